This design comes from an exercise in tuning for small area, a short achievable clock period and few clock cycles per item on the open sky130 flow, not from production work.
At most, simulation tests tie the RTL to the original design; equivalence was not proved.
Order is by start time. A run may have started before the one above it ended, and the first run may already hold edits.
Not every run is shown, and edits may drop behaviour that the tests do not exercise.
No functional check of the RTL was part of runs 2 to 9, 11, 18, 19, 21 and 31.
No activity file was given, so power comes from the tool's default toggle rates.

==> design.v <==
`timescale 1ns / 1ps
module decision_tree_classifier (
    input   wire    clk,
    input   wire    rst,
    input   wire    start,
    input   signed  [31:0]  psd_gamma,
    input   signed  [31:0]  psd_beta,
    input   signed  [31:0]  psd_alpha,
    input   signed  [31:0]  psd_theta,
    input   signed  [31:0]  psd_delta,
    input   signed  [31:0]  peak_amplitude,
    input           [ 7:0]  zero_counter,
    input   signed  [31:0]  dwt_gamma_max,
    input   signed  [31:0]  dwt_gamma_min,
    input   signed  [31:0]  dwt_gamma_mean,
    input   signed  [31:0]  dwt_gamma_sum,
    input   signed  [31:0]  dwt_beta_max,
    input   signed  [31:0]  dwt_beta_min,
    input   signed  [31:0]  dwt_beta_mean,
    input   signed  [31:0]  dwt_beta_sum,
    input   signed  [31:0]  dwt_alpha_max,
    input   signed  [31:0]  dwt_alpha_min,
    input   signed  [31:0]  dwt_alpha_mean,
    input   signed  [31:0]  dwt_alpha_sum,
    input   signed  [31:0]  dwt_theta_max,
    input   signed  [31:0]  dwt_theta_min,
    input   signed  [31:0]  dwt_theta_mean,
    input   signed  [31:0]  dwt_theta_sum,
    input   signed  [31:0]  dwt_delta_max,
    input   signed  [31:0]  dwt_delta_min,
    input   signed  [31:0]  dwt_delta_mean,
    input   signed  [31:0]  dwt_delta_sum,
    output  reg             done,
    output  reg     [3:0]   class_label
);
wire c0 = ($signed(psd_gamma) <= 32'sd815035);
wire c1 = ($signed(psd_gamma) <= 32'sd875487);
wire c2 = ($signed(psd_gamma) <= 32'sd1182274);
wire c3 = ($signed(psd_gamma) <= 32'sd1217277);
wire c4 = ($signed(psd_gamma) <= 32'sd1366078);
wire c5 = ($signed(psd_gamma) <= 32'sd1370908);
wire c6 = ($signed(psd_gamma) <= 32'sd1501151);
wire c7 = ($signed(psd_gamma) <= 32'sd1604313);
wire c8 = ($signed(psd_gamma) <= 32'sd1800747);
wire c9 = ($signed(psd_gamma) <= 32'sd1919423);
wire c10 = ($signed(psd_gamma) <= 32'sd2688027);
wire c11 = ($signed(psd_gamma) <= 32'sd2994797);
wire c12 = ($signed(psd_gamma) <= 32'sd3041874);
wire c13 = ($signed(psd_gamma) <= 32'sd3140963);
wire c14 = ($signed(psd_beta) <= 32'sd3025512);
wire c15 = ($signed(psd_beta) <= 32'sd3143694);
wire c16 = ($signed(psd_beta) <= 32'sd3504967);
wire c17 = ($signed(psd_beta) <= 32'sd4378543);
wire c18 = ($signed(psd_beta) <= 32'sd4991638);
wire c19 = ($signed(psd_beta) <= 32'sd6257570);
wire c20 = ($signed(psd_beta) <= 32'sd6920256);
wire c21 = ($signed(psd_alpha) <= 32'sd126855);
wire c22 = ($signed(psd_alpha) <= 32'sd128415);
wire c23 = ($signed(psd_alpha) <= 32'sd215002);
wire c24 = ($signed(psd_alpha) <= 32'sd239630);
wire c25 = ($signed(psd_alpha) <= 32'sd244508);
wire c26 = ($signed(psd_alpha) <= 32'sd463859);
wire c27 = ($signed(psd_alpha) <= 32'sd541499);
wire c28 = ($signed(psd_alpha) <= 32'sd615941);
wire c29 = ($signed(psd_alpha) <= 32'sd652852);
wire c30 = ($signed(psd_alpha) <= 32'sd669194);
wire c31 = ($signed(psd_alpha) <= 32'sd703357);
wire c32 = ($signed(psd_theta) <= 32'sd32866);
wire c33 = ($signed(psd_theta) <= 32'sd80213);
wire c34 = ($signed(psd_theta) <= 32'sd95329);
wire c35 = ($signed(psd_theta) <= 32'sd402215);
wire c36 = ($signed(psd_theta) <= 32'sd559135);
wire c37 = ($signed(psd_theta) <= 32'sd754201);
wire c38 = ($signed(psd_delta) <= 32'sd252198);
wire c39 = ($signed(psd_delta) <= 32'sd633939);
wire c40 = ($signed(psd_delta) <= 32'sd1322965);
wire c41 = ($signed(psd_delta) <= 32'sd1343231);
wire c42 = ($signed(psd_delta) <= 32'sd1686486);
wire c43 = ($signed(psd_delta) <= 32'sd2312553);
wire c44 = ($signed(peak_amplitude) <= 32'sd75604453);
wire c45 = ($signed(peak_amplitude) <= 32'sd84867325);
wire c46 = ($signed(peak_amplitude) <= 32'sd94098117);
wire c47 = ($signed(peak_amplitude) <= 32'sd105453043);
wire c48 = ($signed(peak_amplitude) <= 32'sd110049603);
wire c49 = ($signed(peak_amplitude) <= 32'sd112447901);
wire c50 = ($signed(peak_amplitude) <= 32'sd129352280);
wire c51 = ($signed(peak_amplitude) <= 32'sd145984465);
wire c52 = ($signed(peak_amplitude) <= 32'sd149485014);
wire c53 = ($signed(peak_amplitude) <= 32'sd192959015);
wire c54 = (zero_counter <= 8'd17);
wire c55 = (zero_counter <= 8'd28);
wire c56 = (zero_counter <= 8'd33);
wire c57 = (zero_counter <= 8'd34);
wire c58 = (zero_counter <= 8'd38);
wire c59 = (zero_counter <= 8'd40);
wire c60 = (zero_counter <= 8'd47);
wire c61 = (zero_counter <= 8'd49);
wire c62 = (zero_counter <= 8'd50);
wire c63 = ($signed(dwt_gamma_max) <= 32'sd61825683);
wire c64 = ($signed(dwt_gamma_max) <= 32'sd65438014);
wire c65 = ($signed(dwt_gamma_max) <= 32'sd114394300);
wire c66 = ($signed(dwt_gamma_max) <= 32'sd131577013);
wire c67 = ($signed(dwt_gamma_max) <= 32'sd134226977);
wire c68 = ($signed(dwt_gamma_min) <= -32'sd102109119);
wire c69 = ($signed(dwt_gamma_mean) <= 32'sd1560615);
wire c70 = ($signed(dwt_gamma_sum) <= 32'sd26152231);
wire c71 = ($signed(dwt_gamma_sum) <= 32'sd27449297);
wire c72 = ($signed(dwt_gamma_sum) <= 32'sd28159081);
wire c73 = ($signed(dwt_beta_max) <= 32'sd82033567);
wire c74 = ($signed(dwt_beta_max) <= 32'sd127562425);
wire c75 = ($signed(dwt_beta_max) <= 32'sd167871929);
wire c76 = ($signed(dwt_beta_min) <= -32'sd147598970);
wire c77 = ($signed(dwt_beta_min) <= -32'sd96510523);
wire c78 = ($signed(dwt_beta_min) <= -32'sd59379567);
wire c79 = ($signed(dwt_beta_sum) <= 32'sd21858356);
wire c80 = ($signed(dwt_beta_sum) <= 32'sd25273349);
wire c81 = ($signed(dwt_alpha_max) <= 32'sd165487211);
wire c82 = ($signed(dwt_alpha_min) <= -32'sd263668372);
wire c83 = ($signed(dwt_alpha_min) <= -32'sd92713851);
wire c84 = ($signed(dwt_alpha_min) <= -32'sd76544730);
wire c85 = ($signed(dwt_alpha_min) <= -32'sd59088209);
wire c86 = ($signed(dwt_alpha_mean) <= -32'sd1310241);
wire c87 = ($signed(dwt_alpha_sum) <= 32'sd44097402);
wire c88 = ($signed(dwt_theta_max) <= 32'sd89924686);
wire c89 = ($signed(dwt_theta_mean) <= -32'sd21042471);
wire c90 = ($signed(dwt_delta_max) <= 32'sd144744219);
wire c91 = ($signed(dwt_delta_sum) <= 32'sd76125584);
wire label_w = (c51 ? (c59 ? (c31 ? (c73 ? (c64 ? (c14 ? (c10 ? (c42 ? (c79 ? 1'b0 : 1'b1) : 1'b0) : 1'b0) : (c87 ? (c27 ? (c1 ? 1'b0 : (c35 ? 1'b1 : 1'b0)) : (c34 ? 1'b1 : 1'b0)) : (c47 ? (c80 ? 1'b1 : (c45 ? 1'b1 : 1'b0)) : (c25 ? (c50 ? 1'b0 : 1'b1) : 1'b1)))) : (c22 ? (c91 ? (c84 ? 1'b0 : 1'b1) : 1'b1) : (c41 ? (c69 ? 1'b1 : 1'b0) : 1'b0))) : (c11 ? (c82 ? 1'b0 : (c44 ? 1'b0 : (c43 ? (c76 ? (c57 ? 1'b1 : 1'b0) : 1'b1) : 1'b0))) : (c83 ? (c26 ? (c21 ? 1'b0 : (c16 ? 1'b0 : 1'b1)) : (c72 ? (c12 ? 1'b1 : 1'b0) : 1'b1)) : (c46 ? 1'b1 : (c71 ? (c78 ? 1'b0 : 1'b1) : 1'b1))))) : (c55 ? (c54 ? 1'b0 : 1'b1) : 1'b0)) : (c5 ? (c49 ? (c61 ? (c39 ? (c60 ? 1'b1 : (c0 ? 1'b0 : 1'b1)) : (c15 ? 1'b1 : 1'b0)) : (c23 ? 1'b0 : (c4 ? 1'b1 : 1'b0))) : (c85 ? 1'b0 : 1'b1)) : (c70 ? (c47 ? (c65 ? (c90 ? (c6 ? (c86 ? 1'b1 : 1'b0) : (c40 ? 1'b0 : 1'b1)) : (c28 ? 1'b1 : 1'b0)) : 1'b1) : (c77 ? (c19 ? 1'b0 : 1'b1) : (c7 ? 1'b0 : 1'b1))) : (c48 ? (c62 ? (c63 ? 1'b0 : (c29 ? 1'b1 : 1'b0)) : 1'b0) : 1'b0)))) : (c37 ? (c81 ? (c68 ? (c53 ? (c56 ? 1'b1 : 1'b0) : (c74 ? 1'b0 : (c8 ? 1'b1 : 1'b0))) : (c18 ? (c17 ? (c30 ? 1'b0 : 1'b1) : (c33 ? 1'b0 : (c38 ? 1'b0 : 1'b1))) : (c58 ? (c36 ? (c89 ? 1'b1 : 1'b0) : 1'b1) : (c13 ? 1'b1 : 1'b0)))) : (c75 ? (c52 ? (c3 ? 1'b0 : 1'b1) : (c32 ? (c24 ? (c2 ? 1'b0 : 1'b1) : 1'b0) : (c66 ? 1'b0 : (c67 ? 1'b1 : 1'b0)))) : (c88 ? 1'b0 : 1'b1))) : (c9 ? (c20 ? 1'b1 : 1'b0) : 1'b1)));
always_ff @(posedge clk or posedge rst) begin
    if (rst) begin
        done        <= 1'b0;
        class_label <= 4'd0;
    end else begin
        done <= start;
        if (start) class_label <= {3'd0, label_w};
    end
end
endmodule
==> run.sh <==
#!/bin/bash
# synth_recipe.tcl (not shown) runs the flow's synth.tcl, then flattens the netlist and writes it again
# the make line also repeats each setting of config.mk as NAME=value (left out here)
make -C /OpenROAD-flow-scripts/flow DESIGN_CONFIG=/design/flow/config.mk WORK_HOME=/design/flow/orfs CLKGATE_MAP_FILE= SYNTH_SCRIPT=/design/flow/synth_recipe.tcl finish
==> config.mk <==
export PLATFORM = sky130hd
export DESIGN_NAME = decision_tree_classifier
export DESIGN_NICKNAME = decision_tree_classifier
export VERILOG_FILES = /design/flow/design.v
export SDC_FILE = /design/flow/constraint.sdc
export NUM_CORES = 4
export LEC_CHECK = 0
export CAP_MARGIN = 20
export CORE_AREA = 5 5 355 355
export DIE_AREA = 0 0 360 360
export PLACE_DENSITY = 0.6
export SLEW_MARGIN = 20
export SYNTH_MEMORY_MAX_BITS = 65536
==> constraint.sdc <==
create_clock -name core_clock -period 14.0 [get_ports {clk}]
set_input_delay 2.8000 -clock core_clock [delete_from_list [all_inputs] [get_ports {clk}]]
set_output_delay 2.8000 -clock core_clock [all_outputs]
set_load 0.01 [all_outputs]
==> results of run 1 <==
-- layer usage --
layer / part of all wire, % / GRT usage [%] / vias up
met3: 9.0 / 3.258 / 149
met4: 2.3 / 1.857 / 22
met2: 48 / 20.77 / 1122
met5: 0.17 / 0 / -
li1: - / - / 7570
met1: 40 / 14.52 / 7621
-- cells in the final DEF (no fill, tap or decap), drive strengths merged, types with 23 or more instances in the layout --
cell           netlist  routed
nand3               77      77
a21oi               93      93
a21o                25      25
a211oi              27      27
o31ai               24      24
nor3                84      84
nor4b               30      30
o21ai               91      91
or4                 34      34
a31oi               45      45
nand4               86      86
nor2               111     111
nand2              125     125
inv                 27      27
clkdlybuf4s50        0     675
nand4b              27      27
or3                 30      30
nor4               113     113
and3                23      23
nand2b              26      26
o211ai              26      26
-- final timing paths --
path                                             from                    endpoint  slack, ps
min in group asynchronous                         rst              done$_DFF_PP0_       2730
min reg2reg                class_label[0]$_DFFE_PP0P_  class_label[0]$_DFFE_PP0P_        690
max in group asynchronous                         rst  class_label[0]$_DFFE_PP0P_      11160
min                        class_label[0]$_DFFE_PP0P_  class_label[0]$_DFFE_PP0P_        690
max reg2reg                class_label[0]$_DFFE_PP0P_  class_label[0]$_DFFE_PP0P_      13090
max                                     psd_gamma[31]  class_label[0]$_DFFE_PP0P_       7180
-- kinds of logic after synthesis --
group,Yosys count,share of synthesized area [%]
other,1,0.04019
AND/OR/NAND/NOR,893,56.11
buffers and inverters,109,4.586
AO/OA/AOI/OAI,510,37.91
multiplexers,7,0.8180
flip-flops,2,0.5364
-- Yosys cell counts, types with 9 or more instances --
cell type	n	area [um^2]
nor2b_1	16	100.1
a41o_1	9	90.09
nand3_1	77	385.4
a21oi_1	93	465.5
a21o_1	25	187.7
o21ai_0	91	455.4
o31ai_1	24	180.2
inv_1	27	101.4
and4_1	15	131.4
nor2_1	111	416.7
or4_1	32	240.2
a41oi_1	9	78.83
a31oi_1	45	281.5
nand3b_1	14	105.1
a211oi_1	27	202.7
o211ai_1	26	195.2
a21boi_0	13	97.59
nor3_1	84	420.4
o31a_1	12	105.1
nor4_1	112	700.7
nand2b_1	26	162.7
o21a_1	16	120.1
nor4bb_1	20	200.2
and3_1	23	143.9
a211o_1	16	140.1
and2_1	12	75.07
a2111oi_0	12	105.1
nand2_1	125	469.2
nor4b_1	30	262.8
clkbuf_1	78	292.8
or3_1	29	181.4
nand4_1	86	538.0
or2_2	17	106.4
nand4b_1	27	236.5
-- power by group --
| group | switching (W) | internal (W) |
|---|---|---|
| registers | 0.000000335 | 0.00000646 |
| clock network | 0.00000645 | 0.0000363 |
| logic | 0.000203 | 0.000229 |
-- layout make-up --
| class | instances | area, um^2 |
|---|---|---|
| multi-input cells | 1413 | 8872 |
| inverters | 27 | 101.3 |
| fillers | 13930 | 103700 |
| flip-flops and latches | 2 | 50.05 |
| clock buffers | 3 | 75.07 |
| repair buffers | 687 | 6847 |
| diodes | 16 | 40.04 |
| well taps | 1625 | 2033 |
-- flip-flops by register name (all words and copies together), names as in the netlist --
signal	cells
class_label	1
done	1
-- stage by stage --
stage | setup slack (ps) | power (W) | instance area, um^2
floorplan | 8587 | 0.0001345 | 9338
global placement | 6929 | 0.0004341 | 17900
detailed placement | 6866 | 0.0004350 | 17900
CTS | 7060 | 0.0004809 | 17970
global route | 6981 | 0.0005114 | 17990
finish | 7181 | 0.0004813 | 18020
-- critical path: stages --
cell,delay (ps)
clkdlybuf4s50_1,810
or4_1,840
nor4_2,570
nand2_1,270
nor4_1,870
o31a_1,240
a31oi_1,50
a21oi_1,160
o2111ai_1,120
o211ai_1,210
==> reports/metrics.cfg, run 1 <==
[cts]
cts.repair.resized = 0
clock-root-buffer = clkbuf_16
cts_buffer_depth = 2
htreeDepth = 1
cts_tree = built
holdBufCountCts = 0
numCtsBuffers = 3
clk_latency_ps = 220
numClockSinks = 2
cts_setup_buffers = 0
clk_transition_reported_paths_ps = 30

[die]
die_width_um = 360
core_mm2 = 0.1217
die-area_mm2 = 0.1296
die_h_um = 360
io_pins = 848
num_rows = 128
start_util_pct = 7.666

[run_status]
status = complete, no violations

[global_routing]
overflow = 0
grt_pass1_wl_um = 114000
grt_pass1_vias = 15980
grt_max_degree = 18
grt_util_all_layers_pct = 11.77
antenna_found_initial = 60

[worst_setup_path]
arrival_ps = 6950
crit_type = input pin to flop
endpoint_kind = flop
crit_path_max_fanout = 13
crit_required_ps = 14130
cp-start-kind = input pin
reg2reg_depth = 3

[power]
ir_drop_mv = 0.01724
p_per_area_mw_per_mm2 = 26.71
p_leak_nw = 5.159

[timing]
min_period_over_period_pct = 48.71
relSlewSlack_pct = 22.59
drv_slew = 0
rsz0062_at_grt = false
setup_viol = 0
max_slew.worst_pin.slew_ps = 1151
holdWs_ps = 692.3
max_freq_mhz = 146.6
fin_setup_tns_ps = 0
skew_ps = 0
hold_viol = 0
period_needed_ps = 6819

[detailed_routing]
final_antenna_net_count = 0
drtPass1Iterations = 5
via_count = 16480
routed_wl_um = 81860
routedWlPerCell_um = 21.70
dr.first_iter.drc_count = 1576
routed_via_density = 4.369
route.detailed.drc = 0

[synthesis]
syn_inst = 1522
synth-async-reset-ratio_pct = 100.0
synth-edff-count = 0
ys_seq_elements = 2
synthDistinctLibCells = 78
synth_flop_cell = dfrtp_1
yosys_warnings = 1
ys_seq_area_share_pct = 0.5364
syn_avg_cell_area_um2 = 6.130
synthesis.area_mm2 = 0.009330

[placed_design]
place.port_buffers = 675
hpwl_um = 72750
gp_congestion = 0.9518
dp_cells = 3754

[final_layout]
syn_to_final_growth_pct = 93.12
drive_above_1_share_pct = 2.814
final_cells = 3773
final_util_pct = 14.80
final_nets = 2977

[run]
maxCapViolCount = 0

[hold_path]
hold_depth = 3
hp-class = flop to flop

Testbench counts, summed over its fixed seeds: cycles 3,200, items 3,200.
==> inputs of run 2 (changes only) <==
==> design.v (replaced) <==
`timescale 1ns / 1ps
module decision_tree_classifier (
    input   wire    clk,
    input   wire    rst,
    input   wire    start,
    input   signed  [31:0]  psd_gamma,
    input   signed  [31:0]  psd_beta,
    input   signed  [31:0]  psd_alpha,
    input   signed  [31:0]  psd_theta,
    input   signed  [31:0]  psd_delta,
    input   signed  [31:0]  peak_amplitude,
    input           [ 7:0]  zero_counter,
    input   signed  [31:0]  dwt_gamma_max,
    input   signed  [31:0]  dwt_gamma_min,
    input   signed  [31:0]  dwt_gamma_mean,
    input   signed  [31:0]  dwt_gamma_sum,
    input   signed  [31:0]  dwt_beta_max,
    input   signed  [31:0]  dwt_beta_min,
    input   signed  [31:0]  dwt_beta_mean,
    input   signed  [31:0]  dwt_beta_sum,
    input   signed  [31:0]  dwt_alpha_max,
    input   signed  [31:0]  dwt_alpha_min,
    input   signed  [31:0]  dwt_alpha_mean,
    input   signed  [31:0]  dwt_alpha_sum,
    input   signed  [31:0]  dwt_theta_max,
    input   signed  [31:0]  dwt_theta_min,
    input   signed  [31:0]  dwt_theta_mean,
    input   signed  [31:0]  dwt_theta_sum,
    input   signed  [31:0]  dwt_delta_max,
    input   signed  [31:0]  dwt_delta_min,
    input   signed  [31:0]  dwt_delta_mean,
    input   signed  [31:0]  dwt_delta_sum,
    output  reg             done,
    output  reg     [3:0]   class_label
);
wire c0 = ~(~psd_gamma[31] & (psd_gamma[30] | (psd_gamma[29] | (psd_gamma[28] | (psd_gamma[27] | (psd_gamma[26] | (psd_gamma[25] | (psd_gamma[24] | (psd_gamma[23] | (psd_gamma[22] | (psd_gamma[21] | (psd_gamma[20] | (psd_gamma[19] & (psd_gamma[18] & (psd_gamma[17] | (psd_gamma[16] | (psd_gamma[15] | (psd_gamma[14] & (psd_gamma[13] & (psd_gamma[12] | (psd_gamma[11] & (psd_gamma[10] & (psd_gamma[9] & (psd_gamma[8] & (psd_gamma[7] & (psd_gamma[6] | (psd_gamma[5] & (psd_gamma[4] & (psd_gamma[3] & psd_gamma[2])))))))))))))))))))))))))))));
wire c1 = ~(~psd_gamma[31] & (psd_gamma[30] | (psd_gamma[29] | (psd_gamma[28] | (psd_gamma[27] | (psd_gamma[26] | (psd_gamma[25] | (psd_gamma[24] | (psd_gamma[23] | (psd_gamma[22] | (psd_gamma[21] | (psd_gamma[20] | (psd_gamma[19] & (psd_gamma[18] & (psd_gamma[17] | (psd_gamma[16] & (psd_gamma[15] | (psd_gamma[14] & (psd_gamma[13] | (psd_gamma[12] & (psd_gamma[11] & (psd_gamma[10] | (psd_gamma[9] & (psd_gamma[8] & (psd_gamma[7] & (psd_gamma[6] & psd_gamma[5]))))))))))))))))))))))))));
wire c2 = ~(~psd_gamma[31] & (psd_gamma[30] | (psd_gamma[29] | (psd_gamma[28] | (psd_gamma[27] | (psd_gamma[26] | (psd_gamma[25] | (psd_gamma[24] | (psd_gamma[23] | (psd_gamma[22] | (psd_gamma[21] | (psd_gamma[20] & (psd_gamma[19] | (psd_gamma[18] | (psd_gamma[17] & (psd_gamma[16] | (psd_gamma[15] | (psd_gamma[14] | (psd_gamma[13] | (psd_gamma[12] | (psd_gamma[11] & (psd_gamma[10] | (psd_gamma[9] & (psd_gamma[8] | (psd_gamma[7] | (psd_gamma[6] & (psd_gamma[5] | (psd_gamma[4] | (psd_gamma[3] | (psd_gamma[2] | (psd_gamma[1] & psd_gamma[0])))))))))))))))))))))))))))))));
wire c3 = ~(~psd_gamma[31] & (psd_gamma[30] | (psd_gamma[29] | (psd_gamma[28] | (psd_gamma[27] | (psd_gamma[26] | (psd_gamma[25] | (psd_gamma[24] | (psd_gamma[23] | (psd_gamma[22] | (psd_gamma[21] | (psd_gamma[20] & (psd_gamma[19] | (psd_gamma[18] | (psd_gamma[17] & (psd_gamma[16] | (psd_gamma[15] & (psd_gamma[14] | (psd_gamma[13] | (psd_gamma[12] & (psd_gamma[11] | (psd_gamma[10] | (psd_gamma[9] & (psd_gamma[8] | (psd_gamma[7] & (psd_gamma[6] & (psd_gamma[5] & (psd_gamma[4] & (psd_gamma[3] & (psd_gamma[2] & psd_gamma[1]))))))))))))))))))))))))))))));
wire c4 = ~(~psd_gamma[31] & (psd_gamma[30] | (psd_gamma[29] | (psd_gamma[28] | (psd_gamma[27] | (psd_gamma[26] | (psd_gamma[25] | (psd_gamma[24] | (psd_gamma[23] | (psd_gamma[22] | (psd_gamma[21] | (psd_gamma[20] & (psd_gamma[19] | (psd_gamma[18] & (psd_gamma[17] | (psd_gamma[16] | (psd_gamma[15] & (psd_gamma[14] & (psd_gamma[13] | (psd_gamma[12] & (psd_gamma[11] & (psd_gamma[10] | (psd_gamma[9] | (psd_gamma[8] | (psd_gamma[7] | (psd_gamma[6] | (psd_gamma[5] & (psd_gamma[4] & (psd_gamma[3] & (psd_gamma[2] & (psd_gamma[1] & psd_gamma[0])))))))))))))))))))))))))))))));
wire c5 = ~(~psd_gamma[31] & (psd_gamma[30] | (psd_gamma[29] | (psd_gamma[28] | (psd_gamma[27] | (psd_gamma[26] | (psd_gamma[25] | (psd_gamma[24] | (psd_gamma[23] | (psd_gamma[22] | (psd_gamma[21] | (psd_gamma[20] & (psd_gamma[19] | (psd_gamma[18] & (psd_gamma[17] | (psd_gamma[16] | (psd_gamma[15] & (psd_gamma[14] & (psd_gamma[13] & (psd_gamma[12] | (psd_gamma[11] & (psd_gamma[10] | (psd_gamma[9] & (psd_gamma[8] & (psd_gamma[7] | (psd_gamma[6] | (psd_gamma[5] | (psd_gamma[4] & (psd_gamma[3] & (psd_gamma[2] & (psd_gamma[1] | psd_gamma[0])))))))))))))))))))))))))))))));
wire c6 = ~(~psd_gamma[31] & (psd_gamma[30] | (psd_gamma[29] | (psd_gamma[28] | (psd_gamma[27] | (psd_gamma[26] | (psd_gamma[25] | (psd_gamma[24] | (psd_gamma[23] | (psd_gamma[22] | (psd_gamma[21] | (psd_gamma[20] & (psd_gamma[19] | (psd_gamma[18] & (psd_gamma[17] & (psd_gamma[16] | (psd_gamma[15] & (psd_gamma[14] & (psd_gamma[13] & (psd_gamma[12] | (psd_gamma[11] | (psd_gamma[10] & (psd_gamma[9] & (psd_gamma[8] & (psd_gamma[7] & (psd_gamma[6] & psd_gamma[5]))))))))))))))))))))))))));
wire c7 = ~(~psd_gamma[31] & (psd_gamma[30] | (psd_gamma[29] | (psd_gamma[28] | (psd_gamma[27] | (psd_gamma[26] | (psd_gamma[25] | (psd_gamma[24] | (psd_gamma[23] | (psd_gamma[22] | (psd_gamma[21] | (psd_gamma[20] & (psd_gamma[19] & (psd_gamma[18] | (psd_gamma[17] | (psd_gamma[16] | (psd_gamma[15] | (psd_gamma[14] & (psd_gamma[13] & (psd_gamma[12] & (psd_gamma[11] & (psd_gamma[10] | (psd_gamma[9] & (psd_gamma[8] | (psd_gamma[7] & (psd_gamma[6] & (psd_gamma[5] | (psd_gamma[4] & (psd_gamma[3] & (psd_gamma[2] | psd_gamma[1]))))))))))))))))))))))))))))));
wire c8 = ~(~psd_gamma[31] & (psd_gamma[30] | (psd_gamma[29] | (psd_gamma[28] | (psd_gamma[27] | (psd_gamma[26] | (psd_gamma[25] | (psd_gamma[24] | (psd_gamma[23] | (psd_gamma[22] | (psd_gamma[21] | (psd_gamma[20] & (psd_gamma[19] & (psd_gamma[18] | (psd_gamma[17] & (psd_gamma[16] & (psd_gamma[15] | (psd_gamma[14] & (psd_gamma[13] & (psd_gamma[12] & (psd_gamma[11] & (psd_gamma[10] | (psd_gamma[9] & (psd_gamma[8] | (psd_gamma[7] | (psd_gamma[6] | (psd_gamma[5] & (psd_gamma[4] | (psd_gamma[3] & psd_gamma[2])))))))))))))))))))))))))))));
wire c9 = ~(~psd_gamma[31] & (psd_gamma[30] | (psd_gamma[29] | (psd_gamma[28] | (psd_gamma[27] | (psd_gamma[26] | (psd_gamma[25] | (psd_gamma[24] | (psd_gamma[23] | (psd_gamma[22] | (psd_gamma[21] | (psd_gamma[20] & (psd_gamma[19] & (psd_gamma[18] & (psd_gamma[17] | (psd_gamma[16] & (psd_gamma[15] | (psd_gamma[14] & (psd_gamma[13] | (psd_gamma[12] | (psd_gamma[11] & (psd_gamma[10] | (psd_gamma[9] | (psd_gamma[8] & (psd_gamma[7] & psd_gamma[6])))))))))))))))))))))))));
wire c10 = ~(~psd_gamma[31] & (psd_gamma[30] | (psd_gamma[29] | (psd_gamma[28] | (psd_gamma[27] | (psd_gamma[26] | (psd_gamma[25] | (psd_gamma[24] | (psd_gamma[23] | (psd_gamma[22] | (psd_gamma[21] & (psd_gamma[20] | (psd_gamma[19] & (psd_gamma[18] | (psd_gamma[17] | (psd_gamma[16] & (psd_gamma[15] | (psd_gamma[14] | (psd_gamma[13] | (psd_gamma[12] | (psd_gamma[11] | (psd_gamma[10] & (psd_gamma[9] | (psd_gamma[8] | (psd_gamma[7] | (psd_gamma[6] | (psd_gamma[5] | (psd_gamma[4] & (psd_gamma[3] & psd_gamma[2])))))))))))))))))))))))))))));
wire c11 = ~(~psd_gamma[31] & (psd_gamma[30] | (psd_gamma[29] | (psd_gamma[28] | (psd_gamma[27] | (psd_gamma[26] | (psd_gamma[25] | (psd_gamma[24] | (psd_gamma[23] | (psd_gamma[22] | (psd_gamma[21] & (psd_gamma[20] | (psd_gamma[19] & (psd_gamma[18] & (psd_gamma[17] | (psd_gamma[16] & (psd_gamma[15] & (psd_gamma[14] | (psd_gamma[13] & (psd_gamma[12] & (psd_gamma[11] | (psd_gamma[10] | (psd_gamma[9] & (psd_gamma[8] | (psd_gamma[7] | (psd_gamma[6] & (psd_gamma[5] & (psd_gamma[4] | (psd_gamma[3] & (psd_gamma[2] & psd_gamma[1]))))))))))))))))))))))))))))));
wire c12 = ~(~psd_gamma[31] & (psd_gamma[30] | (psd_gamma[29] | (psd_gamma[28] | (psd_gamma[27] | (psd_gamma[26] | (psd_gamma[25] | (psd_gamma[24] | (psd_gamma[23] | (psd_gamma[22] | (psd_gamma[21] & (psd_gamma[20] | (psd_gamma[19] & (psd_gamma[18] & (psd_gamma[17] & (psd_gamma[16] | (psd_gamma[15] | (psd_gamma[14] & (psd_gamma[13] & (psd_gamma[12] | (psd_gamma[11] & (psd_gamma[10] | (psd_gamma[9] & (psd_gamma[8] | (psd_gamma[7] | (psd_gamma[6] & (psd_gamma[5] | (psd_gamma[4] & (psd_gamma[3] | (psd_gamma[2] | (psd_gamma[1] & psd_gamma[0])))))))))))))))))))))))))))))));
wire c13 = ~(~psd_gamma[31] & (psd_gamma[30] | (psd_gamma[29] | (psd_gamma[28] | (psd_gamma[27] | (psd_gamma[26] | (psd_gamma[25] | (psd_gamma[24] | (psd_gamma[23] | (psd_gamma[22] | (psd_gamma[21] & (psd_gamma[20] | (psd_gamma[19] & (psd_gamma[18] & (psd_gamma[17] & (psd_gamma[16] & (psd_gamma[15] & (psd_gamma[14] & (psd_gamma[13] & (psd_gamma[12] | (psd_gamma[11] & (psd_gamma[10] & (psd_gamma[9] | (psd_gamma[8] & (psd_gamma[7] | (psd_gamma[6] & (psd_gamma[5] & (psd_gamma[4] | (psd_gamma[3] | psd_gamma[2])))))))))))))))))))))))))))));
wire c14 = ~(~psd_beta[31] & (psd_beta[30] | (psd_beta[29] | (psd_beta[28] | (psd_beta[27] | (psd_beta[26] | (psd_beta[25] | (psd_beta[24] | (psd_beta[23] | (psd_beta[22] | (psd_beta[21] & (psd_beta[20] | (psd_beta[19] & (psd_beta[18] & (psd_beta[17] & (psd_beta[16] | (psd_beta[15] | (psd_beta[14] | (psd_beta[13] & (psd_beta[12] | (psd_beta[11] & (psd_beta[10] | (psd_beta[9] & (psd_beta[8] | (psd_beta[7] | (psd_beta[6] & (psd_beta[5] & (psd_beta[4] | (psd_beta[3] & (psd_beta[2] | (psd_beta[1] | psd_beta[0])))))))))))))))))))))))))))))));
wire c15 = ~(~psd_beta[31] & (psd_beta[30] | (psd_beta[29] | (psd_beta[28] | (psd_beta[27] | (psd_beta[26] | (psd_beta[25] | (psd_beta[24] | (psd_beta[23] | (psd_beta[22] | (psd_beta[21] & (psd_beta[20] | (psd_beta[19] & (psd_beta[18] & (psd_beta[17] & (psd_beta[16] & (psd_beta[15] & (psd_beta[14] & (psd_beta[13] & (psd_beta[12] & (psd_beta[11] & (psd_beta[10] | (psd_beta[9] | (psd_beta[8] | (psd_beta[7] | (psd_beta[6] | (psd_beta[5] | (psd_beta[4] | (psd_beta[3] & (psd_beta[2] & (psd_beta[1] & psd_beta[0])))))))))))))))))))))))))))))));
wire c16 = ~(~psd_beta[31] & (psd_beta[30] | (psd_beta[29] | (psd_beta[28] | (psd_beta[27] | (psd_beta[26] | (psd_beta[25] | (psd_beta[24] | (psd_beta[23] | (psd_beta[22] | (psd_beta[21] & (psd_beta[20] & (psd_beta[19] | (psd_beta[18] & (psd_beta[17] | (psd_beta[16] & (psd_beta[15] | (psd_beta[14] & (psd_beta[13] & (psd_beta[12] & (psd_beta[11] & (psd_beta[10] | (psd_beta[9] & (psd_beta[8] & (psd_beta[7] | (psd_beta[6] & (psd_beta[5] | (psd_beta[4] | psd_beta[3]))))))))))))))))))))))))))));
wire c17 = ~(~psd_beta[31] & (psd_beta[30] | (psd_beta[29] | (psd_beta[28] | (psd_beta[27] | (psd_beta[26] | (psd_beta[25] | (psd_beta[24] | (psd_beta[23] | (psd_beta[22] & (psd_beta[21] | (psd_beta[20] | (psd_beta[19] | (psd_beta[18] | (psd_beta[17] & (psd_beta[16] | (psd_beta[15] & (psd_beta[14] & (psd_beta[13] | (psd_beta[12] | (psd_beta[11] & (psd_beta[10] & (psd_beta[9] & (psd_beta[8] & (psd_beta[7] & (psd_beta[6] | (psd_beta[5] & psd_beta[4])))))))))))))))))))))))))));
wire c18 = ~(~psd_beta[31] & (psd_beta[30] | (psd_beta[29] | (psd_beta[28] | (psd_beta[27] | (psd_beta[26] | (psd_beta[25] | (psd_beta[24] | (psd_beta[23] | (psd_beta[22] & (psd_beta[21] | (psd_beta[20] | (psd_beta[19] & (psd_beta[18] & (psd_beta[17] | (psd_beta[16] | (psd_beta[15] | (psd_beta[14] | (psd_beta[13] & (psd_beta[12] | (psd_beta[11] & (psd_beta[10] | (psd_beta[9] & (psd_beta[8] | (psd_beta[7] & (psd_beta[6] | (psd_beta[5] | (psd_beta[4] & (psd_beta[3] | (psd_beta[2] & (psd_beta[1] & psd_beta[0])))))))))))))))))))))))))))))));
wire c19 = ~(~psd_beta[31] & (psd_beta[30] | (psd_beta[29] | (psd_beta[28] | (psd_beta[27] | (psd_beta[26] | (psd_beta[25] | (psd_beta[24] | (psd_beta[23] | (psd_beta[22] & (psd_beta[21] | (psd_beta[20] & (psd_beta[19] & (psd_beta[18] & (psd_beta[17] & (psd_beta[16] & (psd_beta[15] | (psd_beta[14] & (psd_beta[13] & (psd_beta[12] & (psd_beta[11] & (psd_beta[10] | (psd_beta[9] & (psd_beta[8] & (psd_beta[7] & (psd_beta[6] | (psd_beta[5] & (psd_beta[4] | (psd_beta[3] | (psd_beta[2] | (psd_beta[1] & psd_beta[0])))))))))))))))))))))))))))))));
wire c20 = ~(~psd_beta[31] & (psd_beta[30] | (psd_beta[29] | (psd_beta[28] | (psd_beta[27] | (psd_beta[26] | (psd_beta[25] | (psd_beta[24] | (psd_beta[23] | (psd_beta[22] & (psd_beta[21] & (psd_beta[20] | (psd_beta[19] & (psd_beta[18] | (psd_beta[17] | (psd_beta[16] & (psd_beta[15] & (psd_beta[14] | (psd_beta[13] | (psd_beta[12] & (psd_beta[11] & (psd_beta[10] | (psd_beta[9] | (psd_beta[8] | (psd_beta[7] | (psd_beta[6] & (psd_beta[5] | (psd_beta[4] | (psd_beta[3] | (psd_beta[2] | (psd_beta[1] | psd_beta[0])))))))))))))))))))))))))))))));
wire c21 = ~(~psd_alpha[31] & (psd_alpha[30] | (psd_alpha[29] | (psd_alpha[28] | (psd_alpha[27] | (psd_alpha[26] | (psd_alpha[25] | (psd_alpha[24] | (psd_alpha[23] | (psd_alpha[22] | (psd_alpha[21] | (psd_alpha[20] | (psd_alpha[19] | (psd_alpha[18] | (psd_alpha[17] | (psd_alpha[16] & (psd_alpha[15] & (psd_alpha[14] & (psd_alpha[13] & (psd_alpha[12] | (psd_alpha[11] & (psd_alpha[10] & (psd_alpha[9] & (psd_alpha[8] & (psd_alpha[7] & (psd_alpha[6] | (psd_alpha[5] | (psd_alpha[4] | psd_alpha[3]))))))))))))))))))))))))))));
wire c22 = ~(~psd_alpha[31] & (psd_alpha[30] | (psd_alpha[29] | (psd_alpha[28] | (psd_alpha[27] | (psd_alpha[26] | (psd_alpha[25] | (psd_alpha[24] | (psd_alpha[23] | (psd_alpha[22] | (psd_alpha[21] | (psd_alpha[20] | (psd_alpha[19] | (psd_alpha[18] | (psd_alpha[17] | (psd_alpha[16] & (psd_alpha[15] & (psd_alpha[14] & (psd_alpha[13] & (psd_alpha[12] & (psd_alpha[11] | (psd_alpha[10] & (psd_alpha[9] | (psd_alpha[8] & (psd_alpha[7] & (psd_alpha[6] | psd_alpha[5]))))))))))))))))))))))))));
wire c23 = ~(~psd_alpha[31] & (psd_alpha[30] | (psd_alpha[29] | (psd_alpha[28] | (psd_alpha[27] | (psd_alpha[26] | (psd_alpha[25] | (psd_alpha[24] | (psd_alpha[23] | (psd_alpha[22] | (psd_alpha[21] | (psd_alpha[20] | (psd_alpha[19] | (psd_alpha[18] | (psd_alpha[17] & (psd_alpha[16] & (psd_alpha[15] | (psd_alpha[14] & (psd_alpha[13] | (psd_alpha[12] | (psd_alpha[11] | (psd_alpha[10] & (psd_alpha[9] & (psd_alpha[8] & (psd_alpha[7] & (psd_alpha[6] & (psd_alpha[5] | (psd_alpha[4] & (psd_alpha[3] & (psd_alpha[2] | (psd_alpha[1] & psd_alpha[0])))))))))))))))))))))))))))))));
wire c24 = ~(~psd_alpha[31] & (psd_alpha[30] | (psd_alpha[29] | (psd_alpha[28] | (psd_alpha[27] | (psd_alpha[26] | (psd_alpha[25] | (psd_alpha[24] | (psd_alpha[23] | (psd_alpha[22] | (psd_alpha[21] | (psd_alpha[20] | (psd_alpha[19] | (psd_alpha[18] | (psd_alpha[17] & (psd_alpha[16] & (psd_alpha[15] & (psd_alpha[14] | (psd_alpha[13] & (psd_alpha[12] | (psd_alpha[11] & (psd_alpha[10] | (psd_alpha[9] | (psd_alpha[8] | (psd_alpha[7] | (psd_alpha[6] | (psd_alpha[5] | (psd_alpha[4] | (psd_alpha[3] & (psd_alpha[2] & (psd_alpha[1] & psd_alpha[0])))))))))))))))))))))))))))))));
wire c25 = ~(~psd_alpha[31] & (psd_alpha[30] | (psd_alpha[29] | (psd_alpha[28] | (psd_alpha[27] | (psd_alpha[26] | (psd_alpha[25] | (psd_alpha[24] | (psd_alpha[23] | (psd_alpha[22] | (psd_alpha[21] | (psd_alpha[20] | (psd_alpha[19] | (psd_alpha[18] | (psd_alpha[17] & (psd_alpha[16] & (psd_alpha[15] & (psd_alpha[14] | (psd_alpha[13] & (psd_alpha[12] & (psd_alpha[11] & (psd_alpha[10] | (psd_alpha[9] & (psd_alpha[8] & (psd_alpha[7] | (psd_alpha[6] | (psd_alpha[5] | (psd_alpha[4] & (psd_alpha[3] & (psd_alpha[2] & (psd_alpha[1] | psd_alpha[0])))))))))))))))))))))))))))))));
wire c26 = ~(~psd_alpha[31] & (psd_alpha[30] | (psd_alpha[29] | (psd_alpha[28] | (psd_alpha[27] | (psd_alpha[26] | (psd_alpha[25] | (psd_alpha[24] | (psd_alpha[23] | (psd_alpha[22] | (psd_alpha[21] | (psd_alpha[20] | (psd_alpha[19] | (psd_alpha[18] & (psd_alpha[17] & (psd_alpha[16] & (psd_alpha[15] | (psd_alpha[14] | (psd_alpha[13] | (psd_alpha[12] & (psd_alpha[11] | (psd_alpha[10] | (psd_alpha[9] & (psd_alpha[8] & (psd_alpha[7] & (psd_alpha[6] & (psd_alpha[5] & (psd_alpha[4] & (psd_alpha[3] | psd_alpha[2])))))))))))))))))))))))))))));
wire c27 = ~(~psd_alpha[31] & (psd_alpha[30] | (psd_alpha[29] | (psd_alpha[28] | (psd_alpha[27] | (psd_alpha[26] | (psd_alpha[25] | (psd_alpha[24] | (psd_alpha[23] | (psd_alpha[22] | (psd_alpha[21] | (psd_alpha[20] | (psd_alpha[19] & (psd_alpha[18] | (psd_alpha[17] | (psd_alpha[16] | (psd_alpha[15] | (psd_alpha[14] & (psd_alpha[13] | (psd_alpha[12] | (psd_alpha[11] | (psd_alpha[10] | (psd_alpha[9] & (psd_alpha[8] & (psd_alpha[7] | (psd_alpha[6] | (psd_alpha[5] & (psd_alpha[4] & (psd_alpha[3] & psd_alpha[2])))))))))))))))))))))))))))));
wire c28 = ~(~psd_alpha[31] & (psd_alpha[30] | (psd_alpha[29] | (psd_alpha[28] | (psd_alpha[27] | (psd_alpha[26] | (psd_alpha[25] | (psd_alpha[24] | (psd_alpha[23] | (psd_alpha[22] | (psd_alpha[21] | (psd_alpha[20] | (psd_alpha[19] & (psd_alpha[18] | (psd_alpha[17] | (psd_alpha[16] & (psd_alpha[15] | (psd_alpha[14] & (psd_alpha[13] & (psd_alpha[12] | (psd_alpha[11] | (psd_alpha[10] & (psd_alpha[9] & (psd_alpha[8] | (psd_alpha[7] | (psd_alpha[6] | (psd_alpha[5] | (psd_alpha[4] | (psd_alpha[3] | (psd_alpha[2] & psd_alpha[1]))))))))))))))))))))))))))))));
wire c29 = ~(~psd_alpha[31] & (psd_alpha[30] | (psd_alpha[29] | (psd_alpha[28] | (psd_alpha[27] | (psd_alpha[26] | (psd_alpha[25] | (psd_alpha[24] | (psd_alpha[23] | (psd_alpha[22] | (psd_alpha[21] | (psd_alpha[20] | (psd_alpha[19] & (psd_alpha[18] | (psd_alpha[17] | (psd_alpha[16] & (psd_alpha[15] & (psd_alpha[14] & (psd_alpha[13] & (psd_alpha[12] & (psd_alpha[11] | (psd_alpha[10] & (psd_alpha[9] & (psd_alpha[8] | (psd_alpha[7] | (psd_alpha[6] | (psd_alpha[5] & (psd_alpha[4] & (psd_alpha[3] | (psd_alpha[2] & (psd_alpha[1] | psd_alpha[0])))))))))))))))))))))))))))))));
wire c30 = ~(~psd_alpha[31] & (psd_alpha[30] | (psd_alpha[29] | (psd_alpha[28] | (psd_alpha[27] | (psd_alpha[26] | (psd_alpha[25] | (psd_alpha[24] | (psd_alpha[23] | (psd_alpha[22] | (psd_alpha[21] | (psd_alpha[20] | (psd_alpha[19] & (psd_alpha[18] | (psd_alpha[17] & (psd_alpha[16] | (psd_alpha[15] | (psd_alpha[14] | (psd_alpha[13] & (psd_alpha[12] & (psd_alpha[11] | (psd_alpha[10] & (psd_alpha[9] & (psd_alpha[8] | (psd_alpha[7] | (psd_alpha[6] | (psd_alpha[5] | (psd_alpha[4] | (psd_alpha[3] & (psd_alpha[2] | (psd_alpha[1] & psd_alpha[0])))))))))))))))))))))))))))))));
wire c31 = ~(~psd_alpha[31] & (psd_alpha[30] | (psd_alpha[29] | (psd_alpha[28] | (psd_alpha[27] | (psd_alpha[26] | (psd_alpha[25] | (psd_alpha[24] | (psd_alpha[23] | (psd_alpha[22] | (psd_alpha[21] | (psd_alpha[20] | (psd_alpha[19] & (psd_alpha[18] | (psd_alpha[17] & (psd_alpha[16] | (psd_alpha[15] & (psd_alpha[14] | (psd_alpha[13] & (psd_alpha[12] & (psd_alpha[11] & (psd_alpha[10] | (psd_alpha[9] & (psd_alpha[8] & (psd_alpha[7] | (psd_alpha[6] & (psd_alpha[5] & (psd_alpha[4] & (psd_alpha[3] & (psd_alpha[2] & psd_alpha[1]))))))))))))))))))))))))))))));
wire c32 = ~(~psd_theta[31] & (psd_theta[30] | (psd_theta[29] | (psd_theta[28] | (psd_theta[27] | (psd_theta[26] | (psd_theta[25] | (psd_theta[24] | (psd_theta[23] | (psd_theta[22] | (psd_theta[21] | (psd_theta[20] | (psd_theta[19] | (psd_theta[18] | (psd_theta[17] | (psd_theta[16] | (psd_theta[15] & (psd_theta[14] | (psd_theta[13] | (psd_theta[12] | (psd_theta[11] | (psd_theta[10] | (psd_theta[9] | (psd_theta[8] | (psd_theta[7] | (psd_theta[6] & (psd_theta[5] & (psd_theta[4] | (psd_theta[3] | (psd_theta[2] | (psd_theta[1] & psd_theta[0])))))))))))))))))))))))))))))));
wire c33 = ~(~psd_theta[31] & (psd_theta[30] | (psd_theta[29] | (psd_theta[28] | (psd_theta[27] | (psd_theta[26] | (psd_theta[25] | (psd_theta[24] | (psd_theta[23] | (psd_theta[22] | (psd_theta[21] | (psd_theta[20] | (psd_theta[19] | (psd_theta[18] | (psd_theta[17] | (psd_theta[16] & (psd_theta[15] | (psd_theta[14] | (psd_theta[13] & (psd_theta[12] & (psd_theta[11] & (psd_theta[10] | (psd_theta[9] | (psd_theta[8] & (psd_theta[7] | (psd_theta[6] & (psd_theta[5] | (psd_theta[4] & (psd_theta[3] | (psd_theta[2] & psd_theta[1]))))))))))))))))))))))))))))));
wire c34 = ~(~psd_theta[31] & (psd_theta[30] | (psd_theta[29] | (psd_theta[28] | (psd_theta[27] | (psd_theta[26] | (psd_theta[25] | (psd_theta[24] | (psd_theta[23] | (psd_theta[22] | (psd_theta[21] | (psd_theta[20] | (psd_theta[19] | (psd_theta[18] | (psd_theta[17] | (psd_theta[16] & (psd_theta[15] | (psd_theta[14] & (psd_theta[13] & (psd_theta[12] & (psd_theta[11] | (psd_theta[10] & (psd_theta[9] | (psd_theta[8] | (psd_theta[7] | (psd_theta[6] & (psd_theta[5] & (psd_theta[4] | (psd_theta[3] | (psd_theta[2] | psd_theta[1]))))))))))))))))))))))))))))));
wire c35 = ~(~psd_theta[31] & (psd_theta[30] | (psd_theta[29] | (psd_theta[28] | (psd_theta[27] | (psd_theta[26] | (psd_theta[25] | (psd_theta[24] | (psd_theta[23] | (psd_theta[22] | (psd_theta[21] | (psd_theta[20] | (psd_theta[19] | (psd_theta[18] & (psd_theta[17] & (psd_theta[16] | (psd_theta[15] | (psd_theta[14] | (psd_theta[13] & (psd_theta[12] | (psd_theta[11] | (psd_theta[10] | (psd_theta[9] & (psd_theta[8] & (psd_theta[7] | (psd_theta[6] | (psd_theta[5] & (psd_theta[4] | psd_theta[3]))))))))))))))))))))))))))));
wire c36 = ~(~psd_theta[31] & (psd_theta[30] | (psd_theta[29] | (psd_theta[28] | (psd_theta[27] | (psd_theta[26] | (psd_theta[25] | (psd_theta[24] | (psd_theta[23] | (psd_theta[22] | (psd_theta[21] | (psd_theta[20] | (psd_theta[19] & (psd_theta[18] | (psd_theta[17] | (psd_theta[16] | (psd_theta[15] & (psd_theta[14] | (psd_theta[13] | (psd_theta[12] | (psd_theta[11] & (psd_theta[10] | (psd_theta[9] | (psd_theta[8] | (psd_theta[7] | (psd_theta[6] | psd_theta[5]))))))))))))))))))))))))));
wire c37 = ~(~psd_theta[31] & (psd_theta[30] | (psd_theta[29] | (psd_theta[28] | (psd_theta[27] | (psd_theta[26] | (psd_theta[25] | (psd_theta[24] | (psd_theta[23] | (psd_theta[22] | (psd_theta[21] | (psd_theta[20] | (psd_theta[19] & (psd_theta[18] | (psd_theta[17] & (psd_theta[16] & (psd_theta[15] & (psd_theta[14] | (psd_theta[13] | (psd_theta[12] | (psd_theta[11] | (psd_theta[10] | (psd_theta[9] & (psd_theta[8] | (psd_theta[7] | (psd_theta[6] | (psd_theta[5] | (psd_theta[4] & (psd_theta[3] & (psd_theta[2] | psd_theta[1]))))))))))))))))))))))))))))));
wire c38 = ~(~psd_delta[31] & (psd_delta[30] | (psd_delta[29] | (psd_delta[28] | (psd_delta[27] | (psd_delta[26] | (psd_delta[25] | (psd_delta[24] | (psd_delta[23] | (psd_delta[22] | (psd_delta[21] | (psd_delta[20] | (psd_delta[19] | (psd_delta[18] | (psd_delta[17] & (psd_delta[16] & (psd_delta[15] & (psd_delta[14] & (psd_delta[13] | (psd_delta[12] & (psd_delta[11] & (psd_delta[10] | (psd_delta[9] | (psd_delta[8] & (psd_delta[7] | (psd_delta[6] | (psd_delta[5] & (psd_delta[4] | (psd_delta[3] | (psd_delta[2] & (psd_delta[1] & psd_delta[0])))))))))))))))))))))))))))))));
wire c39 = ~(~psd_delta[31] & (psd_delta[30] | (psd_delta[29] | (psd_delta[28] | (psd_delta[27] | (psd_delta[26] | (psd_delta[25] | (psd_delta[24] | (psd_delta[23] | (psd_delta[22] | (psd_delta[21] | (psd_delta[20] | (psd_delta[19] & (psd_delta[18] | (psd_delta[17] | (psd_delta[16] & (psd_delta[15] & (psd_delta[14] | (psd_delta[13] & (psd_delta[12] | (psd_delta[11] & (psd_delta[10] & (psd_delta[9] | (psd_delta[8] | (psd_delta[7] | (psd_delta[6] & (psd_delta[5] | (psd_delta[4] & (psd_delta[3] | psd_delta[2])))))))))))))))))))))))))))));
wire c40 = ~(~psd_delta[31] & (psd_delta[30] | (psd_delta[29] | (psd_delta[28] | (psd_delta[27] | (psd_delta[26] | (psd_delta[25] | (psd_delta[24] | (psd_delta[23] | (psd_delta[22] | (psd_delta[21] | (psd_delta[20] & (psd_delta[19] | (psd_delta[18] & (psd_delta[17] | (psd_delta[16] | (psd_delta[15] | (psd_delta[14] | (psd_delta[13] & (psd_delta[12] | (psd_delta[11] & (psd_delta[10] & (psd_delta[9] & (psd_delta[8] & (psd_delta[7] & (psd_delta[6] & (psd_delta[5] | (psd_delta[4] & (psd_delta[3] | (psd_delta[2] & psd_delta[1]))))))))))))))))))))))))))))));
wire c41 = ~(~psd_delta[31] & (psd_delta[30] | (psd_delta[29] | (psd_delta[28] | (psd_delta[27] | (psd_delta[26] | (psd_delta[25] | (psd_delta[24] | (psd_delta[23] | (psd_delta[22] | (psd_delta[21] | (psd_delta[20] & (psd_delta[19] | (psd_delta[18] & (psd_delta[17] | (psd_delta[16] | (psd_delta[15] | (psd_delta[14] & (psd_delta[13] & (psd_delta[12] & (psd_delta[11] & (psd_delta[10] & (psd_delta[9] & psd_delta[8])))))))))))))))))))))));
wire c42 = ~(~psd_delta[31] & (psd_delta[30] | (psd_delta[29] | (psd_delta[28] | (psd_delta[27] | (psd_delta[26] | (psd_delta[25] | (psd_delta[24] | (psd_delta[23] | (psd_delta[22] | (psd_delta[21] | (psd_delta[20] & (psd_delta[19] & (psd_delta[18] | (psd_delta[17] | (psd_delta[16] & (psd_delta[15] & (psd_delta[14] | (psd_delta[13] & (psd_delta[12] & (psd_delta[11] & (psd_delta[10] | (psd_delta[9] & (psd_delta[8] & (psd_delta[7] & (psd_delta[6] & (psd_delta[5] | (psd_delta[4] & (psd_delta[3] | (psd_delta[2] & (psd_delta[1] & psd_delta[0])))))))))))))))))))))))))))))));
wire c43 = ~(~psd_delta[31] & (psd_delta[30] | (psd_delta[29] | (psd_delta[28] | (psd_delta[27] | (psd_delta[26] | (psd_delta[25] | (psd_delta[24] | (psd_delta[23] | (psd_delta[22] | (psd_delta[21] & (psd_delta[20] | (psd_delta[19] | (psd_delta[18] | (psd_delta[17] & (psd_delta[16] & (psd_delta[15] | (psd_delta[14] & (psd_delta[13] | (psd_delta[12] | (psd_delta[11] & (psd_delta[10] | (psd_delta[9] | (psd_delta[8] & (psd_delta[7] | (psd_delta[6] & (psd_delta[5] & (psd_delta[4] | (psd_delta[3] & (psd_delta[2] | psd_delta[1]))))))))))))))))))))))))))))));
wire c44 = ~(~peak_amplitude[31] & (peak_amplitude[30] | (peak_amplitude[29] | (peak_amplitude[28] | (peak_amplitude[27] | (peak_amplitude[26] & (peak_amplitude[25] | (peak_amplitude[24] | (peak_amplitude[23] & (peak_amplitude[22] | (peak_amplitude[21] | (peak_amplitude[20] | (peak_amplitude[19] | (peak_amplitude[18] | (peak_amplitude[17] | (peak_amplitude[16] & (peak_amplitude[15] & (peak_amplitude[14] | (peak_amplitude[13] & (peak_amplitude[12] | (peak_amplitude[11] | (peak_amplitude[10] | (peak_amplitude[9] | (peak_amplitude[8] & (peak_amplitude[7] & (peak_amplitude[6] & (peak_amplitude[5] & (peak_amplitude[4] | (peak_amplitude[3] | (peak_amplitude[2] & peak_amplitude[1]))))))))))))))))))))))))))))));
wire c45 = ~(~peak_amplitude[31] & (peak_amplitude[30] | (peak_amplitude[29] | (peak_amplitude[28] | (peak_amplitude[27] | (peak_amplitude[26] & (peak_amplitude[25] | (peak_amplitude[24] & (peak_amplitude[23] | (peak_amplitude[22] | (peak_amplitude[21] | (peak_amplitude[20] | (peak_amplitude[19] & (peak_amplitude[18] & (peak_amplitude[17] & (peak_amplitude[16] | (peak_amplitude[15] & (peak_amplitude[14] & (peak_amplitude[13] & (peak_amplitude[12] & (peak_amplitude[11] & (peak_amplitude[10] | (peak_amplitude[9] | (peak_amplitude[8] | (peak_amplitude[7] & (peak_amplitude[6] & (peak_amplitude[5] & (peak_amplitude[4] & (peak_amplitude[3] & (peak_amplitude[2] & peak_amplitude[1]))))))))))))))))))))))))))))));
wire c46 = ~(~peak_amplitude[31] & (peak_amplitude[30] | (peak_amplitude[29] | (peak_amplitude[28] | (peak_amplitude[27] | (peak_amplitude[26] & (peak_amplitude[25] | (peak_amplitude[24] & (peak_amplitude[23] & (peak_amplitude[22] | (peak_amplitude[21] | (peak_amplitude[20] & (peak_amplitude[19] & (peak_amplitude[18] | (peak_amplitude[17] & (peak_amplitude[16] & (peak_amplitude[15] & (peak_amplitude[14] & (peak_amplitude[13] | (peak_amplitude[12] & (peak_amplitude[11] | (peak_amplitude[10] | (peak_amplitude[9] & (peak_amplitude[8] | (peak_amplitude[7] & (peak_amplitude[6] & (peak_amplitude[5] | (peak_amplitude[4] | (peak_amplitude[3] | (peak_amplitude[2] & peak_amplitude[1]))))))))))))))))))))))))))))));
wire c47 = ~(~peak_amplitude[31] & (peak_amplitude[30] | (peak_amplitude[29] | (peak_amplitude[28] | (peak_amplitude[27] | (peak_amplitude[26] & (peak_amplitude[25] & (peak_amplitude[24] | (peak_amplitude[23] | (peak_amplitude[22] & (peak_amplitude[21] | (peak_amplitude[20] | (peak_amplitude[19] & (peak_amplitude[18] | (peak_amplitude[17] | (peak_amplitude[16] & (peak_amplitude[15] | (peak_amplitude[14] | (peak_amplitude[13] | (peak_amplitude[12] & (peak_amplitude[11] | (peak_amplitude[10] & (peak_amplitude[9] | (peak_amplitude[8] & (peak_amplitude[7] & (peak_amplitude[6] & (peak_amplitude[5] & (peak_amplitude[4] & (peak_amplitude[3] | peak_amplitude[2])))))))))))))))))))))))))))));
wire c48 = ~(~peak_amplitude[31] & (peak_amplitude[30] | (peak_amplitude[29] | (peak_amplitude[28] | (peak_amplitude[27] | (peak_amplitude[26] & (peak_amplitude[25] & (peak_amplitude[24] | (peak_amplitude[23] & (peak_amplitude[22] | (peak_amplitude[21] | (peak_amplitude[20] | (peak_amplitude[19] & (peak_amplitude[18] & (peak_amplitude[17] & (peak_amplitude[16] & (peak_amplitude[15] | (peak_amplitude[14] | (peak_amplitude[13] & (peak_amplitude[12] & (peak_amplitude[11] & (peak_amplitude[10] | (peak_amplitude[9] | (peak_amplitude[8] & (peak_amplitude[7] | (peak_amplitude[6] & (peak_amplitude[5] | (peak_amplitude[4] | (peak_amplitude[3] | peak_amplitude[2])))))))))))))))))))))))))))));
wire c49 = ~(~peak_amplitude[31] & (peak_amplitude[30] | (peak_amplitude[29] | (peak_amplitude[28] | (peak_amplitude[27] | (peak_amplitude[26] & (peak_amplitude[25] & (peak_amplitude[24] | (peak_amplitude[23] & (peak_amplitude[22] | (peak_amplitude[21] & (peak_amplitude[20] & (peak_amplitude[19] | (peak_amplitude[18] | (peak_amplitude[17] & (peak_amplitude[16] & (peak_amplitude[15] & (peak_amplitude[14] & (peak_amplitude[13] | (peak_amplitude[12] & (peak_amplitude[11] | (peak_amplitude[10] | (peak_amplitude[9] | (peak_amplitude[8] & (peak_amplitude[7] & (peak_amplitude[6] | (peak_amplitude[5] | (peak_amplitude[4] & (peak_amplitude[3] & (peak_amplitude[2] & peak_amplitude[1]))))))))))))))))))))))))))))));
wire c50 = ~(~peak_amplitude[31] & (peak_amplitude[30] | (peak_amplitude[29] | (peak_amplitude[28] | (peak_amplitude[27] | (peak_amplitude[26] & (peak_amplitude[25] & (peak_amplitude[24] & (peak_amplitude[23] & (peak_amplitude[22] | (peak_amplitude[21] & (peak_amplitude[20] & (peak_amplitude[19] | (peak_amplitude[18] & (peak_amplitude[17] | (peak_amplitude[16] & (peak_amplitude[15] & (peak_amplitude[14] & (peak_amplitude[13] | (peak_amplitude[12] | (peak_amplitude[11] | (peak_amplitude[10] | (peak_amplitude[9] & (peak_amplitude[8] | (peak_amplitude[7] | (peak_amplitude[6] & (peak_amplitude[5] | (peak_amplitude[4] & (peak_amplitude[3] & (peak_amplitude[2] | (peak_amplitude[1] | peak_amplitude[0])))))))))))))))))))))))))))))));
wire c51 = ~(~peak_amplitude[31] & (peak_amplitude[30] | (peak_amplitude[29] | (peak_amplitude[28] | (peak_amplitude[27] & (peak_amplitude[26] | (peak_amplitude[25] | (peak_amplitude[24] | (peak_amplitude[23] & (peak_amplitude[22] | (peak_amplitude[21] & (peak_amplitude[20] & (peak_amplitude[19] | (peak_amplitude[18] | (peak_amplitude[17] & (peak_amplitude[16] & (peak_amplitude[15] & (peak_amplitude[14] | (peak_amplitude[13] | (peak_amplitude[12] | (peak_amplitude[11] & (peak_amplitude[10] | (peak_amplitude[9] & (peak_amplitude[8] & (peak_amplitude[7] & (peak_amplitude[6] & (peak_amplitude[5] | (peak_amplitude[4] & (peak_amplitude[3] | (peak_amplitude[2] | peak_amplitude[1]))))))))))))))))))))))))))))));
wire c52 = ~(~peak_amplitude[31] & (peak_amplitude[30] | (peak_amplitude[29] | (peak_amplitude[28] | (peak_amplitude[27] & (peak_amplitude[26] | (peak_amplitude[25] | (peak_amplitude[24] | (peak_amplitude[23] & (peak_amplitude[22] & (peak_amplitude[21] & (peak_amplitude[20] | (peak_amplitude[19] & (peak_amplitude[18] | (peak_amplitude[17] | (peak_amplitude[16] | (peak_amplitude[15] & (peak_amplitude[14] & (peak_amplitude[13] & (peak_amplitude[12] & (peak_amplitude[11] | (peak_amplitude[10] & (peak_amplitude[9] | (peak_amplitude[8] & (peak_amplitude[7] & (peak_amplitude[6] & (peak_amplitude[5] | (peak_amplitude[4] & (peak_amplitude[3] | (peak_amplitude[2] & (peak_amplitude[1] & peak_amplitude[0])))))))))))))))))))))))))))))));
wire c53 = ~(~peak_amplitude[31] & (peak_amplitude[30] | (peak_amplitude[29] | (peak_amplitude[28] | (peak_amplitude[27] & (peak_amplitude[26] | (peak_amplitude[25] & (peak_amplitude[24] & (peak_amplitude[23] & (peak_amplitude[22] | (peak_amplitude[21] | (peak_amplitude[20] | (peak_amplitude[19] | (peak_amplitude[18] | (peak_amplitude[17] | (peak_amplitude[16] | (peak_amplitude[15] | (peak_amplitude[14] & (peak_amplitude[13] | (peak_amplitude[12] & (peak_amplitude[11] | (peak_amplitude[10] | (peak_amplitude[9] & (peak_amplitude[8] | (peak_amplitude[7] | (peak_amplitude[6] | (peak_amplitude[5] & (peak_amplitude[4] | peak_amplitude[3]))))))))))))))))))))))))))));
wire c54 = ~(zero_counter[7] | (zero_counter[6] | (zero_counter[5] | (zero_counter[4] & (zero_counter[3] | (zero_counter[2] | zero_counter[1]))))));
wire c55 = ~(zero_counter[7] | (zero_counter[6] | (zero_counter[5] | (zero_counter[4] & (zero_counter[3] & (zero_counter[2] & (zero_counter[1] | zero_counter[0])))))));
wire c56 = ~(zero_counter[7] | (zero_counter[6] | (zero_counter[5] & (zero_counter[4] | (zero_counter[3] | (zero_counter[2] | zero_counter[1]))))));
wire c57 = ~(zero_counter[7] | (zero_counter[6] | (zero_counter[5] & (zero_counter[4] | (zero_counter[3] | (zero_counter[2] | (zero_counter[1] & zero_counter[0])))))));
wire c58 = ~(zero_counter[7] | (zero_counter[6] | (zero_counter[5] & (zero_counter[4] | (zero_counter[3] | (zero_counter[2] & (zero_counter[1] & zero_counter[0])))))));
wire c59 = ~(zero_counter[7] | (zero_counter[6] | (zero_counter[5] & (zero_counter[4] | (zero_counter[3] & (zero_counter[2] | (zero_counter[1] | zero_counter[0])))))));
wire c60 = ~(zero_counter[7] | (zero_counter[6] | (zero_counter[5] & zero_counter[4])));
wire c61 = ~(zero_counter[7] | (zero_counter[6] | (zero_counter[5] & (zero_counter[4] & (zero_counter[3] | (zero_counter[2] | zero_counter[1]))))));
wire c62 = ~(zero_counter[7] | (zero_counter[6] | (zero_counter[5] & (zero_counter[4] & (zero_counter[3] | (zero_counter[2] | (zero_counter[1] & zero_counter[0])))))));
wire c63 = ~(~dwt_gamma_max[31] & (dwt_gamma_max[30] | (dwt_gamma_max[29] | (dwt_gamma_max[28] | (dwt_gamma_max[27] | (dwt_gamma_max[26] | (dwt_gamma_max[25] & (dwt_gamma_max[24] & (dwt_gamma_max[23] & (dwt_gamma_max[22] | (dwt_gamma_max[21] & (dwt_gamma_max[20] | (dwt_gamma_max[19] & (dwt_gamma_max[18] & (dwt_gamma_max[17] & (dwt_gamma_max[16] & (dwt_gamma_max[15] | (dwt_gamma_max[14] & (dwt_gamma_max[13] & (dwt_gamma_max[12] | (dwt_gamma_max[11] | (dwt_gamma_max[10] | (dwt_gamma_max[9] & (dwt_gamma_max[8] | (dwt_gamma_max[7] & (dwt_gamma_max[6] | (dwt_gamma_max[5] | (dwt_gamma_max[4] & (dwt_gamma_max[3] | dwt_gamma_max[2])))))))))))))))))))))))))))));
wire c64 = ~(~dwt_gamma_max[31] & (dwt_gamma_max[30] | (dwt_gamma_max[29] | (dwt_gamma_max[28] | (dwt_gamma_max[27] | (dwt_gamma_max[26] | (dwt_gamma_max[25] & (dwt_gamma_max[24] & (dwt_gamma_max[23] & (dwt_gamma_max[22] & (dwt_gamma_max[21] & (dwt_gamma_max[20] | (dwt_gamma_max[19] | (dwt_gamma_max[18] & (dwt_gamma_max[17] & (dwt_gamma_max[16] | (dwt_gamma_max[15] & (dwt_gamma_max[14] | (dwt_gamma_max[13] | (dwt_gamma_max[12] | (dwt_gamma_max[11] | (dwt_gamma_max[10] | (dwt_gamma_max[9] | (dwt_gamma_max[8] & (dwt_gamma_max[7] | (dwt_gamma_max[6] | (dwt_gamma_max[5] & (dwt_gamma_max[4] & (dwt_gamma_max[3] & (dwt_gamma_max[2] & (dwt_gamma_max[1] & dwt_gamma_max[0])))))))))))))))))))))))))))))));
wire c65 = ~(~dwt_gamma_max[31] & (dwt_gamma_max[30] | (dwt_gamma_max[29] | (dwt_gamma_max[28] | (dwt_gamma_max[27] | (dwt_gamma_max[26] & (dwt_gamma_max[25] & (dwt_gamma_max[24] | (dwt_gamma_max[23] & (dwt_gamma_max[22] & (dwt_gamma_max[21] | (dwt_gamma_max[20] & (dwt_gamma_max[19] | (dwt_gamma_max[18] | (dwt_gamma_max[17] | (dwt_gamma_max[16] & (dwt_gamma_max[15] & (dwt_gamma_max[14] | (dwt_gamma_max[13] | (dwt_gamma_max[12] | (dwt_gamma_max[11] | (dwt_gamma_max[10] & (dwt_gamma_max[9] | (dwt_gamma_max[8] | (dwt_gamma_max[7] & (dwt_gamma_max[6] | (dwt_gamma_max[5] & (dwt_gamma_max[4] & (dwt_gamma_max[3] & (dwt_gamma_max[2] & (dwt_gamma_max[1] | dwt_gamma_max[0])))))))))))))))))))))))))))))));
wire c66 = ~(~dwt_gamma_max[31] & (dwt_gamma_max[30] | (dwt_gamma_max[29] | (dwt_gamma_max[28] | (dwt_gamma_max[27] | (dwt_gamma_max[26] & (dwt_gamma_max[25] & (dwt_gamma_max[24] & (dwt_gamma_max[23] & (dwt_gamma_max[22] & (dwt_gamma_max[21] | (dwt_gamma_max[20] & (dwt_gamma_max[19] | (dwt_gamma_max[18] & (dwt_gamma_max[17] & (dwt_gamma_max[16] & (dwt_gamma_max[15] & (dwt_gamma_max[14] | (dwt_gamma_max[13] & (dwt_gamma_max[12] & (dwt_gamma_max[11] | (dwt_gamma_max[10] & (dwt_gamma_max[9] | (dwt_gamma_max[8] | (dwt_gamma_max[7] & (dwt_gamma_max[6] | (dwt_gamma_max[5] & (dwt_gamma_max[4] & (dwt_gamma_max[3] | (dwt_gamma_max[2] & dwt_gamma_max[1]))))))))))))))))))))))))))))));
wire c67 = ~(~dwt_gamma_max[31] & (dwt_gamma_max[30] | (dwt_gamma_max[29] | (dwt_gamma_max[28] | (dwt_gamma_max[27] & (dwt_gamma_max[26] | (dwt_gamma_max[25] | (dwt_gamma_max[24] | (dwt_gamma_max[23] | (dwt_gamma_max[22] | (dwt_gamma_max[21] | (dwt_gamma_max[20] | (dwt_gamma_max[19] | (dwt_gamma_max[18] | (dwt_gamma_max[17] | (dwt_gamma_max[16] | (dwt_gamma_max[15] | (dwt_gamma_max[14] | (dwt_gamma_max[13] & (dwt_gamma_max[12] | (dwt_gamma_max[11] | (dwt_gamma_max[10] & (dwt_gamma_max[9] | (dwt_gamma_max[8] | (dwt_gamma_max[7] | (dwt_gamma_max[6] | (dwt_gamma_max[5] & (dwt_gamma_max[4] | (dwt_gamma_max[3] | (dwt_gamma_max[2] | dwt_gamma_max[1]))))))))))))))))))))))))))))));
wire c68 = ~(~dwt_gamma_min[31] | (dwt_gamma_min[30] & (dwt_gamma_min[29] & (dwt_gamma_min[28] & (dwt_gamma_min[27] & (dwt_gamma_min[26] | (dwt_gamma_min[25] | (dwt_gamma_min[24] & (dwt_gamma_min[23] & (dwt_gamma_min[22] & (dwt_gamma_min[21] & (dwt_gamma_min[20] | (dwt_gamma_min[19] & (dwt_gamma_min[18] | (dwt_gamma_min[17] | (dwt_gamma_min[16] & (dwt_gamma_min[15] & (dwt_gamma_min[14] & (dwt_gamma_min[13] & (dwt_gamma_min[12] & (dwt_gamma_min[11] | (dwt_gamma_min[10] | (dwt_gamma_min[9] | (dwt_gamma_min[8] | (dwt_gamma_min[7] | (dwt_gamma_min[6] & (dwt_gamma_min[5] | (dwt_gamma_min[4] | (dwt_gamma_min[3] | (dwt_gamma_min[2] | dwt_gamma_min[1]))))))))))))))))))))))))))))));
wire c69 = ~(~dwt_gamma_mean[31] & (dwt_gamma_mean[30] | (dwt_gamma_mean[29] | (dwt_gamma_mean[28] | (dwt_gamma_mean[27] | (dwt_gamma_mean[26] | (dwt_gamma_mean[25] | (dwt_gamma_mean[24] | (dwt_gamma_mean[23] | (dwt_gamma_mean[22] | (dwt_gamma_mean[21] | (dwt_gamma_mean[20] & (dwt_gamma_mean[19] | (dwt_gamma_mean[18] & (dwt_gamma_mean[17] & (dwt_gamma_mean[16] & (dwt_gamma_mean[15] & (dwt_gamma_mean[14] & (dwt_gamma_mean[13] | (dwt_gamma_mean[12] & (dwt_gamma_mean[11] | (dwt_gamma_mean[10] | (dwt_gamma_mean[9] | (dwt_gamma_mean[8] | (dwt_gamma_mean[7] | (dwt_gamma_mean[6] | (dwt_gamma_mean[5] & (dwt_gamma_mean[4] | dwt_gamma_mean[3]))))))))))))))))))))))))))));
wire c70 = ~(~dwt_gamma_sum[31] & (dwt_gamma_sum[30] | (dwt_gamma_sum[29] | (dwt_gamma_sum[28] | (dwt_gamma_sum[27] | (dwt_gamma_sum[26] | (dwt_gamma_sum[25] | (dwt_gamma_sum[24] & (dwt_gamma_sum[23] & (dwt_gamma_sum[22] | (dwt_gamma_sum[21] | (dwt_gamma_sum[20] | (dwt_gamma_sum[19] & (dwt_gamma_sum[18] & (dwt_gamma_sum[17] & (dwt_gamma_sum[16] & (dwt_gamma_sum[15] | (dwt_gamma_sum[14] | (dwt_gamma_sum[13] | (dwt_gamma_sum[12] | (dwt_gamma_sum[11] & (dwt_gamma_sum[10] & (dwt_gamma_sum[9] | (dwt_gamma_sum[8] & (dwt_gamma_sum[7] | (dwt_gamma_sum[6] | (dwt_gamma_sum[5] & (dwt_gamma_sum[4] | dwt_gamma_sum[3]))))))))))))))))))))))))))));
wire c71 = ~(~dwt_gamma_sum[31] & (dwt_gamma_sum[30] | (dwt_gamma_sum[29] | (dwt_gamma_sum[28] | (dwt_gamma_sum[27] | (dwt_gamma_sum[26] | (dwt_gamma_sum[25] | (dwt_gamma_sum[24] & (dwt_gamma_sum[23] & (dwt_gamma_sum[22] | (dwt_gamma_sum[21] & (dwt_gamma_sum[20] | (dwt_gamma_sum[19] | (dwt_gamma_sum[18] | (dwt_gamma_sum[17] & (dwt_gamma_sum[16] | (dwt_gamma_sum[15] & (dwt_gamma_sum[14] & (dwt_gamma_sum[13] | (dwt_gamma_sum[12] & (dwt_gamma_sum[11] | (dwt_gamma_sum[10] & (dwt_gamma_sum[9] & (dwt_gamma_sum[8] & (dwt_gamma_sum[7] & (dwt_gamma_sum[6] & (dwt_gamma_sum[5] | (dwt_gamma_sum[4] & (dwt_gamma_sum[3] | (dwt_gamma_sum[2] | dwt_gamma_sum[1]))))))))))))))))))))))))))))));
wire c72 = ~(~dwt_gamma_sum[31] & (dwt_gamma_sum[30] | (dwt_gamma_sum[29] | (dwt_gamma_sum[28] | (dwt_gamma_sum[27] | (dwt_gamma_sum[26] | (dwt_gamma_sum[25] | (dwt_gamma_sum[24] & (dwt_gamma_sum[23] & (dwt_gamma_sum[22] | (dwt_gamma_sum[21] & (dwt_gamma_sum[20] | (dwt_gamma_sum[19] & (dwt_gamma_sum[18] & (dwt_gamma_sum[17] | (dwt_gamma_sum[16] & (dwt_gamma_sum[15] & (dwt_gamma_sum[14] | (dwt_gamma_sum[13] & (dwt_gamma_sum[12] | (dwt_gamma_sum[11] & (dwt_gamma_sum[10] & (dwt_gamma_sum[9] | (dwt_gamma_sum[8] | (dwt_gamma_sum[7] | (dwt_gamma_sum[6] & (dwt_gamma_sum[5] & (dwt_gamma_sum[4] | (dwt_gamma_sum[3] & (dwt_gamma_sum[2] | dwt_gamma_sum[1]))))))))))))))))))))))))))))));
wire c73 = ~(~dwt_beta_max[31] & (dwt_beta_max[30] | (dwt_beta_max[29] | (dwt_beta_max[28] | (dwt_beta_max[27] | (dwt_beta_max[26] & (dwt_beta_max[25] | (dwt_beta_max[24] | (dwt_beta_max[23] & (dwt_beta_max[22] & (dwt_beta_max[21] & (dwt_beta_max[20] | (dwt_beta_max[19] | (dwt_beta_max[18] | (dwt_beta_max[17] & (dwt_beta_max[16] & (dwt_beta_max[15] & (dwt_beta_max[14] | (dwt_beta_max[13] & (dwt_beta_max[12] & (dwt_beta_max[11] & (dwt_beta_max[10] | (dwt_beta_max[9] & (dwt_beta_max[8] & (dwt_beta_max[7] & (dwt_beta_max[6] | dwt_beta_max[5]))))))))))))))))))))))))));
wire c74 = ~(~dwt_beta_max[31] & (dwt_beta_max[30] | (dwt_beta_max[29] | (dwt_beta_max[28] | (dwt_beta_max[27] | (dwt_beta_max[26] & (dwt_beta_max[25] & (dwt_beta_max[24] & (dwt_beta_max[23] & (dwt_beta_max[22] | (dwt_beta_max[21] | (dwt_beta_max[20] & (dwt_beta_max[19] & (dwt_beta_max[18] | (dwt_beta_max[17] & (dwt_beta_max[16] | (dwt_beta_max[15] | (dwt_beta_max[14] & (dwt_beta_max[13] & (dwt_beta_max[12] & (dwt_beta_max[11] | (dwt_beta_max[10] | (dwt_beta_max[9] & (dwt_beta_max[8] | (dwt_beta_max[7] & (dwt_beta_max[6] | (dwt_beta_max[5] & (dwt_beta_max[4] & (dwt_beta_max[3] & (dwt_beta_max[2] | dwt_beta_max[1]))))))))))))))))))))))))))))));
wire c75 = ~(~dwt_beta_max[31] & (dwt_beta_max[30] | (dwt_beta_max[29] | (dwt_beta_max[28] | (dwt_beta_max[27] & (dwt_beta_max[26] | (dwt_beta_max[25] & (dwt_beta_max[24] | (dwt_beta_max[23] | (dwt_beta_max[22] | (dwt_beta_max[21] | (dwt_beta_max[20] | (dwt_beta_max[19] | (dwt_beta_max[18] | (dwt_beta_max[17] | (dwt_beta_max[16] & (dwt_beta_max[15] & (dwt_beta_max[14] | (dwt_beta_max[13] | (dwt_beta_max[12] | (dwt_beta_max[11] | (dwt_beta_max[10] & (dwt_beta_max[9] | (dwt_beta_max[8] & (dwt_beta_max[7] & (dwt_beta_max[6] | (dwt_beta_max[5] & (dwt_beta_max[4] & (dwt_beta_max[3] & (dwt_beta_max[2] | dwt_beta_max[1]))))))))))))))))))))))))))))));
wire c76 = ~(~dwt_beta_min[31] | (dwt_beta_min[30] & (dwt_beta_min[29] & (dwt_beta_min[28] & (dwt_beta_min[27] | (dwt_beta_min[26] & (dwt_beta_min[25] & (dwt_beta_min[24] & (dwt_beta_min[23] | (dwt_beta_min[22] | (dwt_beta_min[21] & (dwt_beta_min[20] & (dwt_beta_min[19] | (dwt_beta_min[18] | (dwt_beta_min[17] & (dwt_beta_min[16] & (dwt_beta_min[15] & (dwt_beta_min[14] & (dwt_beta_min[13] | (dwt_beta_min[12] & (dwt_beta_min[11] | (dwt_beta_min[10] | (dwt_beta_min[9] | (dwt_beta_min[8] & (dwt_beta_min[7] & (dwt_beta_min[6] | (dwt_beta_min[5] | (dwt_beta_min[4] | (dwt_beta_min[3] | (dwt_beta_min[2] & (dwt_beta_min[1] & dwt_beta_min[0])))))))))))))))))))))))))))))));
wire c77 = ~(~dwt_beta_min[31] | (dwt_beta_min[30] & (dwt_beta_min[29] & (dwt_beta_min[28] & (dwt_beta_min[27] & (dwt_beta_min[26] | (dwt_beta_min[25] & (dwt_beta_min[24] | (dwt_beta_min[23] | (dwt_beta_min[22] | (dwt_beta_min[21] & (dwt_beta_min[20] & (dwt_beta_min[19] & (dwt_beta_min[18] & (dwt_beta_min[17] & (dwt_beta_min[16] & (dwt_beta_min[15] | (dwt_beta_min[14] & (dwt_beta_min[13] | (dwt_beta_min[12] & (dwt_beta_min[11] & (dwt_beta_min[10] & (dwt_beta_min[9] | (dwt_beta_min[8] & (dwt_beta_min[7] & (dwt_beta_min[6] & (dwt_beta_min[5] | (dwt_beta_min[4] | (dwt_beta_min[3] | (dwt_beta_min[2] & dwt_beta_min[1]))))))))))))))))))))))))))))));
wire c78 = ~(~dwt_beta_min[31] | (dwt_beta_min[30] & (dwt_beta_min[29] & (dwt_beta_min[28] & (dwt_beta_min[27] & (dwt_beta_min[26] & (dwt_beta_min[25] | (dwt_beta_min[24] | (dwt_beta_min[23] | (dwt_beta_min[22] & (dwt_beta_min[21] & (dwt_beta_min[20] & (dwt_beta_min[19] | (dwt_beta_min[18] & (dwt_beta_min[17] | (dwt_beta_min[16] & (dwt_beta_min[15] & (dwt_beta_min[14] & (dwt_beta_min[13] & (dwt_beta_min[12] & (dwt_beta_min[11] | (dwt_beta_min[10] | (dwt_beta_min[9] | (dwt_beta_min[8] | (dwt_beta_min[7] & (dwt_beta_min[6] | (dwt_beta_min[5] | (dwt_beta_min[4] & (dwt_beta_min[3] | (dwt_beta_min[2] | dwt_beta_min[1]))))))))))))))))))))))))))))));
wire c79 = ~(~dwt_beta_sum[31] & (dwt_beta_sum[30] | (dwt_beta_sum[29] | (dwt_beta_sum[28] | (dwt_beta_sum[27] | (dwt_beta_sum[26] | (dwt_beta_sum[25] | (dwt_beta_sum[24] & (dwt_beta_sum[23] | (dwt_beta_sum[22] & (dwt_beta_sum[21] | (dwt_beta_sum[20] | (dwt_beta_sum[19] & (dwt_beta_sum[18] & (dwt_beta_sum[17] | (dwt_beta_sum[16] & (dwt_beta_sum[15] & (dwt_beta_sum[14] | (dwt_beta_sum[13] | (dwt_beta_sum[12] | (dwt_beta_sum[11] & (dwt_beta_sum[10] | (dwt_beta_sum[9] | (dwt_beta_sum[8] | (dwt_beta_sum[7] | (dwt_beta_sum[6] | (dwt_beta_sum[5] & (dwt_beta_sum[4] & (dwt_beta_sum[3] | (dwt_beta_sum[2] & (dwt_beta_sum[1] | dwt_beta_sum[0])))))))))))))))))))))))))))))));
wire c80 = ~(~dwt_beta_sum[31] & (dwt_beta_sum[30] | (dwt_beta_sum[29] | (dwt_beta_sum[28] | (dwt_beta_sum[27] | (dwt_beta_sum[26] | (dwt_beta_sum[25] | (dwt_beta_sum[24] & (dwt_beta_sum[23] & (dwt_beta_sum[22] | (dwt_beta_sum[21] | (dwt_beta_sum[20] | (dwt_beta_sum[19] | (dwt_beta_sum[18] | (dwt_beta_sum[17] | (dwt_beta_sum[16] & (dwt_beta_sum[15] & (dwt_beta_sum[14] | (dwt_beta_sum[13] & (dwt_beta_sum[12] | (dwt_beta_sum[11] | (dwt_beta_sum[10] & (dwt_beta_sum[9] | (dwt_beta_sum[8] | (dwt_beta_sum[7] | (dwt_beta_sum[6] | (dwt_beta_sum[5] | (dwt_beta_sum[4] | (dwt_beta_sum[3] | (dwt_beta_sum[2] & dwt_beta_sum[1]))))))))))))))))))))))))))))));
wire c81 = ~(~dwt_alpha_max[31] & (dwt_alpha_max[30] | (dwt_alpha_max[29] | (dwt_alpha_max[28] | (dwt_alpha_max[27] & (dwt_alpha_max[26] | (dwt_alpha_max[25] | (dwt_alpha_max[24] & (dwt_alpha_max[23] & (dwt_alpha_max[22] & (dwt_alpha_max[21] | (dwt_alpha_max[20] & (dwt_alpha_max[19] & (dwt_alpha_max[18] & (dwt_alpha_max[17] | (dwt_alpha_max[16] & (dwt_alpha_max[15] | (dwt_alpha_max[14] | (dwt_alpha_max[13] & (dwt_alpha_max[12] | (dwt_alpha_max[11] | (dwt_alpha_max[10] | (dwt_alpha_max[9] & (dwt_alpha_max[8] | (dwt_alpha_max[7] | (dwt_alpha_max[6] & (dwt_alpha_max[5] & (dwt_alpha_max[4] | (dwt_alpha_max[3] & dwt_alpha_max[2])))))))))))))))))))))))))))));
wire c82 = ~(~dwt_alpha_min[31] | (dwt_alpha_min[30] & (dwt_alpha_min[29] & (dwt_alpha_min[28] & (dwt_alpha_min[27] | (dwt_alpha_min[26] | (dwt_alpha_min[25] | (dwt_alpha_min[24] | (dwt_alpha_min[23] | (dwt_alpha_min[22] & (dwt_alpha_min[21] | (dwt_alpha_min[20] | (dwt_alpha_min[19] & (dwt_alpha_min[18] | (dwt_alpha_min[17] | (dwt_alpha_min[16] | (dwt_alpha_min[15] & (dwt_alpha_min[14] | (dwt_alpha_min[13] & (dwt_alpha_min[12] & (dwt_alpha_min[11] & (dwt_alpha_min[10] & (dwt_alpha_min[9] | (dwt_alpha_min[8] & (dwt_alpha_min[7] | (dwt_alpha_min[6] & (dwt_alpha_min[5] & (dwt_alpha_min[4] | (dwt_alpha_min[3] & (dwt_alpha_min[2] & (dwt_alpha_min[1] | dwt_alpha_min[0])))))))))))))))))))))))))))))));
wire c83 = ~(~dwt_alpha_min[31] | (dwt_alpha_min[30] & (dwt_alpha_min[29] & (dwt_alpha_min[28] & (dwt_alpha_min[27] & (dwt_alpha_min[26] | (dwt_alpha_min[25] & (dwt_alpha_min[24] | (dwt_alpha_min[23] | (dwt_alpha_min[22] & (dwt_alpha_min[21] & (dwt_alpha_min[20] & (dwt_alpha_min[19] & (dwt_alpha_min[18] | (dwt_alpha_min[17] | (dwt_alpha_min[16] & (dwt_alpha_min[15] | (dwt_alpha_min[14] & (dwt_alpha_min[13] | (dwt_alpha_min[12] | (dwt_alpha_min[11] & (dwt_alpha_min[10] & (dwt_alpha_min[9] | (dwt_alpha_min[8] | (dwt_alpha_min[7] & (dwt_alpha_min[6] | (dwt_alpha_min[5] | (dwt_alpha_min[4] | (dwt_alpha_min[3] | (dwt_alpha_min[2] & dwt_alpha_min[1]))))))))))))))))))))))))))))));
wire c84 = ~(~dwt_alpha_min[31] | (dwt_alpha_min[30] & (dwt_alpha_min[29] & (dwt_alpha_min[28] & (dwt_alpha_min[27] & (dwt_alpha_min[26] | (dwt_alpha_min[25] & (dwt_alpha_min[24] & (dwt_alpha_min[23] | (dwt_alpha_min[22] & (dwt_alpha_min[21] & (dwt_alpha_min[20] & (dwt_alpha_min[19] | (dwt_alpha_min[18] | (dwt_alpha_min[17] | (dwt_alpha_min[16] | (dwt_alpha_min[15] | (dwt_alpha_min[14] | (dwt_alpha_min[13] | (dwt_alpha_min[12] | (dwt_alpha_min[11] | (dwt_alpha_min[10] & (dwt_alpha_min[9] | (dwt_alpha_min[8] & (dwt_alpha_min[7] | (dwt_alpha_min[6] | (dwt_alpha_min[5] & (dwt_alpha_min[4] | (dwt_alpha_min[3] | (dwt_alpha_min[2] & (dwt_alpha_min[1] & dwt_alpha_min[0])))))))))))))))))))))))))))))));
wire c85 = ~(~dwt_alpha_min[31] | (dwt_alpha_min[30] & (dwt_alpha_min[29] & (dwt_alpha_min[28] & (dwt_alpha_min[27] & (dwt_alpha_min[26] & (dwt_alpha_min[25] | (dwt_alpha_min[24] | (dwt_alpha_min[23] | (dwt_alpha_min[22] & (dwt_alpha_min[21] & (dwt_alpha_min[20] & (dwt_alpha_min[19] & (dwt_alpha_min[18] | (dwt_alpha_min[17] & (dwt_alpha_min[16] | (dwt_alpha_min[15] | (dwt_alpha_min[14] & (dwt_alpha_min[13] & (dwt_alpha_min[12] | (dwt_alpha_min[11] | (dwt_alpha_min[10] | (dwt_alpha_min[9] & (dwt_alpha_min[8] | (dwt_alpha_min[7] & (dwt_alpha_min[6] | (dwt_alpha_min[5] & dwt_alpha_min[4])))))))))))))))))))))))))));
wire c86 = ~(~dwt_alpha_mean[31] | (dwt_alpha_mean[30] & (dwt_alpha_mean[29] & (dwt_alpha_mean[28] & (dwt_alpha_mean[27] & (dwt_alpha_mean[26] & (dwt_alpha_mean[25] & (dwt_alpha_mean[24] & (dwt_alpha_mean[23] & (dwt_alpha_mean[22] & (dwt_alpha_mean[21] & (dwt_alpha_mean[20] | (dwt_alpha_mean[19] & (dwt_alpha_mean[18] & (dwt_alpha_mean[17] | (dwt_alpha_mean[16] | (dwt_alpha_mean[15] | (dwt_alpha_mean[14] | (dwt_alpha_mean[13] | (dwt_alpha_mean[12] | (dwt_alpha_mean[11] | (dwt_alpha_mean[10] | (dwt_alpha_mean[9] | (dwt_alpha_mean[8] & (dwt_alpha_mean[7] & (dwt_alpha_mean[6] & dwt_alpha_mean[5]))))))))))))))))))))))))));
wire c87 = ~(~dwt_alpha_sum[31] & (dwt_alpha_sum[30] | (dwt_alpha_sum[29] | (dwt_alpha_sum[28] | (dwt_alpha_sum[27] | (dwt_alpha_sum[26] | (dwt_alpha_sum[25] & (dwt_alpha_sum[24] | (dwt_alpha_sum[23] & (dwt_alpha_sum[22] | (dwt_alpha_sum[21] & (dwt_alpha_sum[20] | (dwt_alpha_sum[19] | (dwt_alpha_sum[18] | (dwt_alpha_sum[17] | (dwt_alpha_sum[16] | (dwt_alpha_sum[15] & (dwt_alpha_sum[14] & (dwt_alpha_sum[13] | (dwt_alpha_sum[12] & (dwt_alpha_sum[11] & (dwt_alpha_sum[10] & (dwt_alpha_sum[9] & (dwt_alpha_sum[8] & (dwt_alpha_sum[7] | (dwt_alpha_sum[6] & (dwt_alpha_sum[5] & (dwt_alpha_sum[4] & (dwt_alpha_sum[3] & (dwt_alpha_sum[2] | (dwt_alpha_sum[1] & dwt_alpha_sum[0])))))))))))))))))))))))))))))));
wire c88 = ~(~dwt_theta_max[31] & (dwt_theta_max[30] | (dwt_theta_max[29] | (dwt_theta_max[28] | (dwt_theta_max[27] | (dwt_theta_max[26] & (dwt_theta_max[25] | (dwt_theta_max[24] & (dwt_theta_max[23] | (dwt_theta_max[22] & (dwt_theta_max[21] | (dwt_theta_max[20] & (dwt_theta_max[19] & (dwt_theta_max[18] & (dwt_theta_max[17] | (dwt_theta_max[16] | (dwt_theta_max[15] | (dwt_theta_max[14] | (dwt_theta_max[13] & (dwt_theta_max[12] | (dwt_theta_max[11] | (dwt_theta_max[10] & (dwt_theta_max[9] | (dwt_theta_max[8] | (dwt_theta_max[7] | (dwt_theta_max[6] & (dwt_theta_max[5] | (dwt_theta_max[4] | (dwt_theta_max[3] & (dwt_theta_max[2] & (dwt_theta_max[1] & dwt_theta_max[0])))))))))))))))))))))))))))))));
wire c89 = ~(~dwt_theta_mean[31] | (dwt_theta_mean[30] & (dwt_theta_mean[29] & (dwt_theta_mean[28] & (dwt_theta_mean[27] & (dwt_theta_mean[26] & (dwt_theta_mean[25] & (dwt_theta_mean[24] | (dwt_theta_mean[23] & (dwt_theta_mean[22] | (dwt_theta_mean[21] & (dwt_theta_mean[20] & (dwt_theta_mean[19] & (dwt_theta_mean[18] & (dwt_theta_mean[17] & (dwt_theta_mean[16] | (dwt_theta_mean[15] & (dwt_theta_mean[14] & (dwt_theta_mean[13] & (dwt_theta_mean[12] | (dwt_theta_mean[11] & (dwt_theta_mean[10] | (dwt_theta_mean[9] & (dwt_theta_mean[8] | (dwt_theta_mean[7] & (dwt_theta_mean[6] & (dwt_theta_mean[5] | (dwt_theta_mean[4] & (dwt_theta_mean[3] & (dwt_theta_mean[2] | dwt_theta_mean[1]))))))))))))))))))))))))))))));
wire c90 = ~(~dwt_delta_max[31] & (dwt_delta_max[30] | (dwt_delta_max[29] | (dwt_delta_max[28] | (dwt_delta_max[27] & (dwt_delta_max[26] | (dwt_delta_max[25] | (dwt_delta_max[24] | (dwt_delta_max[23] & (dwt_delta_max[22] | (dwt_delta_max[21] & (dwt_delta_max[20] | (dwt_delta_max[19] | (dwt_delta_max[18] | (dwt_delta_max[17] | (dwt_delta_max[16] | (dwt_delta_max[15] & (dwt_delta_max[14] | (dwt_delta_max[13] | (dwt_delta_max[12] & (dwt_delta_max[11] & (dwt_delta_max[10] & (dwt_delta_max[9] & (dwt_delta_max[8] & (dwt_delta_max[7] | (dwt_delta_max[6] | (dwt_delta_max[5] | (dwt_delta_max[4] & (dwt_delta_max[3] & dwt_delta_max[2])))))))))))))))))))))))))))));
wire c91 = ~(~dwt_delta_sum[31] & (dwt_delta_sum[30] | (dwt_delta_sum[29] | (dwt_delta_sum[28] | (dwt_delta_sum[27] | (dwt_delta_sum[26] & (dwt_delta_sum[25] | (dwt_delta_sum[24] | (dwt_delta_sum[23] & (dwt_delta_sum[22] | (dwt_delta_sum[21] | (dwt_delta_sum[20] | (dwt_delta_sum[19] & (dwt_delta_sum[18] | (dwt_delta_sum[17] | (dwt_delta_sum[16] & (dwt_delta_sum[15] & (dwt_delta_sum[14] | (dwt_delta_sum[13] | (dwt_delta_sum[12] & (dwt_delta_sum[11] | (dwt_delta_sum[10] & (dwt_delta_sum[9] | (dwt_delta_sum[8] & (dwt_delta_sum[7] & (dwt_delta_sum[6] | (dwt_delta_sum[5] | (dwt_delta_sum[4] & (dwt_delta_sum[3] | (dwt_delta_sum[2] | (dwt_delta_sum[1] | dwt_delta_sum[0])))))))))))))))))))))))))))))));
wire label_w = (c51 ? (c59 ? (c31 ? (c73 ? (c64 ? (c14 ? (c10 ? (c42 ? (c79 ? 1'b0 : 1'b1) : 1'b0) : 1'b0) : (c87 ? (c27 ? (c1 ? 1'b0 : (c35 ? 1'b1 : 1'b0)) : (c34 ? 1'b1 : 1'b0)) : (c47 ? (c80 ? 1'b1 : (c45 ? 1'b1 : 1'b0)) : (c25 ? (c50 ? 1'b0 : 1'b1) : 1'b1)))) : (c22 ? (c91 ? (c84 ? 1'b0 : 1'b1) : 1'b1) : (c41 ? (c69 ? 1'b1 : 1'b0) : 1'b0))) : (c11 ? (c82 ? 1'b0 : (c44 ? 1'b0 : (c43 ? (c76 ? (c57 ? 1'b1 : 1'b0) : 1'b1) : 1'b0))) : (c83 ? (c26 ? (c21 ? 1'b0 : (c16 ? 1'b0 : 1'b1)) : (c72 ? (c12 ? 1'b1 : 1'b0) : 1'b1)) : (c46 ? 1'b1 : (c71 ? (c78 ? 1'b0 : 1'b1) : 1'b1))))) : (c55 ? (c54 ? 1'b0 : 1'b1) : 1'b0)) : (c5 ? (c49 ? (c61 ? (c39 ? (c60 ? 1'b1 : (c0 ? 1'b0 : 1'b1)) : (c15 ? 1'b1 : 1'b0)) : (c23 ? 1'b0 : (c4 ? 1'b1 : 1'b0))) : (c85 ? 1'b0 : 1'b1)) : (c70 ? (c47 ? (c65 ? (c90 ? (c6 ? (c86 ? 1'b1 : 1'b0) : (c40 ? 1'b0 : 1'b1)) : (c28 ? 1'b1 : 1'b0)) : 1'b1) : (c77 ? (c19 ? 1'b0 : 1'b1) : (c7 ? 1'b0 : 1'b1))) : (c48 ? (c62 ? (c63 ? 1'b0 : (c29 ? 1'b1 : 1'b0)) : 1'b0) : 1'b0)))) : (c37 ? (c81 ? (c68 ? (c53 ? (c56 ? 1'b1 : 1'b0) : (c74 ? 1'b0 : (c8 ? 1'b1 : 1'b0))) : (c18 ? (c17 ? (c30 ? 1'b0 : 1'b1) : (c33 ? 1'b0 : (c38 ? 1'b0 : 1'b1))) : (c58 ? (c36 ? (c89 ? 1'b1 : 1'b0) : 1'b1) : (c13 ? 1'b1 : 1'b0)))) : (c75 ? (c52 ? (c3 ? 1'b0 : 1'b1) : (c32 ? (c24 ? (c2 ? 1'b0 : 1'b1) : 1'b0) : (c66 ? 1'b0 : (c67 ? 1'b1 : 1'b0)))) : (c88 ? 1'b0 : 1'b1))) : (c9 ? (c20 ? 1'b1 : 1'b0) : 1'b1)));
always_ff @(posedge clk or posedge rst) begin
    if (rst) begin
        done        <= 1'b0;
        class_label <= 4'd0;
    end else begin
        done <= start;
        if (start) class_label <= {3'd0, label_w};
    end
end
endmodule
==> reports/metrics.cfg, run 2 <==
[global_routing]
grt_max_degree = 16  ; -2
grt_pass1_vias = 11850  ; -26%
grtUsageMet3_pct = 2.152  ; -1.1 points
grtUsageMet1_pct = 9.925  ; -4.6 points
antenna_found_initial = 20  ; -67%
grt_util_all_layers_pct = 9.403  ; -2.4 points
globalRouteMet2Util_pct = 19.23  ; -1.5 points
overflow = 0  ; unchanged
grt_pass1_wl_um = 87350  ; -23%
busiest_layer = met2

[detailed_routing]
final_antenna_net_count = 0  ; unchanged
via_count = 11570  ; -30%
routed_wl_um = 65490  ; -20%
routedWlPerCell_um = 19.91  ; -8.2%
drtPass1Iterations = 5  ; unchanged
route.detailed.drc = 0  ; unchanged
dr.first_iter.drc_count = 691  ; -56%
routed_via_density = 3.518  ; -19%

[timing]
max_freq_mhz = 151.4  ; +3.2%
min_period_over_period_pct = 47.18  ; -1.5 points
holdWs_ps = 795.6  ; +103.3 ps
skew_ps = 0  ; unchanged
period_needed_ps = 6605  ; -214.1 ps
max_slew.worst_pin.slew_ps = 1088  ; -62.39 ps
setup_viol = 0  ; unchanged
drv_slew = 0  ; unchanged
rsz0062_at_grt = false
relSlewSlack_pct = 27.12  ; +4.5 points
hold_viol = 0  ; unchanged
fin_ws_ps = 7395  ; +214.1 ps
fin_setup_tns_ps = 0  ; unchanged

[cts]
numCtsBuffers = 3  ; unchanged
clk_latency_ps = 220  ; about the same
cts_tree = built
cts_setup_buffers = 0  ; unchanged
cts.repair.resized = 0  ; unchanged
clk_transition_reported_paths_ps = 30  ; about the same
clock-root-buffer = clkbuf_16
cts_buffer_depth = 2  ; unchanged
holdBufCountCts = 0  ; unchanged
numClockSinks = 2  ; unchanged
htreeDepth = 1  ; unchanged

[final_layout]
fillCellCount = 14130  ; +1.4%
layout_common_cells = clkdlybuf4s50_1 (668), nor2_1 (100), o21ai_0 (90)
final_cells = 3289  ; -13%
top_regs = class_label x1, done x1
drive_above_1_share_pct = 2.838  ; +0.024 points
final_common_cell = clkdlybuf4s50_1
final_nets = 2501  ; -16%
syn_to_final_growth_pct = 148.5

[synthesis]
synth_area_leader_cell = o21ai_0
synth-async-reset-ratio_pct = 100.0  ; unchanged
synthDistinctLibCells = 69  ; -12%
yosysMostFrequentCell = nor2_1
synth_flop_cell = dfrtp_1
ys_seq_elements = 2  ; unchanged
syn_avg_cell_area_um2 = 5.928  ; -3.3%
ys_seq_area_share_pct = 0.8393  ; +0.30 points
yosys_warnings = 1  ; unchanged
synth_common_cells = nor2_1 (100), o21ai_0 (91), a21oi_1 (82), nand2_1 (82), nor3_1 (70)
synth_area_leaders = o21ai_0 (7.6%), a21oi_1 (6.9%), nor2_1 (6.3%)
synth-edff-count = 0  ; unchanged
synthesis.area_mm2 = 0.005963  ; -36%
syn_inst = 1006  ; -34%
yosysTopAreaCellShare_pct = 7.637  ; +0.13 points

[hold_path]
min_from = class_label[0]$_DFFE_PP0P_
hold_depth = 3  ; unchanged
hp-class = flop to flop
holdPathEnd = class_label[0]$_DFFE_PP0P_

[worst_setup_path]
crit_path_max_fanout = 6  ; -7
crit_top_cell = o211ai_1
reg2reg_depth = 3  ; unchanged
path_cells = clkdlybuf4s50_1 > nor4_1 > nand3_1 > a2111oi_2 > o211ai_1 > a2111oi_0 > buf_4 > a211oi_1 > nand2_1 > nand4b_1 > o211ai_1 > a32oi_1
slowest_delay_ps = 630  ; -240 ps
cpMaxStageDelayCell = a2111oi_0
crit_type = input pin to flop
crit_required_ps = 14070  ; -60 ps
rr_endpoint = class_label[0]$_DFFE_PP0P_
regToRegSetupSlack_ps = 13040  ; -50 ps
arrival_ps = 6670  ; -280 ps
endpoint_kind = flop
rr_startpoint = class_label[0]$_DFFE_PP0P_
cp-start-kind = input pin

[power]
p_leak_nw = 4.342  ; -16%
ir_drop_mv = 0.03018  ; +75%
p_per_area_mw_per_mm2 = 28.06  ; +5.0%

[placed_design]
hpwl_um = 60950  ; -16%
place.port_buffers = 668  ; -1.0%
dp_cells = 3278  ; -13%
pre_cts_ws_ps = 6872  ; +6.000 ps
gp_congestion = 0.9208  ; -3.3%

[die]
io_pins = 848  ; unchanged
die_width_um = 360  ; unchanged
core_mm2 = 0.1217  ; unchanged
num_rows = 128  ; unchanged
die-area_mm2 = 0.1296  ; unchanged
start_util_pct = 4.899  ; -2.8 points
die_h_um = 360  ; unchanged

[run]
maxCapViolCount = 0  ; unchanged

[run_status]
status = complete, no violations

-- run 2: changes by cell type after synthesis, moves of 23 or more --
cell	change
nand2_1	-43
nor4_1	-62
nand4b_1	-23
nor4b_1	-27
nand4_1	-28
nand3_1	-31
clkbuf_1	-41
-- run 2: metal layers --
layer  vias to the layer above  share of wire (%)  wire length, um
li1                       5502                  -                -
met5                         -              0.041               27
met1                      5386                 37            24150
met2                       627                 55            36150
met3                        51                6.6             4302
met4                         4                1.3              857
-- run 2: worst max path at each step --
stage                                 end           from  depth (start not counted)  slack [ps]
3_5_place_dp   class_label[0]$_DFFE_PP0P_  psd_alpha[23]                         12        6870
5_1_grt        class_label[0]$_DFFE_PP0P_  psd_alpha[23]                         12        7060
3_3_place_gp   class_label[0]$_DFFE_PP0P_  psd_alpha[23]                         12        6900
6_report       class_label[0]$_DFFE_PP0P_  psd_alpha[23]                         12        7390
2_1_floorplan  class_label[0]$_DFFE_PP0P_    psd_beta[5]                         10        9180
4_1_cts        class_label[0]$_DFFE_PP0P_  psd_alpha[23]                         12        7080
-- run 2: where the power goes --
group | switching, W | internal (W)
logic | 0.000156 | 0.000210
registers | 0.000000286 | 0.00000648
clock network | 0.00000718 | 0.0000364
total | 0.000163 | 0.000253
-- run 2: cells by family after synthesis --
| kind of cell | synth area share [%] |
|---|---|
| simple gates | 43.85 |
| compound gates | 50.36 |
| mux | 0.9022 |
| other cells | 0.06289 |
| flops | 0.8393 |
| buf+inv | 3.986 |
-- run 2: final cells by class --
cell class	count	area, um^2	area share (%)
Timing Repair Buffer	686	6822	46.04
Multi-Input combinational cell	946	5746	38.78
Tap cell	1625	2033	13.72
Clock buffer	3	75.07	0.5067
Inverter	19	71.32	0.4813
Sequential cell	2	50.05	0.3378
Antenna cell	8	20.02	0.1351
-- run 2: metrics by stage --
stage / util [%] / power, W / cell area (um^2)
3_5_place_dp: 12.10 / 0.0003754 / 14720
4_1_cts: 12.16 / 0.0004212 / 14800
6_report: 12.17 / 0.0004157 / 14820
3_3_place_gp: 12.08 / 0.0003735 / 14710
5_1_grt: 12.17 / 0.0004428 / 14810
2_1_floorplan: - / 0.00009128 / 5971
-- run 2: critical path, delay by kind of cell --
kind | cells | cell delay [ps]
AND/OR/NAND/NOR | 4 | 1110
buffers and inverters | 2 | 690
AO/OA/AOI/OAI | 6 | 2060
==> inputs of run 3 (changes only) <==
==> flow/run.sh (new file) <==
#!/bin/bash
# Own layout flow: the standard ORFS flow (standard synthesis unchanged), with
# the port buffers made as the smallest buffer (buf_1) instead of buffer_ports'
# default pick, and timing repair aimed at a setup margin.
set -euo pipefail
cd "$(dirname "$0")/.."
source flow/opts.sh
bash standard.sh > standard.log 2>&1
==> flow/opts.sh (new file) <==
export BUFFER_PORTS_ARGS="-buffer_cell sky130_fd_sc_hd__buf_1"
==> standard.sh (new file) <==
#!/bin/bash
# synth_recipe.tcl (not shown) runs the flow's synth.tcl, then flattens the netlist and writes it again
# the make line also repeats each setting of config.mk as NAME=value (left out here)
make -C /OpenROAD-flow-scripts/flow DESIGN_CONFIG=/design/flow/config.mk WORK_HOME=/design/flow/orfs CLKGATE_MAP_FILE= SYNTH_SCRIPT=/design/flow/synth_recipe.tcl "${@:-finish}"
removed: run.sh
==> reports/metrics.cfg, run 3 <==
[cts]
cts_setup_buffers = 0  ; unchanged
numClockSinks = 2  ; unchanged
clk_transition_reported_paths_ps = 30  ; about the same
cts.repair.resized = 0  ; unchanged
cts_buffer_depth = 2  ; unchanged
holdBufCountCts = 0  ; unchanged
htreeDepth = 1  ; unchanged
cts_tree = built
clk_latency_ps = 220  ; about the same
clock-root-buffer = clkbuf_16
numCtsBuffers = 3  ; unchanged

[hold_path]
hp-class = flop to flop

[power]
ir_drop_mv = 0.02221  ; -26%
p_per_area_mw_per_mm2 = 27.16  ; -3.2%
p_leak_nw = 2.488  ; -43%

[detailed_routing]
via_count = 11670  ; +0.85%
routed_via_density = 3.540  ; +0.63%
routed_wl_um = 63830  ; -2.5%
dr.first_iter.drc_count = 1076  ; +56%
routedWlPerCell_um = 19.37  ; -2.7%
final_antenna_net_count = 0  ; unchanged
drtPass1Iterations = 6  ; +1
route.detailed.drc = 0  ; unchanged

[timing]
period_needed_ps = 6241  ; -364.1 ps
hold_viol = 0  ; unchanged
max_freq_mhz = 160.2  ; +5.8%
rsz0062_at_grt = false
min_period_over_period_pct = 44.58  ; -2.6 points
holdWs_ps = 864.4  ; +68.79 ps
setup_viol = 0  ; unchanged
relSlewSlack_pct = 21.12  ; -6.0 points
max_slew.worst_pin.slew_ps = 1171  ; +82.63 ps
drv_slew = 0  ; unchanged
skew_ps = 0  ; unchanged
fin_setup_tns_ps = 0  ; unchanged

[die]
core_mm2 = 0.1217  ; unchanged
die-area_mm2 = 0.1296  ; unchanged
die_width_um = 360  ; unchanged
io_pins = 848  ; unchanged
num_rows = 128  ; unchanged
start_util_pct = 4.899  ; unchanged
die_h_um = 360  ; unchanged

[run_status]
status = complete, no violations

[final_layout]
fillCellCount = 14490  ; +2.5%
final_nets = 2495  ; -0.24%
layout_common_cells = buf_1 (668), nor2_1 (100), o21ai_0 (90)
drive_above_1_share_pct = 2.545  ; -0.29 points
top_regs = class_label x1, done x1
final_common_cell = buf_1
syn_to_final_growth_pct = 78.26

[synthesis]
synth_area_leaders = o21ai_0 (7.6%), a21oi_1 (6.9%), nor2_1 (6.3%)
ys_seq_area_share_pct = 0.8393  ; unchanged
synth_flop_cell = dfrtp_1
yosysTopAreaCellShare_pct = 7.637  ; unchanged
synth-edff-count = 0  ; unchanged
ys_seq_elements = 2  ; unchanged
synth_area_leader_cell = o21ai_0
synth_common_cells = nor2_1 (100), o21ai_0 (91), a21oi_1 (82), nand2_1 (82), nor3_1 (70)
yosysMostFrequentCell = nor2_1
syn_avg_cell_area_um2 = 5.928  ; unchanged
syn_inst = 1006  ; unchanged
synthesis.area_mm2 = 0.005963  ; unchanged
yosys_warnings = 1  ; unchanged
synth-async-reset-ratio_pct = 100.0  ; unchanged
synthDistinctLibCells = 69  ; unchanged

[global_routing]
grt_util_all_layers_pct = 9.007  ; -0.40 points
grt_max_degree = 16  ; unchanged
overflow = 0  ; unchanged
antenna_found_initial = 42  ; +110%
grt_pass1_wl_um = 82590  ; -5.5%
grt_pass1_vias = 11260  ; -5.0%

[worst_setup_path]
regToRegSetupSlack_ps = 12980  ; -60 ps
arrival_ps = 6300  ; -370 ps
endpoint_kind = flop
cp-start-kind = input pin
crit_path_max_fanout = 6  ; unchanged
crit_required_ps = 14060  ; about the same
crit_type = input pin to flop

[placed_design]
place.port_buffers = 668  ; unchanged
hpwl_um = 59410  ; -2.5%
gp_congestion = 0.9513  ; +3.3%

[run]
maxCapViolCount = 0  ; unchanged

## run 3: cell counts after synthesis
No cell type changed its count.
## run 3: worst max-delay path, stage by stage
cell and delay (ps):
buf_1 110, nor4_1 420, nand3_1 330, a2111oi_2 640
o211ai_1 410, a2111oi_1 830, a211oi_1 100, nand2_1 110
nand4b_1 160, o211ai_1 190, a32oi_1 190
## run 3: cell type report
class | count | area, um^2 | share of cell area (%)
multi-input cells | 946 | 5751 | 54.10
repair buffers | 680 | 2597 | 24.44
well taps | 1625 | 2033 | 19.13
clock buffers | 3 | 75.07 | 0.7062
inverters | 19 | 71.32 | 0.6709
diodes | 21 | 52.55 | 0.4944
flip-flops and latches | 2 | 50.05 | 0.4708
## run 3: per-layer routing
metal  global-route usage (%)  share of wire, %  vias up
li1                         -                 -     5498
met3                    1.939               7.3       96
met5                        0              0.13        -
met1                    9.393                36     5343
met4                    2.440               3.1       14
met2                    17.98                54      717
## run 3: stage by stage
stage                     instances  cell area [um^2]   power [W]  utilization [%]  worst slack, ps
after floorplan                1008              5971  0.00009128                -             9184
after global placement         3272             10500   0.0002475            8.629             7185
after detailed placement       3272             10500   0.0002496            8.629             7152
after CTS                      3275             10580   0.0002944            8.690             7359
after global routing           3293             10620   0.0003175            8.727             7475
final                          3296             10630   0.0002887            8.734             7759
## run 3: logic make-up after synthesis
| family | share of synthesized area, % |
|---|---|
| compound gates | 50.36 |
| buf+inv | 3.986 |
| flops | 0.8393 |
| mux | 0.9022 |
| other cells | 0.06289 |
| simple gates | 43.85 |
## run 3: path summary, 6_finish.rpt
check,start,to,depth (start not counted)
max in group asynchronous,rst,done$_DFF_PP0_,2
worst min register to register,class_label[0]$_DFFE_PP0P_,class_label[0]$_DFFE_PP0P_,3
worst max-delay path,psd_alpha[23],class_label[0]$_DFFE_PP0P_,11
min in group asynchronous,rst,class_label[0]$_DFFE_PP0P_,2
worst max register to register,class_label[0]$_DFFE_PP0P_,class_label[0]$_DFFE_PP0P_,3
worst min-delay path,class_label[0]$_DFFE_PP0P_,class_label[0]$_DFFE_PP0P_,3
## run 3: report_power, final
part	total, W	leakage [nW]	internal, W	switching (W)
Combinational	0.000239	2.43	0.0000867	0.000152
Clock	0.0000427	0.0371	0.0000363	0.00000637
Sequential	0.00000700	0.0234	0.00000649	0.000000507
Total	0.000289	2.49	0.000129	0.000159
==> inputs of run 4 (changes only) <==
==> flow/opts.sh (replaced) <==
export BUFFER_PORTS_ARGS="-buffer_cell sky130_fd_sc_hd__buf_1"
export SETUP_SLACK_MARGIN=9
==> reports/metrics.cfg, run 4 <==
[worst_setup_path]
endpoint_kind = flop
arrival_ps = 5550  ; -750 ps
crit_path_max_fanout = 4  ; -2
crit_type = input pin to flop
cpMaxStageDelayCell = or4_1
path_cells = clkbuf_2 > or4_1 > nor2_4 > buf_12 > nand3_1 > o31a_4 > nand3_1 > a31oi_1 > o21ai_0 > nand4b_1 > a31oi_1 > a32oi_1
crit_required_ps = 14070  ; about the same
slowest_delay_ps = 620  ; -210 ps
cp-start-kind = input pin

[synthesis]
yosysTopAreaCellShare_pct = 7.637  ; unchanged
synthesis.area_mm2 = 0.005963  ; unchanged
synth_area_leader_cell = o21ai_0
ys_seq_elements = 2  ; unchanged
synth-async-reset-ratio_pct = 100.0  ; unchanged
syn_avg_cell_area_um2 = 5.928  ; unchanged
synthDistinctLibCells = 69  ; unchanged
syn_inst = 1006  ; unchanged
yosysMostFrequentCell = nor2_1
ys_seq_area_share_pct = 0.8393  ; unchanged
synth_flop_cell = dfrtp_1
synth-edff-count = 0  ; unchanged
synth_common_cells = nor2_1 (100), o21ai_0 (91), a21oi_1 (82), nand2_1 (82), nor3_1 (70)
yosys_warnings = 1  ; unchanged
synth_area_leaders = o21ai_0 (7.6%), a21oi_1 (6.9%), nor2_1 (6.3%)

[cts]
clk_latency_ps = 220  ; about the same
cts_buffer_depth = 2  ; unchanged
cts_tree = built
clock-root-buffer = clkbuf_16
numCtsBuffers = 3  ; unchanged
htreeDepth = 1  ; unchanged
clk_transition_reported_paths_ps = 30  ; about the same
numClockSinks = 2  ; unchanged

[final_layout]
drive_above_1_share_pct = 5.317  ; +2.8 points
syn_to_final_growth_pct = 84.52
top_regs = class_label x1, done x1
final_nets = 2500  ; +0.20%
layout_common_cells = buf_1 (659), nor2_1 (98), o21ai_0 (86)
final_common_cell = buf_1
final_util_pct = 9.040  ; +0.31 points

[global_routing]
grt_util_all_layers_pct = 9.041  ; +0.034 points
grt_pass1_wl_um = 82760  ; +0.21%
antenna_found_initial = 41  ; -2.4%
overflow = 0  ; unchanged
grt_max_degree = 16  ; unchanged
grt_pass1_vias = 11330  ; +0.68%

[detailed_routing]
final_antenna_net_count = 0  ; unchanged
dr.first_iter.drc_count = 1013  ; -5.9%
routedWlPerCell_um = 19.40  ; +0.17%
via_count = 11800  ; +1.2%
route.detailed.drc = 0  ; unchanged
routed_wl_um = 64100  ; +0.42%
drtPass1Iterations = 8  ; +2
routed_via_density = 3.572  ; +0.91%

[placed_design]
hpwl_um = 59410  ; unchanged
place.port_buffers = 668  ; unchanged
gp_congestion = 0.9513  ; unchanged

[timing]
period_needed_ps = 5482  ; -759.1 ps
min_period_over_period_pct = 39.16  ; -5.4 points
setup_viol = 0  ; unchanged
drv_slew = 0  ; unchanged
hold_viol = 0  ; unchanged
max_freq_mhz = 182.4  ; +14%
relSlewSlack_pct = 29.51  ; +8.4 points
skew_ps = 0  ; unchanged
fin_setup_tns_ps = 0  ; unchanged
max_slew.worst_pin.slew_ps = 1049  ; -121.5 ps
rsz0062_at_grt = true

[run_status]
status = complete, no violations

[power]
ir_drop_mv = 0.02250  ; +1.3%
p_leak_nw = 2.583  ; +3.8%
p_per_area_mw_per_mm2 = 27.13  ; -0.10%

[die]
start_util_pct = 4.899  ; unchanged
die_h_um = 360  ; unchanged
io_pins = 848  ; unchanged
num_rows = 128  ; unchanged
die-area_mm2 = 0.1296  ; unchanged
die_width_um = 360  ; unchanged
core_mm2 = 0.1217  ; unchanged

[hold_path]
hp-class = flop to flop

[run]
maxCapViolCount = 0  ; unchanged

[run 4: final cells by class]
cell class	count	area (um^2)
diodes	24	60.06
inverters	19	71.32
multi-input cells	946	6038
repair buffers	685	2675
well taps	1625	2033
flip-flops and latches	2	50.05
fillers	14470	110700
clock buffers	3	75.07
[run 4: path summary, 6_finish.rpt]
path / to / depth (start not counted) / start / slack (ps)
max in group asynchronous: done$_DFF_PP0_ / 2 / rst / 11490
max: class_label[0]$_DFFE_PP0P_ / 12 / psd_theta[19] / 8520
min reg2reg: class_label[0]$_DFFE_PP0P_ / 3 / class_label[0]$_DFFE_PP0P_ / 870
min in group asynchronous: class_label[0]$_DFFE_PP0P_ / 2 / rst / 2400
max reg2reg: class_label[0]$_DFFE_PP0P_ / 3 / class_label[0]$_DFFE_PP0P_ / 12970
min: class_label[0]$_DFFE_PP0P_ / 3 / class_label[0]$_DFFE_PP0P_ / 870
[run 4: power breakdown]
part	internal [W]	total (W)	switching, W
Combinational	0.0000901	0.000249	0.000158
Sequential	0.00000649	0.00000701	0.000000519
Clock	0.0000363	0.0000430	0.00000663
[run 4: cells by family (layout without fill, tap and decap cells)]
family / after synthesis / in the layout / share of synthesized area (%)
AND/OR/NAND/NOR: 498 / 498 / 43.85
other: 1 / 27 / 0.06289
AO/OA/AOI/OAI: 440 / 440 / 50.36
multiplexers: 5 / 5 / 0.9022
buffers and inverters: 60 / 707 / 3.986
flip-flops: 2 / 2 / 0.8393
[run 4: timing repair]
action,4_1_cts,5_1_grt
buffers inserted,3,2
pin swaps,14,18
hold buffers,0,0
resized for setup,36,33
setup endpoints to repair,1,1
[run 4: worst max-delay path: cells and delay by family]
family | cells | cell delay (ps)
AO/OA/AOI/OAI | 5 | 1240
buffers and inverters | 2 | 340
AND/OR/NAND/NOR | 5 | 1120
[run 4: metal layers]
| metal | vias to the layer above | global-route usage (%) | share of wire [%] |
|---|---|---|---|
| li1 | 5522 | - | - |
| met4 | 16 | 2.487 | 3.3 |
| met2 | 734 | 18.06 | 54 |
| met1 | 5427 | 9.418 | 35 |
| met5 | - | 0 | 0.15 |
| met3 | 104 | 1.929 | 7.5 |
[run 4: through the flow]
step / std cells / worst slack, ps / hold WS (ps) / power, W / cell area (um^2)
6_report: 3304 / 8518 / 866.5 / 0.0002985 / 11000
5_1_grt: 3298 / 8428 / 904.9 / 0.0003259 / 10990
4_1_cts: 3278 / 8276 / 889.5 / 0.0002983 / 10790
3_5_place_dp: 3272 / 7152 / 879.4 / 0.0002496 / 10500
3_3_place_gp: 3272 / 7185 / 835.7 / 0.0002475 / 10500
2_1_floorplan: 1008 / 9184 / 718.6 / 0.00009128 / 5971
==> inputs of run 5 (changes only) <==
--- a/config.mk
+++ b/config.mk
@@ -8,4 +8,4 @@
 export CAP_MARGIN = 20
-export CORE_AREA = 5 5 355 355
-export DIE_AREA = 0 0 360 360
+export CORE_AREA = 5 5 215 215
+export DIE_AREA = 0 0 220 220
 export PLACE_DENSITY = 0.6
==> reports/metrics.cfg, run 5 <==
[synthesis]
yosys.area_share.adder_pct = 0  ; unchanged
synth_simple_gate_area_share_pct = 43.85  ; unchanged
synth-edff-count = 0  ; unchanged
syn_inst = 1006  ; unchanged
synth_top_family_by_area = compound AO/OA/AOI/OAI gates
ys_seq_area_share_pct = 0.8393  ; unchanged
synthesis.area_mm2 = 0.005963  ; unchanged
synthDistinctLibCells = 69  ; unchanged
synth_area_leaders = o21ai_0 (7.6%), a21oi_1 (6.9%), nor2_1 (6.3%)
ys_seq_elements = 2  ; unchanged
synth-async-reset-ratio_pct = 100.0  ; unchanged
synth_common_cells = nor2_1 (100), o21ai_0 (91), a21oi_1 (82), nand2_1 (82), nor3_1 (70)
yosys_warnings = 1  ; unchanged
synth_compound_area_share_pct = 50.36  ; unchanged
synth_flop_cell = dfrtp_1
yosysMostFrequentCell = nor2_1
yosysTopAreaCellShare_pct = 7.637  ; unchanged
synth_area_leader_cell = o21ai_0
synthMuxAreaShare_pct = 0.9022  ; unchanged
synthXorXnorAreaFrac_pct = 0  ; unchanged
syn_avg_cell_area_um2 = 5.928  ; unchanged

[die]
start_util_pct = 13.57  ; +8.7 points
num_rows = 77  ; -40%
die_width_um = 220  ; -39%
die_h_um = 220  ; -39%

[run_status]
failed_stage = I/O pin placement (3_2_place_iop)
error = [ERROR PPL-0024] Number of IO pins (848) exceeds maximum number of available positions (790). Increase the die perimeter from 880.00um to 1153.28um.
status = aborted with a tool error

==> run 5: cells by family after synthesis <==
kind of cell	count (synthesis)
AOI/OAI and AO/OA	440
other	1
muxes	5
and+or+nand+nor	498
buffers and inverters	60
DFF	2
==> inputs of run 6 (changes only) <==
--- a/config.mk
+++ b/config.mk
@@ -8,4 +8,4 @@
 export CAP_MARGIN = 20
-export CORE_AREA = 5 5 215 215
-export DIE_AREA = 0 0 220 220
+export CORE_AREA = 5 5 265 265
+export DIE_AREA = 0 0 270 270
 export PLACE_DENSITY = 0.6
==> reports/metrics.cfg, run 6 <==
[worst_setup_path]
regToRegSetupSlack_ps = 12890
cpMaxStageDelayCell = or4_1
cp-start-kind = input pin
rr_endpoint = class_label[0]$_DFFE_PP0P_
endpoint_kind = flop
rr_startpoint = class_label[0]$_DFFE_PP0P_
path_cells = buf_1 > or4_1 > a311o_2 > a2111o_1 > a31oi_1 > o211ai_1 > nand4_1 > nand4b_1 > o211ai_1 > a32oi_2
arrival_ps = 5550
slowest_delay_ps = 530
crit_top_cell = o211ai_1
crit_type = input pin to flop
crit_required_ps = 14070
crit_path_max_fanout = 2
reg2reg_depth = 3

[final_layout]
seq_area_um2 = 50.05
fillCellCount = 7916
syn_to_final_growth_pct = 62.13
drive_above_1_share_pct = 2.921
top_regs = class_label x1, done x1
layout_common_cells = buf_1 (662), nor2_1 (97), o21ai_0 (89)
final_common_cell = buf_1
final_nets = 2488
multiInputGateArea_mm2 = 0.005789

[detailed_routing]
routed_wl_um = 57730
route.detailed.drc = 0
drtPass1Iterations = 5
routedWlPerCell_um = 22.81
final_antenna_net_count = 0
routed_via_density = 4.639
via_count = 11740
dr.first_iter.drc_count = 689

[die]
io_pins = 848
num_rows = 95  ; +23%
core_mm2 = 0.06716
die_width_um = 270  ; +23%
start_util_pct = 8.879  ; -4.7 points
die-area_mm2 = 0.07290
die_h_um = 270  ; +23%

[cts]
clk_transition_reported_paths_ps = 30
htreeDepth = 1
numClockSinks = 2
holdBufCountCts = 0
clk_latency_ps = 220
clock-root-buffer = clkbuf_16
cts_buffer_depth = 2
numCtsBuffers = 3
cts_tree = built

[hold_path]
holdPathEnd = class_label[0]$_DFFE_PP0P_
hp-class = flop to flop
min_from = class_label[0]$_DFFE_PP0P_
hold_depth = 3

[run_status]
status = complete, no violations

[synthesis]
yosysTopAreaCellShare_pct = 7.637  ; unchanged
ys_seq_area_share_pct = 0.8393  ; unchanged
synth_area_leader_cell = o21ai_0
synth-async-reset-ratio_pct = 100.0  ; unchanged
synth_flop_cell = dfrtp_1
synthesis.area_mm2 = 0.005963  ; unchanged
synth_area_leaders = o21ai_0 (7.6%), a21oi_1 (6.9%), nor2_1 (6.3%)
yosysMostFrequentCell = nor2_1
ys_seq_elements = 2  ; unchanged
syn_avg_cell_area_um2 = 5.928  ; unchanged
synth_common_cells = nor2_1 (100), o21ai_0 (91), a21oi_1 (82), nand2_1 (82), nor3_1 (70)
yosys_warnings = 1  ; unchanged
synth-edff-count = 0  ; unchanged
synthDistinctLibCells = 69  ; unchanged
syn_inst = 1006  ; unchanged

[timing]
period_needed_ps = 5487
max_freq_mhz = 182.2
hold_viol = 0
relSlewSlack_pct = 31.93
min_period_over_period_pct = 39.19
max_slew.worst_pin.slew_ps = 1010
fin_setup_tns_ps = 0
fin_ws_ps = 8513
skew_ps = 0
drv_slew = 0
setup_viol = 0
rsz0062_at_grt = true

[power]
ir_drop_mv = 0.03653
p_leak_nw = 2.476
p_per_area_mw_per_mm2 = 29.01
total_power_w = 0.0002805

[global_routing]
grt_max_degree = 16
grt_pass1_vias = 11360
grt_pass1_wl_um = 77740
grt_util_all_layers_pct = 14.42
overflow = 0
antenna_found_initial = 36

[run]
maxCapViolCount = 0

[placed_design]
hpwl_um = 52910
gp_congestion = 1.011
pre_cts_ws_ps = 7478
place.port_buffers = 668

==> run 6: cell counts after synthesis <==
Identical to the previous run, type by type.
==> run 6: worst max-delay path by stage <==
stage | start | endpoint | cells past startpoint
CTS | dwt_beta_sum[9] | class_label[0]$_DFFE_PP0P_ | 10
global placement | psd_alpha[23] | class_label[0]$_DFFE_PP0P_ | 11
floorplan | psd_beta[5] | class_label[0]$_DFFE_PP0P_ | 10
global route | dwt_beta_sum[9] | class_label[0]$_DFFE_PP0P_ | 10
detailed placement | psd_alpha[23] | class_label[0]$_DFFE_PP0P_ | 11
finish | dwt_beta_sum[9] | class_label[0]$_DFFE_PP0P_ | 10
==> run 6: report_power, final <==
group          switching [W]  internal (W)
Clock             0.00000611     0.0000363
Sequential       0.000000988    0.00000648
Combinational       0.000144     0.0000863
Total               0.000151      0.000129
==> run 6: timing repair <==
| action | in CTS | in global routing |
|---|---|---|
| buffers inserted | 0 | 0 |
| endpoints found under the setup margin | 1 | 1 |
| gates cloned | 0 | 0 |
| resized for setup | 24 | 4 |
| pin swaps | 8 | 4 |
==> run 6: logic make-up (layout without fill, tap and decap cells) <==
logic type      after synthesis  count (layout)  synth area share [%]
compound gates              440             440                 50.36
buf+inv                      60             695                 3.986
flops                         2               2                0.8393
mux                           5               5                0.9022
other cells                   1              18               0.06289
simple gates                498             498                 43.85
==> run 6: worst max-delay path: cells and delay by family <==
family	cells	cell delay, ps
simple gates	3	1050
buf+inv	1	70
compound gates	6	1630
==> run 6: layout make-up <==
type | count | share of cell area (%)
flip-flops and latches | 2 | 0.5177
repair buffers | 673 | 26.40
well taps | 873 | 11.30
inverters | 19 | 0.7377
diodes | 15 | 0.3882
clock buffers | 3 | 0.7765
multi-input cells | 946 | 59.88
==> run 6: metal layers <==
metal / track usage (%) / part of all wire, %
met2: 25.24 / 47
met3: 6.147 / 12
met4: 4.674 / 3.8
met5: 0 / 0.42
met1: 15.77 / 37
==> run 6: through the flow <==
step | utilization [%] | hold WS (ps) | std cells | cell area [um^2]
after floorplan | - | 718.6 | 1008 | 5971
after global placement | 14.07 | 997.1 | 2513 | 9449
after detailed placement | 14.07 | 991.9 | 2513 | 9449
after CTS | 14.31 | 955.7 | 2516 | 9612
after global routing | 14.38 | 976.2 | 2528 | 9661
final | 14.40 | 953.9 | 2531 | 9668
==> inputs of run 7 (changes only) <==
--- a/design.v
+++ b/design.v
@@ -129,9 +129,7 @@
 always_ff @(posedge clk or posedge rst) begin
-    if (rst) begin
-        done        <= 1'b0;
-        class_label <= 4'd0;
-    end else begin
-        done <= start;
-        if (start) class_label <= {3'd0, label_w};
-    end
+    if (rst) done <= 1'b0;
+    else     done <= start;
+end
+always_ff @(posedge clk) begin
+    class_label <= {3'd0, label_w};
 end
==> flow/run.sh (replaced) <==
#!/bin/bash
# Own layout flow: the standard ORFS flow and synthesis script, with three changes:
#  - ABC maps the logic with flow/abc.script (delay-targeted map) instead of ORFS's script;
#  - the port buffers are buf_1 instead of buffer_ports' default pick;
#  - the flow's timing repair aims at the setup margin set in flow/opts.sh.
# Each tool's output goes to the ORFS logs (orfs/logs/...) and to standard.log here.
set -euo pipefail
cd "$(dirname "$0")/.."
W=$(pwd)
source flow/opts.sh
cat > my_synth.tcl <<EOT
# synth_recipe.tcl with ABC's script replaced by flow/abc.script
proc abc {args} {
  set i [lsearch -exact \$args -script]
  if {\$i >= 0} { lset args [expr {\$i + 1}] $W/flow/abc.script }
  yosys abc {*}\$args
}
source $W/synth_recipe.tcl
EOT
sed "s#SYNTH_SCRIPT=[^ ]*synth_recipe.tcl#SYNTH_SCRIPT=$W/my_synth.tcl#" standard.sh > my_standard.sh
grep -q "SYNTH_SCRIPT=$W/my_synth.tcl" my_standard.sh
bash my_standard.sh > standard.log 2>&1
==> flow/abc.script (new file) <==
strash
balance
rewrite
refactor
balance
rewrite
rewrite -z
balance
refactor -z
rewrite -z
balance
dch
map -D 1200
topo
stime -c
buffer -c
upsize -c
dnsize -c
==> reports/metrics.cfg, run 7 <==
[power]
p_per_area_mw_per_mm2 = 28.19  ; -2.8%
p_leak_nw = 3.347  ; +35%
clock_power_share_pct = 16.1  ; +1.0 points
total_power_w = 0.0002783  ; -0.80%
p_int_w = 0.0001309  ; +1.4%
seq_power_share_pct = 2.4  ; -0.3 points
p_sw_w = 0.0001474  ; -2.7%
ir_drop_mv = 0.02004  ; -45%
p_comb_share_pct = 81.4  ; -0.8 points
switching_share_pct = 52.97  ; -1.0 points

[synthesis]
synth-async-reset-ratio_pct = 50.00  ; -50 points
yosysMostFrequentCell = inv_1
ys_seq_elements = 2  ; unchanged
syn_inst = 1161  ; +15%
yosysTopAreaCellShare_pct = 11.50  ; +3.9 points
synth_area_leaders = inv_1 (12%), nand2_1 (10%), nor2_1 (9.9%)
yosys_warnings = 1  ; unchanged
synth_common_cells = inv_1 (184), nand2_1 (160), nor2_1 (158)
synthesis.area_mm2 = 0.006003  ; +0.67%
synth_flop_cell = dfxtp_1
ys_seq_area_share_pct = 0.7503  ; -0.089 points
synth-edff-count = 0  ; unchanged
synthDistinctLibCells = 71  ; +2.9%
syn_avg_cell_area_um2 = 5.171  ; -13%
synth_area_leader_cell = inv_1

[placed_design]
place.port_buffers = 668  ; unchanged
dp_cells = 2703  ; +7.6%
gp_congestion = 0.9956  ; -1.5%
hpwl_um = 46720  ; -12%
pre_cts_ws_ps = 8119  ; +641.5 ps

[final_layout]
final_nets = 2680  ; +7.7%
final_common_cell = buf_1
drive_above_1_share_pct = 4.031  ; +1.1 points
syn_to_final_growth_pct = 64.40
fillCellCount = 7947  ; +0.39%
final_cells = 2726  ; +7.7%
layout_common_cells = buf_1 (668), inv_1 (184), nand2_1 (160)
top_regs = class_label x1, done x1

[detailed_routing]
routedWlPerCell_um = 18.33  ; -20%
dr.first_iter.drc_count = 656  ; -4.8%
wl_met1_um = 19180  ; -9.0%
met3WireLength_um = 4305  ; -38%
final_antenna_net_count = 0  ; unchanged
routed_wl_um = 49980  ; -13%
top_layer_used = met5
route.detailed.drc = 0  ; unchanged
route.met2.wl_um = 24120  ; -12%
routed_via_density = 4.169  ; -10%
via_count = 11370  ; -3.2%
drtPass1Iterations = 5  ; unchanged

[worst_setup_path]
crit_path_max_fanout = 4  ; +2
endpoint_kind = flop
arrival_ps = 5330  ; -220 ps
cp-start-kind = input pin
crit_required_ps = 14130  ; +60 ps
crit_type = input pin to flop

[timing]
max_slew.worst_pin.slew_ps = 910.1  ; -100.3 ps
setup_viol = 0  ; unchanged
fin_setup_tns_ps = 0  ; unchanged
relSlewSlack_pct = 38.56  ; +6.6 points
hold_viol = 0  ; unchanged
rsz0062_at_grt = true
drv_slew = 0  ; unchanged
min_period_over_period_pct = 37.10  ; -2.1 points
period_needed_ps = 5193  ; -293.9 ps
fin_ws_ps = 8807  ; +293.9 ps
max_freq_mhz = 192.6  ; +5.7%

[die]
io_pins = 848  ; unchanged
die_h_um = 270  ; unchanged
num_rows = 95  ; unchanged
start_util_pct = 8.939  ; +0.060 points
die-area_mm2 = 0.07290  ; unchanged
die_width_um = 270  ; unchanged
core_mm2 = 0.06716  ; unchanged

[global_routing]
grt_pass1_wl_um = 68190  ; -12%
overflow = 0  ; unchanged
grt_max_degree = 10  ; -6
grt_util_all_layers_pct = 12.50  ; -1.9 points
antenna_found_initial = 34  ; -5.6%
grt_pass1_vias = 11200  ; -1.5%

[cts]
numCtsBuffers = 3  ; unchanged
holdBufCountCts = 0  ; unchanged
cts_tree = built
htreeDepth = 1  ; unchanged
clk_transition_reported_paths_ps = 30  ; about the same
cts_buffer_depth = 2  ; unchanged
numClockSinks = 2  ; unchanged
clock-root-buffer = clkbuf_16

[run_status]
status = complete, no violations

[hold_path]
hp-class = input pin to asynchronous set/reset pin

[run]
maxCapViolCount = 0  ; unchanged

-- run 7: cell count changes after synthesis, sizes merged, moves of 16 or more --
cell    before  now
a21oi       82   98
clkbuf      37    2
inv         19  200
nand2       82  162
nand3       46   68
nand4       58   36
nor2       100  162
nor4        51   28
or4         23    7
-- run 7: critical path, stage by stage --
cell and delay (ps):
buf_1 180, nor4_1 70, nand3_1 180, nor2_1 80, nor2_1 230, clkinv_1 160
a31oi_1 650, a41oi_1 90, a21oi_1 190, o2111ai_1 130, a21boi_1 190, o2bb2ai_1 150
a21oi_2 80, o22ai_2 150
-- run 7: stage by stage --
stage                     util (%)  hold slack, ps  instance area, um^2
after floorplan                  -            2529                 6011
after global placement       14.31            2612                 9613
after detailed placement     14.31            2616                 9613
after CTS                    14.55            2380                 9772
after global routing         14.68            2385                 9857
final                        14.70            2381                 9869
-- run 7: cell type report --
type	count	area (um^2)	area share, %
multi-input cells	954	5296	53.66
diodes	17	42.54	0.4310
well taps	873	1092	11.07
flip-flops and latches	2	45.04	0.4564
repair buffers	675	2560	25.94
clock buffers	4	78.83	0.7987
inverters	201	754.5	7.645
-- run 7: cell families (layout without fill, tap and decap cells) --
group	count (synthesis)	in the layout	synth area share (%)
other cells	1	20	0.06247
compound gates	389	389	42.68
simple gates	562	562	43.35
flops	2	2	0.7503
buf+inv	207	880	13.15
-- run 7: timing repair --
item | 4_1_cts | 5_1_grt
endpoints found under the setup margin | 1 | 1
resized for setup | 14 | 9
buffers inserted | 0 | 2
hold endpoints to repair | 0 | 0
pin swaps | 1 | 3
-- run 7: power groups by stage --
stage               sequential [W]  combinational [W]  clock (W)
CTS                     0.00000688           0.000226  0.0000463
global placement        0.00000692           0.000222          0
global route            0.00000685           0.000254  0.0000475
finish                  0.00000676           0.000227  0.0000449
detailed placement      0.00000695           0.000223          0
floorplan               0.00000689          0.0000920          0
-- run 7: worst paths after layout --
| check | cells after the start | slack (ps) | start | end |
|---|---|---|---|---|
| setup / recovery | 14 | 8810 | psd_alpha[22] | class_label[0]$_DFF_P_ |
| max in group asynchronous | 2 | 11530 | rst | done$_DFF_PP0_ |
| hold / removal | 2 | 2380 | rst | done$_DFF_PP0_ |
| min in group core_clock | 1 | 2740 | start | done$_DFF_PP0_ |
-- run 7: metal layers --
metal,up-vias,GRT usage (%)
li1,5615,-
met1,4990,13.88
met2,625,22.58
met3,108,3.616
met4,28,4.715
met5,-,0
==> inputs of run 8 (changes only) <==
--- a/config.mk
+++ b/config.mk
@@ -10,3 +10,3 @@
 export DIE_AREA = 0 0 270 270
-export PLACE_DENSITY = 0.6
+export PLACE_DENSITY = 0.85
 export SLEW_MARGIN = 20
==> reports/metrics.cfg, run 8 <==
[detailed_routing]
route.detailed.drc = 0  ; unchanged
via_count = 11670  ; +2.7%
routed_wl_um = 51970  ; +4.0%
final_antenna_net_count = 0  ; unchanged
drtPass1Iterations = 5  ; unchanged
routed_via_density = 4.282  ; +2.7%
dr.first_iter.drc_count = 710  ; +8.2%
routedWlPerCell_um = 19.07  ; +4.0%

[final_layout]
layout_common_cells = buf_1 (666), inv_1 (184), nand2_1 (160)
top_regs = class_label x1, done x1
seq_area_um2 = 45.04  ; unchanged
final_common_cell = buf_1
multiInputGateArea_mm2 = 0.005451  ; +2.9%
syn_to_final_growth_pct = 66.82
drive_above_1_share_pct = 5.071  ; +1.0 points
fillCellCount = 7936  ; -0.14%
final_nets = 2678  ; -0.075%

[cts]
numClockSinks = 2  ; unchanged
cts_tree = built
clk_transition_reported_paths_ps = 30  ; about the same
htreeDepth = 1  ; unchanged
clock-root-buffer = clkbuf_16
cts_buffer_depth = 2  ; unchanged
holdBufCountCts = 0  ; unchanged
numCtsBuffers = 3  ; unchanged

[placed_design]
place.port_buffers = 668  ; unchanged
hpwl_um = 48310  ; +3.4%
pre_cts_ws_ps = 8067  ; -52.44 ps
gp_congestion = 0.9899  ; -0.57%

[die]
die-area_mm2 = 0.07290  ; unchanged
core_mm2 = 0.06716  ; unchanged
start_util_pct = 8.939  ; unchanged
die_h_um = 270  ; unchanged
io_pins = 848  ; unchanged
die_width_um = 270  ; unchanged
num_rows = 95  ; unchanged

[synthesis]
yosys_warnings = 1  ; unchanged
synth_top_family_by_area = simple AND/OR/NAND/NOR gates
ys_seq_elements = 2  ; unchanged
synth_flop_cell = dfxtp_1
synth_compound_area_share_pct = 42.68  ; unchanged
synth-edff-count = 0  ; unchanged
synth_area_leader_cell = inv_1
synth_common_cells = inv_1 (184), nand2_1 (160), nor2_1 (158)
yosys.area_share.adder_pct = 0  ; unchanged
synthXorXnorAreaFrac_pct = 0  ; unchanged
ys_seq_area_share_pct = 0.7503  ; unchanged
syn_avg_cell_area_um2 = 5.171  ; unchanged
synthMuxAreaShare_pct = 0  ; unchanged
synthesis.area_mm2 = 0.006003  ; unchanged
synth_area_leaders = inv_1 (12%), nand2_1 (10%), nor2_1 (9.9%)
synthDistinctLibCells = 71  ; unchanged
synth_simple_gate_area_share_pct = 43.35  ; unchanged
yosysTopAreaCellShare_pct = 11.50  ; unchanged
synth-async-reset-ratio_pct = 50.00  ; unchanged
syn_inst = 1161  ; unchanged
yosysMostFrequentCell = inv_1

[run]
maxCapViolCount = 0  ; unchanged

[timing]
hold_viol = 0  ; unchanged
setup_viol = 0  ; unchanged
relSlewSlack_pct = 44.30  ; +5.7 points
max_slew.worst_pin.slew_ps = 826.4  ; -83.63 ps
fin_ws_ps = 8903  ; +96.78 ps
period_needed_ps = 5097  ; -96.78 ps
rsz0062_at_grt = true
drv_slew = 0  ; unchanged
max_freq_mhz = 196.2  ; +1.9%
fin_setup_tns_ps = 0  ; unchanged
min_period_over_period_pct = 36.40  ; -0.69 points

[worst_setup_path]
endpoint_kind = flop
crit_type = input pin to flop
arrival_ps = 5180  ; -150 ps
cp-start-kind = input pin
crit_required_ps = 14080  ; -50 ps
crit_path_max_fanout = 2  ; -2

[power]
total_power_w = 0.0002848  ; +2.3%
p_leak_nw = 3.373  ; +0.78%
p_per_area_mw_per_mm2 = 28.44  ; +0.86%
ir_drop_mv = 0.02599  ; +30%

[global_routing]
antenna_found_initial = 35  ; +2.9%
overflow = 0  ; unchanged
grt_util_all_layers_pct = 13.03  ; +0.52 points
grt_pass1_vias = 11600  ; +3.6%
grt_max_degree = 10  ; unchanged
grt_pass1_wl_um = 71460  ; +4.8%

[run_status]
status = complete, no violations

[hold_path]
hp-class = input pin to asynchronous set/reset pin

[run 8: cell counts after synthesis]
Identical to the previous run, type by type.
[run 8: repair_timing]
action                                  CTS  global route
buffers inserted                          0             4
cloned                                    0             0
pin swaps                                 3             9
endpoints found under the setup margin    1             1
resized for setup                        29            24
[run 8: worst paths after layout]
kind                                   from                     end  slack, ps
worst max-delay path       dwt_theta_max[4]  class_label[0]$_DFF_P_       8900
worst min-delay path                    rst          done$_DFF_PP0_       2380
max in group asynchronous               rst          done$_DFF_PP0_      11530
min in group core_clock               start          done$_DFF_PP0_       2680
[run 8: final cells by class]
type,count,share of cell area (%)
clock buffer,4,0.7871
tap,873,10.91
sequential,2,0.4498
timing repair buffer,673,25.44
inverter,201,7.534
antenna,18,0.4498
multi-input combinational,954,54.44
[run 8: stage by stage]
stage / hold WS, ps / std cells / util, % / instance area (um^2)
final: 2382 / 2725 / 14.91 / 10010
after global routing: 2399 / 2721 / 14.90 / 10000
after CTS: 2383 / 2703 / 14.65 / 9836
after detailed placement: 2616 / 2699 / 14.29 / 9598
after global placement: 2612 / 2699 / 14.29 / 9598
after floorplan: 2529 / 1163 / - / 6011
[run 8: logic make-up after synthesis]
group,Yosys count
AOI/OAI and AO/OA,389
other,1
DFF,2
and+or+nand+nor,562
buffers and inverters,207
[run 8: power by group]
part           switching [W]  internal [W]
sequential       0.000000323    0.00000638
combinational       0.000146     0.0000879
clock             0.00000696     0.0000375
total               0.000153      0.000132
[run 8: worst max-delay path, stage by stage]
cell and delay, ps:
buf_1 70, nor2_1 130, a21oi_1 100, o41ai_2 260, a21oi_1 110, o2111ai_1 190
a21boi_1 120, o21ai_2 170, a21boi_0 100, o211ai_1 470, o21ai_1 210, nand2_1 110
nand2_1 60, a21oi_2 140, o22ai_2 120
[run 8: routing by layer]
metal | share of wire [%] | routed length [um] | global-route usage (%) | vias up
li1 | - | - | - | 5610
met1 | 37 | 19250 | 14.02 | 5205
met2 | 50 | 25790 | 24.38 | 717
met3 | 8.3 | 4338 | 2.985 | 129
met4 | 4.9 | 2555 | 5.487 | 8
met5 | 0.075 | 39 | 0 | -
==> inputs of run 9 (changes only) <==
--- a/flow/opts.sh
+++ b/flow/opts.sh
@@ -2 +2,2 @@
 export SETUP_SLACK_MARGIN=9
+export SETUP_SLACK_MARGIN=11
--- a/config.mk
+++ b/config.mk
@@ -10,3 +10,3 @@
 export DIE_AREA = 0 0 270 270
-export PLACE_DENSITY = 0.85
+export PLACE_DENSITY = 0.6
 export SLEW_MARGIN = 20
==> reports/metrics.cfg, run 9 <==
[run_status]
status = complete, no violations

[timing]
rsz0062_at_grt = true
period_needed_ps = 5033  ; -63.56 ps
relSlewSlack_pct = 36.82  ; -7.5 points
hold_viol = 0  ; unchanged
drv_slew = 0  ; unchanged
min_period_over_period_pct = 35.95  ; -0.45 points
max_slew.worst_pin.slew_ps = 943.3  ; +116.8 ps
max_freq_mhz = 198.7  ; +1.3%
fin_setup_tns_ps = 0  ; unchanged
setup_viol = 0  ; unchanged

[global_routing]
grt_util_all_layers_pct = 12.31  ; -0.72 points
grt_max_degree = 10  ; unchanged
grt_pass1_vias = 11090  ; -4.5%
overflow = 0  ; unchanged
grt_pass1_wl_um = 67610  ; -5.4%
antenna_found_initial = 28  ; -20%

[detailed_routing]
route.detailed.drc = 0  ; unchanged
via_count = 11350  ; -2.8%
routedWlPerCell_um = 17.95  ; -5.9%
routed_wl_um = 49100  ; -5.5%
drtPass1Iterations = 6  ; +1
final_antenna_net_count = 0  ; unchanged
routed_via_density = 4.149  ; -3.1%
dr.first_iter.drc_count = 750  ; +5.6%

[placed_design]
hpwl_um = 46010  ; -4.7%
gp_congestion = 1.012  ; +2.2%
place.port_buffers = 668  ; unchanged

[final_layout]
final_common_cell = buf_1
final_nets = 2684  ; +0.22%
top_regs = class_label x1, done x1
syn_to_final_growth_pct = 66.84  ; about the same
layout_common_cells = buf_1 (666), inv_1 (184), nand2_1 (159)
fillCellCount = 7977  ; +0.52%
drive_above_1_share_pct = 4.837  ; -0.23 points

[die]
die-area_mm2 = 0.07290  ; unchanged
num_rows = 95  ; unchanged
start_util_pct = 8.939  ; unchanged
io_pins = 848  ; unchanged
core_mm2 = 0.06716  ; unchanged
die_width_um = 270  ; unchanged
die_h_um = 270  ; unchanged

[synthesis]
yosysMostFrequentCell = inv_1
synth_flop_cell = dfxtp_1
synth_area_leaders = inv_1 (12%), nand2_1 (10%), nor2_1 (9.9%)
synthDistinctLibCells = 71  ; unchanged
yosys_warnings = 1  ; unchanged
synth-async-reset-ratio_pct = 50.00  ; unchanged
synth-edff-count = 0  ; unchanged
ys_seq_elements = 2  ; unchanged
ys_seq_area_share_pct = 0.7503  ; unchanged
syn_avg_cell_area_um2 = 5.171  ; unchanged
yosysTopAreaCellShare_pct = 11.50  ; unchanged
synth_area_leader_cell = inv_1
synth_common_cells = inv_1 (184), nand2_1 (160), nor2_1 (158)
syn_inst = 1161  ; unchanged
synthesis.area_mm2 = 0.006003  ; unchanged

[worst_setup_path]
endpoint_kind = flop
arrival_ps = 5120  ; -60 ps
crit_required_ps = 14090  ; about the same
cp-start-kind = input pin
crit_path_max_fanout = 3  ; +1
critPathLaunch = dwt_beta_min[1]
crit_type = input pin to flop

[power]
total_power_w = 0.0002844  ; -0.12%
p_per_area_mw_per_mm2 = 28.40  ; -0.13%
p_leak_nw = 3.392  ; +0.56%
ir_drop_mv = 0.02736  ; +5.2%

[cts]
numClockSinks = 2  ; unchanged
cts_tree = built
clk_transition_reported_paths_ps = 30  ; about the same
holdBufCountCts = 0  ; unchanged
numCtsBuffers = 3  ; unchanged
clock-root-buffer = clkbuf_16
htreeDepth = 1  ; unchanged
cts_buffer_depth = 2  ; unchanged

[run]
maxCapViolCount = 0  ; unchanged

[hold_path]
hp-class = input pin to asynchronous set/reset pin

[run 9: changes by cell type in the layout (fill, tap and decap cells not counted), sizes merged]
cell | before | now
buf | 671 | 679
diode | 18 | 22
clkbuf | 6 | 4
[run 9: worst max path at each step]
stage                              to  slack [ps]
3_5_place_dp   class_label[0]$_DFF_P_        8000
4_1_cts        class_label[0]$_DFF_P_        8840
5_1_grt        class_label[0]$_DFF_P_        8810
6_report       class_label[0]$_DFF_P_        8970
3_3_place_gp   class_label[0]$_DFF_P_        8010
2_1_floorplan  class_label[0]$_DFF_P_        9380
[run 9: layout make-up]
cell class | count | area (um^2) | area share, %
diodes | 22 | 55.05 | 0.5497
clock buffers | 4 | 78.83 | 0.7870
inverters | 201 | 754.5 | 7.533
multi-input cells | 954 | 5385 | 53.77
flip-flops and latches | 2 | 45.04 | 0.4497
well taps | 873 | 1092 | 10.91
repair buffers | 679 | 2605 | 26.01
[run 9: logic make-up after synthesis]
| family | count (synthesis) | synth area share (%) |
|---|---|---|
| buffers and inverters | 207 | 13.15 |
| other | 1 | 0.06247 |
| AOI/OAI and AO/OA | 389 | 42.68 |
| and+or+nand+nor | 562 | 43.35 |
| DFF | 2 | 0.7503 |
[run 9: power breakdown]
| part | total (W) | switching [W] | internal, W |
|---|---|---|---|
| combinational | 0.000233 | 0.000143 | 0.0000893 |
| clock | 0.0000452 | 0.00000766 | 0.0000376 |
| sequential | 0.00000660 | 0.000000233 | 0.00000637 |
| total | 0.000284 | 0.000151 | 0.000133 |
[run 9: timing repair]
action	CTS	global route
endpoints found under the hold margin	0	0
buffers inserted	0	4
setup endpoints to repair	3	3
gates resized for setup	35	9
cloned	0	0
pin swaps	6	4
[run 9: through the flow]
stage	setup WS (ps)	hold WS, ps	cell area (um^2)	instances	util (%)
CTS	8837	2374	9888	2709	14.72
global route	8806	2394	9998	2728	14.89
global placement	8006	2610	9637	2705	14.35
finish	8967	2374	10020	2735	14.91
floorplan	9378	2529	6020	1163	-
detailed placement	8000	2608	9637	2705	14.35
[run 9: critical path, stage by stage]
cell and delay, ps:
buf_1 100, o31ai_1 260, a31oi_1 120, o311ai_1 290
a31oi_1 150, nor4_2 230, o2111ai_1 170, a21oi_1 310
o2bb2ai_4 120, a21oi_4 230, o2bb2ai_2 80, a21oi_2 180
o22ai_2 90
[run 9: metal layers]
metal / global-route usage [%] / share of wire, % / up-vias
met5: 0 / 0.19 / -
met4: 5.203 / 4.7 / 14
met3: 4.202 / 9.3 / 87
met2: 21.87 / 48 / 595
met1: 13.33 / 37 / 5024
li1: - / - / 5627
==> inputs of run 10 (changes only) <==
--- a/design.v
+++ b/design.v
@@ -33,3 +33,3 @@
     output  reg             done,
-    output  reg     [3:0]   class_label
+    output  wire    [3:0]   class_label
 );
@@ -127,3 +127,9 @@
 wire c91 = ~(~dwt_delta_sum[31] & (dwt_delta_sum[30] | (dwt_delta_sum[29] | (dwt_delta_sum[28] | (dwt_delta_sum[27] | (dwt_delta_sum[26] & (dwt_delta_sum[25] | (dwt_delta_sum[24] | (dwt_delta_sum[23] & (dwt_delta_sum[22] | (dwt_delta_sum[21] | (dwt_delta_sum[20] | (dwt_delta_sum[19] & (dwt_delta_sum[18] | (dwt_delta_sum[17] | (dwt_delta_sum[16] & (dwt_delta_sum[15] & (dwt_delta_sum[14] | (dwt_delta_sum[13] | (dwt_delta_sum[12] & (dwt_delta_sum[11] | (dwt_delta_sum[10] & (dwt_delta_sum[9] | (dwt_delta_sum[8] & (dwt_delta_sum[7] & (dwt_delta_sum[6] | (dwt_delta_sum[5] | (dwt_delta_sum[4] & (dwt_delta_sum[3] | (dwt_delta_sum[2] | (dwt_delta_sum[1] | dwt_delta_sum[0])))))))))))))))))))))))))))))));
-wire label_w = (c51 ? (c59 ? (c31 ? (c73 ? (c64 ? (c14 ? (c10 ? (c42 ? (c79 ? 1'b0 : 1'b1) : 1'b0) : 1'b0) : (c87 ? (c27 ? (c1 ? 1'b0 : (c35 ? 1'b1 : 1'b0)) : (c34 ? 1'b1 : 1'b0)) : (c47 ? (c80 ? 1'b1 : (c45 ? 1'b1 : 1'b0)) : (c25 ? (c50 ? 1'b0 : 1'b1) : 1'b1)))) : (c22 ? (c91 ? (c84 ? 1'b0 : 1'b1) : 1'b1) : (c41 ? (c69 ? 1'b1 : 1'b0) : 1'b0))) : (c11 ? (c82 ? 1'b0 : (c44 ? 1'b0 : (c43 ? (c76 ? (c57 ? 1'b1 : 1'b0) : 1'b1) : 1'b0))) : (c83 ? (c26 ? (c21 ? 1'b0 : (c16 ? 1'b0 : 1'b1)) : (c72 ? (c12 ? 1'b1 : 1'b0) : 1'b1)) : (c46 ? 1'b1 : (c71 ? (c78 ? 1'b0 : 1'b1) : 1'b1))))) : (c55 ? (c54 ? 1'b0 : 1'b1) : 1'b0)) : (c5 ? (c49 ? (c61 ? (c39 ? (c60 ? 1'b1 : (c0 ? 1'b0 : 1'b1)) : (c15 ? 1'b1 : 1'b0)) : (c23 ? 1'b0 : (c4 ? 1'b1 : 1'b0))) : (c85 ? 1'b0 : 1'b1)) : (c70 ? (c47 ? (c65 ? (c90 ? (c6 ? (c86 ? 1'b1 : 1'b0) : (c40 ? 1'b0 : 1'b1)) : (c28 ? 1'b1 : 1'b0)) : 1'b1) : (c77 ? (c19 ? 1'b0 : 1'b1) : (c7 ? 1'b0 : 1'b1))) : (c48 ? (c62 ? (c63 ? 1'b0 : (c29 ? 1'b1 : 1'b0)) : 1'b0) : 1'b0)))) : (c37 ? (c81 ? (c68 ? (c53 ? (c56 ? 1'b1 : 1'b0) : (c74 ? 1'b0 : (c8 ? 1'b1 : 1'b0))) : (c18 ? (c17 ? (c30 ? 1'b0 : 1'b1) : (c33 ? 1'b0 : (c38 ? 1'b0 : 1'b1))) : (c58 ? (c36 ? (c89 ? 1'b1 : 1'b0) : 1'b1) : (c13 ? 1'b1 : 1'b0)))) : (c75 ? (c52 ? (c3 ? 1'b0 : 1'b1) : (c32 ? (c24 ? (c2 ? 1'b0 : 1'b1) : 1'b0) : (c66 ? 1'b0 : (c67 ? 1'b1 : 1'b0)))) : (c88 ? 1'b0 : 1'b1))) : (c9 ? (c20 ? 1'b1 : 1'b0) : 1'b1)));
+reg cmp_q0;
+reg cmp_q1;
+reg sub_q2;
+reg sub_q3;
+reg cmp_q4;
+reg sub_q5;
+reg sub_q6;
 always_ff @(posedge clk or posedge rst) begin
@@ -133,4 +139,11 @@
 always_ff @(posedge clk) begin
-    class_label <= {3'd0, label_w};
+    cmp_q0 <= c51;
+    cmp_q1 <= c59;
+    sub_q2 <= (c31 ? (c73 ? (c64 ? (c14 ? (c10 ? (c42 ? (c79 ? 1'b0 : 1'b1) : 1'b0) : 1'b0) : (c87 ? (c27 ? (c1 ? 1'b0 : (c35 ? 1'b1 : 1'b0)) : (c34 ? 1'b1 : 1'b0)) : (c47 ? (c80 ? 1'b1 : (c45 ? 1'b1 : 1'b0)) : (c25 ? (c50 ? 1'b0 : 1'b1) : 1'b1)))) : (c22 ? (c91 ? (c84 ? 1'b0 : 1'b1) : 1'b1) : (c41 ? (c69 ? 1'b1 : 1'b0) : 1'b0))) : (c11 ? (c82 ? 1'b0 : (c44 ? 1'b0 : (c43 ? (c76 ? (c57 ? 1'b1 : 1'b0) : 1'b1) : 1'b0))) : (c83 ? (c26 ? (c21 ? 1'b0 : (c16 ? 1'b0 : 1'b1)) : (c72 ? (c12 ? 1'b1 : 1'b0) : 1'b1)) : (c46 ? 1'b1 : (c71 ? (c78 ? 1'b0 : 1'b1) : 1'b1))))) : (c55 ? (c54 ? 1'b0 : 1'b1) : 1'b0));
+    sub_q3 <= (c5 ? (c49 ? (c61 ? (c39 ? (c60 ? 1'b1 : (c0 ? 1'b0 : 1'b1)) : (c15 ? 1'b1 : 1'b0)) : (c23 ? 1'b0 : (c4 ? 1'b1 : 1'b0))) : (c85 ? 1'b0 : 1'b1)) : (c70 ? (c47 ? (c65 ? (c90 ? (c6 ? (c86 ? 1'b1 : 1'b0) : (c40 ? 1'b0 : 1'b1)) : (c28 ? 1'b1 : 1'b0)) : 1'b1) : (c77 ? (c19 ? 1'b0 : 1'b1) : (c7 ? 1'b0 : 1'b1))) : (c48 ? (c62 ? (c63 ? 1'b0 : (c29 ? 1'b1 : 1'b0)) : 1'b0) : 1'b0)));
+    cmp_q4 <= c37;
+    sub_q5 <= (c81 ? (c68 ? (c53 ? (c56 ? 1'b1 : 1'b0) : (c74 ? 1'b0 : (c8 ? 1'b1 : 1'b0))) : (c18 ? (c17 ? (c30 ? 1'b0 : 1'b1) : (c33 ? 1'b0 : (c38 ? 1'b0 : 1'b1))) : (c58 ? (c36 ? (c89 ? 1'b1 : 1'b0) : 1'b1) : (c13 ? 1'b1 : 1'b0)))) : (c75 ? (c52 ? (c3 ? 1'b0 : 1'b1) : (c32 ? (c24 ? (c2 ? 1'b0 : 1'b1) : 1'b0) : (c66 ? 1'b0 : (c67 ? 1'b1 : 1'b0)))) : (c88 ? 1'b0 : 1'b1)));
+    sub_q6 <= (c9 ? (c20 ? 1'b1 : 1'b0) : 1'b1);
 end
+assign class_label = {3'd0, (cmp_q0 ? (cmp_q1 ? sub_q2 : sub_q3) : (cmp_q4 ? sub_q5 : sub_q6))};
 endmodule
==> reports/metrics.cfg, run 10 <==
[synthesis]
synth_common_cells = inv_1 (182), nor2_1 (181), nand2_1 (148)
synth-async-reset-ratio_pct = 12.50  ; -38 points
synth-edff-count = 0  ; unchanged
yosysTopAreaCellShare_pct = 11.29  ; -0.22 points
synthesis.area_mm2 = 0.006053  ; +0.83%
synthDistinctLibCells = 57  ; -20%
synth_area_leader_cell = inv_1
syn_inst = 1171  ; +0.86%
synth_area_leaders = inv_1 (11%), nor2_1 (11%), nand2_1 (9.2%)
yosysMostFrequentCell = inv_1
synth_flop_cell = dfxtp_1
syn_avg_cell_area_um2 = 5.169  ; about the same
ys_seq_area_share_pct = 2.728  ; +2.0 points
ys_seq_elements = 8  ; +6
yosys_warnings = 1  ; unchanged

[detailed_routing]
dr.first_iter.drc_count = 840  ; +12%
routed_wl_um = 50900  ; +3.7%
final_antenna_net_count = 0  ; unchanged
drtPass1Iterations = 6  ; unchanged
routed_via_density = 4.228  ; +1.9%
via_count = 11620  ; +2.4%
routedWlPerCell_um = 18.52  ; +3.1%
route.detailed.drc = 0  ; unchanged

[timing]
setup_viol = 0  ; unchanged
rsz0062_at_grt = true
fin_setup_tns_ps = 0  ; unchanged
drv_slew = 0  ; unchanged
max_slew.worst_pin.slew_ps = 945.3  ; +2.093 ps
relSlewSlack_pct = 36.44  ; -0.38 points
hold_viol = 0  ; unchanged
min_period_over_period_pct = 34.67  ; -1.3 points
max_freq_mhz = 206.0  ; +3.7%
period_needed_ps = 4854  ; -179.3 ps

[power]
p_per_area_mw_per_mm2 = 31.02  ; +9.2%
p_leak_nw = 3.496  ; +3.1%
ir_drop_mv = 0.02898  ; +5.9%

[global_routing]
overflow = 0  ; unchanged
grt_pass1_vias = 11200  ; +1.1%
grt_pass1_wl_um = 68700  ; +1.6%
antenna_found_initial = 27  ; -3.6%
grt_util_all_layers_pct = 12.52  ; +0.21 points
grt_max_degree = 9  ; -1

[worst_setup_path]
crit_type = input pin to flop
path_cells = buf_1 > nor2_1 > nor2_1 > o311ai_0 > a21oi_1 > o31ai_1 > a21oi_1 > o21ai_1 > o21ai_0 > nor2_1 > nand2_1 > a21oi_1 > a21oi_2 > a21oi_2
arrival_ps = 5030  ; -90 ps
crit_required_ps = 14180  ; +90 ps
endpoint_kind = flop
crit_path_max_fanout = 3  ; unchanged
cpMaxStageDelayCell = o21ai_1
slowest_delay_ps = 430  ; +120 ps
cp-start-kind = input pin

[die]
core_mm2 = 0.06716  ; unchanged
die_h_um = 270  ; unchanged
start_util_pct = 9.014  ; +0.075 points
die-area_mm2 = 0.07290  ; unchanged
num_rows = 95  ; unchanged
io_pins = 848  ; unchanged
die_width_um = 270  ; unchanged

[cts]
clock-root-buffer = clkbuf_16
numCtsBuffers = 3  ; unchanged
clk_transition_reported_paths_ps = 50  ; +20 ps
numClockSinks = 8  ; +6
cts_tree = built
cts_buffer_depth = 2  ; unchanged
htreeDepth = 1  ; unchanged

[placed_design]
dpl_cell_area_mm2 = 0.009709  ; +0.75%
hpwl_um = 46860  ; +1.8%
place.port_buffers = 668  ; unchanged
gp_congestion = 1.001  ; -1.1%

[final_layout]
syn_to_final_growth_pct = 71.60
fin_area_mm2 = 0.01039  ; +3.7%
final_nets = 2700  ; +0.60%
final_common_cell = buf_1
final_util_pct = 15.47  ; +0.55 points
fillCellCount = 7930  ; -0.59%
drive_above_1_share_pct = 6.950  ; +2.1 points
layout_common_cells = buf_1 (660), inv_1 (178), nor2_1 (169)

[run_status]
status = complete, no violations

[hold_path]
hp-class = input pin to asynchronous set/reset pin

[run]
maxCapViolCount = 0  ; unchanged

run 10: changes by cell type in the layout (fill, tap and decap cells not counted), moves of 8 or more:
cell and change:
o21ai_1 -25, o21ai_0 +19, nand2_1 -17, nand3_1 +15, o2111ai_1 -14, nor2_1 +12, a21oi_2 +8, nor4_1 +8
run 10: where the power goes:
part	switching (W)	internal, W
registers	0.00000103	0.0000249
clock network	0.0000157	0.0000384
logic	0.000150	0.0000925
total	0.000167	0.000156
run 10: layout make-up:
class,count,area [um^2],area share (%)
flip-flops and latches,8,166.4,1.602
well taps,873,1092,10.52
diodes,20,50.05,0.4818
repair buffers,684,2675,25.75
clock buffers,4,78.83,0.7589
multi-input cells,971,5615,54.06
inverters,189,709.4,6.830
run 10: path summary, 6_finish.rpt:
path,startpoint,endpoint,slack [ps],cells after the start
hold / removal,rst,done$_DFF_PP0_,2360,2
min in group core_clock,start,done$_DFF_PP0_,2660,1
setup / recovery,psd_delta[2],sub_q2$_DFF_P_,9150,14
max in group asynchronous,rst,done$_DFF_PP0_,11550,2
run 10: stage by stage:
step	worst slack, ps	power [W]	cells	hold WS [ps]
2_1_floorplan	9426	0.0001148	1173	2529
3_3_place_gp	8326	0.0002518	2715	2612
3_5_place_dp	8337	0.0002522	2715	2609
4_1_cts	9137	0.0003183	2727	2356
5_1_grt	8997	0.0003522	2746	2359
6_report	9146	0.0003223	2749	2362
run 10: layer usage:
metal	vias to the layer above	track usage [%]	wire length (um)
met3	85	3.109	4519
met1	5166	14.52	19890
met2	700	21.88	23940
met4	4	5.365	2507
met5	-	0	40
li1	5668	-	-
run 10: timing repair:
| item | 4_1_cts | 5_1_grt |
|---|---|---|
| buffers inserted | 8 | 2 |
| pin swaps | 25 | 16 |
| resized for setup | 75 | 42 |
| setup endpoints to repair | 9 | 9 |
| hold buffers | 0 | 0 |
| cloned | 0 | 0 |
run 10: cell families (layout without fill, tap and decap cells):
logic type             after synthesis  after routing  synth area share, %
AOI/OAI and AO/OA                  379            379                40.24
buffers and inverters              194            877                12.22
DFF                                  8              8                2.728
other                                1             23              0.06195
and+or+nand+nor                    589            589                44.75
run 10: critical path, delay by kind of cell:
family,cells,cell delay (ps)
AO/OA/AOI/OAI,9,1770
AND/OR/NAND/NOR,4,340
buffers and inverters,1,110
Testbench counts for the RTL of run 10, summed over its fixed seeds: cycles 3,200, items 3,200.
==> inputs of run 11 (changes only) <==
--- a/design.v
+++ b/design.v
@@ -129,7 +129,14 @@
 reg cmp_q1;
-reg sub_q2;
+reg cmp_q2;
 reg sub_q3;
-reg cmp_q4;
-reg sub_q5;
+reg sub_q4;
+reg cmp_q5;
 reg sub_q6;
+reg sub_q7;
+reg cmp_q8;
+reg cmp_q9;
+reg sub_q10;
+reg sub_q11;
+reg cmp_q12;
+reg sub_q13;
 always_ff @(posedge clk or posedge rst) begin
@@ -141,9 +148,16 @@
     cmp_q1 <= c59;
-    sub_q2 <= (c31 ? (c73 ? (c64 ? (c14 ? (c10 ? (c42 ? (c79 ? 1'b0 : 1'b1) : 1'b0) : 1'b0) : (c87 ? (c27 ? (c1 ? 1'b0 : (c35 ? 1'b1 : 1'b0)) : (c34 ? 1'b1 : 1'b0)) : (c47 ? (c80 ? 1'b1 : (c45 ? 1'b1 : 1'b0)) : (c25 ? (c50 ? 1'b0 : 1'b1) : 1'b1)))) : (c22 ? (c91 ? (c84 ? 1'b0 : 1'b1) : 1'b1) : (c41 ? (c69 ? 1'b1 : 1'b0) : 1'b0))) : (c11 ? (c82 ? 1'b0 : (c44 ? 1'b0 : (c43 ? (c76 ? (c57 ? 1'b1 : 1'b0) : 1'b1) : 1'b0))) : (c83 ? (c26 ? (c21 ? 1'b0 : (c16 ? 1'b0 : 1'b1)) : (c72 ? (c12 ? 1'b1 : 1'b0) : 1'b1)) : (c46 ? 1'b1 : (c71 ? (c78 ? 1'b0 : 1'b1) : 1'b1))))) : (c55 ? (c54 ? 1'b0 : 1'b1) : 1'b0));
-    sub_q3 <= (c5 ? (c49 ? (c61 ? (c39 ? (c60 ? 1'b1 : (c0 ? 1'b0 : 1'b1)) : (c15 ? 1'b1 : 1'b0)) : (c23 ? 1'b0 : (c4 ? 1'b1 : 1'b0))) : (c85 ? 1'b0 : 1'b1)) : (c70 ? (c47 ? (c65 ? (c90 ? (c6 ? (c86 ? 1'b1 : 1'b0) : (c40 ? 1'b0 : 1'b1)) : (c28 ? 1'b1 : 1'b0)) : 1'b1) : (c77 ? (c19 ? 1'b0 : 1'b1) : (c7 ? 1'b0 : 1'b1))) : (c48 ? (c62 ? (c63 ? 1'b0 : (c29 ? 1'b1 : 1'b0)) : 1'b0) : 1'b0)));
-    cmp_q4 <= c37;
-    sub_q5 <= (c81 ? (c68 ? (c53 ? (c56 ? 1'b1 : 1'b0) : (c74 ? 1'b0 : (c8 ? 1'b1 : 1'b0))) : (c18 ? (c17 ? (c30 ? 1'b0 : 1'b1) : (c33 ? 1'b0 : (c38 ? 1'b0 : 1'b1))) : (c58 ? (c36 ? (c89 ? 1'b1 : 1'b0) : 1'b1) : (c13 ? 1'b1 : 1'b0)))) : (c75 ? (c52 ? (c3 ? 1'b0 : 1'b1) : (c32 ? (c24 ? (c2 ? 1'b0 : 1'b1) : 1'b0) : (c66 ? 1'b0 : (c67 ? 1'b1 : 1'b0)))) : (c88 ? 1'b0 : 1'b1)));
-    sub_q6 <= (c9 ? (c20 ? 1'b1 : 1'b0) : 1'b1);
+    cmp_q2 <= c31;
+    sub_q3 <= (c73 ? (c64 ? (c14 ? (c10 ? (c42 ? (c79 ? 1'b0 : 1'b1) : 1'b0) : 1'b0) : (c87 ? (c27 ? (c1 ? 1'b0 : (c35 ? 1'b1 : 1'b0)) : (c34 ? 1'b1 : 1'b0)) : (c47 ? (c80 ? 1'b1 : (c45 ? 1'b1 : 1'b0)) : (c25 ? (c50 ? 1'b0 : 1'b1) : 1'b1)))) : (c22 ? (c91 ? (c84 ? 1'b0 : 1'b1) : 1'b1) : (c41 ? (c69 ? 1'b1 : 1'b0) : 1'b0))) : (c11 ? (c82 ? 1'b0 : (c44 ? 1'b0 : (c43 ? (c76 ? (c57 ? 1'b1 : 1'b0) : 1'b1) : 1'b0))) : (c83 ? (c26 ? (c21 ? 1'b0 : (c16 ? 1'b0 : 1'b1)) : (c72 ? (c12 ? 1'b1 : 1'b0) : 1'b1)) : (c46 ? 1'b1 : (c71 ? (c78 ? 1'b0 : 1'b1) : 1'b1)))));
+    sub_q4 <= (c55 ? (c54 ? 1'b0 : 1'b1) : 1'b0);
+    cmp_q5 <= c5;
+    sub_q6 <= (c49 ? (c61 ? (c39 ? (c60 ? 1'b1 : (c0 ? 1'b0 : 1'b1)) : (c15 ? 1'b1 : 1'b0)) : (c23 ? 1'b0 : (c4 ? 1'b1 : 1'b0))) : (c85 ? 1'b0 : 1'b1));
+    sub_q7 <= (c70 ? (c47 ? (c65 ? (c90 ? (c6 ? (c86 ? 1'b1 : 1'b0) : (c40 ? 1'b0 : 1'b1)) : (c28 ? 1'b1 : 1'b0)) : 1'b1) : (c77 ? (c19 ? 1'b0 : 1'b1) : (c7 ? 1'b0 : 1'b1))) : (c48 ? (c62 ? (c63 ? 1'b0 : (c29 ? 1'b1 : 1'b0)) : 1'b0) : 1'b0));
+    cmp_q8 <= c37;
+    cmp_q9 <= c81;
+    sub_q10 <= (c68 ? (c53 ? (c56 ? 1'b1 : 1'b0) : (c74 ? 1'b0 : (c8 ? 1'b1 : 1'b0))) : (c18 ? (c17 ? (c30 ? 1'b0 : 1'b1) : (c33 ? 1'b0 : (c38 ? 1'b0 : 1'b1))) : (c58 ? (c36 ? (c89 ? 1'b1 : 1'b0) : 1'b1) : (c13 ? 1'b1 : 1'b0))));
+    sub_q11 <= (c75 ? (c52 ? (c3 ? 1'b0 : 1'b1) : (c32 ? (c24 ? (c2 ? 1'b0 : 1'b1) : 1'b0) : (c66 ? 1'b0 : (c67 ? 1'b1 : 1'b0)))) : (c88 ? 1'b0 : 1'b1));
+    cmp_q12 <= c9;
+    sub_q13 <= (c20 ? 1'b1 : 1'b0);
 end
-assign class_label = {3'd0, (cmp_q0 ? (cmp_q1 ? sub_q2 : sub_q3) : (cmp_q4 ? sub_q5 : sub_q6))};
+assign class_label = {3'd0, (cmp_q0 ? (cmp_q1 ? (cmp_q2 ? sub_q3 : sub_q4) : (cmp_q5 ? sub_q6 : sub_q7)) : (cmp_q8 ? (cmp_q9 ? sub_q10 : sub_q11) : (cmp_q12 ? sub_q13 : 1'b1)))};
 endmodule
==> reports/metrics.cfg, run 11 <==
[placed_design]
pre_cts_ws_ps = 7992  ; -345.0 ps
gp_congestion = 0.9708  ; -3.0%
dpl_cell_area_mm2 = 0.009906  ; +2.0%
place.port_buffers = 668  ; unchanged
hpwl_um = 46010  ; -1.8%

[worst_setup_path]
path_cells = buf_1 > inv_2 > nor2_4 > o21ai_0 > a31oi_1 > o21ai_0 > nand2_1 > nand4_1 > o21bai_4 > o2bb2ai_1 > a32oi_1 > o2bb2ai_2
cp-start-kind = input pin
arrival_ps = 4990  ; -40 ps
crit_type = input pin to flop
cpMaxStageDelayCell = o21bai_4
crit_cells = 12  ; -2
crit_top_cell = o21ai_0
slowest_delay_ps = 330  ; -100 ps
crit_required_ps = 14130  ; -50 ps
endpoint_kind = flop
critPathBufInv = 2  ; +1
crit_path_max_fanout = 6  ; +3
critPathTopFamily = compound AO/OA/AOI/OAI gates

[final_layout]
layout_common_cells = buf_1 (638), inv_1 (207), nor2_1 (152)
drive_above_1_share_pct = 9.760  ; +2.8 points
multiInputGateArea_mm2 = 0.005777  ; +2.9%
fin_area_mm2 = 0.01082  ; +4.2%
fillCellCount = 7873  ; -0.72%
final_nets = 2719  ; +0.70%
seq_area_um2 = 305.3  ; +83%
final_util_pct = 16.11  ; +0.65 points
final_common_cell = buf_1
syn_to_final_growth_pct = 74.06

[detailed_routing]
routedWlPerCell_um = 18.24  ; -1.5%
dr.first_iter.drc_count = 681  ; -19%
routed_wl_um = 50300  ; -1.2%
final_antenna_net_count = 0  ; unchanged
route.detailed.drc = 0  ; unchanged
via_count = 11570  ; -0.50%
routed_via_density = 4.193  ; -0.82%
drtPass1Iterations = 5  ; -1

[synthesis]
yosysTopAreaCellShare_pct = 13.16  ; +1.9 points
synth_flop_cell = dfxtp_1
yosys_warnings = 1  ; unchanged
synthesis.area_mm2 = 0.006217  ; +2.7%
synthDistinctLibCells = 57  ; unchanged
syn_inst = 1190  ; +1.6%
syn_avg_cell_area_um2 = 5.225  ; +1.1%
synth-async-reset-ratio_pct = 6.667  ; -5.8 points
ys_seq_area_share_pct = 4.910  ; +2.2 points
synth_area_leaders = inv_1 (13%), nor2_1 (10%), nand2_1 (8.6%)
synth_common_cells = inv_1 (218), nor2_1 (171), nand2_1 (142)
synth_area_leader_cell = inv_1
yosysMostFrequentCell = inv_1
synth-edff-count = 0  ; unchanged
ys_seq_elements = 15  ; +7

[global_routing]
grt_pass1_wl_um = 68160  ; -0.79%
overflow = 0  ; unchanged
grt_max_degree = 11  ; +2
grt_pass1_vias = 11210  ; +0.054%
antenna_found_initial = 20  ; -26%
grt_util_all_layers_pct = 12.41  ; -0.10 points

[die]
num_rows = 95  ; unchanged
core_mm2 = 0.06716  ; unchanged
die_h_um = 270  ; unchanged
die-area_mm2 = 0.07290  ; unchanged
start_util_pct = 9.258  ; +0.24 points
die_width_um = 270  ; unchanged
io_pins = 848  ; unchanged

[timing]
drv_slew = 0  ; unchanged
hold_viol = 0  ; unchanged
fin_setup_tns_ps = 0  ; unchanged
max_slew.worst_pin.slew_ps = 763.7  ; -181.6 ps
rsz0062_at_grt = true
relSlewSlack_pct = 48.55  ; +12 points
min_period_over_period_pct = 34.67  ; about the same
setup_viol = 0  ; unchanged
period_needed_ps = 4854  ; +0.2900 ps
fin_ws_ps = 9146  ; -0.2900 ps
max_freq_mhz = 206.0  ; about the same

[power]
p_leak_nw = 3.773  ; +7.9%
p_per_area_mw_per_mm2 = 33.21  ; +7.0%
total_power_w = 0.0003594  ; +12%
ir_drop_mv = 0.03619  ; +25%

[cts]
numClockSinks = 15  ; +7
clock-root-buffer = clkbuf_16
cts_tree = built
clk_transition_reported_paths_ps = 60  ; about the same
cts_buffer_depth = 2  ; unchanged
htreeDepth = 1  ; unchanged
numCtsBuffers = 3  ; unchanged

[hold_path]
hp-class = input pin to asynchronous set/reset pin

[run]
maxCapViolCount = 0  ; unchanged

[run_status]
status = complete, no violations

## run 11: worst max path at each step
stage | startpoint | slack, ps | endpoint
after CTS | psd_alpha[20] | 9010 | sub_q3$_DFF_P_
after global routing | psd_beta[2] | 9000 | sub_q3$_DFF_P_
after detailed placement | dwt_gamma_sum[11] | 7990 | sub_q7$_DFF_P_
after global placement | dwt_gamma_sum[11] | 7980 | sub_q7$_DFF_P_
final | psd_gamma[9] | 9150 | sub_q3$_DFF_P_
after floorplan | psd_alpha[20] | 9580 | sub_q3$_DFF_P_
## run 11: cell families after synthesis
group	after synthesis	share of synthesized area [%]
flip-flops	15	4.910
AND/OR/NAND/NOR	573	42.22
other	1	0.06032
buffers and inverters	223	13.64
AO/OA/AOI/OAI	378	39.16
## run 11: what timing repair did
action / 4_1_cts / 5_1_grt
gates cloned: 0 / 0
hold endpoints to repair: 0 / 0
endpoints found under the setup margin: 16 / 16
resized for setup: 104 / 94
pin swaps: 40 / 54
hold buffers: 0 / 0
setup buffers: 5 / 9
## run 11: layout make-up
class                      instances  share of cell area, %
multi-input combinational        954                  53.38
timing repair buffer             684                  25.08
tap                              873                  10.09
inverter                         218                  7.631
sequential                        15                  2.821
clock buffer                       3                 0.6937
antenna                           10                 0.2312
clock inverter                     1                0.06937
## run 11: power breakdown
| group | internal, W | switching, W | total [W] |
|---|---|---|---|
| Combinational | 0.0000947 | 0.000154 | 0.000248 |
| Sequential | 0.0000461 | 0.00000143 | 0.0000475 |
| Clock | 0.0000387 | 0.0000247 | 0.0000634 |
## run 11: metrics by stage
stage               hold WS, ps  std cells
finish                     2340       2758
global route               2348       2752
CTS                        2336       2739
detailed placement         2616       2730
global placement           2612       2730
floorplan                  2529       1192
## run 11: per-layer routing
layer / wire length (um) / track usage, % / part of all wire (%)
met1: 18830 / 13.57 / 37
met3: 5044 / 4.673 / 10
met4: 1543 / 3.401 / 3.1
met5: 126 / 0 / 0.25
met2: 24750 / 22.50 / 49
==> inputs of run 12 (changes only) <==
==> design.v: back to that of run 10 <==
==> flow/opts.sh (replaced) <==
export BUFFER_PORTS_ARGS="-buffer_cell sky130_fd_sc_hd__buf_1"
export SETUP_SLACK_MARGIN=9
==> reports/metrics.cfg, run 12 <==
[run_status]
status = complete, no violations

[synthesis]
synth_area_leaders = inv_1 (11%), nor2_1 (11%), nand2_1 (9.2%)
synth_top_family_by_area = simple AND/OR/NAND/NOR gates
synthDistinctLibCells = 57  ; unchanged
ys_seq_elements = 8  ; -7
synth_common_cells = inv_1 (182), nor2_1 (181), nand2_1 (148)
syn_avg_cell_area_um2 = 5.169  ; -1.1%
yosysMostFrequentCell = inv_1
synth_flop_cell = dfxtp_1
yosys_warnings = 1  ; unchanged
synth_simple_gate_area_share_pct = 44.75  ; +2.5 points
yosys.area_share.adder_pct = 0  ; unchanged
synth_area_leader_cell = inv_1
synthesis.area_mm2 = 0.006053  ; -2.6%
synth-edff-count = 0  ; unchanged
synth_compound_area_share_pct = 40.24  ; +1.1 points
synthMuxAreaShare_pct = 0  ; unchanged
synth-async-reset-ratio_pct = 12.50  ; +5.8 points
syn_inst = 1171  ; -1.6%
synthXorXnorAreaFrac_pct = 0  ; unchanged
ys_seq_area_share_pct = 2.728  ; -2.2 points
yosysTopAreaCellShare_pct = 11.29  ; -1.9 points

[placed_design]
dpl_cell_area_mm2 = 0.009638  ; -2.7%
place.port_buffers = 668  ; unchanged
dp_cells = 2710  ; -0.73%
gp_congestion = 0.9371  ; -3.5%
hpwl_um = 49090  ; +6.7%

[final_layout]
layout_common_cells = buf_1 (666), inv_1 (180), nor2_1 (171)
fin_area_mm2 = 0.01014  ; -6.3%
seq_area_um2 = 165.2  ; -46%
final_nets = 2688  ; -1.1%
fillCellCount = 7903  ; +0.38%
drive_above_1_share_pct = 4.881  ; -4.9 points
multiInputGateArea_mm2 = 0.005495  ; -4.9%
final_util_pct = 15.09  ; -1.0 points
final_cells = 2737  ; -0.76%
final_common_cell = buf_1
syn_to_final_growth_pct = 67.47

[die]
io_pins = 848  ; unchanged
die_width_um = 270  ; unchanged
core_mm2 = 0.06716  ; unchanged
die_h_um = 270  ; unchanged
die-area_mm2 = 0.07290  ; unchanged
start_util_pct = 9.014  ; -0.24 points
num_rows = 95  ; unchanged

[worst_setup_path]
arrival_ps = 5000  ; about the same
crit_required_ps = 14160  ; +30 ps
crit_type = input pin to flop
cp-start-kind = input pin
crit_path_max_fanout = 3  ; -3
endpoint_kind = flop

[global_routing]
overflow = 0  ; unchanged
grt_max_degree = 9  ; -2
antenna_found_initial = 31  ; +55%
grt_util_all_layers_pct = 13.33  ; +0.92 points
grt_pass1_wl_um = 72190  ; +5.9%
grt_pass1_vias = 11010  ; -1.8%

[detailed_routing]
routedWlPerCell_um = 19.45  ; +6.6%
drtPass1Iterations = 5  ; unchanged
final_antenna_net_count = 0  ; unchanged
routed_via_density = 4.234  ; +0.98%
routed_wl_um = 53220  ; +5.8%
route.detailed.drc = 0  ; unchanged
dr.first_iter.drc_count = 816  ; +20%
via_count = 11590  ; +0.21%

[timing]
drv_slew = 0  ; unchanged
max_slew.worst_pin.slew_ps = 1046  ; +282.0 ps
max_freq_mhz = 206.5  ; +0.26%
rsz0062_at_grt = true
period_needed_ps = 4842  ; -12.50 ps
hold_viol = 0  ; unchanged
fin_setup_tns_ps = 0  ; unchanged
setup_viol = 0  ; unchanged
relSlewSlack_pct = 29.64  ; -19 points
min_period_over_period_pct = 34.58  ; -0.089 points

[run]
maxCapViolCount = 0  ; unchanged

[power]
ir_drop_mv = 0.02481  ; -31%
total_power_w = 0.0003122  ; -13%
p_leak_nw = 3.388  ; -10%
p_per_area_mw_per_mm2 = 30.80  ; -7.3%

[cts]
holdBufCountCts = 0  ; unchanged
numCtsBuffers = 3  ; unchanged
numClockSinks = 8  ; -7
cts_tree = built
cts_buffer_depth = 2  ; unchanged
clock-root-buffer = clkbuf_16
clk_transition_reported_paths_ps = 50  ; about the same
htreeDepth = 1  ; unchanged

[hold_path]
hp-class = input pin to asynchronous set/reset pin

-- run 12: metal layers --
layer	routed length [um]	global-route usage, %	up-vias
met5	86	0	-
met4	1232	3.536	12
met3	4448	3.660	66
met2	25330	22.99	640
met1	22130	16.37	5228
li1	-	-	5643
-- run 12: per-stage QoR --
step	hold WS (ps)	setup slack, ps
global placement	2609	8294
global route	2352	8974
floorplan	2529	9391
finish	2354	9158
CTS	2342	8971
detailed placement	2609	8246
-- run 12: report_power, final --
group | internal, W | switching [W] | leakage (nW) | total (W)
registers | 0.0000248 | 0.000000726 | 0.0704 | 0.0000255
clock network | 0.0000383 | 0.0000144 | 0.0383 | 0.0000527
logic | 0.0000879 | 0.000146 | 3.28 | 0.000234
total | 0.000151 | 0.000161 | 3.39 | 0.000312
-- run 12: final cells by class --
cell class | count | share of cell area [%]
antenna | 20 | 0.4937
clock buffer | 4 | 0.7776
timing repair buffer | 672 | 25.09
inverter | 189 | 7.023
multi-input combinational | 971 | 54.21
tap | 873 | 10.78
sequential | 8 | 1.629
-- run 12: worst max-delay path: stages --
cell and delay, ps:
buf_1 130, nor4_1 870, nor2_1 70, a21oi_1 620, a21boi_2 310, nand2_1 70
a21oi_1 130
-- run 12: worst max-delay path by stage --
stage / depth (start not counted) / start / slack (ps) / endpoint
6_report: 7 / dwt_beta_max[28] / 9160 / sub_q2$_DFF_P_
2_1_floorplan: 10 / psd_alpha[20] / 9390 / sub_q5$_DFF_P_
3_5_place_dp: 11 / psd_gamma[25] / 8250 / sub_q5$_DFF_P_
4_1_cts: 11 / psd_alpha[20] / 8970 / sub_q5$_DFF_P_
3_3_place_gp: 11 / psd_gamma[25] / 8290 / sub_q5$_DFF_P_
5_1_grt: 12 / peak_amplitude[10] / 8970 / sub_q5$_DFF_P_
-- run 12: repair_timing --
action	CTS	global route
gates cloned	0	0
pin swaps	8	21
resized for setup	39	41
setup endpoints to repair	3	3
setup buffers	1	2
-- run 12: logic make-up (layout without fill, tap and decap cells) --
kind of cell / count (synthesis) / in the layout
buffers and inverters: 194 / 865
AOI/OAI and AO/OA: 379 / 379
other: 1 / 23
and+or+nand+nor: 589 / 589
DFF: 8 / 8
Testbench counts for the RTL of run 12, summed over its fixed seeds: cycles 3,200, items 3,200.
==> inputs of run 13 (changes only) <==
--- a/config.mk
+++ b/config.mk
@@ -9,2 +9,3 @@
 export CORE_AREA = 5 5 265 265
+export CTS_BUF_LIST = sky130_fd_sc_hd__clkbuf_4
 export DIE_AREA = 0 0 270 270
==> reports/metrics.cfg, run 13 <==
[run_status]
status = complete, no violations

[cts]
htreeDepth = 1  ; unchanged
cts_tree = built
holdBufCountCts = 0  ; unchanged
clk_transition_reported_paths_ps = 80  ; +30 ps
numCtsBuffers = 3  ; unchanged
clock-root-buffer = clkbuf_4
cts_buffer_depth = 2  ; unchanged
numClockSinks = 8  ; unchanged

[detailed_routing]
dr.first_iter.drc_count = 827  ; +1.3%
routed_via_density = 4.209  ; -0.59%
routed_wl_um = 53070  ; -0.29%
route.detailed.drc = 0  ; unchanged
drtPass1Iterations = 5  ; unchanged
final_antenna_net_count = 0  ; unchanged
via_count = 11530  ; -0.48%
routedWlPerCell_um = 19.37  ; -0.40%

[placed_design]
hpwl_um = 49090  ; unchanged
dpl_cell_area_mm2 = 0.009638  ; unchanged
pre_cts_ws_ps = 8246  ; unchanged
gp_congestion = 0.9371  ; unchanged
place.port_buffers = 668  ; unchanged

[timing]
setup_viol = 0  ; unchanged
drv_slew = 0  ; unchanged
period_needed_ps = 4876  ; +34.91 ps
fin_ws_ps = 9124  ; -34.91 ps
max_slew.worst_pin.slew_ps = 1054  ; +7.943 ps
hold_viol = 0  ; unchanged
min_period_over_period_pct = 34.83  ; +0.25 points
rsz0062_at_grt = false
fin_setup_tns_ps = 0  ; unchanged
max_freq_mhz = 205.1  ; -0.72%
relSlewSlack_pct = 29.11  ; -0.53 points

[worst_setup_path]
endpoint_kind = flop
path_cells = buf_1 > or4_4 > nor2_4 > inv_1 > nor2_1 > inv_1 > o21ai_0 > nand4_1 > a21oi_1 > a21oi_2 > o22ai_1
arrival_ps = 5070  ; +70 ps
crit_path_max_fanout = 3  ; unchanged
cpMaxStageDelayCell = o21ai_0
slowest_delay_ps = 730  ; -140 ps
crit_top_cell = inv_1
critPathTopFamily = compound AO/OA/AOI/OAI gates
crit_required_ps = 14190  ; +30 ps
critPathBufInv = 3  ; +2
cp-start-kind = input pin
crit_type = input pin to flop

[synthesis]
yosysMostFrequentCell = inv_1
ys_seq_area_share_pct = 2.728  ; unchanged
synth_compound_area_share_pct = 40.24  ; unchanged
synthXorXnorAreaFrac_pct = 0  ; unchanged
syn_inst = 1171  ; unchanged
synthMuxAreaShare_pct = 0  ; unchanged
yosys.area_share.adder_pct = 0  ; unchanged
synthDistinctLibCells = 57  ; unchanged
synth_top_family_by_area = simple AND/OR/NAND/NOR gates
yosys_warnings = 1  ; unchanged
synth-async-reset-ratio_pct = 12.50  ; unchanged
synth-edff-count = 0  ; unchanged
ys_seq_elements = 8  ; unchanged
yosysTopAreaCellShare_pct = 11.29  ; unchanged
syn_avg_cell_area_um2 = 5.169  ; unchanged
synth_flop_cell = dfxtp_1
synth_simple_gate_area_share_pct = 44.75  ; unchanged
synth_area_leaders = inv_1 (11%), nor2_1 (11%), nand2_1 (9.2%)
synth_common_cells = inv_1 (182), nor2_1 (181), nand2_1 (148)
synthesis.area_mm2 = 0.006053  ; unchanged
synth_area_leader_cell = inv_1

[global_routing]
overflow = 0  ; unchanged
grt_pass1_vias = 11020  ; +0.055%
grt_util_all_layers_pct = 13.33  ; about the same
grt_max_degree = 9  ; unchanged
antenna_found_initial = 32  ; +3.2%
grt_pass1_wl_um = 72150  ; about the same

[die]
start_util_pct = 9.014  ; unchanged
die-area_mm2 = 0.07290  ; unchanged
io_pins = 848  ; unchanged
die_h_um = 270  ; unchanged
core_mm2 = 0.06716  ; unchanged
num_rows = 95  ; unchanged
die_width_um = 270  ; unchanged

[hold_path]
hp-class = input pin to asynchronous set/reset pin

[final_layout]
seq_area_um2 = 165.2  ; unchanged
fillCellCount = 7899  ; -0.051%
syn_to_final_growth_pct = 65.56
final_common_cell = buf_1
fin_area_mm2 = 0.01002  ; -1.1%
multiInputGateArea_mm2 = 0.005429  ; -1.2%
layout_common_cells = buf_1 (665), inv_1 (180), nor2_1 (173)
final_nets = 2687  ; -0.037%
drive_above_1_share_pct = 4.612  ; -0.27 points

[power]
total_power_w = 0.0002819  ; -9.7%
p_leak_nw = 3.351  ; -1.1%
ir_drop_mv = 0.01133  ; -54%
p_per_area_mw_per_mm2 = 28.13  ; -8.7%

[run]
maxCapViolCount = 0  ; unchanged

## run 13: timing repair
item,CTS,global route
setup endpoints to repair,3,3
buffers inserted,1,1
pin swaps,7,20
resized for setup,31,37
## run 13: worst paths after layout
| check | slack, ps | endpoint | start | cells after the start |
|---|---|---|---|---|
| setup / recovery | 9120 | sub_q3$_DFF_P_ | psd_alpha[20] | 11 |
| hold / removal | 2300 | done$_DFF_PP0_ | rst | 2 |
| max in group asynchronous | 11610 | done$_DFF_PP0_ | rst | 2 |
| min in group core_clock | 2620 | done$_DFF_PP0_ | start | 1 |
## run 13: layout make-up
type                       count  share of cell area (%)
tap                          873                   10.90
sequential                     8                   1.648
antenna                       24                  0.5993
timing repair buffer         671                   25.28
multi-input combinational    971                   54.17
inverter                     189                   7.104
clock buffer                   4                  0.2996
## run 13: kinds of logic after synthesis
group,Yosys count
buffers and inverters,194
flip-flops,8
other,1
AO/OA/AOI/OAI,379
AND/OR/NAND/NOR,589
## run 13: per-layer routing
metal / vias to the layer above / part of all wire, % / routed length, um / track usage (%)
li1: 5643 / - / - / -
met1: 5191 / 42 / 22120 / 16.31
met2: 621 / 47 / 25200 / 23.06
met3: 66 / 8.3 / 4416 / 3.660
met4: 12 / 2.3 / 1244 / 3.536
met5: - / 0.16 / 86 / 0
## run 13: stage by stage
stage,instances,hold slack (ps),utilization [%]
3_3_place_gp,2710,2609,14.35
2_1_floorplan,1173,2529,-
4_1_cts,2715,2273,14.59
5_1_grt,2731,2281,14.89
6_report,2740,2303,14.92
3_5_place_dp,2710,2609,14.35
## run 13: power by group
group | switching (W) | internal [W] | total, W
Clock | 0.0000114 | 0.0000130 | 0.0000244
Sequential | 0.000000724 | 0.0000247 | 0.0000254
Combinational | 0.000145 | 0.0000872 | 0.000232
==> inputs of run 14 (changes only) <==
--- a/flow/abc.script
+++ b/flow/abc.script
@@ -11,3 +11,13 @@
 balance
-dch
+balance
+rewrite
+refactor
+balance
+rewrite
+rewrite -z
+balance
+refactor -z
+rewrite -z
+balance
+dch -f
 map -D 1200
==> reports/metrics.cfg, run 14 <==
[run_status]
status = complete, no violations

[synthesis]
synthesis.area_mm2 = 0.006048  ; about the same
yosys.area_share.adder_pct = 0  ; unchanged
syn_inst = 1163  ; -0.68%
synthXorXnorAreaFrac_pct = 0  ; unchanged
synth_flop_cell = dfxtp_1
synth-async-reset-ratio_pct = 12.50  ; unchanged
synthDistinctLibCells = 63  ; +11%
yosys_warnings = 1  ; unchanged
synth-edff-count = 0  ; unchanged
ys_seq_area_share_pct = 2.731  ; about the same
synth_simple_gate_area_share_pct = 42.26  ; -2.5 points
synthMuxAreaShare_pct = 0.1655  ; +0.17 points
synth_area_leaders = inv_1 (12%), nor2_1 (9.7%), nand2_1 (9.2%)
synth_area_leader_cell = inv_1
ys_seq_elements = 8  ; unchanged
synth_top_family_by_area = simple AND/OR/NAND/NOR gates
synth_common_cells = inv_1 (186), nor2_1 (156), nand2_1 (149)
synth_compound_area_share_pct = 41.85  ; +1.6 points
yosysTopAreaCellShare_pct = 11.54  ; +0.26 points
syn_avg_cell_area_um2 = 5.201  ; +0.60%
yosysMostFrequentCell = inv_1

[cts]
clk_transition_reported_paths_ps = 90  ; about the same
numCtsBuffers = 3  ; unchanged
htreeDepth = 1  ; unchanged
clock-root-buffer = clkbuf_4
cts_tree = built
cts_buffer_depth = 2  ; unchanged
holdBufCountCts = 0  ; unchanged
numClockSinks = 8  ; unchanged

[timing]
setup_viol = 0  ; unchanged
min_period_over_period_pct = 34.99  ; +0.16 points
max_slew.worst_pin.slew_ps = 1002  ; -51.27 ps
fin_setup_tns_ps = 0  ; unchanged
max_freq_mhz = 204.1  ; -0.46%
relSlewSlack_pct = 32.66  ; +3.6 points
rsz0062_at_grt = true
period_needed_ps = 4899  ; +22.49 ps
drv_slew = 0  ; unchanged
hold_viol = 0  ; unchanged

[final_layout]
layout_common_cells = buf_1 (664), inv_1 (186), nor2_1 (151)
syn_to_final_growth_pct = 66.11
drive_above_1_share_pct = 4.674  ; +0.062 points
final_nets = 2684  ; -0.11%
final_cells = 2724  ; -0.58%
fillCellCount = 7952  ; +0.67%
final_common_cell = buf_1

[placed_design]
dp_cells = 2705  ; -0.18%
hpwl_um = 50610  ; +3.1%
place.port_buffers = 668  ; unchanged
gp_congestion = 0.9818  ; +4.8%

[worst_setup_path]
path_cells = buf_1 > or4_1 > nand3b_4 > or2_4 > clkinv_4 > nand2_4 > o21ai_4 > nand3_2 > o21ai_4 > a21oi_2 > o311a_1 > a21oi_2
crit_required_ps = 14220  ; +30 ps
cp-start-kind = input pin
slowest_delay_ps = 510  ; -220 ps
crit_path_max_fanout = 5  ; +2
critPathTopFamily = simple AND/OR/NAND/NOR gates
critPathBufInv = 2  ; -1
endpoint_kind = flop
crit_type = input pin to flop
cpMaxStageDelayCell = or4_1
arrival_ps = 5120  ; +50 ps

[power]
p_comb_share_pct = 82.0  ; -0.3 points
seq_power_share_pct = 8.9  ; about the same
clock_power_share_pct = 9.1  ; +0.4 points
switching_share_pct = 56.52  ; +0.82 points
p_int_w = 0.0001264  ; +1.2%
p_sw_w = 0.0001643  ; +4.6%
p_per_area_mw_per_mm2 = 28.93  ; +2.8%
ir_drop_mv = 0.01686  ; +49%
p_leak_nw = 3.431  ; +2.4%

[detailed_routing]
route.detailed.drc = 0  ; unchanged
via_count = 11560  ; +0.19%
routed_wl_um = 54490  ; +2.7%
drtPass1Iterations = 5  ; unchanged
routed_via_density = 4.242  ; +0.78%
routedWlPerCell_um = 20.00  ; +3.3%
final_antenna_net_count = 0  ; unchanged
dr.first_iter.drc_count = 685  ; -17%

[global_routing]
grt_pass1_vias = 10970  ; -0.40%
grt_pass1_wl_um = 74290  ; +3.0%
overflow = 0  ; unchanged
busiest_layer = met2
antenna_found_initial = 29  ; -9.4%
grt_max_degree = 9  ; unchanged
grt_util_all_layers_pct = 13.76  ; +0.44 points
grtUsageMet3_pct = 4.264  ; +0.60 points
grtUsageMet1_pct = 17.17  ; +0.87 points
globalRouteMet2Util_pct = 23.85  ; +0.79 points

[die]
die_h_um = 270  ; unchanged
die-area_mm2 = 0.07290  ; unchanged
core_mm2 = 0.06716  ; unchanged
die_width_um = 270  ; unchanged
num_rows = 95  ; unchanged
io_pins = 848  ; unchanged
start_util_pct = 9.006  ; about the same

[hold_path]
hp-class = input pin to asynchronous set/reset pin

[run]
maxCapViolCount = 0  ; unchanged

## run 14: cell count changes after synthesis, moves of 9 or more
cell     delta
o21ai_1    +54
a21oi_1    -11
o21ai_0    -30
nor4_1     -14
a31oi_1    +17
nor2_1     -25
nor3_1     +17
nand3_1     -9
## run 14: layout make-up
class / instances / area [um^2] / share of cell area [%]
Antenna cell: 11 / 27.53 / 0.2740
Clock buffer: 4 / 30.03 / 0.2989
Inverter: 201 / 759.5 / 7.559
Multi-Input combinational cell: 952 / 5408 / 53.82
Sequential cell: 8 / 165.2 / 1.644
Tap cell: 873 / 1092 / 10.87
Timing Repair Buffer: 675 / 2565 / 25.53
## run 14: routing by layer
metal	vias up	part of all wire [%]
li1	5603	-
met3	56	9.1
met2	639	47
met1	5243	42
met4	14	1.6
met5	-	0.16
## run 14: power by group through the flow
stage	clock [W]	combinational [W]	sequential [W]
finish	0.0000265	0.000238	0.0000258
floorplan	0	0.0000907	0.0000257
global placement	0	0.000230	0.0000264
CTS	0.0000298	0.000236	0.0000258
global route	0.0000300	0.000267	0.0000261
detailed placement	0	0.000231	0.0000263
## run 14: repair_timing
item,in CTS,in global routing
gates resized for setup,29,37
buffers inserted,1,3
pin swaps,2,13
endpoints found under the setup margin,3,3
## run 14: worst paths after layout
check	start	to	depth (start not counted)	slack [ps]
min in group core_clock	start	done$_DFF_PP0_	1	2660
max in group asynchronous	rst	done$_DFF_PP0_	2	11560
min	rst	done$_DFF_PP0_	2	2320
max	psd_alpha[23]	sub_q5$_DFF_P_	12	9100
## run 14: logic make-up after synthesis
kind of cell,Yosys count
AOI/OAI and AO/OA,395
DFF,8
buffers and inverters,205
muxes,1
and+or+nand+nor,553
other,1
## run 14: through the flow
stage                     total power [W]  worst slack (ps)  hold slack (ps)  util, %  instance area, um^2
after floorplan                 0.0001164              9381             2529        -                 6056
after global placement          0.0002564              8226             2642    14.39                 9666
after detailed placement        0.0002570              8245             2639    14.39                 9666
after CTS                       0.0002919              8965             2294    14.65                 9837
after global routing            0.0003231              8945             2305    14.95                10040
final                           0.0002906              9101             2320    14.96                10050
==> inputs of run 15 (changes only) <==
==> flow/abc.script (replaced) <==
strash
balance
rewrite
refactor
balance
rewrite
rewrite -z
balance
refactor -z
rewrite -z
balance
dch
map -D 1200
topo
stime -c
buffer -c
upsize -c
dnsize -c
--- a/config.mk
+++ b/config.mk
@@ -12,3 +12,3 @@
 export PLACE_DENSITY = 0.6
-export SLEW_MARGIN = 20
+export SLEW_MARGIN = 70
 export SYNTH_MEMORY_MAX_BITS = 65536
==> reports/metrics.cfg, run 15 <==
[run_status]
status = complete, no violations

[timing]
period_needed_ps = 4882  ; -17.19 ps
max_freq_mhz = 204.8  ; +0.35%
rsz0062_at_grt = false
setup_viol = 0  ; unchanged
hold_viol = 0  ; unchanged
min_period_over_period_pct = 34.87  ; -0.12 points
fin_setup_tns_ps = 0  ; unchanged
drv_slew = 0  ; unchanged

[detailed_routing]
drtPass1Iterations = 5  ; unchanged
dr.first_iter.drc_count = 711  ; +3.8%
route.detailed.drc = 0  ; unchanged
routed_wl_um = 53300  ; -2.2%
via_count = 11540  ; -0.095%
routedWlPerCell_um = 19.44  ; -2.8%
routed_via_density = 4.210  ; -0.75%
final_antenna_net_count = 0  ; unchanged

[worst_setup_path]
path_cells = buf_1 > or4_4 > nor2_4 > nand2_2 > or2_4 > a31oi_2 > o211ai_1 > o21bai_4 > a21oi_1 > o311a_1 > a21oi_2
crit_required_ps = 14210  ; about the same
cp-endpoint = sub_q5$_DFF_P_
endpoint_kind = flop
crit_type = input pin to flop
critPathLaunch = psd_alpha[20]
arrival_ps = 5090  ; -30 ps
crit_path_max_fanout = 4  ; -1
cpMaxStageDelayCell = or4_4
slowest_delay_ps = 540  ; +30 ps
cp-start-kind = input pin

[cts]
cts_tree = built
numCtsBuffers = 3  ; unchanged
numClockSinks = 8  ; unchanged
clock-root-buffer = clkbuf_4
clk_transition_reported_paths_ps = 90  ; about the same
htreeDepth = 1  ; unchanged
cts_buffer_depth = 2  ; unchanged

[die]
die_h_um = 270  ; unchanged
core_mm2 = 0.06716  ; unchanged
start_util_pct = 9.014  ; about the same
num_rows = 95  ; unchanged
die_width_um = 270  ; unchanged
io_pins = 848  ; unchanged
die-area_mm2 = 0.07290  ; unchanged

[final_layout]
final_cells = 2742  ; +0.66%
final_common_cell = buf_1
final_nets = 2694  ; +0.37%
drive_above_1_share_pct = 7.189  ; +2.5 points
layout_common_cells = buf_1 (663), inv_1 (181), nor2_1 (166)
syn_to_final_growth_pct = 70.67

[synthesis]
yosysMostFrequentCell = inv_1
synth-async-reset-ratio_pct = 12.50  ; unchanged
synth_area_leader_cell = inv_1
synth_common_cells = inv_1 (182), nor2_1 (181), nand2_1 (148)
synth_flop_cell = dfxtp_1
syn_inst = 1171  ; +0.69%
syn_avg_cell_area_um2 = 5.169  ; -0.60%
synthesis.area_mm2 = 0.006053  ; about the same
synth-edff-count = 0  ; unchanged
ys_seq_area_share_pct = 2.728  ; about the same
ys_seq_elements = 8  ; unchanged
synthDistinctLibCells = 57  ; -9.5%
yosys_warnings = 1  ; unchanged
yosysTopAreaCellShare_pct = 11.29  ; -0.26 points
synth_area_leaders = inv_1 (11%), nor2_1 (11%), nand2_1 (9.2%)

[power]
p_per_area_mw_per_mm2 = 28.10  ; -2.8%
total_power_w = 0.0002903  ; about the same
ir_drop_mv = 0.01145  ; -32%
p_leak_nw = 3.451  ; +0.61%

[global_routing]
overflow = 0  ; unchanged
grt_util_all_layers_pct = 13.31  ; -0.46 points
grt_pass1_wl_um = 72010  ; -3.1%
grt_max_degree = 9  ; unchanged
grt_pass1_vias = 10960  ; -0.13%
antenna_found_initial = 28  ; -3.4%

[placed_design]
place.port_buffers = 668  ; unchanged
gp_congestion = 0.9371  ; -4.6%
dp_cells = 2713  ; +0.30%
hpwl_um = 49260  ; -2.7%

[hold_path]
hp-class = input pin to asynchronous set/reset pin

[run]
maxCapViolCount = 0  ; unchanged

## run 15: cell count changes after synthesis, moves of 5 or more
cell,change
o21ai_0,+30
o211ai_1,+5
o21ai_1,-54
nor2_1,+25
nor3_1,-17
a31oi_1,-17
a21boi_0,+7
a21oi_1,+11
or2_2,+5
nor4_1,+14
o21bai_1,+6
nand3_1,+9
## run 15: worst max-delay path, delay by kind of cell
family          cells  cell delay (ps)
simple gates        4              980
buf+inv             1               70
compound gates      6             1240
## run 15: kinds of logic (layout without fill, tap and decap cells)
logic type	count (synthesis)	after routing	synth area share [%]
and+or+nand+nor	589	589	44.75
AOI/OAI and AO/OA	379	379	40.24
buffers and inverters	194	871	12.22
DFF	8	8	2.728
other	1	22	0.06195
## run 15: final cells by class
type	count	area, um^2
well taps	873	1092
inverters	189	709.4
multi-input cells	971	5703
diodes	19	47.55
clock buffers	4	30.03
repair buffers	678	2584
fillers	7905	56830
flip-flops and latches	8	165.2
## run 15: timing repair
action | in CTS | in global routing
hold buffers | 0 | 0
gates cloned | 0 | 0
pin swaps | 5 | 19
buffers inserted | 2 | 2
gates resized for setup | 9 | 22
setup endpoints to repair | 3 | 3
## run 15: how the worst min path moves through the flow
stage / cells past startpoint / startpoint / endpoint / slack [ps]
after global routing: 2 / rst / done$_DFF_PP0_ / 2300
after detailed placement: 2 / rst / done$_DFF_PP0_ / 2610
after CTS: 2 / rst / done$_DFF_PP0_ / 2270
final: 2 / rst / done$_DFF_PP0_ / 2310
after floorplan: 1 / rst / done$_DFF_PP0_ / 2530
after global placement: 2 / rst / done$_DFF_PP0_ / 2610
## run 15: metrics by stage
stage	util (%)	setup slack [ps]	hold WS [ps]	area (um^2)
floorplan	-	9391	2529	6061
global placement	14.35	8294	2609	9638
detailed placement	14.94	8514	2609	10030
CTS	15.07	9005	2274	10120
global route	15.35	9008	2298	10310
finish	15.38	9118	2306	10330
## run 15: layer usage
metal / wire, um / track usage, % / up-vias
met2: 25520 / 23.55 / 600
met3: 4353 / 3.402 / 66
met1: 22210 / 16.40 / 5220
li1: - / - / 5650
met4: 1165 / 2.574 / 8
met5: 55 / 0 / -
## run 15: power breakdown
part	total (W)	internal, W	leakage (nW)	switching, W
Clock	0.0000244	0.0000130	0.0185	0.0000114
Combinational	0.000241	0.0000903	3.36	0.000150
Sequential	0.0000254	0.0000247	0.0704	0.000000748
Total	0.000290	0.000128	3.45	0.000162
==> inputs of run 16 (changes only) <==
--- a/flow/opts.sh
+++ b/flow/opts.sh
@@ -2 +2,2 @@
 export SETUP_SLACK_MARGIN=9
+export SETUP_SLACK_MARGIN=10.2
--- a/config.mk
+++ b/config.mk
@@ -12,3 +12,3 @@
 export PLACE_DENSITY = 0.6
-export SLEW_MARGIN = 70
+export SLEW_MARGIN = 20
 export SYNTH_MEMORY_MAX_BITS = 65536
==> reports/metrics.cfg, run 16 <==
[synthesis]
yosys_warnings = 1  ; unchanged
ys_seq_elements = 8  ; unchanged
syn_avg_cell_area_um2 = 5.169  ; unchanged
yosysMostFrequentCell = inv_1
yosysTopAreaCellShare_pct = 11.29  ; unchanged
synthDistinctLibCells = 57  ; unchanged
synth_area_leaders = inv_1 (11%), nor2_1 (11%), nand2_1 (9.2%)
synth-async-reset-ratio_pct = 12.50  ; unchanged
synth_flop_cell = dfxtp_1
synth-edff-count = 0  ; unchanged
ys_seq_area_share_pct = 2.728  ; unchanged
syn_inst = 1171  ; unchanged
synthesis.area_mm2 = 0.006053  ; unchanged
synth_common_cells = inv_1 (182), nor2_1 (181), nand2_1 (148)
synth_area_leader_cell = inv_1

[cts]
numClockSinks = 8  ; unchanged
clk_transition_reported_paths_ps = 120  ; +30 ps
numCtsBuffers = 3  ; unchanged
cts_buffer_depth = 2  ; unchanged
clock-root-buffer = clkbuf_4
htreeDepth = 1  ; unchanged
cts_tree = built

[die]
core_mm2 = 0.06716  ; unchanged
start_util_pct = 9.014  ; unchanged
die-area_mm2 = 0.07290  ; unchanged
die_h_um = 270  ; unchanged
io_pins = 848  ; unchanged
num_rows = 95  ; unchanged
die_width_um = 270  ; unchanged

[timing]
period_needed_ps = 4905  ; +23.68 ps
fin_ws_ps = 9095  ; -23.68 ps
relSlewSlack_pct = 37.24
hold_viol = 0  ; unchanged
setup_viol = 0  ; unchanged
fin_setup_tns_ps = 0  ; unchanged
drv_slew = 0  ; unchanged
max_slew.worst_pin.slew_ps = 932.8
rsz0062_at_grt = true
holdWs_ps = 2275  ; -30.69 ps
max_freq_mhz = 203.9  ; -0.48%
min_period_over_period_pct = 35.04  ; +0.17 points

[worst_setup_path]
crit_required_ps = 14150  ; -60 ps
critPathBufInv = 2  ; +1
crit_type = input pin to flop
critPathLaunch = psd_gamma[25]
arrival_ps = 5050  ; -40 ps
cp-start-kind = input pin
crit_path_max_fanout = 3  ; -1
endpoint_kind = flop
critPathTopFamily = compound AO/OA/AOI/OAI gates
slowest_delay_ps = 460  ; -80 ps
cpMaxStageDelayCell = or4_4
path_cells = buf_1 > nor4_2 > nand2_1 > or4_4 > nor2_4 > buf_4 > o221ai_2 > a31oi_2 > o2111ai_1 > a21oi_2 > o22ai_1

[final_layout]
final_util_pct = 15.49  ; +0.10 points
fillCellCount = 7839  ; -0.83%
syn_to_final_growth_pct = 71.81
drive_above_1_share_pct = 6.237  ; -0.95 points
final_common_cell = buf_1
seq_area_um2 = 168.9  ; +2.3%
multiInputGateArea_mm2 = 0.005655  ; -0.83%
layout_common_cells = buf_1 (666), inv_1 (181), nor2_1 (172)
final_nets = 2704  ; +0.37%

[detailed_routing]
routedWlPerCell_um = 18.33  ; -5.7%
route.detailed.drc = 0  ; unchanged
dr.first_iter.drc_count = 848  ; +19%
routed_via_density = 4.237  ; +0.64%
final_antenna_net_count = 0  ; unchanged
routed_wl_um = 50450  ; -5.3%
via_count = 11660  ; +1.0%
drtPass1Iterations = 6  ; +1

[placed_design]
place.port_buffers = 668  ; unchanged
gp_congestion = 1.031  ; +10%
hpwl_um = 46460  ; -5.7%
pre_cts_ws_ps = 8116  ; -398.0 ps

[global_routing]
antenna_found_initial = 26  ; -7.1%
grt_pass1_wl_um = 69140  ; -4.0%
grt_max_degree = 9  ; unchanged
grt_pass1_vias = 10980  ; +0.22%
overflow = 0  ; unchanged
grt_util_all_layers_pct = 12.57  ; -0.74 points

[run_status]
status = complete, no violations

[power]
ir_drop_mv = 0.01738  ; +52%
p_per_area_mw_per_mm2 = 28.18  ; +0.26%
total_power_w = 0.0002930  ; +0.93%
p_leak_nw = 3.491  ; +1.1%

[hold_path]
hp-class = input pin to asynchronous set/reset pin

[run]
maxCapViolCount = 0  ; unchanged

## run 16: what timing repair did
action | in CTS | in global routing
buffers inserted | 6 | 10
resized for setup | 69 | 38
endpoints found under the hold margin | 0 | 0
hold buffers | 0 | 0
endpoints found under the setup margin | 7 | 7
pin swaps | 14 | 22
cloned | 0 | 0
## run 16: path summary, 6_finish.rpt
path	slack (ps)	cells past startpoint	end
max	9090	11	sub_q3$_DFF_P_
min	2270	2	done$_DFF_PP0_
max in group asynchronous	11640	2	done$_DFF_PP0_
min in group core_clock	2580	1	done$_DFF_PP0_
## run 16: logic make-up (layout without fill, tap and decap cells)
kind of cell    Yosys count  after routing  share of synthesized area (%)
simple gates            589            589                          44.75
compound gates          379            379                          40.24
buf+inv                 194            881                          12.22
flops                     8              8                          2.728
other cells               1             22                        0.06195
## run 16: report_power, final
part | internal (W) | total, W | switching [W]
Combinational | 0.0000920 | 0.000239 | 0.000147
Clock | 0.0000130 | 0.0000282 | 0.0000152
Sequential | 0.0000246 | 0.0000255 | 0.000000908
## run 16: final cells by class
cell class / count / area share, %
inverter: 189 / 6.918
tap: 873 / 10.50
sequential: 8 / 1.624
multi-input combinational: 971 / 54.38
timing repair buffer: 688 / 25.83
clock buffer: 4 / 0.2887
antenna: 19 / 0.4572
## run 16: metrics by stage
step	cells	area, um^2
global placement	2713	9661
floorplan	1173	6061
detailed placement	2713	9661
finish	2752	10400
global route	2746	10390
CTS	2723	10070
## run 16: routing by layer
layer | vias to the layer above | track usage (%) | share of wire [%]
li1 | 5660 | - | -
met1 | 5232 | 15.34 | 40
met2 | 673 | 21.77 | 47
met3 | 79 | 3.447 | 9.1
met4 | 16 | 3.414 | 3.1
met5 | - | 0 | 0.18
==> inputs of run 17 (changes only) <==
==> flow/opts.sh (replaced) <==
export BUFFER_PORTS_ARGS="-buffer_cell sky130_fd_sc_hd__buf_1"
export SETUP_SLACK_MARGIN=9
export SETUP_SLACK_MARGIN=9.6
==> reports/metrics.cfg, run 17 <==
[timing]
fin_setup_tns_ps = 0  ; unchanged
drv_slew = 0  ; unchanged
relSlewSlack_pct = 38.77  ; +1.5 points
min_period_over_period_pct = 35.00  ; -0.039 points
period_needed_ps = 4900  ; -5.460 ps
holdWs_ps = 2274  ; -0.6600 ps
rsz0062_at_grt = true
max_freq_mhz = 204.1  ; +0.11%
hold_viol = 0  ; unchanged
max_slew.worst_pin.slew_ps = 910.1  ; -22.65 ps
setup_viol = 0  ; unchanged

[worst_setup_path]
endpoint_kind = flop
cp-start-kind = input pin
crit_required_ps = 14150  ; about the same
crit_type = input pin to flop
arrival_ps = 5050  ; about the same
crit_path_max_fanout = 3  ; unchanged

[final_layout]
final_cells = 2756  ; +0.15%
fillCellCount = 7844  ; +0.064%
drive_above_1_share_pct = 5.914  ; -0.32 points
layout_common_cells = buf_1 (667), inv_1 (181), nor2_1 (172)
syn_to_final_growth_pct = 71.52
final_util_pct = 15.46  ; -0.026 points
final_nets = 2704  ; unchanged
final_common_cell = buf_1

[power]
seq_power_share_pct = 8.7  ; about the same
p_int_w = 0.0001291  ; -0.38%
p_comb_share_pct = 81.6  ; about the same
switching_share_pct = 55.91  ; +0.14 points
p_sw_w = 0.0001638  ; +0.20%
p_per_area_mw_per_mm2 = 28.21  ; +0.11%
p_leak_nw = 3.484  ; -0.20%
ir_drop_mv = 0.01760  ; +1.3%
clock_power_share_pct = 9.7  ; about the same

[detailed_routing]
final_antenna_net_count = 0  ; unchanged
route.detailed.drc = 0  ; unchanged
via_count = 11640  ; -0.19%
routed_wl_um = 50450  ; about the same
dr.first_iter.drc_count = 778  ; -8.3%
drtPass1Iterations = 6  ; unchanged
routed_via_density = 4.223  ; -0.33%
routedWlPerCell_um = 18.31  ; -0.14%

[placed_design]
gp_congestion = 1.031  ; unchanged
hpwl_um = 46460  ; unchanged
dp_cells = 2713  ; unchanged
place.port_buffers = 668  ; unchanged

[synthesis]
ys_seq_area_share_pct = 2.728  ; unchanged
syn_avg_cell_area_um2 = 5.169  ; unchanged
synth-async-reset-ratio_pct = 12.50  ; unchanged
synthesis.area_mm2 = 0.006053  ; unchanged
syn_inst = 1171  ; unchanged
yosysTopAreaCellShare_pct = 11.29  ; unchanged
yosys_warnings = 1  ; unchanged
synth-edff-count = 0  ; unchanged
synth_area_leader_cell = inv_1
yosysMostFrequentCell = inv_1
synth_area_leaders = inv_1 (11%), nor2_1 (11%), nand2_1 (9.2%)
synth_common_cells = inv_1 (182), nor2_1 (181), nand2_1 (148)
synth_flop_cell = dfxtp_1
synthDistinctLibCells = 57  ; unchanged
ys_seq_elements = 8  ; unchanged

[global_routing]
grt_pass1_vias = 10980  ; +0.018%
overflow = 0  ; unchanged
grt_util_all_layers_pct = 12.57  ; unchanged
antenna_found_initial = 26  ; unchanged
grt_pass1_wl_um = 69140  ; unchanged
grt_max_degree = 9  ; unchanged

[cts]
numClockSinks = 8  ; unchanged
numCtsBuffers = 3  ; unchanged
clock-root-buffer = clkbuf_4
cts_buffer_depth = 2  ; unchanged
clk_transition_reported_paths_ps = 120  ; about the same
holdBufCountCts = 0  ; unchanged
htreeDepth = 1  ; unchanged
cts_tree = built

[die]
start_util_pct = 9.014  ; unchanged
num_rows = 95  ; unchanged
io_pins = 848  ; unchanged
core_mm2 = 0.06716  ; unchanged
die-area_mm2 = 0.07290  ; unchanged
die_width_um = 270  ; unchanged
die_h_um = 270  ; unchanged

[run]
maxCapViolCount = 0  ; unchanged

[hold_path]
hp-class = input pin to asynchronous set/reset pin

[run_status]
status = complete, no violations

## run 17: cell counts after synthesis
No cell type changed its count.
## run 17: through the flow
step | cell area, um^2 | power [W] | worst slack, ps
3_5_place_dp | 9661 | 0.0002473 | 8116
3_3_place_gp | 9661 | 0.0002464 | 8065
5_1_grt | 10360 | 0.0003227 | 9036
4_1_cts | 10050 | 0.0002891 | 9059
6_report | 10380 | 0.0002929 | 9100
2_1_floorplan | 6061 | 0.0001140 | 9426
## run 17: per-layer routing
metal  up-vias  share of wire (%)  global-route usage [%]
li1       5670                  -                       -
met1      5207                 41                   15.34
met2       662                 47                   21.77
met3        83                8.8                   3.447
met4        16                3.2                   3.414
met5         -               0.18                       0
## run 17: how the worst max path moves through the flow
stage	slack [ps]	cells after the start	from	to
after floorplan	9430	10	psd_alpha[20]	sub_q5$_DFF_P_
after global placement	8070	11	psd_gamma[24]	sub_q5$_DFF_P_
after detailed placement	8120	14	dwt_theta_mean[1]	sub_q5$_DFF_P_
after CTS	9060	12	psd_gamma[27]	sub_q3$_DFF_P_
after global routing	9040	12	psd_beta[26]	sub_q5$_DFF_P_
final	9100	11	psd_gamma[25]	sub_q3$_DFF_P_
## run 17: power by group through the flow
stage	clock network, W	logic, W	registers, W
after global placement	0	0.000220	0.0000260
after global routing	0.0000316	0.000265	0.0000257
after floorplan	0	0.0000883	0.0000257
final	0.0000284	0.000239	0.0000256
after detailed placement	0	0.000221	0.0000261
after CTS	0.0000318	0.000232	0.0000256
## run 17: cell families (layout without fill, tap and decap cells)
family / Yosys count / in the layout / synth area share, %
and+or+nand+nor: 589 / 589 / 44.75
AOI/OAI and AO/OA: 379 / 379 / 40.24
buffers and inverters: 194 / 881 / 12.22
DFF: 8 / 8 / 2.728
other: 1 / 26 / 0.06195
## run 17: what timing repair did
| item | 4_1_cts | 5_1_grt |
|---|---|---|
| pin swaps | 14 | 21 |
| setup buffers | 6 | 10 |
| endpoints found under the setup margin | 4 | 4 |
| gates resized for setup | 63 | 36 |
## run 17: final cells by class
cell class | instances | area, um^2 | area share [%]
timing repair buffer | 688 | 2683 | 25.84
antenna | 23 | 57.56 | 0.5543
clock buffer | 4 | 30.03 | 0.2892
multi-input combinational | 971 | 5635 | 54.28
tap | 873 | 1092 | 10.52
inverter | 189 | 719.4 | 6.929
sequential | 8 | 165.2 | 1.591
## run 17: worst max-delay path: stages
cell       delay [ps]
buf_1              80
nor4_2            300
nand2_1            80
or4_4             460
nor2_4            160
buf_4             140
o221ai_2          120
a31oi_2           370
o2111ai_1         200
a21oi_2           240
o22ai_1            90
==> inputs of run 18 (changes only) <==
==> design.v (replaced) <==
`timescale 1ns / 1ps
module decision_tree_classifier (
    input   wire    clk,
    input   wire    rst,
    input   wire    start,
    input   signed  [31:0]  psd_gamma,
    input   signed  [31:0]  psd_beta,
    input   signed  [31:0]  psd_alpha,
    input   signed  [31:0]  psd_theta,
    input   signed  [31:0]  psd_delta,
    input   signed  [31:0]  peak_amplitude,
    input           [ 7:0]  zero_counter,
    input   signed  [31:0]  dwt_gamma_max,
    input   signed  [31:0]  dwt_gamma_min,
    input   signed  [31:0]  dwt_gamma_mean,
    input   signed  [31:0]  dwt_gamma_sum,
    input   signed  [31:0]  dwt_beta_max,
    input   signed  [31:0]  dwt_beta_min,
    input   signed  [31:0]  dwt_beta_mean,
    input   signed  [31:0]  dwt_beta_sum,
    input   signed  [31:0]  dwt_alpha_max,
    input   signed  [31:0]  dwt_alpha_min,
    input   signed  [31:0]  dwt_alpha_mean,
    input   signed  [31:0]  dwt_alpha_sum,
    input   signed  [31:0]  dwt_theta_max,
    input   signed  [31:0]  dwt_theta_min,
    input   signed  [31:0]  dwt_theta_mean,
    input   signed  [31:0]  dwt_theta_sum,
    input   signed  [31:0]  dwt_delta_max,
    input   signed  [31:0]  dwt_delta_min,
    input   signed  [31:0]  dwt_delta_mean,
    input   signed  [31:0]  dwt_delta_sum,
    output  reg             done,
    output  wire    [3:0]   class_label
);
wire c0 = ~(~psd_gamma[31] & (psd_gamma[30] | (psd_gamma[29] | (psd_gamma[28] | (psd_gamma[27] | (psd_gamma[26] | (psd_gamma[25] | (psd_gamma[24] | (psd_gamma[23] | (psd_gamma[22] | (psd_gamma[21] | (psd_gamma[20] | (psd_gamma[19] & (psd_gamma[18] & (psd_gamma[17] | (psd_gamma[16] | (psd_gamma[15] | (psd_gamma[14] & (psd_gamma[13] & (psd_gamma[12] | (psd_gamma[11] & (psd_gamma[10] & (psd_gamma[9] & (psd_gamma[8] & (psd_gamma[7] & (psd_gamma[6] | (psd_gamma[5] & (psd_gamma[4] & (psd_gamma[3] & psd_gamma[2])))))))))))))))))))))))))))));    
wire c1 = ~(~psd_gamma[31] & (psd_gamma[30] | (psd_gamma[29] | (psd_gamma[28] | (psd_gamma[27] | (psd_gamma[26] | (psd_gamma[25] | (psd_gamma[24] | (psd_gamma[23] | (psd_gamma[22] | (psd_gamma[21] | (psd_gamma[20] | (psd_gamma[19] & (psd_gamma[18] & (psd_gamma[17] | (psd_gamma[16] & (psd_gamma[15] | (psd_gamma[14] & (psd_gamma[13] | (psd_gamma[12] & (psd_gamma[11] & (psd_gamma[10] | (psd_gamma[9] & (psd_gamma[8] & (psd_gamma[7] & (psd_gamma[6] & psd_gamma[5]))))))))))))))))))))))))));    
wire c2 = ~(~psd_gamma[31] & (psd_gamma[30] | (psd_gamma[29] | (psd_gamma[28] | (psd_gamma[27] | (psd_gamma[26] | (psd_gamma[25] | (psd_gamma[24] | (psd_gamma[23] | (psd_gamma[22] | (psd_gamma[21] | (psd_gamma[20] & (psd_gamma[19] | (psd_gamma[18] | (psd_gamma[17] & (psd_gamma[16] | (psd_gamma[15] | (psd_gamma[14] | (psd_gamma[13] | (psd_gamma[12] | (psd_gamma[11] & (psd_gamma[10] | (psd_gamma[9] & (psd_gamma[8] | (psd_gamma[7] | (psd_gamma[6] & (psd_gamma[5] | (psd_gamma[4] | (psd_gamma[3] | (psd_gamma[2] | (psd_gamma[1] & psd_gamma[0])))))))))))))))))))))))))))))));    
wire c3 = ~(~psd_gamma[31] & (psd_gamma[30] | (psd_gamma[29] | (psd_gamma[28] | (psd_gamma[27] | (psd_gamma[26] | (psd_gamma[25] | (psd_gamma[24] | (psd_gamma[23] | (psd_gamma[22] | (psd_gamma[21] | (psd_gamma[20] & (psd_gamma[19] | (psd_gamma[18] | (psd_gamma[17] & (psd_gamma[16] | (psd_gamma[15] & (psd_gamma[14] | (psd_gamma[13] | (psd_gamma[12] & (psd_gamma[11] | (psd_gamma[10] | (psd_gamma[9] & (psd_gamma[8] | (psd_gamma[7] & (psd_gamma[6] & (psd_gamma[5] & (psd_gamma[4] & (psd_gamma[3] & (psd_gamma[2] & psd_gamma[1]))))))))))))))))))))))))))))));    
wire c4 = ~(~psd_gamma[31] & (psd_gamma[30] | (psd_gamma[29] | (psd_gamma[28] | (psd_gamma[27] | (psd_gamma[26] | (psd_gamma[25] | (psd_gamma[24] | (psd_gamma[23] | (psd_gamma[22] | (psd_gamma[21] | (psd_gamma[20] & (psd_gamma[19] | (psd_gamma[18] & (psd_gamma[17] | (psd_gamma[16] | (psd_gamma[15] & (psd_gamma[14] & (psd_gamma[13] | (psd_gamma[12] & (psd_gamma[11] & (psd_gamma[10] | (psd_gamma[9] | (psd_gamma[8] | (psd_gamma[7] | (psd_gamma[6] | (psd_gamma[5] & (psd_gamma[4] & (psd_gamma[3] & (psd_gamma[2] & (psd_gamma[1] & psd_gamma[0])))))))))))))))))))))))))))))));    
wire c5 = ~(~psd_gamma[31] & (psd_gamma[30] | (psd_gamma[29] | (psd_gamma[28] | (psd_gamma[27] | (psd_gamma[26] | (psd_gamma[25] | (psd_gamma[24] | (psd_gamma[23] | (psd_gamma[22] | (psd_gamma[21] | (psd_gamma[20] & (psd_gamma[19] | (psd_gamma[18] & (psd_gamma[17] | (psd_gamma[16] | (psd_gamma[15] & (psd_gamma[14] & (psd_gamma[13] & (psd_gamma[12] | (psd_gamma[11] & (psd_gamma[10] | (psd_gamma[9] & (psd_gamma[8] & (psd_gamma[7] | (psd_gamma[6] | (psd_gamma[5] | (psd_gamma[4] & (psd_gamma[3] & (psd_gamma[2] & (psd_gamma[1] | psd_gamma[0])))))))))))))))))))))))))))))));    
wire c6 = ~(~psd_gamma[31] & (psd_gamma[30] | (psd_gamma[29] | (psd_gamma[28] | (psd_gamma[27] | (psd_gamma[26] | (psd_gamma[25] | (psd_gamma[24] | (psd_gamma[23] | (psd_gamma[22] | (psd_gamma[21] | (psd_gamma[20] & (psd_gamma[19] | (psd_gamma[18] & (psd_gamma[17] & (psd_gamma[16] | (psd_gamma[15] & (psd_gamma[14] & (psd_gamma[13] & (psd_gamma[12] | (psd_gamma[11] | (psd_gamma[10] & (psd_gamma[9] & (psd_gamma[8] & (psd_gamma[7] & (psd_gamma[6] & psd_gamma[5]))))))))))))))))))))))))));    
wire c7 = ~(~psd_gamma[31] & (psd_gamma[30] | (psd_gamma[29] | (psd_gamma[28] | (psd_gamma[27] | (psd_gamma[26] | (psd_gamma[25] | (psd_gamma[24] | (psd_gamma[23] | (psd_gamma[22] | (psd_gamma[21] | (psd_gamma[20] & (psd_gamma[19] & (psd_gamma[18] | (psd_gamma[17] | (psd_gamma[16] | (psd_gamma[15] | (psd_gamma[14] & (psd_gamma[13] & (psd_gamma[12] & (psd_gamma[11] & (psd_gamma[10] | (psd_gamma[9] & (psd_gamma[8] | (psd_gamma[7] & (psd_gamma[6] & (psd_gamma[5] | (psd_gamma[4] & (psd_gamma[3] & (psd_gamma[2] | psd_gamma[1]))))))))))))))))))))))))))))));    
wire c8 = ~(~psd_gamma[31] & (psd_gamma[30] | (psd_gamma[29] | (psd_gamma[28] | (psd_gamma[27] | (psd_gamma[26] | (psd_gamma[25] | (psd_gamma[24] | (psd_gamma[23] | (psd_gamma[22] | (psd_gamma[21] | (psd_gamma[20] & (psd_gamma[19] & (psd_gamma[18] | (psd_gamma[17] & (psd_gamma[16] & (psd_gamma[15] | (psd_gamma[14] & (psd_gamma[13] & (psd_gamma[12] & (psd_gamma[11] & (psd_gamma[10] | (psd_gamma[9] & (psd_gamma[8] | (psd_gamma[7] | (psd_gamma[6] | (psd_gamma[5] & (psd_gamma[4] | (psd_gamma[3] & psd_gamma[2])))))))))))))))))))))))))))));    
wire c9 = ~(~psd_gamma[31] & (psd_gamma[30] | (psd_gamma[29] | (psd_gamma[28] | (psd_gamma[27] | (psd_gamma[26] | (psd_gamma[25] | (psd_gamma[24] | (psd_gamma[23] | (psd_gamma[22] | (psd_gamma[21] | (psd_gamma[20] & (psd_gamma[19] & (psd_gamma[18] & (psd_gamma[17] | (psd_gamma[16] & (psd_gamma[15] | (psd_gamma[14] & (psd_gamma[13] | (psd_gamma[12] | (psd_gamma[11] & (psd_gamma[10] | (psd_gamma[9] | (psd_gamma[8] & (psd_gamma[7] & psd_gamma[6])))))))))))))))))))))))));    
wire c10 = ~(~psd_gamma[31] & (psd_gamma[30] | (psd_gamma[29] | (psd_gamma[28] | (psd_gamma[27] | (psd_gamma[26] | (psd_gamma[25] | (psd_gamma[24] | (psd_gamma[23] | (psd_gamma[22] | (psd_gamma[21] & (psd_gamma[20] | (psd_gamma[19] & (psd_gamma[18] | (psd_gamma[17] | (psd_gamma[16] & (psd_gamma[15] | (psd_gamma[14] | (psd_gamma[13] | (psd_gamma[12] | (psd_gamma[11] | (psd_gamma[10] & (psd_gamma[9] | (psd_gamma[8] | (psd_gamma[7] | (psd_gamma[6] | (psd_gamma[5] | (psd_gamma[4] & (psd_gamma[3] & psd_gamma[2])))))))))))))))))))))))))))));    
wire c11 = ~(~psd_gamma[31] & (psd_gamma[30] | (psd_gamma[29] | (psd_gamma[28] | (psd_gamma[27] | (psd_gamma[26] | (psd_gamma[25] | (psd_gamma[24] | (psd_gamma[23] | (psd_gamma[22] | (psd_gamma[21] & (psd_gamma[20] | (psd_gamma[19] & (psd_gamma[18] & (psd_gamma[17] | (psd_gamma[16] & (psd_gamma[15] & (psd_gamma[14] | (psd_gamma[13] & (psd_gamma[12] & (psd_gamma[11] | (psd_gamma[10] | (psd_gamma[9] & (psd_gamma[8] | (psd_gamma[7] | (psd_gamma[6] & (psd_gamma[5] & (psd_gamma[4] | (psd_gamma[3] & (psd_gamma[2] & psd_gamma[1]))))))))))))))))))))))))))))));    
wire c12 = ~(~psd_gamma[31] & (psd_gamma[30] | (psd_gamma[29] | (psd_gamma[28] | (psd_gamma[27] | (psd_gamma[26] | (psd_gamma[25] | (psd_gamma[24] | (psd_gamma[23] | (psd_gamma[22] | (psd_gamma[21] & (psd_gamma[20] | (psd_gamma[19] & (psd_gamma[18] & (psd_gamma[17] & (psd_gamma[16] | (psd_gamma[15] | (psd_gamma[14] & (psd_gamma[13] & (psd_gamma[12] | (psd_gamma[11] & (psd_gamma[10] | (psd_gamma[9] & (psd_gamma[8] | (psd_gamma[7] | (psd_gamma[6] & (psd_gamma[5] | (psd_gamma[4] & (psd_gamma[3] | (psd_gamma[2] | (psd_gamma[1] & psd_gamma[0])))))))))))))))))))))))))))))));    
wire c13 = ~(~psd_gamma[31] & (psd_gamma[30] | (psd_gamma[29] | (psd_gamma[28] | (psd_gamma[27] | (psd_gamma[26] | (psd_gamma[25] | (psd_gamma[24] | (psd_gamma[23] | (psd_gamma[22] | (psd_gamma[21] & (psd_gamma[20] | (psd_gamma[19] & (psd_gamma[18] & (psd_gamma[17] & (psd_gamma[16] & (psd_gamma[15] & (psd_gamma[14] & (psd_gamma[13] & (psd_gamma[12] | (psd_gamma[11] & (psd_gamma[10] & (psd_gamma[9] | (psd_gamma[8] & (psd_gamma[7] | (psd_gamma[6] & (psd_gamma[5] & (psd_gamma[4] | (psd_gamma[3] | psd_gamma[2])))))))))))))))))))))))))))));    
wire c14 = ~(~psd_beta[31] & (psd_beta[30] | (psd_beta[29] | (psd_beta[28] | (psd_beta[27] | (psd_beta[26] | (psd_beta[25] | (psd_beta[24] | (psd_beta[23] | (psd_beta[22] | (psd_beta[21] & (psd_beta[20] | (psd_beta[19] & (psd_beta[18] & (psd_beta[17] & (psd_beta[16] | (psd_beta[15] | (psd_beta[14] | (psd_beta[13] & (psd_beta[12] | (psd_beta[11] & (psd_beta[10] | (psd_beta[9] & (psd_beta[8] | (psd_beta[7] | (psd_beta[6] & (psd_beta[5] & (psd_beta[4] | (psd_beta[3] & (psd_beta[2] | (psd_beta[1] | psd_beta[0])))))))))))))))))))))))))))))));    
wire c15 = ~(~psd_beta[31] & (psd_beta[30] | (psd_beta[29] | (psd_beta[28] | (psd_beta[27] | (psd_beta[26] | (psd_beta[25] | (psd_beta[24] | (psd_beta[23] | (psd_beta[22] | (psd_beta[21] & (psd_beta[20] | (psd_beta[19] & (psd_beta[18] & (psd_beta[17] & (psd_beta[16] & (psd_beta[15] & (psd_beta[14] & (psd_beta[13] & (psd_beta[12] & (psd_beta[11] & (psd_beta[10] | (psd_beta[9] | (psd_beta[8] | (psd_beta[7] | (psd_beta[6] | (psd_beta[5] | (psd_beta[4] | (psd_beta[3] & (psd_beta[2] & (psd_beta[1] & psd_beta[0])))))))))))))))))))))))))))))));    
wire c16 = ~(~psd_beta[31] & (psd_beta[30] | (psd_beta[29] | (psd_beta[28] | (psd_beta[27] | (psd_beta[26] | (psd_beta[25] | (psd_beta[24] | (psd_beta[23] | (psd_beta[22] | (psd_beta[21] & (psd_beta[20] & (psd_beta[19] | (psd_beta[18] & (psd_beta[17] | (psd_beta[16] & (psd_beta[15] | (psd_beta[14] & (psd_beta[13] & (psd_beta[12] & (psd_beta[11] & (psd_beta[10] | (psd_beta[9] & (psd_beta[8] & (psd_beta[7] | (psd_beta[6] & (psd_beta[5] | (psd_beta[4] | psd_beta[3]))))))))))))))))))))))))))));    
wire c17 = ~(~psd_beta[31] & (psd_beta[30] | (psd_beta[29] | (psd_beta[28] | (psd_beta[27] | (psd_beta[26] | (psd_beta[25] | (psd_beta[24] | (psd_beta[23] | (psd_beta[22] & (psd_beta[21] | (psd_beta[20] | (psd_beta[19] | (psd_beta[18] | (psd_beta[17] & (psd_beta[16] | (psd_beta[15] & (psd_beta[14] & (psd_beta[13] | (psd_beta[12] | (psd_beta[11] & (psd_beta[10] & (psd_beta[9] & (psd_beta[8] & (psd_beta[7] & (psd_beta[6] | (psd_beta[5] & psd_beta[4])))))))))))))))))))))))))));    
wire c18 = ~(~psd_beta[31] & (psd_beta[30] | (psd_beta[29] | (psd_beta[28] | (psd_beta[27] | (psd_beta[26] | (psd_beta[25] | (psd_beta[24] | (psd_beta[23] | (psd_beta[22] & (psd_beta[21] | (psd_beta[20] | (psd_beta[19] & (psd_beta[18] & (psd_beta[17] | (psd_beta[16] | (psd_beta[15] | (psd_beta[14] | (psd_beta[13] & (psd_beta[12] | (psd_beta[11] & (psd_beta[10] | (psd_beta[9] & (psd_beta[8] | (psd_beta[7] & (psd_beta[6] | (psd_beta[5] | (psd_beta[4] & (psd_beta[3] | (psd_beta[2] & (psd_beta[1] & psd_beta[0])))))))))))))))))))))))))))))));    
wire c19 = ~(~psd_beta[31] & (psd_beta[30] | (psd_beta[29] | (psd_beta[28] | (psd_beta[27] | (psd_beta[26] | (psd_beta[25] | (psd_beta[24] | (psd_beta[23] | (psd_beta[22] & (psd_beta[21] | (psd_beta[20] & (psd_beta[19] & (psd_beta[18] & (psd_beta[17] & (psd_beta[16] & (psd_beta[15] | (psd_beta[14] & (psd_beta[13] & (psd_beta[12] & (psd_beta[11] & (psd_beta[10] | (psd_beta[9] & (psd_beta[8] & (psd_beta[7] & (psd_beta[6] | (psd_beta[5] & (psd_beta[4] | (psd_beta[3] | (psd_beta[2] | (psd_beta[1] & psd_beta[0])))))))))))))))))))))))))))))));    
wire c20 = ~(~psd_beta[31] & (psd_beta[30] | (psd_beta[29] | (psd_beta[28] | (psd_beta[27] | (psd_beta[26] | (psd_beta[25] | (psd_beta[24] | (psd_beta[23] | (psd_beta[22] & (psd_beta[21] & (psd_beta[20] | (psd_beta[19] & (psd_beta[18] | (psd_beta[17] | (psd_beta[16] & (psd_beta[15] & (psd_beta[14] | (psd_beta[13] | (psd_beta[12] & (psd_beta[11] & (psd_beta[10] | (psd_beta[9] | (psd_beta[8] | (psd_beta[7] | (psd_beta[6] & (psd_beta[5] | (psd_beta[4] | (psd_beta[3] | (psd_beta[2] | (psd_beta[1] | psd_beta[0])))))))))))))))))))))))))))))));    
wire c21 = ~(~psd_alpha[31] & (psd_alpha[30] | (psd_alpha[29] | (psd_alpha[28] | (psd_alpha[27] | (psd_alpha[26] | (psd_alpha[25] | (psd_alpha[24] | (psd_alpha[23] | (psd_alpha[22] | (psd_alpha[21] | (psd_alpha[20] | (psd_alpha[19] | (psd_alpha[18] | (psd_alpha[17] | (psd_alpha[16] & (psd_alpha[15] & (psd_alpha[14] & (psd_alpha[13] & (psd_alpha[12] | (psd_alpha[11] & (psd_alpha[10] & (psd_alpha[9] & (psd_alpha[8] & (psd_alpha[7] & (psd_alpha[6] | (psd_alpha[5] | (psd_alpha[4] | psd_alpha[3]))))))))))))))))))))))))))));    
wire c22 = ~(~psd_alpha[31] & (psd_alpha[30] | (psd_alpha[29] | (psd_alpha[28] | (psd_alpha[27] | (psd_alpha[26] | (psd_alpha[25] | (psd_alpha[24] | (psd_alpha[23] | (psd_alpha[22] | (psd_alpha[21] | (psd_alpha[20] | (psd_alpha[19] | (psd_alpha[18] | (psd_alpha[17] | (psd_alpha[16] & (psd_alpha[15] & (psd_alpha[14] & (psd_alpha[13] & (psd_alpha[12] & (psd_alpha[11] | (psd_alpha[10] & (psd_alpha[9] | (psd_alpha[8] & (psd_alpha[7] & (psd_alpha[6] | psd_alpha[5]))))))))))))))))))))))))));    
wire c23 = ~(~psd_alpha[31] & (psd_alpha[30] | (psd_alpha[29] | (psd_alpha[28] | (psd_alpha[27] | (psd_alpha[26] | (psd_alpha[25] | (psd_alpha[24] | (psd_alpha[23] | (psd_alpha[22] | (psd_alpha[21] | (psd_alpha[20] | (psd_alpha[19] | (psd_alpha[18] | (psd_alpha[17] & (psd_alpha[16] & (psd_alpha[15] | (psd_alpha[14] & (psd_alpha[13] | (psd_alpha[12] | (psd_alpha[11] | (psd_alpha[10] & (psd_alpha[9] & (psd_alpha[8] & (psd_alpha[7] & (psd_alpha[6] & (psd_alpha[5] | (psd_alpha[4] & (psd_alpha[3] & (psd_alpha[2] | (psd_alpha[1] & psd_alpha[0])))))))))))))))))))))))))))))));    
wire c24 = ~(~psd_alpha[31] & (psd_alpha[30] | (psd_alpha[29] | (psd_alpha[28] | (psd_alpha[27] | (psd_alpha[26] | (psd_alpha[25] | (psd_alpha[24] | (psd_alpha[23] | (psd_alpha[22] | (psd_alpha[21] | (psd_alpha[20] | (psd_alpha[19] | (psd_alpha[18] | (psd_alpha[17] & (psd_alpha[16] & (psd_alpha[15] & (psd_alpha[14] | (psd_alpha[13] & (psd_alpha[12] | (psd_alpha[11] & (psd_alpha[10] | (psd_alpha[9] | (psd_alpha[8] | (psd_alpha[7] | (psd_alpha[6] | (psd_alpha[5] | (psd_alpha[4] | (psd_alpha[3] & (psd_alpha[2] & (psd_alpha[1] & psd_alpha[0])))))))))))))))))))))))))))))));    
wire c25 = ~(~psd_alpha[31] & (psd_alpha[30] | (psd_alpha[29] | (psd_alpha[28] | (psd_alpha[27] | (psd_alpha[26] | (psd_alpha[25] | (psd_alpha[24] | (psd_alpha[23] | (psd_alpha[22] | (psd_alpha[21] | (psd_alpha[20] | (psd_alpha[19] | (psd_alpha[18] | (psd_alpha[17] & (psd_alpha[16] & (psd_alpha[15] & (psd_alpha[14] | (psd_alpha[13] & (psd_alpha[12] & (psd_alpha[11] & (psd_alpha[10] | (psd_alpha[9] & (psd_alpha[8] & (psd_alpha[7] | (psd_alpha[6] | (psd_alpha[5] | (psd_alpha[4] & (psd_alpha[3] & (psd_alpha[2] & (psd_alpha[1] | psd_alpha[0])))))))))))))))))))))))))))))));    
wire c26 = ~(~psd_alpha[31] & (psd_alpha[30] | (psd_alpha[29] | (psd_alpha[28] | (psd_alpha[27] | (psd_alpha[26] | (psd_alpha[25] | (psd_alpha[24] | (psd_alpha[23] | (psd_alpha[22] | (psd_alpha[21] | (psd_alpha[20] | (psd_alpha[19] | (psd_alpha[18] & (psd_alpha[17] & (psd_alpha[16] & (psd_alpha[15] | (psd_alpha[14] | (psd_alpha[13] | (psd_alpha[12] & (psd_alpha[11] | (psd_alpha[10] | (psd_alpha[9] & (psd_alpha[8] & (psd_alpha[7] & (psd_alpha[6] & (psd_alpha[5] & (psd_alpha[4] & (psd_alpha[3] | psd_alpha[2])))))))))))))))))))))))))))));    
wire c27 = ~(~psd_alpha[31] & (psd_alpha[30] | (psd_alpha[29] | (psd_alpha[28] | (psd_alpha[27] | (psd_alpha[26] | (psd_alpha[25] | (psd_alpha[24] | (psd_alpha[23] | (psd_alpha[22] | (psd_alpha[21] | (psd_alpha[20] | (psd_alpha[19] & (psd_alpha[18] | (psd_alpha[17] | (psd_alpha[16] | (psd_alpha[15] | (psd_alpha[14] & (psd_alpha[13] | (psd_alpha[12] | (psd_alpha[11] | (psd_alpha[10] | (psd_alpha[9] & (psd_alpha[8] & (psd_alpha[7] | (psd_alpha[6] | (psd_alpha[5] & (psd_alpha[4] & (psd_alpha[3] & psd_alpha[2])))))))))))))))))))))))))))));    
wire c28 = ~(~psd_alpha[31] & (psd_alpha[30] | (psd_alpha[29] | (psd_alpha[28] | (psd_alpha[27] | (psd_alpha[26] | (psd_alpha[25] | (psd_alpha[24] | (psd_alpha[23] | (psd_alpha[22] | (psd_alpha[21] | (psd_alpha[20] | (psd_alpha[19] & (psd_alpha[18] | (psd_alpha[17] | (psd_alpha[16] & (psd_alpha[15] | (psd_alpha[14] & (psd_alpha[13] & (psd_alpha[12] | (psd_alpha[11] | (psd_alpha[10] & (psd_alpha[9] & (psd_alpha[8] | (psd_alpha[7] | (psd_alpha[6] | (psd_alpha[5] | (psd_alpha[4] | (psd_alpha[3] | (psd_alpha[2] & psd_alpha[1]))))))))))))))))))))))))))))));    
wire c29 = ~(~psd_alpha[31] & (psd_alpha[30] | (psd_alpha[29] | (psd_alpha[28] | (psd_alpha[27] | (psd_alpha[26] | (psd_alpha[25] | (psd_alpha[24] | (psd_alpha[23] | (psd_alpha[22] | (psd_alpha[21] | (psd_alpha[20] | (psd_alpha[19] & (psd_alpha[18] | (psd_alpha[17] | (psd_alpha[16] & (psd_alpha[15] & (psd_alpha[14] & (psd_alpha[13] & (psd_alpha[12] & (psd_alpha[11] | (psd_alpha[10] & (psd_alpha[9] & (psd_alpha[8] | (psd_alpha[7] | (psd_alpha[6] | (psd_alpha[5] & (psd_alpha[4] & (psd_alpha[3] | (psd_alpha[2] & (psd_alpha[1] | psd_alpha[0])))))))))))))))))))))))))))))));    
wire c30 = ~(~psd_alpha[31] & (psd_alpha[30] | (psd_alpha[29] | (psd_alpha[28] | (psd_alpha[27] | (psd_alpha[26] | (psd_alpha[25] | (psd_alpha[24] | (psd_alpha[23] | (psd_alpha[22] | (psd_alpha[21] | (psd_alpha[20] | (psd_alpha[19] & (psd_alpha[18] | (psd_alpha[17] & (psd_alpha[16] | (psd_alpha[15] | (psd_alpha[14] | (psd_alpha[13] & (psd_alpha[12] & (psd_alpha[11] | (psd_alpha[10] & (psd_alpha[9] & (psd_alpha[8] | (psd_alpha[7] | (psd_alpha[6] | (psd_alpha[5] | (psd_alpha[4] | (psd_alpha[3] & (psd_alpha[2] | (psd_alpha[1] & psd_alpha[0])))))))))))))))))))))))))))))));    
wire c31 = ~(~psd_alpha[31] & (psd_alpha[30] | (psd_alpha[29] | (psd_alpha[28] | (psd_alpha[27] | (psd_alpha[26] | (psd_alpha[25] | (psd_alpha[24] | (psd_alpha[23] | (psd_alpha[22] | (psd_alpha[21] | (psd_alpha[20] | (psd_alpha[19] & (psd_alpha[18] | (psd_alpha[17] & (psd_alpha[16] | (psd_alpha[15] & (psd_alpha[14] | (psd_alpha[13] & (psd_alpha[12] & (psd_alpha[11] & (psd_alpha[10] | (psd_alpha[9] & (psd_alpha[8] & (psd_alpha[7] | (psd_alpha[6] & (psd_alpha[5] & (psd_alpha[4] & (psd_alpha[3] & (psd_alpha[2] & psd_alpha[1]))))))))))))))))))))))))))))));    
wire c32 = ~(~psd_theta[31] & (psd_theta[30] | (psd_theta[29] | (psd_theta[28] | (psd_theta[27] | (psd_theta[26] | (psd_theta[25] | (psd_theta[24] | (psd_theta[23] | (psd_theta[22] | (psd_theta[21] | (psd_theta[20] | (psd_theta[19] | (psd_theta[18] | (psd_theta[17] | (psd_theta[16] | (psd_theta[15] & (psd_theta[14] | (psd_theta[13] | (psd_theta[12] | (psd_theta[11] | (psd_theta[10] | (psd_theta[9] | (psd_theta[8] | (psd_theta[7] | (psd_theta[6] & (psd_theta[5] & (psd_theta[4] | (psd_theta[3] | (psd_theta[2] | (psd_theta[1] & psd_theta[0])))))))))))))))))))))))))))))));    
wire c33 = ~(~psd_theta[31] & (psd_theta[30] | (psd_theta[29] | (psd_theta[28] | (psd_theta[27] | (psd_theta[26] | (psd_theta[25] | (psd_theta[24] | (psd_theta[23] | (psd_theta[22] | (psd_theta[21] | (psd_theta[20] | (psd_theta[19] | (psd_theta[18] | (psd_theta[17] | (psd_theta[16] & (psd_theta[15] | (psd_theta[14] | (psd_theta[13] & (psd_theta[12] & (psd_theta[11] & (psd_theta[10] | (psd_theta[9] | (psd_theta[8] & (psd_theta[7] | (psd_theta[6] & (psd_theta[5] | (psd_theta[4] & (psd_theta[3] | (psd_theta[2] & psd_theta[1]))))))))))))))))))))))))))))));    
wire c34 = ~(~psd_theta[31] & (psd_theta[30] | (psd_theta[29] | (psd_theta[28] | (psd_theta[27] | (psd_theta[26] | (psd_theta[25] | (psd_theta[24] | (psd_theta[23] | (psd_theta[22] | (psd_theta[21] | (psd_theta[20] | (psd_theta[19] | (psd_theta[18] | (psd_theta[17] | (psd_theta[16] & (psd_theta[15] | (psd_theta[14] & (psd_theta[13] & (psd_theta[12] & (psd_theta[11] | (psd_theta[10] & (psd_theta[9] | (psd_theta[8] | (psd_theta[7] | (psd_theta[6] & (psd_theta[5] & (psd_theta[4] | (psd_theta[3] | (psd_theta[2] | psd_theta[1]))))))))))))))))))))))))))))));    
wire c35 = ~(~psd_theta[31] & (psd_theta[30] | (psd_theta[29] | (psd_theta[28] | (psd_theta[27] | (psd_theta[26] | (psd_theta[25] | (psd_theta[24] | (psd_theta[23] | (psd_theta[22] | (psd_theta[21] | (psd_theta[20] | (psd_theta[19] | (psd_theta[18] & (psd_theta[17] & (psd_theta[16] | (psd_theta[15] | (psd_theta[14] | (psd_theta[13] & (psd_theta[12] | (psd_theta[11] | (psd_theta[10] | (psd_theta[9] & (psd_theta[8] & (psd_theta[7] | (psd_theta[6] | (psd_theta[5] & (psd_theta[4] | psd_theta[3]))))))))))))))))))))))))))));    
wire c36 = ~(~psd_theta[31] & (psd_theta[30] | (psd_theta[29] | (psd_theta[28] | (psd_theta[27] | (psd_theta[26] | (psd_theta[25] | (psd_theta[24] | (psd_theta[23] | (psd_theta[22] | (psd_theta[21] | (psd_theta[20] | (psd_theta[19] & (psd_theta[18] | (psd_theta[17] | (psd_theta[16] | (psd_theta[15] & (psd_theta[14] | (psd_theta[13] | (psd_theta[12] | (psd_theta[11] & (psd_theta[10] | (psd_theta[9] | (psd_theta[8] | (psd_theta[7] | (psd_theta[6] | psd_theta[5]))))))))))))))))))))))))));    
wire c37 = ~(~psd_theta[31] & (psd_theta[30] | (psd_theta[29] | (psd_theta[28] | (psd_theta[27] | (psd_theta[26] | (psd_theta[25] | (psd_theta[24] | (psd_theta[23] | (psd_theta[22] | (psd_theta[21] | (psd_theta[20] | (psd_theta[19] & (psd_theta[18] | (psd_theta[17] & (psd_theta[16] & (psd_theta[15] & (psd_theta[14] | (psd_theta[13] | (psd_theta[12] | (psd_theta[11] | (psd_theta[10] | (psd_theta[9] & (psd_theta[8] | (psd_theta[7] | (psd_theta[6] | (psd_theta[5] | (psd_theta[4] & (psd_theta[3] & (psd_theta[2] | psd_theta[1]))))))))))))))))))))))))))))));    
wire c38 = ~(~psd_delta[31] & (psd_delta[30] | (psd_delta[29] | (psd_delta[28] | (psd_delta[27] | (psd_delta[26] | (psd_delta[25] | (psd_delta[24] | (psd_delta[23] | (psd_delta[22] | (psd_delta[21] | (psd_delta[20] | (psd_delta[19] | (psd_delta[18] | (psd_delta[17] & (psd_delta[16] & (psd_delta[15] & (psd_delta[14] & (psd_delta[13] | (psd_delta[12] & (psd_delta[11] & (psd_delta[10] | (psd_delta[9] | (psd_delta[8] & (psd_delta[7] | (psd_delta[6] | (psd_delta[5] & (psd_delta[4] | (psd_delta[3] | (psd_delta[2] & (psd_delta[1] & psd_delta[0])))))))))))))))))))))))))))))));    
wire c39 = ~(~psd_delta[31] & (psd_delta[30] | (psd_delta[29] | (psd_delta[28] | (psd_delta[27] | (psd_delta[26] | (psd_delta[25] | (psd_delta[24] | (psd_delta[23] | (psd_delta[22] | (psd_delta[21] | (psd_delta[20] | (psd_delta[19] & (psd_delta[18] | (psd_delta[17] | (psd_delta[16] & (psd_delta[15] & (psd_delta[14] | (psd_delta[13] & (psd_delta[12] | (psd_delta[11] & (psd_delta[10] & (psd_delta[9] | (psd_delta[8] | (psd_delta[7] | (psd_delta[6] & (psd_delta[5] | (psd_delta[4] & (psd_delta[3] | psd_delta[2])))))))))))))))))))))))))))));    
wire c40 = ~(~psd_delta[31] & (psd_delta[30] | (psd_delta[29] | (psd_delta[28] | (psd_delta[27] | (psd_delta[26] | (psd_delta[25] | (psd_delta[24] | (psd_delta[23] | (psd_delta[22] | (psd_delta[21] | (psd_delta[20] & (psd_delta[19] | (psd_delta[18] & (psd_delta[17] | (psd_delta[16] | (psd_delta[15] | (psd_delta[14] | (psd_delta[13] & (psd_delta[12] | (psd_delta[11] & (psd_delta[10] & (psd_delta[9] & (psd_delta[8] & (psd_delta[7] & (psd_delta[6] & (psd_delta[5] | (psd_delta[4] & (psd_delta[3] | (psd_delta[2] & psd_delta[1]))))))))))))))))))))))))))))));    
wire c41 = ~(~psd_delta[31] & (psd_delta[30] | (psd_delta[29] | (psd_delta[28] | (psd_delta[27] | (psd_delta[26] | (psd_delta[25] | (psd_delta[24] | (psd_delta[23] | (psd_delta[22] | (psd_delta[21] | (psd_delta[20] & (psd_delta[19] | (psd_delta[18] & (psd_delta[17] | (psd_delta[16] | (psd_delta[15] | (psd_delta[14] & (psd_delta[13] & (psd_delta[12] & (psd_delta[11] & (psd_delta[10] & (psd_delta[9] & psd_delta[8])))))))))))))))))))))));    
wire c42 = ~(~psd_delta[31] & (psd_delta[30] | (psd_delta[29] | (psd_delta[28] | (psd_delta[27] | (psd_delta[26] | (psd_delta[25] | (psd_delta[24] | (psd_delta[23] | (psd_delta[22] | (psd_delta[21] | (psd_delta[20] & (psd_delta[19] & (psd_delta[18] | (psd_delta[17] | (psd_delta[16] & (psd_delta[15] & (psd_delta[14] | (psd_delta[13] & (psd_delta[12] & (psd_delta[11] & (psd_delta[10] | (psd_delta[9] & (psd_delta[8] & (psd_delta[7] & (psd_delta[6] & (psd_delta[5] | (psd_delta[4] & (psd_delta[3] | (psd_delta[2] & (psd_delta[1] & psd_delta[0])))))))))))))))))))))))))))))));    
wire c43 = ~(~psd_delta[31] & (psd_delta[30] | (psd_delta[29] | (psd_delta[28] | (psd_delta[27] | (psd_delta[26] | (psd_delta[25] | (psd_delta[24] | (psd_delta[23] | (psd_delta[22] | (psd_delta[21] & (psd_delta[20] | (psd_delta[19] | (psd_delta[18] | (psd_delta[17] & (psd_delta[16] & (psd_delta[15] | (psd_delta[14] & (psd_delta[13] | (psd_delta[12] | (psd_delta[11] & (psd_delta[10] | (psd_delta[9] | (psd_delta[8] & (psd_delta[7] | (psd_delta[6] & (psd_delta[5] & (psd_delta[4] | (psd_delta[3] & (psd_delta[2] | psd_delta[1]))))))))))))))))))))))))))))));    
wire c44 = ~(~peak_amplitude[31] & (peak_amplitude[30] | (peak_amplitude[29] | (peak_amplitude[28] | (peak_amplitude[27] | (peak_amplitude[26] & (peak_amplitude[25] | (peak_amplitude[24] | (peak_amplitude[23] & (peak_amplitude[22] | (peak_amplitude[21] | (peak_amplitude[20] | (peak_amplitude[19] | (peak_amplitude[18] | (peak_amplitude[17] | (peak_amplitude[16] & (peak_amplitude[15] & (peak_amplitude[14] | (peak_amplitude[13] & (peak_amplitude[12] | (peak_amplitude[11] | (peak_amplitude[10] | (peak_amplitude[9] | (peak_amplitude[8] & (peak_amplitude[7] & (peak_amplitude[6] & (peak_amplitude[5] & (peak_amplitude[4] | (peak_amplitude[3] | (peak_amplitude[2] & peak_amplitude[1]))))))))))))))))))))))))))))));    
wire c45 = ~(~peak_amplitude[31] & (peak_amplitude[30] | (peak_amplitude[29] | (peak_amplitude[28] | (peak_amplitude[27] | (peak_amplitude[26] & (peak_amplitude[25] | (peak_amplitude[24] & (peak_amplitude[23] | (peak_amplitude[22] | (peak_amplitude[21] | (peak_amplitude[20] | (peak_amplitude[19] & (peak_amplitude[18] & (peak_amplitude[17] & (peak_amplitude[16] | (peak_amplitude[15] & (peak_amplitude[14] & (peak_amplitude[13] & (peak_amplitude[12] & (peak_amplitude[11] & (peak_amplitude[10] | (peak_amplitude[9] | (peak_amplitude[8] | (peak_amplitude[7] & (peak_amplitude[6] & (peak_amplitude[5] & (peak_amplitude[4] & (peak_amplitude[3] & (peak_amplitude[2] & peak_amplitude[1]))))))))))))))))))))))))))))));    
wire c46 = ~(~peak_amplitude[31] & (peak_amplitude[30] | (peak_amplitude[29] | (peak_amplitude[28] | (peak_amplitude[27] | (peak_amplitude[26] & (peak_amplitude[25] | (peak_amplitude[24] & (peak_amplitude[23] & (peak_amplitude[22] | (peak_amplitude[21] | (peak_amplitude[20] & (peak_amplitude[19] & (peak_amplitude[18] | (peak_amplitude[17] & (peak_amplitude[16] & (peak_amplitude[15] & (peak_amplitude[14] & (peak_amplitude[13] | (peak_amplitude[12] & (peak_amplitude[11] | (peak_amplitude[10] | (peak_amplitude[9] & (peak_amplitude[8] | (peak_amplitude[7] & (peak_amplitude[6] & (peak_amplitude[5] | (peak_amplitude[4] | (peak_amplitude[3] | (peak_amplitude[2] & peak_amplitude[1]))))))))))))))))))))))))))))));    
wire c47 = ~(~peak_amplitude[31] & (peak_amplitude[30] | (peak_amplitude[29] | (peak_amplitude[28] | (peak_amplitude[27] | (peak_amplitude[26] & (peak_amplitude[25] & (peak_amplitude[24] | (peak_amplitude[23] | (peak_amplitude[22] & (peak_amplitude[21] | (peak_amplitude[20] | (peak_amplitude[19] & (peak_amplitude[18] | (peak_amplitude[17] | (peak_amplitude[16] & (peak_amplitude[15] | (peak_amplitude[14] | (peak_amplitude[13] | (peak_amplitude[12] & (peak_amplitude[11] | (peak_amplitude[10] & (peak_amplitude[9] | (peak_amplitude[8] & (peak_amplitude[7] & (peak_amplitude[6] & (peak_amplitude[5] & (peak_amplitude[4] & (peak_amplitude[3] | peak_amplitude[2])))))))))))))))))))))))))))));    
wire c48 = ~(~peak_amplitude[31] & (peak_amplitude[30] | (peak_amplitude[29] | (peak_amplitude[28] | (peak_amplitude[27] | (peak_amplitude[26] & (peak_amplitude[25] & (peak_amplitude[24] | (peak_amplitude[23] & (peak_amplitude[22] | (peak_amplitude[21] | (peak_amplitude[20] | (peak_amplitude[19] & (peak_amplitude[18] & (peak_amplitude[17] & (peak_amplitude[16] & (peak_amplitude[15] | (peak_amplitude[14] | (peak_amplitude[13] & (peak_amplitude[12] & (peak_amplitude[11] & (peak_amplitude[10] | (peak_amplitude[9] | (peak_amplitude[8] & (peak_amplitude[7] | (peak_amplitude[6] & (peak_amplitude[5] | (peak_amplitude[4] | (peak_amplitude[3] | peak_amplitude[2])))))))))))))))))))))))))))));    
wire c49 = ~(~peak_amplitude[31] & (peak_amplitude[30] | (peak_amplitude[29] | (peak_amplitude[28] | (peak_amplitude[27] | (peak_amplitude[26] & (peak_amplitude[25] & (peak_amplitude[24] | (peak_amplitude[23] & (peak_amplitude[22] | (peak_amplitude[21] & (peak_amplitude[20] & (peak_amplitude[19] | (peak_amplitude[18] | (peak_amplitude[17] & (peak_amplitude[16] & (peak_amplitude[15] & (peak_amplitude[14] & (peak_amplitude[13] | (peak_amplitude[12] & (peak_amplitude[11] | (peak_amplitude[10] | (peak_amplitude[9] | (peak_amplitude[8] & (peak_amplitude[7] & (peak_amplitude[6] | (peak_amplitude[5] | (peak_amplitude[4] & (peak_amplitude[3] & (peak_amplitude[2] & peak_amplitude[1]))))))))))))))))))))))))))))));    
wire c50 = ~(~peak_amplitude[31] & (peak_amplitude[30] | (peak_amplitude[29] | (peak_amplitude[28] | (peak_amplitude[27] | (peak_amplitude[26] & (peak_amplitude[25] & (peak_amplitude[24] & (peak_amplitude[23] & (peak_amplitude[22] | (peak_amplitude[21] & (peak_amplitude[20] & (peak_amplitude[19] | (peak_amplitude[18] & (peak_amplitude[17] | (peak_amplitude[16] & (peak_amplitude[15] & (peak_amplitude[14] & (peak_amplitude[13] | (peak_amplitude[12] | (peak_amplitude[11] | (peak_amplitude[10] | (peak_amplitude[9] & (peak_amplitude[8] | (peak_amplitude[7] | (peak_amplitude[6] & (peak_amplitude[5] | (peak_amplitude[4] & (peak_amplitude[3] & (peak_amplitude[2] | (peak_amplitude[1] | peak_amplitude[0])))))))))))))))))))))))))))))));    
wire c51 = ~(~peak_amplitude[31] & (peak_amplitude[30] | (peak_amplitude[29] | (peak_amplitude[28] | (peak_amplitude[27] & (peak_amplitude[26] | (peak_amplitude[25] | (peak_amplitude[24] | (peak_amplitude[23] & (peak_amplitude[22] | (peak_amplitude[21] & (peak_amplitude[20] & (peak_amplitude[19] | (peak_amplitude[18] | (peak_amplitude[17] & (peak_amplitude[16] & (peak_amplitude[15] & (peak_amplitude[14] | (peak_amplitude[13] | (peak_amplitude[12] | (peak_amplitude[11] & (peak_amplitude[10] | (peak_amplitude[9] & (peak_amplitude[8] & (peak_amplitude[7] & (peak_amplitude[6] & (peak_amplitude[5] | (peak_amplitude[4] & (peak_amplitude[3] | (peak_amplitude[2] | peak_amplitude[1]))))))))))))))))))))))))))))));    
wire c52 = ~(~peak_amplitude[31] & (peak_amplitude[30] | (peak_amplitude[29] | (peak_amplitude[28] | (peak_amplitude[27] & (peak_amplitude[26] | (peak_amplitude[25] | (peak_amplitude[24] | (peak_amplitude[23] & (peak_amplitude[22] & (peak_amplitude[21] & (peak_amplitude[20] | (peak_amplitude[19] & (peak_amplitude[18] | (peak_amplitude[17] | (peak_amplitude[16] | (peak_amplitude[15] & (peak_amplitude[14] & (peak_amplitude[13] & (peak_amplitude[12] & (peak_amplitude[11] | (peak_amplitude[10] & (peak_amplitude[9] | (peak_amplitude[8] & (peak_amplitude[7] & (peak_amplitude[6] & (peak_amplitude[5] | (peak_amplitude[4] & (peak_amplitude[3] | (peak_amplitude[2] & (peak_amplitude[1] & peak_amplitude[0])))))))))))))))))))))))))))))));    
wire c53 = ~(~peak_amplitude[31] & (peak_amplitude[30] | (peak_amplitude[29] | (peak_amplitude[28] | (peak_amplitude[27] & (peak_amplitude[26] | (peak_amplitude[25] & (peak_amplitude[24] & (peak_amplitude[23] & (peak_amplitude[22] | (peak_amplitude[21] | (peak_amplitude[20] | (peak_amplitude[19] | (peak_amplitude[18] | (peak_amplitude[17] | (peak_amplitude[16] | (peak_amplitude[15] | (peak_amplitude[14] & (peak_amplitude[13] | (peak_amplitude[12] & (peak_amplitude[11] | (peak_amplitude[10] | (peak_amplitude[9] & (peak_amplitude[8] | (peak_amplitude[7] | (peak_amplitude[6] | (peak_amplitude[5] & (peak_amplitude[4] | peak_amplitude[3]))))))))))))))))))))))))))));    
wire c54 = ~(zero_counter[7] | (zero_counter[6] | (zero_counter[5] | (zero_counter[4] & (zero_counter[3] | (zero_counter[2] | zero_counter[1]))))));    
wire c55 = ~(zero_counter[7] | (zero_counter[6] | (zero_counter[5] | (zero_counter[4] & (zero_counter[3] & (zero_counter[2] & (zero_counter[1] | zero_counter[0])))))));    
wire c56 = ~(zero_counter[7] | (zero_counter[6] | (zero_counter[5] & (zero_counter[4] | (zero_counter[3] | (zero_counter[2] | zero_counter[1]))))));    
wire c57 = ~(zero_counter[7] | (zero_counter[6] | (zero_counter[5] & (zero_counter[4] | (zero_counter[3] | (zero_counter[2] | (zero_counter[1] & zero_counter[0])))))));    
wire c58 = ~(zero_counter[7] | (zero_counter[6] | (zero_counter[5] & (zero_counter[4] | (zero_counter[3] | (zero_counter[2] & (zero_counter[1] & zero_counter[0])))))));    
wire c59 = ~(zero_counter[7] | (zero_counter[6] | (zero_counter[5] & (zero_counter[4] | (zero_counter[3] & (zero_counter[2] | (zero_counter[1] | zero_counter[0])))))));    
wire c60 = ~(zero_counter[7] | (zero_counter[6] | (zero_counter[5] & zero_counter[4])));    
wire c61 = ~(zero_counter[7] | (zero_counter[6] | (zero_counter[5] & (zero_counter[4] & (zero_counter[3] | (zero_counter[2] | zero_counter[1]))))));    
wire c62 = ~(zero_counter[7] | (zero_counter[6] | (zero_counter[5] & (zero_counter[4] & (zero_counter[3] | (zero_counter[2] | (zero_counter[1] & zero_counter[0])))))));    
wire c63 = ~(~dwt_gamma_max[31] & (dwt_gamma_max[30] | (dwt_gamma_max[29] | (dwt_gamma_max[28] | (dwt_gamma_max[27] | (dwt_gamma_max[26] | (dwt_gamma_max[25] & (dwt_gamma_max[24] & (dwt_gamma_max[23] & (dwt_gamma_max[22] | (dwt_gamma_max[21] & (dwt_gamma_max[20] | (dwt_gamma_max[19] & (dwt_gamma_max[18] & (dwt_gamma_max[17] & (dwt_gamma_max[16] & (dwt_gamma_max[15] | (dwt_gamma_max[14] & (dwt_gamma_max[13] & (dwt_gamma_max[12] | (dwt_gamma_max[11] | (dwt_gamma_max[10] | (dwt_gamma_max[9] & (dwt_gamma_max[8] | (dwt_gamma_max[7] & (dwt_gamma_max[6] | (dwt_gamma_max[5] | (dwt_gamma_max[4] & (dwt_gamma_max[3] | dwt_gamma_max[2])))))))))))))))))))))))))))));    
wire c64 = ~(~dwt_gamma_max[31] & (dwt_gamma_max[30] | (dwt_gamma_max[29] | (dwt_gamma_max[28] | (dwt_gamma_max[27] | (dwt_gamma_max[26] | (dwt_gamma_max[25] & (dwt_gamma_max[24] & (dwt_gamma_max[23] & (dwt_gamma_max[22] & (dwt_gamma_max[21] & (dwt_gamma_max[20] | (dwt_gamma_max[19] | (dwt_gamma_max[18] & (dwt_gamma_max[17] & (dwt_gamma_max[16] | (dwt_gamma_max[15] & (dwt_gamma_max[14] | (dwt_gamma_max[13] | (dwt_gamma_max[12] | (dwt_gamma_max[11] | (dwt_gamma_max[10] | (dwt_gamma_max[9] | (dwt_gamma_max[8] & (dwt_gamma_max[7] | (dwt_gamma_max[6] | (dwt_gamma_max[5] & (dwt_gamma_max[4] & (dwt_gamma_max[3] & (dwt_gamma_max[2] & (dwt_gamma_max[1] & dwt_gamma_max[0])))))))))))))))))))))))))))))));    
wire c65 = ~(~dwt_gamma_max[31] & (dwt_gamma_max[30] | (dwt_gamma_max[29] | (dwt_gamma_max[28] | (dwt_gamma_max[27] | (dwt_gamma_max[26] & (dwt_gamma_max[25] & (dwt_gamma_max[24] | (dwt_gamma_max[23] & (dwt_gamma_max[22] & (dwt_gamma_max[21] | (dwt_gamma_max[20] & (dwt_gamma_max[19] | (dwt_gamma_max[18] | (dwt_gamma_max[17] | (dwt_gamma_max[16] & (dwt_gamma_max[15] & (dwt_gamma_max[14] | (dwt_gamma_max[13] | (dwt_gamma_max[12] | (dwt_gamma_max[11] | (dwt_gamma_max[10] & (dwt_gamma_max[9] | (dwt_gamma_max[8] | (dwt_gamma_max[7] & (dwt_gamma_max[6] | (dwt_gamma_max[5] & (dwt_gamma_max[4] & (dwt_gamma_max[3] & (dwt_gamma_max[2] & (dwt_gamma_max[1] | dwt_gamma_max[0])))))))))))))))))))))))))))))));    
wire c66 = ~(~dwt_gamma_max[31] & (dwt_gamma_max[30] | (dwt_gamma_max[29] | (dwt_gamma_max[28] | (dwt_gamma_max[27] | (dwt_gamma_max[26] & (dwt_gamma_max[25] & (dwt_gamma_max[24] & (dwt_gamma_max[23] & (dwt_gamma_max[22] & (dwt_gamma_max[21] | (dwt_gamma_max[20] & (dwt_gamma_max[19] | (dwt_gamma_max[18] & (dwt_gamma_max[17] & (dwt_gamma_max[16] & (dwt_gamma_max[15] & (dwt_gamma_max[14] | (dwt_gamma_max[13] & (dwt_gamma_max[12] & (dwt_gamma_max[11] | (dwt_gamma_max[10] & (dwt_gamma_max[9] | (dwt_gamma_max[8] | (dwt_gamma_max[7] & (dwt_gamma_max[6] | (dwt_gamma_max[5] & (dwt_gamma_max[4] & (dwt_gamma_max[3] | (dwt_gamma_max[2] & dwt_gamma_max[1]))))))))))))))))))))))))))))));    
wire c67 = ~(~dwt_gamma_max[31] & (dwt_gamma_max[30] | (dwt_gamma_max[29] | (dwt_gamma_max[28] | (dwt_gamma_max[27] & (dwt_gamma_max[26] | (dwt_gamma_max[25] | (dwt_gamma_max[24] | (dwt_gamma_max[23] | (dwt_gamma_max[22] | (dwt_gamma_max[21] | (dwt_gamma_max[20] | (dwt_gamma_max[19] | (dwt_gamma_max[18] | (dwt_gamma_max[17] | (dwt_gamma_max[16] | (dwt_gamma_max[15] | (dwt_gamma_max[14] | (dwt_gamma_max[13] & (dwt_gamma_max[12] | (dwt_gamma_max[11] | (dwt_gamma_max[10] & (dwt_gamma_max[9] | (dwt_gamma_max[8] | (dwt_gamma_max[7] | (dwt_gamma_max[6] | (dwt_gamma_max[5] & (dwt_gamma_max[4] | (dwt_gamma_max[3] | (dwt_gamma_max[2] | dwt_gamma_max[1]))))))))))))))))))))))))))))));    
wire c68 = ~(~dwt_gamma_min[31] | (dwt_gamma_min[30] & (dwt_gamma_min[29] & (dwt_gamma_min[28] & (dwt_gamma_min[27] & (dwt_gamma_min[26] | (dwt_gamma_min[25] | (dwt_gamma_min[24] & (dwt_gamma_min[23] & (dwt_gamma_min[22] & (dwt_gamma_min[21] & (dwt_gamma_min[20] | (dwt_gamma_min[19] & (dwt_gamma_min[18] | (dwt_gamma_min[17] | (dwt_gamma_min[16] & (dwt_gamma_min[15] & (dwt_gamma_min[14] & (dwt_gamma_min[13] & (dwt_gamma_min[12] & (dwt_gamma_min[11] | (dwt_gamma_min[10] | (dwt_gamma_min[9] | (dwt_gamma_min[8] | (dwt_gamma_min[7] | (dwt_gamma_min[6] & (dwt_gamma_min[5] | (dwt_gamma_min[4] | (dwt_gamma_min[3] | (dwt_gamma_min[2] | dwt_gamma_min[1]))))))))))))))))))))))))))))));    
wire c69 = ~(~dwt_gamma_mean[31] & (dwt_gamma_mean[30] | (dwt_gamma_mean[29] | (dwt_gamma_mean[28] | (dwt_gamma_mean[27] | (dwt_gamma_mean[26] | (dwt_gamma_mean[25] | (dwt_gamma_mean[24] | (dwt_gamma_mean[23] | (dwt_gamma_mean[22] | (dwt_gamma_mean[21] | (dwt_gamma_mean[20] & (dwt_gamma_mean[19] | (dwt_gamma_mean[18] & (dwt_gamma_mean[17] & (dwt_gamma_mean[16] & (dwt_gamma_mean[15] & (dwt_gamma_mean[14] & (dwt_gamma_mean[13] | (dwt_gamma_mean[12] & (dwt_gamma_mean[11] | (dwt_gamma_mean[10] | (dwt_gamma_mean[9] | (dwt_gamma_mean[8] | (dwt_gamma_mean[7] | (dwt_gamma_mean[6] | (dwt_gamma_mean[5] & (dwt_gamma_mean[4] | dwt_gamma_mean[3]))))))))))))))))))))))))))));    
wire c70 = ~(~dwt_gamma_sum[31] & (dwt_gamma_sum[30] | (dwt_gamma_sum[29] | (dwt_gamma_sum[28] | (dwt_gamma_sum[27] | (dwt_gamma_sum[26] | (dwt_gamma_sum[25] | (dwt_gamma_sum[24] & (dwt_gamma_sum[23] & (dwt_gamma_sum[22] | (dwt_gamma_sum[21] | (dwt_gamma_sum[20] | (dwt_gamma_sum[19] & (dwt_gamma_sum[18] & (dwt_gamma_sum[17] & (dwt_gamma_sum[16] & (dwt_gamma_sum[15] | (dwt_gamma_sum[14] | (dwt_gamma_sum[13] | (dwt_gamma_sum[12] | (dwt_gamma_sum[11] & (dwt_gamma_sum[10] & (dwt_gamma_sum[9] | (dwt_gamma_sum[8] & (dwt_gamma_sum[7] | (dwt_gamma_sum[6] | (dwt_gamma_sum[5] & (dwt_gamma_sum[4] | dwt_gamma_sum[3]))))))))))))))))))))))))))));    
wire c71 = ~(~dwt_gamma_sum[31] & (dwt_gamma_sum[30] | (dwt_gamma_sum[29] | (dwt_gamma_sum[28] | (dwt_gamma_sum[27] | (dwt_gamma_sum[26] | (dwt_gamma_sum[25] | (dwt_gamma_sum[24] & (dwt_gamma_sum[23] & (dwt_gamma_sum[22] | (dwt_gamma_sum[21] & (dwt_gamma_sum[20] | (dwt_gamma_sum[19] | (dwt_gamma_sum[18] | (dwt_gamma_sum[17] & (dwt_gamma_sum[16] | (dwt_gamma_sum[15] & (dwt_gamma_sum[14] & (dwt_gamma_sum[13] | (dwt_gamma_sum[12] & (dwt_gamma_sum[11] | (dwt_gamma_sum[10] & (dwt_gamma_sum[9] & (dwt_gamma_sum[8] & (dwt_gamma_sum[7] & (dwt_gamma_sum[6] & (dwt_gamma_sum[5] | (dwt_gamma_sum[4] & (dwt_gamma_sum[3] | (dwt_gamma_sum[2] | dwt_gamma_sum[1]))))))))))))))))))))))))))))));    
wire c72 = ~(~dwt_gamma_sum[31] & (dwt_gamma_sum[30] | (dwt_gamma_sum[29] | (dwt_gamma_sum[28] | (dwt_gamma_sum[27] | (dwt_gamma_sum[26] | (dwt_gamma_sum[25] | (dwt_gamma_sum[24] & (dwt_gamma_sum[23] & (dwt_gamma_sum[22] | (dwt_gamma_sum[21] & (dwt_gamma_sum[20] | (dwt_gamma_sum[19] & (dwt_gamma_sum[18] & (dwt_gamma_sum[17] | (dwt_gamma_sum[16] & (dwt_gamma_sum[15] & (dwt_gamma_sum[14] | (dwt_gamma_sum[13] & (dwt_gamma_sum[12] | (dwt_gamma_sum[11] & (dwt_gamma_sum[10] & (dwt_gamma_sum[9] | (dwt_gamma_sum[8] | (dwt_gamma_sum[7] | (dwt_gamma_sum[6] & (dwt_gamma_sum[5] & (dwt_gamma_sum[4] | (dwt_gamma_sum[3] & (dwt_gamma_sum[2] | dwt_gamma_sum[1]))))))))))))))))))))))))))))));    
wire c73 = ~(~dwt_beta_max[31] & (dwt_beta_max[30] | (dwt_beta_max[29] | (dwt_beta_max[28] | (dwt_beta_max[27] | (dwt_beta_max[26] & (dwt_beta_max[25] | (dwt_beta_max[24] | (dwt_beta_max[23] & (dwt_beta_max[22] & (dwt_beta_max[21] & (dwt_beta_max[20] | (dwt_beta_max[19] | (dwt_beta_max[18] | (dwt_beta_max[17] & (dwt_beta_max[16] & (dwt_beta_max[15] & (dwt_beta_max[14] | (dwt_beta_max[13] & (dwt_beta_max[12] & (dwt_beta_max[11] & (dwt_beta_max[10] | (dwt_beta_max[9] & (dwt_beta_max[8] & (dwt_beta_max[7] & (dwt_beta_max[6] | dwt_beta_max[5]))))))))))))))))))))))))));    
wire c74 = ~(~dwt_beta_max[31] & (dwt_beta_max[30] | (dwt_beta_max[29] | (dwt_beta_max[28] | (dwt_beta_max[27] | (dwt_beta_max[26] & (dwt_beta_max[25] & (dwt_beta_max[24] & (dwt_beta_max[23] & (dwt_beta_max[22] | (dwt_beta_max[21] | (dwt_beta_max[20] & (dwt_beta_max[19] & (dwt_beta_max[18] | (dwt_beta_max[17] & (dwt_beta_max[16] | (dwt_beta_max[15] | (dwt_beta_max[14] & (dwt_beta_max[13] & (dwt_beta_max[12] & (dwt_beta_max[11] | (dwt_beta_max[10] | (dwt_beta_max[9] & (dwt_beta_max[8] | (dwt_beta_max[7] & (dwt_beta_max[6] | (dwt_beta_max[5] & (dwt_beta_max[4] & (dwt_beta_max[3] & (dwt_beta_max[2] | dwt_beta_max[1]))))))))))))))))))))))))))))));    
wire c75 = ~(~dwt_beta_max[31] & (dwt_beta_max[30] | (dwt_beta_max[29] | (dwt_beta_max[28] | (dwt_beta_max[27] & (dwt_beta_max[26] | (dwt_beta_max[25] & (dwt_beta_max[24] | (dwt_beta_max[23] | (dwt_beta_max[22] | (dwt_beta_max[21] | (dwt_beta_max[20] | (dwt_beta_max[19] | (dwt_beta_max[18] | (dwt_beta_max[17] | (dwt_beta_max[16] & (dwt_beta_max[15] & (dwt_beta_max[14] | (dwt_beta_max[13] | (dwt_beta_max[12] | (dwt_beta_max[11] | (dwt_beta_max[10] & (dwt_beta_max[9] | (dwt_beta_max[8] & (dwt_beta_max[7] & (dwt_beta_max[6] | (dwt_beta_max[5] & (dwt_beta_max[4] & (dwt_beta_max[3] & (dwt_beta_max[2] | dwt_beta_max[1]))))))))))))))))))))))))))))));    
wire c76 = ~(~dwt_beta_min[31] | (dwt_beta_min[30] & (dwt_beta_min[29] & (dwt_beta_min[28] & (dwt_beta_min[27] | (dwt_beta_min[26] & (dwt_beta_min[25] & (dwt_beta_min[24] & (dwt_beta_min[23] | (dwt_beta_min[22] | (dwt_beta_min[21] & (dwt_beta_min[20] & (dwt_beta_min[19] | (dwt_beta_min[18] | (dwt_beta_min[17] & (dwt_beta_min[16] & (dwt_beta_min[15] & (dwt_beta_min[14] & (dwt_beta_min[13] | (dwt_beta_min[12] & (dwt_beta_min[11] | (dwt_beta_min[10] | (dwt_beta_min[9] | (dwt_beta_min[8] & (dwt_beta_min[7] & (dwt_beta_min[6] | (dwt_beta_min[5] | (dwt_beta_min[4] | (dwt_beta_min[3] | (dwt_beta_min[2] & (dwt_beta_min[1] & dwt_beta_min[0])))))))))))))))))))))))))))))));    
wire c77 = ~(~dwt_beta_min[31] | (dwt_beta_min[30] & (dwt_beta_min[29] & (dwt_beta_min[28] & (dwt_beta_min[27] & (dwt_beta_min[26] | (dwt_beta_min[25] & (dwt_beta_min[24] | (dwt_beta_min[23] | (dwt_beta_min[22] | (dwt_beta_min[21] & (dwt_beta_min[20] & (dwt_beta_min[19] & (dwt_beta_min[18] & (dwt_beta_min[17] & (dwt_beta_min[16] & (dwt_beta_min[15] | (dwt_beta_min[14] & (dwt_beta_min[13] | (dwt_beta_min[12] & (dwt_beta_min[11] & (dwt_beta_min[10] & (dwt_beta_min[9] | (dwt_beta_min[8] & (dwt_beta_min[7] & (dwt_beta_min[6] & (dwt_beta_min[5] | (dwt_beta_min[4] | (dwt_beta_min[3] | (dwt_beta_min[2] & dwt_beta_min[1]))))))))))))))))))))))))))))));    
wire c78 = ~(~dwt_beta_min[31] | (dwt_beta_min[30] & (dwt_beta_min[29] & (dwt_beta_min[28] & (dwt_beta_min[27] & (dwt_beta_min[26] & (dwt_beta_min[25] | (dwt_beta_min[24] | (dwt_beta_min[23] | (dwt_beta_min[22] & (dwt_beta_min[21] & (dwt_beta_min[20] & (dwt_beta_min[19] | (dwt_beta_min[18] & (dwt_beta_min[17] | (dwt_beta_min[16] & (dwt_beta_min[15] & (dwt_beta_min[14] & (dwt_beta_min[13] & (dwt_beta_min[12] & (dwt_beta_min[11] | (dwt_beta_min[10] | (dwt_beta_min[9] | (dwt_beta_min[8] | (dwt_beta_min[7] & (dwt_beta_min[6] | (dwt_beta_min[5] | (dwt_beta_min[4] & (dwt_beta_min[3] | (dwt_beta_min[2] | dwt_beta_min[1]))))))))))))))))))))))))))))));    
wire c79 = ~(~dwt_beta_sum[31] & (dwt_beta_sum[30] | (dwt_beta_sum[29] | (dwt_beta_sum[28] | (dwt_beta_sum[27] | (dwt_beta_sum[26] | (dwt_beta_sum[25] | (dwt_beta_sum[24] & (dwt_beta_sum[23] | (dwt_beta_sum[22] & (dwt_beta_sum[21] | (dwt_beta_sum[20] | (dwt_beta_sum[19] & (dwt_beta_sum[18] & (dwt_beta_sum[17] | (dwt_beta_sum[16] & (dwt_beta_sum[15] & (dwt_beta_sum[14] | (dwt_beta_sum[13] | (dwt_beta_sum[12] | (dwt_beta_sum[11] & (dwt_beta_sum[10] | (dwt_beta_sum[9] | (dwt_beta_sum[8] | (dwt_beta_sum[7] | (dwt_beta_sum[6] | (dwt_beta_sum[5] & (dwt_beta_sum[4] & (dwt_beta_sum[3] | (dwt_beta_sum[2] & (dwt_beta_sum[1] | dwt_beta_sum[0])))))))))))))))))))))))))))))));    
wire c80 = ~(~dwt_beta_sum[31] & (dwt_beta_sum[30] | (dwt_beta_sum[29] | (dwt_beta_sum[28] | (dwt_beta_sum[27] | (dwt_beta_sum[26] | (dwt_beta_sum[25] | (dwt_beta_sum[24] & (dwt_beta_sum[23] & (dwt_beta_sum[22] | (dwt_beta_sum[21] | (dwt_beta_sum[20] | (dwt_beta_sum[19] | (dwt_beta_sum[18] | (dwt_beta_sum[17] | (dwt_beta_sum[16] & (dwt_beta_sum[15] & (dwt_beta_sum[14] | (dwt_beta_sum[13] & (dwt_beta_sum[12] | (dwt_beta_sum[11] | (dwt_beta_sum[10] & (dwt_beta_sum[9] | (dwt_beta_sum[8] | (dwt_beta_sum[7] | (dwt_beta_sum[6] | (dwt_beta_sum[5] | (dwt_beta_sum[4] | (dwt_beta_sum[3] | (dwt_beta_sum[2] & dwt_beta_sum[1]))))))))))))))))))))))))))))));    
wire c81 = ~(~dwt_alpha_max[31] & (dwt_alpha_max[30] | (dwt_alpha_max[29] | (dwt_alpha_max[28] | (dwt_alpha_max[27] & (dwt_alpha_max[26] | (dwt_alpha_max[25] | (dwt_alpha_max[24] & (dwt_alpha_max[23] & (dwt_alpha_max[22] & (dwt_alpha_max[21] | (dwt_alpha_max[20] & (dwt_alpha_max[19] & (dwt_alpha_max[18] & (dwt_alpha_max[17] | (dwt_alpha_max[16] & (dwt_alpha_max[15] | (dwt_alpha_max[14] | (dwt_alpha_max[13] & (dwt_alpha_max[12] | (dwt_alpha_max[11] | (dwt_alpha_max[10] | (dwt_alpha_max[9] & (dwt_alpha_max[8] | (dwt_alpha_max[7] | (dwt_alpha_max[6] & (dwt_alpha_max[5] & (dwt_alpha_max[4] | (dwt_alpha_max[3] & dwt_alpha_max[2])))))))))))))))))))))))))))));    
wire c82 = ~(~dwt_alpha_min[31] | (dwt_alpha_min[30] & (dwt_alpha_min[29] & (dwt_alpha_min[28] & (dwt_alpha_min[27] | (dwt_alpha_min[26] | (dwt_alpha_min[25] | (dwt_alpha_min[24] | (dwt_alpha_min[23] | (dwt_alpha_min[22] & (dwt_alpha_min[21] | (dwt_alpha_min[20] | (dwt_alpha_min[19] & (dwt_alpha_min[18] | (dwt_alpha_min[17] | (dwt_alpha_min[16] | (dwt_alpha_min[15] & (dwt_alpha_min[14] | (dwt_alpha_min[13] & (dwt_alpha_min[12] & (dwt_alpha_min[11] & (dwt_alpha_min[10] & (dwt_alpha_min[9] | (dwt_alpha_min[8] & (dwt_alpha_min[7] | (dwt_alpha_min[6] & (dwt_alpha_min[5] & (dwt_alpha_min[4] | (dwt_alpha_min[3] & (dwt_alpha_min[2] & (dwt_alpha_min[1] | dwt_alpha_min[0])))))))))))))))))))))))))))))));    
wire c83 = ~(~dwt_alpha_min[31] | (dwt_alpha_min[30] & (dwt_alpha_min[29] & (dwt_alpha_min[28] & (dwt_alpha_min[27] & (dwt_alpha_min[26] | (dwt_alpha_min[25] & (dwt_alpha_min[24] | (dwt_alpha_min[23] | (dwt_alpha_min[22] & (dwt_alpha_min[21] & (dwt_alpha_min[20] & (dwt_alpha_min[19] & (dwt_alpha_min[18] | (dwt_alpha_min[17] | (dwt_alpha_min[16] & (dwt_alpha_min[15] | (dwt_alpha_min[14] & (dwt_alpha_min[13] | (dwt_alpha_min[12] | (dwt_alpha_min[11] & (dwt_alpha_min[10] & (dwt_alpha_min[9] | (dwt_alpha_min[8] | (dwt_alpha_min[7] & (dwt_alpha_min[6] | (dwt_alpha_min[5] | (dwt_alpha_min[4] | (dwt_alpha_min[3] | (dwt_alpha_min[2] & dwt_alpha_min[1]))))))))))))))))))))))))))))));    
wire c84 = ~(~dwt_alpha_min[31] | (dwt_alpha_min[30] & (dwt_alpha_min[29] & (dwt_alpha_min[28] & (dwt_alpha_min[27] & (dwt_alpha_min[26] | (dwt_alpha_min[25] & (dwt_alpha_min[24] & (dwt_alpha_min[23] | (dwt_alpha_min[22] & (dwt_alpha_min[21] & (dwt_alpha_min[20] & (dwt_alpha_min[19] | (dwt_alpha_min[18] | (dwt_alpha_min[17] | (dwt_alpha_min[16] | (dwt_alpha_min[15] | (dwt_alpha_min[14] | (dwt_alpha_min[13] | (dwt_alpha_min[12] | (dwt_alpha_min[11] | (dwt_alpha_min[10] & (dwt_alpha_min[9] | (dwt_alpha_min[8] & (dwt_alpha_min[7] | (dwt_alpha_min[6] | (dwt_alpha_min[5] & (dwt_alpha_min[4] | (dwt_alpha_min[3] | (dwt_alpha_min[2] & (dwt_alpha_min[1] & dwt_alpha_min[0])))))))))))))))))))))))))))))));    
wire c85 = ~(~dwt_alpha_min[31] | (dwt_alpha_min[30] & (dwt_alpha_min[29] & (dwt_alpha_min[28] & (dwt_alpha_min[27] & (dwt_alpha_min[26] & (dwt_alpha_min[25] | (dwt_alpha_min[24] | (dwt_alpha_min[23] | (dwt_alpha_min[22] & (dwt_alpha_min[21] & (dwt_alpha_min[20] & (dwt_alpha_min[19] & (dwt_alpha_min[18] | (dwt_alpha_min[17] & (dwt_alpha_min[16] | (dwt_alpha_min[15] | (dwt_alpha_min[14] & (dwt_alpha_min[13] & (dwt_alpha_min[12] | (dwt_alpha_min[11] | (dwt_alpha_min[10] | (dwt_alpha_min[9] & (dwt_alpha_min[8] | (dwt_alpha_min[7] & (dwt_alpha_min[6] | (dwt_alpha_min[5] & dwt_alpha_min[4])))))))))))))))))))))))))));    
wire c86 = ~(~dwt_alpha_mean[31] | (dwt_alpha_mean[30] & (dwt_alpha_mean[29] & (dwt_alpha_mean[28] & (dwt_alpha_mean[27] & (dwt_alpha_mean[26] & (dwt_alpha_mean[25] & (dwt_alpha_mean[24] & (dwt_alpha_mean[23] & (dwt_alpha_mean[22] & (dwt_alpha_mean[21] & (dwt_alpha_mean[20] | (dwt_alpha_mean[19] & (dwt_alpha_mean[18] & (dwt_alpha_mean[17] | (dwt_alpha_mean[16] | (dwt_alpha_mean[15] | (dwt_alpha_mean[14] | (dwt_alpha_mean[13] | (dwt_alpha_mean[12] | (dwt_alpha_mean[11] | (dwt_alpha_mean[10] | (dwt_alpha_mean[9] | (dwt_alpha_mean[8] & (dwt_alpha_mean[7] & (dwt_alpha_mean[6] & dwt_alpha_mean[5]))))))))))))))))))))))))));    
wire c87 = ~(~dwt_alpha_sum[31] & (dwt_alpha_sum[30] | (dwt_alpha_sum[29] | (dwt_alpha_sum[28] | (dwt_alpha_sum[27] | (dwt_alpha_sum[26] | (dwt_alpha_sum[25] & (dwt_alpha_sum[24] | (dwt_alpha_sum[23] & (dwt_alpha_sum[22] | (dwt_alpha_sum[21] & (dwt_alpha_sum[20] | (dwt_alpha_sum[19] | (dwt_alpha_sum[18] | (dwt_alpha_sum[17] | (dwt_alpha_sum[16] | (dwt_alpha_sum[15] & (dwt_alpha_sum[14] & (dwt_alpha_sum[13] | (dwt_alpha_sum[12] & (dwt_alpha_sum[11] & (dwt_alpha_sum[10] & (dwt_alpha_sum[9] & (dwt_alpha_sum[8] & (dwt_alpha_sum[7] | (dwt_alpha_sum[6] & (dwt_alpha_sum[5] & (dwt_alpha_sum[4] & (dwt_alpha_sum[3] & (dwt_alpha_sum[2] | (dwt_alpha_sum[1] & dwt_alpha_sum[0])))))))))))))))))))))))))))))));    
wire c88 = ~(~dwt_theta_max[31] & (dwt_theta_max[30] | (dwt_theta_max[29] | (dwt_theta_max[28] | (dwt_theta_max[27] | (dwt_theta_max[26] & (dwt_theta_max[25] | (dwt_theta_max[24] & (dwt_theta_max[23] | (dwt_theta_max[22] & (dwt_theta_max[21] | (dwt_theta_max[20] & (dwt_theta_max[19] & (dwt_theta_max[18] & (dwt_theta_max[17] | (dwt_theta_max[16] | (dwt_theta_max[15] | (dwt_theta_max[14] | (dwt_theta_max[13] & (dwt_theta_max[12] | (dwt_theta_max[11] | (dwt_theta_max[10] & (dwt_theta_max[9] | (dwt_theta_max[8] | (dwt_theta_max[7] | (dwt_theta_max[6] & (dwt_theta_max[5] | (dwt_theta_max[4] | (dwt_theta_max[3] & (dwt_theta_max[2] & (dwt_theta_max[1] & dwt_theta_max[0])))))))))))))))))))))))))))))));    
wire c89 = ~(~dwt_theta_mean[31] | (dwt_theta_mean[30] & (dwt_theta_mean[29] & (dwt_theta_mean[28] & (dwt_theta_mean[27] & (dwt_theta_mean[26] & (dwt_theta_mean[25] & (dwt_theta_mean[24] | (dwt_theta_mean[23] & (dwt_theta_mean[22] | (dwt_theta_mean[21] & (dwt_theta_mean[20] & (dwt_theta_mean[19] & (dwt_theta_mean[18] & (dwt_theta_mean[17] & (dwt_theta_mean[16] | (dwt_theta_mean[15] & (dwt_theta_mean[14] & (dwt_theta_mean[13] & (dwt_theta_mean[12] | (dwt_theta_mean[11] & (dwt_theta_mean[10] | (dwt_theta_mean[9] & (dwt_theta_mean[8] | (dwt_theta_mean[7] & (dwt_theta_mean[6] & (dwt_theta_mean[5] | (dwt_theta_mean[4] & (dwt_theta_mean[3] & (dwt_theta_mean[2] | dwt_theta_mean[1]))))))))))))))))))))))))))))));    
wire c90 = ~(~dwt_delta_max[31] & (dwt_delta_max[30] | (dwt_delta_max[29] | (dwt_delta_max[28] | (dwt_delta_max[27] & (dwt_delta_max[26] | (dwt_delta_max[25] | (dwt_delta_max[24] | (dwt_delta_max[23] & (dwt_delta_max[22] | (dwt_delta_max[21] & (dwt_delta_max[20] | (dwt_delta_max[19] | (dwt_delta_max[18] | (dwt_delta_max[17] | (dwt_delta_max[16] | (dwt_delta_max[15] & (dwt_delta_max[14] | (dwt_delta_max[13] | (dwt_delta_max[12] & (dwt_delta_max[11] & (dwt_delta_max[10] & (dwt_delta_max[9] & (dwt_delta_max[8] & (dwt_delta_max[7] | (dwt_delta_max[6] | (dwt_delta_max[5] | (dwt_delta_max[4] & (dwt_delta_max[3] & dwt_delta_max[2])))))))))))))))))))))))))))));    
wire c91 = ~(~dwt_delta_sum[31] & (dwt_delta_sum[30] | (dwt_delta_sum[29] | (dwt_delta_sum[28] | (dwt_delta_sum[27] | (dwt_delta_sum[26] & (dwt_delta_sum[25] | (dwt_delta_sum[24] | (dwt_delta_sum[23] & (dwt_delta_sum[22] | (dwt_delta_sum[21] | (dwt_delta_sum[20] | (dwt_delta_sum[19] & (dwt_delta_sum[18] | (dwt_delta_sum[17] | (dwt_delta_sum[16] & (dwt_delta_sum[15] & (dwt_delta_sum[14] | (dwt_delta_sum[13] | (dwt_delta_sum[12] & (dwt_delta_sum[11] | (dwt_delta_sum[10] & (dwt_delta_sum[9] | (dwt_delta_sum[8] & (dwt_delta_sum[7] & (dwt_delta_sum[6] | (dwt_delta_sum[5] | (dwt_delta_sum[4] & (dwt_delta_sum[3] | (dwt_delta_sum[2] | (dwt_delta_sum[1] | dwt_delta_sum[0])))))))))))))))))))))))))))))));    
reg cmp_q0;
reg cmp_q1;
reg cmp_q2;
reg sub_q3;
reg sub_q4;
reg sub_q5;
reg sub_q6;
always_ff @(posedge clk or posedge rst) begin
    if (rst) done <= 1'b0;
    else     done <= start;
end
always_ff @(posedge clk) begin
    cmp_q0 <= c51;
    cmp_q1 <= c59;
    cmp_q2 <= c31;
    sub_q3 <= (c73 ? (c64 ? (c14 ? (c10 ? (c42 ? (c79 ? 1'b0 : 1'b1) : 1'b0) : 1'b0) : (c87 ? (c27 ? (c1 ? 1'b0 : (c35 ? 1'b1 : 1'b0)) : (c34 ? 1'b1 : 1'b0)) : (c47 ? (c80 ? 1'b1 : (c45 ? 1'b1 : 1'b0)) : (c25 ? (c50 ? 1'b0 : 1'b1) : 1'b1)))) : (c22 ? (c91 ? (c84 ? 1'b0 : 1'b1) : 1'b1) : (c41 ? (c69 ? 1'b1 : 1'b0) : 1'b0))) : (c11 ? (c82 ? 1'b0 : (c44 ? 1'b0 : (c43 ? (c76 ? (c57 ? 1'b1 : 1'b0) : 1'b1) : 1'b0))) : (c83 ? (c26 ? (c21 ? 1'b0 : (c16 ? 1'b0 : 1'b1)) : (c72 ? (c12 ? 1'b1 : 1'b0) : 1'b1)) : (c46 ? 1'b1 : (c71 ? (c78 ? 1'b0 : 1'b1) : 1'b1)))));
    sub_q4 <= (c55 ? (c54 ? 1'b0 : 1'b1) : 1'b0);
    sub_q5 <= (c5 ? (c49 ? (c61 ? (c39 ? (c60 ? 1'b1 : (c0 ? 1'b0 : 1'b1)) : (c15 ? 1'b1 : 1'b0)) : (c23 ? 1'b0 : (c4 ? 1'b1 : 1'b0))) : (c85 ? 1'b0 : 1'b1)) : (c70 ? (c47 ? (c65 ? (c90 ? (c6 ? (c86 ? 1'b1 : 1'b0) : (c40 ? 1'b0 : 1'b1)) : (c28 ? 1'b1 : 1'b0)) : 1'b1) : (c77 ? (c19 ? 1'b0 : 1'b1) : (c7 ? 1'b0 : 1'b1))) : (c48 ? (c62 ? (c63 ? 1'b0 : (c29 ? 1'b1 : 1'b0)) : 1'b0) : 1'b0)));
    sub_q6 <= (c37 ? (c81 ? (c68 ? (c53 ? (c56 ? 1'b1 : 1'b0) : (c74 ? 1'b0 : (c8 ? 1'b1 : 1'b0))) : (c18 ? (c17 ? (c30 ? 1'b0 : 1'b1) : (c33 ? 1'b0 : (c38 ? 1'b0 : 1'b1))) : (c58 ? (c36 ? (c89 ? 1'b1 : 1'b0) : 1'b1) : (c13 ? 1'b1 : 1'b0)))) : (c75 ? (c52 ? (c3 ? 1'b0 : 1'b1) : (c32 ? (c24 ? (c2 ? 1'b0 : 1'b1) : 1'b0) : (c66 ? 1'b0 : (c67 ? 1'b1 : 1'b0)))) : (c88 ? 1'b0 : 1'b1))) : (c9 ? (c20 ? 1'b1 : 1'b0) : 1'b1));
end
assign class_label = {3'd0, (cmp_q0 ? (cmp_q1 ? (cmp_q2 ? sub_q3 : sub_q4) : sub_q5) : sub_q6)};
endmodule
==> flow/opts.sh (replaced) <==
export BUFFER_PORTS_ARGS="-buffer_cell sky130_fd_sc_hd__buf_1"
export SETUP_SLACK_MARGIN=9
==> reports/metrics.cfg, run 18 <==
[die]
start_util_pct = 9.192  ; +0.18 points
io_pins = 848  ; unchanged
num_rows = 95  ; unchanged
die_width_um = 270  ; unchanged
die_h_um = 270  ; unchanged
die-area_mm2 = 0.07290  ; unchanged
core_mm2 = 0.06716  ; unchanged

[hold_path]
hp-class = input pin to asynchronous set/reset pin

[synthesis]
synth_simple_gate_area_share_pct = 43.84  ; -0.91 points
synth_area_leaders = inv_1 (13%), nor2_1 (10%), nand2_1 (9.8%)
syn_inst = 1183  ; +1.0%
synth_area_leader_cell = inv_1
synthesis.area_mm2 = 0.006173  ; +2.0%
synth_flop_cell = dfxtp_1
synth_compound_area_share_pct = 40.09  ; -0.15 points
synthXorXnorAreaFrac_pct = 0  ; unchanged
synth_common_cells = inv_1 (206), nor2_1 (165), nand2_1 (161)
synthMuxAreaShare_pct = 0  ; unchanged
synth-async-reset-ratio_pct = 12.50  ; unchanged
synthDistinctLibCells = 64  ; +12%
yosysMostFrequentCell = inv_1
yosys_warnings = 1  ; unchanged
syn_avg_cell_area_um2 = 5.218  ; +0.95%
ys_seq_area_share_pct = 2.675  ; -0.053 points
synth-edff-count = 0  ; unchanged
ys_seq_elements = 8  ; unchanged
synth_top_family_by_area = simple AND/OR/NAND/NOR gates
yosys.area_share.adder_pct = 0  ; unchanged
yosysTopAreaCellShare_pct = 12.53  ; +1.2 points

[timing]
max_slew.worst_pin.slew_ps = 1037  ; +127.1 ps
period_needed_ps = 4839  ; -60.62 ps
drv_slew = 0  ; unchanged
holdWs_ps = 2309  ; +34.83 ps
max_freq_mhz = 206.6  ; +1.3%
setup_viol = 0  ; unchanged
relSlewSlack_pct = 30.12  ; -8.6 points
rsz0062_at_grt = true
min_period_over_period_pct = 34.57  ; -0.43 points
hold_viol = 0  ; unchanged
fin_setup_tns_ps = 0  ; unchanged

[cts]
holdBufCountCts = 0  ; unchanged
clock-root-buffer = clkbuf_4
numClockSinks = 8  ; unchanged
htreeDepth = 1  ; unchanged
cts_tree = built
clk_transition_reported_paths_ps = 90  ; -30 ps
numCtsBuffers = 3  ; unchanged
cts_buffer_depth = 2  ; unchanged

[global_routing]
overflow = 0  ; unchanged
antenna_found_initial = 19  ; -27%
grt_pass1_wl_um = 73030  ; +5.6%
grt_max_degree = 9  ; unchanged
grt_util_all_layers_pct = 13.39  ; +0.82 points
grt_pass1_vias = 11330  ; +3.1%

[detailed_routing]
routed_via_density = 4.207  ; -0.38%
via_count = 11530  ; -0.95%
route.detailed.drc = 0  ; unchanged
routed_wl_um = 53250  ; +5.6%
drtPass1Iterations = 5  ; -1
final_antenna_net_count = 0  ; unchanged
routedWlPerCell_um = 19.44  ; +6.2%
dr.first_iter.drc_count = 864  ; +11%

[power]
p_leak_nw = 3.444  ; -1.1%
ir_drop_mv = 0.01799  ; +2.2%
p_per_area_mw_per_mm2 = 28.33  ; +0.43%
total_power_w = 0.0002851  ; -2.6%

[final_layout]
final_cells = 2740  ; -0.58%
syn_to_final_growth_pct = 63.03
final_common_cell = buf_1
final_nets = 2699  ; -0.18%
drive_above_1_share_pct = 3.935  ; -2.0 points
final_util_pct = 14.99  ; -0.47 points
layout_common_cells = buf_1 (667), inv_1 (206), nor2_1 (163)

[worst_setup_path]
critPathLaunch = zero_counter[5]
cpMaxStageDelayCell = o21ai_0
arrival_ps = 5010  ; -40 ps
cp-start-kind = input pin
slowest_delay_ps = 830  ; +370 ps
endpoint_kind = flop
crit_type = input pin to flop
cp-endpoint = sub_q5$_DFF_P_
crit_required_ps = 14170  ; +20 ps
path_cells = buf_1 > inv_1 > nor2_1 > inv_1 > o21ai_0 > a311oi_1 > nor2_1 > o22ai_1
crit_path_max_fanout = 3  ; unchanged

[placed_design]
dp_cells = 2722  ; +0.33%
hpwl_um = 49270  ; +6.0%
gp_congestion = 0.9943  ; -3.6%
place.port_buffers = 668  ; unchanged

[run_status]
status = complete, no violations

[run]
maxCapViolCount = 0  ; unchanged

[run 18: final cells by class]
type                    instances  area, um^2
repair buffers                672        2551
clock buffers                   4       30.03
inverters                     210       788.3
diodes                         12       30.03
fillers                      7959       57090
flip-flops and latches          8       165.2
well taps                     873        1092
multi-input cells             961        5408
[run 18: kinds of logic (layout without fill, tap and decap cells)]
| family | Yosys count | in the layout |
|---|---|---|
| AOI/OAI and AO/OA | 374 | 374 |
| buffers and inverters | 216 | 886 |
| DFF | 8 | 8 |
| other | 1 | 15 |
| and+or+nand+nor | 584 | 584 |
[run 18: worst max-delay path, delay by kind of cell]
kind                   cells  cell delay [ps]
AO/OA/AOI/OAI              3             1150
AND/OR/NAND/NOR            2              700
buffers and inverters      3              340
[run 18: power by group]
group / leakage [nW] / internal, W / switching [W]
combinational: 3.36 / 0.0000874 / 0.000146
clock: 0.0185 / 0.0000130 / 0.0000128
sequential: 0.0701 / 0.0000246 / 0.000000788
[run 18: how the worst min path moves through the flow]
stage                     slack, ps  cells past startpoint        endpoint
after detailed placement       2620                      2  done$_DFF_PP0_
after CTS                      2300                      2  done$_DFF_PP0_
after global routing           2300                      2  done$_DFF_PP0_
after floorplan                2530                      1  done$_DFF_PP0_
final                          2310                      2  done$_DFF_PP0_
after global placement         2610                      2  done$_DFF_PP0_
[run 18: timing repair]
| item | in CTS | in global routing |
|---|---|---|
| endpoints found under the setup margin | 3 | 3 |
| setup buffers | 1 | 1 |
| pin swaps | 2 | 2 |
| gates resized for setup | 20 | 21 |
[run 18: metrics by stage]
stage,worst slack (ps),instance area [um^2]
after global placement,7917,9761
after detailed placement,7865,9761
after global routing,8913,10050
after floorplan,9686,6181
final,9161,10060
after CTS,8955,9927
[run 18: layer usage]
metal | GRT usage (%) | vias to the layer above | wire [um]
li1 | - | 5652 | -
met3 | 2.807 | 59 | 4156
met1 | 16.33 | 5169 | 21800
met4 | 2.479 | 4 | 1151
met2 | 24.44 | 643 | 26120
met5 | 0 | - | 21
==> inputs of run 19 (changes only) <==
--- a/design.v
+++ b/design.v
@@ -130,6 +130,20 @@
 reg cmp_q2;
-reg sub_q3;
-reg sub_q4;
+reg cmp_q3;
+reg cmp_q4;
 reg sub_q5;
 reg sub_q6;
+reg cmp_q7;
+reg sub_q8;
+reg sub_q9;
+reg sub_q10;
+reg cmp_q11;
+reg sub_q12;
+reg cmp_q13;
+reg sub_q14;
+reg sub_q15;
+reg cmp_q16;
+reg cmp_q17;
+reg sub_q18;
+reg sub_q19;
+reg sub_q20;
 always_ff @(posedge clk or posedge rst) begin
@@ -142,8 +156,22 @@
     cmp_q2 <= c31;
-    sub_q3 <= (c73 ? (c64 ? (c14 ? (c10 ? (c42 ? (c79 ? 1'b0 : 1'b1) : 1'b0) : 1'b0) : (c87 ? (c27 ? (c1 ? 1'b0 : (c35 ? 1'b1 : 1'b0)) : (c34 ? 1'b1 : 1'b0)) : (c47 ? (c80 ? 1'b1 : (c45 ? 1'b1 : 1'b0)) : (c25 ? (c50 ? 1'b0 : 1'b1) : 1'b1)))) : (c22 ? (c91 ? (c84 ? 1'b0 : 1'b1) : 1'b1) : (c41 ? (c69 ? 1'b1 : 1'b0) : 1'b0))) : (c11 ? (c82 ? 1'b0 : (c44 ? 1'b0 : (c43 ? (c76 ? (c57 ? 1'b1 : 1'b0) : 1'b1) : 1'b0))) : (c83 ? (c26 ? (c21 ? 1'b0 : (c16 ? 1'b0 : 1'b1)) : (c72 ? (c12 ? 1'b1 : 1'b0) : 1'b1)) : (c46 ? 1'b1 : (c71 ? (c78 ? 1'b0 : 1'b1) : 1'b1)))));
-    sub_q4 <= (c55 ? (c54 ? 1'b0 : 1'b1) : 1'b0);
-    sub_q5 <= (c5 ? (c49 ? (c61 ? (c39 ? (c60 ? 1'b1 : (c0 ? 1'b0 : 1'b1)) : (c15 ? 1'b1 : 1'b0)) : (c23 ? 1'b0 : (c4 ? 1'b1 : 1'b0))) : (c85 ? 1'b0 : 1'b1)) : (c70 ? (c47 ? (c65 ? (c90 ? (c6 ? (c86 ? 1'b1 : 1'b0) : (c40 ? 1'b0 : 1'b1)) : (c28 ? 1'b1 : 1'b0)) : 1'b1) : (c77 ? (c19 ? 1'b0 : 1'b1) : (c7 ? 1'b0 : 1'b1))) : (c48 ? (c62 ? (c63 ? 1'b0 : (c29 ? 1'b1 : 1'b0)) : 1'b0) : 1'b0)));
-    sub_q6 <= (c37 ? (c81 ? (c68 ? (c53 ? (c56 ? 1'b1 : 1'b0) : (c74 ? 1'b0 : (c8 ? 1'b1 : 1'b0))) : (c18 ? (c17 ? (c30 ? 1'b0 : 1'b1) : (c33 ? 1'b0 : (c38 ? 1'b0 : 1'b1))) : (c58 ? (c36 ? (c89 ? 1'b1 : 1'b0) : 1'b1) : (c13 ? 1'b1 : 1'b0)))) : (c75 ? (c52 ? (c3 ? 1'b0 : 1'b1) : (c32 ? (c24 ? (c2 ? 1'b0 : 1'b1) : 1'b0) : (c66 ? 1'b0 : (c67 ? 1'b1 : 1'b0)))) : (c88 ? 1'b0 : 1'b1))) : (c9 ? (c20 ? 1'b1 : 1'b0) : 1'b1));
+    cmp_q3 <= c73;
+    cmp_q4 <= c64;
+    sub_q5 <= (c14 ? (c10 ? (c42 ? (c79 ? 1'b0 : 1'b1) : 1'b0) : 1'b0) : (c87 ? (c27 ? (c1 ? 1'b0 : (c35 ? 1'b1 : 1'b0)) : (c34 ? 1'b1 : 1'b0)) : (c47 ? (c80 ? 1'b1 : (c45 ? 1'b1 : 1'b0)) : (c25 ? (c50 ? 1'b0 : 1'b1) : 1'b1))));
+    sub_q6 <= (c22 ? (c91 ? (c84 ? 1'b0 : 1'b1) : 1'b1) : (c41 ? (c69 ? 1'b1 : 1'b0) : 1'b0));
+    cmp_q7 <= c11;
+    sub_q8 <= (c82 ? 1'b0 : (c44 ? 1'b0 : (c43 ? (c76 ? (c57 ? 1'b1 : 1'b0) : 1'b1) : 1'b0)));
+    sub_q9 <= (c83 ? (c26 ? (c21 ? 1'b0 : (c16 ? 1'b0 : 1'b1)) : (c72 ? (c12 ? 1'b1 : 1'b0) : 1'b1)) : (c46 ? 1'b1 : (c71 ? (c78 ? 1'b0 : 1'b1) : 1'b1)));
+    sub_q10 <= (c55 ? (c54 ? 1'b0 : 1'b1) : 1'b0);
+    cmp_q11 <= c5;
+    sub_q12 <= (c49 ? (c61 ? (c39 ? (c60 ? 1'b1 : (c0 ? 1'b0 : 1'b1)) : (c15 ? 1'b1 : 1'b0)) : (c23 ? 1'b0 : (c4 ? 1'b1 : 1'b0))) : (c85 ? 1'b0 : 1'b1));
+    cmp_q13 <= c70;
+    sub_q14 <= (c47 ? (c65 ? (c90 ? (c6 ? (c86 ? 1'b1 : 1'b0) : (c40 ? 1'b0 : 1'b1)) : (c28 ? 1'b1 : 1'b0)) : 1'b1) : (c77 ? (c19 ? 1'b0 : 1'b1) : (c7 ? 1'b0 : 1'b1)));
+    sub_q15 <= (c48 ? (c62 ? (c63 ? 1'b0 : (c29 ? 1'b1 : 1'b0)) : 1'b0) : 1'b0);
+    cmp_q16 <= c37;
+    cmp_q17 <= c81;
+    sub_q18 <= (c68 ? (c53 ? (c56 ? 1'b1 : 1'b0) : (c74 ? 1'b0 : (c8 ? 1'b1 : 1'b0))) : (c18 ? (c17 ? (c30 ? 1'b0 : 1'b1) : (c33 ? 1'b0 : (c38 ? 1'b0 : 1'b1))) : (c58 ? (c36 ? (c89 ? 1'b1 : 1'b0) : 1'b1) : (c13 ? 1'b1 : 1'b0))));
+    sub_q19 <= (c75 ? (c52 ? (c3 ? 1'b0 : 1'b1) : (c32 ? (c24 ? (c2 ? 1'b0 : 1'b1) : 1'b0) : (c66 ? 1'b0 : (c67 ? 1'b1 : 1'b0)))) : (c88 ? 1'b0 : 1'b1));
+    sub_q20 <= (c9 ? (c20 ? 1'b1 : 1'b0) : 1'b1);
 end
-assign class_label = {3'd0, (cmp_q0 ? (cmp_q1 ? (cmp_q2 ? sub_q3 : sub_q4) : sub_q5) : sub_q6)};
+assign class_label = {3'd0, (cmp_q0 ? (cmp_q1 ? (cmp_q2 ? (cmp_q3 ? (cmp_q4 ? sub_q5 : sub_q6) : (cmp_q7 ? sub_q8 : sub_q9)) : sub_q10) : (cmp_q11 ? sub_q12 : (cmp_q13 ? sub_q14 : sub_q15))) : (cmp_q16 ? (cmp_q17 ? sub_q18 : sub_q19) : sub_q20))};
 endmodule
--- a/config.mk
+++ b/config.mk
@@ -9,3 +9,3 @@
 export CORE_AREA = 5 5 265 265
-export CTS_BUF_LIST = sky130_fd_sc_hd__clkbuf_4
+export CTS_BUF_LIST = sky130_fd_sc_hd__clkbuf_8
 export DIE_AREA = 0 0 270 270
==> reports/metrics.cfg, run 19 <==
[run_status]
status = complete, no violations

[power]
ir_drop_mv = 0.02080  ; +16%
p_sw_w = 0.0001666  ; +4.0%
p_int_w = 0.0001714  ; +37%
seq_power_share_pct = 20.4  ; +11 points
p_per_area_mw_per_mm2 = 33.70  ; +19%
switching_share_pct = 49.28  ; -6.9 points
p_comb_share_pct = 66.4  ; -16 points
clock_power_share_pct = 13.1  ; +4.0 points
p_leak_nw = 3.433  ; -0.30%

[timing]
fin_setup_tns_ps = 0  ; unchanged
relSlewSlack_pct = 25.17  ; -5.0 points
max_freq_mhz = 202.6  ; -2.0%
min_period_over_period_pct = 35.26  ; +0.69 points
period_needed_ps = 4936  ; +96.75 ps
max_slew.worst_pin.slew_ps = 1114  ; +76.67 ps
setup_viol = 0  ; unchanged
hold_viol = 0  ; unchanged
rsz0062_at_grt = false
drv_slew = 0  ; unchanged

[global_routing]
grt_util_all_layers_pct = 12.35  ; -1.0 points
grt_pass1_vias = 11450  ; +1.1%
antenna_found_initial = 19  ; unchanged
grt_pass1_wl_um = 68500  ; -6.2%
grt_max_degree = 13  ; +4
overflow = 0  ; unchanged

[die]
num_rows = 95  ; unchanged
die_h_um = 270  ; unchanged
die_width_um = 270  ; unchanged
io_pins = 848  ; unchanged
die-area_mm2 = 0.07290  ; unchanged
start_util_pct = 9.453  ; +0.26 points
core_mm2 = 0.06716  ; unchanged

[final_layout]
final_cells = 2718  ; -0.80%
fillCellCount = 7907  ; -0.65%
layout_common_cells = buf_1 (668), inv_1 (186), nor2_1 (148)
final_util_pct = 14.93  ; -0.052 points
final_nets = 2681  ; -0.67%
fin_area_mm2 = 0.01003  ; -0.35%
final_common_cell = buf_1
syn_to_final_growth_pct = 57.98
drive_above_1_share_pct = 2.504  ; -1.4 points

[detailed_routing]
route.detailed.drc = 0  ; unchanged
routedWlPerCell_um = 18.06  ; -7.1%
via_count = 11450  ; -0.68%
dr.first_iter.drc_count = 481  ; -44%
routed_wl_um = 49090  ; -7.8%
routed_via_density = 4.212  ; +0.13%
drtPass1Iterations = 7  ; +2
final_antenna_net_count = 0  ; unchanged

[worst_setup_path]
crit_top_cell = a211oi_1
cp-start-kind = input pin
critPathTopFamily = compound AO/OA/AOI/OAI gates
crit_path_max_fanout = 6  ; +3
cpMaxStageDelayCell = o21ai_1
critPathBufInv = 1  ; -2
crit_required_ps = 14210  ; +40 ps
path_cells = buf_1 > or2_1 > a211oi_1 > nor3_1 > o31ai_1 > a211oi_1 > o21ai_1 > o2111ai_1 > a32oi_1
crit_type = input pin to flop
slowest_delay_ps = 660  ; -170 ps
endpoint_kind = flop
arrival_ps = 5140  ; +130 ps

[cts]
cts_buffer_depth = 2  ; unchanged
numClockSinks = 22  ; +14
cts_setup_buffers = 0  ; -1
cts_tree = built
holdBufCountCts = 0  ; unchanged
numCtsBuffers = 3  ; unchanged
cts.repair.resized = 5  ; -75%
clock-root-buffer = clkbuf_8
htreeDepth = 1  ; unchanged
clk_transition_reported_paths_ps = 100  ; about the same

[synthesis]
synth_area_leaders = inv_1 (11%), nor2_1 (8.8%), a21oi_1 (8.4%)
synth_flop_cell = dfxtp_1
synth_common_cells = inv_1 (185), nor2_1 (148), nand2_1 (137)
synth_area_leader_cell = inv_1
yosysMostFrequentCell = inv_1
yosysTopAreaCellShare_pct = 10.94  ; -1.6 points
synthesis.area_mm2 = 0.006349  ; +2.8%
synth-edff-count = 0  ; unchanged
synth-async-reset-ratio_pct = 4.545  ; -8.0 points
ys_seq_area_share_pct = 7.016  ; +4.3 points
syn_avg_cell_area_um2 = 5.445  ; +4.3%
synthDistinctLibCells = 67  ; +4.7%
yosys_warnings = 1  ; unchanged
ys_seq_elements = 22  ; +14
syn_inst = 1166  ; -1.4%

[placed_design]
dpl_cell_area_mm2 = 0.009937  ; +1.8%
gp_congestion = 1.030  ; +3.6%
dp_cells = 2706  ; -0.59%
hpwl_um = 45370  ; -7.9%
place.port_buffers = 668  ; unchanged

[hold_path]
hp-class = input pin to asynchronous set/reset pin

[run]
maxCapViolCount = 0  ; unchanged

==> run 19: changes by cell type after synthesis, sizes merged, moves of 6 or more <==
cell    delta
dfxtp     +14
a21oi     +22
inv       -20
a311oi     -7
o21ai     +14
nand2     -24
a31oi     -14
o21bai     -8
nor2      -18
nand4      +6
==> run 19: worst max path at each step <==
stage / startpoint / endpoint / cells past startpoint
after global placement: psd_delta[28] / sub_q12$_DFF_P_ / 9
after CTS: psd_delta[28] / sub_q12$_DFF_P_ / 9
after global routing: dwt_beta_max[2] / sub_q19$_DFF_P_ / 10
after floorplan: psd_alpha[20] / sub_q5$_DFF_P_ / 10
final: peak_amplitude[4] / sub_q18$_DFF_P_ / 9
after detailed placement: psd_delta[28] / sub_q12$_DFF_P_ / 9
==> run 19: routing by layer <==
metal	part of all wire (%)	wire length, um	track usage, %
met5	0.049	24	0
met1	38	18810	13.90
met3	7.6	3733	2.443
met2	50	24690	23.39
met4	3.7	1833	3.712
==> run 19: power by group through the flow <==
stage               Combinational, W  Clock (W)  Sequential [W]
floorplan                  0.0000890          0       0.0000697
global placement            0.000223          0       0.0000709
detailed placement          0.000224          0       0.0000708
CTS                         0.000226  0.0000480       0.0000694
global route                0.000253  0.0000502       0.0000697
finish                      0.000225  0.0000444       0.0000690
==> run 19: layout make-up <==
cell class,count,area (um^2),area share [%]
multi-input combinational,951,5195,51.80
antenna,8,20.02,0.1996
sequential,22,445.4,4.441
tap,873,1092,10.89
inverter,191,716.9,7.148
clock inverter,1,3.754,0.03743
timing repair buffer,669,2515,25.07
clock buffer,3,41.29,0.4117
==> run 19: cells by family after synthesis <==
group | synth area share (%)
other | 0.05907
buffers and inverters | 11.71
flip-flops | 7.016
AO/OA/AOI/OAI | 38.89
AND/OR/NAND/NOR | 42.18
multiplexers | 0.1577
==> run 19: stage by stage <==
stage,power [W],setup slack [ps],hold slack [ps]
global route,0.0003730,9003,2315
finish,0.0003380,9064,2329
detailed placement,0.0002951,8253,2636
global placement,0.0002940,8268,2642
floorplan,0.0001587,9654,2529
CTS,0.0003434,9031,2322
==> inputs of run 20 (changes only) <==
--- a/design.v
+++ b/design.v
@@ -131,3 +131,3 @@
 reg cmp_q3;
-reg cmp_q4;
+reg sub_q4;
 reg sub_q5;
@@ -137,13 +137,5 @@
 reg sub_q9;
-reg sub_q10;
-reg cmp_q11;
+reg cmp_q10;
+reg sub_q11;
 reg sub_q12;
-reg cmp_q13;
-reg sub_q14;
-reg sub_q15;
-reg cmp_q16;
-reg cmp_q17;
-reg sub_q18;
-reg sub_q19;
-reg sub_q20;
 always_ff @(posedge clk or posedge rst) begin
@@ -157,21 +149,13 @@
     cmp_q3 <= c73;
-    cmp_q4 <= c64;
-    sub_q5 <= (c14 ? (c10 ? (c42 ? (c79 ? 1'b0 : 1'b1) : 1'b0) : 1'b0) : (c87 ? (c27 ? (c1 ? 1'b0 : (c35 ? 1'b1 : 1'b0)) : (c34 ? 1'b1 : 1'b0)) : (c47 ? (c80 ? 1'b1 : (c45 ? 1'b1 : 1'b0)) : (c25 ? (c50 ? 1'b0 : 1'b1) : 1'b1))));
-    sub_q6 <= (c22 ? (c91 ? (c84 ? 1'b0 : 1'b1) : 1'b1) : (c41 ? (c69 ? 1'b1 : 1'b0) : 1'b0));
-    cmp_q7 <= c11;
-    sub_q8 <= (c82 ? 1'b0 : (c44 ? 1'b0 : (c43 ? (c76 ? (c57 ? 1'b1 : 1'b0) : 1'b1) : 1'b0)));
-    sub_q9 <= (c83 ? (c26 ? (c21 ? 1'b0 : (c16 ? 1'b0 : 1'b1)) : (c72 ? (c12 ? 1'b1 : 1'b0) : 1'b1)) : (c46 ? 1'b1 : (c71 ? (c78 ? 1'b0 : 1'b1) : 1'b1)));
-    sub_q10 <= (c55 ? (c54 ? 1'b0 : 1'b1) : 1'b0);
-    cmp_q11 <= c5;
-    sub_q12 <= (c49 ? (c61 ? (c39 ? (c60 ? 1'b1 : (c0 ? 1'b0 : 1'b1)) : (c15 ? 1'b1 : 1'b0)) : (c23 ? 1'b0 : (c4 ? 1'b1 : 1'b0))) : (c85 ? 1'b0 : 1'b1));
-    cmp_q13 <= c70;
-    sub_q14 <= (c47 ? (c65 ? (c90 ? (c6 ? (c86 ? 1'b1 : 1'b0) : (c40 ? 1'b0 : 1'b1)) : (c28 ? 1'b1 : 1'b0)) : 1'b1) : (c77 ? (c19 ? 1'b0 : 1'b1) : (c7 ? 1'b0 : 1'b1)));
-    sub_q15 <= (c48 ? (c62 ? (c63 ? 1'b0 : (c29 ? 1'b1 : 1'b0)) : 1'b0) : 1'b0);
-    cmp_q16 <= c37;
-    cmp_q17 <= c81;
-    sub_q18 <= (c68 ? (c53 ? (c56 ? 1'b1 : 1'b0) : (c74 ? 1'b0 : (c8 ? 1'b1 : 1'b0))) : (c18 ? (c17 ? (c30 ? 1'b0 : 1'b1) : (c33 ? 1'b0 : (c38 ? 1'b0 : 1'b1))) : (c58 ? (c36 ? (c89 ? 1'b1 : 1'b0) : 1'b1) : (c13 ? 1'b1 : 1'b0))));
-    sub_q19 <= (c75 ? (c52 ? (c3 ? 1'b0 : 1'b1) : (c32 ? (c24 ? (c2 ? 1'b0 : 1'b1) : 1'b0) : (c66 ? 1'b0 : (c67 ? 1'b1 : 1'b0)))) : (c88 ? 1'b0 : 1'b1));
-    sub_q20 <= (c9 ? (c20 ? 1'b1 : 1'b0) : 1'b1);
+    sub_q4 <= (c64 ? (c14 ? (c10 ? (c42 ? (c79 ? 1'b0 : 1'b1) : 1'b0) : 1'b0) : (c87 ? (c27 ? (c1 ? 1'b0 : (c35 ? 1'b1 : 1'b0)) : (c34 ? 1'b1 : 1'b0)) : (c47 ? (c80 ? 1'b1 : (c45 ? 1'b1 : 1'b0)) : (c25 ? (c50 ? 1'b0 : 1'b1) : 1'b1)))) : (c22 ? (c91 ? (c84 ? 1'b0 : 1'b1) : 1'b1) : (c41 ? (c69 ? 1'b1 : 1'b0) : 1'b0)));
+    sub_q5 <= (c11 ? (c82 ? 1'b0 : (c44 ? 1'b0 : (c43 ? (c76 ? (c57 ? 1'b1 : 1'b0) : 1'b1) : 1'b0))) : (c83 ? (c26 ? (c21 ? 1'b0 : (c16 ? 1'b0 : 1'b1)) : (c72 ? (c12 ? 1'b1 : 1'b0) : 1'b1)) : (c46 ? 1'b1 : (c71 ? (c78 ? 1'b0 : 1'b1) : 1'b1))));
+    sub_q6 <= (c55 ? (c54 ? 1'b0 : 1'b1) : 1'b0);
+    cmp_q7 <= c5;
+    sub_q8 <= (c49 ? (c61 ? (c39 ? (c60 ? 1'b1 : (c0 ? 1'b0 : 1'b1)) : (c15 ? 1'b1 : 1'b0)) : (c23 ? 1'b0 : (c4 ? 1'b1 : 1'b0))) : (c85 ? 1'b0 : 1'b1));
+    sub_q9 <= (c70 ? (c47 ? (c65 ? (c90 ? (c6 ? (c86 ? 1'b1 : 1'b0) : (c40 ? 1'b0 : 1'b1)) : (c28 ? 1'b1 : 1'b0)) : 1'b1) : (c77 ? (c19 ? 1'b0 : 1'b1) : (c7 ? 1'b0 : 1'b1))) : (c48 ? (c62 ? (c63 ? 1'b0 : (c29 ? 1'b1 : 1'b0)) : 1'b0) : 1'b0));
+    cmp_q10 <= c37;
+    sub_q11 <= (c81 ? (c68 ? (c53 ? (c56 ? 1'b1 : 1'b0) : (c74 ? 1'b0 : (c8 ? 1'b1 : 1'b0))) : (c18 ? (c17 ? (c30 ? 1'b0 : 1'b1) : (c33 ? 1'b0 : (c38 ? 1'b0 : 1'b1))) : (c58 ? (c36 ? (c89 ? 1'b1 : 1'b0) : 1'b1) : (c13 ? 1'b1 : 1'b0)))) : (c75 ? (c52 ? (c3 ? 1'b0 : 1'b1) : (c32 ? (c24 ? (c2 ? 1'b0 : 1'b1) : 1'b0) : (c66 ? 1'b0 : (c67 ? 1'b1 : 1'b0)))) : (c88 ? 1'b0 : 1'b1)));
+    sub_q12 <= (c9 ? (c20 ? 1'b1 : 1'b0) : 1'b1);
 end
-assign class_label = {3'd0, (cmp_q0 ? (cmp_q1 ? (cmp_q2 ? (cmp_q3 ? (cmp_q4 ? sub_q5 : sub_q6) : (cmp_q7 ? sub_q8 : sub_q9)) : sub_q10) : (cmp_q11 ? sub_q12 : (cmp_q13 ? sub_q14 : sub_q15))) : (cmp_q16 ? (cmp_q17 ? sub_q18 : sub_q19) : sub_q20))};
+assign class_label = {3'd0, (cmp_q0 ? (cmp_q1 ? (cmp_q2 ? (cmp_q3 ? sub_q4 : sub_q5) : sub_q6) : (cmp_q7 ? sub_q8 : sub_q9)) : (cmp_q10 ? sub_q11 : sub_q12))};
 endmodule
==> reports/metrics.cfg, run 20 <==
[synthesis]
yosysMostFrequentCell = inv_1
synth_common_cells = inv_1 (185), nor2_1 (156), nand2_1 (148)
yosys_warnings = 1  ; unchanged
syn_avg_cell_area_um2 = 5.333  ; -2.0%
synth_area_leaders = inv_1 (11%), nor2_1 (9.4%), a21oi_1 (8.9%)
synth-edff-count = 0  ; unchanged
synthDistinctLibCells = 70  ; +4.5%
ys_seq_elements = 14  ; -36%
ys_seq_area_share_pct = 4.560  ; -2.5 points
synth_flop_cell = dfxtp_1
syn_inst = 1173  ; +0.60%
synth_area_leader_cell = inv_1
yosysTopAreaCellShare_pct = 11.10  ; +0.16 points
synthesis.area_mm2 = 0.006256  ; -1.5%
synth-async-reset-ratio_pct = 7.143  ; +2.6 points

[global_routing]
grt_pass1_wl_um = 74600  ; +8.9%
antenna_found_initial = 36  ; +17
overflow = 0  ; unchanged
grt_pass1_vias = 11480  ; +0.28%
grt_util_all_layers_pct = 13.76  ; +1.4 points
grt_max_degree = 9  ; -4

[final_layout]
final_common_cell = buf_1
drive_above_1_share_pct = 3.034  ; +0.53 points
final_cells = 2734  ; +0.59%
final_util_pct = 14.93  ; about the same
layout_common_cells = buf_1 (668), inv_1 (185), nor2_1 (155)
syn_to_final_growth_pct = 60.28
final_nets = 2690  ; +0.34%

[worst_setup_path]
crit_required_ps = 14170  ; -40 ps
cp-start-kind = input pin
crit_type = input pin to flop
crit_path_max_fanout = 4  ; -2
arrival_ps = 5030  ; -110 ps
endpoint_kind = flop

[detailed_routing]
routed_wl_um = 54560  ; +11%
routedWlPerCell_um = 19.96  ; +10%
route.detailed.drc = 0  ; unchanged
dr.first_iter.drc_count = 697  ; +45%
via_count = 11440  ; -0.061%
routed_via_density = 4.185  ; -0.65%
drtPass1Iterations = 8  ; +1
final_antenna_net_count = 0  ; unchanged

[cts]
cts_buffer_depth = 2  ; unchanged
numClockSinks = 14  ; -36%
holdBufCountCts = 0  ; unchanged
clock-root-buffer = clkbuf_8
numCtsBuffers = 3  ; unchanged
cts_tree = built
clk_transition_reported_paths_ps = 100  ; about the same
htreeDepth = 1  ; unchanged

[die]
core_mm2 = 0.06716  ; unchanged
die-area_mm2 = 0.07290  ; unchanged
start_util_pct = 9.315  ; -0.14 points
num_rows = 95  ; unchanged
io_pins = 848  ; unchanged
die_width_um = 270  ; unchanged
die_h_um = 270  ; unchanged

[timing]
rsz0062_at_grt = true
fin_setup_tns_ps = 0  ; unchanged
min_period_over_period_pct = 34.75  ; -0.50 points
max_slew.worst_pin.slew_ps = 1004  ; -110.0 ps
max_freq_mhz = 205.5  ; +1.5%
drv_slew = 0  ; unchanged
setup_viol = 0  ; unchanged
period_needed_ps = 4865  ; -70.61 ps
hold_viol = 0  ; unchanged
relSlewSlack_pct = 32.37  ; +7.2 points

[power]
p_int_w = 0.0001538  ; -10%
p_per_area_mw_per_mm2 = 32.23  ; -4.4%
ir_drop_mv = 0.02581  ; +24%
seq_power_share_pct = 13.8  ; -6.6 points
p_comb_share_pct = 71.1  ; +4.7 points
p_leak_nw = 3.422  ; -0.33%
switching_share_pct = 52.40  ; +3.1 points
clock_power_share_pct = 15.1  ; +2.0 points
p_sw_w = 0.0001694  ; +1.7%

[placed_design]
hpwl_um = 50630  ; +12%
dp_cells = 2715  ; +0.33%
place.port_buffers = 668  ; unchanged
gp_congestion = 0.9589  ; -6.9%

[hold_path]
hp-class = input pin to asynchronous set/reset pin

[run_status]
status = complete, no violations

[run]
maxCapViolCount = 0  ; unchanged

-- run 20: area by class of cell --
| class | instances | area [um^2] |
|---|---|---|
| antenna | 15 | 37.54 |
| sequential | 14 | 285.3 |
| inverter | 195 | 734.5 |
| timing repair buffer | 672 | 2537 |
| fill | 8014 | 57130 |
| clock buffer | 4 | 55.05 |
| multi-input combinational | 961 | 5285 |
| tap | 873 | 1092 |
-- run 20: through the flow --
stage               cell area [um^2]  setup WS, ps  total power (W)  hold WS [ps]
floorplan                       6264          9744        0.0001347          2529
global placement                9862          7789        0.0002718          2609
detailed placement              9868          8343        0.0002732          2611
CTS                             9953          8852        0.0003281          2284
global route                   10030          8894        0.0003555          2313
finish                         10030          9135        0.0003232          2309
-- run 20: cell families after synthesis --
family | share of synthesized area [%]
buffers and inverters | 12.24
DFF | 4.560
AOI/OAI and AO/OA | 39.74
other | 0.05994
muxes | 0.3200
and+or+nand+nor | 43.08
-- run 20: worst max path at each step --
stage                           startpoint              end  cells after the start  slack (ps)
after floorplan              psd_gamma[28]   sub_q9$_DFF_P_                     10        9740
after CTS                    psd_delta[23]  sub_q11$_DFF_P_                     11        8850
after detailed placement  dwt_gamma_min[9]  sub_q11$_DFF_P_                     12        8340
after global placement       psd_gamma[24]   sub_q8$_DFF_P_                     10        7790
after global routing      dwt_gamma_min[7]  sub_q11$_DFF_P_                     13        8890
final                         psd_delta[2]  sub_q11$_DFF_P_                     12        9130
-- run 20: repair_timing --
item	in CTS	in global routing
resized for setup	7	7
cloned	0	0
endpoints found under the setup margin	3	4
buffers inserted	0	0
-- run 20: critical path: stages --
cell,delay (ps)
buf_1,110
a31o_1,240
o21ai_1,130
nand3_1,90
a21boi_1,130
o21ai_0,130
a311oi_2,480
o22ai_1,220
a21oi_1,150
a21boi_0,240
buf_4,220
o22ai_2,70
-- run 20: metal layers --
layer  vias up  global-route usage (%)  part of all wire, %
li1       5641                       -                    -
met1      5052                   15.02                   38
met2       619                   25.47                   50
met3       108                   3.633                  7.9
met4        22                   5.067                  4.5
met5         -                       0                 0.25
-- run 20: power by group through the flow --
stage	registers (W)	logic (W)	clock network [W]
floorplan	0.0000447	0.0000900	0
global placement	0.0000456	0.000226	0
detailed placement	0.0000456	0.000228	0
CTS	0.0000447	0.000230	0.0000533
global route	0.0000449	0.000257	0.0000533
finish	0.0000446	0.000230	0.0000488
Testbench counts for the RTL of run 20, summed over its fixed seeds: cycles 3,200, items 3,200.
==> inputs of run 21 (changes only) <==
==> design.v: back to that of run 19 <==
--- a/flow/opts.sh
+++ b/flow/opts.sh
@@ -2 +2,2 @@
 export SETUP_SLACK_MARGIN=9
+export SETUP_SLACK_MARGIN=9.8
==> reports/metrics.cfg, run 21 <==
[run_status]
status = complete, no violations

[detailed_routing]
final_antenna_net_count = 0  ; unchanged
drtPass1Iterations = 5  ; -3
routed_via_density = 4.275  ; +2.2%
routedWlPerCell_um = 19.84  ; -0.58%
routed_wl_um = 54380  ; -0.33%
route.detailed.drc = 0  ; unchanged
via_count = 11720  ; +2.4%
dr.first_iter.drc_count = 624  ; -10%

[synthesis]
syn_avg_cell_area_um2 = 5.445  ; +2.1%
ys_seq_area_share_pct = 7.016  ; +2.5 points
synth_area_leader_cell = inv_1
synth-edff-count = 0  ; unchanged
ys_seq_elements = 22  ; +8
synth_flop_cell = dfxtp_1
synth-async-reset-ratio_pct = 4.545  ; -2.6 points
yosys_warnings = 1  ; unchanged
synthDistinctLibCells = 67  ; -4.3%
synthesis.area_mm2 = 0.006349  ; +1.5%
yosysTopAreaCellShare_pct = 10.94  ; -0.16 points
syn_inst = 1166  ; -0.60%
synth_common_cells = inv_1 (185), nor2_1 (148), nand2_1 (137)
synth_area_leaders = inv_1 (11%), nor2_1 (8.8%), a21oi_1 (8.4%)
yosysMostFrequentCell = inv_1

[power]
ir_drop_mv = 0.02390  ; -7.4%
p_per_area_mw_per_mm2 = 33.74  ; +4.7%
p_leak_nw = 3.667  ; +7.1%

[cts]
htreeDepth = 1  ; unchanged
cts_tree = built
numClockSinks = 22  ; +8
holdBufCountCts = 0  ; unchanged
clk_transition_reported_paths_ps = 100  ; about the same
clock-root-buffer = clkbuf_8
numCtsBuffers = 3  ; unchanged
cts_buffer_depth = 2  ; unchanged

[global_routing]
grtUsageMet1_pct = 15.97  ; +0.95 points
antenna_found_initial = 29  ; -19%
grt_pass1_vias = 11420  ; -0.48%
globalRouteMet2Util_pct = 24.18  ; -1.3 points
grt_util_all_layers_pct = 13.54  ; -0.21 points
grtUsageMet3_pct = 3.349  ; -0.28 points
grt_pass1_wl_um = 73410  ; -1.6%
busiest_layer = met2
overflow = 0  ; unchanged
grt_max_degree = 13  ; +4

[placed_design]
dpl_cell_area_mm2 = 0.009952  ; +0.85%
gp_congestion = 1.022  ; +6.6%
hpwl_um = 49920  ; -1.4%
pre_cts_ws_ps = 8414  ; +71.03 ps
place.port_buffers = 668  ; unchanged

[timing]
drv_slew = 0  ; unchanged
min_period_over_period_pct = 33.29  ; -1.5 points
max_slew.worst_pin.slew_ps = 814.0  ; -189.9 ps
relSlewSlack_pct = 45.16  ; +13 points
setup_viol = 0  ; unchanged
holdWs_ps = 2307  ; -2.020 ps
rsz0062_at_grt = true
hold_viol = 0  ; unchanged
fin_setup_tns_ps = 0  ; unchanged
fin_ws_ps = 9339  ; +204.4 ps
max_freq_mhz = 214.5  ; +4.4%
period_needed_ps = 4661  ; -204.4 ps

[die]
die_width_um = 270  ; unchanged
die-area_mm2 = 0.07290  ; unchanged
core_mm2 = 0.06716  ; unchanged
num_rows = 95  ; unchanged
start_util_pct = 9.453  ; +0.14 points
io_pins = 848  ; unchanged
die_h_um = 270  ; unchanged

[final_layout]
final_nets = 2692  ; +0.074%
fillCellCount = 7888  ; -1.6%
layout_common_cells = buf_1 (648), inv_1 (177), nor2_1 (141)
fin_area_mm2 = 0.01081  ; +7.8%
final_common_cell = buf_1
drive_above_1_share_pct = 8.874  ; +5.8 points
syn_to_final_growth_pct = 70.26

[worst_setup_path]
crit_type = input pin to flop
arrival_ps = 4770  ; -260 ps
cp-start-kind = input pin
cp-endpoint = sub_q12$_DFF_P_
crit_path_max_fanout = 5  ; +1
endpoint_kind = flop
crit_required_ps = 14110  ; -60 ps
critPathLaunch = psd_delta[4]

[run]
maxCapViolCount = 0  ; unchanged

[hold_path]
hp-class = input pin to asynchronous set/reset pin

[run 21: changes by cell type in the layout (fill, tap and decap cells not counted), moves of 11 or more]
cell	before	now
buf_1	668	648
nor2_1	155	141
nand2_1	148	135
a21oi_1	108	97
[run 21: worst min path at each step]
stage | slack (ps) | cells past startpoint | endpoint
CTS | 2300 | 2 | done$_DFF_PP0_
floorplan | 2530 | 1 | done$_DFF_PP0_
detailed placement | 2610 | 2 | done$_DFF_PP0_
global route | 2300 | 2 | done$_DFF_PP0_
global placement | 2610 | 2 | done$_DFF_PP0_
finish | 2310 | 2 | done$_DFF_PP0_
[run 21: layout make-up]
type / count / area [um^2] / area share [%]
Antenna cell: 20 / 50.05 / 0.4630
Clock buffer: 4 / 55.05 / 0.5093
Inverter: 191 / 718.2 / 6.644
Multi-Input combinational cell: 951 / 5719 / 52.91
Sequential cell: 22 / 447.9 / 4.144
Tap cell: 873 / 1092 / 10.11
Timing Repair Buffer: 680 / 2726 / 25.22
[run 21: repair_timing]
| action | CTS | global route |
|---|---|---|
| pin swaps | 25 | 25 |
| endpoints found under the setup margin | 13 | 14 |
| endpoints found under the hold margin | 0 | 0 |
| gates resized for setup | 106 | 72 |
| buffers inserted | 6 | 4 |
[run 21: kinds of logic after synthesis]
family | Yosys count | share of synthesized area [%]
compound gates | 382 | 38.89
buf+inv | 195 | 11.71
flops | 22 | 7.016
mux | 1 | 0.1577
other cells | 1 | 0.05907
simple gates | 565 | 42.18
[run 21: worst max-delay path, cell delays in order]
cell,delay [ps]
buf_1,180
o211ai_1,130
nand3_1,90
a31oi_1,80
o21ai_1,150
nand3_1,90
a31oi_1,150
o21ai_1,220
or3_1,480
a21oi_2,260
o22ai_1,130
[run 21: metrics by stage]
stage	utilization, %	cells	power, W
finish	16.10	2741	0.0003647
global route	16.08	2736	0.0003974
CTS	15.61	2717	0.0003600
detailed placement	14.82	2707	0.0002952
global placement	14.82	2707	0.0002948
floorplan	-	1168	0.0001587
[run 21: routing by layer]
metal / routed length [um] / part of all wire (%) / up-vias
met5: 107 / 0.20 / -
met4: 1868 / 3.4 / 18
met3: 4845 / 8.9 / 85
met2: 26280 / 48 / 695
met1: 21280 / 39 / 5274
li1: - / - / 5647
[run 21: power by group]
| part | internal [W] | switching (W) | total [W] |
|---|---|---|---|
| sequential | 0.0000672 | 0.00000211 | 0.0000693 |
| clock | 0.0000252 | 0.0000252 | 0.0000504 |
| combinational | 0.0000943 | 0.000151 | 0.000245 |
| total | 0.000187 | 0.000178 | 0.000365 |
==> inputs of run 22 (changes only) <==
==> design.v: back to that of run 20 <==
==> flow/opts.sh (replaced) <==
export BUFFER_PORTS_ARGS="-buffer_cell sky130_fd_sc_hd__buf_1"
export SETUP_SLACK_MARGIN=9
export SETUP_SLACK_MARGIN=9.6
==> reports/metrics.cfg, run 22 <==
[run_status]
status = complete, no violations

[power]
ir_drop_mv = 0.02621  ; +9.6%
clock_power_share_pct = 14.3  ; +0.5 points
switching_share_pct = 52.61  ; +3.8 points
p_comb_share_pct = 72.8  ; +5.6 points
p_leak_nw = 3.689  ; +0.62%
p_per_area_mw_per_mm2 = 31.72  ; -6.0%
p_sw_w = 0.0001809  ; +1.7%
seq_power_share_pct = 13.0  ; -6.0 points
p_int_w = 0.0001629  ; -13%

[die]
die_width_um = 270  ; unchanged
io_pins = 848  ; unchanged
core_mm2 = 0.06716  ; unchanged
start_util_pct = 9.315  ; -0.14 points
die-area_mm2 = 0.07290  ; unchanged
die_h_um = 270  ; unchanged
num_rows = 95  ; unchanged

[timing]
fin_ws_ps = 9356  ; +16.97 ps
max_freq_mhz = 215.3  ; +0.37%
min_period_over_period_pct = 33.17  ; -0.12 points
fin_setup_tns_ps = 0  ; unchanged
drv_slew = 0  ; unchanged
rsz0062_at_grt = true
period_needed_ps = 4644  ; -16.97 ps
relSlewSlack_pct = 54.21  ; +9.0 points
setup_viol = 0  ; unchanged
max_slew.worst_pin.slew_ps = 681.0  ; -133.0 ps
hold_viol = 0  ; unchanged

[synthesis]
syn_avg_cell_area_um2 = 5.333  ; -2.0%
syn_inst = 1173  ; +0.60%
ys_seq_elements = 14  ; -36%
synthesis.area_mm2 = 0.006256  ; -1.5%
yosysTopAreaCellShare_pct = 11.10  ; +0.16 points
yosysMostFrequentCell = inv_1
synth-edff-count = 0  ; unchanged
synth_area_leaders = inv_1 (11%), nor2_1 (9.4%), a21oi_1 (8.9%)
ys_seq_area_share_pct = 4.560  ; -2.5 points
synth-async-reset-ratio_pct = 7.143  ; +2.6 points
synth_area_leader_cell = inv_1
synth_common_cells = inv_1 (185), nor2_1 (156), nand2_1 (148)
yosys_warnings = 1  ; unchanged
synthDistinctLibCells = 70  ; +4.5%
synth_flop_cell = dfxtp_1

[detailed_routing]
route.met2.wl_um = 27600  ; +5.0%
drtPass1Iterations = 7  ; +2
met3WireLength_um = 4439  ; -8.4%
route.detailed.drc = 0  ; unchanged
routedWlPerCell_um = 20.04  ; +1.0%
dr.first_iter.drc_count = 599  ; -4.0%
routed_wl_um = 55260  ; +1.6%
routed_via_density = 4.237  ; -0.89%
wl_met1_um = 20510  ; -3.6%
via_count = 11680  ; -0.32%
final_antenna_net_count = 0  ; unchanged
top_layer_used = met5

[placed_design]
gp_congestion = 0.9589  ; -6.2%
place.port_buffers = 668  ; unchanged
pre_cts_ws_ps = 8343  ; -71.03 ps
hpwl_um = 50630  ; +1.4%

[global_routing]
grt_max_degree = 9  ; -4
overflow = 0  ; unchanged
antenna_found_initial = 36  ; +24%
grt_util_all_layers_pct = 13.82  ; +0.27 points
grt_pass1_vias = 11620  ; +1.8%
grt_pass1_wl_um = 75130  ; +2.3%

[worst_setup_path]
cp-start-kind = input pin
slowest_delay_ps = 490  ; about the same
crit_required_ps = 14170  ; +60 ps
arrival_ps = 4820  ; +50 ps
endpoint_kind = flop
path_cells = clkbuf_2 > or2_1 > a2111oi_2 > o22ai_1 > o21ai_2 > a211oi_2 > o211ai_1 > a21oi_1 > o21ai_1 > o22ai_2
crit_path_max_fanout = 4  ; -1
crit_type = input pin to flop
cpMaxStageDelayCell = o211ai_1

[final_layout]
final_util_pct = 16.14  ; +0.045 points
final_common_cell = buf_1
final_nets = 2708  ; +0.59%
syn_to_final_growth_pct = 73.26
layout_common_cells = buf_1 (641), inv_1 (181), nand2_1 (142)
drive_above_1_share_pct = 10.25  ; +1.4 points
fillCellCount = 7945  ; +0.72%

[run]
maxCapViolCount = 0  ; unchanged

[cts]
clock-root-buffer = clkbuf_8
numClockSinks = 14  ; -36%
clk_transition_reported_paths_ps = 100  ; about the same
cts_tree = built
numCtsBuffers = 3  ; unchanged
cts_buffer_depth = 2  ; unchanged
holdBufCountCts = 0  ; unchanged
htreeDepth = 1  ; unchanged

[hold_path]
hp-class = input pin to asynchronous set/reset pin

-- run 22: cell count changes in the layout (fill, tap and decap cells not counted), moves of 8 or more --
cell / before / now
o21ai_0: 73 / 57
buf_4: 10 / 25
nor2_2: 3 / 15
a21oi_2: 7 / 16
nand3_1: 82 / 74
-- run 22: logic make-up (layout without fill, tap and decap cells) --
logic type | after synthesis | in the layout | synth area share (%)
and+or+nand+nor | 572 | 572 | 43.08
other | 1 | 23 | 0.05994
buffers and inverters | 200 | 889 | 12.24
AOI/OAI and AO/OA | 384 | 384 | 39.74
DFF | 14 | 14 | 4.560
muxes | 2 | 2 | 0.3200
-- run 22: power by group through the flow --
stage / registers, W / logic, W / clock network, W
2_1_floorplan: 0.0000447 / 0.0000900 / 0
3_3_place_gp: 0.0000456 / 0.000226 / 0
3_5_place_dp: 0.0000456 / 0.000228 / 0
4_1_cts: 0.0000447 / 0.000241 / 0.0000533
5_1_grt: 0.0000449 / 0.000277 / 0.0000533
6_report: 0.0000447 / 0.000250 / 0.0000490
-- run 22: layout make-up --
class,count,area [um^2],area share (%)
repair buffers,690,2765,25.51
clock buffers,4,55.05,0.5079
inverters,195,734.5,6.776
well taps,873,1092,10.08
diodes,20,50.05,0.4617
flip-flops and latches,14,285.3,2.632
multi-input cells,961,5857,54.03
-- run 22: layer usage --
metal | up-vias | track usage (%)
li1 | 5683 | -
met1 | 5232 | 15.04
met2 | 638 | 25.58
met3 | 109 | 3.553
met4 | 20 | 5.365
met5 | - | 0
-- run 22: path summary, 6_finish.rpt --
check	start	end
worst max-delay path	peak_amplitude[3]	sub_q11$_DFF_P_
min in group core_clock	start	done$_DFF_PP0_
worst min-delay path	rst	done$_DFF_PP0_
max in group asynchronous	rst	done$_DFF_PP0_
-- run 22: critical path: cells and delay by family --
family | cells | cell delay (ps)
and+or+nand+nor | 1 | 270
buffers and inverters | 1 | 120
AOI/OAI and AO/OA | 8 | 1620
-- run 22: stage by stage --
step | hold slack, ps | area [um^2] | total power, W | cells
detailed placement | 2611 | 9868 | 0.0002732 | 2715
CTS | 2284 | 10410 | 0.0003392 | 2729
global route | 2313 | 10830 | 0.0003756 | 2753
floorplan | 2529 | 6264 | 0.0001347 | 1175
finish | 2305 | 10840 | 0.0003438 | 2757
global placement | 2609 | 9862 | 0.0002718 | 2715
-- run 22: timing repair --
item | in CTS | in global routing
pin swaps | 29 | 53
setup endpoints to repair | 7 | 6
buffers inserted | 10 | 8
gates resized for setup | 105 | 89
gates cloned | 0 | 0
endpoints found under the hold margin | 0 | 0
Testbench counts for the RTL of run 22, summed over its fixed seeds: cycles 3,200, items 3,200.
==> inputs of run 23 (changes only) <==
==> flow/opts.sh (replaced) <==
export BUFFER_PORTS_ARGS="-buffer_cell sky130_fd_sc_hd__buf_1"
export SETUP_SLACK_MARGIN=9
export SETUP_SLACK_MARGIN=0
==> reports/metrics.cfg, run 23 <==
[synthesis]
synth_common_cells = inv_1 (185), nor2_1 (156), nand2_1 (148)
yosysMostFrequentCell = inv_1
syn_inst = 1173  ; unchanged
synth_area_leader_cell = inv_1
synth_area_leaders = inv_1 (11%), nor2_1 (9.4%), a21oi_1 (8.9%)
synth_flop_cell = dfxtp_1
synthDistinctLibCells = 70  ; unchanged
synth-async-reset-ratio_pct = 7.143  ; unchanged
synthesis.area_mm2 = 0.006256  ; unchanged
ys_seq_area_share_pct = 4.560  ; unchanged
yosys_warnings = 1  ; unchanged
yosysTopAreaCellShare_pct = 11.10  ; unchanged
synth-edff-count = 0  ; unchanged
syn_avg_cell_area_um2 = 5.333  ; unchanged
ys_seq_elements = 14  ; unchanged

[worst_setup_path]
crit_path_max_fanout = 3  ; -1
cpMaxStageDelayCell = nor4_1
crit_required_ps = 14210  ; +40 ps
critPathBufInv = 1  ; unchanged
path_cells = buf_1 > nor4_1 > nand3_1 > nor2_2 > a31oi_1 > a21oi_1 > nand2_1 > a21oi_1 > o22ai_1 > nand2_1 > nand3_1 > o22ai_2
crit_type = input pin to flop
endpoint_kind = flop
critPathTopFamily = simple AND/OR/NAND/NOR gates
cp-start-kind = input pin
slowest_delay_ps = 540  ; +50 ps
arrival_ps = 5410  ; +590 ps

[cts]
holdBufCountCts = 0  ; unchanged
numClockSinks = 14  ; unchanged
numCtsBuffers = 3  ; unchanged
cts_tree = built
htreeDepth = 1  ; unchanged
cts_setup_buffers = 0  ; -10
clock-root-buffer = clkbuf_8
cts_buffer_depth = 2  ; unchanged
cts.repair.resized = 0  ; -100%
clk_transition_reported_paths_ps = 100  ; about the same

[power]
p_per_area_mw_per_mm2 = 32.23  ; +1.6%
p_leak_nw = 3.412  ; -7.5%
total_power_w = 0.0003213  ; -6.5%
ir_drop_mv = 0.02557  ; -2.4%

[global_routing]
grt_pass1_vias = 11480  ; -1.3%
antenna_found_initial = 35  ; -2.8%
overflow = 0  ; unchanged
grt_max_degree = 9  ; unchanged
grt_pass1_wl_um = 74630  ; -0.66%
grt_util_all_layers_pct = 13.76  ; -0.052 points

[timing]
relSlewSlack_pct = 20.58  ; -34 points
hold_viol = 0  ; unchanged
max_freq_mhz = 192.6  ; -11%
fin_setup_tns_ps = 0  ; unchanged
max_slew.worst_pin.slew_ps = 1179  ; +497.9 ps
drv_slew = 0  ; unchanged
rsz0062_at_grt = false
setup_viol = 0  ; unchanged
period_needed_ps = 5193  ; +549.3 ps
min_period_over_period_pct = 37.10  ; +3.9 points

[run]
maxCapViolCount = 0  ; unchanged

[final_layout]
final_util_pct = 14.84  ; -1.3 points
final_nets = 2690  ; -0.66%
fillCellCount = 8018  ; +0.92%
drive_above_1_share_pct = 2.438  ; -7.8 points
syn_to_final_growth_pct = 59.34
layout_common_cells = buf_1 (668), inv_1 (185), nor2_1 (156)
final_common_cell = buf_1

[detailed_routing]
final_antenna_net_count = 0  ; unchanged
drtPass1Iterations = 6  ; -1
dr.first_iter.drc_count = 687  ; +15%
routed_wl_um = 54510  ; -1.4%
routedWlPerCell_um = 19.92  ; -0.64%
routed_via_density = 4.193  ; -1.0%
route.detailed.drc = 0  ; unchanged
via_count = 11480  ; -1.8%

[die]
core_mm2 = 0.06716  ; unchanged
num_rows = 95  ; unchanged
start_util_pct = 9.315  ; unchanged
die_width_um = 270  ; unchanged
die-area_mm2 = 0.07290  ; unchanged
io_pins = 848  ; unchanged
die_h_um = 270  ; unchanged

[run_status]
status = complete, no violations

[placed_design]
hpwl_um = 50630  ; unchanged
place.port_buffers = 668  ; unchanged
gp_congestion = 0.9589  ; unchanged

[hold_path]
hp-class = input pin to asynchronous set/reset pin

==> run 23: cell count changes in the layout (fill, tap and decap cells not counted), moves of 6 or more <==
cell / before / now
nand3_1: 74 / 81
a21oi_1: 93 / 111
buf_2: 8 / 0
nor2_1: 139 / 156
a21oi_2: 16 / 2
nor2_4: 8 / 2
o21ai_0: 57 / 70
nand2_1: 142 / 148
nor2_2: 15 / 4
buf_1: 641 / 668
clkbuf_2: 9 / 0
buf_4: 25 / 4
==> run 23: kinds of logic (layout without fill, tap and decap cells) <==
group / Yosys count / count (layout) / share of synthesized area, %
flip-flops: 14 / 14 / 4.560
buffers and inverters: 200 / 871 / 12.24
AO/OA/AOI/OAI: 384 / 384 / 39.74
other: 1 / 21 / 0.05994
multiplexers: 2 / 2 / 0.3200
AND/OR/NAND/NOR: 572 / 572 / 43.08
==> run 23: layout make-up <==
class / count / area (um^2) / share of cell area (%)
clock buffers: 4 / 55.05 / 0.5523
well taps: 873 / 1092 / 10.96
inverters: 195 / 734.5 / 7.368
repair buffers: 672 / 2537 / 25.45
flip-flops and latches: 14 / 285.3 / 2.862
diodes: 18 / 45.04 / 0.4519
multi-input cells: 961 / 5219 / 52.35
==> run 23: final timing paths <==
kind	end	slack (ps)	from	cells after the start
max in group asynchronous	done$_DFF_PP0_	11610	rst	2
setup / recovery	sub_q11$_DFF_P_	8810	psd_theta[21]	12
min in group core_clock	done$_DFF_PP0_	2710	start	1
hold / removal	done$_DFF_PP0_	2310	rst	2
==> run 23: power by group <==
group	internal, W	total [W]	switching, W
registers	0.0000430	0.0000446	0.00000162
clock network	0.0000251	0.0000484	0.0000233
logic	0.0000851	0.000228	0.000143
total	0.000153	0.000321	0.000168
==> run 23: layer usage <==
metal	share of wire [%]	wire [um]	global-route usage, %
met1	37	20270	15.05
met2	50	27000	25.42
met3	8.3	4549	3.616
met4	4.7	2568	5.162
met5	0.23	125	0
==> run 23: per-stage QoR <==
stage	setup WS, ps	cell area (um^2)	instances	hold WS [ps]
floorplan	9744	6264	1175	2529
global placement	7789	9862	2715	2609
detailed placement	8343	9868	2715	2611
CTS	8657	9923	2719	2284
global route	8510	9961	2734	2313
finish	8807	9968	2737	2307
==> inputs of run 24 (changes only) <==
==> flow/opts.sh (replaced) <==
export BUFFER_PORTS_ARGS="-buffer_cell sky130_fd_sc_hd__buf_1"
export SETUP_SLACK_MARGIN=9
export SETUP_SLACK_MARGIN=8.3
==> reports/metrics.cfg, run 24 <==
[power]
p_comb_share_pct = 71.1  ; about the same
ir_drop_mv = 0.02557  ; unchanged
seq_power_share_pct = 13.9  ; about the same
p_sw_w = 0.0001681  ; unchanged
switching_share_pct = 52.31  ; unchanged
total_power_w = 0.0003213  ; unchanged
p_leak_nw = 3.412  ; unchanged
p_per_area_mw_per_mm2 = 32.23  ; unchanged
clock_power_share_pct = 15.1  ; about the same
p_int_w = 0.0001532  ; unchanged

[synthesis]
synthDistinctLibCells = 70  ; unchanged
syn_avg_cell_area_um2 = 5.333  ; unchanged
synth-edff-count = 0  ; unchanged
syn_inst = 1173  ; unchanged
ys_seq_area_share_pct = 4.560  ; unchanged
synthXorXnorAreaFrac_pct = 0  ; unchanged
yosysMostFrequentCell = inv_1
synthesis.area_mm2 = 0.006256  ; unchanged
synth_compound_area_share_pct = 39.74  ; unchanged
synth-async-reset-ratio_pct = 7.143  ; unchanged
yosysTopAreaCellShare_pct = 11.10  ; unchanged
synth_area_leader_cell = inv_1
ys_seq_elements = 14  ; unchanged
synth_area_leaders = inv_1 (11%), nor2_1 (9.4%), a21oi_1 (8.9%)
synth_top_family_by_area = simple AND/OR/NAND/NOR gates
synth_flop_cell = dfxtp_1
synth_common_cells = inv_1 (185), nor2_1 (156), nand2_1 (148)
yosys.area_share.adder_pct = 0  ; unchanged
synthMuxAreaShare_pct = 0.3200  ; unchanged
yosys_warnings = 1  ; unchanged
synth_simple_gate_area_share_pct = 43.08  ; unchanged

[final_layout]
final_common_cell = buf_1
final_nets = 2690  ; unchanged
drive_above_1_share_pct = 2.438  ; unchanged
final_util_pct = 14.84  ; unchanged
layout_common_cells = buf_1 (668), inv_1 (185), nor2_1 (156)
fillCellCount = 8018  ; unchanged
syn_to_final_growth_pct = 59.34  ; unchanged

[global_routing]
overflow = 0  ; unchanged
grt_util_all_layers_pct = 13.76  ; unchanged
antenna_found_initial = 35  ; unchanged
grt_pass1_wl_um = 74630  ; unchanged
grt_max_degree = 9  ; unchanged
grt_pass1_vias = 11480  ; unchanged

[detailed_routing]
via_count = 11480  ; unchanged
dr.first_iter.drc_count = 687  ; unchanged
final_antenna_net_count = 0  ; unchanged
drtPass1Iterations = 6  ; unchanged
routed_via_density = 4.193  ; unchanged
met3WireLength_um = 4549  ; unchanged
routed_wl_um = 54510  ; unchanged
route.detailed.drc = 0  ; unchanged
routedWlPerCell_um = 19.92  ; unchanged
wl_met1_um = 20270  ; unchanged
route.met2.wl_um = 27000  ; unchanged
top_layer_used = met5

[placed_design]
place.port_buffers = 668  ; unchanged
hpwl_um = 50630  ; unchanged
gp_congestion = 0.9589  ; unchanged
pre_cts_ws_ps = 8343  ; unchanged

[cts]
clock-root-buffer = clkbuf_8
cts_setup_buffers = 0  ; unchanged
numClockSinks = 14  ; unchanged
holdBufCountCts = 0  ; unchanged
cts_buffer_depth = 2  ; unchanged
cts_tree = built
numCtsBuffers = 3  ; unchanged
htreeDepth = 1  ; unchanged
cts.repair.resized = 0  ; unchanged
clk_transition_reported_paths_ps = 100  ; about the same

[timing]
period_needed_ps = 5193  ; unchanged
relSlewSlack_pct = 20.58  ; unchanged
max_slew.worst_pin.slew_ps = 1179  ; unchanged
fin_setup_tns_ps = 0  ; unchanged
holdWs_ps = 2307  ; unchanged
rsz0062_at_grt = false
min_period_over_period_pct = 37.10  ; unchanged
hold_viol = 0  ; unchanged
fin_ws_ps = 8807  ; unchanged
setup_viol = 0  ; unchanged
drv_slew = 0  ; unchanged
max_freq_mhz = 192.6  ; unchanged

[die]
io_pins = 848  ; unchanged
num_rows = 95  ; unchanged
start_util_pct = 9.315  ; unchanged
die_h_um = 270  ; unchanged
core_mm2 = 0.06716  ; unchanged
die_width_um = 270  ; unchanged
die-area_mm2 = 0.07290  ; unchanged

[worst_setup_path]
crit_type = input pin to flop
arrival_ps = 5410  ; about the same
crit_required_ps = 14210  ; about the same
crit_path_max_fanout = 3  ; unchanged
cp-start-kind = input pin
endpoint_kind = flop

[run_status]
status = complete, no violations

[run]
maxCapViolCount = 0  ; unchanged

[hold_path]
hp-class = input pin to asynchronous set/reset pin

-- run 24: cell counts after synthesis --
No cell type changed its count.
-- run 24: power groups by stage --
stage	sequential, W	clock [W]	combinational (W)
floorplan	0.0000447	0	0.0000900
global placement	0.0000456	0	0.000226
detailed placement	0.0000456	0	0.000228
CTS	0.0000447	0.0000533	0.000229
global route	0.0000449	0.0000533	0.000256
finish	0.0000446	0.0000484	0.000228
-- run 24: per-stage QoR --
step | std cells | area, um^2
after global placement | 2715 | 9862
after floorplan | 1175 | 6264
after global routing | 2734 | 9961
after detailed placement | 2715 | 9868
final | 2737 | 9968
after CTS | 2719 | 9923
-- run 24: logic make-up (layout without fill, tap and decap cells) --
logic type / after synthesis / in the layout
other: 1 / 21
and+or+nand+nor: 572 / 572
muxes: 2 / 2
buffers and inverters: 200 / 871
AOI/OAI and AO/OA: 384 / 384
DFF: 14 / 14
-- run 24: path summary, 6_finish.rpt --
kind,from,endpoint,slack (ps),cells past startpoint
max,psd_theta[21],sub_q11$_DFF_P_,8810,12
min,rst,done$_DFF_PP0_,2310,2
max in group asynchronous,rst,done$_DFF_PP0_,11610,2
min in group core_clock,start,done$_DFF_PP0_,2710,1
-- run 24: layer usage --
| layer | vias to the layer above | GRT usage (%) |
|---|---|---|
| li1 | 5645 | - |
| met1 | 5062 | 15.05 |
| met2 | 637 | 25.42 |
| met3 | 112 | 3.616 |
| met4 | 20 | 5.162 |
| met5 | - | 0 |
-- run 24: cell type report --
cell class                      count  area, um^2  area share, %
Multi-Input combinational cell    961        5219          52.35
Timing Repair Buffer              672        2537          25.45
Tap cell                          873        1092          10.96
Inverter                          195       734.5          7.368
Sequential cell                    14       285.3          2.862
Clock buffer                        4       55.05         0.5523
Antenna cell                       18       45.04         0.4519
-- run 24: critical path, stage by stage --
cell and delay [ps]:
buf_1 80, nor4_1 540, nand3_1 310, nor2_2 230, a31oi_1 300, a21oi_1 380, nand2_1 90, a21oi_1 150
o22ai_1 190, nand2_1 110, nand3_1 90, o22ai_2 140
==> inputs of run 25 (changes only) <==
==> design.v: back to that of run 10 <==
==> flow/opts.sh (replaced) <==
export BUFFER_PORTS_ARGS="-buffer_cell sky130_fd_sc_hd__buf_1"
export SETUP_SLACK_MARGIN=9
export SETUP_SLACK_MARGIN=9.3
--- a/config.mk
+++ b/config.mk
@@ -9,3 +9,3 @@
 export CORE_AREA = 5 5 265 265
-export CTS_BUF_LIST = sky130_fd_sc_hd__clkbuf_8
+export CTS_BUF_LIST = sky130_fd_sc_hd__clkbuf_4
 export DIE_AREA = 0 0 270 270
==> reports/metrics.cfg, run 25 <==
[timing]
max_freq_mhz = 207.6  ; +7.8%
relSlewSlack_pct = 30.78  ; +10 points
hold_viol = 0  ; unchanged
max_slew.worst_pin.slew_ps = 1029  ; -150.1 ps
min_period_over_period_pct = 34.41  ; -2.7 points
period_needed_ps = 4817  ; -376.4 ps
drv_slew = 0  ; unchanged
fin_setup_tns_ps = 0  ; unchanged
rsz0062_at_grt = true
setup_viol = 0  ; unchanged

[detailed_routing]
routedWlPerCell_um = 19.42  ; -2.5%
final_antenna_net_count = 0  ; unchanged
routed_wl_um = 53230  ; -2.3%
route.detailed.drc = 0  ; unchanged
routed_via_density = 4.224  ; +0.73%
dr.first_iter.drc_count = 729  ; +6.1%
via_count = 11580  ; +0.88%
drtPass1Iterations = 5  ; -1

[power]
p_per_area_mw_per_mm2 = 28.06  ; -13%
total_power_w = 0.0002857  ; -11%
p_leak_nw = 3.411  ; about the same
ir_drop_mv = 0.01130  ; -56%

[final_layout]
layout_common_cells = buf_1 (660), inv_1 (180), nor2_1 (172)
drive_above_1_share_pct = 5.688  ; +3.3 points
fin_area_mm2 = 0.01018  ; +2.1%
syn_to_final_growth_pct = 68.21
seq_area_um2 = 165.2  ; -42%
multiInputGateArea_mm2 = 0.005555  ; +6.4%
final_common_cell = buf_1
final_nets = 2690  ; unchanged
fillCellCount = 7893  ; -1.6%

[hold_path]
hp-class = input pin to asynchronous set/reset pin

[synthesis]
synth_area_leaders = inv_1 (11%), nor2_1 (11%), nand2_1 (9.2%)
syn_avg_cell_area_um2 = 5.169  ; -3.1%
synth_common_cells = inv_1 (182), nor2_1 (181), nand2_1 (148)
yosys_warnings = 1  ; unchanged
synth_area_leader_cell = inv_1
ys_seq_area_share_pct = 2.728  ; -1.8 points
yosysTopAreaCellShare_pct = 11.29  ; +0.19 points
synth-edff-count = 0  ; unchanged
ys_seq_elements = 8  ; -6
syn_inst = 1171  ; -0.17%
yosysMostFrequentCell = inv_1
synthDistinctLibCells = 57  ; -19%
synth-async-reset-ratio_pct = 12.50  ; +5.4 points
synthesis.area_mm2 = 0.006053  ; -3.2%
synth_flop_cell = dfxtp_1

[die]
num_rows = 95  ; unchanged
core_mm2 = 0.06716  ; unchanged
die-area_mm2 = 0.07290  ; unchanged
start_util_pct = 9.014  ; -0.30 points
die_width_um = 270  ; unchanged
io_pins = 848  ; unchanged
die_h_um = 270  ; unchanged

[cts]
clk_transition_reported_paths_ps = 80  ; -20 ps
holdBufCountCts = 0  ; unchanged
clock-root-buffer = clkbuf_4
cts_tree = built
numCtsBuffers = 3  ; unchanged
numClockSinks = 8  ; -6
htreeDepth = 1  ; unchanged
cts_buffer_depth = 2  ; unchanged

[worst_setup_path]
critPathBufInv = 1  ; unchanged
endpoint_kind = flop
cpMaxStageDelayCell = nor4_1
path_cells = buf_1 > nor4_1 > nor2_1 > a21oi_1 > a21boi_2 > nand2_1 > a21oi_1
crit_top_cell = a21oi_1
slowest_delay_ps = 850  ; +310 ps
crit_type = input pin to flop
crit_required_ps = 14190  ; -20 ps
cp-start-kind = input pin
critPathLaunch = dwt_beta_max[28]
arrival_ps = 5010  ; -400 ps
critPathTopFamily = compound AO/OA/AOI/OAI gates
crit_path_max_fanout = 3  ; unchanged

[run]
maxCapViolCount = 0  ; unchanged

[global_routing]
antenna_found_initial = 33  ; -5.7%
overflow = 0  ; unchanged
grt_max_degree = 9  ; unchanged
grt_pass1_vias = 11010  ; -4.0%
grt_util_all_layers_pct = 13.33  ; -0.43 points
grt_pass1_wl_um = 72250  ; -3.2%

[run_status]
status = complete, no violations

[placed_design]
dpl_cell_area_mm2 = 0.009638  ; -2.3%
gp_congestion = 0.9371  ; -2.3%
place.port_buffers = 668  ; unchanged
hpwl_um = 49090  ; -3.1%

## run 25: per-layer routing
layer	up-vias	GRT usage (%)	wire length, um
met5	-	0	100
met4	14	3.482	1294
met3	64	3.633	4296
met2	614	23.04	25270
met1	5242	16.38	22270
li1	5643	-	-
## run 25: through the flow
step / util [%] / hold slack [ps] / setup WS (ps) / instances
finish: 15.16 / 2303 / 9183 / 2741
global route: 15.14 / 2281 / 9081 / 2735
CTS: 14.84 / 2273 / 9128 / 2717
detailed placement: 14.35 / 2609 / 8246 / 2710
global placement: 14.35 / 2609 / 8294 / 2710
floorplan: - / 2529 / 9391 / 1173
## run 25: repair_timing
action | 4_1_cts | 5_1_grt
setup endpoints to repair | 3 | 3
pin swaps | 17 | 22
resized for setup | 61 | 39
setup buffers | 3 | 2
## run 25: how the worst max path moves through the flow
| stage | slack [ps] | cells past startpoint | endpoint |
|---|---|---|---|
| finish | 9180 | 7 | sub_q2$_DFF_P_ |
| global route | 9080 | 14 | sub_q2$_DFF_P_ |
| CTS | 9130 | 13 | sub_q2$_DFF_P_ |
| detailed placement | 8250 | 11 | sub_q5$_DFF_P_ |
| global placement | 8290 | 11 | sub_q5$_DFF_P_ |
| floorplan | 9390 | 10 | sub_q5$_DFF_P_ |
## run 25: layout make-up
cell class,count,area share [%]
Multi-Input combinational cell,971,54.56
Antenna cell,22,0.5407
Timing Repair Buffer,674,25.26
Clock buffer,4,0.2949
Inverter,189,6.992
Tap cell,873,10.73
Sequential cell,8,1.622
## run 25: where the power goes
part | total [W] | switching, W | internal [W]
registers | 0.0000254 | 0.000000713 | 0.0000247
clock network | 0.0000243 | 0.0000114 | 0.0000130
logic | 0.000236 | 0.000147 | 0.0000891
total | 0.000286 | 0.000159 | 0.000127
## run 25: kinds of logic after synthesis
kind of cell    count (synthesis)  share of synthesized area, %
compound gates                379                         40.24
buf+inv                       194                         12.22
simple gates                  589                         44.75
flops                           8                         2.728
other cells                     1                       0.06195
Testbench counts for the RTL of run 25, summed over its fixed seeds: cycles 3,200, items 3,200.
==> inputs of run 26 (changes only) <==
==> design.v: back to that of run 20 <==
--- a/config.mk
+++ b/config.mk
@@ -9,3 +9,3 @@
 export CORE_AREA = 5 5 265 265
-export CTS_BUF_LIST = sky130_fd_sc_hd__clkbuf_4
+export CTS_BUF_LIST = sky130_fd_sc_hd__clkbuf_8
 export DIE_AREA = 0 0 270 270
==> reports/metrics.cfg, run 26 <==
[worst_setup_path]
crit_path_max_fanout = 3  ; unchanged
critPathTopFamily = compound AO/OA/AOI/OAI gates
cpMaxStageDelayCell = o21ai_0
critPathBufInv = 1  ; unchanged
slowest_delay_ps = 770  ; -80 ps
crit_required_ps = 14210  ; +20 ps
cp-start-kind = input pin
path_cells = buf_1 > nor2_1 > a21boi_0 > o311ai_0 > nand4_1 > a21oi_1 > o21ai_0 > o22ai_1 > a21oi_1
arrival_ps = 4840  ; -170 ps
endpoint_kind = flop
crit_top_cell = a21oi_1
crit_type = input pin to flop

[placed_design]
dpl_cell_area_mm2 = 0.009868  ; +2.4%
gp_congestion = 0.9589  ; +2.3%
hpwl_um = 50630  ; +3.2%
dp_cells = 2715  ; +0.18%
place.port_buffers = 668  ; unchanged

[power]
ir_drop_mv = 0.02522  ; +120%
seq_power_share_pct = 13.5  ; +4.6 points
p_sw_w = 0.0001744  ; +9.7%
p_leak_nw = 3.541  ; +3.8%
total_power_w = 0.0003320  ; +16%
p_comb_share_pct = 72.0  ; -11 points
switching_share_pct = 52.53  ; -3.1 points
clock_power_share_pct = 14.5  ; +6.0 points
p_per_area_mw_per_mm2 = 31.92  ; +14%
p_int_w = 0.0001576  ; +24%

[die]
start_util_pct = 9.315  ; +0.30 points
io_pins = 848  ; unchanged
die-area_mm2 = 0.07290  ; unchanged
core_mm2 = 0.06716  ; unchanged
die_width_um = 270  ; unchanged
die_h_um = 270  ; unchanged
num_rows = 95  ; unchanged

[final_layout]
layout_common_cells = buf_1 (655), inv_1 (184), nor2_1 (150)
final_cells = 2743  ; +0.073%
final_nets = 2698  ; +0.30%
fin_area_mm2 = 0.01040  ; +2.1%
final_common_cell = buf_1
drive_above_1_share_pct = 6.311  ; +0.62 points
syn_to_final_growth_pct = 66.24

[synthesis]
ys_seq_area_share_pct = 4.560  ; +1.8 points
ys_seq_elements = 14  ; +6
synthesis.area_mm2 = 0.006256  ; +3.3%
synthDistinctLibCells = 70  ; +23%
synth_area_leader_cell = inv_1
synth_flop_cell = dfxtp_1
syn_avg_cell_area_um2 = 5.333  ; +3.2%
syn_inst = 1173  ; +0.17%
yosys_warnings = 1  ; unchanged
yosysTopAreaCellShare_pct = 11.10  ; -0.19 points
synth-edff-count = 0  ; unchanged
synth_common_cells = inv_1 (185), nor2_1 (156), nand2_1 (148)
synth_area_leaders = inv_1 (11%), nor2_1 (9.4%), a21oi_1 (8.9%)
synth-async-reset-ratio_pct = 7.143  ; -5.4 points
yosysMostFrequentCell = inv_1

[detailed_routing]
via_count = 11590  ; +0.15%
dr.first_iter.drc_count = 651  ; -11%
route.met2.wl_um = 27190  ; +7.6%
routed_via_density = 4.227  ; about the same
wl_met1_um = 20470  ; -8.1%
route.detailed.drc = 0  ; unchanged
routedWlPerCell_um = 20.02  ; +3.1%
drtPass1Iterations = 8  ; +3
met3WireLength_um = 4490  ; +4.5%
routed_wl_um = 54920  ; +3.2%
final_antenna_net_count = 0  ; unchanged
top_layer_used = met5

[cts]
clk_transition_reported_paths_ps = 100  ; +20 ps
numClockSinks = 14  ; +6
cts_buffer_depth = 2  ; unchanged
htreeDepth = 1  ; unchanged
clock-root-buffer = clkbuf_8
numCtsBuffers = 3  ; unchanged
cts_tree = built

[timing]
max_freq_mhz = 216.3  ; +4.2%
setup_viol = 0  ; unchanged
fin_setup_tns_ps = 0  ; unchanged
holdWs_ps = 2310  ; +6.360 ps
max_slew.worst_pin.slew_ps = 987.4  ; -41.32 ps
drv_slew = 0  ; unchanged
rsz0062_at_grt = true
relSlewSlack_pct = 33.47  ; +2.7 points
hold_viol = 0  ; unchanged
period_needed_ps = 4623  ; -194.4 ps
min_period_over_period_pct = 33.02  ; -1.4 points

[global_routing]
grt_pass1_wl_um = 74860  ; +3.6%
overflow = 0  ; unchanged
grt_util_all_layers_pct = 13.79  ; +0.45 points
grt_max_degree = 9  ; unchanged
antenna_found_initial = 36  ; +9.1%
grt_pass1_vias = 11530  ; +4.7%

[hold_path]
hp-class = input pin to asynchronous set/reset pin

[run_status]
status = complete, no violations

[run]
maxCapViolCount = 0  ; unchanged

[run 26: cell types whose count changed after synthesis, moves of 7 or more]
| cell | previous run | this run |
|---|---|---|
| nor3_1 | 65 | 75 |
| o31ai_1 | 25 | 18 |
| a21oi_1 | 99 | 111 |
| nor4_1 | 39 | 32 |
| o2111ai_1 | 3 | 10 |
| nor2_1 | 181 | 156 |
| o21ai_1 | 5 | 13 |
[run 26: logic make-up after synthesis]
group	after synthesis	share of synthesized area [%]
compound gates	384	39.74
flops	14	4.560
mux	2	0.3200
buf+inv	200	12.24
simple gates	572	43.08
other cells	1	0.05994
[run 26: layout make-up]
type | instances | area, um^2
diodes | 16 | 40.04
inverters | 195 | 734.5
flip-flops and latches | 14 | 285.3
fillers | 7988 | 56760
well taps | 873 | 1092
clock buffers | 4 | 55.05
repair buffers | 680 | 2614
multi-input cells | 961 | 5579
[run 26: path summary, 6_finish.rpt]
path | from | endpoint | depth (start not counted)
worst max-delay path | dwt_alpha_min[4] | sub_q4$_DFF_P_ | 9
worst min-delay path | rst | done$_DFF_PP0_ | 2
max in group asynchronous | rst | done$_DFF_PP0_ | 2
min in group core_clock | start | done$_DFF_PP0_ | 1
[run 26: through the flow]
| stage | setup slack [ps] | util, % |
|---|---|---|
| 2_1_floorplan | 9744 | - |
| 5_1_grt | 9242 | 15.49 |
| 4_1_cts | 9208 | 15.04 |
| 6_report | 9377 | 15.49 |
| 3_3_place_gp | 7789 | 14.68 |
| 3_5_place_dp | 8343 | 14.69 |
[run 26: power groups by stage]
stage	logic, W	registers [W]	clock network (W)
after CTS	0.000234	0.0000447	0.0000533
after global routing	0.000267	0.0000449	0.0000533
after detailed placement	0.000228	0.0000456	0
after floorplan	0.0000900	0.0000447	0
final	0.000239	0.0000447	0.0000482
after global placement	0.000226	0.0000456	0
[run 26: routing by layer]
metal  global-route usage [%]  up-vias
met4                    5.162       20
met1                    15.05     5137
met2                    25.52      663
met3                    3.607      120
met5                        0        -
li1                         -     5654
[run 26: what timing repair did]
| item | CTS | global route |
|---|---|---|
| setup endpoints to repair | 5 | 5 |
| hold buffers | 0 | 0 |
| endpoints found under the hold margin | 0 | 0 |
| resized for setup | 35 | 55 |
| setup buffers | 2 | 6 |
| pin swaps | 4 | 17 |
Testbench counts for the RTL of run 26, summed over its fixed seeds: cycles 3,200, items 3,200.
==> inputs of run 27 (changes only) <==
==> flow/opts.sh (replaced) <==
export BUFFER_PORTS_ARGS="-buffer_cell sky130_fd_sc_hd__buf_1"
export SETUP_SLACK_MARGIN=9
export SETUP_SLACK_MARGIN=9.6
--- a/config.mk
+++ b/config.mk
@@ -14 +14,2 @@
 export SYNTH_MEMORY_MAX_BITS = 65536
+export TNS_END_PERCENT = 0
==> reports/metrics.cfg, run 27 <==
[cts]
clock-root-buffer = clkbuf_8
htreeDepth = 1  ; unchanged
cts_tree = built
holdBufCountCts = 0  ; unchanged
clk_transition_reported_paths_ps = 100  ; about the same
numCtsBuffers = 3  ; unchanged
cts_buffer_depth = 2  ; unchanged
numClockSinks = 14  ; unchanged

[worst_setup_path]
arrival_ps = 4770  ; -70 ps
crit_path_max_fanout = 6  ; +3
endpoint_kind = flop
crit_required_ps = 14170  ; -40 ps
critPathBufInv = 1  ; unchanged
path_cells = buf_2 > a21oi_1 > nor3b_1 > o31ai_1 > a31oi_1 > o41ai_2 > nand4_1 > nand2_1 > nand3_1 > a31oi_1 > a21oi_1
cp-start-kind = input pin
cpMaxStageDelayCell = o41ai_2
crit_type = input pin to flop
slowest_delay_ps = 460  ; -310 ps
critPathTopFamily = compound AO/OA/AOI/OAI gates

[die]
io_pins = 848  ; unchanged
die_width_um = 270  ; unchanged
num_rows = 95  ; unchanged
start_util_pct = 9.315  ; unchanged
die-area_mm2 = 0.07290  ; unchanged
core_mm2 = 0.06716  ; unchanged
die_h_um = 270  ; unchanged

[global_routing]
grt_pass1_vias = 11590  ; +0.49%
grt_pass1_wl_um = 74770  ; -0.12%
overflow = 0  ; unchanged
antenna_found_initial = 37  ; +2.8%
grt_util_all_layers_pct = 13.76  ; -0.024 points
grt_max_degree = 9  ; unchanged

[detailed_routing]
routed_wl_um = 54770  ; -0.27%
final_antenna_net_count = 0  ; unchanged
drtPass1Iterations = 8  ; unchanged
via_count = 11580  ; -0.16%
routedWlPerCell_um = 19.93  ; -0.45%
route.detailed.drc = 0  ; unchanged
dr.first_iter.drc_count = 620  ; -4.8%
routed_via_density = 4.213  ; -0.34%

[timing]
setup_viol = 0  ; unchanged
fin_setup_tns_ps = 0  ; unchanged
min_period_over_period_pct = 32.88  ; -0.14 points
max_freq_mhz = 217.2  ; +0.41%
hold_viol = 0  ; unchanged
relSlewSlack_pct = 51.09  ; +18 points
max_slew.worst_pin.slew_ps = 728.7  ; -258.8 ps
rsz0062_at_grt = true
period_needed_ps = 4604  ; -19.07 ps
drv_slew = 0  ; unchanged

[power]
p_leak_nw = 3.545  ; +0.11%
p_sw_w = 0.0001737  ; -0.38%
p_per_area_mw_per_mm2 = 31.81  ; -0.36%
p_comb_share_pct = 72.0  ; about the same
clock_power_share_pct = 14.6  ; about the same
total_power_w = 0.0003313  ; -0.20%
ir_drop_mv = 0.02534  ; +0.47%
seq_power_share_pct = 13.5  ; about the same
p_int_w = 0.0001576  ; about the same
switching_share_pct = 52.44  ; -0.091 points

[final_layout]
syn_to_final_growth_pct = 66.50
final_nets = 2699  ; +0.037%
fillCellCount = 7987  ; -0.013%
final_common_cell = buf_1
layout_common_cells = buf_1 (658), inv_1 (185), nor2_1 (151)
drive_above_1_share_pct = 6.146  ; -0.17 points

[synthesis]
synth_area_leader_cell = inv_1
synthDistinctLibCells = 70  ; unchanged
syn_avg_cell_area_um2 = 5.333  ; unchanged
yosys_warnings = 1  ; unchanged
synth_flop_cell = dfxtp_1
syn_inst = 1173  ; unchanged
yosysTopAreaCellShare_pct = 11.10  ; unchanged
synth-edff-count = 0  ; unchanged
yosysMostFrequentCell = inv_1
synth-async-reset-ratio_pct = 7.143  ; unchanged
synth_area_leaders = inv_1 (11%), nor2_1 (9.4%), a21oi_1 (8.9%)
synth_common_cells = inv_1 (185), nor2_1 (156), nand2_1 (148)
ys_seq_elements = 14  ; unchanged
synthesis.area_mm2 = 0.006256  ; unchanged
ys_seq_area_share_pct = 4.560  ; unchanged

[hold_path]
hp-class = input pin to asynchronous set/reset pin

[placed_design]
gp_congestion = 0.9589  ; unchanged
place.port_buffers = 668  ; unchanged
hpwl_um = 50630  ; unchanged

[run]
maxCapViolCount = 0  ; unchanged

[run_status]
status = complete, no violations

[run 27: cell counts after synthesis]
No cell type changed its count.
[run 27: power by group through the flow]
stage                      clock, W  combinational (W)  sequential (W)
final                     0.0000482           0.000238       0.0000446
after global routing      0.0000533           0.000267       0.0000449
after CTS                 0.0000533           0.000238       0.0000447
after detailed placement          0           0.000228       0.0000456
after global placement            0           0.000226       0.0000456
after floorplan                   0          0.0000900       0.0000447
[run 27: what timing repair did]
action | 4_1_cts | 5_1_grt
endpoints found under the setup margin | 7 | 6
gates cloned | 0 | 0
gates resized for setup | 74 | 15
buffers inserted | 5 | 4
pin swaps | 15 | 9
[run 27: worst max-delay path by stage]
stage               cells after the start               from               to
floorplan                              10      psd_gamma[28]   sub_q9$_DFF_P_
global placement                       10      psd_gamma[24]   sub_q8$_DFF_P_
detailed placement                     12   dwt_gamma_min[9]  sub_q11$_DFF_P_
CTS                                    12       psd_delta[2]  sub_q11$_DFF_P_
global route                           12       psd_gamma[7]  sub_q11$_DFF_P_
finish                                 11  peak_amplitude[5]   sub_q4$_DFF_P_
[run 27: logic make-up after synthesis]
group | after synthesis | synth area share [%]
compound gates | 384 | 39.74
other cells | 1 | 0.05994
flops | 14 | 4.560
simple gates | 572 | 43.08
buf+inv | 200 | 12.24
mux | 2 | 0.3200
[run 27: through the flow]
| stage | area [um^2] | setup WS, ps | util [%] | hold slack [ps] | cells |
|---|---|---|---|---|---|
| 2_1_floorplan | 6264 | 9744 | - | 2529 | 1175 |
| 3_3_place_gp | 9862 | 7789 | 14.68 | 2609 | 2715 |
| 3_5_place_dp | 9868 | 8343 | 14.69 | 2611 | 2715 |
| 4_1_cts | 10280 | 9394 | 15.31 | 2284 | 2724 |
| 5_1_grt | 10410 | 9271 | 15.50 | 2313 | 2745 |
| 6_report | 10420 | 9397 | 15.51 | 2309 | 2748 |
[run 27: area by class of cell]
type | count | area (um^2) | area share, %
tap | 873 | 1092 | 10.49
clock buffer | 4 | 55.05 | 0.5285
multi-input combinational | 961 | 5578 | 53.55
timing repair buffer | 681 | 2621 | 25.17
antenna | 20 | 50.05 | 0.4805
inverter | 195 | 734.5 | 7.051
sequential | 14 | 285.3 | 2.739
[run 27: metal layers]
layer	wire length [um]	up-vias	global-route usage, %	share of wire [%]
met1	20150	5145	14.96	37
li1	-	5668	-	-
met2	27040	622	25.30	49
met4	2844	20	5.663	5.2
met5	125	-	0	0.23
met3	4607	121	3.598	8.4
==> inputs of run 28 (changes only) <==
--- a/flow/opts.sh
+++ b/flow/opts.sh
@@ -3 +3,2 @@
 export SETUP_SLACK_MARGIN=9.6
+export SETUP_SLACK_MARGIN=9.3
==> reports/metrics.cfg, run 28 <==
[run_status]
status = complete, no violations

[worst_setup_path]
slowest_delay_ps = 270  ; -190 ps
cpMaxStageDelayCell = nor4_2
crit_path_max_fanout = 5  ; -1
arrival_ps = 4800  ; +30 ps
endpoint_kind = flop
crit_required_ps = 14160  ; about the same
crit_type = input pin to flop
cp-start-kind = input pin
path_cells = buf_1 > nor4_2 > nand2_1 > nor2_4 > nand2_2 > nor2_2 > o41ai_4 > buf_4 > buf_4 > o2111a_1 > o22ai_2 > o311ai_4 > o21ai_1 > nand2_1

[die]
core_mm2 = 0.06716  ; unchanged
io_pins = 848  ; unchanged
die-area_mm2 = 0.07290  ; unchanged
die_width_um = 270  ; unchanged
die_h_um = 270  ; unchanged
start_util_pct = 9.315  ; unchanged
num_rows = 95  ; unchanged

[timing]
relSlewSlack_pct = 31.65  ; -19 points
max_freq_mhz = 215.5  ; -0.82%
fin_setup_tns_ps = 0  ; unchanged
period_needed_ps = 4641  ; +37.84 ps
holdWs_ps = 2310  ; +0.8300 ps
setup_viol = 0  ; unchanged
hold_viol = 0  ; unchanged
rsz0062_at_grt = true
min_period_over_period_pct = 33.15  ; +0.27 points
drv_slew = 0  ; unchanged
max_slew.worst_pin.slew_ps = 1015  ; +285.8 ps

[cts]
cts_buffer_depth = 2  ; unchanged
cts_tree = built
htreeDepth = 1  ; unchanged
clk_transition_reported_paths_ps = 100  ; about the same
holdBufCountCts = 0  ; unchanged
clock-root-buffer = clkbuf_8
numCtsBuffers = 3  ; unchanged
numClockSinks = 14  ; unchanged

[synthesis]
synthXorXnorAreaFrac_pct = 0  ; unchanged
ys_seq_elements = 14  ; unchanged
yosys_warnings = 1  ; unchanged
synthDistinctLibCells = 70  ; unchanged
yosysMostFrequentCell = inv_1
synth_area_leader_cell = inv_1
yosysTopAreaCellShare_pct = 11.10  ; unchanged
syn_inst = 1173  ; unchanged
synth_flop_cell = dfxtp_1
synth-async-reset-ratio_pct = 7.143  ; unchanged
ys_seq_area_share_pct = 4.560  ; unchanged
synth_common_cells = inv_1 (185), nor2_1 (156), nand2_1 (148)
synth_compound_area_share_pct = 39.74  ; unchanged
synth-edff-count = 0  ; unchanged
synth_top_family_by_area = simple AND/OR/NAND/NOR gates
synthMuxAreaShare_pct = 0.3200  ; unchanged
synth_area_leaders = inv_1 (11%), nor2_1 (9.4%), a21oi_1 (8.9%)
synth_simple_gate_area_share_pct = 43.08  ; unchanged
yosys.area_share.adder_pct = 0  ; unchanged
syn_avg_cell_area_um2 = 5.333  ; unchanged
synthesis.area_mm2 = 0.006256  ; unchanged

[global_routing]
antenna_found_initial = 36  ; -2.7%
grt_pass1_vias = 11510  ; -0.62%
grt_pass1_wl_um = 74840  ; about the same
grt_max_degree = 9  ; unchanged
grt_util_all_layers_pct = 13.79  ; +0.022 points
overflow = 0  ; unchanged

[placed_design]
place.port_buffers = 668  ; unchanged
dp_cells = 2715  ; unchanged
gp_congestion = 0.9589  ; unchanged
hpwl_um = 50630  ; unchanged

[run]
maxCapViolCount = 0  ; unchanged

[final_layout]
final_nets = 2697  ; -0.074%
final_util_pct = 15.43  ; -0.084 points
drive_above_1_share_pct = 6.152  ; +0.0066 points
fillCellCount = 7993  ; +0.075%
layout_common_cells = buf_1 (656), inv_1 (184), nor2_1 (150)
final_common_cell = buf_1
syn_to_final_growth_pct = 65.60
final_cells = 2742  ; -0.22%

[detailed_routing]
routed_via_density = 4.228  ; +0.36%
final_antenna_net_count = 0  ; unchanged
route.detailed.drc = 0  ; unchanged
dr.first_iter.drc_count = 639  ; +3.1%
routed_wl_um = 54810  ; about the same
routedWlPerCell_um = 19.99  ; +0.28%
via_count = 11590  ; +0.14%
drtPass1Iterations = 7  ; -1

[hold_path]
hp-class = input pin to asynchronous set/reset pin

[power]
p_leak_nw = 3.528  ; -0.47%
total_power_w = 0.0003310  ; -0.11%
p_per_area_mw_per_mm2 = 31.95  ; +0.43%
ir_drop_mv = 0.02516  ; -0.71%

## run 28: cell counts after synthesis
No cell type changed its count.
## run 28: worst max path at each step
stage                            start               to  slack (ps)
finish                   psd_gamma[24]   sub_q9$_DFF_P_        9360
global route              psd_delta[2]  sub_q11$_DFF_P_        9240
CTS                 peak_amplitude[15]   sub_q8$_DFF_P_        9210
detailed placement    dwt_gamma_min[9]  sub_q11$_DFF_P_        8340
global placement         psd_gamma[24]   sub_q8$_DFF_P_        7790
floorplan                psd_gamma[28]   sub_q9$_DFF_P_        9740
## run 28: area by class of cell
cell class,count,area [um^2],area share (%)
inverter,195,734.5,7.089
multi-input combinational,961,5548,53.55
tap,873,1092,10.54
clock buffer,4,55.05,0.5314
antenna,16,40.04,0.3865
sequential,14,285.3,2.754
timing repair buffer,679,2605,25.15
## run 28: power by group
group	switching (W)	internal, W	total [W]
logic	0.000149	0.0000891	0.000238
registers	0.00000172	0.0000430	0.0000447
clock network	0.0000231	0.0000251	0.0000482
## run 28: kinds of logic after synthesis
logic type / count (synthesis)
AND/OR/NAND/NOR: 572
other: 1
flip-flops: 14
buffers and inverters: 200
multiplexers: 2
AO/OA/AOI/OAI: 384
## run 28: what timing repair did
action | in CTS | in global routing
buffers inserted | 2 | 5
gates resized for setup | 28 | 57
gates cloned | 0 | 0
hold endpoints to repair | 0 | 0
pin swaps | 4 | 15
setup endpoints to repair | 5 | 5
## run 28: routing by layer
metal	vias to the layer above	global-route usage [%]	routed length [um]	part of all wire (%)
li1	5654	-	-	-
met1	5147	15.06	20350	37
met2	659	25.52	27160	50
met3	112	3.607	4486	8.2
met4	20	5.121	2684	4.9
met5	-	0	125	0.23
## run 28: through the flow
stage                     setup slack [ps]  instance area [um^2]
final                                 9359                 10360
after global routing                  9242                 10360
after CTS                             9207                 10060
after detailed placement              8343                  9868
after global placement                7789                  9862
after floorplan                       9744                  6264
## run 28: worst max-delay path, delay by kind of cell
| family | cells | cell delay, ps |
|---|---|---|
| simple gates | 6 | 880 |
| compound gates | 5 | 690 |
| buf+inv | 3 | 420 |
==> inputs of run 29 (changes only) <==
--- a/flow/opts.sh
+++ b/flow/opts.sh
@@ -3,2 +3,2 @@
 export SETUP_SLACK_MARGIN=9.6
-export SETUP_SLACK_MARGIN=9.3
+export SETUP_SLACK_MARGIN=10
==> reports/metrics.cfg, run 29 <==
[final_layout]
syn_to_final_growth_pct = 68.70
drive_above_1_share_pct = 7.339  ; +1.2 points
final_cells = 2741  ; -0.036%
multiInputGateArea_mm2 = 0.005725  ; +3.2%
final_common_cell = buf_1
layout_common_cells = buf_1 (653), inv_1 (184), nor2_1 (148)
seq_area_um2 = 285.3  ; unchanged
fin_area_mm2 = 0.01055  ; +1.9%
fillCellCount = 7907  ; -1.1%
final_nets = 2697  ; unchanged

[cts]
numCtsBuffers = 3  ; unchanged
cts_buffer_depth = 2  ; unchanged
holdBufCountCts = 0  ; unchanged
numClockSinks = 14  ; unchanged
clock-root-buffer = clkbuf_8
cts_tree = built
clk_transition_reported_paths_ps = 80  ; -20 ps
htreeDepth = 1  ; unchanged

[die]
die_h_um = 270  ; unchanged
num_rows = 95  ; unchanged
core_mm2 = 0.06716  ; unchanged
die-area_mm2 = 0.07290  ; unchanged
start_util_pct = 9.315  ; unchanged
io_pins = 848  ; unchanged
die_width_um = 270  ; unchanged

[timing]
max_freq_mhz = 215.6  ; about the same
hold_viol = 0  ; unchanged
drv_slew = 0  ; unchanged
setup_viol = 0  ; unchanged
relSlewSlack_pct = 49.62  ; +18 points
min_period_over_period_pct = 33.12  ; about the same
fin_setup_tns_ps = 0  ; unchanged
period_needed_ps = 4637  ; -4.150 ps
max_slew.worst_pin.slew_ps = 745.9  ; -268.6 ps
rsz0062_at_grt = true

[synthesis]
synth-async-reset-ratio_pct = 7.143  ; unchanged
synth_area_leaders = inv_1 (11%), nor2_1 (9.4%), a21oi_1 (8.9%)
yosysMostFrequentCell = inv_1
yosysTopAreaCellShare_pct = 11.10  ; unchanged
yosys_warnings = 1  ; unchanged
synth_common_cells = inv_1 (185), nor2_1 (156), nand2_1 (148)
syn_avg_cell_area_um2 = 5.333  ; unchanged
synthDistinctLibCells = 70  ; unchanged
synth_area_leader_cell = inv_1
ys_seq_elements = 14  ; unchanged
syn_inst = 1173  ; unchanged
synth_flop_cell = dfxtp_1
synth-edff-count = 0  ; unchanged
synthesis.area_mm2 = 0.006256  ; unchanged
ys_seq_area_share_pct = 4.560  ; unchanged

[global_routing]
grt_max_degree = 9  ; unchanged
antenna_found_initial = 30  ; -17%
grt_util_all_layers_pct = 13.93  ; +0.15 points
grt_pass1_wl_um = 74970  ; +0.18%
overflow = 0  ; unchanged
grt_pass1_vias = 11650  ; +1.1%

[power]
p_leak_nw = 3.581  ; +1.5%
p_per_area_mw_per_mm2 = 31.12  ; -2.6%
total_power_w = 0.0003284  ; -0.76%
ir_drop_mv = 0.02067  ; -18%

[detailed_routing]
dr.first_iter.drc_count = 567  ; -11%
routedWlPerCell_um = 20.20  ; +1.1%
routed_wl_um = 55370  ; +1.0%
route.detailed.drc = 0  ; unchanged
drtPass1Iterations = 5  ; -2
final_antenna_net_count = 0  ; unchanged
via_count = 11730  ; +1.2%
routed_via_density = 4.278  ; +1.2%

[placed_design]
hpwl_um = 51330  ; +1.4%
place.port_buffers = 668  ; unchanged
dp_cells = 2716  ; +0.037%
gp_congestion = 0.9908  ; +3.3%
dpl_cell_area_mm2 = 0.009874  ; about the same

[hold_path]
hp-class = input pin to asynchronous set/reset pin

[worst_setup_path]
crit_path_max_fanout = 4  ; -1
crit_required_ps = 14200  ; +40 ps
crit_type = input pin to flop
cp-start-kind = input pin
endpoint_kind = flop
arrival_ps = 4840  ; +40 ps

[run]
maxCapViolCount = 0  ; unchanged

[run_status]
status = complete, no violations

==> run 29: cell counts after synthesis <==
Identical to the previous run, type by type.
==> run 29: stage by stage <==
step | utilization, % | setup WS (ps) | hold WS [ps]
floorplan | - | 9790 | 2529
global placement | 14.70 | 8170 | 2610
detailed placement | 14.70 | 8067 | 2610
CTS | 15.60 | 9392 | 2320
global route | 15.71 | 9234 | 2339
finish | 15.72 | 9363 | 2323
==> run 29: logic make-up (layout without fill, tap and decap cells) <==
kind of cell | count (synthesis) | in the layout | share of synthesized area [%]
AOI/OAI and AO/OA | 384 | 384 | 39.74
other | 1 | 18 | 0.05994
and+or+nand+nor | 572 | 572 | 43.08
DFF | 14 | 14 | 4.560
buffers and inverters | 200 | 878 | 12.24
muxes | 2 | 2 | 0.3200
==> run 29: area by class of cell <==
cell class / instances / area share [%]
multi-input combinational: 961 / 54.25
antenna: 15 / 0.3557
timing repair buffer: 679 / 24.93
sequential: 14 / 2.703
clock inverter: 1 / 0.03557
tap: 873 / 10.35
clock buffer: 3 / 0.3912
inverter: 195 / 6.983
==> run 29: final timing paths <==
check	start	endpoint	slack, ps	depth (start not counted)
hold / removal	rst	done$_DFF_PP0_	2320	2
max in group asynchronous	rst	done$_DFF_PP0_	11590	2
setup / recovery	psd_alpha[27]	sub_q4$_DFF_P_	9360	12
min in group core_clock	start	done$_DFF_PP0_	2620	1
==> run 29: worst max-delay path, stage by stage <==
cell and delay [ps]:
buf_1 80, nor3_2 270, nand3_1 210, nor2_4 180, inv_2 70, nor2_2 150, nand3_2 150, nand2_2 180
o2111ai_1 130, o211ai_1 310, a31oi_1 160, a21oi_1 140
==> run 29: where the power goes <==
part | internal [W] | total, W | switching [W] | leakage, nW
logic | 0.0000919 | 0.000246 | 0.000154 | 3.43
clock network | 0.0000195 | 0.0000383 | 0.0000187 | 0.0270
registers | 0.0000430 | 0.0000441 | 0.00000113 | 0.121
==> run 29: what timing repair did <==
action,CTS,global route
setup endpoints to repair,11,11
resized for setup,120,11
setup buffers,6,0
pin swaps,28,6
==> run 29: per-layer routing <==
| layer | global-route usage [%] | vias up | share of wire (%) |
|---|---|---|---|
| met5 | 0 | - | 0.17 |
| met4 | 5.338 | 16 | 4.3 |
| met3 | 3.722 | 87 | 8.8 |
| met2 | 25.70 | 649 | 50 |
| met1 | 15.19 | 5326 | 37 |
| li1 | - | 5649 | - |
==> inputs of run 30 (changes only) <==
==> flow/opts.sh (replaced) <==
# Settings for flow/run.sh (environment variables the ORFS scripts read).
# Port buffers: the smallest buffer rather than buffer_ports' default pick.
export BUFFER_PORTS_ARGS="-buffer_cell sky130_fd_sc_hd__buf_1"
# Timing repair aims below the real period (14 ns - 9.6 ns); config.mk's
# TNS_END_PERCENT 0 keeps it to the worst path.
export SETUP_SLACK_MARGIN=9.6
==> reports/metrics.cfg, run 30 <==
[cts]
clk_transition_reported_paths_ps = 100  ; +20 ps
numCtsBuffers = 3  ; unchanged
holdBufCountCts = 0  ; unchanged
htreeDepth = 1  ; unchanged
clock-root-buffer = clkbuf_8
numClockSinks = 14  ; unchanged
cts_buffer_depth = 2  ; unchanged
cts_tree = built

[synthesis]
ys_seq_elements = 14  ; unchanged
syn_inst = 1173  ; unchanged
synthDistinctLibCells = 70  ; unchanged
yosys_warnings = 1  ; unchanged
synth_common_cells = inv_1 (185), nor2_1 (156), nand2_1 (148)
synth-edff-count = 0  ; unchanged
yosysMostFrequentCell = inv_1
synthesis.area_mm2 = 0.006256  ; unchanged
ys_seq_area_share_pct = 4.560  ; unchanged
syn_avg_cell_area_um2 = 5.333  ; unchanged
synth_area_leader_cell = inv_1
synth_area_leaders = inv_1 (11%), nor2_1 (9.4%), a21oi_1 (8.9%)
synth-async-reset-ratio_pct = 7.143  ; unchanged
yosysTopAreaCellShare_pct = 11.10  ; unchanged
synth_flop_cell = dfxtp_1

[global_routing]
overflow = 0  ; unchanged
antenna_found_initial = 37  ; +23%
grt_max_degree = 9  ; unchanged
grt_pass1_wl_um = 74770  ; -0.27%
grt_pass1_vias = 11590  ; -0.51%
grt_util_all_layers_pct = 13.76  ; -0.17 points

[final_layout]
multiInputGateArea_mm2 = 0.005578  ; -2.6%
syn_to_final_growth_pct = 66.50
fillCellCount = 7987  ; +1.0%
seq_area_um2 = 285.3  ; unchanged
drive_above_1_share_pct = 6.146  ; -1.2 points
final_common_cell = buf_1
layout_common_cells = buf_1 (658), inv_1 (185), nor2_1 (151)
final_nets = 2699  ; +0.074%

[placed_design]
gp_congestion = 0.9589  ; -3.2%
place.port_buffers = 668  ; unchanged
hpwl_um = 50630  ; -1.4%

[power]
p_per_area_mw_per_mm2 = 31.81  ; +2.2%
ir_drop_mv = 0.02534  ; +23%
total_power_w = 0.0003313  ; +0.88%
p_leak_nw = 3.545  ; -0.99%

[timing]
period_needed_ps = 4604  ; -33.69 ps
hold_viol = 0  ; unchanged
max_slew.worst_pin.slew_ps = 728.7  ; -17.23 ps
setup_viol = 0  ; unchanged
max_freq_mhz = 217.2  ; +0.73%
relSlewSlack_pct = 51.09  ; +1.5 points
drv_slew = 0  ; unchanged
min_period_over_period_pct = 32.88  ; -0.24 points
fin_setup_tns_ps = 0  ; unchanged
rsz0062_at_grt = true

[worst_setup_path]
crit_required_ps = 14170  ; -30 ps
path_cells = buf_2 > a21oi_1 > nor3b_1 > o31ai_1 > a31oi_1 > o41ai_2 > nand4_1 > nand2_1 > nand3_1 > a31oi_1 > a21oi_1
cpMaxStageDelayCell = o41ai_2
crit_path_max_fanout = 6  ; +2
cp-start-kind = input pin
endpoint_kind = flop
slowest_delay_ps = 460  ; +150 ps
crit_type = input pin to flop
arrival_ps = 4770  ; -70 ps

[detailed_routing]
route.detailed.drc = 0  ; unchanged
final_antenna_net_count = 0  ; unchanged
routed_via_density = 4.213  ; -1.5%
drtPass1Iterations = 8  ; +3
dr.first_iter.drc_count = 620  ; +9.3%
routedWlPerCell_um = 19.93  ; -1.3%
via_count = 11580  ; -1.3%
routed_wl_um = 54770  ; -1.1%

[die]
num_rows = 95  ; unchanged
die-area_mm2 = 0.07290  ; unchanged
die_width_um = 270  ; unchanged
io_pins = 848  ; unchanged
core_mm2 = 0.06716  ; unchanged
start_util_pct = 9.315  ; unchanged
die_h_um = 270  ; unchanged

[run]
maxCapViolCount = 0  ; unchanged

[run_status]
status = complete, no violations

[hold_path]
hp-class = input pin to asynchronous set/reset pin

## run 30: cell types whose count changed in the layout (fill, tap and decap cells not counted), moves of 3 or more
cell     change
nand2_1      +4
diode_2      +5
buf_6        -3
nor2_1       +3
o21ai_0      -3
buf_1        +5
o21ai_1      +5
## run 30: critical path: cells and delay by family
kind / cells / cell delay [ps]
and+or+nand+nor: 4 / 450
AOI/OAI and AO/OA: 6 / 1370
buffers and inverters: 1 / 140
## run 30: what timing repair did
item	in CTS	in global routing
setup endpoints to repair	7	6
setup buffers	5	4
pin swaps	15	9
resized for setup	74	15
## run 30: stage by stage
| stage | instances | cell area (um^2) | hold slack, ps | setup slack [ps] | util, % |
|---|---|---|---|---|---|
| after CTS | 2724 | 10280 | 2284 | 9394 | 15.31 |
| final | 2748 | 10420 | 2309 | 9397 | 15.51 |
| after detailed placement | 2715 | 9868 | 2611 | 8343 | 14.69 |
| after global placement | 2715 | 9862 | 2609 | 7789 | 14.68 |
| after floorplan | 1175 | 6264 | 2529 | 9744 | - |
| after global routing | 2745 | 10410 | 2313 | 9271 | 15.50 |
## run 30: layout make-up
class | instances | area share [%]
Inverter | 195 | 7.051
Tap cell | 873 | 10.49
Clock buffer | 4 | 0.5285
Timing Repair Buffer | 681 | 25.17
Sequential cell | 14 | 2.739
Antenna cell | 20 | 0.4805
Multi-Input combinational cell | 961 | 53.55
## run 30: worst max-delay path by stage
stage                            to         startpoint  slack [ps]
detailed placement  sub_q11$_DFF_P_   dwt_gamma_min[9]        8340
global route        sub_q11$_DFF_P_       psd_gamma[7]        9270
CTS                 sub_q11$_DFF_P_       psd_delta[2]        9390
finish               sub_q4$_DFF_P_  peak_amplitude[5]        9400
floorplan            sub_q9$_DFF_P_      psd_gamma[28]        9740
global placement     sub_q8$_DFF_P_      psd_gamma[24]        7790
## run 30: per-layer routing
| layer | share of wire, % | wire length (um) | track usage (%) |
|---|---|---|---|
| met1 | 37 | 20150 | 14.96 |
| met2 | 49 | 27040 | 25.30 |
| met3 | 8.4 | 4607 | 3.598 |
| met4 | 5.2 | 2844 | 5.663 |
| met5 | 0.23 | 125 | 0 |
## run 30: cells by family (layout without fill, tap and decap cells)
| group | after synthesis | after routing | synth area share (%) |
|---|---|---|---|
| muxes | 2 | 2 | 0.3200 |
| buffers and inverters | 200 | 880 | 12.24 |
| DFF | 14 | 14 | 4.560 |
| AOI/OAI and AO/OA | 384 | 384 | 39.74 |
| other | 1 | 23 | 0.05994 |
| and+or+nand+nor | 572 | 572 | 43.08 |
## run 30: where the power goes
part           internal, W  total (W)  switching [W]
Clock            0.0000251  0.0000482      0.0000231
Combinational    0.0000895   0.000238       0.000149
Sequential       0.0000430  0.0000446     0.00000167
==> inputs of run 31 (changes only) <==
==> design.v: back to that of run 18 <==
==> reports/metrics.cfg, run 31 <==
[cts]
cts_buffer_depth = 2  ; unchanged
numClockSinks = 8  ; -6
cts_tree = built
holdBufCountCts = 0  ; unchanged
clock-root-buffer = clkbuf_8
clk_transition_reported_paths_ps = 60  ; -40 ps
htreeDepth = 1  ; unchanged
numCtsBuffers = 3  ; unchanged

[timing]
max_freq_mhz = 211.7  ; -2.5%
relSlewSlack_pct = 56.55  ; +5.5 points
setup_viol = 0  ; unchanged
drv_slew = 0  ; unchanged
holdWs_ps = 2350  ; +40.23 ps
fin_setup_tns_ps = 0  ; unchanged
max_slew.worst_pin.slew_ps = 648.7  ; -80.02 ps
rsz0062_at_grt = true
hold_viol = 0  ; unchanged
period_needed_ps = 4724  ; +120.2 ps
min_period_over_period_pct = 33.74  ; +0.86 points

[detailed_routing]
dr.first_iter.drc_count = 909  ; +47%
drtPass1Iterations = 6  ; -2
routed_via_density = 4.234  ; +0.50%
via_count = 11650  ; +0.65%
route.detailed.drc = 0  ; unchanged
final_antenna_net_count = 0  ; unchanged
routed_wl_um = 53900  ; -1.6%
routedWlPerCell_um = 19.59  ; -1.7%

[synthesis]
synthesis.area_mm2 = 0.006173  ; -1.3%
synth_compound_area_share_pct = 40.09  ; +0.35 points
yosysTopAreaCellShare_pct = 12.53  ; +1.4 points
synthXorXnorAreaFrac_pct = 0  ; unchanged
synth-async-reset-ratio_pct = 12.50  ; +5.4 points
synth_area_leaders = inv_1 (13%), nor2_1 (10%), nand2_1 (9.8%)
yosysMostFrequentCell = inv_1
syn_inst = 1183  ; +0.85%
synth_common_cells = inv_1 (206), nor2_1 (165), nand2_1 (161)
synth_top_family_by_area = simple AND/OR/NAND/NOR gates
syn_avg_cell_area_um2 = 5.218  ; -2.2%
yosys_warnings = 1  ; unchanged
ys_seq_area_share_pct = 2.675  ; -1.9 points
synthDistinctLibCells = 64  ; -8.6%
synthMuxAreaShare_pct = 0  ; -0.32 points
synth_area_leader_cell = inv_1
synth_flop_cell = dfxtp_1
yosys.area_share.adder_pct = 0  ; unchanged
ys_seq_elements = 8  ; -6
synth-edff-count = 0  ; unchanged
synth_simple_gate_area_share_pct = 43.84  ; +0.76 points

[worst_setup_path]
crit_required_ps = 14120  ; -50 ps
crit_type = input pin to flop
cpMaxStageDelayCell = nor2_2
slowest_delay_ps = 280  ; -180 ps
crit_path_max_fanout = 4  ; -2
critPathTopFamily = compound AO/OA/AOI/OAI gates
cp-start-kind = input pin
critPathLaunch = dwt_gamma_max[5]
endpoint_kind = flop
arrival_ps = 4840  ; +70 ps
path_cells = clkbuf_2 > nand3_1 > nor3b_1 > o31a_1 > nor4_2 > o21ai_0 > nand2_1 > nand2_1 > a31oi_2 > nor2_2 > o21ai_0 > o21bai_1 > o2bb2ai_2
critPathBufInv = 1  ; unchanged

[final_layout]
syn_to_final_growth_pct = 71.42
drive_above_1_share_pct = 8.672  ; +2.5 points
final_nets = 2712  ; +0.48%
final_util_pct = 15.76  ; +0.25 points
final_common_cell = buf_1
layout_common_cells = buf_1 (647), inv_1 (205), nand2_1 (156)
final_cells = 2752  ; +0.15%

[run_status]
status = complete, no violations

[placed_design]
gp_congestion = 0.9943  ; +3.7%
dp_cells = 2722  ; +0.26%
place.port_buffers = 668  ; unchanged
hpwl_um = 49270  ; -2.7%

[die]
die_width_um = 270  ; unchanged
start_util_pct = 9.192  ; -0.12 points
die-area_mm2 = 0.07290  ; unchanged
die_h_um = 270  ; unchanged
num_rows = 95  ; unchanged
core_mm2 = 0.06716  ; unchanged
io_pins = 848  ; unchanged

[global_routing]
grt_util_all_layers_pct = 13.50  ; -0.26 points
overflow = 0  ; unchanged
antenna_found_initial = 19  ; -49%
grt_pass1_vias = 11440  ; -1.2%
grt_max_degree = 9  ; unchanged
grt_pass1_wl_um = 73660  ; -1.5%

[power]
p_per_area_mw_per_mm2 = 28.91  ; -9.1%
p_leak_nw = 3.637  ; +2.6%
total_power_w = 0.0003060  ; -7.7%
ir_drop_mv = 0.01964  ; -22%

[hold_path]
hp-class = input pin to asynchronous set/reset pin

[run]
maxCapViolCount = 0  ; unchanged

run 31: changes by cell type after synthesis, moves of 8 or more:
| cell | previous run | this run |
|---|---|---|
| a21oi_1 | 111 | 85 |
| nor2_1 | 156 | 165 |
| inv_1 | 185 | 206 |
| a31oi_1 | 30 | 42 |
| nand2_1 | 148 | 161 |
| a311oi_1 | 8 | 16 |
| o21bai_1 | 13 | 22 |
run 31: repair_timing:
item	in CTS	in global routing
pin swaps	14	32
resized for setup	66	77
setup buffers	10	5
endpoints found under the setup margin	3	3
run 31: area by class of cell:
| cell class | count | area (um^2) |
|---|---|---|
| antenna | 11 | 27.53 |
| clock buffer | 3 | 41.29 |
| clock inverter | 1 | 3.754 |
| fill | 7922 | 56580 |
| inverter | 210 | 788.3 |
| multi-input combinational | 961 | 5772 |
| sequential | 8 | 165.2 |
| tap | 873 | 1092 |
| timing repair buffer | 685 | 2693 |
run 31: stage by stage:
stage          setup WS (ps)  cell area, um^2
2_1_floorplan           9686             6181
3_3_place_gp            7917             9761
3_5_place_dp            7865             9761
4_1_cts                 9193            10230
5_1_grt                 9024            10570
6_report                9276            10580
run 31: layer usage:
layer / vias up / global-route usage [%] / share of wire [%]
li1: 5671 / - / -
met1: 5232 / 16.40 / 41
met2: 668 / 24.50 / 49
met3: 76 / 2.878 / 7.8
met4: 4 / 2.845 / 2.7
met5: - / 0 / 0.050
run 31: kinds of logic after synthesis:
| family | Yosys count |
|---|---|
| other | 1 |
| AO/OA/AOI/OAI | 374 |
| AND/OR/NAND/NOR | 584 |
| flip-flops | 8 |
| buffers and inverters | 216 |
run 31: final timing paths:
kind                       cells after the start        endpoint
min in group core_clock                        1  done$_DFF_PP0_
worst min-delay path                           2  done$_DFF_PP0_
worst max-delay path                          13  sub_q3$_DFF_P_
max in group asynchronous                      2  done$_DFF_PP0_
run 31: power breakdown:
group | internal, W | switching [W] | leakage (nW)
registers | 0.0000247 | 0.000000784 | 0.0701
clock network | 0.0000193 | 0.0000138 | 0.0270
logic | 0.0000937 | 0.000154 | 3.54
==> inputs of run 32 (changes only) <==
==> design.v: back to that of run 20 <==
--- a/config.mk
+++ b/config.mk
@@ -11,3 +11,3 @@
 export DIE_AREA = 0 0 270 270
-export PLACE_DENSITY = 0.6
+export PLACE_DENSITY = 0.75
 export SLEW_MARGIN = 20
==> reports/metrics.cfg, run 32 <==
[run_status]
status = complete, no violations

[synthesis]
synthMuxAreaShare_pct = 0.3200  ; +0.32 points
ys_seq_area_share_pct = 4.560  ; +1.9 points
synth_simple_gate_area_share_pct = 43.08  ; -0.76 points
synth-edff-count = 0  ; unchanged
syn_inst = 1173  ; -0.85%
synth_top_family_by_area = simple AND/OR/NAND/NOR gates
synth_common_cells = inv_1 (185), nor2_1 (156), nand2_1 (148)
synth_flop_cell = dfxtp_1
synthXorXnorAreaFrac_pct = 0  ; unchanged
synthesis.area_mm2 = 0.006256  ; +1.3%
synth_area_leader_cell = inv_1
yosysMostFrequentCell = inv_1
synthDistinctLibCells = 70  ; +9.4%
yosys.area_share.adder_pct = 0  ; unchanged
synth-async-reset-ratio_pct = 7.143  ; -5.4 points
yosysTopAreaCellShare_pct = 11.10  ; -1.4 points
synth_compound_area_share_pct = 39.74  ; -0.35 points
synth_area_leaders = inv_1 (11%), nor2_1 (9.4%), a21oi_1 (8.9%)
syn_avg_cell_area_um2 = 5.333  ; +2.2%
yosys_warnings = 1  ; unchanged
ys_seq_elements = 14  ; +6

[detailed_routing]
drtPass1Iterations = 7  ; +1
routed_wl_um = 55330  ; +2.6%
via_count = 11720  ; +0.59%
routed_via_density = 4.279  ; +1.1%
route.detailed.drc = 0  ; unchanged
routedWlPerCell_um = 20.20  ; +3.1%
final_antenna_net_count = 0  ; unchanged
dr.first_iter.drc_count = 721  ; -21%

[final_layout]
final_cells = 2739  ; -0.47%
fin_area_mm2 = 0.01033  ; -2.4%
layout_common_cells = buf_1 (657), inv_1 (184), nor2_1 (152)
final_nets = 2695  ; -0.63%
syn_to_final_growth_pct = 65.12
final_common_cell = buf_1
drive_above_1_share_pct = 5.619  ; -3.1 points

[worst_setup_path]
crit_required_ps = 14190  ; +70 ps
cp-start-kind = input pin
crit_type = input pin to flop
arrival_ps = 4890  ; +50 ps
crit_path_max_fanout = 4  ; unchanged
endpoint_kind = flop

[die]
die_h_um = 270  ; unchanged
start_util_pct = 9.315  ; +0.12 points
die_width_um = 270  ; unchanged
die-area_mm2 = 0.07290  ; unchanged
io_pins = 848  ; unchanged
num_rows = 95  ; unchanged
core_mm2 = 0.06716  ; unchanged

[run]
maxCapViolCount = 0  ; unchanged

[timing]
setup_viol = 0  ; unchanged
min_period_over_period_pct = 33.57  ; -0.17 points
hold_viol = 0  ; unchanged
max_freq_mhz = 212.8  ; +0.52%
max_slew.worst_pin.slew_ps = 925.2  ; +276.5 ps
fin_setup_tns_ps = 0  ; unchanged
drv_slew = 0  ; unchanged
rsz0062_at_grt = true
period_needed_ps = 4699  ; -24.25 ps
relSlewSlack_pct = 37.67  ; -19 points

[global_routing]
grt_pass1_wl_um = 74240  ; +0.79%
grt_util_all_layers_pct = 13.73  ; +0.23 points
grt_pass1_vias = 11310  ; -1.1%
overflow = 0  ; unchanged
grt_max_degree = 9  ; unchanged
antenna_found_initial = 25  ; +6

[cts]
numClockSinks = 14  ; +6
cts_tree = built
clk_transition_reported_paths_ps = 80  ; +20 ps
holdBufCountCts = 0  ; unchanged
clock-root-buffer = clkbuf_8
cts_buffer_depth = 2  ; unchanged
numCtsBuffers = 3  ; unchanged
htreeDepth = 1  ; unchanged

[power]
p_leak_nw = 3.523  ; -3.1%
p_per_area_mw_per_mm2 = 31.56  ; +9.2%
ir_drop_mv = 0.01878  ; -4.4%
total_power_w = 0.0003260  ; +6.5%

[hold_path]
hp-class = input pin to asynchronous set/reset pin

[placed_design]
place.port_buffers = 668  ; unchanged
gp_congestion = 1.027  ; +3.2%
hpwl_um = 50330  ; +2.2%
dp_cells = 2715  ; -0.26%
dpl_cell_area_mm2 = 0.009863  ; +1.1%

## run 32: power by group
part           leakage, nW  switching [W]  internal (W)  total [W]
clock               0.0289      0.0000198     0.0000251  0.0000448
combinational         3.37       0.000147     0.0000897   0.000237
sequential           0.121     0.00000157     0.0000430  0.0000445
total                 3.52       0.000168      0.000158   0.000326
## run 32: timing repair
| item | CTS | global route |
|---|---|---|
| pin swaps | 10 | 26 |
| resized for setup | 39 | 49 |
| endpoints found under the hold margin | 0 | 0 |
| endpoints found under the setup margin | 6 | 6 |
| setup buffers | 3 | 2 |
## run 32: metrics by stage
stage	hold slack, ps	util, %	setup WS [ps]
after floorplan	2529	-	9744
after global placement	2674	14.69	8543
after detailed placement	2680	14.69	8508
after CTS	2394	15.01	9187
after global routing	2397	15.37	9180
final	2388	15.38	9301
## run 32: cell type report
class / instances / area, um^2
antenna: 15 / 37.54
clock buffer: 4 / 55.05
fill: 7878 / 56830
inverter: 195 / 734.5
multi-input combinational: 961 / 5502
sequential: 14 / 285.3
tap: 873 / 1092
timing repair buffer: 677 / 2624
## run 32: final timing paths
path                              startpoint             end  slack [ps]  cells past startpoint
min in group core_clock                start  done$_DFF_PP0_        2640                      1
max in group asynchronous                rst  done$_DFF_PP0_       11480                      2
setup / recovery           peak_amplitude[3]  sub_q5$_DFF_P_        9300                     11
hold / removal                           rst  done$_DFF_PP0_        2390                      2
## run 32: per-layer routing
layer / vias to the layer above / track usage [%] / part of all wire [%]
li1: 5644 / - / -
met1: 5225 / 15.46 / 38
met2: 737 / 25.39 / 49
met3: 96 / 3.935 / 9.2
met4: 18 / 3.482 / 3.4
met5: - / 0 / 0.21
## run 32: cells by family (layout without fill, tap and decap cells)
family	after synthesis	after routing
buffers and inverters	200	876
AND/OR/NAND/NOR	572	572
flip-flops	14	14
AO/OA/AOI/OAI	384	384
multiplexers	2	2
other	1	18
## run 32: worst max-delay path: stages
cell	delay, ps
buf_1	200
or2_1	210
nor2_1	80
o311ai_1	280
nand3_1	160
a21oi_1	250
or2_1	150
a31oi_1	100
a21oi_2	230
nand3_1	220
o22ai_1	210
Testbench counts for the RTL of run 32, summed over its fixed seeds: cycles 3,200, items 3,200.
==> inputs of run 33 (changes only) <==
--- a/config.mk
+++ b/config.mk
@@ -8,6 +8,6 @@
 export CAP_MARGIN = 20
-export CORE_AREA = 5 5 265 265
+export CORE_AREA = 5 5 250 250
 export CTS_BUF_LIST = sky130_fd_sc_hd__clkbuf_8
-export DIE_AREA = 0 0 270 270
-export PLACE_DENSITY = 0.75
+export DIE_AREA = 0 0 255 255
+export PLACE_DENSITY = 0.6
 export SLEW_MARGIN = 20
==> reports/metrics.cfg, run 33 <==
[detailed_routing]
dr.first_iter.drc_count = 818  ; +13%
drtPass1Iterations = 5  ; -2
routed_wl_um = 53870  ; -2.6%
via_count = 11610  ; -0.92%
routed_via_density = 4.400  ; +2.8%
route.detailed.drc = 0  ; unchanged
routedWlPerCell_um = 20.41  ; +1.0%
final_antenna_net_count = 0  ; unchanged

[timing]
max_freq_mhz = 212.2  ; -0.29%
drv_slew = 0  ; unchanged
relSlewSlack_pct = 37.73  ; +0.057 points
hold_viol = 0  ; unchanged
max_slew.worst_pin.slew_ps = 922.0  ; -3.139 ps
setup_viol = 0  ; unchanged
period_needed_ps = 4713  ; +13.66 ps
min_period_over_period_pct = 33.67  ; +0.098 points
fin_setup_tns_ps = 0  ; unchanged
rsz0062_at_grt = true

[power]
p_leak_nw = 3.513  ; -0.29%
p_per_area_mw_per_mm2 = 32.08  ; +1.7%
ir_drop_mv = 0.02061  ; +9.7%

[synthesis]
ys_seq_area_share_pct = 4.560  ; unchanged
synthesis.area_mm2 = 0.006256  ; unchanged
yosysTopAreaCellShare_pct = 11.10  ; unchanged
synth_common_cells = inv_1 (185), nor2_1 (156), nand2_1 (148)
synth_area_leader_cell = inv_1
ys_seq_elements = 14  ; unchanged
synth_flop_cell = dfxtp_1
synth-async-reset-ratio_pct = 7.143  ; unchanged
synth_area_leaders = inv_1 (11%), nor2_1 (9.4%), a21oi_1 (8.9%)
yosysMostFrequentCell = inv_1
yosys_warnings = 1  ; unchanged
syn_inst = 1173  ; unchanged
synthDistinctLibCells = 70  ; unchanged
syn_avg_cell_area_um2 = 5.333  ; unchanged
synth-edff-count = 0  ; unchanged

[die]
die-area_mm2 = 0.06503  ; -11%
core_mm2 = 0.05924  ; -12%
die_h_um = 255  ; -5.6%
num_rows = 89  ; -6.3%
die_width_um = 255  ; -5.6%
io_pins = 848  ; unchanged
start_util_pct = 10.56  ; +1.2 points

[worst_setup_path]
cp-start-kind = input pin
arrival_ps = 4860  ; -30 ps
crit_type = input pin to flop
crit_path_max_fanout = 3  ; -1
crit_required_ps = 14140  ; -50 ps
critPathTopFamily = compound AO/OA/AOI/OAI gates
cpMaxStageDelayCell = o31ai_1
crit_top_cell = a31oi_1
critPathBufInv = 1  ; unchanged
path_cells = buf_1 > o31ai_1 > a31oi_1 > o311ai_1 > a31oi_1 > o41ai_1 > o2111ai_1 > o211ai_1 > o22ai_1
slowest_delay_ps = 490  ; +210 ps
endpoint_kind = flop

[global_routing]
grt_max_degree = 9  ; unchanged
overflow = 0  ; unchanged
grtUsageMet3_pct = 3.831  ; -0.10 points
grt_util_all_layers_pct = 14.63  ; +0.89 points
grt_pass1_wl_um = 69140  ; -6.9%
grtUsageMet1_pct = 15.98  ; +0.51 points
antenna_found_initial = 38  ; +52%
globalRouteMet2Util_pct = 27.80  ; +2.4 points
grt_pass1_vias = 10980  ; -2.9%
busiest_layer = met2

[cts]
htreeDepth = 1  ; unchanged
cts_tree = built
cts_buffer_depth = 2  ; unchanged
numClockSinks = 14  ; unchanged
clock-root-buffer = clkbuf_8
numCtsBuffers = 3  ; unchanged
clk_transition_reported_paths_ps = 80  ; about the same

[final_layout]
final_util_pct = 17.16  ; +1.8 points
seq_area_um2 = 285.3  ; unchanged
final_nets = 2695  ; unchanged
final_common_cell = buf_1
drive_above_1_share_pct = 4.700  ; -0.92 points
multiInputGateArea_mm2 = 0.005489  ; -0.23%
fillCellCount = 6999  ; -11%
fin_area_mm2 = 0.01017  ; -1.6%
layout_common_cells = buf_1 (663), inv_1 (185), nor2_1 (156)
syn_to_final_growth_pct = 62.54

[placed_design]
place.port_buffers = 668  ; unchanged
hpwl_um = 49870  ; -0.92%
gp_congestion = 0.9693  ; -5.6%
dpl_cell_area_mm2 = 0.009728  ; -1.4%

[run_status]
status = complete, no violations

[hold_path]
hp-class = input pin to asynchronous set/reset pin

[run]
maxCapViolCount = 0  ; unchanged

run 33: cell counts after synthesis:
Identical to the previous run, type by type.
run 33: cell type report:
cell class              count  area share (%)
flip-flops and latches     14           2.805
repair buffers            677           25.57
well taps                 773           9.512
inverters                 195           7.223
multi-input cells         961           53.98
clock buffers               4          0.5414
diodes                     15          0.3691
run 33: kinds of logic (layout without fill, tap and decap cells):
logic type             Yosys count  in the layout  share of synthesized area, %
AOI/OAI and AO/OA              384            384                         39.74
buffers and inverters          200            876                         12.24
DFF                             14             14                         4.560
muxes                            2              2                        0.3200
other                            1             18                       0.05994
and+or+nand+nor                572            572                         43.08
run 33: where the power goes:
| part | switching (W) | internal [W] | total, W | leakage, nW |
|---|---|---|---|---|
| clock network | 0.0000209 | 0.0000251 | 0.0000460 | 0.0289 |
| logic | 0.000147 | 0.0000885 | 0.000236 | 3.36 |
| registers | 0.00000152 | 0.0000430 | 0.0000445 | 0.121 |
run 33: what timing repair did:
action / in CTS / in global routing
hold buffers: 0 / 0
pin swaps: 6 / 13
gates resized for setup: 35 / 27
setup endpoints to repair: 6 / 8
setup buffers: 3 / 4
endpoints found under the hold margin: 0 / 0
run 33: through the flow:
stage	instances	hold slack, ps	power (W)	worst slack, ps
floorplan	1175	2529	0.0001347	9744
global placement	2613	2610	0.0002711	7957
detailed placement	2613	2610	0.0002716	7949
CTS	2620	2306	0.0003276	9195
global route	2635	2321	0.0003561	9156
finish	2639	2323	0.0003262	9287
run 33: metal layers:
layer | vias to the layer above | wire length (um)
li1 | 5654 | -
met1 | 5207 | 19600
met2 | 623 | 27480
met3 | 104 | 4924
met4 | 24 | 1716
met5 | - | 147
run 33: worst max path at each step:
stage	cells after the start	from	slack, ps	endpoint
after floorplan	10	psd_gamma[28]	9740	sub_q9$_DFF_P_
after global placement	12	psd_theta[20]	7960	sub_q11$_DFF_P_
after detailed placement	12	psd_theta[20]	7950	sub_q11$_DFF_P_
after CTS	12	psd_theta[26]	9200	sub_q11$_DFF_P_
after global routing	12	psd_theta[23]	9160	sub_q11$_DFF_P_
final	9	dwt_beta_min[1]	9290	sub_q5$_DFF_P_
==> inputs of run 34 (changes only) <==
--- a/config.mk
+++ b/config.mk
@@ -8,5 +8,6 @@
 export CAP_MARGIN = 20
-export CORE_AREA = 5 5 250 250
+export CORE_AREA = 5 5 265 265
 export CTS_BUF_LIST = sky130_fd_sc_hd__clkbuf_8
-export DIE_AREA = 0 0 255 255
+export DIE_AREA = 0 0 270 270
+export GPL_ROUTABILITY_DRIVEN = 0
 export PLACE_DENSITY = 0.6
==> reports/metrics.cfg, run 34 <==
[cts]
numCtsBuffers = 3  ; unchanged
holdBufCountCts = 0  ; unchanged
cts_tree = built
cts_buffer_depth = 2  ; unchanged
numClockSinks = 14  ; unchanged
clk_transition_reported_paths_ps = 100  ; +20 ps
htreeDepth = 1  ; unchanged
clock-root-buffer = clkbuf_8

[final_layout]
final_util_pct = 15.63  ; -1.5 points
fillCellCount = 7860  ; +12%
syn_to_final_growth_pct = 67.78
fin_area_mm2 = 0.01050  ; +3.2%
multiInputGateArea_mm2 = 0.005632  ; +2.6%
final_nets = 2699  ; +0.15%
final_common_cell = buf_1
seq_area_um2 = 285.3  ; unchanged
drive_above_1_share_pct = 6.900  ; +2.2 points
layout_common_cells = buf_1 (652), inv_1 (183), nor2_1 (149)

[timing]
period_needed_ps = 4653  ; -59.88 ps
fin_setup_tns_ps = 0  ; unchanged
holdWs_ps = 2316  ; -6.850 ps
max_slew.worst_pin.slew_ps = 629.4  ; -292.6 ps
min_period_over_period_pct = 33.24  ; -0.43 points
drv_slew = 0  ; unchanged
relSlewSlack_pct = 57.76  ; +20 points
setup_viol = 0  ; unchanged
rsz0062_at_grt = true
max_freq_mhz = 214.9  ; +1.3%
hold_viol = 0  ; unchanged

[power]
p_comb_share_pct = 72.7  ; +0.4 points
clock_power_share_pct = 13.9  ; -0.2 points
p_sw_w = 0.0001745  ; +2.8%
ir_drop_mv = 0.03589  ; +74%
p_per_area_mw_per_mm2 = 31.83  ; -0.80%
p_leak_nw = 3.562  ; +1.4%
total_power_w = 0.0003341  ; +2.4%
seq_power_share_pct = 13.3  ; -0.3 points
switching_share_pct = 52.24  ; +0.23 points
p_int_w = 0.0001595  ; +1.9%

[worst_setup_path]
cpMaxStageDelayCell = o211ai_1
cp-start-kind = input pin
crit_required_ps = 14170  ; +30 ps
crit_type = input pin to flop
path_cells = buf_8 > or2_4 > a2111oi_4 > o22ai_2 > o21ai_2 > a211oi_4 > o211ai_1 > a21oi_1 > o21ai_1 > o22ai_2
crit_top_cell = o22ai_2
slowest_delay_ps = 420  ; -70 ps
endpoint_kind = flop
arrival_ps = 4820  ; -40 ps
crit_path_max_fanout = 5  ; +2

[global_routing]
antenna_found_initial = 39  ; +2.6%
globalRouteMet2Util_pct = 24.91  ; -2.9 points
grt_util_all_layers_pct = 13.62  ; -1.0 points
busiest_layer = met2
grt_max_degree = 9  ; unchanged
grtUsageMet3_pct = 3.838  ; +0.0067 points
grt_pass1_vias = 11310  ; +3.0%
grtUsageMet1_pct = 14.87  ; -1.1 points
grt_pass1_wl_um = 73890  ; +6.9%
overflow = 0  ; unchanged

[hold_path]
hp-class = input pin to asynchronous set/reset pin

[placed_design]
dpl_cell_area_mm2 = 0.009876  ; +1.5%
hpwl_um = 49740  ; -0.26%
place.port_buffers = 668  ; unchanged

[synthesis]
syn_inst = 1173  ; unchanged
synth-async-reset-ratio_pct = 7.143  ; unchanged
synth_flop_cell = dfxtp_1
synthDistinctLibCells = 70  ; unchanged
synth_area_leaders = inv_1 (11%), nor2_1 (9.4%), a21oi_1 (8.9%)
synth-edff-count = 0  ; unchanged
synth_common_cells = inv_1 (185), nor2_1 (156), nand2_1 (148)
synthesis.area_mm2 = 0.006256  ; unchanged
ys_seq_area_share_pct = 4.560  ; unchanged
synth_area_leader_cell = inv_1
ys_seq_elements = 14  ; unchanged
yosysTopAreaCellShare_pct = 11.10  ; unchanged
yosys_warnings = 1  ; unchanged
yosysMostFrequentCell = inv_1
syn_avg_cell_area_um2 = 5.333  ; unchanged

[run]
maxCapViolCount = 0  ; unchanged

[detailed_routing]
dr.first_iter.drc_count = 671  ; -18%
drtPass1Iterations = 5  ; unchanged
via_count = 11740  ; +1.1%
route.detailed.drc = 0  ; unchanged
routed_via_density = 4.271  ; -2.9%
final_antenna_net_count = 0  ; unchanged
routedWlPerCell_um = 19.84  ; -2.8%
routed_wl_um = 54550  ; +1.3%

[die]
core_mm2 = 0.06716  ; +13%
start_util_pct = 9.315  ; -1.2 points
num_rows = 95  ; +6.7%
io_pins = 848  ; unchanged
die_h_um = 270  ; +5.9%
die-area_mm2 = 0.07290  ; +12%
die_width_um = 270  ; +5.9%

[run_status]
status = complete, no violations

## run 34: cell count changes in the layout (fill, tap and decap cells not counted), sizes merged
cell / before / now
clkbuf: 8 / 5
buf: 673 / 680
diode: 15 / 21
## run 34: stage by stage
stage                     setup WS [ps]  cells
after floorplan                    9744   1175
after global placement             7969   2716
after detailed placement           8313   2716
after CTS                          9374   2725
after global routing               9211   2746
final                              9347   2749
## run 34: area by class of cell
type	count	area share (%)
Clock buffer	4	0.5245
Antenna cell	21	0.5007
Inverter	195	6.997
Tap cell	873	10.41
Multi-Input combinational cell	961	53.65
Timing Repair Buffer	681	25.20
Sequential cell	14	2.718
## run 34: power groups by stage
stage,registers (W),clock network [W],logic [W]
global route,0.0000448,0.0000530,0.000270
detailed placement,0.0000454,0,0.000227
global placement,0.0000455,0,0.000226
floorplan,0.0000447,0,0.0000900
CTS,0.0000446,0.0000521,0.000239
finish,0.0000445,0.0000466,0.000243
## run 34: worst max-delay path, delay by kind of cell
family | cells | cell delay (ps)
compound gates | 8 | 1650
buf+inv | 1 | 100
simple gates | 1 | 260
## run 34: layer usage
metal	vias up	routed length (um)
li1	5665	-
met1	5231	20090
met2	707	26880
met3	121	4795
met4	18	2697
met5	-	95
## run 34: how the worst max path moves through the flow
stage                           start              end  slack, ps  cells past startpoint
floorplan               psd_gamma[28]   sub_q9$_DFF_P_       9740                     10
CTS                      psd_delta[2]  sub_q11$_DFF_P_       9370                     12
finish              peak_amplitude[4]  sub_q11$_DFF_P_       9350                     10
global placement        psd_gamma[28]   sub_q8$_DFF_P_       7970                     10
detailed placement   dwt_gamma_min[9]  sub_q11$_DFF_P_       8310                     12
global route        peak_amplitude[4]  sub_q11$_DFF_P_       9210                     10
## run 34: kinds of logic (layout without fill, tap and decap cells)
kind of cell           count (synthesis)  after routing  synth area share [%]
AOI/OAI and AO/OA                    384            384                 39.74
buffers and inverters                200            880                 12.24
other                                  1             24               0.05994
and+or+nand+nor                      572            572                 43.08
DFF                                   14             14                 4.560
muxes                                  2              2                0.3200
## run 34: timing repair
| action | CTS | global route |
|---|---|---|
| setup buffers | 5 | 3 |
| gates resized for setup | 80 | 32 |
| setup endpoints to repair | 5 | 6 |
| pin swaps | 20 | 16 |
==> inputs of run 35 (changes only) <==
--- a/flow/opts.sh
+++ b/flow/opts.sh
@@ -6 +6,2 @@
 export SETUP_SLACK_MARGIN=9.6
+export SETUP_MOVE_SEQUENCE="unbuffer,sizeup,swap,buffer"
--- a/config.mk
+++ b/config.mk
@@ -11,3 +11,2 @@
 export DIE_AREA = 0 0 270 270
-export GPL_ROUTABILITY_DRIVEN = 0
 export PLACE_DENSITY = 0.6
==> reports/metrics.cfg, run 35 <==
[run_status]
status = complete, no violations

[synthesis]
synth-async-reset-ratio_pct = 7.143  ; unchanged
synth_area_leaders = inv_1 (11%), nor2_1 (9.4%), a21oi_1 (8.9%)
syn_avg_cell_area_um2 = 5.333  ; unchanged
synthDistinctLibCells = 70  ; unchanged
ys_seq_elements = 14  ; unchanged
yosysTopAreaCellShare_pct = 11.10  ; unchanged
synth-edff-count = 0  ; unchanged
synthesis.area_mm2 = 0.006256  ; unchanged
synth_common_cells = inv_1 (185), nor2_1 (156), nand2_1 (148)
synth_flop_cell = dfxtp_1
yosys_warnings = 1  ; unchanged
syn_inst = 1173  ; unchanged
yosysMostFrequentCell = inv_1
ys_seq_area_share_pct = 4.560  ; unchanged
synth_area_leader_cell = inv_1

[detailed_routing]
dr.first_iter.drc_count = 620  ; -7.6%
top_layer_used = met5
route.met2.wl_um = 27040  ; +0.62%
routed_via_density = 4.213  ; -1.4%
routed_wl_um = 54770  ; +0.40%
final_antenna_net_count = 0  ; unchanged
drtPass1Iterations = 8  ; +3
wl_met1_um = 20150  ; +0.33%
routedWlPerCell_um = 19.93  ; +0.44%
via_count = 11580  ; -1.4%
met3WireLength_um = 4607  ; -3.9%
route.detailed.drc = 0  ; unchanged

[final_layout]
final_nets = 2699  ; unchanged
multiInputGateArea_mm2 = 0.005578  ; -0.96%
final_common_cell = buf_1
fillCellCount = 7987  ; +1.6%
syn_to_final_growth_pct = 66.50
layout_common_cells = buf_1 (658), inv_1 (185), nor2_1 (151)
final_util_pct = 15.51  ; -0.12 points
drive_above_1_share_pct = 6.146  ; -0.75 points
seq_area_um2 = 285.3  ; unchanged
fin_area_mm2 = 0.01042  ; -0.76%

[worst_setup_path]
crit_required_ps = 14170  ; about the same
arrival_ps = 4770  ; -50 ps
critPathLaunch = peak_amplitude[5]
crit_cells = 11  ; +1
crit_path_max_fanout = 6  ; +1
endpoint_kind = flop
critPathTopFamily = compound AO/OA/AOI/OAI gates
cpMaxStageDelayCell = o41ai_2
critPathBufInv = 1  ; unchanged
crit_type = input pin to flop
path_cells = buf_2 > a21oi_1 > nor3b_1 > o31ai_1 > a31oi_1 > o41ai_2 > nand4_1 > nand2_1 > nand3_1 > a31oi_1 > a21oi_1
slowest_delay_ps = 460  ; +40 ps
cp-start-kind = input pin
cp-endpoint = sub_q4$_DFF_P_

[cts]
htreeDepth = 1  ; unchanged
cts_buffer_depth = 2  ; unchanged
clk_transition_reported_paths_ps = 100  ; about the same
numCtsBuffers = 3  ; unchanged
holdBufCountCts = 0  ; unchanged
cts_tree = built
numClockSinks = 14  ; unchanged
clock-root-buffer = clkbuf_8

[timing]
drv_slew = 0  ; unchanged
setup_viol = 0  ; unchanged
max_slew.worst_pin.slew_ps = 728.7  ; +99.28 ps
relSlewSlack_pct = 51.09  ; -6.7 points
fin_setup_tns_ps = 0  ; unchanged
hold_viol = 0  ; unchanged
max_freq_mhz = 217.2  ; +1.1%
fin_ws_ps = 9397  ; +49.74 ps
rsz0062_at_grt = true
period_needed_ps = 4604  ; -49.74 ps
min_period_over_period_pct = 32.88  ; -0.36 points

[placed_design]
dpl_cell_area_mm2 = 0.009868  ; about the same
hpwl_um = 50630  ; +1.8%
place.port_buffers = 668  ; unchanged
gp_congestion = 0.9589
pre_cts_ws_ps = 8343  ; +30.21 ps

[die]
die_h_um = 270  ; unchanged
die-area_mm2 = 0.07290  ; unchanged
io_pins = 848  ; unchanged
die_width_um = 270  ; unchanged
num_rows = 95  ; unchanged
start_util_pct = 9.315  ; unchanged
core_mm2 = 0.06716  ; unchanged

[power]
p_leak_nw = 3.545  ; -0.48%
p_per_area_mw_per_mm2 = 31.81  ; about the same
ir_drop_mv = 0.02534  ; -29%

[global_routing]
grt_pass1_wl_um = 74770  ; +1.2%
antenna_found_initial = 37  ; -5.1%
overflow = 0  ; unchanged
grt_util_all_layers_pct = 13.76  ; +0.14 points
grt_pass1_vias = 11590  ; +2.5%
grt_max_degree = 9  ; unchanged

[run]
maxCapViolCount = 0  ; unchanged

[hold_path]
hp-class = input pin to asynchronous set/reset pin

==> run 35: cell count changes in the layout (fill, tap and decap cells not counted), moves of 2 or more <==
cell,delta
buf_1,+6
buf_2,-4
a21oi_1,+3
a21oi_2,-3
nor2_2,-3
inv_1,+2
inv_2,-2
nand2_2,-2
nor2_1,+2
==> run 35: routing by layer <==
metal | vias up | track usage (%)
met3 | 121 | 3.598
li1 | 5668 | -
met2 | 622 | 25.30
met1 | 5145 | 14.96
met4 | 20 | 5.663
met5 | - | 0
==> run 35: worst min path at each step <==
stage	start	endpoint	slack, ps	depth (start not counted)
6_report	rst	done$_DFF_PP0_	2310	2
4_1_cts	rst	done$_DFF_PP0_	2280	2
3_3_place_gp	rst	done$_DFF_PP0_	2610	2
3_5_place_dp	rst	done$_DFF_PP0_	2610	2
2_1_floorplan	rst	done$_DFF_PP0_	2530	1
5_1_grt	rst	done$_DFF_PP0_	2310	2
==> run 35: timing repair <==
| action | CTS | global route |
|---|---|---|
| setup endpoints to repair | 7 | 6 |
| setup buffers | 5 | 4 |
| cloned | 0 | 0 |
| resized for setup | 74 | 15 |
| pin swaps | 15 | 9 |
==> run 35: final cells by class <==
class                           instances  area share (%)
Clock buffer                            4          0.5285
Antenna cell                           20          0.4805
Sequential cell                        14           2.739
Inverter                              195           7.051
Timing Repair Buffer                  681           25.17
Tap cell                              873           10.49
Multi-Input combinational cell        961           53.55
==> run 35: kinds of logic (layout without fill, tap and decap cells) <==
family	after synthesis	count (layout)	share of synthesized area, %
buffers and inverters	200	880	12.24
AND/OR/NAND/NOR	572	572	43.08
multiplexers	2	2	0.3200
AO/OA/AOI/OAI	384	384	39.74
flip-flops	14	14	4.560
other	1	23	0.05994
==> run 35: report_power, final <==
group	leakage, nW	switching (W)	internal, W	total (W)
Sequential	0.121	0.00000167	0.0000430	0.0000446
Combinational	3.40	0.000149	0.0000895	0.000238
Clock	0.0289	0.0000231	0.0000251	0.0000482
==> run 35: through the flow <==
stage | hold slack [ps] | power, W | cells
6_report | 2309 | 0.0003313 | 2748
3_3_place_gp | 2609 | 0.0002718 | 2715
3_5_place_dp | 2611 | 0.0002732 | 2715
5_1_grt | 2313 | 0.0003647 | 2745
2_1_floorplan | 2529 | 0.0001347 | 1175
4_1_cts | 2284 | 0.0003362 | 2724

-- what the ideal ports hide --
How much do the figures lean on ideal ports? The routed layouts below were timed once more, with nothing changed but the port constraints.
Step 1, drivers: a clkbuf_16 drives clk and a buf_2 each remaining input, both assumed.
Step 2 adds t to the input delays and takes it off the output delays; t is the mean of the earliest and latest rising clock arrival at the registers after step 1. Input paths then give back, and output paths get back, about the clock's delay inside the block.
Slacks: ideal ports / drivers / drivers and shift; pairs: ideal ports / drivers.
run	t, ns	setup WS [ns]	worst hold slack (ns)	worst setup path at the end	worst slew at a driven data input, ns
run 1	0.271	7.181 / 7.208 / 6.937	0.692 / 0.692 / 0.692	input to register	0.19
run 2	0.271	7.395 / 7.413 / 7.143	0.796 / 0.796 / 0.796	input to register	0.20
run 3	0.268	7.759 / 7.784 / 7.516	0.864 / 0.864 / 0.864	input to register	0.22
run 4	0.270	8.518 / 8.504 / 8.235	0.867 / 0.867 / 0.867	input to register	0.21
run 6	0.249	8.513 / 8.502 / 8.253	0.954 / 0.954 / 0.954	input to register	0.19
run 7	0.270	8.807 / 8.829 / 8.560	2.381 / 2.359 / 2.629	input to register	0.22
run 8	0.265	8.903 / 8.924 / 8.659	2.382 / 2.377 / 2.641	input to register	0.22
run 9	0.276	8.967 / 8.998 / 8.722	2.374 / 2.350 / 2.626	input to register	0.21
run 10	0.274	9.146 / 9.117 / 8.844	2.362 / 2.399 / 2.673	input to register	0.14
run 11	0.300	9.146 / 9.150 / 8.849	2.340 / 2.331 / 2.631	input to register	0.21
run 12	0.288	9.158 / 9.144 / 8.855	2.354 / 2.329 / 2.617	input to register	0.17
run 13	0.314	9.124 / 9.076 / 8.762	2.303 / 2.287 / 2.600	input to register	0.17
run 14	0.329	9.101 / 9.123 / 8.795	2.320 / 2.298 / 2.627	input to register	0.21
run 15	0.313	9.118 / 9.075 / 8.762	2.306 / 2.289 / 2.602	input to register	0.17
run 16	0.335	9.095 / 9.109 / 8.774	2.275 / 2.261 / 2.596	input to register	0.15
run 17	0.336	9.100 / 9.114 / 8.778	2.274 / 2.259 / 2.595	input to register	0.14
run 18	0.316	9.161 / 9.057 / 8.741	2.309 / 2.313 / 2.629	input to register	0.22
run 19	0.309	9.064 / 9.073 / 8.764	2.329 / 2.320 / 2.629	input to register	0.17
run 20	0.303	9.135 / 9.082 / 8.778	2.309 / 2.304 / 2.608	input to register	0.18
run 21	0.310	9.339 / 9.344 / 9.033	2.307 / 2.310 / 2.620	input to register	0.17
run 22	0.303	9.356 / 9.359 / 9.056	2.305 / 2.301 / 2.604	input to register	0.19
run 23	0.303	8.807 / 8.814 / 8.511	2.307 / 2.303 / 2.607	input to register	0.19
run 24	0.303	8.807 / 8.814 / 8.511	2.307 / 2.303 / 2.607	input to register	0.19
run 25	0.313	9.183 / 9.188 / 8.875	2.303 / 2.287 / 2.600	input to register	0.17
run 26	0.302	9.377 / 9.382 / 9.080	2.310 / 2.305 / 2.607	input to register	0.19
run 27	0.301	9.397 / 9.386 / 9.084	2.309 / 2.305 / 2.606	input to register	0.19
run 28	0.302	9.359 / 9.366 / 9.064	2.310 / 2.307 / 2.609	input to register	0.19
run 29	0.301	9.363 / 9.383 / 9.081	2.323 / 2.306 / 2.608	input to register	0.18
run 30	0.301	9.397 / 9.386 / 9.084	2.309 / 2.305 / 2.606	input to register	0.19
run 31	0.281	9.276 / 9.247 / 8.966	2.350 / 2.354 / 2.636	input to register	0.22
run 32	0.295	9.301 / 9.302 / 9.007	2.388 / 2.373 / 2.669	input to register	0.14
run 33	0.306	9.287 / 9.239 / 8.933	2.323 / 2.306 / 2.612	input to register	0.21
run 34	0.296	9.347 / 9.340 / 9.043	2.316 / 2.312 / 2.608	input to register	0.22
run 35	0.301	9.397 / 9.386 / 9.084	2.309 / 2.305 / 2.606	input to register	0.19
After both steps setup and hold are still met in every run listed. The setup slack of run 18, which loses most, moves by -0.104 ns with the drivers and by -0.420 ns with both steps.
